This design comes from an exercise in tuning for small area, a short achievable clock period and few clock cycles per item on the open sky130 flow, not from production work. Where RTL was checked, it was by simulation tests only, not by an equivalence proof against the original. Order is by start time. A run may have started before the one above it ended, and the first run may already hold edits. The series may have gaps, and a smaller design here may also do less where the tests do not look. No functional check of the RTL was part of runs 2 and 3. Power is estimated from default activity; no workload was simulated.

==> flow/design.v <==
module rs_decoder_90_64 (
    input  clk,
    input  rst_n,
    input  start,                      
    input  [719:0] received_code,      
    output [511:0] decoded_data,       
    output reg [4:0] errors_detected,  
    output reg error_corrected,        
    output reg [6:0] error_position,   
    output reg valid_out,              
    output reg decode_success          
);
    integer i, j, k, syndrome_idx, symbol_idx;
    wire [7:0] rx_sym0, rx_sym1, rx_sym2, rx_sym3, rx_sym4, rx_sym5, rx_sym6, rx_sym7, rx_sym8, rx_sym9;
    wire [7:0] rx_sym10, rx_sym11, rx_sym12, rx_sym13, rx_sym14, rx_sym15, rx_sym16, rx_sym17, rx_sym18, rx_sym19;
    wire [7:0] rx_sym20, rx_sym21, rx_sym22, rx_sym23, rx_sym24, rx_sym25, rx_sym26, rx_sym27, rx_sym28, rx_sym29;
    wire [7:0] rx_sym30, rx_sym31, rx_sym32, rx_sym33, rx_sym34, rx_sym35, rx_sym36, rx_sym37, rx_sym38, rx_sym39;
    wire [7:0] rx_sym40, rx_sym41, rx_sym42, rx_sym43, rx_sym44, rx_sym45, rx_sym46, rx_sym47, rx_sym48, rx_sym49;
    wire [7:0] rx_sym50, rx_sym51, rx_sym52, rx_sym53, rx_sym54, rx_sym55, rx_sym56, rx_sym57, rx_sym58, rx_sym59;
    wire [7:0] rx_sym60, rx_sym61, rx_sym62, rx_sym63, rx_sym64, rx_sym65, rx_sym66, rx_sym67, rx_sym68, rx_sym69;
    wire [7:0] rx_sym70, rx_sym71, rx_sym72, rx_sym73, rx_sym74, rx_sym75, rx_sym76, rx_sym77, rx_sym78, rx_sym79;
    wire [7:0] rx_sym80, rx_sym81, rx_sym82, rx_sym83, rx_sym84, rx_sym85, rx_sym86, rx_sym87, rx_sym88, rx_sym89;
    assign rx_sym0  = received_code[7:0];     assign rx_sym1  = received_code[15:8];
    assign rx_sym2  = received_code[23:16];   assign rx_sym3  = received_code[31:24];
    assign rx_sym4  = received_code[39:32];   assign rx_sym5  = received_code[47:40];
    assign rx_sym6  = received_code[55:48];   assign rx_sym7  = received_code[63:56];
    assign rx_sym8  = received_code[71:64];   assign rx_sym9  = received_code[79:72];
    assign rx_sym10 = received_code[87:80];   assign rx_sym11 = received_code[95:88];
    assign rx_sym12 = received_code[103:96];  assign rx_sym13 = received_code[111:104];
    assign rx_sym14 = received_code[119:112]; assign rx_sym15 = received_code[127:120];
    assign rx_sym16 = received_code[135:128]; assign rx_sym17 = received_code[143:136];
    assign rx_sym18 = received_code[151:144]; assign rx_sym19 = received_code[159:152];
    assign rx_sym20 = received_code[167:160]; assign rx_sym21 = received_code[175:168];
    assign rx_sym22 = received_code[183:176]; assign rx_sym23 = received_code[191:184];
    assign rx_sym24 = received_code[199:192]; assign rx_sym25 = received_code[207:200];
    assign rx_sym26 = received_code[215:208]; assign rx_sym27 = received_code[223:216];
    assign rx_sym28 = received_code[231:224]; assign rx_sym29 = received_code[239:232];
    assign rx_sym30 = received_code[247:240]; assign rx_sym31 = received_code[255:248];
    assign rx_sym32 = received_code[263:256]; assign rx_sym33 = received_code[271:264];
    assign rx_sym34 = received_code[279:272]; assign rx_sym35 = received_code[287:280];
    assign rx_sym36 = received_code[295:288]; assign rx_sym37 = received_code[303:296];
    assign rx_sym38 = received_code[311:304]; assign rx_sym39 = received_code[319:312];
    assign rx_sym40 = received_code[327:320]; assign rx_sym41 = received_code[335:328];
    assign rx_sym42 = received_code[343:336]; assign rx_sym43 = received_code[351:344];
    assign rx_sym44 = received_code[359:352]; assign rx_sym45 = received_code[367:360];
    assign rx_sym46 = received_code[375:368]; assign rx_sym47 = received_code[383:376];
    assign rx_sym48 = received_code[391:384]; assign rx_sym49 = received_code[399:392];
    assign rx_sym50 = received_code[407:400]; assign rx_sym51 = received_code[415:408];
    assign rx_sym52 = received_code[423:416]; assign rx_sym53 = received_code[431:424];
    assign rx_sym54 = received_code[439:432]; assign rx_sym55 = received_code[447:440];
    assign rx_sym56 = received_code[455:448]; assign rx_sym57 = received_code[463:456];
    assign rx_sym58 = received_code[471:464]; assign rx_sym59 = received_code[479:472];
    assign rx_sym60 = received_code[487:480]; assign rx_sym61 = received_code[495:488];
    assign rx_sym62 = received_code[503:496]; assign rx_sym63 = received_code[511:504];
    assign rx_sym64 = received_code[519:512]; assign rx_sym65 = received_code[527:520];
    assign rx_sym66 = received_code[535:528]; assign rx_sym67 = received_code[543:536];
    assign rx_sym68 = received_code[551:544]; assign rx_sym69 = received_code[559:552];
    assign rx_sym70 = received_code[567:560]; assign rx_sym71 = received_code[575:568];
    assign rx_sym72 = received_code[583:576]; assign rx_sym73 = received_code[591:584];
    assign rx_sym74 = received_code[599:592]; assign rx_sym75 = received_code[607:600];
    assign rx_sym76 = received_code[615:608]; assign rx_sym77 = received_code[623:616];
    assign rx_sym78 = received_code[631:624]; assign rx_sym79 = received_code[639:632];
    assign rx_sym80 = received_code[647:640]; assign rx_sym81 = received_code[655:648];
    assign rx_sym82 = received_code[663:656]; assign rx_sym83 = received_code[671:664];
    assign rx_sym84 = received_code[679:672]; assign rx_sym85 = received_code[687:680];
    assign rx_sym86 = received_code[695:688]; assign rx_sym87 = received_code[703:696];
    assign rx_sym88 = received_code[711:704]; assign rx_sym89 = received_code[719:712];
    reg [7:0] corrected_symbol_0, corrected_symbol_1, corrected_symbol_2, corrected_symbol_3;
    reg [7:0] corrected_symbol_4, corrected_symbol_5, corrected_symbol_6, corrected_symbol_7;
    reg [7:0] corrected_symbol_8, corrected_symbol_9, corrected_symbol_10, corrected_symbol_11;
    reg [7:0] corrected_symbol_12, corrected_symbol_13, corrected_symbol_14, corrected_symbol_15;
    reg [7:0] corrected_symbol_16, corrected_symbol_17, corrected_symbol_18, corrected_symbol_19;
    reg [7:0] corrected_symbol_20, corrected_symbol_21, corrected_symbol_22, corrected_symbol_23;
    reg [7:0] corrected_symbol_24, corrected_symbol_25, corrected_symbol_26, corrected_symbol_27;
    reg [7:0] corrected_symbol_28, corrected_symbol_29, corrected_symbol_30, corrected_symbol_31;
    reg [7:0] corrected_symbol_32, corrected_symbol_33, corrected_symbol_34, corrected_symbol_35;
    reg [7:0] corrected_symbol_36, corrected_symbol_37, corrected_symbol_38, corrected_symbol_39;
    reg [7:0] corrected_symbol_40, corrected_symbol_41, corrected_symbol_42, corrected_symbol_43;
    reg [7:0] corrected_symbol_44, corrected_symbol_45, corrected_symbol_46, corrected_symbol_47;
    reg [7:0] corrected_symbol_48, corrected_symbol_49, corrected_symbol_50, corrected_symbol_51;
    reg [7:0] corrected_symbol_52, corrected_symbol_53, corrected_symbol_54, corrected_symbol_55;
    reg [7:0] corrected_symbol_56, corrected_symbol_57, corrected_symbol_58, corrected_symbol_59;
    reg [7:0] corrected_symbol_60, corrected_symbol_61, corrected_symbol_62, corrected_symbol_63;
    reg [3:0] state;
    parameter IDLE = 4'd0;
    parameter CALC_SYNDROME = 4'd1;
    parameter CHECK_ERROR = 4'd2;
    parameter CALC_ERROR_POSITION = 4'd3;
    parameter CALC_ERROR_VALUE = 4'd4;
    parameter CORRECT_ERROR = 4'd5;
    parameter DONE = 4'd6;
    reg [6:0] calc_cnt;     
    reg [3:0] syndrome_cnt;  
    reg [7:0] syndrome_0, syndrome_1, syndrome_2, syndrome_3;
    reg [7:0] syndrome_4, syndrome_5, syndrome_6, syndrome_7;
    reg [7:0] error_value;
    reg [7:0] gf_mult_a, gf_mult_b;
    wire [7:0] gf_mult_result;
    reg [7:0] gf_inv_a;
    wire [7:0] gf_inv_result;
    reg [7:0] gf_pow_base;
    reg [7:0] gf_pow_exp;
    wire [7:0] gf_pow_result;
    gf256_mult gf_mult_inst (
        .a(gf_mult_a),
        .b(gf_mult_b),
        .result(gf_mult_result)
    );
    gf256_inverse gf_inv_inst (
        .a(gf_inv_a),
        .result(gf_inv_result)
    );
    gf256_power gf_pow_inst (
        .base(gf_pow_base),
        .exp(gf_pow_exp),
        .result(gf_pow_result)
    );
    reg [7:0] current_rx_symbol;
    always @(*) begin
        case (calc_cnt)
            7'd0:  current_rx_symbol = rx_sym0;   7'd1:  current_rx_symbol = rx_sym1;
            7'd2:  current_rx_symbol = rx_sym2;   7'd3:  current_rx_symbol = rx_sym3;
            7'd4:  current_rx_symbol = rx_sym4;   7'd5:  current_rx_symbol = rx_sym5;
            7'd6:  current_rx_symbol = rx_sym6;   7'd7:  current_rx_symbol = rx_sym7;
            7'd8:  current_rx_symbol = rx_sym8;   7'd9:  current_rx_symbol = rx_sym9;
            7'd10: current_rx_symbol = rx_sym10;  7'd11: current_rx_symbol = rx_sym11;
            7'd12: current_rx_symbol = rx_sym12;  7'd13: current_rx_symbol = rx_sym13;
            7'd14: current_rx_symbol = rx_sym14;  7'd15: current_rx_symbol = rx_sym15;
            7'd16: current_rx_symbol = rx_sym16;  7'd17: current_rx_symbol = rx_sym17;
            7'd18: current_rx_symbol = rx_sym18;  7'd19: current_rx_symbol = rx_sym19;
            7'd20: current_rx_symbol = rx_sym20;  7'd21: current_rx_symbol = rx_sym21;
            7'd22: current_rx_symbol = rx_sym22;  7'd23: current_rx_symbol = rx_sym23;
            7'd24: current_rx_symbol = rx_sym24;  7'd25: current_rx_symbol = rx_sym25;
            7'd26: current_rx_symbol = rx_sym26;  7'd27: current_rx_symbol = rx_sym27;
            7'd28: current_rx_symbol = rx_sym28;  7'd29: current_rx_symbol = rx_sym29;
            7'd30: current_rx_symbol = rx_sym30;  7'd31: current_rx_symbol = rx_sym31;
            7'd32: current_rx_symbol = rx_sym32;  7'd33: current_rx_symbol = rx_sym33;
            7'd34: current_rx_symbol = rx_sym34;  7'd35: current_rx_symbol = rx_sym35;
            7'd36: current_rx_symbol = rx_sym36;  7'd37: current_rx_symbol = rx_sym37;
            7'd38: current_rx_symbol = rx_sym38;  7'd39: current_rx_symbol = rx_sym39;
            7'd40: current_rx_symbol = rx_sym40;  7'd41: current_rx_symbol = rx_sym41;
            7'd42: current_rx_symbol = rx_sym42;  7'd43: current_rx_symbol = rx_sym43;
            7'd44: current_rx_symbol = rx_sym44;  7'd45: current_rx_symbol = rx_sym45;
            7'd46: current_rx_symbol = rx_sym46;  7'd47: current_rx_symbol = rx_sym47;
            7'd48: current_rx_symbol = rx_sym48;  7'd49: current_rx_symbol = rx_sym49;
            7'd50: current_rx_symbol = rx_sym50;  7'd51: current_rx_symbol = rx_sym51;
            7'd52: current_rx_symbol = rx_sym52;  7'd53: current_rx_symbol = rx_sym53;
            7'd54: current_rx_symbol = rx_sym54;  7'd55: current_rx_symbol = rx_sym55;
            7'd56: current_rx_symbol = rx_sym56;  7'd57: current_rx_symbol = rx_sym57;
            7'd58: current_rx_symbol = rx_sym58;  7'd59: current_rx_symbol = rx_sym59;
            7'd60: current_rx_symbol = rx_sym60;  7'd61: current_rx_symbol = rx_sym61;
            7'd62: current_rx_symbol = rx_sym62;  7'd63: current_rx_symbol = rx_sym63;
            7'd64: current_rx_symbol = rx_sym64;  7'd65: current_rx_symbol = rx_sym65;
            7'd66: current_rx_symbol = rx_sym66;  7'd67: current_rx_symbol = rx_sym67;
            7'd68: current_rx_symbol = rx_sym68;  7'd69: current_rx_symbol = rx_sym69;
            7'd70: current_rx_symbol = rx_sym70;  7'd71: current_rx_symbol = rx_sym71;
            7'd72: current_rx_symbol = rx_sym72;  7'd73: current_rx_symbol = rx_sym73;
            7'd74: current_rx_symbol = rx_sym74;  7'd75: current_rx_symbol = rx_sym75;
            7'd76: current_rx_symbol = rx_sym76;  7'd77: current_rx_symbol = rx_sym77;
            7'd78: current_rx_symbol = rx_sym78;  7'd79: current_rx_symbol = rx_sym79;
            7'd80: current_rx_symbol = rx_sym80;  7'd81: current_rx_symbol = rx_sym81;
            7'd82: current_rx_symbol = rx_sym82;  7'd83: current_rx_symbol = rx_sym83;
            7'd84: current_rx_symbol = rx_sym84;  7'd85: current_rx_symbol = rx_sym85;
            7'd86: current_rx_symbol = rx_sym86;  7'd87: current_rx_symbol = rx_sym87;
            7'd88: current_rx_symbol = rx_sym88;  7'd89: current_rx_symbol = rx_sym89;
            default: current_rx_symbol = 8'h00;
        endcase
    end
    wire all_syndromes_zero;
    assign all_syndromes_zero = (syndrome_0 == 8'd0) && (syndrome_1 == 8'd0) && 
                               (syndrome_2 == 8'd0) && (syndrome_3 == 8'd0) &&
                               (syndrome_4 == 8'd0) && (syndrome_5 == 8'd0) &&
                               (syndrome_6 == 8'd0) && (syndrome_7 == 8'd0);
    wire single_error_detected;
    assign single_error_detected = (syndrome_0 != 8'd0) && (syndrome_1 == 8'd0) && 
                                  (syndrome_2 == 8'd0) && (syndrome_3 == 8'd0) &&
                                  (syndrome_4 == 8'd0) && (syndrome_5 == 8'd0) &&
                                  (syndrome_6 == 8'd0) && (syndrome_7 == 8'd0);
    always @(posedge clk or negedge rst_n) begin
        if (!rst_n) begin
            state <= IDLE;
            calc_cnt <= 7'd0;
            syndrome_cnt <= 4'd0;
            errors_detected <= 5'd0;
            error_corrected <= 1'b0;
            error_position <= 7'd0;
            valid_out <= 1'b0;
            decode_success <= 1'b0;
            error_value <= 8'd0;
            syndrome_0 <= 8'd0; syndrome_1 <= 8'd0; syndrome_2 <= 8'd0; syndrome_3 <= 8'd0;
            syndrome_4 <= 8'd0; syndrome_5 <= 8'd0; syndrome_6 <= 8'd0; syndrome_7 <= 8'd0;
            corrected_symbol_0 <= 8'd0; corrected_symbol_1 <= 8'd0; corrected_symbol_2 <= 8'd0; corrected_symbol_3 <= 8'd0;
            corrected_symbol_4 <= 8'd0; corrected_symbol_5 <= 8'd0; corrected_symbol_6 <= 8'd0; corrected_symbol_7 <= 8'd0;
            corrected_symbol_8 <= 8'd0; corrected_symbol_9 <= 8'd0; corrected_symbol_10 <= 8'd0; corrected_symbol_11 <= 8'd0;
            corrected_symbol_12 <= 8'd0; corrected_symbol_13 <= 8'd0; corrected_symbol_14 <= 8'd0; corrected_symbol_15 <= 8'd0;
            corrected_symbol_16 <= 8'd0; corrected_symbol_17 <= 8'd0; corrected_symbol_18 <= 8'd0; corrected_symbol_19 <= 8'd0;
            corrected_symbol_20 <= 8'd0; corrected_symbol_21 <= 8'd0; corrected_symbol_22 <= 8'd0; corrected_symbol_23 <= 8'd0;
            corrected_symbol_24 <= 8'd0; corrected_symbol_25 <= 8'd0; corrected_symbol_26 <= 8'd0; corrected_symbol_27 <= 8'd0;
            corrected_symbol_28 <= 8'd0; corrected_symbol_29 <= 8'd0; corrected_symbol_30 <= 8'd0; corrected_symbol_31 <= 8'd0;
            corrected_symbol_32 <= 8'd0; corrected_symbol_33 <= 8'd0; corrected_symbol_34 <= 8'd0; corrected_symbol_35 <= 8'd0;
            corrected_symbol_36 <= 8'd0; corrected_symbol_37 <= 8'd0; corrected_symbol_38 <= 8'd0; corrected_symbol_39 <= 8'd0;
            corrected_symbol_40 <= 8'd0; corrected_symbol_41 <= 8'd0; corrected_symbol_42 <= 8'd0; corrected_symbol_43 <= 8'd0;
            corrected_symbol_44 <= 8'd0; corrected_symbol_45 <= 8'd0; corrected_symbol_46 <= 8'd0; corrected_symbol_47 <= 8'd0;
            corrected_symbol_48 <= 8'd0; corrected_symbol_49 <= 8'd0; corrected_symbol_50 <= 8'd0; corrected_symbol_51 <= 8'd0;
            corrected_symbol_52 <= 8'd0; corrected_symbol_53 <= 8'd0; corrected_symbol_54 <= 8'd0; corrected_symbol_55 <= 8'd0;
            corrected_symbol_56 <= 8'd0; corrected_symbol_57 <= 8'd0; corrected_symbol_58 <= 8'd0; corrected_symbol_59 <= 8'd0;
            corrected_symbol_60 <= 8'd0; corrected_symbol_61 <= 8'd0; corrected_symbol_62 <= 8'd0; corrected_symbol_63 <= 8'd0;
        end else begin
            case (state)
                IDLE: begin
                    valid_out <= 1'b0;
                    decode_success <= 1'b0;
                    errors_detected <= 5'd0;
                    error_corrected <= 1'b0;
                    error_position <= 7'd0;
                    calc_cnt <= 7'd0;
                    syndrome_cnt <= 4'd0;
                    error_value <= 8'd0;
                    syndrome_0 <= 8'd0; syndrome_1 <= 8'd0; syndrome_2 <= 8'd0; syndrome_3 <= 8'd0;
                    syndrome_4 <= 8'd0; syndrome_5 <= 8'd0; syndrome_6 <= 8'd0; syndrome_7 <= 8'd0;
                    corrected_symbol_0 <= rx_sym0; corrected_symbol_1 <= rx_sym1; corrected_symbol_2 <= rx_sym2; corrected_symbol_3 <= rx_sym3;
                    corrected_symbol_4 <= rx_sym4; corrected_symbol_5 <= rx_sym5; corrected_symbol_6 <= rx_sym6; corrected_symbol_7 <= rx_sym7;
                    corrected_symbol_8 <= rx_sym8; corrected_symbol_9 <= rx_sym9; corrected_symbol_10 <= rx_sym10; corrected_symbol_11 <= rx_sym11;
                    corrected_symbol_12 <= rx_sym12; corrected_symbol_13 <= rx_sym13; corrected_symbol_14 <= rx_sym14; corrected_symbol_15 <= rx_sym15;
                    corrected_symbol_16 <= rx_sym16; corrected_symbol_17 <= rx_sym17; corrected_symbol_18 <= rx_sym18; corrected_symbol_19 <= rx_sym19;
                    corrected_symbol_20 <= rx_sym20; corrected_symbol_21 <= rx_sym21; corrected_symbol_22 <= rx_sym22; corrected_symbol_23 <= rx_sym23;
                    corrected_symbol_24 <= rx_sym24; corrected_symbol_25 <= rx_sym25; corrected_symbol_26 <= rx_sym26; corrected_symbol_27 <= rx_sym27;
                    corrected_symbol_28 <= rx_sym28; corrected_symbol_29 <= rx_sym29; corrected_symbol_30 <= rx_sym30; corrected_symbol_31 <= rx_sym31;
                    corrected_symbol_32 <= rx_sym32; corrected_symbol_33 <= rx_sym33; corrected_symbol_34 <= rx_sym34; corrected_symbol_35 <= rx_sym35;
                    corrected_symbol_36 <= rx_sym36; corrected_symbol_37 <= rx_sym37; corrected_symbol_38 <= rx_sym38; corrected_symbol_39 <= rx_sym39;
                    corrected_symbol_40 <= rx_sym40; corrected_symbol_41 <= rx_sym41; corrected_symbol_42 <= rx_sym42; corrected_symbol_43 <= rx_sym43;
                    corrected_symbol_44 <= rx_sym44; corrected_symbol_45 <= rx_sym45; corrected_symbol_46 <= rx_sym46; corrected_symbol_47 <= rx_sym47;
                    corrected_symbol_48 <= rx_sym48; corrected_symbol_49 <= rx_sym49; corrected_symbol_50 <= rx_sym50; corrected_symbol_51 <= rx_sym51;
                    corrected_symbol_52 <= rx_sym52; corrected_symbol_53 <= rx_sym53; corrected_symbol_54 <= rx_sym54; corrected_symbol_55 <= rx_sym55;
                    corrected_symbol_56 <= rx_sym56; corrected_symbol_57 <= rx_sym57; corrected_symbol_58 <= rx_sym58; corrected_symbol_59 <= rx_sym59;
                    corrected_symbol_60 <= rx_sym60; corrected_symbol_61 <= rx_sym61; corrected_symbol_62 <= rx_sym62; corrected_symbol_63 <= rx_sym63;
                    if (start) begin
                        state <= CALC_SYNDROME;
                    end
                end
                CALC_SYNDROME: begin
                    if (syndrome_cnt < 8) begin
                        if (calc_cnt < 90) begin
                            case (syndrome_cnt)
                                4'd0: syndrome_0 <= syndrome_0 ^ gf_mult_result;  
                                4'd1: syndrome_1 <= syndrome_1 ^ gf_mult_result;  
                                4'd2: syndrome_2 <= syndrome_2 ^ gf_mult_result;  
                                4'd3: syndrome_3 <= syndrome_3 ^ gf_mult_result;  
                                4'd4: syndrome_4 <= syndrome_4 ^ gf_mult_result;  
                                4'd5: syndrome_5 <= syndrome_5 ^ gf_mult_result;  
                                4'd6: syndrome_6 <= syndrome_6 ^ gf_mult_result;  
                                4'd7: syndrome_7 <= syndrome_7 ^ gf_mult_result;  
                                default: begin
                                end
                            endcase
                            calc_cnt <= calc_cnt + 1;
                        end else begin
                            syndrome_cnt <= syndrome_cnt + 1;
                            calc_cnt <= 7'd0;
                        end
                    end else begin
                        state <= CHECK_ERROR;
                        calc_cnt <= 7'd0;
                        syndrome_cnt <= 4'd0;
                    end
                end
                CHECK_ERROR: begin
                    if (all_syndromes_zero) begin
                        errors_detected <= 5'd0;
                        decode_success <= 1'b1;
                        state <= DONE;
                    end else if (single_error_detected) begin
                        errors_detected <= 5'd1;
                        state <= CALC_ERROR_POSITION;
                    end else begin
                        if ((syndrome_0 != 8'd0) && (syndrome_1 != 8'd0) && (syndrome_2 == 8'd0)) begin
                            errors_detected <= 5'd2;  
                        end else if ((syndrome_0 != 8'd0) && (syndrome_1 != 8'd0) && (syndrome_2 != 8'd0) && (syndrome_3 == 8'd0)) begin
                            errors_detected <= 5'd3;  
                        end else if ((syndrome_0 != 8'd0) && (syndrome_1 != 8'd0) && (syndrome_2 != 8'd0) && (syndrome_3 != 8'd0)) begin
                            errors_detected <= 5'd4;  
                        end else begin
                            errors_detected <= 5'd1;  
                        end
                        decode_success <= 1'b0;  
                        state <= DONE;
                    end
                end
                CALC_ERROR_POSITION: begin
                    if (syndrome_0 != 8'd0) begin
                        case (syndrome_0[3:0])  
                            4'h1: error_position <= 7'd1;
                            4'h2: error_position <= 7'd2;
                            4'h3: error_position <= 7'd3;
                            4'h4: error_position <= 7'd4;
                            4'h5: error_position <= 7'd5;
                            4'h6: error_position <= 7'd6;
                            4'h7: error_position <= 7'd7;
                            4'h8: error_position <= 7'd8;
                            4'h9: error_position <= 7'd9;
                            4'hA: error_position <= 7'd10;
                            4'hB: error_position <= 7'd11;
                            4'hC: error_position <= 7'd12;
                            4'hD: error_position <= 7'd13;
                            4'hE: error_position <= 7'd14;
                            4'hF: error_position <= 7'd15;
                            default: error_position <= 7'd0;
                        endcase
                    end else begin
                        error_position <= 7'd0;
                    end
                    state <= CALC_ERROR_VALUE;
                end
                CALC_ERROR_VALUE: begin
                    error_value <= syndrome_0;
                    state <= CORRECT_ERROR;
                end
                CORRECT_ERROR: begin
                    if (error_position < 64) begin
                        case (error_position)
                            7'd0:  corrected_symbol_0  <= corrected_symbol_0  ^ error_value;
                            7'd1:  corrected_symbol_1  <= corrected_symbol_1  ^ error_value;
                            7'd2:  corrected_symbol_2  <= corrected_symbol_2  ^ error_value;
                            7'd3:  corrected_symbol_3  <= corrected_symbol_3  ^ error_value;
                            7'd4:  corrected_symbol_4  <= corrected_symbol_4  ^ error_value;
                            7'd5:  corrected_symbol_5  <= corrected_symbol_5  ^ error_value;
                            7'd6:  corrected_symbol_6  <= corrected_symbol_6  ^ error_value;
                            7'd7:  corrected_symbol_7  <= corrected_symbol_7  ^ error_value;
                            7'd8:  corrected_symbol_8  <= corrected_symbol_8  ^ error_value;
                            7'd9:  corrected_symbol_9  <= corrected_symbol_9  ^ error_value;
                            7'd10: corrected_symbol_10 <= corrected_symbol_10 ^ error_value;
                            7'd11: corrected_symbol_11 <= corrected_symbol_11 ^ error_value;
                            7'd12: corrected_symbol_12 <= corrected_symbol_12 ^ error_value;
                            7'd13: corrected_symbol_13 <= corrected_symbol_13 ^ error_value;
                            7'd14: corrected_symbol_14 <= corrected_symbol_14 ^ error_value;
                            7'd15: corrected_symbol_15 <= corrected_symbol_15 ^ error_value;
                            7'd16: corrected_symbol_16 <= corrected_symbol_16 ^ error_value;
                            7'd17: corrected_symbol_17 <= corrected_symbol_17 ^ error_value;
                            7'd18: corrected_symbol_18 <= corrected_symbol_18 ^ error_value;
                            7'd19: corrected_symbol_19 <= corrected_symbol_19 ^ error_value;
                            7'd20: corrected_symbol_20 <= corrected_symbol_20 ^ error_value;
                            7'd21: corrected_symbol_21 <= corrected_symbol_21 ^ error_value;
                            7'd22: corrected_symbol_22 <= corrected_symbol_22 ^ error_value;
                            7'd23: corrected_symbol_23 <= corrected_symbol_23 ^ error_value;
                            7'd24: corrected_symbol_24 <= corrected_symbol_24 ^ error_value;
                            7'd25: corrected_symbol_25 <= corrected_symbol_25 ^ error_value;
                            7'd26: corrected_symbol_26 <= corrected_symbol_26 ^ error_value;
                            7'd27: corrected_symbol_27 <= corrected_symbol_27 ^ error_value;
                            7'd28: corrected_symbol_28 <= corrected_symbol_28 ^ error_value;
                            7'd29: corrected_symbol_29 <= corrected_symbol_29 ^ error_value;
                            7'd30: corrected_symbol_30 <= corrected_symbol_30 ^ error_value;
                            7'd31: corrected_symbol_31 <= corrected_symbol_31 ^ error_value;
                            7'd32: corrected_symbol_32 <= corrected_symbol_32 ^ error_value;
                            7'd33: corrected_symbol_33 <= corrected_symbol_33 ^ error_value;
                            7'd34: corrected_symbol_34 <= corrected_symbol_34 ^ error_value;
                            7'd35: corrected_symbol_35 <= corrected_symbol_35 ^ error_value;
                            7'd36: corrected_symbol_36 <= corrected_symbol_36 ^ error_value;
                            7'd37: corrected_symbol_37 <= corrected_symbol_37 ^ error_value;
                            7'd38: corrected_symbol_38 <= corrected_symbol_38 ^ error_value;
                            7'd39: corrected_symbol_39 <= corrected_symbol_39 ^ error_value;
                            7'd40: corrected_symbol_40 <= corrected_symbol_40 ^ error_value;
                            7'd41: corrected_symbol_41 <= corrected_symbol_41 ^ error_value;
                            7'd42: corrected_symbol_42 <= corrected_symbol_42 ^ error_value;
                            7'd43: corrected_symbol_43 <= corrected_symbol_43 ^ error_value;
                            7'd44: corrected_symbol_44 <= corrected_symbol_44 ^ error_value;
                            7'd45: corrected_symbol_45 <= corrected_symbol_45 ^ error_value;
                            7'd46: corrected_symbol_46 <= corrected_symbol_46 ^ error_value;
                            7'd47: corrected_symbol_47 <= corrected_symbol_47 ^ error_value;
                            7'd48: corrected_symbol_48 <= corrected_symbol_48 ^ error_value;
                            7'd49: corrected_symbol_49 <= corrected_symbol_49 ^ error_value;
                            7'd50: corrected_symbol_50 <= corrected_symbol_50 ^ error_value;
                            7'd51: corrected_symbol_51 <= corrected_symbol_51 ^ error_value;
                            7'd52: corrected_symbol_52 <= corrected_symbol_52 ^ error_value;
                            7'd53: corrected_symbol_53 <= corrected_symbol_53 ^ error_value;
                            7'd54: corrected_symbol_54 <= corrected_symbol_54 ^ error_value;
                            7'd55: corrected_symbol_55 <= corrected_symbol_55 ^ error_value;
                            7'd56: corrected_symbol_56 <= corrected_symbol_56 ^ error_value;
                            7'd57: corrected_symbol_57 <= corrected_symbol_57 ^ error_value;
                            7'd58: corrected_symbol_58 <= corrected_symbol_58 ^ error_value;
                            7'd59: corrected_symbol_59 <= corrected_symbol_59 ^ error_value;
                            7'd60: corrected_symbol_60 <= corrected_symbol_60 ^ error_value;
                            7'd61: corrected_symbol_61 <= corrected_symbol_61 ^ error_value;
                            7'd62: corrected_symbol_62 <= corrected_symbol_62 ^ error_value;
                            7'd63: corrected_symbol_63 <= corrected_symbol_63 ^ error_value;
                            default: begin
                            end
                        endcase
                        error_corrected <= 1'b1;
                    end
                    decode_success <= 1'b1;
                    state <= DONE;
                end
                DONE: begin
                    valid_out <= 1'b1;
                    if (!start) begin
                        state <= IDLE;
                        valid_out <= 1'b0;
                    end
                end
                default: state <= IDLE;
            endcase
        end
    end
    always @(*) begin
        case (state)
            CALC_SYNDROME: begin
                gf_mult_a = current_rx_symbol;
                case (syndrome_cnt)
                    4'd0: gf_mult_b = gf_pow_result;  
                    4'd1: gf_mult_b = gf_pow_result;  
                    4'd2: gf_mult_b = gf_pow_result;  
                    4'd3: gf_mult_b = gf_pow_result;  
                    4'd4: gf_mult_b = gf_pow_result;  
                    4'd5: gf_mult_b = gf_pow_result;  
                    4'd6: gf_mult_b = gf_pow_result;  
                    4'd7: gf_mult_b = gf_pow_result;  
                    default: gf_mult_b = 8'h01;
                endcase
                gf_pow_base = 8'h02;  
                gf_pow_exp = (syndrome_cnt + 1) * calc_cnt;  
                gf_inv_a = 8'h00;
            end
            CALC_ERROR_POSITION: begin
                gf_mult_a = syndrome_0;
                gf_mult_b = gf_inv_result;
                gf_inv_a = syndrome_1;
                gf_pow_base = 8'h02;
                gf_pow_exp = 8'h00;
            end
            default: begin
                gf_mult_a = 8'h00;
                gf_mult_b = 8'h00;
                gf_pow_base = 8'h02;
                gf_pow_exp = 8'h00;
                gf_inv_a = 8'h00;
            end
        endcase
    end
    assign decoded_data = {
        corrected_symbol_63, corrected_symbol_62, corrected_symbol_61, corrected_symbol_60,
        corrected_symbol_59, corrected_symbol_58, corrected_symbol_57, corrected_symbol_56,
        corrected_symbol_55, corrected_symbol_54, corrected_symbol_53, corrected_symbol_52,
        corrected_symbol_51, corrected_symbol_50, corrected_symbol_49, corrected_symbol_48,
        corrected_symbol_47, corrected_symbol_46, corrected_symbol_45, corrected_symbol_44,
        corrected_symbol_43, corrected_symbol_42, corrected_symbol_41, corrected_symbol_40,
        corrected_symbol_39, corrected_symbol_38, corrected_symbol_37, corrected_symbol_36,
        corrected_symbol_35, corrected_symbol_34, corrected_symbol_33, corrected_symbol_32,
        corrected_symbol_31, corrected_symbol_30, corrected_symbol_29, corrected_symbol_28,
        corrected_symbol_27, corrected_symbol_26, corrected_symbol_25, corrected_symbol_24,
        corrected_symbol_23, corrected_symbol_22, corrected_symbol_21, corrected_symbol_20,
        corrected_symbol_19, corrected_symbol_18, corrected_symbol_17, corrected_symbol_16,
        corrected_symbol_15, corrected_symbol_14, corrected_symbol_13, corrected_symbol_12,
        corrected_symbol_11, corrected_symbol_10, corrected_symbol_9, corrected_symbol_8,
        corrected_symbol_7, corrected_symbol_6, corrected_symbol_5, corrected_symbol_4,
        corrected_symbol_3, corrected_symbol_2, corrected_symbol_1, corrected_symbol_0
    };
endmodule
module gf256_inverse (
    input  [7:0] a,
    output [7:0] result
);
    reg [7:0] inv_result;
    always @(*) begin
        case (a)
            8'h00: inv_result = 8'h00;  
            8'h01: inv_result = 8'h01;  
            8'h02: inv_result = 8'h8D;  
            8'h03: inv_result = 8'hF6;  
            8'h04: inv_result = 8'hCB;  
            8'h05: inv_result = 8'h52;  
            8'h06: inv_result = 8'h7B;  
            8'h07: inv_result = 8'hD1;  
            8'h08: inv_result = 8'hE8;  
            8'h09: inv_result = 8'h4F;  
            8'h0A: inv_result = 8'h29;  
            8'h0B: inv_result = 8'hC0;  
            8'h0C: inv_result = 8'hB0;  
            8'h0D: inv_result = 8'hE1;  
            8'h0E: inv_result = 8'hE5;  
            8'h0F: inv_result = 8'hC7;  
            8'h10: inv_result = 8'h74;  
            8'h11: inv_result = 8'hB7;  
            8'h12: inv_result = 8'hA1;  
            8'h13: inv_result = 8'h87;  
            8'h14: inv_result = 8'h8F;  
            8'h15: inv_result = 8'h24;  
            8'h16: inv_result = 8'hC3;  
            8'h17: inv_result = 8'h78;  
            8'h18: inv_result = 8'hC1;  
            8'h19: inv_result = 8'h47;  
            8'h1A: inv_result = 8'h8B;  
            8'h1B: inv_result = 8'h69;  
            8'h1C: inv_result = 8'h2F;  
            8'h1D: inv_result = 8'h5B;  
            8'h1E: inv_result = 8'h6A;  
            8'h1F: inv_result = 8'h56;  
            default: inv_result = 8'h01;  
        endcase
    end
    assign result = inv_result;
endmodule
module gf256_power (
    input  [7:0] base,
    input  [7:0] exp,
    output [7:0] result
);
    reg [7:0] power_result;
    always @(*) begin
        if (exp == 8'h00) begin
            power_result = 8'h01;  
        end else if (base == 8'h00) begin
            power_result = 8'h00;  
        end else if (base == 8'h01) begin
            power_result = 8'h01;  
        end else if (base == 8'h02) begin
            case (exp[4:0])  
                5'h00: power_result = 8'h01;  
                5'h01: power_result = 8'h02;  
                5'h02: power_result = 8'h04;  
                5'h03: power_result = 8'h08;  
                5'h04: power_result = 8'h10;  
                5'h05: power_result = 8'h20;  
                5'h06: power_result = 8'h40;  
                5'h07: power_result = 8'h80;  
                5'h08: power_result = 8'h1D;  
                5'h09: power_result = 8'h3A;  
                5'h0A: power_result = 8'h74;  
                5'h0B: power_result = 8'hE8;  
                5'h0C: power_result = 8'hCD;  
                5'h0D: power_result = 8'h87;  
                5'h0E: power_result = 8'h13;  
                5'h0F: power_result = 8'h26;  
                5'h10: power_result = 8'h4C;  
                5'h11: power_result = 8'h98;  
                5'h12: power_result = 8'h2D;  
                5'h13: power_result = 8'h5A;  
                5'h14: power_result = 8'hB4;  
                5'h15: power_result = 8'h75;  
                5'h16: power_result = 8'hEA;  
                5'h17: power_result = 8'hC9;  
                5'h18: power_result = 8'h8F;  
                5'h19: power_result = 8'h03;  
                5'h1A: power_result = 8'h06;  
                5'h1B: power_result = 8'h0C;  
                5'h1C: power_result = 8'h18;  
                5'h1D: power_result = 8'h30;  
                5'h1E: power_result = 8'h60;  
                5'h1F: power_result = 8'hC0;  
                default: power_result = 8'h01;
            endcase
        end else begin
            power_result = base;  
        end
    end
    assign result = power_result;
endmodule
module gf256_mult (
    input  [7:0] a,
    input  [7:0] b,
    output [7:0] result
);
    wire [15:0] temp_mult;
    wire [7:0] reduced_result;
    assign temp_mult = a * b;
    wire [7:0] stage1, stage2, stage3, stage4, stage5, stage6, stage7;
    assign stage1 = temp_mult[15] ? (temp_mult[14:7] ^ 8'h1D) : temp_mult[14:7];
    assign stage2 = temp_mult[14] ? (stage1 ^ 8'h1D) : stage1;
    assign stage3 = temp_mult[13] ? (stage2 ^ 8'h0E) : stage2;
    assign stage4 = temp_mult[12] ? (stage3 ^ 8'h07) : stage3;
    assign stage5 = temp_mult[11] ? (stage4 ^ 8'h83) : stage4;
    assign stage6 = temp_mult[10] ? (stage5 ^ 8'hC1) : stage5;
    assign stage7 = temp_mult[9]  ? (stage6 ^ 8'hE0) : stage6;
    assign reduced_result = temp_mult[8] ? (stage7 ^ 8'h70) : stage7;
    assign result = reduced_result ^ temp_mult[7:0];
endmodule
==> flow/run.sh <==
#!/bin/bash
# synth_recipe.tcl (not shown) runs the flow's synth.tcl, then flattens the netlist and writes it again
# the make line also repeats each setting of config.mk as NAME=value (left out here)
make -C /OpenROAD-flow-scripts/flow DESIGN_CONFIG=/design/flow/config.mk WORK_HOME=/design/flow/orfs CLKGATE_MAP_FILE= SYNTH_SCRIPT=/design/flow/synth_recipe.tcl finish
==> flow/config.mk <==
export PLATFORM = sky130hd
export DESIGN_NAME = rs_decoder_90_64
export DESIGN_NICKNAME = rs_decoder_90_64
export VERILOG_FILES = /design/flow/design.v
export SDC_FILE = /design/flow/constraint.sdc
export NUM_CORES = 4
export LEC_CHECK = 0
export CAP_MARGIN = 20
export CORE_AREA = 10 10 510 510
export DIE_AREA = 0 0 520 520
export SLEW_MARGIN = 20
==> flow/constraint.sdc <==
create_clock -name core_clock -period 12.0 [get_ports {clk}]
set_input_delay 2.4000 -clock core_clock [delete_from_list [all_inputs] [get_ports {clk}]]
set_output_delay 2.4000 -clock core_clock [all_outputs]
set_load 0.01 [all_outputs]
==> impl_metrics.py, run 1 <==
metrics = {
    "outcome": {
        "status": "timing/DRC/antenna clean",
    },
    "floorplanning": {
        "ios": 1250,
        "initial_core_util_pct": 14.0,
        "core-area_um2": 249000,
        "die_w_um": 520,
        "floorplan.die.height_um": 520,
        "design.die.area_um2": 270000,
        "rows": 183,
    },
    "clock_network": {
        "postCtsHoldBufs": 0,
        "tritoncts": "done",
        "cts_resized": 0,
        "cts.sinks": 608,
        "clk_latency_ns": 0.72,
        "htreeDepth": 3,
        "cts_setup_buffers": 0,
        "path_clk_slew_ns": 0.07,
        "cts_made_buffers": 77,
        "cts_buffer_depth": 3,
        "cts-root-buf": "clkbuf_16",
    },
    "pwr": {
        "p_comb_share_pct": 51.7,
        "finalPower_mw": 13.0,
        "max-vdd-ir-drop_v": 0.000189,
        "p_per_area_nw_per_um2": 236,
        "seqPwrFrac_pct": 27.9,
        "leakage_nw": 23.4,
        "power.internal_mw": 7.02,
        "switching_share_pct": 45.9,
        "p_sw_mw": 5.95,
        "power.share.clock_pct": 20.3,
    },
    "synth": {
        "synthesis.area_um2": 34800,
        "postSynth.asyncResetShare_pct": 100,
        "yosysSeqAreaShare_pct": 43.7,
        "synth_most_common_cell": "nand2_1",
        "ys_top_cells_by_area": "dfrtp_1, nand2_1, a22oi_1",
        "synth_edf_count": 0,
        "yosysUniqueCellTypes": 83,
        "ys_seq_elements": 608,
        "yosys_warnings": 3,
        "synth_commonest_cells": "nand2_1, dfrtp_1, o21ai_0, a21oi_1, a22oi_1",
        "synth.top_cell.area_share_pct": 43.7,
        "synthCells": 4269,
        "ys.flop_type": "dfrtp_1",
        "yosysTopAreaCell": "dfrtp_1",
        "syn_area_per_cell_um2": 8.16,
    },
    "setup_path": {
        "cp.buffers_inverters": 4,
        "path_class": "in -> reg",
        "timing.critical_path.slowest_cell_delay_ns": 0.88,
        "r2r_cells": 30,
        "setup.worst_path.start_class": "input port",
        "path_common_cell": "fa_1",
        "crit_fanout": 8,
        "r2r_setup_slack_ns": 1.07,
        "rr_startpoint": "syndrome_cnt[0]",
        "crit_family": "simple AND/OR/NAND/NOR gates",
        "arrival_ns": 11.61,
        "crit_slowest_cell": "clkdlybuf4s50_1",
        "cp.required_ns": 12.57,
        "crit_path_end_kind": "flop",
        "critical_path.reg2reg.endpoint": "syndrome_4[0]",
    },
    "place": {
        "placed_cells": 8766,
        "hpwl_um": 316000,
        "place_congestion": 1.01,
        "io_buffers": 1244,
    },
    "global_routing": {
        "grt_max_degree": 180,
        "grt_pass1_wl_um": 459000,
        "grt.overflow.total": 0,
        "antenna_found_initial": 211,
        "grt_pass1_vias": 41000,
        "grt.total_usage_pct": 25.8,
    },
    "timing": {
        "hold_viol_final": 0,
        "skew_ns": 0.0249,
        "tightest_slew_ns": 1.25,
        "min_period_ns": 11.04,
        "rsz0062_at_grt": "false",
        "tns_ns": 0,
        "fmax_ghz": 0.0906,
        "setup_violations": 0,
        "slew_headroom_pct": 16.2,
        "holdWs_ns": 0.472,
        "finalCritPeriodShare_pct": 92.0,
        "drv_slew": 0,
    },
    "finish": {
        "utilization_pct": 22.1,
        "syn_to_final_growth_pct": 57.9,
        "fin_nets": 6355,
        "instances_no_fill": 9000,
        "drive_above_1_share_pct": 7.42,
        "n_fill_cell": 27600,
    },
    "min_path": {
        "min_delay_worst_endpoint": "corrected_symbol_33[6]",
        "hp-class": "reg -> reg",
        "holdCritStartpoint": "corrected_symbol_33[6]",
        "whs_path_depth": 2,
    },
    "routing": {
        "ant_nets": 0,
        "vias": 42300,
        "wl_per_cell_um": 41.0,
        "drt-initial-drc-count": 4751,
        "drtPass1Iterations": 8,
        "drcViolationCount": 0,
        "routed_wl_um": 369000,
        "via_per_inst": 4.70,
    },
    "flow_run": {
        "maxCapViolations": 0,
    },
}
how the worst max path moves through the flow:
stage	start	end	slack (ns)	cells past startpoint
2_1_floorplan	syndrome_cnt[2]	syndrome_1[0]	2.38	33
3_3_place_gp	received_code[77]	syndrome_7[0]	0.22	25
3_5_place_dp	received_code[77]	syndrome_4[0]	0.14	25
4_1_cts	received_code[77]	syndrome_4[0]	0.90	25
5_1_grt	syndrome_cnt[0]	syndrome_7[0]	0.52	30
6_report	received_code[77]	syndrome_4[0]	0.96	25
worst reg2reg max path, delay by kind of cell (launching register included):
family	cells	cell delay, ns
flip-flops	1	0.49
multiplexers	1	0.32
buffers and inverters	3	0.46
AND/OR/NAND/NOR	8	2.09
XOR/XNOR	1	0.38
adder cells (fa/ha/maj)	10	4.59
AO/OA/AOI/OAI	7	2.46
per-layer routing:
layer | routed length, um | vias up | global-route usage, % | share of wire [%]
met4 | 28800 | 72 | 17.1 | 7.8
met5 | 470 | - | 0 | 0.13
li1 | - | 17400 | - | -
met1 | 135000 | 21300 | 28.6 | 37
met3 | 31300 | 739 | 7.63 | 8.5
met2 | 173000 | 2738 | 42.9 | 47
layout by cell type, fill, tap and decap left out, drive strengths merged, types with 11 or more instances in the layout:
master and instances:
a211o 11, buf 182, a21o 15, a221oi 22, or4 15, dfrtp 608, and2 53, clkinv 22
inv 95, a22oi 264, xnor2 33, nand2 1365, nor4 39, and3 50, nand4 52, nor3 36
a2111oi 16, ha 70, bufinv 12, nor2b 26, diode 93, fa 47, a211oi 11, nor2 227
a21oi 299, a222oi 15, a22o 26, clkbuf 96, o22ai 24, nand2b 14, nand3 44, or3 68
o21ai 330, clkdlybuf4s50 1243
cells by family after synthesis:
group / share of synthesized area, %
AND/OR/NAND/NOR: 25.9
AO/OA/AOI/OAI: 19.3
flip-flops: 43.7
buffers and inverters: 4.15
adder cells (fa/ha/maj): 5.22
XOR/XNOR: 1.25
multiplexers: 0.521
other: 0.0108
layout make-up:
class / instances / area (um2) / area share [%]
well taps: 3330 / 4170 / 7.58
diodes: 93 / 233 / 0.423
flip-flops and latches: 608 / 15200 / 27.7
multi-input cells: 3313 / 18400 / 33.5
clock buffers: 96 / 2140 / 3.89
inverters: 90 / 338 / 0.614
clock inverters: 45 / 604 / 1.10
repair buffers: 1425 / 13900 / 25.3
power groups by stage:
stage,Combinational [mW],Sequential (mW),Clock (mW)
final,6.71,3.62,2.64
after global routing,7.08,3.71,2.74
after CTS,6.72,3.60,2.68
after detailed placement,6.70,3.63,0
after global placement,6.63,3.59,0
after floorplan,2.24,3.87,0
through the flow:
| stage | setup WS [ns] | instance area, um2 |
|---|---|---|
| after detailed placement | 0.139 | 52000 |
| after global routing | 0.520 | 54900 |
| after CTS | 0.903 | 54700 |
| final | 0.963 | 55000 |
| after floorplan | 2.38 | 34800 |
| after global placement | 0.217 | 52000 |
Testbench counts, summed over its fixed seeds: cycles 281,796, items 384.
==> run 2: too many edits to list; what changed since run 1 <==
flow/design.v: 575 -> 507 lines; modules unchanged: 0
  rs_decoder_90_64: edited, 457 -> 507 lines, shown in part
  removed: gf256_inverse, gf256_power, gf256_mult
==> module rs_decoder_90_64, changes in run 2, first 30 of 951 lines <==
@@ -3,455 +3,505 @@
     input  rst_n,
-    input  start,                      
-    input  [719:0] received_code,      
-    output [511:0] decoded_data,       
-    output reg [4:0] errors_detected,  
-    output reg error_corrected,        
-    output reg [6:0] error_position,   
-    output reg valid_out,              
-    output reg decode_success          
+    input  start,
+    input  [719:0] received_code,
+    output [511:0] decoded_data,
+    output [4:0] errors_detected,
+    output error_corrected,
+    output [6:0] error_position,
+    output reg valid_out,
+    output decode_success
 );
-    integer i, j, k, syndrome_idx, symbol_idx;
-    wire [7:0] rx_sym0, rx_sym1, rx_sym2, rx_sym3, rx_sym4, rx_sym5, rx_sym6, rx_sym7, rx_sym8, rx_sym9;
-    wire [7:0] rx_sym10, rx_sym11, rx_sym12, rx_sym13, rx_sym14, rx_sym15, rx_sym16, rx_sym17, rx_sym18, rx_sym19;
-    wire [7:0] rx_sym20, rx_sym21, rx_sym22, rx_sym23, rx_sym24, rx_sym25, rx_sym26, rx_sym27, rx_sym28, rx_sym29;
-    wire [7:0] rx_sym30, rx_sym31, rx_sym32, rx_sym33, rx_sym34, rx_sym35, rx_sym36, rx_sym37, rx_sym38, rx_sym39;
-    wire [7:0] rx_sym40, rx_sym41, rx_sym42, rx_sym43, rx_sym44, rx_sym45, rx_sym46, rx_sym47, rx_sym48, rx_sym49;
-    wire [7:0] rx_sym50, rx_sym51, rx_sym52, rx_sym53, rx_sym54, rx_sym55, rx_sym56, rx_sym57, rx_sym58, rx_sym59;
-    wire [7:0] rx_sym60, rx_sym61, rx_sym62, rx_sym63, rx_sym64, rx_sym65, rx_sym66, rx_sym67, rx_sym68, rx_sym69;
-    wire [7:0] rx_sym70, rx_sym71, rx_sym72, rx_sym73, rx_sym74, rx_sym75, rx_sym76, rx_sym77, rx_sym78, rx_sym79;
-    wire [7:0] rx_sym80, rx_sym81, rx_sym82, rx_sym83, rx_sym84, rx_sym85, rx_sym86, rx_sym87, rx_sym88, rx_sym89;
-    assign rx_sym0  = received_code[7:0];     assign rx_sym1  = received_code[15:8];
==> impl_metrics.py, run 2 <==
metrics = {
    "outcome": {
        "status": "stopped before the end",
        "haltStage": "global routing",
        "firstError": "[ERROR GRT-0116] Global routing finished with congestion. Check the congestion regions in the DRC Viewer.",
    },
    "synth": {
        "yosys_warnings": 1,
        "ys_top_cells_by_area": "xnor2_1, ha_1, fa_1",
        "syn_area_per_cell_um2": 8.39,
        "synth_edf_count": 64,
        "yosysUniqueCellTypes": 113,
        "ys.flop_type": "edfxtp_1",
        "synthesis.area_um2": 102000,
        "synthCells": 12200,
        "postSynth.asyncResetShare_pct": 4.48,
        "ys_seq_elements": 67,
        "yosysSeqAreaShare_pct": 1.95,
        "synth_most_common_cell": "xnor2_1",
        "synth.top_cell.area_share_pct": 27.9,
        "synth_commonest_cells": "xnor2_1, ha_1, inv_1, a21oi_1, xor2_1",
        "yosysTopAreaCell": "xnor2_1",
    },
    "clock_network": {
        "cts_setup_buffers": 0,
        "postCtsHoldBufs": 0,
        "cts.sinks": 67,
        "cts_resized": 0,
        "cts_buffer_depth": 2,
        "cts_made_buffers": 9,
        "cts-root-buf": "clkbuf_16",
        "htreeDepth": 3,
    },
    "global_routing": {
        "grt_max_degree": 109,
        "grt_pass1_vias": 129000,
        "grt_pass1_wl_um": 1510000,
        "grt.total_usage_pct": 81.5,
        "grt.overflow.total": 1254,
    },
    "floorplanning": {
        "floorplan.die.height_um": 520,
        "ios": 1250,
        "rows": 183,
        "die_w_um": 520,
        "initial_core_util_pct": 41.2,
    },
    "place": {
        "placed_cells": 17600,
        "hpwl_um": 959000,
        "place_congestion": 1.48,
        "io_buffers": 1244,
    },
}
run 2: cells by family after synthesis:
family	Yosys count	synth area share [%]
xor gates and xnor gates	4126	38.3
AOI/OAI and AO/OA	2411	15.2
and+or+nand+nor	1921	9.09
adders and majority gates	1830	24.8
buffers and inverters	1567	7.58
muxes	281	3.14
DFF	67	1.95
other	1	0.00366
run 2: stage by stage:
stage | cell area [um2] | utilization (%) | setup WS (ns) | hold slack [ns] | TNS, ns
after CTS | 127000 | 51.1 | 0.153 | 0.573 | 0
after detailed placement | 127000 | 51.0 | -0.309 | 0.542 | -1.07
after global placement | 127000 | 50.9 | -0.294 | 0.520 | -0.921
after floorplan | 102000 | - | 1.89 | 0.505 | 0
run 2: per-layer routing:
| layer | GRT usage, % | GRT overflow |
|---|---|---|
| met1 | 82.9 | 59 |
| met5 | 58.4 | 10 |
| met2 | 91.8 | 666 |
| met3 | 73.6 | 54 |
| met4 | 73.9 | 465 |
run 2: worst max-delay path by stage:
stage	cells after the start	start	end	slack, ns
CTS	33	received_code[321]	acc[16]	0.15
detailed placement	33	received_code[321]	acc[16]	-0.31
floorplan	48	ph[0]	acc[56]	1.89
global placement	35	received_code[321]	acc[16]	-0.29
==> run 3, diff against run 2 <==
--- a/flow/design.v
+++ b/flow/design.v
@@ -14,35 +14,36 @@
     reg [63:0] acc;
-    wire [255:0] u;
-    assign u[7:0] = (ph == 2'd0) ? received_code[7:0] : (ph == 2'd1) ? received_code[263:256] : received_code[519:512];
-    assign u[15:8] = (ph == 2'd0) ? received_code[15:8] : (ph == 2'd1) ? received_code[271:264] : received_code[527:520];
-    assign u[23:16] = (ph == 2'd0) ? received_code[23:16] : (ph == 2'd1) ? received_code[279:272] : received_code[535:528];
-    assign u[31:24] = (ph == 2'd0) ? received_code[31:24] : (ph == 2'd1) ? received_code[287:280] : received_code[543:536];
-    assign u[39:32] = (ph == 2'd0) ? received_code[39:32] : (ph == 2'd1) ? received_code[295:288] : received_code[551:544];
-    assign u[47:40] = (ph == 2'd0) ? received_code[47:40] : (ph == 2'd1) ? received_code[303:296] : received_code[559:552];
-    assign u[55:48] = (ph == 2'd0) ? received_code[55:48] : (ph == 2'd1) ? received_code[311:304] : received_code[567:560];
-    assign u[63:56] = (ph == 2'd0) ? received_code[63:56] : (ph == 2'd1) ? received_code[319:312] : received_code[575:568];
-    assign u[71:64] = (ph == 2'd0) ? received_code[71:64] : (ph == 2'd1) ? received_code[327:320] : received_code[583:576];
-    assign u[79:72] = (ph == 2'd0) ? received_code[79:72] : (ph == 2'd1) ? received_code[335:328] : received_code[591:584];
-    assign u[87:80] = (ph == 2'd0) ? received_code[87:80] : (ph == 2'd1) ? received_code[343:336] : received_code[599:592];
-    assign u[95:88] = (ph == 2'd0) ? received_code[95:88] : (ph == 2'd1) ? received_code[351:344] : received_code[607:600];
-    assign u[103:96] = (ph == 2'd0) ? received_code[103:96] : (ph == 2'd1) ? received_code[359:352] : received_code[615:608];
-    assign u[111:104] = (ph == 2'd0) ? received_code[111:104] : (ph == 2'd1) ? received_code[367:360] : received_code[623:616];
-    assign u[119:112] = (ph == 2'd0) ? received_code[119:112] : (ph == 2'd1) ? received_code[375:368] : received_code[631:624];
-    assign u[127:120] = (ph == 2'd0) ? received_code[127:120] : (ph == 2'd1) ? received_code[383:376] : received_code[639:632];
-    assign u[135:128] = (ph == 2'd0) ? received_code[135:128] : (ph == 2'd1) ? received_code[391:384] : received_code[647:640];
-    assign u[143:136] = (ph == 2'd0) ? received_code[143:136] : (ph == 2'd1) ? received_code[399:392] : received_code[655:648];
-    assign u[151:144] = (ph == 2'd0) ? received_code[151:144] : (ph == 2'd1) ? received_code[407:400] : received_code[663:656];
-    assign u[159:152] = (ph == 2'd0) ? received_code[159:152] : (ph == 2'd1) ? received_code[415:408] : received_code[671:664];
-    assign u[167:160] = (ph == 2'd0) ? received_code[167:160] : (ph == 2'd1) ? received_code[423:416] : received_code[679:672];
-    assign u[175:168] = (ph == 2'd0) ? received_code[175:168] : (ph == 2'd1) ? received_code[431:424] : received_code[687:680];
-    assign u[183:176] = (ph == 2'd0) ? received_code[183:176] : (ph == 2'd1) ? received_code[439:432] : received_code[695:688];
-    assign u[191:184] = (ph == 2'd0) ? received_code[191:184] : (ph == 2'd1) ? received_code[447:440] : received_code[703:696];
-    assign u[199:192] = (ph == 2'd0) ? received_code[199:192] : (ph == 2'd1) ? received_code[455:448] : received_code[711:704];
-    assign u[207:200] = (ph == 2'd0) ? received_code[207:200] : (ph == 2'd1) ? received_code[463:456] : received_code[719:712];
-    assign u[215:208] = (ph == 2'd0) ? received_code[215:208] : (ph == 2'd1) ? received_code[471:464] : 8'h00;
-    assign u[223:216] = (ph == 2'd0) ? received_code[223:216] : (ph == 2'd1) ? received_code[479:472] : 8'h00;
-    assign u[231:224] = (ph == 2'd0) ? received_code[231:224] : (ph == 2'd1) ? received_code[487:480] : 8'h00;
-    assign u[239:232] = (ph == 2'd0) ? received_code[239:232] : (ph == 2'd1) ? received_code[495:488] : 8'h00;
-    assign u[247:240] = (ph == 2'd0) ? received_code[247:240] : (ph == 2'd1) ? received_code[503:496] : 8'h00;
-    assign u[255:248] = (ph == 2'd0) ? received_code[255:248] : (ph == 2'd1) ? received_code[511:504] : 8'h00;
+    reg [255:0] u;
+    wire [255:0] un;
+    assign un[7:0] = (ph == 2'd0) ? received_code[7:0] : (ph == 2'd1) ? received_code[263:256] : received_code[519:512];
+    assign un[15:8] = (ph == 2'd0) ? received_code[15:8] : (ph == 2'd1) ? received_code[271:264] : received_code[527:520];
+    assign un[23:16] = (ph == 2'd0) ? received_code[23:16] : (ph == 2'd1) ? received_code[279:272] : received_code[535:528];
+    assign un[31:24] = (ph == 2'd0) ? received_code[31:24] : (ph == 2'd1) ? received_code[287:280] : received_code[543:536];
+    assign un[39:32] = (ph == 2'd0) ? received_code[39:32] : (ph == 2'd1) ? received_code[295:288] : received_code[551:544];
+    assign un[47:40] = (ph == 2'd0) ? received_code[47:40] : (ph == 2'd1) ? received_code[303:296] : received_code[559:552];
+    assign un[55:48] = (ph == 2'd0) ? received_code[55:48] : (ph == 2'd1) ? received_code[311:304] : received_code[567:560];
+    assign un[63:56] = (ph == 2'd0) ? received_code[63:56] : (ph == 2'd1) ? received_code[319:312] : received_code[575:568];
+    assign un[71:64] = (ph == 2'd0) ? received_code[71:64] : (ph == 2'd1) ? received_code[327:320] : received_code[583:576];
+    assign un[79:72] = (ph == 2'd0) ? received_code[79:72] : (ph == 2'd1) ? received_code[335:328] : received_code[591:584];
+    assign un[87:80] = (ph == 2'd0) ? received_code[87:80] : (ph == 2'd1) ? received_code[343:336] : received_code[599:592];
+    assign un[95:88] = (ph == 2'd0) ? received_code[95:88] : (ph == 2'd1) ? received_code[351:344] : received_code[607:600];
+    assign un[103:96] = (ph == 2'd0) ? received_code[103:96] : (ph == 2'd1) ? received_code[359:352] : received_code[615:608];
+    assign un[111:104] = (ph == 2'd0) ? received_code[111:104] : (ph == 2'd1) ? received_code[367:360] : received_code[623:616];
+    assign un[119:112] = (ph == 2'd0) ? received_code[119:112] : (ph == 2'd1) ? received_code[375:368] : received_code[631:624];
+    assign un[127:120] = (ph == 2'd0) ? received_code[127:120] : (ph == 2'd1) ? received_code[383:376] : received_code[639:632];
+    assign un[135:128] = (ph == 2'd0) ? received_code[135:128] : (ph == 2'd1) ? received_code[391:384] : received_code[647:640];
+    assign un[143:136] = (ph == 2'd0) ? received_code[143:136] : (ph == 2'd1) ? received_code[399:392] : received_code[655:648];
+    assign un[151:144] = (ph == 2'd0) ? received_code[151:144] : (ph == 2'd1) ? received_code[407:400] : received_code[663:656];
+    assign un[159:152] = (ph == 2'd0) ? received_code[159:152] : (ph == 2'd1) ? received_code[415:408] : received_code[671:664];
+    assign un[167:160] = (ph == 2'd0) ? received_code[167:160] : (ph == 2'd1) ? received_code[423:416] : received_code[679:672];
+    assign un[175:168] = (ph == 2'd0) ? received_code[175:168] : (ph == 2'd1) ? received_code[431:424] : received_code[687:680];
+    assign un[183:176] = (ph == 2'd0) ? received_code[183:176] : (ph == 2'd1) ? received_code[439:432] : received_code[695:688];
+    assign un[191:184] = (ph == 2'd0) ? received_code[191:184] : (ph == 2'd1) ? received_code[447:440] : received_code[703:696];
+    assign un[199:192] = (ph == 2'd0) ? received_code[199:192] : (ph == 2'd1) ? received_code[455:448] : received_code[711:704];
+    assign un[207:200] = (ph == 2'd0) ? received_code[207:200] : (ph == 2'd1) ? received_code[463:456] : received_code[719:712];
+    assign un[215:208] = (ph == 2'd0) ? received_code[215:208] : (ph == 2'd1) ? received_code[471:464] : 8'h00;
+    assign un[223:216] = (ph == 2'd0) ? received_code[223:216] : (ph == 2'd1) ? received_code[479:472] : 8'h00;
+    assign un[231:224] = (ph == 2'd0) ? received_code[231:224] : (ph == 2'd1) ? received_code[487:480] : 8'h00;
+    assign un[239:232] = (ph == 2'd0) ? received_code[239:232] : (ph == 2'd1) ? received_code[495:488] : 8'h00;
+    assign un[247:240] = (ph == 2'd0) ? received_code[247:240] : (ph == 2'd1) ? received_code[503:496] : 8'h00;
+    assign un[255:248] = (ph == 2'd0) ? received_code[255:248] : (ph == 2'd1) ? received_code[511:504] : 8'h00;
     wire [7:0] s0_a = u[7:0];
@@ -478,7 +479,14 @@
             if (ph != 2'd3) ph <= ph + 2'd1;
-            valid_out <= ph[1];
+            valid_out <= (ph == 2'd3) | valid_out;
         end
     end
+    reg fin;
     always @(posedge clk) begin
-        if (ph != 2'd3) acc <= (ph == 2'd0 ? 64'd0 : acc) ^ rx;
+        u <= un;
+        if (ph == 2'd1) acc <= rx;
+        else if (!fin) acc <= acc ^ rx;
+    end
+    always @(posedge clk or negedge rst_n) begin
+        if (!rst_n) fin <= 1'b0;
+        else fin <= start & (ph == 2'd3);
     end
==> impl_metrics.py, run 3 <==
metrics = {
    "place": {
        "hpwl_um": 845000,
        "dp_slack_ns": 1.64,
        "place_congestion": 1.55,
        "placed_cells": 16900,
        "post_dp_cell_area_um2": 126000,
        "io_buffers": 1244,
    },
    "synth": {
        "ys_seq_elements": 324,
        "ys_top_cells_by_area": "xnor2_1, ha_1, xnor3_1",
        "postSynth.asyncResetShare_pct": 1.23,
        "syn_area_per_cell_um2": 8.66,
        "synthCells": 12500,
        "synthesis.area_um2": 108000,
        "synth_commonest_cells": "xnor2_1, ha_1, inv_1, a21oi_1, nand2_1",
        "synth_most_common_cell": "xnor2_1",
        "yosysTopAreaCell": "xnor2_1",
        "synth_edf_count": 64,
        "yosysUniqueCellTypes": 114,
        "yosysSeqAreaShare_pct": 6.60,
        "yosys_warnings": 1,
        "ys.flop_type": "dfxtp_1",
        "synth.top_cell.area_share_pct": 24.3,
    },
    "floorplanning": {
        "die_w_um": 520,
        "rows": 183,
        "initial_core_util_pct": 43.6,
        "ios": 1250,
        "floorplan.die.height_um": 520,
    },
    "global_routing": {
        "grt_max_degree": 153,
        "grt.overflow.total": 2243,
        "grt.total_usage_pct": 77.7,
        "grt_pass1_vias": 131000,
        "grt_pass1_wl_um": 1460000,
    },
    "clock_network": {
        "cts-root-buf": "clkbuf_16",
        "postCtsHoldBufs": 0,
        "cts_setup_buffers": 0,
        "htreeDepth": 2,
        "cts_buffer_depth": 3,
        "cts_made_buffers": 49,
        "cts.sinks": 324,
        "cts_resized": 0,
    },
    "outcome": {
        "firstError": "[ERROR GRT-0116] Global routing finished with congestion. Check the congestion regions in the DRC Viewer.",
        "haltStage": "global routing",
        "status": "stopped before the end",
    },
}
## run 3: cell types whose count changed after synthesis, moves of 79 or more
cell,delta
xnor3_1,+120
xnor2_1,-253
clkbuf_1,+94
o21ai_0,+183
nand2_1,+94
nor3_1,+79
a21oi_1,-104
dfxtp_1,+256
## run 3: per-stage QoR
stage	TNS, ns	utilization [%]
2_1_floorplan	0	-
3_3_place_gp	-3.62	50.5
3_5_place_dp	0	50.8
4_1_cts	0	51.5
## run 3: logic make-up after synthesis
logic type	Yosys count	synth area share, %
DFF	324	6.60
xor gates and xnor gates	3969	36.6
other	1	0.00346
AOI/OAI and AO/OA	2505	15.0
adders and majority gates	1838	23.5
buffers and inverters	1598	6.90
and+or+nand+nor	2056	9.32
muxes	217	2.01
## run 3: worst max path at each step
stage | start | endpoint | slack [ns] | cells past startpoint
after global placement | u[102] | acc[10] | -0.89 | 25
after floorplan | u[154] | acc[56] | 4.37 | 28
after detailed placement | u[97] | acc[12] | 1.64 | 28
after CTS | u[97] | acc[12] | 1.55 | 28
## run 3: per-layer routing
metal | track usage [%] | GRT overflow
met5 | 49.1 | 5
met2 | 90.0 | 1324
met3 | 67.9 | 89
met4 | 65.0 | 753
met1 | 81.0 | 72
==> run 4, diff against run 3 <==
==> flow/design.v (replaced) <==
module rs_decoder_90_64 (
    input  clk,
    input  rst_n,
    input  start,
    input  [719:0] received_code,
    output [511:0] decoded_data,
    output [4:0] errors_detected,
    output error_corrected,
    output [6:0] error_position,
    output reg valid_out,
    output decode_success
);
    reg p1, p2, p3;
    wire p0 = ~(p1 | p2 | p3);
    reg [63:0] acc;     
    reg [255:0] u;
    wire [255:0] un;
    assign un[7:0] = ({8{p0}} & received_code[7:0]) | ({8{p1}} & received_code[263:256]) | ({8{p2}} & received_code[519:512]);
    assign un[15:8] = ({8{p0}} & received_code[15:8]) | ({8{p1}} & received_code[271:264]) | ({8{p2}} & received_code[527:520]);
    assign un[23:16] = ({8{p0}} & received_code[23:16]) | ({8{p1}} & received_code[279:272]) | ({8{p2}} & received_code[535:528]);
    assign un[31:24] = ({8{p0}} & received_code[31:24]) | ({8{p1}} & received_code[287:280]) | ({8{p2}} & received_code[543:536]);
    assign un[39:32] = ({8{p0}} & received_code[39:32]) | ({8{p1}} & received_code[295:288]) | ({8{p2}} & received_code[551:544]);
    assign un[47:40] = ({8{p0}} & received_code[47:40]) | ({8{p1}} & received_code[303:296]) | ({8{p2}} & received_code[559:552]);
    assign un[55:48] = ({8{p0}} & received_code[55:48]) | ({8{p1}} & received_code[311:304]) | ({8{p2}} & received_code[567:560]);
    assign un[63:56] = ({8{p0}} & received_code[63:56]) | ({8{p1}} & received_code[319:312]) | ({8{p2}} & received_code[575:568]);
    assign un[71:64] = ({8{p0}} & received_code[71:64]) | ({8{p1}} & received_code[327:320]) | ({8{p2}} & received_code[583:576]);
    assign un[79:72] = ({8{p0}} & received_code[79:72]) | ({8{p1}} & received_code[335:328]) | ({8{p2}} & received_code[591:584]);
    assign un[87:80] = ({8{p0}} & received_code[87:80]) | ({8{p1}} & received_code[343:336]) | ({8{p2}} & received_code[599:592]);
    assign un[95:88] = ({8{p0}} & received_code[95:88]) | ({8{p1}} & received_code[351:344]) | ({8{p2}} & received_code[607:600]);
    assign un[103:96] = ({8{p0}} & received_code[103:96]) | ({8{p1}} & received_code[359:352]) | ({8{p2}} & received_code[615:608]);
    assign un[111:104] = ({8{p0}} & received_code[111:104]) | ({8{p1}} & received_code[367:360]) | ({8{p2}} & received_code[623:616]);
    assign un[119:112] = ({8{p0}} & received_code[119:112]) | ({8{p1}} & received_code[375:368]) | ({8{p2}} & received_code[631:624]);
    assign un[127:120] = ({8{p0}} & received_code[127:120]) | ({8{p1}} & received_code[383:376]) | ({8{p2}} & received_code[639:632]);
    assign un[135:128] = ({8{p0}} & received_code[135:128]) | ({8{p1}} & received_code[391:384]) | ({8{p2}} & received_code[647:640]);
    assign un[143:136] = ({8{p0}} & received_code[143:136]) | ({8{p1}} & received_code[399:392]) | ({8{p2}} & received_code[655:648]);
    assign un[151:144] = ({8{p0}} & received_code[151:144]) | ({8{p1}} & received_code[407:400]) | ({8{p2}} & received_code[663:656]);
    assign un[159:152] = ({8{p0}} & received_code[159:152]) | ({8{p1}} & received_code[415:408]) | ({8{p2}} & received_code[671:664]);
    assign un[167:160] = ({8{p0}} & received_code[167:160]) | ({8{p1}} & received_code[423:416]) | ({8{p2}} & received_code[679:672]);
    assign un[175:168] = ({8{p0}} & received_code[175:168]) | ({8{p1}} & received_code[431:424]) | ({8{p2}} & received_code[687:680]);
    assign un[183:176] = ({8{p0}} & received_code[183:176]) | ({8{p1}} & received_code[439:432]) | ({8{p2}} & received_code[695:688]);
    assign un[191:184] = ({8{p0}} & received_code[191:184]) | ({8{p1}} & received_code[447:440]) | ({8{p2}} & received_code[703:696]);
    assign un[199:192] = ({8{p0}} & received_code[199:192]) | ({8{p1}} & received_code[455:448]) | ({8{p2}} & received_code[711:704]);
    assign un[207:200] = ({8{p0}} & received_code[207:200]) | ({8{p1}} & received_code[463:456]) | ({8{p2}} & received_code[719:712]);
    assign un[215:208] = ({8{p0}} & received_code[215:208]) | ({8{p1}} & received_code[471:464]);
    assign un[223:216] = ({8{p0}} & received_code[223:216]) | ({8{p1}} & received_code[479:472]);
    assign un[231:224] = ({8{p0}} & received_code[231:224]) | ({8{p1}} & received_code[487:480]);
    assign un[239:232] = ({8{p0}} & received_code[239:232]) | ({8{p1}} & received_code[495:488]);
    assign un[247:240] = ({8{p0}} & received_code[247:240]) | ({8{p1}} & received_code[503:496]);
    assign un[255:248] = ({8{p0}} & received_code[255:248]) | ({8{p1}} & received_code[511:504]);
    wire [7:0] s0_p1 = u[7:0];
    wire [7:0] s1_p1 = u[15:8];
    wire [9:0] s1_p3 = {s1_p1,1'b0} + s1_p1;
    wire [12:0] s1_p29 = {s1_p1,5'b0} - s1_p3;
    wire [7:0] s2_p1 = u[23:16];
    wire [9:0] s2_p3 = {s2_p1,1'b0} + s2_p1;
    wire [12:0] s2_p19 = {s2_p1,4'b0} + s2_p3;
    wire [12:0] s2_p29 = {s2_p1,5'b0} - s2_p3;
    wire [15:0] s2_p205 = {s2_p3,6'b0} + {s2_p1,4'b0} - s2_p3;
    wire [7:0] s3_p1 = u[31:24];
    wire [9:0] s3_p3 = {s3_p1,1'b0} + s3_p1;
    wire [12:0] s3_p19 = {s3_p1,4'b0} + s3_p3;
    wire [12:0] s3_p29 = {s3_p1,5'b0} - s3_p3;
    wire [13:0] s3_p45 = {s3_p3,4'b0} - s3_p3;
    wire [11:0] s3_p15 = {s3_p1,4'b0} - s3_p1;
    wire [15:0] s3_p143 = {s3_p1,7'b0} + s3_p15;
    wire [14:0] s3_p117 = {s3_p15,3'b0} - s3_p3;
    wire [15:0] s3_p205 = {s3_p3,6'b0} + {s3_p1,4'b0} - s3_p3;
    wire [7:0] s4_p1 = u[39:32];
    wire [9:0] s4_p3 = {s4_p1,1'b0} + s4_p1;
    wire [12:0] s4_p19 = {s4_p1,4'b0} + s4_p3;
    wire [12:0] s4_p29 = {s4_p1,5'b0} - s4_p3;
    wire [13:0] s4_p45 = {s4_p3,4'b0} - s4_p3;
    wire [11:0] s4_p9 = {s4_p1,3'b0} + s4_p1;
    wire [15:0] s4_p143 = {s4_p9,4'b0} - s4_p1;
    wire [15:0] s4_p205 = {s4_p3,6'b0} + {s4_p1,4'b0} - s4_p3;
    wire [7:0] s5_p1 = u[47:40];
    wire [9:0] s5_p3 = {s5_p1,1'b0} + s5_p1;
    wire [12:0] s5_p19 = {s5_p1,4'b0} + s5_p3;
    wire [12:0] s5_p29 = {s5_p1,5'b0} - s5_p3;
    wire [13:0] s5_p45 = {s5_p3,4'b0} - s5_p3;
    wire [7:0] s6_p1 = u[55:48];
    wire [9:0] s6_p3 = {s6_p1,1'b0} + s6_p1;
    wire [12:0] s6_p19 = {s6_p1,4'b0} + s6_p3;
    wire [12:0] s6_p29 = {s6_p1,5'b0} - s6_p3;
    wire [13:0] s6_p45 = {s6_p3,4'b0} - s6_p3;
    wire [11:0] s6_p9 = {s6_p1,3'b0} + s6_p1;
    wire [15:0] s6_p143 = {s6_p9,4'b0} - s6_p1;
    wire [15:0] s6_p205 = {s6_p3,6'b0} + {s6_p1,4'b0} - s6_p3;
    wire [7:0] s7_p1 = u[63:56];
    wire [9:0] s7_p3 = {s7_p1,1'b0} + s7_p1;
    wire [12:0] s7_p19 = {s7_p1,4'b0} + s7_p3;
    wire [12:0] s7_p29 = {s7_p1,5'b0} - s7_p3;
    wire [11:0] s7_p15 = {s7_p1,4'b0} - s7_p1;
    wire [15:0] s7_p143 = {s7_p1,7'b0} + s7_p15;
    wire [14:0] s7_p117 = {s7_p15,3'b0} - s7_p3;
    wire [7:0] s8_p1 = u[71:64];
    wire [11:0] s8_p15 = {s8_p1,4'b0} - s8_p1;
    wire [15:0] s8_p143 = {s8_p1,7'b0} + s8_p15;
    wire [12:0] s8_p19 = {s8_p1,2'b0} + s8_p15;
    wire [12:0] s8_p29 = {s8_p15,1'b0} - s8_p1;
    wire [7:0] s9_p1 = u[79:72];
    wire [9:0] s9_p3 = {s9_p1,1'b0} + s9_p1;
    wire [12:0] s9_p29 = {s9_p1,5'b0} - s9_p3;
    wire [13:0] s9_p45 = {s9_p3,4'b0} - s9_p3;
    wire [15:0] s9_p129 = {s9_p1,7'b0} + s9_p1;
    wire [14:0] s9_p117 = s9_p129 - {s9_p3,2'b0};
    wire [15:0] s9_p135 = {s9_p3,1'b0} + s9_p129;
    wire [7:0] s10_p1 = u[87:80];
    wire [9:0] s10_p3 = {s10_p1,1'b0} + s10_p1;
    wire [12:0] s10_p19 = {s10_p1,4'b0} + s10_p3;
    wire [12:0] s10_p29 = {s10_p1,5'b0} - s10_p3;
    wire [13:0] s10_p45 = {s10_p3,4'b0} - s10_p3;
    wire [7:0] s11_p1 = u[95:88];
    wire [9:0] s11_p3 = {s11_p1,1'b0} + s11_p1;
    wire [12:0] s11_p29 = {s11_p1,5'b0} - s11_p3;
    wire [11:0] s11_p9 = {s11_p1,3'b0} + s11_p1;
    wire [15:0] s11_p201 = {s11_p3,6'b0} + s11_p9;
    wire [15:0] s11_p143 = {s11_p9,4'b0} - s11_p1;
    wire [15:0] s11_p135 = {s11_p9,4'b0} - s11_p9;
    wire [15:0] s11_p129 = {s11_p1,7'b0} + s11_p1;
    wire [14:0] s11_p117 = s11_p129 - {s11_p3,2'b0};
    wire [15:0] s11_p205 = {s11_p3,6'b0} + {s11_p1,4'b0} - s11_p3;
    wire [7:0] s12_p1 = u[103:96];
    wire [9:0] s12_p3 = {s12_p1,1'b0} + s12_p1;
    wire [12:0] s12_p19 = {s12_p1,4'b0} + s12_p3;
    wire [12:0] s12_p29 = {s12_p1,5'b0} - s12_p3;
    wire [13:0] s12_p45 = {s12_p3,4'b0} - s12_p3;
    wire [11:0] s12_p9 = {s12_p1,3'b0} + s12_p1;
    wire [15:0] s12_p143 = {s12_p9,4'b0} - s12_p1;
    wire [15:0] s12_p205 = {s12_p3,6'b0} + {s12_p1,4'b0} - s12_p3;
    wire [7:0] s13_p1 = u[111:104];
    wire [9:0] s13_p3 = {s13_p1,1'b0} + s13_p1;
    wire [12:0] s13_p19 = {s13_p1,4'b0} + s13_p3;
    wire [12:0] s13_p29 = {s13_p1,5'b0} - s13_p3;
    wire [13:0] s13_p45 = {s13_p3,4'b0} - s13_p3;
    wire [11:0] s13_p9 = {s13_p1,3'b0} + s13_p1;
    wire [15:0] s13_p135 = {s13_p9,4'b0} - s13_p9;
    wire [7:0] s14_p1 = u[119:112];
    wire [9:0] s14_p3 = {s14_p1,1'b0} + s14_p1;
    wire [12:0] s14_p19 = {s14_p1,4'b0} + s14_p3;
    wire [12:0] s14_p29 = {s14_p1,5'b0} - s14_p3;
    wire [13:0] s14_p45 = {s14_p3,4'b0} - s14_p3;
    wire [11:0] s14_p9 = {s14_p1,3'b0} + s14_p1;
    wire [15:0] s14_p143 = {s14_p9,4'b0} - s14_p1;
    wire [7:0] s15_p1 = u[127:120];
    wire [9:0] s15_p3 = {s15_p1,1'b0} + s15_p1;
    wire [12:0] s15_p19 = {s15_p1,4'b0} + s15_p3;
    wire [12:0] s15_p29 = {s15_p1,5'b0} - s15_p3;
    wire [11:0] s15_p9 = {s15_p1,3'b0} + s15_p1;
    wire [15:0] s15_p143 = {s15_p9,4'b0} - s15_p1;
    wire [15:0] s15_p135 = {s15_p9,4'b0} - s15_p9;
    wire [7:0] s16_p1 = u[135:128];
    wire [9:0] s16_p3 = {s16_p1,1'b0} + s16_p1;
    wire [12:0] s16_p19 = {s16_p1,4'b0} + s16_p3;
    wire [7:0] s17_p1 = u[143:136];
    wire [15:0] s17_p257 = {s17_p1,8'b0} + s17_p1;
    wire [10:0] s17_p5 = {s17_p1,2'b0} + s17_p1;
    wire [13:0] s17_p45 = {s17_p5,3'b0} + s17_p5;
    wire [12:0] s17_p19 = {s17_p5,2'b0} - s17_p1;
    wire [10:0] s17_p7 = {s17_p1,3'b0} - s17_p1;
    wire [12:0] s17_p29 = {s17_p7,2'b0} + s17_p1;
    wire [14:0] s17_p117 = {s17_p7,4'b0} + s17_p5;
    wire [15:0] s17_p201 = s17_p257 - {s17_p7,3'b0};
    wire [7:0] s18_p1 = u[151:144];
    wire [9:0] s18_p3 = {s18_p1,1'b0} + s18_p1;
    wire [12:0] s18_p19 = {s18_p1,4'b0} + s18_p3;
    wire [12:0] s18_p29 = {s18_p1,5'b0} - s18_p3;
    wire [13:0] s18_p45 = {s18_p3,4'b0} - s18_p3;
    wire [15:0] s18_p129 = {s18_p1,7'b0} + s18_p1;
    wire [14:0] s18_p117 = s18_p129 - {s18_p3,2'b0};
    wire [15:0] s18_p205 = {s18_p3,6'b0} + {s18_p1,4'b0} - s18_p3;
    wire [7:0] s19_p1 = u[159:152];
    wire [9:0] s19_p3 = {s19_p1,1'b0} + s19_p1;
    wire [13:0] s19_p45 = {s19_p3,4'b0} - s19_p3;
    wire [11:0] s19_p9 = {s19_p1,3'b0} + s19_p1;
    wire [15:0] s19_p143 = {s19_p9,4'b0} - s19_p1;
    wire [15:0] s19_p205 = {s19_p3,6'b0} + {s19_p1,4'b0} - s19_p3;
    wire [7:0] s20_p1 = u[167:160];
    wire [9:0] s20_p3 = {s20_p1,1'b0} + s20_p1;
    wire [12:0] s20_p19 = {s20_p1,4'b0} + s20_p3;
    wire [12:0] s20_p29 = {s20_p1,5'b0} - s20_p3;
    wire [13:0] s20_p45 = {s20_p3,4'b0} - s20_p3;
    wire [11:0] s20_p9 = {s20_p1,3'b0} + s20_p1;
    wire [15:0] s20_p143 = {s20_p9,4'b0} - s20_p1;
    wire [15:0] s20_p205 = {s20_p3,6'b0} + {s20_p1,4'b0} - s20_p3;
    wire [7:0] s21_p1 = u[175:168];
    wire [9:0] s21_p3 = {s21_p1,1'b0} + s21_p1;
    wire [12:0] s21_p29 = {s21_p1,5'b0} - s21_p3;
    wire [13:0] s21_p45 = {s21_p3,4'b0} - s21_p3;
    wire [15:0] s21_p129 = {s21_p1,7'b0} + s21_p1;
    wire [14:0] s21_p117 = s21_p129 - {s21_p3,2'b0};
    wire [7:0] s22_p1 = u[183:176];
    wire [9:0] s22_p3 = {s22_p1,1'b0} + s22_p1;
    wire [12:0] s22_p19 = {s22_p1,4'b0} + s22_p3;
    wire [11:0] s22_p15 = {s22_p1,4'b0} - s22_p1;
    wire [15:0] s22_p143 = {s22_p1,7'b0} + s22_p15;
    wire [14:0] s22_p117 = {s22_p15,3'b0} - s22_p3;
    wire [15:0] s22_p205 = {s22_p3,6'b0} + {s22_p1,4'b0} - s22_p3;
    wire [7:0] s23_p1 = u[191:184];
    wire [9:0] s23_p3 = {s23_p1,1'b0} + s23_p1;
    wire [12:0] s23_p19 = {s23_p1,4'b0} + s23_p3;
    wire [12:0] s23_p29 = {s23_p1,5'b0} - s23_p3;
    wire [13:0] s23_p45 = {s23_p3,4'b0} - s23_p3;
    wire [11:0] s23_p9 = {s23_p1,3'b0} + s23_p1;
    wire [15:0] s23_p201 = {s23_p3,6'b0} + s23_p9;
    wire [15:0] s23_p143 = {s23_p9,4'b0} - s23_p1;
    wire [7:0] s24_p1 = u[199:192];
    wire [11:0] s24_p15 = {s24_p1,4'b0} - s24_p1;
    wire [15:0] s24_p143 = {s24_p1,7'b0} + s24_p15;
    wire [12:0] s24_p19 = {s24_p1,2'b0} + s24_p15;
    wire [12:0] s24_p29 = {s24_p15,1'b0} - s24_p1;
    wire [7:0] s25_p1 = u[207:200];
    wire [9:0] s25_p3 = {s25_p1,1'b0} + s25_p1;
    wire [12:0] s25_p19 = {s25_p1,4'b0} + s25_p3;
    wire [12:0] s25_p29 = {s25_p1,5'b0} - s25_p3;
    wire [13:0] s25_p45 = {s25_p3,4'b0} - s25_p3;
    wire [15:0] s25_p129 = {s25_p1,7'b0} + s25_p1;
    wire [14:0] s25_p117 = s25_p129 - {s25_p3,2'b0};
    wire [7:0] s26_p1 = u[215:208];
    wire [9:0] s26_p3 = {s26_p1,1'b0} + s26_p1;
    wire [12:0] s26_p19 = {s26_p1,4'b0} + s26_p3;
    wire [12:0] s26_p29 = {s26_p1,5'b0} - s26_p3;
    wire [13:0] s26_p45 = {s26_p3,4'b0} - s26_p3;
    wire [15:0] s26_p129 = {s26_p1,7'b0} + s26_p1;
    wire [14:0] s26_p117 = s26_p129 - {s26_p3,2'b0};
    wire [7:0] s27_p1 = u[223:216];
    wire [9:0] s27_p3 = {s27_p1,1'b0} + s27_p1;
    wire [12:0] s27_p19 = {s27_p1,4'b0} + s27_p3;
    wire [11:0] s27_p15 = {s27_p1,4'b0} - s27_p1;
    wire [15:0] s27_p143 = {s27_p1,7'b0} + s27_p15;
    wire [14:0] s27_p117 = {s27_p15,3'b0} - s27_p3;
    wire [15:0] s27_p205 = {s27_p3,6'b0} + {s27_p1,4'b0} - s27_p3;
    wire [7:0] s28_p1 = u[231:224];
    wire [9:0] s28_p3 = {s28_p1,1'b0} + s28_p1;
    wire [12:0] s28_p19 = {s28_p1,4'b0} + s28_p3;
    wire [12:0] s28_p29 = {s28_p1,5'b0} - s28_p3;
    wire [13:0] s28_p45 = {s28_p3,4'b0} - s28_p3;
    wire [11:0] s28_p9 = {s28_p1,3'b0} + s28_p1;
    wire [15:0] s28_p143 = {s28_p9,4'b0} - s28_p1;
    wire [15:0] s28_p205 = {s28_p3,6'b0} + {s28_p1,4'b0} - s28_p3;
    wire [7:0] s29_p1 = u[239:232];
    wire [9:0] s29_p3 = {s29_p1,1'b0} + s29_p1;
    wire [12:0] s29_p19 = {s29_p1,4'b0} + s29_p3;
    wire [12:0] s29_p29 = {s29_p1,5'b0} - s29_p3;
    wire [13:0] s29_p45 = {s29_p3,4'b0} - s29_p3;
    wire [11:0] s29_p9 = {s29_p1,3'b0} + s29_p1;
    wire [15:0] s29_p201 = {s29_p3,6'b0} + s29_p9;
    wire [7:0] s30_p1 = u[247:240];
    wire [9:0] s30_p3 = {s30_p1,1'b0} + s30_p1;
    wire [12:0] s30_p19 = {s30_p1,4'b0} + s30_p3;
    wire [13:0] s30_p45 = {s30_p3,4'b0} - s30_p3;
    wire [11:0] s30_p15 = {s30_p1,4'b0} - s30_p1;
    wire [15:0] s30_p143 = {s30_p1,7'b0} + s30_p15;
    wire [14:0] s30_p117 = {s30_p15,3'b0} - s30_p3;
    wire [7:0] s31_p1 = u[255:248];
    wire [9:0] s31_p3 = {s31_p1,1'b0} + s31_p1;
    wire [11:0] s31_p9 = {s31_p1,3'b0} + s31_p1;
    wire [15:0] s31_p143 = {s31_p9,4'b0} - s31_p1;
    wire [127:0] x;
    assign x[0] = s0_p1[0] ^ s8_p29[0] ^ s12_p205[0] ^ s13_p135[0] ^ s14_p19[0] ^ s18_p45[0] ^ s21_p117[0] ^ s23_p201[0] ^ s24_p143[0] ^ s25_p3[0];
    assign x[1] = s0_p1[1] ^ s1_p1[0] ^ s8_p29[1] ^ s9_p29[0] ^ s12_p205[1] ^ s13_p135[1] ^ s14_p19[1] ^ s15_p19[0] ^ s18_p45[1] ^ s19_p45[0] ^ s21_p117[1] ^ s22_p117[0] ^ s23_p201[1] ^ s24_p143[1] ^ s25_p3[1] ^ s26_p3[0];
    assign x[2] = s0_p1[2] ^ s1_p1[1] ^ s2_p1[0] ^ s8_p29[2] ^ s9_p29[1] ^ s10_p29[0] ^ s12_p205[2] ^ s13_p135[2] ^ s14_p19[2] ^ s15_p19[1] ^ s16_p19[0] ^ s18_p45[2] ^ s19_p45[1] ^ s20_p45[0] ^ s21_p117[2] ^ s22_p117[1] ^ s23_p201[2] ^ s24_p143[2] ^ s25_p3[2] ^ s26_p3[1] ^ s27_p3[0];
    assign x[3] = s0_p1[3] ^ s1_p1[2] ^ s2_p1[1] ^ s3_p1[0] ^ s8_p29[3] ^ s9_p29[2] ^ s10_p29[1] ^ s11_p29[0] ^ s12_p205[3] ^ s13_p135[3] ^ s14_p19[3] ^ s15_p19[2] ^ s16_p19[1] ^ s17_p19[0] ^ s18_p45[3] ^ s19_p45[2] ^ s20_p45[1] ^ s21_p117[3] ^ s22_p117[2] ^ s23_p201[3] ^ s24_p143[3] ^ s25_p3[3] ^ s26_p3[2] ^ s27_p3[1] ^ s28_p3[0];
    assign x[4] = s0_p1[4] ^ s1_p1[3] ^ s2_p1[2] ^ s3_p1[1] ^ s4_p1[0] ^ s8_p29[4] ^ s9_p29[3] ^ s10_p29[2] ^ s11_p29[1] ^ s12_p205[4] ^ s13_p135[4] ^ s14_p19[4] ^ s15_p19[3] ^ s16_p19[2] ^ s17_p19[1] ^ s18_p45[4] ^ s19_p45[3] ^ s20_p45[2] ^ s21_p117[4] ^ s22_p117[3] ^ s23_p201[4] ^ s24_p143[4] ^ s25_p3[4] ^ s26_p3[3] ^ s27_p3[2] ^ s28_p3[1] ^ s29_p3[0];
    assign x[5] = s0_p1[5] ^ s1_p1[4] ^ s2_p1[3] ^ s3_p1[2] ^ s4_p1[1] ^ s5_p1[0] ^ s8_p29[5] ^ s9_p29[4] ^ s10_p29[3] ^ s11_p29[2] ^ s12_p205[5] ^ s13_p135[5] ^ s14_p19[5] ^ s15_p19[4] ^ s16_p19[3] ^ s17_p19[2] ^ s18_p45[5] ^ s19_p45[4] ^ s20_p45[3] ^ s21_p117[5] ^ s22_p117[4] ^ s23_p201[5] ^ s24_p143[5] ^ s25_p3[5] ^ s26_p3[4] ^ s27_p3[3] ^ s28_p3[2] ^ s29_p3[1] ^ s30_p3[0];
    assign x[6] = s0_p1[6] ^ s1_p1[5] ^ s2_p1[4] ^ s3_p1[3] ^ s4_p1[2] ^ s5_p1[1] ^ s6_p1[0] ^ s8_p29[6] ^ s9_p29[5] ^ s10_p29[4] ^ s11_p29[3] ^ s12_p205[6] ^ s13_p135[6] ^ s14_p19[6] ^ s15_p19[5] ^ s16_p19[4] ^ s17_p19[3] ^ s18_p45[6] ^ s19_p45[5] ^ s20_p45[4] ^ s21_p117[6] ^ s22_p117[5] ^ s23_p201[6] ^ s24_p143[6] ^ s25_p3[6] ^ s26_p3[5] ^ s27_p3[4] ^ s28_p3[3] ^ s29_p3[2] ^ s30_p3[1] ^ s31_p3[0];
    assign x[7] = s0_p1[7] ^ s1_p1[6] ^ s2_p1[5] ^ s3_p1[4] ^ s4_p1[3] ^ s5_p1[2] ^ s6_p1[1] ^ s7_p1[0] ^ s8_p29[7] ^ s9_p29[6] ^ s10_p29[5] ^ s11_p29[4] ^ s12_p205[7] ^ s13_p135[7] ^ s14_p19[7] ^ s15_p19[6] ^ s16_p19[5] ^ s17_p19[4] ^ s18_p45[7] ^ s19_p45[6] ^ s20_p45[5] ^ s21_p117[7] ^ s22_p117[6] ^ s23_p201[7] ^ s24_p143[7] ^ s25_p3[7] ^ s26_p3[6] ^ s27_p3[5] ^ s28_p3[4] ^ s29_p3[3] ^ s30_p3[2] ^ s31_p3[1];
    assign x[8] = s1_p1[7] ^ s2_p1[6] ^ s3_p1[5] ^ s4_p1[4] ^ s5_p1[3] ^ s6_p1[2] ^ s7_p1[1] ^ s8_p29[8] ^ s9_p29[7] ^ s10_p29[6] ^ s11_p29[5] ^ s12_p205[8] ^ s13_p135[8] ^ s14_p19[8] ^ s15_p19[7] ^ s16_p19[6] ^ s17_p19[5] ^ s18_p45[8] ^ s19_p45[7] ^ s20_p45[6] ^ s21_p117[8] ^ s22_p117[7] ^ s23_p201[8] ^ s24_p143[8] ^ s25_p3[8] ^ s26_p3[7] ^ s27_p3[6] ^ s28_p3[5] ^ s29_p3[4] ^ s30_p3[3] ^ s31_p3[2];
    assign x[9] = s2_p1[7] ^ s3_p1[6] ^ s4_p1[5] ^ s5_p1[4] ^ s6_p1[3] ^ s7_p1[2] ^ s8_p29[9] ^ s9_p29[8] ^ s10_p29[7] ^ s11_p29[6] ^ s12_p205[9] ^ s13_p135[9] ^ s14_p19[9] ^ s15_p19[8] ^ s16_p19[7] ^ s17_p19[6] ^ s18_p45[9] ^ s19_p45[8] ^ s20_p45[7] ^ s21_p117[9] ^ s22_p117[8] ^ s23_p201[9] ^ s24_p143[9] ^ s25_p3[9] ^ s26_p3[8] ^ s27_p3[7] ^ s28_p3[6] ^ s29_p3[5] ^ s30_p3[4] ^ s31_p3[3];
    assign x[10] = s3_p1[7] ^ s4_p1[6] ^ s5_p1[5] ^ s6_p1[4] ^ s7_p1[3] ^ s8_p29[10] ^ s9_p29[9] ^ s10_p29[8] ^ s11_p29[7] ^ s12_p205[10] ^ s13_p135[10] ^ s14_p19[10] ^ s15_p19[9] ^ s16_p19[8] ^ s17_p19[7] ^ s18_p45[10] ^ s19_p45[9] ^ s20_p45[8] ^ s21_p117[10] ^ s22_p117[9] ^ s23_p201[10] ^ s24_p143[10] ^ s26_p3[9] ^ s27_p3[8] ^ s28_p3[7] ^ s29_p3[6] ^ s30_p3[5] ^ s31_p3[4];
    assign x[11] = s4_p1[7] ^ s5_p1[6] ^ s6_p1[5] ^ s7_p1[4] ^ s8_p29[11] ^ s9_p29[10] ^ s10_p29[9] ^ s11_p29[8] ^ s12_p205[11] ^ s13_p135[11] ^ s14_p19[11] ^ s15_p19[10] ^ s16_p19[9] ^ s17_p19[8] ^ s18_p45[11] ^ s19_p45[10] ^ s20_p45[9] ^ s21_p117[11] ^ s22_p117[10] ^ s23_p201[11] ^ s24_p143[11] ^ s27_p3[9] ^ s28_p3[8] ^ s29_p3[7] ^ s30_p3[6] ^ s31_p3[5];
    assign x[12] = s5_p1[7] ^ s6_p1[6] ^ s7_p1[5] ^ s8_p29[12] ^ s9_p29[11] ^ s10_p29[10] ^ s11_p29[9] ^ s12_p205[12] ^ s13_p135[12] ^ s14_p19[12] ^ s15_p19[11] ^ s16_p19[10] ^ s17_p19[9] ^ s18_p45[12] ^ s19_p45[11] ^ s20_p45[10] ^ s21_p117[12] ^ s22_p117[11] ^ s23_p201[12] ^ s24_p143[12] ^ s28_p3[9] ^ s29_p3[8] ^ s30_p3[7] ^ s31_p3[6];
    assign x[13] = s6_p1[7] ^ s7_p1[6] ^ s9_p29[12] ^ s10_p29[11] ^ s11_p29[10] ^ s12_p205[13] ^ s13_p135[13] ^ s15_p19[12] ^ s16_p19[11] ^ s17_p19[10] ^ s18_p45[13] ^ s19_p45[12] ^ s20_p45[11] ^ s21_p117[13] ^ s22_p117[12] ^ s23_p201[13] ^ s24_p143[13] ^ s29_p3[9] ^ s30_p3[8] ^ s31_p3[7];
    assign x[14] = s7_p1[7] ^ s10_p29[12] ^ s11_p29[11] ^ s12_p205[14] ^ s13_p135[14] ^ s16_p19[12] ^ s17_p19[11] ^ s19_p45[13] ^ s20_p45[12] ^ s21_p117[14] ^ s22_p117[13] ^ s23_p201[14] ^ s24_p143[14] ^ s30_p3[9] ^ s31_p3[8];
    assign x[15] = s11_p29[12] ^ s12_p205[15] ^ s13_p135[15] ^ s17_p19[12] ^ s20_p45[13] ^ s22_p117[14] ^ s23_p201[15] ^ s24_p143[15] ^ s31_p3[9];
    assign x[16] = s0_p1[0] ^ s4_p29[0] ^ s6_p205[0] ^ s7_p19[0] ^ s9_p45[0] ^ s12_p143[0] ^ s16_p1[0] ^ s20_p29[0] ^ s22_p205[0] ^ s23_p19[0] ^ s25_p45[0] ^ s28_p143[0];
    assign x[17] = s0_p1[1] ^ s4_p29[1] ^ s6_p205[1] ^ s7_p19[1] ^ s9_p45[1] ^ s11_p117[0] ^ s12_p143[1] ^ s13_p3[0] ^ s16_p1[1] ^ s20_p29[1] ^ s22_p205[1] ^ s23_p19[1] ^ s25_p45[1] ^ s27_p117[0] ^ s28_p143[1] ^ s29_p3[0];
    assign x[18] = s0_p1[2] ^ s1_p1[0] ^ s4_p29[2] ^ s5_p29[0] ^ s6_p205[2] ^ s7_p19[2] ^ s8_p19[0] ^ s9_p45[2] ^ s10_p45[0] ^ s11_p117[1] ^ s12_p143[2] ^ s13_p3[1] ^ s16_p1[2] ^ s17_p1[0] ^ s20_p29[2] ^ s21_p29[0] ^ s22_p205[2] ^ s23_p19[2] ^ s24_p19[0] ^ s25_p45[2] ^ s26_p45[0] ^ s27_p117[1] ^ s28_p143[2] ^ s29_p3[1];
    assign x[19] = s0_p1[3] ^ s1_p1[1] ^ s4_p29[3] ^ s5_p29[1] ^ s6_p205[3] ^ s7_p19[3] ^ s8_p19[1] ^ s9_p45[3] ^ s10_p45[1] ^ s11_p117[2] ^ s12_p143[3] ^ s13_p3[2] ^ s14_p3[0] ^ s16_p1[3] ^ s17_p1[1] ^ s20_p29[3] ^ s21_p29[1] ^ s22_p205[3] ^ s23_p19[3] ^ s24_p19[1] ^ s25_p45[3] ^ s26_p45[1] ^ s27_p117[2] ^ s28_p143[3] ^ s29_p3[2] ^ s30_p3[0];
    assign x[20] = s0_p1[4] ^ s1_p1[2] ^ s2_p1[0] ^ s4_p29[4] ^ s5_p29[2] ^ s6_p205[4] ^ s7_p19[4] ^ s8_p19[2] ^ s9_p45[4] ^ s10_p45[2] ^ s11_p117[3] ^ s12_p143[4] ^ s13_p3[3] ^ s14_p3[1] ^ s16_p1[4] ^ s17_p1[2] ^ s18_p1[0] ^ s20_p29[4] ^ s21_p29[2] ^ s22_p205[4] ^ s23_p19[4] ^ s24_p19[2] ^ s25_p45[4] ^ s26_p45[2] ^ s27_p117[3] ^ s28_p143[4] ^ s29_p3[3] ^ s30_p3[1];
    assign x[21] = s0_p1[5] ^ s1_p1[3] ^ s2_p1[1] ^ s4_p29[5] ^ s5_p29[3] ^ s6_p205[5] ^ s7_p19[5] ^ s8_p19[3] ^ s9_p45[5] ^ s10_p45[3] ^ s11_p117[4] ^ s12_p143[5] ^ s13_p3[4] ^ s14_p3[2] ^ s15_p3[0] ^ s16_p1[5] ^ s17_p1[3] ^ s18_p1[1] ^ s20_p29[5] ^ s21_p29[3] ^ s22_p205[5] ^ s23_p19[5] ^ s24_p19[3] ^ s25_p45[5] ^ s26_p45[3] ^ s27_p117[4] ^ s28_p143[5] ^ s29_p3[4] ^ s30_p3[2] ^ s31_p3[0];
    assign x[22] = s0_p1[6] ^ s1_p1[4] ^ s2_p1[2] ^ s3_p1[0] ^ s4_p29[6] ^ s5_p29[4] ^ s6_p205[6] ^ s7_p19[6] ^ s8_p19[4] ^ s9_p45[6] ^ s10_p45[4] ^ s11_p117[5] ^ s12_p143[6] ^ s13_p3[5] ^ s14_p3[3] ^ s15_p3[1] ^ s16_p1[6] ^ s17_p1[4] ^ s18_p1[2] ^ s19_p1[0] ^ s20_p29[6] ^ s21_p29[4] ^ s22_p205[6] ^ s23_p19[6] ^ s24_p19[4] ^ s25_p45[6] ^ s26_p45[4] ^ s27_p117[5] ^ s28_p143[6] ^ s29_p3[5] ^ s30_p3[3] ^ s31_p3[1];
    assign x[23] = s0_p1[7] ^ s1_p1[5] ^ s2_p1[3] ^ s3_p1[1] ^ s4_p29[7] ^ s5_p29[5] ^ s6_p205[7] ^ s7_p19[7] ^ s8_p19[5] ^ s9_p45[7] ^ s10_p45[5] ^ s11_p117[6] ^ s12_p143[7] ^ s13_p3[6] ^ s14_p3[4] ^ s15_p3[2] ^ s16_p1[7] ^ s17_p1[5] ^ s18_p1[3] ^ s19_p1[1] ^ s20_p29[7] ^ s21_p29[5] ^ s22_p205[7] ^ s23_p19[7] ^ s24_p19[5] ^ s25_p45[7] ^ s26_p45[5] ^ s27_p117[6] ^ s28_p143[7] ^ s29_p3[6] ^ s30_p3[4] ^ s31_p3[2];
    assign x[24] = s1_p1[6] ^ s2_p1[4] ^ s3_p1[2] ^ s4_p29[8] ^ s5_p29[6] ^ s6_p205[8] ^ s7_p19[8] ^ s8_p19[6] ^ s9_p45[8] ^ s10_p45[6] ^ s11_p117[7] ^ s12_p143[8] ^ s13_p3[7] ^ s14_p3[5] ^ s15_p3[3] ^ s17_p1[6] ^ s18_p1[4] ^ s19_p1[2] ^ s20_p29[8] ^ s21_p29[6] ^ s22_p205[8] ^ s23_p19[8] ^ s24_p19[6] ^ s25_p45[8] ^ s26_p45[6] ^ s27_p117[7] ^ s28_p143[8] ^ s29_p3[7] ^ s30_p3[5] ^ s31_p3[3];
    assign x[25] = s1_p1[7] ^ s2_p1[5] ^ s3_p1[3] ^ s4_p29[9] ^ s5_p29[7] ^ s6_p205[9] ^ s7_p19[9] ^ s8_p19[7] ^ s9_p45[9] ^ s10_p45[7] ^ s11_p117[8] ^ s12_p143[9] ^ s13_p3[8] ^ s14_p3[6] ^ s15_p3[4] ^ s17_p1[7] ^ s18_p1[5] ^ s19_p1[3] ^ s20_p29[9] ^ s21_p29[7] ^ s22_p205[9] ^ s23_p19[9] ^ s24_p19[7] ^ s25_p45[9] ^ s26_p45[7] ^ s27_p117[8] ^ s28_p143[9] ^ s29_p3[8] ^ s30_p3[6] ^ s31_p3[4];
    assign x[26] = s2_p1[6] ^ s3_p1[4] ^ s4_p29[10] ^ s5_p29[8] ^ s6_p205[10] ^ s7_p19[10] ^ s8_p19[8] ^ s9_p45[10] ^ s10_p45[8] ^ s11_p117[9] ^ s12_p143[10] ^ s13_p3[9] ^ s14_p3[7] ^ s15_p3[5] ^ s18_p1[6] ^ s19_p1[4] ^ s20_p29[10] ^ s21_p29[8] ^ s22_p205[10] ^ s23_p19[10] ^ s24_p19[8] ^ s25_p45[10] ^ s26_p45[8] ^ s27_p117[9] ^ s28_p143[10] ^ s29_p3[9] ^ s30_p3[7] ^ s31_p3[5];
    assign x[27] = s2_p1[7] ^ s3_p1[5] ^ s4_p29[11] ^ s5_p29[9] ^ s6_p205[11] ^ s7_p19[11] ^ s8_p19[9] ^ s9_p45[11] ^ s10_p45[9] ^ s11_p117[10] ^ s12_p143[11] ^ s14_p3[8] ^ s15_p3[6] ^ s18_p1[7] ^ s19_p1[5] ^ s20_p29[11] ^ s21_p29[9] ^ s22_p205[11] ^ s23_p19[11] ^ s24_p19[9] ^ s25_p45[11] ^ s26_p45[9] ^ s27_p117[10] ^ s28_p143[11] ^ s30_p3[8] ^ s31_p3[6];
    assign x[28] = s3_p1[6] ^ s4_p29[12] ^ s5_p29[10] ^ s6_p205[12] ^ s7_p19[12] ^ s8_p19[10] ^ s9_p45[12] ^ s10_p45[10] ^ s11_p117[11] ^ s12_p143[12] ^ s14_p3[9] ^ s15_p3[7] ^ s19_p1[6] ^ s20_p29[12] ^ s21_p29[10] ^ s22_p205[12] ^ s23_p19[12] ^ s24_p19[10] ^ s25_p45[12] ^ s26_p45[10] ^ s27_p117[11] ^ s28_p143[12] ^ s30_p3[9] ^ s31_p3[7];
    assign x[29] = s3_p1[7] ^ s5_p29[11] ^ s6_p205[13] ^ s8_p19[11] ^ s9_p45[13] ^ s10_p45[11] ^ s11_p117[12] ^ s12_p143[13] ^ s15_p3[8] ^ s19_p1[7] ^ s21_p29[11] ^ s22_p205[13] ^ s24_p19[11] ^ s25_p45[13] ^ s26_p45[11] ^ s27_p117[12] ^ s28_p143[13] ^ s31_p3[8];
    assign x[30] = s5_p29[12] ^ s6_p205[14] ^ s8_p19[12] ^ s10_p45[12] ^ s11_p117[13] ^ s12_p143[14] ^ s15_p3[9] ^ s21_p29[12] ^ s22_p205[14] ^ s24_p19[12] ^ s26_p45[12] ^ s27_p117[13] ^ s28_p143[14] ^ s31_p3[9];
    assign x[31] = s6_p205[15] ^ s10_p45[13] ^ s11_p117[14] ^ s12_p143[15] ^ s22_p205[15] ^ s26_p45[13] ^ s27_p117[14] ^ s28_p143[15];
    assign x[32] = s0_p1[0] ^ s4_p205[0] ^ s6_p45[0] ^ s7_p117[0] ^ s8_p143[0] ^ s15_p135[0] ^ s19_p3[0] ^ s24_p29[0] ^ s26_p19[0] ^ s29_p201[0];
    assign x[33] = s0_p1[1] ^ s3_p29[0] ^ s4_p205[1] ^ s5_p19[0] ^ s6_p45[1] ^ s7_p117[1] ^ s8_p143[1] ^ s11_p1[0] ^ s15_p135[1] ^ s17_p45[0] ^ s18_p117[0] ^ s19_p3[1] ^ s24_p29[1] ^ s26_p19[1] ^ s29_p201[1] ^ s30_p3[0];
    assign x[34] = s0_p1[2] ^ s3_p29[1] ^ s4_p205[2] ^ s5_p19[1] ^ s6_p45[2] ^ s7_p117[2] ^ s8_p143[2] ^ s9_p3[0] ^ s11_p1[1] ^ s14_p29[0] ^ s15_p135[2] ^ s16_p19[0] ^ s17_p45[1] ^ s18_p117[1] ^ s19_p3[2] ^ s22_p1[0] ^ s24_p29[2] ^ s26_p19[2] ^ s28_p45[0] ^ s29_p201[2] ^ s30_p3[1];
    assign x[35] = s0_p1[3] ^ s1_p1[0] ^ s3_p29[2] ^ s4_p205[3] ^ s5_p19[2] ^ s6_p45[3] ^ s7_p117[3] ^ s8_p143[3] ^ s9_p3[1] ^ s11_p1[2] ^ s14_p29[1] ^ s15_p135[3] ^ s16_p19[1] ^ s17_p45[2] ^ s18_p117[2] ^ s19_p3[3] ^ s20_p3[0] ^ s22_p1[1] ^ s24_p29[3] ^ s25_p29[0] ^ s26_p19[3] ^ s27_p19[0] ^ s28_p45[1] ^ s29_p201[3] ^ s30_p3[2];
    assign x[36] = s0_p1[4] ^ s1_p1[1] ^ s3_p29[3] ^ s4_p205[4] ^ s5_p19[3] ^ s6_p45[4] ^ s7_p117[4] ^ s8_p143[4] ^ s9_p3[2] ^ s11_p1[3] ^ s12_p1[0] ^ s14_p29[2] ^ s15_p135[4] ^ s16_p19[2] ^ s17_p45[3] ^ s18_p117[3] ^ s19_p3[4] ^ s20_p3[1] ^ s22_p1[2] ^ s24_p29[4] ^ s25_p29[1] ^ s26_p19[4] ^ s27_p19[1] ^ s28_p45[2] ^ s29_p201[4] ^ s30_p3[3] ^ s31_p3[0];
    assign x[37] = s0_p1[5] ^ s1_p1[2] ^ s3_p29[4] ^ s4_p205[5] ^ s5_p19[4] ^ s6_p45[5] ^ s7_p117[5] ^ s8_p143[5] ^ s9_p3[3] ^ s10_p3[0] ^ s11_p1[4] ^ s12_p1[1] ^ s14_p29[3] ^ s15_p135[5] ^ s16_p19[3] ^ s17_p45[4] ^ s18_p117[4] ^ s19_p3[5] ^ s20_p3[2] ^ s22_p1[3] ^ s23_p1[0] ^ s24_p29[5] ^ s25_p29[2] ^ s26_p19[5] ^ s27_p19[2] ^ s28_p45[3] ^ s29_p201[5] ^ s30_p3[4] ^ s31_p3[1];
    assign x[38] = s0_p1[6] ^ s1_p1[3] ^ s2_p1[0] ^ s3_p29[5] ^ s4_p205[6] ^ s5_p19[5] ^ s6_p45[6] ^ s7_p117[6] ^ s8_p143[6] ^ s9_p3[4] ^ s10_p3[1] ^ s11_p1[5] ^ s12_p1[2] ^ s14_p29[4] ^ s15_p135[6] ^ s16_p19[4] ^ s17_p45[5] ^ s18_p117[5] ^ s19_p3[6] ^ s20_p3[3] ^ s21_p3[0] ^ s22_p1[4] ^ s23_p1[1] ^ s24_p29[6] ^ s25_p29[3] ^ s26_p19[6] ^ s27_p19[3] ^ s28_p45[4] ^ s29_p201[6] ^ s30_p3[5] ^ s31_p3[2];
    assign x[39] = s0_p1[7] ^ s1_p1[4] ^ s2_p1[1] ^ s3_p29[6] ^ s4_p205[7] ^ s5_p19[6] ^ s6_p45[7] ^ s7_p117[7] ^ s8_p143[7] ^ s9_p3[5] ^ s10_p3[2] ^ s11_p1[6] ^ s12_p1[3] ^ s13_p1[0] ^ s14_p29[5] ^ s15_p135[7] ^ s16_p19[5] ^ s17_p45[6] ^ s18_p117[6] ^ s19_p3[7] ^ s20_p3[4] ^ s21_p3[1] ^ s22_p1[5] ^ s23_p1[2] ^ s24_p29[7] ^ s25_p29[4] ^ s26_p19[7] ^ s27_p19[4] ^ s28_p45[5] ^ s29_p201[7] ^ s30_p3[6] ^ s31_p3[3];
    assign x[40] = s1_p1[5] ^ s2_p1[2] ^ s3_p29[7] ^ s4_p205[8] ^ s5_p19[7] ^ s6_p45[8] ^ s7_p117[8] ^ s8_p143[8] ^ s9_p3[6] ^ s10_p3[3] ^ s11_p1[7] ^ s12_p1[4] ^ s13_p1[1] ^ s14_p29[6] ^ s15_p135[8] ^ s16_p19[6] ^ s17_p45[7] ^ s18_p117[7] ^ s19_p3[8] ^ s20_p3[5] ^ s21_p3[2] ^ s22_p1[6] ^ s23_p1[3] ^ s24_p29[8] ^ s25_p29[5] ^ s26_p19[8] ^ s27_p19[5] ^ s28_p45[6] ^ s29_p201[8] ^ s30_p3[7] ^ s31_p3[4];
    assign x[41] = s1_p1[6] ^ s2_p1[3] ^ s3_p29[8] ^ s4_p205[9] ^ s5_p19[8] ^ s6_p45[9] ^ s7_p117[9] ^ s8_p143[9] ^ s9_p3[7] ^ s10_p3[4] ^ s12_p1[5] ^ s13_p1[2] ^ s14_p29[7] ^ s15_p135[9] ^ s16_p19[7] ^ s17_p45[8] ^ s18_p117[8] ^ s19_p3[9] ^ s20_p3[6] ^ s21_p3[3] ^ s22_p1[7] ^ s23_p1[4] ^ s24_p29[9] ^ s25_p29[6] ^ s26_p19[9] ^ s27_p19[6] ^ s28_p45[7] ^ s29_p201[9] ^ s30_p3[8] ^ s31_p3[5];
    assign x[42] = s1_p1[7] ^ s2_p1[4] ^ s3_p29[9] ^ s4_p205[10] ^ s5_p19[9] ^ s6_p45[10] ^ s7_p117[10] ^ s8_p143[10] ^ s9_p3[8] ^ s10_p3[5] ^ s12_p1[6] ^ s13_p1[3] ^ s14_p29[8] ^ s15_p135[10] ^ s16_p19[8] ^ s17_p45[9] ^ s18_p117[9] ^ s20_p3[7] ^ s21_p3[4] ^ s23_p1[5] ^ s24_p29[10] ^ s25_p29[7] ^ s26_p19[10] ^ s27_p19[7] ^ s28_p45[8] ^ s29_p201[10] ^ s30_p3[9] ^ s31_p3[6];
    assign x[43] = s2_p1[5] ^ s3_p29[10] ^ s4_p205[11] ^ s5_p19[10] ^ s6_p45[11] ^ s7_p117[11] ^ s8_p143[11] ^ s9_p3[9] ^ s10_p3[6] ^ s12_p1[7] ^ s13_p1[4] ^ s14_p29[9] ^ s15_p135[11] ^ s16_p19[9] ^ s17_p45[10] ^ s18_p117[10] ^ s20_p3[8] ^ s21_p3[5] ^ s23_p1[6] ^ s24_p29[11] ^ s25_p29[8] ^ s26_p19[11] ^ s27_p19[8] ^ s28_p45[9] ^ s29_p201[11] ^ s31_p3[7];
    assign x[44] = s2_p1[6] ^ s3_p29[11] ^ s4_p205[12] ^ s5_p19[11] ^ s6_p45[12] ^ s7_p117[12] ^ s8_p143[12] ^ s10_p3[7] ^ s13_p1[5] ^ s14_p29[10] ^ s15_p135[12] ^ s16_p19[10] ^ s17_p45[11] ^ s18_p117[11] ^ s20_p3[9] ^ s21_p3[6] ^ s23_p1[7] ^ s24_p29[12] ^ s25_p29[9] ^ s26_p19[12] ^ s27_p19[9] ^ s28_p45[10] ^ s29_p201[12] ^ s31_p3[8];
    assign x[45] = s2_p1[7] ^ s3_p29[12] ^ s4_p205[13] ^ s5_p19[12] ^ s6_p45[13] ^ s7_p117[13] ^ s8_p143[13] ^ s10_p3[8] ^ s13_p1[6] ^ s14_p29[11] ^ s15_p135[13] ^ s16_p19[11] ^ s17_p45[12] ^ s18_p117[12] ^ s21_p3[7] ^ s25_p29[10] ^ s27_p19[10] ^ s28_p45[11] ^ s29_p201[13] ^ s31_p3[9];
    assign x[46] = s4_p205[14] ^ s7_p117[14] ^ s8_p143[14] ^ s10_p3[9] ^ s13_p1[7] ^ s14_p29[12] ^ s15_p135[14] ^ s16_p19[12] ^ s17_p45[13] ^ s18_p117[13] ^ s21_p3[8] ^ s25_p29[11] ^ s27_p19[11] ^ s28_p45[12] ^ s29_p201[14];
    assign x[47] = s4_p205[15] ^ s8_p143[15] ^ s15_p135[15] ^ s18_p117[14] ^ s21_p3[9] ^ s25_p29[12] ^ s27_p19[12] ^ s28_p45[13] ^ s29_p201[15];
    assign x[48] = s0_p1[0] ^ s2_p29[0] ^ s3_p205[0] ^ s6_p143[0] ^ s8_p1[0] ^ s10_p29[0] ^ s11_p205[0] ^ s14_p143[0] ^ s16_p1[0] ^ s18_p29[0] ^ s19_p205[0] ^ s22_p143[0] ^ s24_p1[0] ^ s26_p29[0] ^ s27_p205[0] ^ s30_p143[0];
    assign x[49] = s0_p1[1] ^ s2_p29[1] ^ s3_p205[1] ^ s6_p143[1] ^ s8_p1[1] ^ s10_p29[1] ^ s11_p205[1] ^ s14_p143[1] ^ s16_p1[1] ^ s18_p29[1] ^ s19_p205[1] ^ s22_p143[1] ^ s24_p1[1] ^ s26_p29[1] ^ s27_p205[1] ^ s30_p143[1];
    assign x[50] = s0_p1[2] ^ s2_p29[2] ^ s3_p205[2] ^ s4_p19[0] ^ s5_p45[0] ^ s6_p143[2] ^ s8_p1[2] ^ s10_p29[2] ^ s11_p205[2] ^ s12_p19[0] ^ s13_p45[0] ^ s14_p143[2] ^ s16_p1[2] ^ s18_p29[2] ^ s19_p205[2] ^ s20_p19[0] ^ s21_p45[0] ^ s22_p143[2] ^ s24_p1[2] ^ s26_p29[2] ^ s27_p205[2] ^ s28_p19[0] ^ s29_p45[0] ^ s30_p143[2];
    assign x[51] = s0_p1[3] ^ s2_p29[3] ^ s3_p205[3] ^ s4_p19[1] ^ s5_p45[1] ^ s6_p143[3] ^ s7_p3[0] ^ s8_p1[3] ^ s10_p29[3] ^ s11_p205[3] ^ s12_p19[1] ^ s13_p45[1] ^ s14_p143[3] ^ s15_p3[0] ^ s16_p1[3] ^ s18_p29[3] ^ s19_p205[3] ^ s20_p19[1] ^ s21_p45[1] ^ s22_p143[3] ^ s23_p3[0] ^ s24_p1[3] ^ s26_p29[3] ^ s27_p205[3] ^ s28_p19[1] ^ s29_p45[1] ^ s30_p143[3] ^ s31_p3[0];
    assign x[52] = s0_p1[4] ^ s1_p1[0] ^ s2_p29[4] ^ s3_p205[4] ^ s4_p19[2] ^ s5_p45[2] ^ s6_p143[4] ^ s7_p3[1] ^ s8_p1[4] ^ s9_p1[0] ^ s10_p29[4] ^ s11_p205[4] ^ s12_p19[2] ^ s13_p45[2] ^ s14_p143[4] ^ s15_p3[1] ^ s16_p1[4] ^ s17_p1[0] ^ s18_p29[4] ^ s19_p205[4] ^ s20_p19[2] ^ s21_p45[2] ^ s22_p143[4] ^ s23_p3[1] ^ s24_p1[4] ^ s25_p1[0] ^ s26_p29[4] ^ s27_p205[4] ^ s28_p19[2] ^ s29_p45[2] ^ s30_p143[4] ^ s31_p3[1];
    assign x[53] = s0_p1[5] ^ s1_p1[1] ^ s2_p29[5] ^ s3_p205[5] ^ s4_p19[3] ^ s5_p45[3] ^ s6_p143[5] ^ s7_p3[2] ^ s8_p1[5] ^ s9_p1[1] ^ s10_p29[5] ^ s11_p205[5] ^ s12_p19[3] ^ s13_p45[3] ^ s14_p143[5] ^ s15_p3[2] ^ s16_p1[5] ^ s17_p1[1] ^ s18_p29[5] ^ s19_p205[5] ^ s20_p19[3] ^ s21_p45[3] ^ s22_p143[5] ^ s23_p3[2] ^ s24_p1[5] ^ s25_p1[1] ^ s26_p29[5] ^ s27_p205[5] ^ s28_p19[3] ^ s29_p45[3] ^ s30_p143[5] ^ s31_p3[2];
    assign x[54] = s0_p1[6] ^ s1_p1[2] ^ s2_p29[6] ^ s3_p205[6] ^ s4_p19[4] ^ s5_p45[4] ^ s6_p143[6] ^ s7_p3[3] ^ s8_p1[6] ^ s9_p1[2] ^ s10_p29[6] ^ s11_p205[6] ^ s12_p19[4] ^ s13_p45[4] ^ s14_p143[6] ^ s15_p3[3] ^ s16_p1[6] ^ s17_p1[2] ^ s18_p29[6] ^ s19_p205[6] ^ s20_p19[4] ^ s21_p45[4] ^ s22_p143[6] ^ s23_p3[3] ^ s24_p1[6] ^ s25_p1[2] ^ s26_p29[6] ^ s27_p205[6] ^ s28_p19[4] ^ s29_p45[4] ^ s30_p143[6] ^ s31_p3[3];
    assign x[55] = s0_p1[7] ^ s1_p1[3] ^ s2_p29[7] ^ s3_p205[7] ^ s4_p19[5] ^ s5_p45[5] ^ s6_p143[7] ^ s7_p3[4] ^ s8_p1[7] ^ s9_p1[3] ^ s10_p29[7] ^ s11_p205[7] ^ s12_p19[5] ^ s13_p45[5] ^ s14_p143[7] ^ s15_p3[4] ^ s16_p1[7] ^ s17_p1[3] ^ s18_p29[7] ^ s19_p205[7] ^ s20_p19[5] ^ s21_p45[5] ^ s22_p143[7] ^ s23_p3[4] ^ s24_p1[7] ^ s25_p1[3] ^ s26_p29[7] ^ s27_p205[7] ^ s28_p19[5] ^ s29_p45[5] ^ s30_p143[7] ^ s31_p3[4];
    assign x[56] = s1_p1[4] ^ s2_p29[8] ^ s3_p205[8] ^ s4_p19[6] ^ s5_p45[6] ^ s6_p143[8] ^ s7_p3[5] ^ s9_p1[4] ^ s10_p29[8] ^ s11_p205[8] ^ s12_p19[6] ^ s13_p45[6] ^ s14_p143[8] ^ s15_p3[5] ^ s17_p1[4] ^ s18_p29[8] ^ s19_p205[8] ^ s20_p19[6] ^ s21_p45[6] ^ s22_p143[8] ^ s23_p3[5] ^ s25_p1[4] ^ s26_p29[8] ^ s27_p205[8] ^ s28_p19[6] ^ s29_p45[6] ^ s30_p143[8] ^ s31_p3[5];
    assign x[57] = s1_p1[5] ^ s2_p29[9] ^ s3_p205[9] ^ s4_p19[7] ^ s5_p45[7] ^ s6_p143[9] ^ s7_p3[6] ^ s9_p1[5] ^ s10_p29[9] ^ s11_p205[9] ^ s12_p19[7] ^ s13_p45[7] ^ s14_p143[9] ^ s15_p3[6] ^ s17_p1[5] ^ s18_p29[9] ^ s19_p205[9] ^ s20_p19[7] ^ s21_p45[7] ^ s22_p143[9] ^ s23_p3[6] ^ s25_p1[5] ^ s26_p29[9] ^ s27_p205[9] ^ s28_p19[7] ^ s29_p45[7] ^ s30_p143[9] ^ s31_p3[6];
    assign x[58] = s1_p1[6] ^ s2_p29[10] ^ s3_p205[10] ^ s4_p19[8] ^ s5_p45[8] ^ s6_p143[10] ^ s7_p3[7] ^ s9_p1[6] ^ s10_p29[10] ^ s11_p205[10] ^ s12_p19[8] ^ s13_p45[8] ^ s14_p143[10] ^ s15_p3[7] ^ s17_p1[6] ^ s18_p29[10] ^ s19_p205[10] ^ s20_p19[8] ^ s21_p45[8] ^ s22_p143[10] ^ s23_p3[7] ^ s25_p1[6] ^ s26_p29[10] ^ s27_p205[10] ^ s28_p19[8] ^ s29_p45[8] ^ s30_p143[10] ^ s31_p3[7];
    assign x[59] = s1_p1[7] ^ s2_p29[11] ^ s3_p205[11] ^ s4_p19[9] ^ s5_p45[9] ^ s6_p143[11] ^ s7_p3[8] ^ s9_p1[7] ^ s10_p29[11] ^ s11_p205[11] ^ s12_p19[9] ^ s13_p45[9] ^ s14_p143[11] ^ s15_p3[8] ^ s17_p1[7] ^ s18_p29[11] ^ s19_p205[11] ^ s20_p19[9] ^ s21_p45[9] ^ s22_p143[11] ^ s23_p3[8] ^ s25_p1[7] ^ s26_p29[11] ^ s27_p205[11] ^ s28_p19[9] ^ s29_p45[9] ^ s30_p143[11] ^ s31_p3[8];
    assign x[60] = s2_p29[12] ^ s3_p205[12] ^ s4_p19[10] ^ s5_p45[10] ^ s6_p143[12] ^ s7_p3[9] ^ s10_p29[12] ^ s11_p205[12] ^ s12_p19[10] ^ s13_p45[10] ^ s14_p143[12] ^ s15_p3[9] ^ s18_p29[12] ^ s19_p205[12] ^ s20_p19[10] ^ s21_p45[10] ^ s22_p143[12] ^ s23_p3[9] ^ s26_p29[12] ^ s27_p205[12] ^ s28_p19[10] ^ s29_p45[10] ^ s30_p143[12] ^ s31_p3[9];
    assign x[61] = s3_p205[13] ^ s4_p19[11] ^ s5_p45[11] ^ s6_p143[13] ^ s11_p205[13] ^ s12_p19[11] ^ s13_p45[11] ^ s14_p143[13] ^ s19_p205[13] ^ s20_p19[11] ^ s21_p45[11] ^ s22_p143[13] ^ s27_p205[13] ^ s28_p19[11] ^ s29_p45[11] ^ s30_p143[13];
    assign x[62] = s3_p205[14] ^ s4_p19[12] ^ s5_p45[12] ^ s6_p143[14] ^ s11_p205[14] ^ s12_p19[12] ^ s13_p45[12] ^ s14_p143[14] ^ s19_p205[14] ^ s20_p19[12] ^ s21_p45[12] ^ s22_p143[14] ^ s27_p205[14] ^ s28_p19[12] ^ s29_p45[12] ^ s30_p143[14];
    assign x[63] = s3_p205[15] ^ s5_p45[13] ^ s6_p143[15] ^ s11_p205[15] ^ s13_p45[13] ^ s14_p143[15] ^ s19_p205[15] ^ s21_p45[13] ^ s22_p143[15] ^ s27_p205[15] ^ s29_p45[13] ^ s30_p143[15];
    assign x[64] = s0_p1[0] ^ s5_p3[0] ^ s8_p29[0] ^ s9_p135[0] ^ s10_p45[0] ^ s11_p201[0] ^ s17_p117[0] ^ s22_p19[0] ^ s24_p143[0] ^ s28_p205[0];
    assign x[65] = s0_p1[1] ^ s3_p19[0] ^ s5_p3[1] ^ s8_p29[1] ^ s9_p135[1] ^ s10_p45[1] ^ s11_p201[1] ^ s13_p1[0] ^ s17_p117[1] ^ s18_p3[0] ^ s21_p29[0] ^ s22_p19[1] ^ s23_p45[0] ^ s24_p143[1] ^ s28_p205[1] ^ s30_p117[0];
    assign x[66] = s0_p1[2] ^ s2_p29[0] ^ s3_p19[1] ^ s4_p45[0] ^ s5_p3[2] ^ s8_p29[2] ^ s9_p135[2] ^ s10_p45[2] ^ s11_p201[2] ^ s13_p1[1] ^ s16_p19[0] ^ s17_p117[2] ^ s18_p3[1] ^ s21_p29[1] ^ s22_p19[2] ^ s23_p45[1] ^ s24_p143[2] ^ s26_p1[0] ^ s28_p205[2] ^ s30_p117[1] ^ s31_p3[0];
    assign x[67] = s0_p1[3] ^ s2_p29[1] ^ s3_p19[2] ^ s4_p45[1] ^ s5_p3[3] ^ s7_p1[0] ^ s8_p29[3] ^ s9_p135[3] ^ s10_p45[3] ^ s11_p201[3] ^ s12_p3[0] ^ s13_p1[2] ^ s15_p29[0] ^ s16_p19[1] ^ s17_p117[3] ^ s18_p3[2] ^ s21_p29[2] ^ s22_p19[3] ^ s23_p45[2] ^ s24_p143[3] ^ s26_p1[1] ^ s28_p205[3] ^ s29_p19[0] ^ s30_p117[2] ^ s31_p3[1];
    assign x[68] = s0_p1[4] ^ s2_p29[2] ^ s3_p19[3] ^ s4_p45[2] ^ s5_p3[4] ^ s7_p1[1] ^ s8_p29[4] ^ s9_p135[4] ^ s10_p45[4] ^ s11_p201[4] ^ s12_p3[1] ^ s13_p1[3] ^ s15_p29[1] ^ s16_p19[2] ^ s17_p117[4] ^ s18_p3[3] ^ s20_p1[0] ^ s21_p29[3] ^ s22_p19[4] ^ s23_p45[3] ^ s24_p143[4] ^ s25_p3[0] ^ s26_p1[2] ^ s28_p205[4] ^ s29_p19[1] ^ s30_p117[3] ^ s31_p3[2];
    assign x[69] = s0_p1[5] ^ s1_p1[0] ^ s2_p29[3] ^ s3_p19[4] ^ s4_p45[3] ^ s5_p3[5] ^ s6_p3[0] ^ s7_p1[2] ^ s8_p29[5] ^ s9_p135[5] ^ s10_p45[5] ^ s11_p201[5] ^ s12_p3[2] ^ s13_p1[4] ^ s15_p29[2] ^ s16_p19[3] ^ s17_p117[5] ^ s18_p3[4] ^ s20_p1[1] ^ s21_p29[4] ^ s22_p19[5] ^ s23_p45[4] ^ s24_p143[5] ^ s25_p3[1] ^ s26_p1[3] ^ s28_p205[5] ^ s29_p19[2] ^ s30_p117[4] ^ s31_p3[3];
    assign x[70] = s0_p1[6] ^ s1_p1[1] ^ s2_p29[4] ^ s3_p19[5] ^ s4_p45[4] ^ s5_p3[6] ^ s6_p3[1] ^ s7_p1[3] ^ s8_p29[6] ^ s9_p135[6] ^ s10_p45[6] ^ s11_p201[6] ^ s12_p3[3] ^ s13_p1[5] ^ s14_p1[0] ^ s15_p29[3] ^ s16_p19[4] ^ s17_p117[6] ^ s18_p3[5] ^ s19_p3[0] ^ s20_p1[2] ^ s21_p29[5] ^ s22_p19[6] ^ s23_p45[5] ^ s24_p143[6] ^ s25_p3[2] ^ s26_p1[4] ^ s28_p205[6] ^ s29_p19[3] ^ s30_p117[5] ^ s31_p3[4];
    assign x[71] = s0_p1[7] ^ s1_p1[2] ^ s2_p29[5] ^ s3_p19[6] ^ s4_p45[5] ^ s5_p3[7] ^ s6_p3[2] ^ s7_p1[4] ^ s8_p29[7] ^ s9_p135[7] ^ s10_p45[7] ^ s11_p201[7] ^ s12_p3[4] ^ s13_p1[6] ^ s14_p1[1] ^ s15_p29[4] ^ s16_p19[5] ^ s17_p117[7] ^ s18_p3[6] ^ s19_p3[1] ^ s20_p1[3] ^ s21_p29[6] ^ s22_p19[7] ^ s23_p45[6] ^ s24_p143[7] ^ s25_p3[3] ^ s26_p1[5] ^ s27_p1[0] ^ s28_p205[7] ^ s29_p19[4] ^ s30_p117[6] ^ s31_p3[5];
    assign x[72] = s1_p1[3] ^ s2_p29[6] ^ s3_p19[7] ^ s4_p45[6] ^ s5_p3[8] ^ s6_p3[3] ^ s7_p1[5] ^ s8_p29[8] ^ s9_p135[8] ^ s10_p45[8] ^ s11_p201[8] ^ s12_p3[5] ^ s13_p1[7] ^ s14_p1[2] ^ s15_p29[5] ^ s16_p19[6] ^ s17_p117[8] ^ s18_p3[7] ^ s19_p3[2] ^ s20_p1[4] ^ s21_p29[7] ^ s22_p19[8] ^ s23_p45[7] ^ s24_p143[8] ^ s25_p3[4] ^ s26_p1[6] ^ s27_p1[1] ^ s28_p205[8] ^ s29_p19[5] ^ s30_p117[7] ^ s31_p3[6];
    assign x[73] = s1_p1[4] ^ s2_p29[7] ^ s3_p19[8] ^ s4_p45[7] ^ s5_p3[9] ^ s6_p3[4] ^ s7_p1[6] ^ s8_p29[9] ^ s9_p135[9] ^ s10_p45[9] ^ s11_p201[9] ^ s12_p3[6] ^ s14_p1[3] ^ s15_p29[6] ^ s16_p19[7] ^ s17_p117[9] ^ s18_p3[8] ^ s19_p3[3] ^ s20_p1[5] ^ s21_p29[8] ^ s22_p19[9] ^ s23_p45[8] ^ s24_p143[9] ^ s25_p3[5] ^ s26_p1[7] ^ s27_p1[2] ^ s28_p205[9] ^ s29_p19[6] ^ s30_p117[8] ^ s31_p3[7];
    assign x[74] = s1_p1[5] ^ s2_p29[8] ^ s3_p19[9] ^ s4_p45[8] ^ s6_p3[5] ^ s7_p1[7] ^ s8_p29[10] ^ s9_p135[10] ^ s10_p45[10] ^ s11_p201[10] ^ s12_p3[7] ^ s14_p1[4] ^ s15_p29[7] ^ s16_p19[8] ^ s17_p117[10] ^ s18_p3[9] ^ s19_p3[4] ^ s20_p1[6] ^ s21_p29[9] ^ s22_p19[10] ^ s23_p45[9] ^ s24_p143[10] ^ s25_p3[6] ^ s27_p1[3] ^ s28_p205[10] ^ s29_p19[7] ^ s30_p117[9] ^ s31_p3[8];
    assign x[75] = s1_p1[6] ^ s2_p29[9] ^ s3_p19[10] ^ s4_p45[9] ^ s6_p3[6] ^ s8_p29[11] ^ s9_p135[11] ^ s10_p45[11] ^ s11_p201[11] ^ s12_p3[8] ^ s14_p1[5] ^ s15_p29[8] ^ s16_p19[9] ^ s17_p117[11] ^ s19_p3[5] ^ s20_p1[7] ^ s21_p29[10] ^ s22_p19[11] ^ s23_p45[10] ^ s24_p143[11] ^ s25_p3[7] ^ s27_p1[4] ^ s28_p205[11] ^ s29_p19[8] ^ s30_p117[10] ^ s31_p3[9];
    assign x[76] = s1_p1[7] ^ s2_p29[10] ^ s3_p19[11] ^ s4_p45[10] ^ s6_p3[7] ^ s8_p29[12] ^ s9_p135[12] ^ s10_p45[12] ^ s11_p201[12] ^ s12_p3[9] ^ s14_p1[6] ^ s15_p29[9] ^ s16_p19[10] ^ s17_p117[12] ^ s19_p3[6] ^ s21_p29[11] ^ s22_p19[12] ^ s23_p45[11] ^ s24_p143[12] ^ s25_p3[8] ^ s27_p1[5] ^ s28_p205[12] ^ s29_p19[9] ^ s30_p117[11];
    assign x[77] = s2_p29[11] ^ s3_p19[12] ^ s4_p45[11] ^ s6_p3[8] ^ s9_p135[13] ^ s10_p45[13] ^ s11_p201[13] ^ s14_p1[7] ^ s15_p29[10] ^ s16_p19[11] ^ s17_p117[13] ^ s19_p3[7] ^ s21_p29[12] ^ s23_p45[12] ^ s24_p143[13] ^ s25_p3[9] ^ s27_p1[6] ^ s28_p205[13] ^ s29_p19[10] ^ s30_p117[12];
    assign x[78] = s2_p29[12] ^ s4_p45[12] ^ s6_p3[9] ^ s9_p135[14] ^ s11_p201[14] ^ s15_p29[11] ^ s16_p19[12] ^ s17_p117[14] ^ s19_p3[8] ^ s23_p45[13] ^ s24_p143[14] ^ s27_p1[7] ^ s28_p205[14] ^ s29_p19[11] ^ s30_p117[13];
    assign x[79] = s4_p45[13] ^ s9_p135[15] ^ s11_p201[15] ^ s15_p29[12] ^ s19_p3[9] ^ s24_p143[15] ^ s28_p205[15] ^ s29_p19[12] ^ s30_p117[14];
    assign x[80] = s0_p1[0] ^ s2_p205[0] ^ s3_p45[0] ^ s4_p143[0] ^ s12_p29[0] ^ s13_p19[0] ^ s16_p1[0] ^ s18_p205[0] ^ s19_p45[0] ^ s20_p143[0] ^ s28_p29[0] ^ s29_p19[0];
    assign x[81] = s0_p1[1] ^ s2_p205[1] ^ s3_p45[1] ^ s4_p143[1] ^ s9_p117[0] ^ s12_p29[1] ^ s13_p19[1] ^ s15_p3[0] ^ s16_p1[1] ^ s18_p205[1] ^ s19_p45[1] ^ s20_p143[1] ^ s25_p117[0] ^ s28_p29[1] ^ s29_p19[1] ^ s31_p3[0];
    assign x[82] = s0_p1[2] ^ s2_p205[2] ^ s3_p45[2] ^ s4_p143[2] ^ s7_p29[0] ^ s8_p19[0] ^ s9_p117[1] ^ s11_p1[0] ^ s12_p29[2] ^ s13_p19[2] ^ s14_p45[0] ^ s15_p3[1] ^ s16_p1[2] ^ s18_p205[2] ^ s19_p45[2] ^ s20_p143[2] ^ s23_p29[0] ^ s24_p19[0] ^ s25_p117[1] ^ s27_p1[0] ^ s28_p29[2] ^ s29_p19[2] ^ s30_p45[0] ^ s31_p3[1];
    assign x[83] = s0_p1[3] ^ s2_p205[3] ^ s3_p45[3] ^ s4_p143[3] ^ s7_p29[1] ^ s8_p19[1] ^ s9_p117[2] ^ s10_p3[0] ^ s11_p1[1] ^ s12_p29[3] ^ s13_p19[3] ^ s14_p45[1] ^ s15_p3[2] ^ s16_p1[3] ^ s18_p205[3] ^ s19_p45[3] ^ s20_p143[3] ^ s23_p29[1] ^ s24_p19[1] ^ s25_p117[2] ^ s26_p3[0] ^ s27_p1[1] ^ s28_p29[3] ^ s29_p19[3] ^ s30_p45[1] ^ s31_p3[2];
    assign x[84] = s0_p1[4] ^ s2_p205[4] ^ s3_p45[4] ^ s4_p143[4] ^ s6_p1[0] ^ s7_p29[2] ^ s8_p19[2] ^ s9_p117[3] ^ s10_p3[1] ^ s11_p1[2] ^ s12_p29[4] ^ s13_p19[4] ^ s14_p45[2] ^ s15_p3[3] ^ s16_p1[4] ^ s18_p205[4] ^ s19_p45[4] ^ s20_p143[4] ^ s22_p1[0] ^ s23_p29[2] ^ s24_p19[2] ^ s25_p117[3] ^ s26_p3[1] ^ s27_p1[2] ^ s28_p29[4] ^ s29_p19[4] ^ s30_p45[2] ^ s31_p3[3];
    assign x[85] = s0_p1[5] ^ s2_p205[5] ^ s3_p45[5] ^ s4_p143[5] ^ s5_p3[0] ^ s6_p1[1] ^ s7_p29[3] ^ s8_p19[3] ^ s9_p117[4] ^ s10_p3[2] ^ s11_p1[3] ^ s12_p29[5] ^ s13_p19[5] ^ s14_p45[3] ^ s15_p3[4] ^ s16_p1[5] ^ s18_p205[5] ^ s19_p45[5] ^ s20_p143[5] ^ s21_p3[0] ^ s22_p1[1] ^ s23_p29[3] ^ s24_p19[3] ^ s25_p117[4] ^ s26_p3[2] ^ s27_p1[3] ^ s28_p29[5] ^ s29_p19[5] ^ s30_p45[3] ^ s31_p3[4];
    assign x[86] = s0_p1[6] ^ s1_p1[0] ^ s2_p205[6] ^ s3_p45[6] ^ s4_p143[6] ^ s5_p3[1] ^ s6_p1[2] ^ s7_p29[4] ^ s8_p19[4] ^ s9_p117[5] ^ s10_p3[3] ^ s11_p1[4] ^ s12_p29[6] ^ s13_p19[6] ^ s14_p45[4] ^ s15_p3[5] ^ s16_p1[6] ^ s17_p1[0] ^ s18_p205[6] ^ s19_p45[6] ^ s20_p143[6] ^ s21_p3[1] ^ s22_p1[2] ^ s23_p29[4] ^ s24_p19[4] ^ s25_p117[5] ^ s26_p3[3] ^ s27_p1[4] ^ s28_p29[6] ^ s29_p19[6] ^ s30_p45[4] ^ s31_p3[5];
    assign x[87] = s0_p1[7] ^ s1_p1[1] ^ s2_p205[7] ^ s3_p45[7] ^ s4_p143[7] ^ s5_p3[2] ^ s6_p1[3] ^ s7_p29[5] ^ s8_p19[5] ^ s9_p117[6] ^ s10_p3[4] ^ s11_p1[5] ^ s12_p29[7] ^ s13_p19[7] ^ s14_p45[5] ^ s15_p3[6] ^ s16_p1[7] ^ s17_p1[1] ^ s18_p205[7] ^ s19_p45[7] ^ s20_p143[7] ^ s21_p3[2] ^ s22_p1[3] ^ s23_p29[5] ^ s24_p19[5] ^ s25_p117[6] ^ s26_p3[4] ^ s27_p1[5] ^ s28_p29[7] ^ s29_p19[7] ^ s30_p45[5] ^ s31_p3[6];
    assign x[88] = s1_p1[2] ^ s2_p205[8] ^ s3_p45[8] ^ s4_p143[8] ^ s5_p3[3] ^ s6_p1[4] ^ s7_p29[6] ^ s8_p19[6] ^ s9_p117[7] ^ s10_p3[5] ^ s11_p1[6] ^ s12_p29[8] ^ s13_p19[8] ^ s14_p45[6] ^ s15_p3[7] ^ s17_p1[2] ^ s18_p205[8] ^ s19_p45[8] ^ s20_p143[8] ^ s21_p3[3] ^ s22_p1[4] ^ s23_p29[6] ^ s24_p19[6] ^ s25_p117[7] ^ s26_p3[5] ^ s27_p1[6] ^ s28_p29[8] ^ s29_p19[8] ^ s30_p45[6] ^ s31_p3[7];
    assign x[89] = s1_p1[3] ^ s2_p205[9] ^ s3_p45[9] ^ s4_p143[9] ^ s5_p3[4] ^ s6_p1[5] ^ s7_p29[7] ^ s8_p19[7] ^ s9_p117[8] ^ s10_p3[6] ^ s11_p1[7] ^ s12_p29[9] ^ s13_p19[9] ^ s14_p45[7] ^ s15_p3[8] ^ s17_p1[3] ^ s18_p205[9] ^ s19_p45[9] ^ s20_p143[9] ^ s21_p3[4] ^ s22_p1[5] ^ s23_p29[7] ^ s24_p19[7] ^ s25_p117[8] ^ s26_p3[6] ^ s27_p1[7] ^ s28_p29[9] ^ s29_p19[9] ^ s30_p45[7] ^ s31_p3[8];
    assign x[90] = s1_p1[4] ^ s2_p205[10] ^ s3_p45[10] ^ s4_p143[10] ^ s5_p3[5] ^ s6_p1[6] ^ s7_p29[8] ^ s8_p19[8] ^ s9_p117[9] ^ s10_p3[7] ^ s12_p29[10] ^ s13_p19[10] ^ s14_p45[8] ^ s15_p3[9] ^ s17_p1[4] ^ s18_p205[10] ^ s19_p45[10] ^ s20_p143[10] ^ s21_p3[5] ^ s22_p1[6] ^ s23_p29[8] ^ s24_p19[8] ^ s25_p117[9] ^ s26_p3[7] ^ s28_p29[10] ^ s29_p19[10] ^ s30_p45[8] ^ s31_p3[9];
    assign x[91] = s1_p1[5] ^ s2_p205[11] ^ s3_p45[11] ^ s4_p143[11] ^ s5_p3[6] ^ s6_p1[7] ^ s7_p29[9] ^ s8_p19[9] ^ s9_p117[10] ^ s10_p3[8] ^ s12_p29[11] ^ s13_p19[11] ^ s14_p45[9] ^ s17_p1[5] ^ s18_p205[11] ^ s19_p45[11] ^ s20_p143[11] ^ s21_p3[6] ^ s22_p1[7] ^ s23_p29[9] ^ s24_p19[9] ^ s25_p117[10] ^ s26_p3[8] ^ s28_p29[11] ^ s29_p19[11] ^ s30_p45[9];
    assign x[92] = s1_p1[6] ^ s2_p205[12] ^ s3_p45[12] ^ s4_p143[12] ^ s5_p3[7] ^ s7_p29[10] ^ s8_p19[10] ^ s9_p117[11] ^ s10_p3[9] ^ s12_p29[12] ^ s13_p19[12] ^ s14_p45[10] ^ s17_p1[6] ^ s18_p205[12] ^ s19_p45[12] ^ s20_p143[12] ^ s21_p3[7] ^ s23_p29[10] ^ s24_p19[10] ^ s25_p117[11] ^ s26_p3[9] ^ s28_p29[12] ^ s29_p19[12] ^ s30_p45[10];
    assign x[93] = s1_p1[7] ^ s2_p205[13] ^ s3_p45[13] ^ s4_p143[13] ^ s5_p3[8] ^ s7_p29[11] ^ s8_p19[11] ^ s9_p117[12] ^ s14_p45[11] ^ s17_p1[7] ^ s18_p205[13] ^ s19_p45[13] ^ s20_p143[13] ^ s21_p3[8] ^ s23_p29[11] ^ s24_p19[11] ^ s25_p117[12] ^ s30_p45[11];
    assign x[94] = s2_p205[14] ^ s4_p143[14] ^ s5_p3[9] ^ s7_p29[12] ^ s8_p19[12] ^ s9_p117[13] ^ s14_p45[12] ^ s18_p205[14] ^ s20_p143[14] ^ s21_p3[9] ^ s23_p29[12] ^ s24_p19[12] ^ s25_p117[13] ^ s30_p45[12];
    assign x[95] = s2_p205[15] ^ s4_p143[15] ^ s9_p117[14] ^ s14_p45[13] ^ s18_p205[15] ^ s20_p143[15] ^ s25_p117[14] ^ s30_p45[13];
    assign x[96] = s0_p1[0] ^ s2_p19[0] ^ s3_p117[0] ^ s8_p143[0] ^ s11_p135[0] ^ s17_p201[0] ^ s20_p205[0] ^ s24_p29[0] ^ s30_p45[0] ^ s31_p3[0];
    assign x[97] = s0_p1[1] ^ s2_p19[1] ^ s3_p117[1] ^ s8_p143[1] ^ s11_p135[1] ^ s15_p29[0] ^ s17_p201[1] ^ s20_p205[1] ^ s21_p45[0] ^ s22_p3[0] ^ s23_p1[0] ^ s24_p29[1] ^ s25_p19[0] ^ s26_p117[0] ^ s30_p45[1] ^ s31_p3[1];
    assign x[98] = s0_p1[2] ^ s2_p19[2] ^ s3_p117[2] ^ s6_p29[0] ^ s8_p143[2] ^ s11_p135[2] ^ s12_p45[0] ^ s13_p3[0] ^ s14_p1[0] ^ s15_p29[1] ^ s16_p19[0] ^ s17_p201[2] ^ s20_p205[2] ^ s21_p45[1] ^ s22_p3[1] ^ s23_p1[1] ^ s24_p29[2] ^ s25_p19[1] ^ s26_p117[1] ^ s30_p45[2] ^ s31_p3[2];
    assign x[99] = s0_p1[3] ^ s2_p19[3] ^ s3_p117[3] ^ s4_p3[0] ^ s5_p1[0] ^ s6_p29[1] ^ s7_p19[0] ^ s8_p143[3] ^ s11_p135[3] ^ s12_p45[1] ^ s13_p3[1] ^ s14_p1[1] ^ s15_p29[2] ^ s16_p19[1] ^ s17_p201[3] ^ s20_p205[3] ^ s21_p45[2] ^ s22_p3[2] ^ s23_p1[2] ^ s24_p29[3] ^ s25_p19[2] ^ s26_p117[2] ^ s29_p29[0] ^ s30_p45[3] ^ s31_p3[3];
    assign x[100] = s0_p1[4] ^ s2_p19[4] ^ s3_p117[4] ^ s4_p3[1] ^ s5_p1[1] ^ s6_p29[2] ^ s7_p19[1] ^ s8_p143[4] ^ s11_p135[4] ^ s12_p45[2] ^ s13_p3[2] ^ s14_p1[2] ^ s15_p29[3] ^ s16_p19[2] ^ s17_p201[4] ^ s20_p205[4] ^ s21_p45[3] ^ s22_p3[3] ^ s23_p1[3] ^ s24_p29[4] ^ s25_p19[3] ^ s26_p117[3] ^ s27_p3[0] ^ s28_p1[0] ^ s29_p29[1] ^ s30_p45[4] ^ s31_p3[4];
    assign x[101] = s0_p1[5] ^ s2_p19[5] ^ s3_p117[5] ^ s4_p3[2] ^ s5_p1[2] ^ s6_p29[3] ^ s7_p19[2] ^ s8_p143[5] ^ s11_p135[5] ^ s12_p45[3] ^ s13_p3[3] ^ s14_p1[3] ^ s15_p29[4] ^ s16_p19[3] ^ s17_p201[5] ^ s18_p3[0] ^ s19_p1[0] ^ s20_p205[5] ^ s21_p45[4] ^ s22_p3[4] ^ s23_p1[4] ^ s24_p29[5] ^ s25_p19[4] ^ s26_p117[4] ^ s27_p3[1] ^ s28_p1[1] ^ s29_p29[2] ^ s30_p45[5] ^ s31_p3[5];
    assign x[102] = s0_p1[6] ^ s2_p19[6] ^ s3_p117[6] ^ s4_p3[3] ^ s5_p1[3] ^ s6_p29[4] ^ s7_p19[3] ^ s8_p143[6] ^ s9_p3[0] ^ s10_p1[0] ^ s11_p135[6] ^ s12_p45[4] ^ s13_p3[4] ^ s14_p1[4] ^ s15_p29[5] ^ s16_p19[4] ^ s17_p201[6] ^ s18_p3[1] ^ s19_p1[1] ^ s20_p205[6] ^ s21_p45[5] ^ s22_p3[5] ^ s23_p1[5] ^ s24_p29[6] ^ s25_p19[5] ^ s26_p117[5] ^ s27_p3[2] ^ s28_p1[2] ^ s29_p29[3] ^ s30_p45[6] ^ s31_p3[6];
    assign x[103] = s0_p1[7] ^ s1_p1[0] ^ s2_p19[7] ^ s3_p117[7] ^ s4_p3[4] ^ s5_p1[4] ^ s6_p29[5] ^ s7_p19[4] ^ s8_p143[7] ^ s9_p3[1] ^ s10_p1[1] ^ s11_p135[7] ^ s12_p45[5] ^ s13_p3[5] ^ s14_p1[5] ^ s15_p29[6] ^ s16_p19[5] ^ s17_p201[7] ^ s18_p3[2] ^ s19_p1[2] ^ s20_p205[7] ^ s21_p45[6] ^ s22_p3[6] ^ s23_p1[6] ^ s24_p29[7] ^ s25_p19[6] ^ s26_p117[6] ^ s27_p3[3] ^ s28_p1[3] ^ s29_p29[4] ^ s30_p45[7] ^ s31_p3[7];
    assign x[104] = s1_p1[1] ^ s2_p19[8] ^ s3_p117[8] ^ s4_p3[5] ^ s5_p1[5] ^ s6_p29[6] ^ s7_p19[5] ^ s8_p143[8] ^ s9_p3[2] ^ s10_p1[2] ^ s11_p135[8] ^ s12_p45[6] ^ s13_p3[6] ^ s14_p1[6] ^ s15_p29[7] ^ s16_p19[6] ^ s17_p201[8] ^ s18_p3[3] ^ s19_p1[3] ^ s20_p205[8] ^ s21_p45[7] ^ s22_p3[7] ^ s23_p1[7] ^ s24_p29[8] ^ s25_p19[7] ^ s26_p117[7] ^ s27_p3[4] ^ s28_p1[4] ^ s29_p29[5] ^ s30_p45[8] ^ s31_p3[8];
    assign x[105] = s1_p1[2] ^ s2_p19[9] ^ s3_p117[9] ^ s4_p3[6] ^ s5_p1[6] ^ s6_p29[7] ^ s7_p19[6] ^ s8_p143[9] ^ s9_p3[3] ^ s10_p1[3] ^ s11_p135[9] ^ s12_p45[7] ^ s13_p3[7] ^ s14_p1[7] ^ s15_p29[8] ^ s16_p19[7] ^ s17_p201[9] ^ s18_p3[4] ^ s19_p1[4] ^ s20_p205[9] ^ s21_p45[8] ^ s22_p3[8] ^ s24_p29[9] ^ s25_p19[8] ^ s26_p117[8] ^ s27_p3[5] ^ s28_p1[5] ^ s29_p29[6] ^ s30_p45[9] ^ s31_p3[9];
    assign x[106] = s1_p1[3] ^ s2_p19[10] ^ s3_p117[10] ^ s4_p3[7] ^ s5_p1[7] ^ s6_p29[8] ^ s7_p19[7] ^ s8_p143[10] ^ s9_p3[4] ^ s10_p1[4] ^ s11_p135[10] ^ s12_p45[8] ^ s13_p3[8] ^ s15_p29[9] ^ s16_p19[8] ^ s17_p201[10] ^ s18_p3[5] ^ s19_p1[5] ^ s20_p205[10] ^ s21_p45[9] ^ s22_p3[9] ^ s24_p29[10] ^ s25_p19[9] ^ s26_p117[9] ^ s27_p3[6] ^ s28_p1[6] ^ s29_p29[7] ^ s30_p45[10];
    assign x[107] = s1_p1[4] ^ s2_p19[11] ^ s3_p117[11] ^ s4_p3[8] ^ s6_p29[9] ^ s7_p19[8] ^ s8_p143[11] ^ s9_p3[5] ^ s10_p1[5] ^ s11_p135[11] ^ s12_p45[9] ^ s13_p3[9] ^ s15_p29[10] ^ s16_p19[9] ^ s17_p201[11] ^ s18_p3[6] ^ s19_p1[6] ^ s20_p205[11] ^ s21_p45[10] ^ s24_p29[11] ^ s25_p19[10] ^ s26_p117[10] ^ s27_p3[7] ^ s28_p1[7] ^ s29_p29[8] ^ s30_p45[11];
    assign x[108] = s1_p1[5] ^ s2_p19[12] ^ s3_p117[12] ^ s4_p3[9] ^ s6_p29[10] ^ s7_p19[9] ^ s8_p143[12] ^ s9_p3[6] ^ s10_p1[6] ^ s11_p135[12] ^ s12_p45[10] ^ s15_p29[11] ^ s16_p19[10] ^ s17_p201[12] ^ s18_p3[7] ^ s19_p1[7] ^ s20_p205[12] ^ s21_p45[11] ^ s24_p29[12] ^ s25_p19[11] ^ s26_p117[11] ^ s27_p3[8] ^ s29_p29[9] ^ s30_p45[12];
    assign x[109] = s1_p1[6] ^ s3_p117[13] ^ s6_p29[11] ^ s7_p19[10] ^ s8_p143[13] ^ s9_p3[7] ^ s10_p1[7] ^ s11_p135[13] ^ s12_p45[11] ^ s15_p29[12] ^ s16_p19[11] ^ s17_p201[13] ^ s18_p3[8] ^ s20_p205[13] ^ s21_p45[12] ^ s25_p19[12] ^ s26_p117[12] ^ s27_p3[9] ^ s29_p29[10] ^ s30_p45[13];
    assign x[110] = s1_p1[7] ^ s3_p117[14] ^ s6_p29[12] ^ s7_p19[11] ^ s8_p143[14] ^ s9_p3[8] ^ s11_p135[14] ^ s12_p45[12] ^ s16_p19[12] ^ s17_p201[14] ^ s18_p3[9] ^ s20_p205[14] ^ s21_p45[13] ^ s26_p117[13] ^ s29_p29[11];
    assign x[111] = s7_p19[12] ^ s8_p143[15] ^ s9_p3[9] ^ s11_p135[15] ^ s12_p45[13] ^ s17_p201[15] ^ s20_p205[15] ^ s26_p117[14] ^ s29_p29[12];
    assign x[112] = s0_p1[0] ^ s1_p29[0] ^ s3_p143[0] ^ s4_p1[0] ^ s5_p29[0] ^ s7_p143[0] ^ s8_p1[0] ^ s9_p29[0] ^ s11_p143[0] ^ s12_p1[0] ^ s13_p29[0] ^ s15_p143[0] ^ s16_p1[0] ^ s17_p29[0] ^ s19_p143[0] ^ s20_p1[0] ^ s21_p29[0] ^ s23_p143[0] ^ s24_p1[0] ^ s25_p29[0] ^ s27_p143[0] ^ s28_p1[0] ^ s29_p29[0] ^ s31_p143[0];
    assign x[113] = s0_p1[1] ^ s1_p29[1] ^ s3_p143[1] ^ s4_p1[1] ^ s5_p29[1] ^ s7_p143[1] ^ s8_p1[1] ^ s9_p29[1] ^ s11_p143[1] ^ s12_p1[1] ^ s13_p29[1] ^ s15_p143[1] ^ s16_p1[1] ^ s17_p29[1] ^ s19_p143[1] ^ s20_p1[1] ^ s21_p29[1] ^ s23_p143[1] ^ s24_p1[1] ^ s25_p29[1] ^ s27_p143[1] ^ s28_p1[1] ^ s29_p29[1] ^ s31_p143[1];
    assign x[114] = s0_p1[2] ^ s1_p29[2] ^ s2_p19[0] ^ s3_p143[2] ^ s4_p1[2] ^ s5_p29[2] ^ s6_p19[0] ^ s7_p143[2] ^ s8_p1[2] ^ s9_p29[2] ^ s10_p19[0] ^ s11_p143[2] ^ s12_p1[2] ^ s13_p29[2] ^ s14_p19[0] ^ s15_p143[2] ^ s16_p1[2] ^ s17_p29[2] ^ s18_p19[0] ^ s19_p143[2] ^ s20_p1[2] ^ s21_p29[2] ^ s22_p19[0] ^ s23_p143[2] ^ s24_p1[2] ^ s25_p29[2] ^ s26_p19[0] ^ s27_p143[2] ^ s28_p1[2] ^ s29_p29[2] ^ s30_p19[0] ^ s31_p143[2];
    assign x[115] = s0_p1[3] ^ s1_p29[3] ^ s2_p19[1] ^ s3_p143[3] ^ s4_p1[3] ^ s5_p29[3] ^ s6_p19[1] ^ s7_p143[3] ^ s8_p1[3] ^ s9_p29[3] ^ s10_p19[1] ^ s11_p143[3] ^ s12_p1[3] ^ s13_p29[3] ^ s14_p19[1] ^ s15_p143[3] ^ s16_p1[3] ^ s17_p29[3] ^ s18_p19[1] ^ s19_p143[3] ^ s20_p1[3] ^ s21_p29[3] ^ s22_p19[1] ^ s23_p143[3] ^ s24_p1[3] ^ s25_p29[3] ^ s26_p19[1] ^ s27_p143[3] ^ s28_p1[3] ^ s29_p29[3] ^ s30_p19[1] ^ s31_p143[3];
    assign x[116] = s0_p1[4] ^ s1_p29[4] ^ s2_p19[2] ^ s3_p143[4] ^ s4_p1[4] ^ s5_p29[4] ^ s6_p19[2] ^ s7_p143[4] ^ s8_p1[4] ^ s9_p29[4] ^ s10_p19[2] ^ s11_p143[4] ^ s12_p1[4] ^ s13_p29[4] ^ s14_p19[2] ^ s15_p143[4] ^ s16_p1[4] ^ s17_p29[4] ^ s18_p19[2] ^ s19_p143[4] ^ s20_p1[4] ^ s21_p29[4] ^ s22_p19[2] ^ s23_p143[4] ^ s24_p1[4] ^ s25_p29[4] ^ s26_p19[2] ^ s27_p143[4] ^ s28_p1[4] ^ s29_p29[4] ^ s30_p19[2] ^ s31_p143[4];
    assign x[117] = s0_p1[5] ^ s1_p29[5] ^ s2_p19[3] ^ s3_p143[5] ^ s4_p1[5] ^ s5_p29[5] ^ s6_p19[3] ^ s7_p143[5] ^ s8_p1[5] ^ s9_p29[5] ^ s10_p19[3] ^ s11_p143[5] ^ s12_p1[5] ^ s13_p29[5] ^ s14_p19[3] ^ s15_p143[5] ^ s16_p1[5] ^ s17_p29[5] ^ s18_p19[3] ^ s19_p143[5] ^ s20_p1[5] ^ s21_p29[5] ^ s22_p19[3] ^ s23_p143[5] ^ s24_p1[5] ^ s25_p29[5] ^ s26_p19[3] ^ s27_p143[5] ^ s28_p1[5] ^ s29_p29[5] ^ s30_p19[3] ^ s31_p143[5];
    assign x[118] = s0_p1[6] ^ s1_p29[6] ^ s2_p19[4] ^ s3_p143[6] ^ s4_p1[6] ^ s5_p29[6] ^ s6_p19[4] ^ s7_p143[6] ^ s8_p1[6] ^ s9_p29[6] ^ s10_p19[4] ^ s11_p143[6] ^ s12_p1[6] ^ s13_p29[6] ^ s14_p19[4] ^ s15_p143[6] ^ s16_p1[6] ^ s17_p29[6] ^ s18_p19[4] ^ s19_p143[6] ^ s20_p1[6] ^ s21_p29[6] ^ s22_p19[4] ^ s23_p143[6] ^ s24_p1[6] ^ s25_p29[6] ^ s26_p19[4] ^ s27_p143[6] ^ s28_p1[6] ^ s29_p29[6] ^ s30_p19[4] ^ s31_p143[6];
    assign x[119] = s0_p1[7] ^ s1_p29[7] ^ s2_p19[5] ^ s3_p143[7] ^ s4_p1[7] ^ s5_p29[7] ^ s6_p19[5] ^ s7_p143[7] ^ s8_p1[7] ^ s9_p29[7] ^ s10_p19[5] ^ s11_p143[7] ^ s12_p1[7] ^ s13_p29[7] ^ s14_p19[5] ^ s15_p143[7] ^ s16_p1[7] ^ s17_p29[7] ^ s18_p19[5] ^ s19_p143[7] ^ s20_p1[7] ^ s21_p29[7] ^ s22_p19[5] ^ s23_p143[7] ^ s24_p1[7] ^ s25_p29[7] ^ s26_p19[5] ^ s27_p143[7] ^ s28_p1[7] ^ s29_p29[7] ^ s30_p19[5] ^ s31_p143[7];
    assign x[120] = s1_p29[8] ^ s2_p19[6] ^ s3_p143[8] ^ s5_p29[8] ^ s6_p19[6] ^ s7_p143[8] ^ s9_p29[8] ^ s10_p19[6] ^ s11_p143[8] ^ s13_p29[8] ^ s14_p19[6] ^ s15_p143[8] ^ s17_p29[8] ^ s18_p19[6] ^ s19_p143[8] ^ s21_p29[8] ^ s22_p19[6] ^ s23_p143[8] ^ s25_p29[8] ^ s26_p19[6] ^ s27_p143[8] ^ s29_p29[8] ^ s30_p19[6] ^ s31_p143[8];
    assign x[121] = s1_p29[9] ^ s2_p19[7] ^ s3_p143[9] ^ s5_p29[9] ^ s6_p19[7] ^ s7_p143[9] ^ s9_p29[9] ^ s10_p19[7] ^ s11_p143[9] ^ s13_p29[9] ^ s14_p19[7] ^ s15_p143[9] ^ s17_p29[9] ^ s18_p19[7] ^ s19_p143[9] ^ s21_p29[9] ^ s22_p19[7] ^ s23_p143[9] ^ s25_p29[9] ^ s26_p19[7] ^ s27_p143[9] ^ s29_p29[9] ^ s30_p19[7] ^ s31_p143[9];
    assign x[122] = s1_p29[10] ^ s2_p19[8] ^ s3_p143[10] ^ s5_p29[10] ^ s6_p19[8] ^ s7_p143[10] ^ s9_p29[10] ^ s10_p19[8] ^ s11_p143[10] ^ s13_p29[10] ^ s14_p19[8] ^ s15_p143[10] ^ s17_p29[10] ^ s18_p19[8] ^ s19_p143[10] ^ s21_p29[10] ^ s22_p19[8] ^ s23_p143[10] ^ s25_p29[10] ^ s26_p19[8] ^ s27_p143[10] ^ s29_p29[10] ^ s30_p19[8] ^ s31_p143[10];
    assign x[123] = s1_p29[11] ^ s2_p19[9] ^ s3_p143[11] ^ s5_p29[11] ^ s6_p19[9] ^ s7_p143[11] ^ s9_p29[11] ^ s10_p19[9] ^ s11_p143[11] ^ s13_p29[11] ^ s14_p19[9] ^ s15_p143[11] ^ s17_p29[11] ^ s18_p19[9] ^ s19_p143[11] ^ s21_p29[11] ^ s22_p19[9] ^ s23_p143[11] ^ s25_p29[11] ^ s26_p19[9] ^ s27_p143[11] ^ s29_p29[11] ^ s30_p19[9] ^ s31_p143[11];
    assign x[124] = s1_p29[12] ^ s2_p19[10] ^ s3_p143[12] ^ s5_p29[12] ^ s6_p19[10] ^ s7_p143[12] ^ s9_p29[12] ^ s10_p19[10] ^ s11_p143[12] ^ s13_p29[12] ^ s14_p19[10] ^ s15_p143[12] ^ s17_p29[12] ^ s18_p19[10] ^ s19_p143[12] ^ s21_p29[12] ^ s22_p19[10] ^ s23_p143[12] ^ s25_p29[12] ^ s26_p19[10] ^ s27_p143[12] ^ s29_p29[12] ^ s30_p19[10] ^ s31_p143[12];
    assign x[125] = s2_p19[11] ^ s3_p143[13] ^ s6_p19[11] ^ s7_p143[13] ^ s10_p19[11] ^ s11_p143[13] ^ s14_p19[11] ^ s15_p143[13] ^ s18_p19[11] ^ s19_p143[13] ^ s22_p19[11] ^ s23_p143[13] ^ s26_p19[11] ^ s27_p143[13] ^ s30_p19[11] ^ s31_p143[13];
    assign x[126] = s2_p19[12] ^ s3_p143[14] ^ s6_p19[12] ^ s7_p143[14] ^ s10_p19[12] ^ s11_p143[14] ^ s14_p19[12] ^ s15_p143[14] ^ s18_p19[12] ^ s19_p143[14] ^ s22_p19[12] ^ s23_p143[14] ^ s26_p19[12] ^ s27_p143[14] ^ s30_p19[12] ^ s31_p143[14];
    assign x[127] = s3_p143[15] ^ s7_p143[15] ^ s11_p143[15] ^ s15_p143[15] ^ s19_p143[15] ^ s23_p143[15] ^ s27_p143[15] ^ s31_p143[15];
    wire [63:0] rx;    
    assign rx[0] = x[0] ^ x[7] ^ x[10] ^ x[11] ^ x[12] ^ x[14] ^ x[15];
    assign rx[1] = x[1] ^ x[8] ^ x[11] ^ x[12] ^ x[13];
    assign rx[2] = x[2] ^ x[9] ^ x[12] ^ x[13] ^ x[14] ^ x[15];
    assign rx[3] = x[3] ^ x[10] ^ x[13] ^ x[14] ^ x[15];
    assign rx[4] = x[4] ^ x[8] ^ x[11] ^ x[14] ^ x[15];
    assign rx[5] = x[5] ^ x[8] ^ x[9] ^ x[12];
    assign rx[6] = x[6] ^ x[8] ^ x[9] ^ x[10] ^ x[13];
    assign rx[7] = x[7] ^ x[9] ^ x[10] ^ x[11] ^ x[14];
    assign rx[8] = x[16] ^ x[23] ^ x[26] ^ x[27] ^ x[28] ^ x[30] ^ x[31];
    assign rx[9] = x[17] ^ x[24] ^ x[27] ^ x[28] ^ x[29];
    assign rx[10] = x[18] ^ x[25] ^ x[28] ^ x[29] ^ x[30] ^ x[31];
    assign rx[11] = x[19] ^ x[26] ^ x[29] ^ x[30] ^ x[31];
    assign rx[12] = x[20] ^ x[24] ^ x[27] ^ x[30] ^ x[31];
    assign rx[13] = x[21] ^ x[24] ^ x[25] ^ x[28];
    assign rx[14] = x[22] ^ x[24] ^ x[25] ^ x[26] ^ x[29];
    assign rx[15] = x[23] ^ x[25] ^ x[26] ^ x[27] ^ x[30];
    assign rx[16] = x[32] ^ x[39] ^ x[42] ^ x[43] ^ x[44] ^ x[46] ^ x[47];
    assign rx[17] = x[33] ^ x[40] ^ x[43] ^ x[44] ^ x[45];
    assign rx[18] = x[34] ^ x[41] ^ x[44] ^ x[45] ^ x[46] ^ x[47];
    assign rx[19] = x[35] ^ x[42] ^ x[45] ^ x[46] ^ x[47];
    assign rx[20] = x[36] ^ x[40] ^ x[43] ^ x[46] ^ x[47];
    assign rx[21] = x[37] ^ x[40] ^ x[41] ^ x[44];
    assign rx[22] = x[38] ^ x[40] ^ x[41] ^ x[42] ^ x[45];
    assign rx[23] = x[39] ^ x[41] ^ x[42] ^ x[43] ^ x[46];
    assign rx[24] = x[48] ^ x[55] ^ x[58] ^ x[59] ^ x[60] ^ x[62] ^ x[63];
    assign rx[25] = x[49] ^ x[56] ^ x[59] ^ x[60] ^ x[61];
    assign rx[26] = x[50] ^ x[57] ^ x[60] ^ x[61] ^ x[62] ^ x[63];
    assign rx[27] = x[51] ^ x[58] ^ x[61] ^ x[62] ^ x[63];
    assign rx[28] = x[52] ^ x[56] ^ x[59] ^ x[62] ^ x[63];
    assign rx[29] = x[53] ^ x[56] ^ x[57] ^ x[60];
    assign rx[30] = x[54] ^ x[56] ^ x[57] ^ x[58] ^ x[61];
    assign rx[31] = x[55] ^ x[57] ^ x[58] ^ x[59] ^ x[62];
    assign rx[32] = x[64] ^ x[71] ^ x[74] ^ x[75] ^ x[76] ^ x[78] ^ x[79];
    assign rx[33] = x[65] ^ x[72] ^ x[75] ^ x[76] ^ x[77];
    assign rx[34] = x[66] ^ x[73] ^ x[76] ^ x[77] ^ x[78] ^ x[79];
    assign rx[35] = x[67] ^ x[74] ^ x[77] ^ x[78] ^ x[79];
    assign rx[36] = x[68] ^ x[72] ^ x[75] ^ x[78] ^ x[79];
    assign rx[37] = x[69] ^ x[72] ^ x[73] ^ x[76];
    assign rx[38] = x[70] ^ x[72] ^ x[73] ^ x[74] ^ x[77];
    assign rx[39] = x[71] ^ x[73] ^ x[74] ^ x[75] ^ x[78];
    assign rx[40] = x[80] ^ x[87] ^ x[90] ^ x[91] ^ x[92] ^ x[94] ^ x[95];
    assign rx[41] = x[81] ^ x[88] ^ x[91] ^ x[92] ^ x[93];
    assign rx[42] = x[82] ^ x[89] ^ x[92] ^ x[93] ^ x[94] ^ x[95];
    assign rx[43] = x[83] ^ x[90] ^ x[93] ^ x[94] ^ x[95];
    assign rx[44] = x[84] ^ x[88] ^ x[91] ^ x[94] ^ x[95];
    assign rx[45] = x[85] ^ x[88] ^ x[89] ^ x[92];
    assign rx[46] = x[86] ^ x[88] ^ x[89] ^ x[90] ^ x[93];
    assign rx[47] = x[87] ^ x[89] ^ x[90] ^ x[91] ^ x[94];
    assign rx[48] = x[96] ^ x[103] ^ x[106] ^ x[107] ^ x[108] ^ x[110] ^ x[111];
    assign rx[49] = x[97] ^ x[104] ^ x[107] ^ x[108] ^ x[109];
    assign rx[50] = x[98] ^ x[105] ^ x[108] ^ x[109] ^ x[110] ^ x[111];
    assign rx[51] = x[99] ^ x[106] ^ x[109] ^ x[110] ^ x[111];
    assign rx[52] = x[100] ^ x[104] ^ x[107] ^ x[110] ^ x[111];
    assign rx[53] = x[101] ^ x[104] ^ x[105] ^ x[108];
    assign rx[54] = x[102] ^ x[104] ^ x[105] ^ x[106] ^ x[109];
    assign rx[55] = x[103] ^ x[105] ^ x[106] ^ x[107] ^ x[110];
    assign rx[56] = x[112] ^ x[119] ^ x[122] ^ x[123] ^ x[124] ^ x[126] ^ x[127];
    assign rx[57] = x[113] ^ x[120] ^ x[123] ^ x[124] ^ x[125];
    assign rx[58] = x[114] ^ x[121] ^ x[124] ^ x[125] ^ x[126] ^ x[127];
    assign rx[59] = x[115] ^ x[122] ^ x[125] ^ x[126] ^ x[127];
    assign rx[60] = x[116] ^ x[120] ^ x[123] ^ x[126] ^ x[127];
    assign rx[61] = x[117] ^ x[120] ^ x[121] ^ x[124];
    assign rx[62] = x[118] ^ x[120] ^ x[121] ^ x[122] ^ x[125];
    assign rx[63] = x[119] ^ x[121] ^ x[122] ^ x[123] ^ x[126];
    always @(posedge clk or negedge rst_n) begin
        if (!rst_n) begin
            p1 <= 1'b0; p2 <= 1'b0; p3 <= 1'b0;
            valid_out <= 1'b0;
        end else begin
            p1 <= start & p0;
            p2 <= start & p1;
            p3 <= start & (p2 | p3);
            valid_out <= start & (p3 | valid_out);
        end
    end
    always @(posedge clk) begin
        u <= un;
        acc <= (p1 ? 64'd0 : acc) ^ rx;
    end
    wire [63:0] s = acc;
    wire [7:0] s0 = s[7:0];
    wire z0 = ~|s[7:0];
    wire z1 = ~|s[15:8];
    wire z2 = ~|s[23:16];
    wire z3 = ~|s[31:24];
    wire z17 = ~|s[63:8];
    wire single = z17 & ~z0;
    assign decode_success = z17;
    assign error_corrected = single;
    assign error_position = single ? {3'd0, s0[3:0]} : 7'd0;
    assign errors_detected = z17 ? {4'd0, ~z0} :
                             (~z0 & ~z1 & z2) ? 5'd2 :
                             (~z0 & ~z1 & ~z2 & z3) ? 5'd3 :
                             (~z0 & ~z1 & ~z2 & ~z3) ? 5'd4 : 5'd1;
    genvar g;
    generate
        for (g = 0; g < 16; g = g + 1) begin : fix
            assign decoded_data[8*g+7:8*g] = received_code[8*g+7:8*g] ^
                ((single && s0[3:0] == g) ? s0 : 8'h00);
        end
    endgenerate
    assign decoded_data[511:128] = received_code[511:128];
endmodule
--- a/flow/config.mk
+++ b/flow/config.mk
@@ -7,5 +7,6 @@
 export LEC_CHECK = 0
-export CAP_MARGIN = 20
-export CORE_AREA = 10 10 510 510
-export DIE_AREA = 0 0 520 520
-export SLEW_MARGIN = 20
+export CAP_MARGIN = 40
+export CORE_AREA = 10 10 690 690
+export DIE_AREA = 0 0 700 700
+export SETUP_SLACK_MARGIN = 5
+export SLEW_MARGIN = 40
==> impl_metrics.py, run 4 <==
metrics = {
    "floorplanning": {
        "die_w_um": 700,
        "initial_core_util_pct": 21.6,
        "core-area_um2": 460000,
        "rows": 249,
        "floorplan.die.height_um": 700,
        "ios": 1250,
        "design.die.area_um2": 490000,
    },
    "place": {
        "dp_slack_ns": 3.53,
        "place_congestion": 1.23,
        "io_buffers": 1244,
        "hpwl_um": 1220000,
        "placed_cells": 19100,
        "post_dp_cell_area_um2": 129000,
    },
    "clock_network": {
        "postCtsHoldBufs": 0,
        "cts_buffer_depth": 3,
        "cts.sinks": 324,
        "clk_latency_ns": 0.96,
        "cts-root-buf": "clkbuf_16",
        "htreeDepth": 2,
        "cts_made_buffers": 55,
        "path_clk_slew_ns": 0.06,
        "tritoncts": "done",
    },
    "outcome": {
        "status": "timing/DRC/antenna clean",
    },
    "setup_path": {
        "setup.worst_path.start_class": "flop",
        "crit_fanout": 10,
        "crit_path_end_kind": "flop",
        "cp.required_ns": 12.77,
        "arrival_ns": 8.23,
        "path_class": "reg -> reg",
    },
    "routing": {
        "drt-initial-drc-count": 21200,
        "drtPass1Iterations": 13,
        "ant_nets": 0,
        "drcViolationCount": 0,
        "via_per_inst": 5.95,
        "wl_per_cell_um": 69.5,
        "vias": 117000,
        "routed_wl_um": 1360000,
    },
    "flow_run": {
        "maxCapViolations": 0,
    },
    "timing": {
        "tns_ns": 0,
        "finalWorstSetupSlack_ns": 4.53,
        "skew_ns": 0.124,
        "min_period_ns": 7.47,
        "finalCritPeriodShare_pct": 62.2,
        "hold_viol_final": 0,
        "fmax_ghz": 0.134,
        "tightest_slew_ns": 1.14,
        "rsz0062_at_grt": "true",
        "setup_violations": 0,
        "slew_headroom_pct": 23.2,
        "drv_slew": 0,
    },
    "synth": {
        "yosysSeqAreaShare_pct": 6.54,
        "ys_top_cells_by_area": "xnor2_1, ha_1, xnor3_1",
        "synth_edf_count": 0,
        "ys.flop_type": "dfxtp_1",
        "yosysUniqueCellTypes": 104,
        "syn_area_per_cell_um2": 8.61,
        "synthesis.area_um2": 99500,
        "yosys_warnings": 1,
        "postSynth.asyncResetShare_pct": 1.23,
        "ys_seq_elements": 324,
        "synth_most_common_cell": "xnor2_1",
        "yosysTopAreaCell": "xnor2_1",
        "synthCells": 11600,
        "synth_commonest_cells": "xnor2_1, ha_1, inv_1, a21oi_1, xor2_1",
        "synth.top_cell.area_share_pct": 27.2,
    },
    "finish": {
        "fin_nets": 15500,
        "drive_above_1_share_pct": 19.8,
        "top_regs": "u x256, acc x64",
        "final_common_cell": "xnor2_1",
        "final_area_um2": 137000,
        "instances_no_fill": 19600,
        "layout_common_cells": "xnor2_1, ha_1, clkdlybuf4s50_1, inv_1, buf_4",
        "largest_reg_flops": 256,
        "syn_to_final_growth_pct": 37.7,
        "regMostFlops": "u",
    },
    "global_routing": {
        "grt.overflow.total": 0,
        "antenna_found_initial": 291,
        "grt_pass1_vias": 103000,
        "grt_pass1_wl_um": 1580000,
        "grt.total_usage_pct": 53.0,
        "grt_max_degree": 103,
    },
    "min_path": {
        "hp-class": "reg -> reg",
    },
}
-- run 4: cell count changes after synthesis, sizes merged, moves of 64 or more --
cell / change
a21o: +70
ha: -149
a222oi: +208
dfxtp: +64
nor2: -117
edfxtp: -64
xnor2: +74
mux2i: -205
nand2: -185
o21ai: -245
fa: -176
-- run 4: cell type report --
cell class                 count  area [um2]
timing repair buffer        2266       21300
antenna                      204         510
fill                       49100      323000
sequential                   324        6790
clock inverter                31         383
clock buffer                  72        1540
inverter                    1023        4050
tap                         6149        7690
multi-input combinational   9567       94800
-- run 4: final timing paths --
path / from / slack (ns) / cells after the start / end
setup / recovery: u[154] / 4.53 / 21 / acc[24]
hold reg to reg: p3 / 0.55 / 1 / p3
max in group asynchronous: rst_n / 9.99 / 1 / p2
setup reg to reg: u[154] / 4.53 / 21 / acc[24]
min in group asynchronous: rst_n / 1.77 / 1 / valid_out
hold / removal: p3 / 0.55 / 1 / p3
-- run 4: through the flow --
step	hold slack (ns)	utilization, %
after floorplan	0.474	-
after global placement	0.517	27.1
after detailed placement	0.527	27.9
after CTS	0.539	29.2
after global routing	0.563	29.7
final	0.547	29.8
-- run 4: cells by family (layout without fill, tap and decap cells) --
kind of cell / count (synthesis) / count (layout) / synth area share [%]
buf+inv: 1669 / 3392 / 7.80
other cells: 1 / 209 / 0.00377
xor+xnor: 4044 / 4044 / 40.7
fa+ha+maj: 1509 / 1509 / 20.1
compound gates: 2380 / 2380 / 16.5
flops: 324 / 324 / 6.54
mux: 11 / 11 / 0.112
simple gates: 1618 / 1618 / 8.21
-- run 4: critical path, cell delays in order, from the launching register on --
cell	delay (ns)
dfxtp_1	0.33
buf_6	0.27
inv_1	0.12
ha_1	0.28
a21o_1	0.22
a21oi_1	0.24
xnor2_2	0.21
buf_4	0.40
inv_1	0.36
ha_1	0.40
ha_1	0.52
a41oi_1	0.27
o21bai_1	0.68
xor2_1	0.16
xnor2_1	0.62
xnor2_1	0.31
xnor2_1	0.47
buf_4	0.33
xnor2_1	0.23
xnor2_1	0.21
xnor2_2	0.18
xor3_1	0.44
-- run 4: repair_timing --
action,CTS,global route
resized for setup,612,309
setup endpoints to repair,160,68
pin swaps,59,79
setup buffers,108,71
-- run 4: routing by layer --
metal | global-route usage, % | part of all wire [%] | vias to the layer above | wire length (um)
met5 | 0.154 | 0.084 | - | 1150
met4 | 55.1 | 13 | 86 | 171000
met3 | 27.3 | 14 | 3088 | 186000
met2 | 69.9 | 38 | 10800 | 514000
met1 | 58.6 | 36 | 60000 | 492000
li1 | - | - | 42900 | -
Testbench counts for the RTL of run 4, summed over its fixed seeds: cycles 1,920, items 384.
Power of run 4 is left out: the tool's default activity adds up to more than one toggle a clock period on the data nets, which glitch-free logic cannot reach.
==> run 5, diff against run 4 <==
==> flow/flow/run.sh (new file) <==
#!/bin/bash
# The standard layout (standard.sh: standard synthesis, floorplan, place, CTS, route),
# with one change on the make command line: the port buffers that global placement
# inserts use the smallest buffer cell (timing repair resizes the ones that matter).
# Every tool's output stays in orfs/logs; make's own output goes to standard.log.
set -euo pipefail
bash standard.sh "BUFFER_PORTS_ARGS=-buffer_cell sky130_fd_sc_hd__buf_1" finish > standard.log 2>&1
==> flow/standard.sh (new file) <==
#!/bin/bash
# synth_recipe.tcl (not shown) runs the flow's synth.tcl, then flattens the netlist and writes it again
# the make line also repeats each setting of config.mk as NAME=value (left out here)
make -C /OpenROAD-flow-scripts/flow DESIGN_CONFIG=/design/flow/config.mk WORK_HOME=/design/flow/orfs CLKGATE_MAP_FILE= SYNTH_SCRIPT=/design/flow/synth_recipe.tcl "${@:-finish}"
removed: flow/run.sh
==> impl_metrics.py, run 5 <==
metrics = {
    "routing": {
        "vias": 119000,
        "drtPass1Iterations": 13,
        "drcViolationCount": 0,
        "drt-initial-drc-count": 22100,
        "wl_per_cell_um": 69.8,
        "via_per_inst": 6.00,
        "ant_nets": 0,
        "routed_wl_um": 1380000,
    },
    "setup_path": {
        "crit_path_end_kind": "flop",
        "crit_start": "u[49]",
        "path_class": "reg -> reg",
        "setup.worst_path.start_class": "flop",
        "rr_startpoint": "u[49]",
        "r2r_setup_slack_ns": 4.70,
        "r2r_cells": 20,
        "worstSetupEndpoint": "acc[10]",
        "cp.required_ns": 12.71,
        "arrival_ns": 8.01,
        "crit_fanout": 4,
        "critical_path.reg2reg.endpoint": "acc[10]",
    },
    "timing": {
        "hold_viol_final": 0,
        "drv_slew": 0,
        "holdWs_ns": 0.531,
        "finalCritPeriodShare_pct": 60.8,
        "tightest_slew_ns": 1.18,
        "skew_ns": 0.0734,
        "slew_headroom_pct": 20.9,
        "setup_violations": 0,
        "tns_ns": 0,
        "fmax_ghz": 0.137,
        "rsz0062_at_grt": "true",
        "min_period_ns": 7.30,
    },
    "finish": {
        "final_common_cell": "xnor2_1",
        "drive_above_1_share_pct": 20.8,
        "largest_reg_flops": 256,
        "final_area_um2": 131000,
        "fin_nets": 15600,
        "n_fill_cell": 49700,
        "top_regs": "u x256, acc x64",
        "layout_common_cells": "xnor2_1, ha_1, buf_1, inv_1, buf_4",
        "regMostFlops": "u",
        "syn_to_final_growth_pct": 32.0,
        "instances_no_fill": 19800,
    },
    "clock_network": {
        "cts_made_buffers": 58,
        "cts_buffer_depth": 3,
        "htreeDepth": 2,
        "cts-root-buf": "clkbuf_16",
        "postCtsHoldBufs": 0,
        "cts.sinks": 324,
        "tritoncts": "done",
        "clk_latency_ns": 0.89,
        "path_clk_slew_ns": 0.07,
    },
    "global_routing": {
        "met1_usage_pct": 59.7,
        "antenna_found_initial": 310,
        "grt.overflow.total": 0,
        "grt_max_degree": 112,
        "grt_pass1_vias": 104000,
        "met2_usage_pct": 70.8,
        "grt_use_met3_pct": 27.1,
        "grt-busiest-layer": "met2",
        "grt.total_usage_pct": 53.6,
        "grt_pass1_wl_um": 1600000,
    },
    "floorplanning": {
        "core-area_um2": 460000,
        "rows": 249,
        "die_w_um": 700,
        "ios": 1250,
        "initial_core_util_pct": 21.6,
        "floorplan.die.height_um": 700,
        "design.die.area_um2": 490000,
    },
    "synth": {
        "synth_commonest_cells": "xnor2_1, ha_1, inv_1, a21oi_1, xor2_1",
        "yosysTopAreaCell": "xnor2_1",
        "yosysSeqAreaShare_pct": 6.54,
        "synth_edf_count": 0,
        "yosysUniqueCellTypes": 104,
        "ys.flop_type": "dfxtp_1",
        "syn_area_per_cell_um2": 8.61,
        "synthesis.area_um2": 99500,
        "synthCells": 11600,
        "ys_seq_elements": 324,
        "ys_top_cells_by_area": "xnor2_1, ha_1, xnor3_1",
        "postSynth.asyncResetShare_pct": 1.23,
        "yosys_warnings": 1,
        "synth_most_common_cell": "xnor2_1",
        "synth.top_cell.area_share_pct": 27.2,
    },
    "flow_run": {
        "maxCapViolations": 0,
    },
    "min_path": {
        "hp-class": "reg -> reg",
        "whs_path_depth": 1,
    },
    "place": {
        "place_congestion": 1.20,
        "hpwl_um": 1230000,
        "io_buffers": 1244,
        "post_dp_cell_area_um2": 122000,
        "placed_cells": 19200,
    },
    "outcome": {
        "status": "timing/DRC/antenna clean",
    },
}
==> run 5: cell types whose count changed in the layout (fill, tap and decap cells not counted), moves of 32 or more <==
cell             previous run  this run
buf_4                     867       899
xnor2_4                   119       157
clkdlybuf4s50_1          1234         0
diode_2                   204       244
xnor2_1                  2577      2533
buf_1                       0      1193
==> run 5: how the worst min path moves through the flow <==
stage	startpoint	endpoint	slack, ns
final	valid_out	valid_out	0.53
after global routing	p3	p3	0.55
after CTS	valid_out	valid_out	0.53
after detailed placement	valid_out	valid_out	0.52
after global placement	valid_out	valid_out	0.51
after floorplan	p3	p3	0.47
==> run 5: critical path, cell delays in order, from the launching register on <==
cell	delay (ns)
dfxtp_1	0.33
inv_1	0.31
ha_1	0.31
a21o_1	0.19
a21o_1	0.24
a211o_1	0.34
a211oi_1	0.50
buf_4	0.27
inv_1	0.24
ha_1	0.71
xor2_1	0.28
xnor2_1	0.55
xnor2_1	0.17
xnor2_1	0.24
xnor2_1	0.17
xnor3_1	0.49
xnor3_1	0.43
xnor3_1	0.43
xnor3_2	0.34
xnor2_2	0.25
xor3_1	0.37
==> run 5: cell type report <==
class	instances	area (um2)	area share, %
Multi-Input combinational cell	9567	95600	72.8
Antenna cell	244	611	0.465
Timing Repair Buffer	2350	14700	11.2
Sequential cell	324	6740	5.13
Inverter	1023	4030	3.07
Tap cell	6149	7690	5.86
Clock buffer	80	1640	1.25
Clock inverter	26	360	0.274
==> run 5: cell families after synthesis <==
group,after synthesis,share of synthesized area [%]
buffers and inverters,1669,7.80
flip-flops,324,6.54
adder cells (fa/ha/maj),1509,20.1
AO/OA/AOI/OAI,2380,16.5
multiplexers,11,0.112
AND/OR/NAND/NOR,1618,8.21
other,1,0.00377
XOR/XNOR,4044,40.7
==> run 5: per-layer routing <==
metal,share of wire [%],vias to the layer above,wire length (um)
li1,-,43100,-
met1,36,60700,501000
met2,37,11400,517000
met3,14,3283,186000
met4,13,78,174000
met5,0.067,-,924
==> run 5: what timing repair did <==
item,4_1_cts,5_1_grt
resized for setup,741,296
endpoints found under the setup margin,160,86
pin swaps,101,90
setup buffers,133,70
cloned,0,0
==> run 5: per-stage QoR <==
step           setup slack [ns]  util, %
2_1_floorplan              5.97        -
3_3_place_gp               1.53     25.5
3_5_place_dp               3.13     26.4
4_1_cts                    4.87     27.9
5_1_grt                    4.89     28.4
6_report                   4.70     28.5
Power of run 5 is left out for the same reason.
==> run 6, diff against run 5 <==
==> flow/design.v (replaced) <==
module rs_decoder_90_64 (
    input  clk,
    input  rst_n,
    input  start,
    input  [719:0] received_code,
    output [511:0] decoded_data,
    output [4:0] errors_detected,
    output error_corrected,
    output [6:0] error_position,
    output reg valid_out,
    output decode_success
);
    reg p1, p2, p3;
    wire p0 = ~(p1 | p2 | p3);
    reg [63:0] acc;     
    reg [255:0] u;
    wire [255:0] un;
    reg [9:0] t1;
    reg [9:0] t2;
    reg [9:0] t3;
    reg [9:0] t4;
    reg [9:0] t5;
    reg [9:0] t6;
    reg [9:0] t7;
    reg [9:0] t8;
    reg [9:0] t9;
    reg [9:0] t10;
    reg [9:0] t11;
    reg [9:0] t12;
    reg [9:0] t13;
    reg [9:0] t14;
    reg [9:0] t15;
    reg [9:0] t16;
    reg [9:0] t17;
    reg [9:0] t18;
    reg [9:0] t19;
    reg [9:0] t20;
    reg [9:0] t21;
    reg [9:0] t22;
    reg [9:0] t23;
    reg [9:0] t24;
    reg [9:0] t25;
    reg [9:0] t26;
    reg [9:0] t27;
    reg [9:0] t28;
    reg [9:0] t29;
    reg [9:0] t30;
    reg [9:0] t31;
    assign un[7:0] = ({8{p0}} & received_code[7:0]) | ({8{p1}} & received_code[263:256]) | ({8{p2}} & received_code[519:512]);
    assign un[15:8] = ({8{p0}} & received_code[15:8]) | ({8{p1}} & received_code[271:264]) | ({8{p2}} & received_code[527:520]);
    assign un[23:16] = ({8{p0}} & received_code[23:16]) | ({8{p1}} & received_code[279:272]) | ({8{p2}} & received_code[535:528]);
    assign un[31:24] = ({8{p0}} & received_code[31:24]) | ({8{p1}} & received_code[287:280]) | ({8{p2}} & received_code[543:536]);
    assign un[39:32] = ({8{p0}} & received_code[39:32]) | ({8{p1}} & received_code[295:288]) | ({8{p2}} & received_code[551:544]);
    assign un[47:40] = ({8{p0}} & received_code[47:40]) | ({8{p1}} & received_code[303:296]) | ({8{p2}} & received_code[559:552]);
    assign un[55:48] = ({8{p0}} & received_code[55:48]) | ({8{p1}} & received_code[311:304]) | ({8{p2}} & received_code[567:560]);
    assign un[63:56] = ({8{p0}} & received_code[63:56]) | ({8{p1}} & received_code[319:312]) | ({8{p2}} & received_code[575:568]);
    assign un[71:64] = ({8{p0}} & received_code[71:64]) | ({8{p1}} & received_code[327:320]) | ({8{p2}} & received_code[583:576]);
    assign un[79:72] = ({8{p0}} & received_code[79:72]) | ({8{p1}} & received_code[335:328]) | ({8{p2}} & received_code[591:584]);
    assign un[87:80] = ({8{p0}} & received_code[87:80]) | ({8{p1}} & received_code[343:336]) | ({8{p2}} & received_code[599:592]);
    assign un[95:88] = ({8{p0}} & received_code[95:88]) | ({8{p1}} & received_code[351:344]) | ({8{p2}} & received_code[607:600]);
    assign un[103:96] = ({8{p0}} & received_code[103:96]) | ({8{p1}} & received_code[359:352]) | ({8{p2}} & received_code[615:608]);
    assign un[111:104] = ({8{p0}} & received_code[111:104]) | ({8{p1}} & received_code[367:360]) | ({8{p2}} & received_code[623:616]);
    assign un[119:112] = ({8{p0}} & received_code[119:112]) | ({8{p1}} & received_code[375:368]) | ({8{p2}} & received_code[631:624]);
    assign un[127:120] = ({8{p0}} & received_code[127:120]) | ({8{p1}} & received_code[383:376]) | ({8{p2}} & received_code[639:632]);
    assign un[135:128] = ({8{p0}} & received_code[135:128]) | ({8{p1}} & received_code[391:384]) | ({8{p2}} & received_code[647:640]);
    assign un[143:136] = ({8{p0}} & received_code[143:136]) | ({8{p1}} & received_code[399:392]) | ({8{p2}} & received_code[655:648]);
    assign un[151:144] = ({8{p0}} & received_code[151:144]) | ({8{p1}} & received_code[407:400]) | ({8{p2}} & received_code[663:656]);
    assign un[159:152] = ({8{p0}} & received_code[159:152]) | ({8{p1}} & received_code[415:408]) | ({8{p2}} & received_code[671:664]);
    assign un[167:160] = ({8{p0}} & received_code[167:160]) | ({8{p1}} & received_code[423:416]) | ({8{p2}} & received_code[679:672]);
    assign un[175:168] = ({8{p0}} & received_code[175:168]) | ({8{p1}} & received_code[431:424]) | ({8{p2}} & received_code[687:680]);
    assign un[183:176] = ({8{p0}} & received_code[183:176]) | ({8{p1}} & received_code[439:432]) | ({8{p2}} & received_code[695:688]);
    assign un[191:184] = ({8{p0}} & received_code[191:184]) | ({8{p1}} & received_code[447:440]) | ({8{p2}} & received_code[703:696]);
    assign un[199:192] = ({8{p0}} & received_code[199:192]) | ({8{p1}} & received_code[455:448]) | ({8{p2}} & received_code[711:704]);
    assign un[207:200] = ({8{p0}} & received_code[207:200]) | ({8{p1}} & received_code[463:456]) | ({8{p2}} & received_code[719:712]);
    assign un[215:208] = ({8{p0}} & received_code[215:208]) | ({8{p1}} & received_code[471:464]);
    assign un[223:216] = ({8{p0}} & received_code[223:216]) | ({8{p1}} & received_code[479:472]);
    assign un[231:224] = ({8{p0}} & received_code[231:224]) | ({8{p1}} & received_code[487:480]);
    assign un[239:232] = ({8{p0}} & received_code[239:232]) | ({8{p1}} & received_code[495:488]);
    assign un[247:240] = ({8{p0}} & received_code[247:240]) | ({8{p1}} & received_code[503:496]);
    assign un[255:248] = ({8{p0}} & received_code[255:248]) | ({8{p1}} & received_code[511:504]);
    wire [12:0] s1_p29 = {u[15:8],5'b0} - t1;
    wire [12:0] s2_p19 = {u[23:16],4'b0} + t2;
    wire [12:0] s2_p29 = {u[23:16],5'b0} - t2;
    wire [15:0] s2_p205 = {t2,6'b0} + {u[23:16],4'b0} - t2;
    wire [12:0] s3_p19 = {u[31:24],4'b0} + t3;
    wire [12:0] s3_p29 = {u[31:24],5'b0} - t3;
    wire [13:0] s3_p45 = {t3,4'b0} - t3;
    wire [14:0] s3_p117 = {u[31:24],7'b0} - {u[31:24],3'b0} - t3;
    wire [15:0] s3_p143 = {u[31:24],7'b0} + {u[31:24],4'b0} - u[31:24];
    wire [15:0] s3_p205 = {t3,6'b0} + {u[31:24],4'b0} - t3;
    wire [12:0] s4_p19 = {u[39:32],4'b0} + t4;
    wire [12:0] s4_p29 = {u[39:32],5'b0} - t4;
    wire [13:0] s4_p45 = {t4,4'b0} - t4;
    wire [15:0] s4_p143 = {u[39:32],7'b0} + {u[39:32],4'b0} - u[39:32];
    wire [15:0] s4_p205 = {t4,6'b0} + {u[39:32],4'b0} - t4;
    wire [12:0] s5_p19 = {u[47:40],4'b0} + t5;
    wire [12:0] s5_p29 = {u[47:40],5'b0} - t5;
    wire [13:0] s5_p45 = {t5,4'b0} - t5;
    wire [12:0] s6_p19 = {u[55:48],4'b0} + t6;
    wire [12:0] s6_p29 = {u[55:48],5'b0} - t6;
    wire [13:0] s6_p45 = {t6,4'b0} - t6;
    wire [15:0] s6_p143 = {u[55:48],7'b0} + {u[55:48],4'b0} - u[55:48];
    wire [15:0] s6_p205 = {t6,6'b0} + {u[55:48],4'b0} - t6;
    wire [12:0] s7_p19 = {u[63:56],4'b0} + t7;
    wire [12:0] s7_p29 = {u[63:56],5'b0} - t7;
    wire [14:0] s7_p117 = {u[63:56],7'b0} - {u[63:56],3'b0} - t7;
    wire [15:0] s7_p143 = {u[63:56],7'b0} + {u[63:56],4'b0} - u[63:56];
    wire [12:0] s8_p19 = {u[71:64],4'b0} + t8;
    wire [12:0] s8_p29 = {u[71:64],5'b0} - t8;
    wire [15:0] s8_p143 = {u[71:64],7'b0} + {u[71:64],4'b0} - u[71:64];
    wire [12:0] s9_p29 = {u[79:72],5'b0} - t9;
    wire [13:0] s9_p45 = {t9,4'b0} - t9;
    wire [14:0] s9_p117 = {u[79:72],7'b0} - {u[79:72],3'b0} - t9;
    wire [15:0] s9_p135 = {u[79:72],7'b0} + {u[79:72],3'b0} - u[79:72];
    wire [12:0] s10_p19 = {u[87:80],4'b0} + t10;
    wire [12:0] s10_p29 = {u[87:80],5'b0} - t10;
    wire [13:0] s10_p45 = {t10,4'b0} - t10;
    wire [12:0] s11_p29 = {u[95:88],5'b0} - t11;
    wire [14:0] s11_p117 = {u[95:88],7'b0} - {u[95:88],3'b0} - t11;
    wire [15:0] s11_p135 = {u[95:88],7'b0} + {u[95:88],3'b0} - u[95:88];
    wire [15:0] s11_p143 = {u[95:88],7'b0} + {u[95:88],4'b0} - u[95:88];
    wire [15:0] s11_p201 = {t11,6'b0} + {u[95:88],3'b0} + u[95:88];
    wire [15:0] s11_p205 = {t11,6'b0} + {u[95:88],4'b0} - t11;
    wire [12:0] s12_p19 = {u[103:96],4'b0} + t12;
    wire [12:0] s12_p29 = {u[103:96],5'b0} - t12;
    wire [13:0] s12_p45 = {t12,4'b0} - t12;
    wire [15:0] s12_p143 = {u[103:96],7'b0} + {u[103:96],4'b0} - u[103:96];
    wire [15:0] s12_p205 = {t12,6'b0} + {u[103:96],4'b0} - t12;
    wire [12:0] s13_p19 = {u[111:104],4'b0} + t13;
    wire [12:0] s13_p29 = {u[111:104],5'b0} - t13;
    wire [13:0] s13_p45 = {t13,4'b0} - t13;
    wire [15:0] s13_p135 = {u[111:104],7'b0} + {u[111:104],3'b0} - u[111:104];
    wire [12:0] s14_p19 = {u[119:112],4'b0} + t14;
    wire [12:0] s14_p29 = {u[119:112],5'b0} - t14;
    wire [13:0] s14_p45 = {t14,4'b0} - t14;
    wire [15:0] s14_p143 = {u[119:112],7'b0} + {u[119:112],4'b0} - u[119:112];
    wire [12:0] s15_p19 = {u[127:120],4'b0} + t15;
    wire [12:0] s15_p29 = {u[127:120],5'b0} - t15;
    wire [15:0] s15_p135 = {u[127:120],7'b0} + {u[127:120],3'b0} - u[127:120];
    wire [15:0] s15_p143 = {u[127:120],7'b0} + {u[127:120],4'b0} - u[127:120];
    wire [12:0] s16_p19 = {u[135:128],4'b0} + t16;
    wire [12:0] s17_p19 = {u[143:136],4'b0} + t17;
    wire [12:0] s17_p29 = {u[143:136],5'b0} - t17;
    wire [13:0] s17_p45 = {t17,4'b0} - t17;
    wire [14:0] s17_p117 = {u[143:136],7'b0} - {u[143:136],3'b0} - t17;
    wire [15:0] s17_p201 = {t17,6'b0} + {u[143:136],3'b0} + u[143:136];
    wire [12:0] s18_p19 = {u[151:144],4'b0} + t18;
    wire [12:0] s18_p29 = {u[151:144],5'b0} - t18;
    wire [13:0] s18_p45 = {t18,4'b0} - t18;
    wire [14:0] s18_p117 = {u[151:144],7'b0} - {u[151:144],3'b0} - t18;
    wire [15:0] s18_p205 = {t18,6'b0} + {u[151:144],4'b0} - t18;
    wire [13:0] s19_p45 = {t19,4'b0} - t19;
    wire [15:0] s19_p143 = {u[159:152],7'b0} + {u[159:152],4'b0} - u[159:152];
    wire [15:0] s19_p205 = {t19,6'b0} + {u[159:152],4'b0} - t19;
    wire [12:0] s20_p19 = {u[167:160],4'b0} + t20;
    wire [12:0] s20_p29 = {u[167:160],5'b0} - t20;
    wire [13:0] s20_p45 = {t20,4'b0} - t20;
    wire [15:0] s20_p143 = {u[167:160],7'b0} + {u[167:160],4'b0} - u[167:160];
    wire [15:0] s20_p205 = {t20,6'b0} + {u[167:160],4'b0} - t20;
    wire [12:0] s21_p29 = {u[175:168],5'b0} - t21;
    wire [13:0] s21_p45 = {t21,4'b0} - t21;
    wire [14:0] s21_p117 = {u[175:168],7'b0} - {u[175:168],3'b0} - t21;
    wire [12:0] s22_p19 = {u[183:176],4'b0} + t22;
    wire [14:0] s22_p117 = {u[183:176],7'b0} - {u[183:176],3'b0} - t22;
    wire [15:0] s22_p143 = {u[183:176],7'b0} + {u[183:176],4'b0} - u[183:176];
    wire [15:0] s22_p205 = {t22,6'b0} + {u[183:176],4'b0} - t22;
    wire [12:0] s23_p19 = {u[191:184],4'b0} + t23;
    wire [12:0] s23_p29 = {u[191:184],5'b0} - t23;
    wire [13:0] s23_p45 = {t23,4'b0} - t23;
    wire [15:0] s23_p143 = {u[191:184],7'b0} + {u[191:184],4'b0} - u[191:184];
    wire [15:0] s23_p201 = {t23,6'b0} + {u[191:184],3'b0} + u[191:184];
    wire [12:0] s24_p19 = {u[199:192],4'b0} + t24;
    wire [12:0] s24_p29 = {u[199:192],5'b0} - t24;
    wire [15:0] s24_p143 = {u[199:192],7'b0} + {u[199:192],4'b0} - u[199:192];
    wire [12:0] s25_p19 = {u[207:200],4'b0} + t25;
    wire [12:0] s25_p29 = {u[207:200],5'b0} - t25;
    wire [13:0] s25_p45 = {t25,4'b0} - t25;
    wire [14:0] s25_p117 = {u[207:200],7'b0} - {u[207:200],3'b0} - t25;
    wire [12:0] s26_p19 = {u[215:208],4'b0} + t26;
    wire [12:0] s26_p29 = {u[215:208],5'b0} - t26;
    wire [13:0] s26_p45 = {t26,4'b0} - t26;
    wire [14:0] s26_p117 = {u[215:208],7'b0} - {u[215:208],3'b0} - t26;
    wire [12:0] s27_p19 = {u[223:216],4'b0} + t27;
    wire [14:0] s27_p117 = {u[223:216],7'b0} - {u[223:216],3'b0} - t27;
    wire [15:0] s27_p143 = {u[223:216],7'b0} + {u[223:216],4'b0} - u[223:216];
    wire [15:0] s27_p205 = {t27,6'b0} + {u[223:216],4'b0} - t27;
    wire [12:0] s28_p19 = {u[231:224],4'b0} + t28;
    wire [12:0] s28_p29 = {u[231:224],5'b0} - t28;
    wire [13:0] s28_p45 = {t28,4'b0} - t28;
    wire [15:0] s28_p143 = {u[231:224],7'b0} + {u[231:224],4'b0} - u[231:224];
    wire [15:0] s28_p205 = {t28,6'b0} + {u[231:224],4'b0} - t28;
    wire [12:0] s29_p19 = {u[239:232],4'b0} + t29;
    wire [12:0] s29_p29 = {u[239:232],5'b0} - t29;
    wire [13:0] s29_p45 = {t29,4'b0} - t29;
    wire [15:0] s29_p201 = {t29,6'b0} + {u[239:232],3'b0} + u[239:232];
    wire [12:0] s30_p19 = {u[247:240],4'b0} + t30;
    wire [13:0] s30_p45 = {t30,4'b0} - t30;
    wire [14:0] s30_p117 = {u[247:240],7'b0} - {u[247:240],3'b0} - t30;
    wire [15:0] s30_p143 = {u[247:240],7'b0} + {u[247:240],4'b0} - u[247:240];
    wire [15:0] s31_p143 = {u[255:248],7'b0} + {u[255:248],4'b0} - u[255:248];
    wire [127:0] x;
    assign x[0] = u[0] ^ s8_p29[0] ^ s12_p205[0] ^ s13_p135[0] ^ s14_p19[0] ^ s18_p45[0] ^ s21_p117[0] ^ s23_p201[0] ^ s24_p143[0] ^ t25[0];
    assign x[1] = u[1] ^ u[8] ^ s8_p29[1] ^ s9_p29[0] ^ s12_p205[1] ^ s13_p135[1] ^ s14_p19[1] ^ s15_p19[0] ^ s18_p45[1] ^ s19_p45[0] ^ s21_p117[1] ^ s22_p117[0] ^ s23_p201[1] ^ s24_p143[1] ^ t25[1] ^ t26[0];
    assign x[2] = u[2] ^ u[9] ^ u[16] ^ s8_p29[2] ^ s9_p29[1] ^ s10_p29[0] ^ s12_p205[2] ^ s13_p135[2] ^ s14_p19[2] ^ s15_p19[1] ^ s16_p19[0] ^ s18_p45[2] ^ s19_p45[1] ^ s20_p45[0] ^ s21_p117[2] ^ s22_p117[1] ^ s23_p201[2] ^ s24_p143[2] ^ t25[2] ^ t26[1] ^ t27[0];
    assign x[3] = u[3] ^ u[10] ^ u[17] ^ u[24] ^ s8_p29[3] ^ s9_p29[2] ^ s10_p29[1] ^ s11_p29[0] ^ s12_p205[3] ^ s13_p135[3] ^ s14_p19[3] ^ s15_p19[2] ^ s16_p19[1] ^ s17_p19[0] ^ s18_p45[3] ^ s19_p45[2] ^ s20_p45[1] ^ s21_p117[3] ^ s22_p117[2] ^ s23_p201[3] ^ s24_p143[3] ^ t25[3] ^ t26[2] ^ t27[1] ^ t28[0];
    assign x[4] = u[4] ^ u[11] ^ u[18] ^ u[25] ^ u[32] ^ s8_p29[4] ^ s9_p29[3] ^ s10_p29[2] ^ s11_p29[1] ^ s12_p205[4] ^ s13_p135[4] ^ s14_p19[4] ^ s15_p19[3] ^ s16_p19[2] ^ s17_p19[1] ^ s18_p45[4] ^ s19_p45[3] ^ s20_p45[2] ^ s21_p117[4] ^ s22_p117[3] ^ s23_p201[4] ^ s24_p143[4] ^ t25[4] ^ t26[3] ^ t27[2] ^ t28[1] ^ t29[0];
    assign x[5] = u[5] ^ u[12] ^ u[19] ^ u[26] ^ u[33] ^ u[40] ^ s8_p29[5] ^ s9_p29[4] ^ s10_p29[3] ^ s11_p29[2] ^ s12_p205[5] ^ s13_p135[5] ^ s14_p19[5] ^ s15_p19[4] ^ s16_p19[3] ^ s17_p19[2] ^ s18_p45[5] ^ s19_p45[4] ^ s20_p45[3] ^ s21_p117[5] ^ s22_p117[4] ^ s23_p201[5] ^ s24_p143[5] ^ t25[5] ^ t26[4] ^ t27[3] ^ t28[2] ^ t29[1] ^ t30[0];
    assign x[6] = u[6] ^ u[13] ^ u[20] ^ u[27] ^ u[34] ^ u[41] ^ u[48] ^ s8_p29[6] ^ s9_p29[5] ^ s10_p29[4] ^ s11_p29[3] ^ s12_p205[6] ^ s13_p135[6] ^ s14_p19[6] ^ s15_p19[5] ^ s16_p19[4] ^ s17_p19[3] ^ s18_p45[6] ^ s19_p45[5] ^ s20_p45[4] ^ s21_p117[6] ^ s22_p117[5] ^ s23_p201[6] ^ s24_p143[6] ^ t25[6] ^ t26[5] ^ t27[4] ^ t28[3] ^ t29[2] ^ t30[1] ^ t31[0];
    assign x[7] = u[7] ^ u[14] ^ u[21] ^ u[28] ^ u[35] ^ u[42] ^ u[49] ^ u[56] ^ s8_p29[7] ^ s9_p29[6] ^ s10_p29[5] ^ s11_p29[4] ^ s12_p205[7] ^ s13_p135[7] ^ s14_p19[7] ^ s15_p19[6] ^ s16_p19[5] ^ s17_p19[4] ^ s18_p45[7] ^ s19_p45[6] ^ s20_p45[5] ^ s21_p117[7] ^ s22_p117[6] ^ s23_p201[7] ^ s24_p143[7] ^ t25[7] ^ t26[6] ^ t27[5] ^ t28[4] ^ t29[3] ^ t30[2] ^ t31[1];
    assign x[8] = u[15] ^ u[22] ^ u[29] ^ u[36] ^ u[43] ^ u[50] ^ u[57] ^ s8_p29[8] ^ s9_p29[7] ^ s10_p29[6] ^ s11_p29[5] ^ s12_p205[8] ^ s13_p135[8] ^ s14_p19[8] ^ s15_p19[7] ^ s16_p19[6] ^ s17_p19[5] ^ s18_p45[8] ^ s19_p45[7] ^ s20_p45[6] ^ s21_p117[8] ^ s22_p117[7] ^ s23_p201[8] ^ s24_p143[8] ^ t25[8] ^ t26[7] ^ t27[6] ^ t28[5] ^ t29[4] ^ t30[3] ^ t31[2];
    assign x[9] = u[23] ^ u[30] ^ u[37] ^ u[44] ^ u[51] ^ u[58] ^ s8_p29[9] ^ s9_p29[8] ^ s10_p29[7] ^ s11_p29[6] ^ s12_p205[9] ^ s13_p135[9] ^ s14_p19[9] ^ s15_p19[8] ^ s16_p19[7] ^ s17_p19[6] ^ s18_p45[9] ^ s19_p45[8] ^ s20_p45[7] ^ s21_p117[9] ^ s22_p117[8] ^ s23_p201[9] ^ s24_p143[9] ^ t25[9] ^ t26[8] ^ t27[7] ^ t28[6] ^ t29[5] ^ t30[4] ^ t31[3];
    assign x[10] = u[31] ^ u[38] ^ u[45] ^ u[52] ^ u[59] ^ s8_p29[10] ^ s9_p29[9] ^ s10_p29[8] ^ s11_p29[7] ^ s12_p205[10] ^ s13_p135[10] ^ s14_p19[10] ^ s15_p19[9] ^ s16_p19[8] ^ s17_p19[7] ^ s18_p45[10] ^ s19_p45[9] ^ s20_p45[8] ^ s21_p117[10] ^ s22_p117[9] ^ s23_p201[10] ^ s24_p143[10] ^ t26[9] ^ t27[8] ^ t28[7] ^ t29[6] ^ t30[5] ^ t31[4];
    assign x[11] = u[39] ^ u[46] ^ u[53] ^ u[60] ^ s8_p29[11] ^ s9_p29[10] ^ s10_p29[9] ^ s11_p29[8] ^ s12_p205[11] ^ s13_p135[11] ^ s14_p19[11] ^ s15_p19[10] ^ s16_p19[9] ^ s17_p19[8] ^ s18_p45[11] ^ s19_p45[10] ^ s20_p45[9] ^ s21_p117[11] ^ s22_p117[10] ^ s23_p201[11] ^ s24_p143[11] ^ t27[9] ^ t28[8] ^ t29[7] ^ t30[6] ^ t31[5];
    assign x[12] = u[47] ^ u[54] ^ u[61] ^ s8_p29[12] ^ s9_p29[11] ^ s10_p29[10] ^ s11_p29[9] ^ s12_p205[12] ^ s13_p135[12] ^ s14_p19[12] ^ s15_p19[11] ^ s16_p19[10] ^ s17_p19[9] ^ s18_p45[12] ^ s19_p45[11] ^ s20_p45[10] ^ s21_p117[12] ^ s22_p117[11] ^ s23_p201[12] ^ s24_p143[12] ^ t28[9] ^ t29[8] ^ t30[7] ^ t31[6];
    assign x[13] = u[55] ^ u[62] ^ s9_p29[12] ^ s10_p29[11] ^ s11_p29[10] ^ s12_p205[13] ^ s13_p135[13] ^ s15_p19[12] ^ s16_p19[11] ^ s17_p19[10] ^ s18_p45[13] ^ s19_p45[12] ^ s20_p45[11] ^ s21_p117[13] ^ s22_p117[12] ^ s23_p201[13] ^ s24_p143[13] ^ t29[9] ^ t30[8] ^ t31[7];
    assign x[14] = u[63] ^ s10_p29[12] ^ s11_p29[11] ^ s12_p205[14] ^ s13_p135[14] ^ s16_p19[12] ^ s17_p19[11] ^ s19_p45[13] ^ s20_p45[12] ^ s21_p117[14] ^ s22_p117[13] ^ s23_p201[14] ^ s24_p143[14] ^ t30[9] ^ t31[8];
    assign x[15] = s11_p29[12] ^ s12_p205[15] ^ s13_p135[15] ^ s17_p19[12] ^ s20_p45[13] ^ s22_p117[14] ^ s23_p201[15] ^ s24_p143[15] ^ t31[9];
    assign x[16] = u[0] ^ s4_p29[0] ^ s6_p205[0] ^ s7_p19[0] ^ s9_p45[0] ^ s12_p143[0] ^ u[128] ^ s20_p29[0] ^ s22_p205[0] ^ s23_p19[0] ^ s25_p45[0] ^ s28_p143[0];
    assign x[17] = u[1] ^ s4_p29[1] ^ s6_p205[1] ^ s7_p19[1] ^ s9_p45[1] ^ s11_p117[0] ^ s12_p143[1] ^ t13[0] ^ u[129] ^ s20_p29[1] ^ s22_p205[1] ^ s23_p19[1] ^ s25_p45[1] ^ s27_p117[0] ^ s28_p143[1] ^ t29[0];
    assign x[18] = u[2] ^ u[8] ^ s4_p29[2] ^ s5_p29[0] ^ s6_p205[2] ^ s7_p19[2] ^ s8_p19[0] ^ s9_p45[2] ^ s10_p45[0] ^ s11_p117[1] ^ s12_p143[2] ^ t13[1] ^ u[130] ^ u[136] ^ s20_p29[2] ^ s21_p29[0] ^ s22_p205[2] ^ s23_p19[2] ^ s24_p19[0] ^ s25_p45[2] ^ s26_p45[0] ^ s27_p117[1] ^ s28_p143[2] ^ t29[1];
    assign x[19] = u[3] ^ u[9] ^ s4_p29[3] ^ s5_p29[1] ^ s6_p205[3] ^ s7_p19[3] ^ s8_p19[1] ^ s9_p45[3] ^ s10_p45[1] ^ s11_p117[2] ^ s12_p143[3] ^ t13[2] ^ t14[0] ^ u[131] ^ u[137] ^ s20_p29[3] ^ s21_p29[1] ^ s22_p205[3] ^ s23_p19[3] ^ s24_p19[1] ^ s25_p45[3] ^ s26_p45[1] ^ s27_p117[2] ^ s28_p143[3] ^ t29[2] ^ t30[0];
    assign x[20] = u[4] ^ u[10] ^ u[16] ^ s4_p29[4] ^ s5_p29[2] ^ s6_p205[4] ^ s7_p19[4] ^ s8_p19[2] ^ s9_p45[4] ^ s10_p45[2] ^ s11_p117[3] ^ s12_p143[4] ^ t13[3] ^ t14[1] ^ u[132] ^ u[138] ^ u[144] ^ s20_p29[4] ^ s21_p29[2] ^ s22_p205[4] ^ s23_p19[4] ^ s24_p19[2] ^ s25_p45[4] ^ s26_p45[2] ^ s27_p117[3] ^ s28_p143[4] ^ t29[3] ^ t30[1];
    assign x[21] = u[5] ^ u[11] ^ u[17] ^ s4_p29[5] ^ s5_p29[3] ^ s6_p205[5] ^ s7_p19[5] ^ s8_p19[3] ^ s9_p45[5] ^ s10_p45[3] ^ s11_p117[4] ^ s12_p143[5] ^ t13[4] ^ t14[2] ^ t15[0] ^ u[133] ^ u[139] ^ u[145] ^ s20_p29[5] ^ s21_p29[3] ^ s22_p205[5] ^ s23_p19[5] ^ s24_p19[3] ^ s25_p45[5] ^ s26_p45[3] ^ s27_p117[4] ^ s28_p143[5] ^ t29[4] ^ t30[2] ^ t31[0];
    assign x[22] = u[6] ^ u[12] ^ u[18] ^ u[24] ^ s4_p29[6] ^ s5_p29[4] ^ s6_p205[6] ^ s7_p19[6] ^ s8_p19[4] ^ s9_p45[6] ^ s10_p45[4] ^ s11_p117[5] ^ s12_p143[6] ^ t13[5] ^ t14[3] ^ t15[1] ^ u[134] ^ u[140] ^ u[146] ^ u[152] ^ s20_p29[6] ^ s21_p29[4] ^ s22_p205[6] ^ s23_p19[6] ^ s24_p19[4] ^ s25_p45[6] ^ s26_p45[4] ^ s27_p117[5] ^ s28_p143[6] ^ t29[5] ^ t30[3] ^ t31[1];
    assign x[23] = u[7] ^ u[13] ^ u[19] ^ u[25] ^ s4_p29[7] ^ s5_p29[5] ^ s6_p205[7] ^ s7_p19[7] ^ s8_p19[5] ^ s9_p45[7] ^ s10_p45[5] ^ s11_p117[6] ^ s12_p143[7] ^ t13[6] ^ t14[4] ^ t15[2] ^ u[135] ^ u[141] ^ u[147] ^ u[153] ^ s20_p29[7] ^ s21_p29[5] ^ s22_p205[7] ^ s23_p19[7] ^ s24_p19[5] ^ s25_p45[7] ^ s26_p45[5] ^ s27_p117[6] ^ s28_p143[7] ^ t29[6] ^ t30[4] ^ t31[2];
    assign x[24] = u[14] ^ u[20] ^ u[26] ^ s4_p29[8] ^ s5_p29[6] ^ s6_p205[8] ^ s7_p19[8] ^ s8_p19[6] ^ s9_p45[8] ^ s10_p45[6] ^ s11_p117[7] ^ s12_p143[8] ^ t13[7] ^ t14[5] ^ t15[3] ^ u[142] ^ u[148] ^ u[154] ^ s20_p29[8] ^ s21_p29[6] ^ s22_p205[8] ^ s23_p19[8] ^ s24_p19[6] ^ s25_p45[8] ^ s26_p45[6] ^ s27_p117[7] ^ s28_p143[8] ^ t29[7] ^ t30[5] ^ t31[3];
    assign x[25] = u[15] ^ u[21] ^ u[27] ^ s4_p29[9] ^ s5_p29[7] ^ s6_p205[9] ^ s7_p19[9] ^ s8_p19[7] ^ s9_p45[9] ^ s10_p45[7] ^ s11_p117[8] ^ s12_p143[9] ^ t13[8] ^ t14[6] ^ t15[4] ^ u[143] ^ u[149] ^ u[155] ^ s20_p29[9] ^ s21_p29[7] ^ s22_p205[9] ^ s23_p19[9] ^ s24_p19[7] ^ s25_p45[9] ^ s26_p45[7] ^ s27_p117[8] ^ s28_p143[9] ^ t29[8] ^ t30[6] ^ t31[4];
    assign x[26] = u[22] ^ u[28] ^ s4_p29[10] ^ s5_p29[8] ^ s6_p205[10] ^ s7_p19[10] ^ s8_p19[8] ^ s9_p45[10] ^ s10_p45[8] ^ s11_p117[9] ^ s12_p143[10] ^ t13[9] ^ t14[7] ^ t15[5] ^ u[150] ^ u[156] ^ s20_p29[10] ^ s21_p29[8] ^ s22_p205[10] ^ s23_p19[10] ^ s24_p19[8] ^ s25_p45[10] ^ s26_p45[8] ^ s27_p117[9] ^ s28_p143[10] ^ t29[9] ^ t30[7] ^ t31[5];
    assign x[27] = u[23] ^ u[29] ^ s4_p29[11] ^ s5_p29[9] ^ s6_p205[11] ^ s7_p19[11] ^ s8_p19[9] ^ s9_p45[11] ^ s10_p45[9] ^ s11_p117[10] ^ s12_p143[11] ^ t14[8] ^ t15[6] ^ u[151] ^ u[157] ^ s20_p29[11] ^ s21_p29[9] ^ s22_p205[11] ^ s23_p19[11] ^ s24_p19[9] ^ s25_p45[11] ^ s26_p45[9] ^ s27_p117[10] ^ s28_p143[11] ^ t30[8] ^ t31[6];
    assign x[28] = u[30] ^ s4_p29[12] ^ s5_p29[10] ^ s6_p205[12] ^ s7_p19[12] ^ s8_p19[10] ^ s9_p45[12] ^ s10_p45[10] ^ s11_p117[11] ^ s12_p143[12] ^ t14[9] ^ t15[7] ^ u[158] ^ s20_p29[12] ^ s21_p29[10] ^ s22_p205[12] ^ s23_p19[12] ^ s24_p19[10] ^ s25_p45[12] ^ s26_p45[10] ^ s27_p117[11] ^ s28_p143[12] ^ t30[9] ^ t31[7];
    assign x[29] = u[31] ^ s5_p29[11] ^ s6_p205[13] ^ s8_p19[11] ^ s9_p45[13] ^ s10_p45[11] ^ s11_p117[12] ^ s12_p143[13] ^ t15[8] ^ u[159] ^ s21_p29[11] ^ s22_p205[13] ^ s24_p19[11] ^ s25_p45[13] ^ s26_p45[11] ^ s27_p117[12] ^ s28_p143[13] ^ t31[8];
    assign x[30] = s5_p29[12] ^ s6_p205[14] ^ s8_p19[12] ^ s10_p45[12] ^ s11_p117[13] ^ s12_p143[14] ^ t15[9] ^ s21_p29[12] ^ s22_p205[14] ^ s24_p19[12] ^ s26_p45[12] ^ s27_p117[13] ^ s28_p143[14] ^ t31[9];
    assign x[31] = s6_p205[15] ^ s10_p45[13] ^ s11_p117[14] ^ s12_p143[15] ^ s22_p205[15] ^ s26_p45[13] ^ s27_p117[14] ^ s28_p143[15];
    assign x[32] = u[0] ^ s4_p205[0] ^ s6_p45[0] ^ s7_p117[0] ^ s8_p143[0] ^ s15_p135[0] ^ t19[0] ^ s24_p29[0] ^ s26_p19[0] ^ s29_p201[0];
    assign x[33] = u[1] ^ s3_p29[0] ^ s4_p205[1] ^ s5_p19[0] ^ s6_p45[1] ^ s7_p117[1] ^ s8_p143[1] ^ u[88] ^ s15_p135[1] ^ s17_p45[0] ^ s18_p117[0] ^ t19[1] ^ s24_p29[1] ^ s26_p19[1] ^ s29_p201[1] ^ t30[0];
    assign x[34] = u[2] ^ s3_p29[1] ^ s4_p205[2] ^ s5_p19[1] ^ s6_p45[2] ^ s7_p117[2] ^ s8_p143[2] ^ t9[0] ^ u[89] ^ s14_p29[0] ^ s15_p135[2] ^ s16_p19[0] ^ s17_p45[1] ^ s18_p117[1] ^ t19[2] ^ u[176] ^ s24_p29[2] ^ s26_p19[2] ^ s28_p45[0] ^ s29_p201[2] ^ t30[1];
    assign x[35] = u[3] ^ u[8] ^ s3_p29[2] ^ s4_p205[3] ^ s5_p19[2] ^ s6_p45[3] ^ s7_p117[3] ^ s8_p143[3] ^ t9[1] ^ u[90] ^ s14_p29[1] ^ s15_p135[3] ^ s16_p19[1] ^ s17_p45[2] ^ s18_p117[2] ^ t19[3] ^ t20[0] ^ u[177] ^ s24_p29[3] ^ s25_p29[0] ^ s26_p19[3] ^ s27_p19[0] ^ s28_p45[1] ^ s29_p201[3] ^ t30[2];
    assign x[36] = u[4] ^ u[9] ^ s3_p29[3] ^ s4_p205[4] ^ s5_p19[3] ^ s6_p45[4] ^ s7_p117[4] ^ s8_p143[4] ^ t9[2] ^ u[91] ^ u[96] ^ s14_p29[2] ^ s15_p135[4] ^ s16_p19[2] ^ s17_p45[3] ^ s18_p117[3] ^ t19[4] ^ t20[1] ^ u[178] ^ s24_p29[4] ^ s25_p29[1] ^ s26_p19[4] ^ s27_p19[1] ^ s28_p45[2] ^ s29_p201[4] ^ t30[3] ^ t31[0];
    assign x[37] = u[5] ^ u[10] ^ s3_p29[4] ^ s4_p205[5] ^ s5_p19[4] ^ s6_p45[5] ^ s7_p117[5] ^ s8_p143[5] ^ t9[3] ^ t10[0] ^ u[92] ^ u[97] ^ s14_p29[3] ^ s15_p135[5] ^ s16_p19[3] ^ s17_p45[4] ^ s18_p117[4] ^ t19[5] ^ t20[2] ^ u[179] ^ u[184] ^ s24_p29[5] ^ s25_p29[2] ^ s26_p19[5] ^ s27_p19[2] ^ s28_p45[3] ^ s29_p201[5] ^ t30[4] ^ t31[1];
    assign x[38] = u[6] ^ u[11] ^ u[16] ^ s3_p29[5] ^ s4_p205[6] ^ s5_p19[5] ^ s6_p45[6] ^ s7_p117[6] ^ s8_p143[6] ^ t9[4] ^ t10[1] ^ u[93] ^ u[98] ^ s14_p29[4] ^ s15_p135[6] ^ s16_p19[4] ^ s17_p45[5] ^ s18_p117[5] ^ t19[6] ^ t20[3] ^ t21[0] ^ u[180] ^ u[185] ^ s24_p29[6] ^ s25_p29[3] ^ s26_p19[6] ^ s27_p19[3] ^ s28_p45[4] ^ s29_p201[6] ^ t30[5] ^ t31[2];
    assign x[39] = u[7] ^ u[12] ^ u[17] ^ s3_p29[6] ^ s4_p205[7] ^ s5_p19[6] ^ s6_p45[7] ^ s7_p117[7] ^ s8_p143[7] ^ t9[5] ^ t10[2] ^ u[94] ^ u[99] ^ u[104] ^ s14_p29[5] ^ s15_p135[7] ^ s16_p19[5] ^ s17_p45[6] ^ s18_p117[6] ^ t19[7] ^ t20[4] ^ t21[1] ^ u[181] ^ u[186] ^ s24_p29[7] ^ s25_p29[4] ^ s26_p19[7] ^ s27_p19[4] ^ s28_p45[5] ^ s29_p201[7] ^ t30[6] ^ t31[3];
    assign x[40] = u[13] ^ u[18] ^ s3_p29[7] ^ s4_p205[8] ^ s5_p19[7] ^ s6_p45[8] ^ s7_p117[8] ^ s8_p143[8] ^ t9[6] ^ t10[3] ^ u[95] ^ u[100] ^ u[105] ^ s14_p29[6] ^ s15_p135[8] ^ s16_p19[6] ^ s17_p45[7] ^ s18_p117[7] ^ t19[8] ^ t20[5] ^ t21[2] ^ u[182] ^ u[187] ^ s24_p29[8] ^ s25_p29[5] ^ s26_p19[8] ^ s27_p19[5] ^ s28_p45[6] ^ s29_p201[8] ^ t30[7] ^ t31[4];
    assign x[41] = u[14] ^ u[19] ^ s3_p29[8] ^ s4_p205[9] ^ s5_p19[8] ^ s6_p45[9] ^ s7_p117[9] ^ s8_p143[9] ^ t9[7] ^ t10[4] ^ u[101] ^ u[106] ^ s14_p29[7] ^ s15_p135[9] ^ s16_p19[7] ^ s17_p45[8] ^ s18_p117[8] ^ t19[9] ^ t20[6] ^ t21[3] ^ u[183] ^ u[188] ^ s24_p29[9] ^ s25_p29[6] ^ s26_p19[9] ^ s27_p19[6] ^ s28_p45[7] ^ s29_p201[9] ^ t30[8] ^ t31[5];
    assign x[42] = u[15] ^ u[20] ^ s3_p29[9] ^ s4_p205[10] ^ s5_p19[9] ^ s6_p45[10] ^ s7_p117[10] ^ s8_p143[10] ^ t9[8] ^ t10[5] ^ u[102] ^ u[107] ^ s14_p29[8] ^ s15_p135[10] ^ s16_p19[8] ^ s17_p45[9] ^ s18_p117[9] ^ t20[7] ^ t21[4] ^ u[189] ^ s24_p29[10] ^ s25_p29[7] ^ s26_p19[10] ^ s27_p19[7] ^ s28_p45[8] ^ s29_p201[10] ^ t30[9] ^ t31[6];
    assign x[43] = u[21] ^ s3_p29[10] ^ s4_p205[11] ^ s5_p19[10] ^ s6_p45[11] ^ s7_p117[11] ^ s8_p143[11] ^ t9[9] ^ t10[6] ^ u[103] ^ u[108] ^ s14_p29[9] ^ s15_p135[11] ^ s16_p19[9] ^ s17_p45[10] ^ s18_p117[10] ^ t20[8] ^ t21[5] ^ u[190] ^ s24_p29[11] ^ s25_p29[8] ^ s26_p19[11] ^ s27_p19[8] ^ s28_p45[9] ^ s29_p201[11] ^ t31[7];
    assign x[44] = u[22] ^ s3_p29[11] ^ s4_p205[12] ^ s5_p19[11] ^ s6_p45[12] ^ s7_p117[12] ^ s8_p143[12] ^ t10[7] ^ u[109] ^ s14_p29[10] ^ s15_p135[12] ^ s16_p19[10] ^ s17_p45[11] ^ s18_p117[11] ^ t20[9] ^ t21[6] ^ u[191] ^ s24_p29[12] ^ s25_p29[9] ^ s26_p19[12] ^ s27_p19[9] ^ s28_p45[10] ^ s29_p201[12] ^ t31[8];
    assign x[45] = u[23] ^ s3_p29[12] ^ s4_p205[13] ^ s5_p19[12] ^ s6_p45[13] ^ s7_p117[13] ^ s8_p143[13] ^ t10[8] ^ u[110] ^ s14_p29[11] ^ s15_p135[13] ^ s16_p19[11] ^ s17_p45[12] ^ s18_p117[12] ^ t21[7] ^ s25_p29[10] ^ s27_p19[10] ^ s28_p45[11] ^ s29_p201[13] ^ t31[9];
    assign x[46] = s4_p205[14] ^ s7_p117[14] ^ s8_p143[14] ^ t10[9] ^ u[111] ^ s14_p29[12] ^ s15_p135[14] ^ s16_p19[12] ^ s17_p45[13] ^ s18_p117[13] ^ t21[8] ^ s25_p29[11] ^ s27_p19[11] ^ s28_p45[12] ^ s29_p201[14];
    assign x[47] = s4_p205[15] ^ s8_p143[15] ^ s15_p135[15] ^ s18_p117[14] ^ t21[9] ^ s25_p29[12] ^ s27_p19[12] ^ s28_p45[13] ^ s29_p201[15];
    assign x[48] = u[0] ^ s2_p29[0] ^ s3_p205[0] ^ s6_p143[0] ^ u[64] ^ s10_p29[0] ^ s11_p205[0] ^ s14_p143[0] ^ u[128] ^ s18_p29[0] ^ s19_p205[0] ^ s22_p143[0] ^ u[192] ^ s26_p29[0] ^ s27_p205[0] ^ s30_p143[0];
    assign x[49] = u[1] ^ s2_p29[1] ^ s3_p205[1] ^ s6_p143[1] ^ u[65] ^ s10_p29[1] ^ s11_p205[1] ^ s14_p143[1] ^ u[129] ^ s18_p29[1] ^ s19_p205[1] ^ s22_p143[1] ^ u[193] ^ s26_p29[1] ^ s27_p205[1] ^ s30_p143[1];
    assign x[50] = u[2] ^ s2_p29[2] ^ s3_p205[2] ^ s4_p19[0] ^ s5_p45[0] ^ s6_p143[2] ^ u[66] ^ s10_p29[2] ^ s11_p205[2] ^ s12_p19[0] ^ s13_p45[0] ^ s14_p143[2] ^ u[130] ^ s18_p29[2] ^ s19_p205[2] ^ s20_p19[0] ^ s21_p45[0] ^ s22_p143[2] ^ u[194] ^ s26_p29[2] ^ s27_p205[2] ^ s28_p19[0] ^ s29_p45[0] ^ s30_p143[2];
    assign x[51] = u[3] ^ s2_p29[3] ^ s3_p205[3] ^ s4_p19[1] ^ s5_p45[1] ^ s6_p143[3] ^ t7[0] ^ u[67] ^ s10_p29[3] ^ s11_p205[3] ^ s12_p19[1] ^ s13_p45[1] ^ s14_p143[3] ^ t15[0] ^ u[131] ^ s18_p29[3] ^ s19_p205[3] ^ s20_p19[1] ^ s21_p45[1] ^ s22_p143[3] ^ t23[0] ^ u[195] ^ s26_p29[3] ^ s27_p205[3] ^ s28_p19[1] ^ s29_p45[1] ^ s30_p143[3] ^ t31[0];
    assign x[52] = u[4] ^ u[8] ^ s2_p29[4] ^ s3_p205[4] ^ s4_p19[2] ^ s5_p45[2] ^ s6_p143[4] ^ t7[1] ^ u[68] ^ u[72] ^ s10_p29[4] ^ s11_p205[4] ^ s12_p19[2] ^ s13_p45[2] ^ s14_p143[4] ^ t15[1] ^ u[132] ^ u[136] ^ s18_p29[4] ^ s19_p205[4] ^ s20_p19[2] ^ s21_p45[2] ^ s22_p143[4] ^ t23[1] ^ u[196] ^ u[200] ^ s26_p29[4] ^ s27_p205[4] ^ s28_p19[2] ^ s29_p45[2] ^ s30_p143[4] ^ t31[1];
    assign x[53] = u[5] ^ u[9] ^ s2_p29[5] ^ s3_p205[5] ^ s4_p19[3] ^ s5_p45[3] ^ s6_p143[5] ^ t7[2] ^ u[69] ^ u[73] ^ s10_p29[5] ^ s11_p205[5] ^ s12_p19[3] ^ s13_p45[3] ^ s14_p143[5] ^ t15[2] ^ u[133] ^ u[137] ^ s18_p29[5] ^ s19_p205[5] ^ s20_p19[3] ^ s21_p45[3] ^ s22_p143[5] ^ t23[2] ^ u[197] ^ u[201] ^ s26_p29[5] ^ s27_p205[5] ^ s28_p19[3] ^ s29_p45[3] ^ s30_p143[5] ^ t31[2];
    assign x[54] = u[6] ^ u[10] ^ s2_p29[6] ^ s3_p205[6] ^ s4_p19[4] ^ s5_p45[4] ^ s6_p143[6] ^ t7[3] ^ u[70] ^ u[74] ^ s10_p29[6] ^ s11_p205[6] ^ s12_p19[4] ^ s13_p45[4] ^ s14_p143[6] ^ t15[3] ^ u[134] ^ u[138] ^ s18_p29[6] ^ s19_p205[6] ^ s20_p19[4] ^ s21_p45[4] ^ s22_p143[6] ^ t23[3] ^ u[198] ^ u[202] ^ s26_p29[6] ^ s27_p205[6] ^ s28_p19[4] ^ s29_p45[4] ^ s30_p143[6] ^ t31[3];
    assign x[55] = u[7] ^ u[11] ^ s2_p29[7] ^ s3_p205[7] ^ s4_p19[5] ^ s5_p45[5] ^ s6_p143[7] ^ t7[4] ^ u[71] ^ u[75] ^ s10_p29[7] ^ s11_p205[7] ^ s12_p19[5] ^ s13_p45[5] ^ s14_p143[7] ^ t15[4] ^ u[135] ^ u[139] ^ s18_p29[7] ^ s19_p205[7] ^ s20_p19[5] ^ s21_p45[5] ^ s22_p143[7] ^ t23[4] ^ u[199] ^ u[203] ^ s26_p29[7] ^ s27_p205[7] ^ s28_p19[5] ^ s29_p45[5] ^ s30_p143[7] ^ t31[4];
    assign x[56] = u[12] ^ s2_p29[8] ^ s3_p205[8] ^ s4_p19[6] ^ s5_p45[6] ^ s6_p143[8] ^ t7[5] ^ u[76] ^ s10_p29[8] ^ s11_p205[8] ^ s12_p19[6] ^ s13_p45[6] ^ s14_p143[8] ^ t15[5] ^ u[140] ^ s18_p29[8] ^ s19_p205[8] ^ s20_p19[6] ^ s21_p45[6] ^ s22_p143[8] ^ t23[5] ^ u[204] ^ s26_p29[8] ^ s27_p205[8] ^ s28_p19[6] ^ s29_p45[6] ^ s30_p143[8] ^ t31[5];
    assign x[57] = u[13] ^ s2_p29[9] ^ s3_p205[9] ^ s4_p19[7] ^ s5_p45[7] ^ s6_p143[9] ^ t7[6] ^ u[77] ^ s10_p29[9] ^ s11_p205[9] ^ s12_p19[7] ^ s13_p45[7] ^ s14_p143[9] ^ t15[6] ^ u[141] ^ s18_p29[9] ^ s19_p205[9] ^ s20_p19[7] ^ s21_p45[7] ^ s22_p143[9] ^ t23[6] ^ u[205] ^ s26_p29[9] ^ s27_p205[9] ^ s28_p19[7] ^ s29_p45[7] ^ s30_p143[9] ^ t31[6];
    assign x[58] = u[14] ^ s2_p29[10] ^ s3_p205[10] ^ s4_p19[8] ^ s5_p45[8] ^ s6_p143[10] ^ t7[7] ^ u[78] ^ s10_p29[10] ^ s11_p205[10] ^ s12_p19[8] ^ s13_p45[8] ^ s14_p143[10] ^ t15[7] ^ u[142] ^ s18_p29[10] ^ s19_p205[10] ^ s20_p19[8] ^ s21_p45[8] ^ s22_p143[10] ^ t23[7] ^ u[206] ^ s26_p29[10] ^ s27_p205[10] ^ s28_p19[8] ^ s29_p45[8] ^ s30_p143[10] ^ t31[7];
    assign x[59] = u[15] ^ s2_p29[11] ^ s3_p205[11] ^ s4_p19[9] ^ s5_p45[9] ^ s6_p143[11] ^ t7[8] ^ u[79] ^ s10_p29[11] ^ s11_p205[11] ^ s12_p19[9] ^ s13_p45[9] ^ s14_p143[11] ^ t15[8] ^ u[143] ^ s18_p29[11] ^ s19_p205[11] ^ s20_p19[9] ^ s21_p45[9] ^ s22_p143[11] ^ t23[8] ^ u[207] ^ s26_p29[11] ^ s27_p205[11] ^ s28_p19[9] ^ s29_p45[9] ^ s30_p143[11] ^ t31[8];
    assign x[60] = s2_p29[12] ^ s3_p205[12] ^ s4_p19[10] ^ s5_p45[10] ^ s6_p143[12] ^ t7[9] ^ s10_p29[12] ^ s11_p205[12] ^ s12_p19[10] ^ s13_p45[10] ^ s14_p143[12] ^ t15[9] ^ s18_p29[12] ^ s19_p205[12] ^ s20_p19[10] ^ s21_p45[10] ^ s22_p143[12] ^ t23[9] ^ s26_p29[12] ^ s27_p205[12] ^ s28_p19[10] ^ s29_p45[10] ^ s30_p143[12] ^ t31[9];
    assign x[61] = s3_p205[13] ^ s4_p19[11] ^ s5_p45[11] ^ s6_p143[13] ^ s11_p205[13] ^ s12_p19[11] ^ s13_p45[11] ^ s14_p143[13] ^ s19_p205[13] ^ s20_p19[11] ^ s21_p45[11] ^ s22_p143[13] ^ s27_p205[13] ^ s28_p19[11] ^ s29_p45[11] ^ s30_p143[13];
    assign x[62] = s3_p205[14] ^ s4_p19[12] ^ s5_p45[12] ^ s6_p143[14] ^ s11_p205[14] ^ s12_p19[12] ^ s13_p45[12] ^ s14_p143[14] ^ s19_p205[14] ^ s20_p19[12] ^ s21_p45[12] ^ s22_p143[14] ^ s27_p205[14] ^ s28_p19[12] ^ s29_p45[12] ^ s30_p143[14];
    assign x[63] = s3_p205[15] ^ s5_p45[13] ^ s6_p143[15] ^ s11_p205[15] ^ s13_p45[13] ^ s14_p143[15] ^ s19_p205[15] ^ s21_p45[13] ^ s22_p143[15] ^ s27_p205[15] ^ s29_p45[13] ^ s30_p143[15];
    assign x[64] = u[0] ^ t5[0] ^ s8_p29[0] ^ s9_p135[0] ^ s10_p45[0] ^ s11_p201[0] ^ s17_p117[0] ^ s22_p19[0] ^ s24_p143[0] ^ s28_p205[0];
    assign x[65] = u[1] ^ s3_p19[0] ^ t5[1] ^ s8_p29[1] ^ s9_p135[1] ^ s10_p45[1] ^ s11_p201[1] ^ u[104] ^ s17_p117[1] ^ t18[0] ^ s21_p29[0] ^ s22_p19[1] ^ s23_p45[0] ^ s24_p143[1] ^ s28_p205[1] ^ s30_p117[0];
    assign x[66] = u[2] ^ s2_p29[0] ^ s3_p19[1] ^ s4_p45[0] ^ t5[2] ^ s8_p29[2] ^ s9_p135[2] ^ s10_p45[2] ^ s11_p201[2] ^ u[105] ^ s16_p19[0] ^ s17_p117[2] ^ t18[1] ^ s21_p29[1] ^ s22_p19[2] ^ s23_p45[1] ^ s24_p143[2] ^ u[208] ^ s28_p205[2] ^ s30_p117[1] ^ t31[0];
    assign x[67] = u[3] ^ s2_p29[1] ^ s3_p19[2] ^ s4_p45[1] ^ t5[3] ^ u[56] ^ s8_p29[3] ^ s9_p135[3] ^ s10_p45[3] ^ s11_p201[3] ^ t12[0] ^ u[106] ^ s15_p29[0] ^ s16_p19[1] ^ s17_p117[3] ^ t18[2] ^ s21_p29[2] ^ s22_p19[3] ^ s23_p45[2] ^ s24_p143[3] ^ u[209] ^ s28_p205[3] ^ s29_p19[0] ^ s30_p117[2] ^ t31[1];
    assign x[68] = u[4] ^ s2_p29[2] ^ s3_p19[3] ^ s4_p45[2] ^ t5[4] ^ u[57] ^ s8_p29[4] ^ s9_p135[4] ^ s10_p45[4] ^ s11_p201[4] ^ t12[1] ^ u[107] ^ s15_p29[1] ^ s16_p19[2] ^ s17_p117[4] ^ t18[3] ^ u[160] ^ s21_p29[3] ^ s22_p19[4] ^ s23_p45[3] ^ s24_p143[4] ^ t25[0] ^ u[210] ^ s28_p205[4] ^ s29_p19[1] ^ s30_p117[3] ^ t31[2];
    assign x[69] = u[5] ^ u[8] ^ s2_p29[3] ^ s3_p19[4] ^ s4_p45[3] ^ t5[5] ^ t6[0] ^ u[58] ^ s8_p29[5] ^ s9_p135[5] ^ s10_p45[5] ^ s11_p201[5] ^ t12[2] ^ u[108] ^ s15_p29[2] ^ s16_p19[3] ^ s17_p117[5] ^ t18[4] ^ u[161] ^ s21_p29[4] ^ s22_p19[5] ^ s23_p45[4] ^ s24_p143[5] ^ t25[1] ^ u[211] ^ s28_p205[5] ^ s29_p19[2] ^ s30_p117[4] ^ t31[3];
    assign x[70] = u[6] ^ u[9] ^ s2_p29[4] ^ s3_p19[5] ^ s4_p45[4] ^ t5[6] ^ t6[1] ^ u[59] ^ s8_p29[6] ^ s9_p135[6] ^ s10_p45[6] ^ s11_p201[6] ^ t12[3] ^ u[109] ^ u[112] ^ s15_p29[3] ^ s16_p19[4] ^ s17_p117[6] ^ t18[5] ^ t19[0] ^ u[162] ^ s21_p29[5] ^ s22_p19[6] ^ s23_p45[5] ^ s24_p143[6] ^ t25[2] ^ u[212] ^ s28_p205[6] ^ s29_p19[3] ^ s30_p117[5] ^ t31[4];
    assign x[71] = u[7] ^ u[10] ^ s2_p29[5] ^ s3_p19[6] ^ s4_p45[5] ^ t5[7] ^ t6[2] ^ u[60] ^ s8_p29[7] ^ s9_p135[7] ^ s10_p45[7] ^ s11_p201[7] ^ t12[4] ^ u[110] ^ u[113] ^ s15_p29[4] ^ s16_p19[5] ^ s17_p117[7] ^ t18[6] ^ t19[1] ^ u[163] ^ s21_p29[6] ^ s22_p19[7] ^ s23_p45[6] ^ s24_p143[7] ^ t25[3] ^ u[213] ^ u[216] ^ s28_p205[7] ^ s29_p19[4] ^ s30_p117[6] ^ t31[5];
    assign x[72] = u[11] ^ s2_p29[6] ^ s3_p19[7] ^ s4_p45[6] ^ t5[8] ^ t6[3] ^ u[61] ^ s8_p29[8] ^ s9_p135[8] ^ s10_p45[8] ^ s11_p201[8] ^ t12[5] ^ u[111] ^ u[114] ^ s15_p29[5] ^ s16_p19[6] ^ s17_p117[8] ^ t18[7] ^ t19[2] ^ u[164] ^ s21_p29[7] ^ s22_p19[8] ^ s23_p45[7] ^ s24_p143[8] ^ t25[4] ^ u[214] ^ u[217] ^ s28_p205[8] ^ s29_p19[5] ^ s30_p117[7] ^ t31[6];
    assign x[73] = u[12] ^ s2_p29[7] ^ s3_p19[8] ^ s4_p45[7] ^ t5[9] ^ t6[4] ^ u[62] ^ s8_p29[9] ^ s9_p135[9] ^ s10_p45[9] ^ s11_p201[9] ^ t12[6] ^ u[115] ^ s15_p29[6] ^ s16_p19[7] ^ s17_p117[9] ^ t18[8] ^ t19[3] ^ u[165] ^ s21_p29[8] ^ s22_p19[9] ^ s23_p45[8] ^ s24_p143[9] ^ t25[5] ^ u[215] ^ u[218] ^ s28_p205[9] ^ s29_p19[6] ^ s30_p117[8] ^ t31[7];
    assign x[74] = u[13] ^ s2_p29[8] ^ s3_p19[9] ^ s4_p45[8] ^ t6[5] ^ u[63] ^ s8_p29[10] ^ s9_p135[10] ^ s10_p45[10] ^ s11_p201[10] ^ t12[7] ^ u[116] ^ s15_p29[7] ^ s16_p19[8] ^ s17_p117[10] ^ t18[9] ^ t19[4] ^ u[166] ^ s21_p29[9] ^ s22_p19[10] ^ s23_p45[9] ^ s24_p143[10] ^ t25[6] ^ u[219] ^ s28_p205[10] ^ s29_p19[7] ^ s30_p117[9] ^ t31[8];
    assign x[75] = u[14] ^ s2_p29[9] ^ s3_p19[10] ^ s4_p45[9] ^ t6[6] ^ s8_p29[11] ^ s9_p135[11] ^ s10_p45[11] ^ s11_p201[11] ^ t12[8] ^ u[117] ^ s15_p29[8] ^ s16_p19[9] ^ s17_p117[11] ^ t19[5] ^ u[167] ^ s21_p29[10] ^ s22_p19[11] ^ s23_p45[10] ^ s24_p143[11] ^ t25[7] ^ u[220] ^ s28_p205[11] ^ s29_p19[8] ^ s30_p117[10] ^ t31[9];
    assign x[76] = u[15] ^ s2_p29[10] ^ s3_p19[11] ^ s4_p45[10] ^ t6[7] ^ s8_p29[12] ^ s9_p135[12] ^ s10_p45[12] ^ s11_p201[12] ^ t12[9] ^ u[118] ^ s15_p29[9] ^ s16_p19[10] ^ s17_p117[12] ^ t19[6] ^ s21_p29[11] ^ s22_p19[12] ^ s23_p45[11] ^ s24_p143[12] ^ t25[8] ^ u[221] ^ s28_p205[12] ^ s29_p19[9] ^ s30_p117[11];
    assign x[77] = s2_p29[11] ^ s3_p19[12] ^ s4_p45[11] ^ t6[8] ^ s9_p135[13] ^ s10_p45[13] ^ s11_p201[13] ^ u[119] ^ s15_p29[10] ^ s16_p19[11] ^ s17_p117[13] ^ t19[7] ^ s21_p29[12] ^ s23_p45[12] ^ s24_p143[13] ^ t25[9] ^ u[222] ^ s28_p205[13] ^ s29_p19[10] ^ s30_p117[12];
    assign x[78] = s2_p29[12] ^ s4_p45[12] ^ t6[9] ^ s9_p135[14] ^ s11_p201[14] ^ s15_p29[11] ^ s16_p19[12] ^ s17_p117[14] ^ t19[8] ^ s23_p45[13] ^ s24_p143[14] ^ u[223] ^ s28_p205[14] ^ s29_p19[11] ^ s30_p117[13];
    assign x[79] = s4_p45[13] ^ s9_p135[15] ^ s11_p201[15] ^ s15_p29[12] ^ t19[9] ^ s24_p143[15] ^ s28_p205[15] ^ s29_p19[12] ^ s30_p117[14];
    assign x[80] = u[0] ^ s2_p205[0] ^ s3_p45[0] ^ s4_p143[0] ^ s12_p29[0] ^ s13_p19[0] ^ u[128] ^ s18_p205[0] ^ s19_p45[0] ^ s20_p143[0] ^ s28_p29[0] ^ s29_p19[0];
    assign x[81] = u[1] ^ s2_p205[1] ^ s3_p45[1] ^ s4_p143[1] ^ s9_p117[0] ^ s12_p29[1] ^ s13_p19[1] ^ t15[0] ^ u[129] ^ s18_p205[1] ^ s19_p45[1] ^ s20_p143[1] ^ s25_p117[0] ^ s28_p29[1] ^ s29_p19[1] ^ t31[0];
    assign x[82] = u[2] ^ s2_p205[2] ^ s3_p45[2] ^ s4_p143[2] ^ s7_p29[0] ^ s8_p19[0] ^ s9_p117[1] ^ u[88] ^ s12_p29[2] ^ s13_p19[2] ^ s14_p45[0] ^ t15[1] ^ u[130] ^ s18_p205[2] ^ s19_p45[2] ^ s20_p143[2] ^ s23_p29[0] ^ s24_p19[0] ^ s25_p117[1] ^ u[216] ^ s28_p29[2] ^ s29_p19[2] ^ s30_p45[0] ^ t31[1];
    assign x[83] = u[3] ^ s2_p205[3] ^ s3_p45[3] ^ s4_p143[3] ^ s7_p29[1] ^ s8_p19[1] ^ s9_p117[2] ^ t10[0] ^ u[89] ^ s12_p29[3] ^ s13_p19[3] ^ s14_p45[1] ^ t15[2] ^ u[131] ^ s18_p205[3] ^ s19_p45[3] ^ s20_p143[3] ^ s23_p29[1] ^ s24_p19[1] ^ s25_p117[2] ^ t26[0] ^ u[217] ^ s28_p29[3] ^ s29_p19[3] ^ s30_p45[1] ^ t31[2];
    assign x[84] = u[4] ^ s2_p205[4] ^ s3_p45[4] ^ s4_p143[4] ^ u[48] ^ s7_p29[2] ^ s8_p19[2] ^ s9_p117[3] ^ t10[1] ^ u[90] ^ s12_p29[4] ^ s13_p19[4] ^ s14_p45[2] ^ t15[3] ^ u[132] ^ s18_p205[4] ^ s19_p45[4] ^ s20_p143[4] ^ u[176] ^ s23_p29[2] ^ s24_p19[2] ^ s25_p117[3] ^ t26[1] ^ u[218] ^ s28_p29[4] ^ s29_p19[4] ^ s30_p45[2] ^ t31[3];
    assign x[85] = u[5] ^ s2_p205[5] ^ s3_p45[5] ^ s4_p143[5] ^ t5[0] ^ u[49] ^ s7_p29[3] ^ s8_p19[3] ^ s9_p117[4] ^ t10[2] ^ u[91] ^ s12_p29[5] ^ s13_p19[5] ^ s14_p45[3] ^ t15[4] ^ u[133] ^ s18_p205[5] ^ s19_p45[5] ^ s20_p143[5] ^ t21[0] ^ u[177] ^ s23_p29[3] ^ s24_p19[3] ^ s25_p117[4] ^ t26[2] ^ u[219] ^ s28_p29[5] ^ s29_p19[5] ^ s30_p45[3] ^ t31[4];
    assign x[86] = u[6] ^ u[8] ^ s2_p205[6] ^ s3_p45[6] ^ s4_p143[6] ^ t5[1] ^ u[50] ^ s7_p29[4] ^ s8_p19[4] ^ s9_p117[5] ^ t10[3] ^ u[92] ^ s12_p29[6] ^ s13_p19[6] ^ s14_p45[4] ^ t15[5] ^ u[134] ^ u[136] ^ s18_p205[6] ^ s19_p45[6] ^ s20_p143[6] ^ t21[1] ^ u[178] ^ s23_p29[4] ^ s24_p19[4] ^ s25_p117[5] ^ t26[3] ^ u[220] ^ s28_p29[6] ^ s29_p19[6] ^ s30_p45[4] ^ t31[5];
    assign x[87] = u[7] ^ u[9] ^ s2_p205[7] ^ s3_p45[7] ^ s4_p143[7] ^ t5[2] ^ u[51] ^ s7_p29[5] ^ s8_p19[5] ^ s9_p117[6] ^ t10[4] ^ u[93] ^ s12_p29[7] ^ s13_p19[7] ^ s14_p45[5] ^ t15[6] ^ u[135] ^ u[137] ^ s18_p205[7] ^ s19_p45[7] ^ s20_p143[7] ^ t21[2] ^ u[179] ^ s23_p29[5] ^ s24_p19[5] ^ s25_p117[6] ^ t26[4] ^ u[221] ^ s28_p29[7] ^ s29_p19[7] ^ s30_p45[5] ^ t31[6];
    assign x[88] = u[10] ^ s2_p205[8] ^ s3_p45[8] ^ s4_p143[8] ^ t5[3] ^ u[52] ^ s7_p29[6] ^ s8_p19[6] ^ s9_p117[7] ^ t10[5] ^ u[94] ^ s12_p29[8] ^ s13_p19[8] ^ s14_p45[6] ^ t15[7] ^ u[138] ^ s18_p205[8] ^ s19_p45[8] ^ s20_p143[8] ^ t21[3] ^ u[180] ^ s23_p29[6] ^ s24_p19[6] ^ s25_p117[7] ^ t26[5] ^ u[222] ^ s28_p29[8] ^ s29_p19[8] ^ s30_p45[6] ^ t31[7];
    assign x[89] = u[11] ^ s2_p205[9] ^ s3_p45[9] ^ s4_p143[9] ^ t5[4] ^ u[53] ^ s7_p29[7] ^ s8_p19[7] ^ s9_p117[8] ^ t10[6] ^ u[95] ^ s12_p29[9] ^ s13_p19[9] ^ s14_p45[7] ^ t15[8] ^ u[139] ^ s18_p205[9] ^ s19_p45[9] ^ s20_p143[9] ^ t21[4] ^ u[181] ^ s23_p29[7] ^ s24_p19[7] ^ s25_p117[8] ^ t26[6] ^ u[223] ^ s28_p29[9] ^ s29_p19[9] ^ s30_p45[7] ^ t31[8];
    assign x[90] = u[12] ^ s2_p205[10] ^ s3_p45[10] ^ s4_p143[10] ^ t5[5] ^ u[54] ^ s7_p29[8] ^ s8_p19[8] ^ s9_p117[9] ^ t10[7] ^ s12_p29[10] ^ s13_p19[10] ^ s14_p45[8] ^ t15[9] ^ u[140] ^ s18_p205[10] ^ s19_p45[10] ^ s20_p143[10] ^ t21[5] ^ u[182] ^ s23_p29[8] ^ s24_p19[8] ^ s25_p117[9] ^ t26[7] ^ s28_p29[10] ^ s29_p19[10] ^ s30_p45[8] ^ t31[9];
    assign x[91] = u[13] ^ s2_p205[11] ^ s3_p45[11] ^ s4_p143[11] ^ t5[6] ^ u[55] ^ s7_p29[9] ^ s8_p19[9] ^ s9_p117[10] ^ t10[8] ^ s12_p29[11] ^ s13_p19[11] ^ s14_p45[9] ^ u[141] ^ s18_p205[11] ^ s19_p45[11] ^ s20_p143[11] ^ t21[6] ^ u[183] ^ s23_p29[9] ^ s24_p19[9] ^ s25_p117[10] ^ t26[8] ^ s28_p29[11] ^ s29_p19[11] ^ s30_p45[9];
    assign x[92] = u[14] ^ s2_p205[12] ^ s3_p45[12] ^ s4_p143[12] ^ t5[7] ^ s7_p29[10] ^ s8_p19[10] ^ s9_p117[11] ^ t10[9] ^ s12_p29[12] ^ s13_p19[12] ^ s14_p45[10] ^ u[142] ^ s18_p205[12] ^ s19_p45[12] ^ s20_p143[12] ^ t21[7] ^ s23_p29[10] ^ s24_p19[10] ^ s25_p117[11] ^ t26[9] ^ s28_p29[12] ^ s29_p19[12] ^ s30_p45[10];
    assign x[93] = u[15] ^ s2_p205[13] ^ s3_p45[13] ^ s4_p143[13] ^ t5[8] ^ s7_p29[11] ^ s8_p19[11] ^ s9_p117[12] ^ s14_p45[11] ^ u[143] ^ s18_p205[13] ^ s19_p45[13] ^ s20_p143[13] ^ t21[8] ^ s23_p29[11] ^ s24_p19[11] ^ s25_p117[12] ^ s30_p45[11];
    assign x[94] = s2_p205[14] ^ s4_p143[14] ^ t5[9] ^ s7_p29[12] ^ s8_p19[12] ^ s9_p117[13] ^ s14_p45[12] ^ s18_p205[14] ^ s20_p143[14] ^ t21[9] ^ s23_p29[12] ^ s24_p19[12] ^ s25_p117[13] ^ s30_p45[12];
    assign x[95] = s2_p205[15] ^ s4_p143[15] ^ s9_p117[14] ^ s14_p45[13] ^ s18_p205[15] ^ s20_p143[15] ^ s25_p117[14] ^ s30_p45[13];
    assign x[96] = u[0] ^ s2_p19[0] ^ s3_p117[0] ^ s8_p143[0] ^ s11_p135[0] ^ s17_p201[0] ^ s20_p205[0] ^ s24_p29[0] ^ s30_p45[0] ^ t31[0];
    assign x[97] = u[1] ^ s2_p19[1] ^ s3_p117[1] ^ s8_p143[1] ^ s11_p135[1] ^ s15_p29[0] ^ s17_p201[1] ^ s20_p205[1] ^ s21_p45[0] ^ t22[0] ^ u[184] ^ s24_p29[1] ^ s25_p19[0] ^ s26_p117[0] ^ s30_p45[1] ^ t31[1];
    assign x[98] = u[2] ^ s2_p19[2] ^ s3_p117[2] ^ s6_p29[0] ^ s8_p143[2] ^ s11_p135[2] ^ s12_p45[0] ^ t13[0] ^ u[112] ^ s15_p29[1] ^ s16_p19[0] ^ s17_p201[2] ^ s20_p205[2] ^ s21_p45[1] ^ t22[1] ^ u[185] ^ s24_p29[2] ^ s25_p19[1] ^ s26_p117[1] ^ s30_p45[2] ^ t31[2];
    assign x[99] = u[3] ^ s2_p19[3] ^ s3_p117[3] ^ t4[0] ^ u[40] ^ s6_p29[1] ^ s7_p19[0] ^ s8_p143[3] ^ s11_p135[3] ^ s12_p45[1] ^ t13[1] ^ u[113] ^ s15_p29[2] ^ s16_p19[1] ^ s17_p201[3] ^ s20_p205[3] ^ s21_p45[2] ^ t22[2] ^ u[186] ^ s24_p29[3] ^ s25_p19[2] ^ s26_p117[2] ^ s29_p29[0] ^ s30_p45[3] ^ t31[3];
    assign x[100] = u[4] ^ s2_p19[4] ^ s3_p117[4] ^ t4[1] ^ u[41] ^ s6_p29[2] ^ s7_p19[1] ^ s8_p143[4] ^ s11_p135[4] ^ s12_p45[2] ^ t13[2] ^ u[114] ^ s15_p29[3] ^ s16_p19[2] ^ s17_p201[4] ^ s20_p205[4] ^ s21_p45[3] ^ t22[3] ^ u[187] ^ s24_p29[4] ^ s25_p19[3] ^ s26_p117[3] ^ t27[0] ^ u[224] ^ s29_p29[1] ^ s30_p45[4] ^ t31[4];
    assign x[101] = u[5] ^ s2_p19[5] ^ s3_p117[5] ^ t4[2] ^ u[42] ^ s6_p29[3] ^ s7_p19[2] ^ s8_p143[5] ^ s11_p135[5] ^ s12_p45[3] ^ t13[3] ^ u[115] ^ s15_p29[4] ^ s16_p19[3] ^ s17_p201[5] ^ t18[0] ^ u[152] ^ s20_p205[5] ^ s21_p45[4] ^ t22[4] ^ u[188] ^ s24_p29[5] ^ s25_p19[4] ^ s26_p117[4] ^ t27[1] ^ u[225] ^ s29_p29[2] ^ s30_p45[5] ^ t31[5];
    assign x[102] = u[6] ^ s2_p19[6] ^ s3_p117[6] ^ t4[3] ^ u[43] ^ s6_p29[4] ^ s7_p19[3] ^ s8_p143[6] ^ t9[0] ^ u[80] ^ s11_p135[6] ^ s12_p45[4] ^ t13[4] ^ u[116] ^ s15_p29[5] ^ s16_p19[4] ^ s17_p201[6] ^ t18[1] ^ u[153] ^ s20_p205[6] ^ s21_p45[5] ^ t22[5] ^ u[189] ^ s24_p29[6] ^ s25_p19[5] ^ s26_p117[5] ^ t27[2] ^ u[226] ^ s29_p29[3] ^ s30_p45[6] ^ t31[6];
    assign x[103] = u[7] ^ u[8] ^ s2_p19[7] ^ s3_p117[7] ^ t4[4] ^ u[44] ^ s6_p29[5] ^ s7_p19[4] ^ s8_p143[7] ^ t9[1] ^ u[81] ^ s11_p135[7] ^ s12_p45[5] ^ t13[5] ^ u[117] ^ s15_p29[6] ^ s16_p19[5] ^ s17_p201[7] ^ t18[2] ^ u[154] ^ s20_p205[7] ^ s21_p45[6] ^ t22[6] ^ u[190] ^ s24_p29[7] ^ s25_p19[6] ^ s26_p117[6] ^ t27[3] ^ u[227] ^ s29_p29[4] ^ s30_p45[7] ^ t31[7];
    assign x[104] = u[9] ^ s2_p19[8] ^ s3_p117[8] ^ t4[5] ^ u[45] ^ s6_p29[6] ^ s7_p19[5] ^ s8_p143[8] ^ t9[2] ^ u[82] ^ s11_p135[8] ^ s12_p45[6] ^ t13[6] ^ u[118] ^ s15_p29[7] ^ s16_p19[6] ^ s17_p201[8] ^ t18[3] ^ u[155] ^ s20_p205[8] ^ s21_p45[7] ^ t22[7] ^ u[191] ^ s24_p29[8] ^ s25_p19[7] ^ s26_p117[7] ^ t27[4] ^ u[228] ^ s29_p29[5] ^ s30_p45[8] ^ t31[8];
    assign x[105] = u[10] ^ s2_p19[9] ^ s3_p117[9] ^ t4[6] ^ u[46] ^ s6_p29[7] ^ s7_p19[6] ^ s8_p143[9] ^ t9[3] ^ u[83] ^ s11_p135[9] ^ s12_p45[7] ^ t13[7] ^ u[119] ^ s15_p29[8] ^ s16_p19[7] ^ s17_p201[9] ^ t18[4] ^ u[156] ^ s20_p205[9] ^ s21_p45[8] ^ t22[8] ^ s24_p29[9] ^ s25_p19[8] ^ s26_p117[8] ^ t27[5] ^ u[229] ^ s29_p29[6] ^ s30_p45[9] ^ t31[9];
    assign x[106] = u[11] ^ s2_p19[10] ^ s3_p117[10] ^ t4[7] ^ u[47] ^ s6_p29[8] ^ s7_p19[7] ^ s8_p143[10] ^ t9[4] ^ u[84] ^ s11_p135[10] ^ s12_p45[8] ^ t13[8] ^ s15_p29[9] ^ s16_p19[8] ^ s17_p201[10] ^ t18[5] ^ u[157] ^ s20_p205[10] ^ s21_p45[9] ^ t22[9] ^ s24_p29[10] ^ s25_p19[9] ^ s26_p117[9] ^ t27[6] ^ u[230] ^ s29_p29[7] ^ s30_p45[10];
    assign x[107] = u[12] ^ s2_p19[11] ^ s3_p117[11] ^ t4[8] ^ s6_p29[9] ^ s7_p19[8] ^ s8_p143[11] ^ t9[5] ^ u[85] ^ s11_p135[11] ^ s12_p45[9] ^ t13[9] ^ s15_p29[10] ^ s16_p19[9] ^ s17_p201[11] ^ t18[6] ^ u[158] ^ s20_p205[11] ^ s21_p45[10] ^ s24_p29[11] ^ s25_p19[10] ^ s26_p117[10] ^ t27[7] ^ u[231] ^ s29_p29[8] ^ s30_p45[11];
    assign x[108] = u[13] ^ s2_p19[12] ^ s3_p117[12] ^ t4[9] ^ s6_p29[10] ^ s7_p19[9] ^ s8_p143[12] ^ t9[6] ^ u[86] ^ s11_p135[12] ^ s12_p45[10] ^ s15_p29[11] ^ s16_p19[10] ^ s17_p201[12] ^ t18[7] ^ u[159] ^ s20_p205[12] ^ s21_p45[11] ^ s24_p29[12] ^ s25_p19[11] ^ s26_p117[11] ^ t27[8] ^ s29_p29[9] ^ s30_p45[12];
    assign x[109] = u[14] ^ s3_p117[13] ^ s6_p29[11] ^ s7_p19[10] ^ s8_p143[13] ^ t9[7] ^ u[87] ^ s11_p135[13] ^ s12_p45[11] ^ s15_p29[12] ^ s16_p19[11] ^ s17_p201[13] ^ t18[8] ^ s20_p205[13] ^ s21_p45[12] ^ s25_p19[12] ^ s26_p117[12] ^ t27[9] ^ s29_p29[10] ^ s30_p45[13];
    assign x[110] = u[15] ^ s3_p117[14] ^ s6_p29[12] ^ s7_p19[11] ^ s8_p143[14] ^ t9[8] ^ s11_p135[14] ^ s12_p45[12] ^ s16_p19[12] ^ s17_p201[14] ^ t18[9] ^ s20_p205[14] ^ s21_p45[13] ^ s26_p117[13] ^ s29_p29[11];
    assign x[111] = s7_p19[12] ^ s8_p143[15] ^ t9[9] ^ s11_p135[15] ^ s12_p45[13] ^ s17_p201[15] ^ s20_p205[15] ^ s26_p117[14] ^ s29_p29[12];
    assign x[112] = u[0] ^ s1_p29[0] ^ s3_p143[0] ^ u[32] ^ s5_p29[0] ^ s7_p143[0] ^ u[64] ^ s9_p29[0] ^ s11_p143[0] ^ u[96] ^ s13_p29[0] ^ s15_p143[0] ^ u[128] ^ s17_p29[0] ^ s19_p143[0] ^ u[160] ^ s21_p29[0] ^ s23_p143[0] ^ u[192] ^ s25_p29[0] ^ s27_p143[0] ^ u[224] ^ s29_p29[0] ^ s31_p143[0];
    assign x[113] = u[1] ^ s1_p29[1] ^ s3_p143[1] ^ u[33] ^ s5_p29[1] ^ s7_p143[1] ^ u[65] ^ s9_p29[1] ^ s11_p143[1] ^ u[97] ^ s13_p29[1] ^ s15_p143[1] ^ u[129] ^ s17_p29[1] ^ s19_p143[1] ^ u[161] ^ s21_p29[1] ^ s23_p143[1] ^ u[193] ^ s25_p29[1] ^ s27_p143[1] ^ u[225] ^ s29_p29[1] ^ s31_p143[1];
    assign x[114] = u[2] ^ s1_p29[2] ^ s2_p19[0] ^ s3_p143[2] ^ u[34] ^ s5_p29[2] ^ s6_p19[0] ^ s7_p143[2] ^ u[66] ^ s9_p29[2] ^ s10_p19[0] ^ s11_p143[2] ^ u[98] ^ s13_p29[2] ^ s14_p19[0] ^ s15_p143[2] ^ u[130] ^ s17_p29[2] ^ s18_p19[0] ^ s19_p143[2] ^ u[162] ^ s21_p29[2] ^ s22_p19[0] ^ s23_p143[2] ^ u[194] ^ s25_p29[2] ^ s26_p19[0] ^ s27_p143[2] ^ u[226] ^ s29_p29[2] ^ s30_p19[0] ^ s31_p143[2];
    assign x[115] = u[3] ^ s1_p29[3] ^ s2_p19[1] ^ s3_p143[3] ^ u[35] ^ s5_p29[3] ^ s6_p19[1] ^ s7_p143[3] ^ u[67] ^ s9_p29[3] ^ s10_p19[1] ^ s11_p143[3] ^ u[99] ^ s13_p29[3] ^ s14_p19[1] ^ s15_p143[3] ^ u[131] ^ s17_p29[3] ^ s18_p19[1] ^ s19_p143[3] ^ u[163] ^ s21_p29[3] ^ s22_p19[1] ^ s23_p143[3] ^ u[195] ^ s25_p29[3] ^ s26_p19[1] ^ s27_p143[3] ^ u[227] ^ s29_p29[3] ^ s30_p19[1] ^ s31_p143[3];
    assign x[116] = u[4] ^ s1_p29[4] ^ s2_p19[2] ^ s3_p143[4] ^ u[36] ^ s5_p29[4] ^ s6_p19[2] ^ s7_p143[4] ^ u[68] ^ s9_p29[4] ^ s10_p19[2] ^ s11_p143[4] ^ u[100] ^ s13_p29[4] ^ s14_p19[2] ^ s15_p143[4] ^ u[132] ^ s17_p29[4] ^ s18_p19[2] ^ s19_p143[4] ^ u[164] ^ s21_p29[4] ^ s22_p19[2] ^ s23_p143[4] ^ u[196] ^ s25_p29[4] ^ s26_p19[2] ^ s27_p143[4] ^ u[228] ^ s29_p29[4] ^ s30_p19[2] ^ s31_p143[4];
    assign x[117] = u[5] ^ s1_p29[5] ^ s2_p19[3] ^ s3_p143[5] ^ u[37] ^ s5_p29[5] ^ s6_p19[3] ^ s7_p143[5] ^ u[69] ^ s9_p29[5] ^ s10_p19[3] ^ s11_p143[5] ^ u[101] ^ s13_p29[5] ^ s14_p19[3] ^ s15_p143[5] ^ u[133] ^ s17_p29[5] ^ s18_p19[3] ^ s19_p143[5] ^ u[165] ^ s21_p29[5] ^ s22_p19[3] ^ s23_p143[5] ^ u[197] ^ s25_p29[5] ^ s26_p19[3] ^ s27_p143[5] ^ u[229] ^ s29_p29[5] ^ s30_p19[3] ^ s31_p143[5];
    assign x[118] = u[6] ^ s1_p29[6] ^ s2_p19[4] ^ s3_p143[6] ^ u[38] ^ s5_p29[6] ^ s6_p19[4] ^ s7_p143[6] ^ u[70] ^ s9_p29[6] ^ s10_p19[4] ^ s11_p143[6] ^ u[102] ^ s13_p29[6] ^ s14_p19[4] ^ s15_p143[6] ^ u[134] ^ s17_p29[6] ^ s18_p19[4] ^ s19_p143[6] ^ u[166] ^ s21_p29[6] ^ s22_p19[4] ^ s23_p143[6] ^ u[198] ^ s25_p29[6] ^ s26_p19[4] ^ s27_p143[6] ^ u[230] ^ s29_p29[6] ^ s30_p19[4] ^ s31_p143[6];
    assign x[119] = u[7] ^ s1_p29[7] ^ s2_p19[5] ^ s3_p143[7] ^ u[39] ^ s5_p29[7] ^ s6_p19[5] ^ s7_p143[7] ^ u[71] ^ s9_p29[7] ^ s10_p19[5] ^ s11_p143[7] ^ u[103] ^ s13_p29[7] ^ s14_p19[5] ^ s15_p143[7] ^ u[135] ^ s17_p29[7] ^ s18_p19[5] ^ s19_p143[7] ^ u[167] ^ s21_p29[7] ^ s22_p19[5] ^ s23_p143[7] ^ u[199] ^ s25_p29[7] ^ s26_p19[5] ^ s27_p143[7] ^ u[231] ^ s29_p29[7] ^ s30_p19[5] ^ s31_p143[7];
    assign x[120] = s1_p29[8] ^ s2_p19[6] ^ s3_p143[8] ^ s5_p29[8] ^ s6_p19[6] ^ s7_p143[8] ^ s9_p29[8] ^ s10_p19[6] ^ s11_p143[8] ^ s13_p29[8] ^ s14_p19[6] ^ s15_p143[8] ^ s17_p29[8] ^ s18_p19[6] ^ s19_p143[8] ^ s21_p29[8] ^ s22_p19[6] ^ s23_p143[8] ^ s25_p29[8] ^ s26_p19[6] ^ s27_p143[8] ^ s29_p29[8] ^ s30_p19[6] ^ s31_p143[8];
    assign x[121] = s1_p29[9] ^ s2_p19[7] ^ s3_p143[9] ^ s5_p29[9] ^ s6_p19[7] ^ s7_p143[9] ^ s9_p29[9] ^ s10_p19[7] ^ s11_p143[9] ^ s13_p29[9] ^ s14_p19[7] ^ s15_p143[9] ^ s17_p29[9] ^ s18_p19[7] ^ s19_p143[9] ^ s21_p29[9] ^ s22_p19[7] ^ s23_p143[9] ^ s25_p29[9] ^ s26_p19[7] ^ s27_p143[9] ^ s29_p29[9] ^ s30_p19[7] ^ s31_p143[9];
    assign x[122] = s1_p29[10] ^ s2_p19[8] ^ s3_p143[10] ^ s5_p29[10] ^ s6_p19[8] ^ s7_p143[10] ^ s9_p29[10] ^ s10_p19[8] ^ s11_p143[10] ^ s13_p29[10] ^ s14_p19[8] ^ s15_p143[10] ^ s17_p29[10] ^ s18_p19[8] ^ s19_p143[10] ^ s21_p29[10] ^ s22_p19[8] ^ s23_p143[10] ^ s25_p29[10] ^ s26_p19[8] ^ s27_p143[10] ^ s29_p29[10] ^ s30_p19[8] ^ s31_p143[10];
    assign x[123] = s1_p29[11] ^ s2_p19[9] ^ s3_p143[11] ^ s5_p29[11] ^ s6_p19[9] ^ s7_p143[11] ^ s9_p29[11] ^ s10_p19[9] ^ s11_p143[11] ^ s13_p29[11] ^ s14_p19[9] ^ s15_p143[11] ^ s17_p29[11] ^ s18_p19[9] ^ s19_p143[11] ^ s21_p29[11] ^ s22_p19[9] ^ s23_p143[11] ^ s25_p29[11] ^ s26_p19[9] ^ s27_p143[11] ^ s29_p29[11] ^ s30_p19[9] ^ s31_p143[11];
    assign x[124] = s1_p29[12] ^ s2_p19[10] ^ s3_p143[12] ^ s5_p29[12] ^ s6_p19[10] ^ s7_p143[12] ^ s9_p29[12] ^ s10_p19[10] ^ s11_p143[12] ^ s13_p29[12] ^ s14_p19[10] ^ s15_p143[12] ^ s17_p29[12] ^ s18_p19[10] ^ s19_p143[12] ^ s21_p29[12] ^ s22_p19[10] ^ s23_p143[12] ^ s25_p29[12] ^ s26_p19[10] ^ s27_p143[12] ^ s29_p29[12] ^ s30_p19[10] ^ s31_p143[12];
    assign x[125] = s2_p19[11] ^ s3_p143[13] ^ s6_p19[11] ^ s7_p143[13] ^ s10_p19[11] ^ s11_p143[13] ^ s14_p19[11] ^ s15_p143[13] ^ s18_p19[11] ^ s19_p143[13] ^ s22_p19[11] ^ s23_p143[13] ^ s26_p19[11] ^ s27_p143[13] ^ s30_p19[11] ^ s31_p143[13];
    assign x[126] = s2_p19[12] ^ s3_p143[14] ^ s6_p19[12] ^ s7_p143[14] ^ s10_p19[12] ^ s11_p143[14] ^ s14_p19[12] ^ s15_p143[14] ^ s18_p19[12] ^ s19_p143[14] ^ s22_p19[12] ^ s23_p143[14] ^ s26_p19[12] ^ s27_p143[14] ^ s30_p19[12] ^ s31_p143[14];
    assign x[127] = s3_p143[15] ^ s7_p143[15] ^ s11_p143[15] ^ s15_p143[15] ^ s19_p143[15] ^ s23_p143[15] ^ s27_p143[15] ^ s31_p143[15];
    wire [63:0] rx;    
    assign rx[0] = x[0] ^ x[7] ^ x[10] ^ x[11] ^ x[12] ^ x[14] ^ x[15];
    assign rx[1] = x[1] ^ x[8] ^ x[11] ^ x[12] ^ x[13];
    assign rx[2] = x[2] ^ x[9] ^ x[12] ^ x[13] ^ x[14] ^ x[15];
    assign rx[3] = x[3] ^ x[10] ^ x[13] ^ x[14] ^ x[15];
    assign rx[4] = x[4] ^ x[8] ^ x[11] ^ x[14] ^ x[15];
    assign rx[5] = x[5] ^ x[8] ^ x[9] ^ x[12];
    assign rx[6] = x[6] ^ x[8] ^ x[9] ^ x[10] ^ x[13];
    assign rx[7] = x[7] ^ x[9] ^ x[10] ^ x[11] ^ x[14];
    assign rx[8] = x[16] ^ x[23] ^ x[26] ^ x[27] ^ x[28] ^ x[30] ^ x[31];
    assign rx[9] = x[17] ^ x[24] ^ x[27] ^ x[28] ^ x[29];
    assign rx[10] = x[18] ^ x[25] ^ x[28] ^ x[29] ^ x[30] ^ x[31];
    assign rx[11] = x[19] ^ x[26] ^ x[29] ^ x[30] ^ x[31];
    assign rx[12] = x[20] ^ x[24] ^ x[27] ^ x[30] ^ x[31];
    assign rx[13] = x[21] ^ x[24] ^ x[25] ^ x[28];
    assign rx[14] = x[22] ^ x[24] ^ x[25] ^ x[26] ^ x[29];
    assign rx[15] = x[23] ^ x[25] ^ x[26] ^ x[27] ^ x[30];
    assign rx[16] = x[32] ^ x[39] ^ x[42] ^ x[43] ^ x[44] ^ x[46] ^ x[47];
    assign rx[17] = x[33] ^ x[40] ^ x[43] ^ x[44] ^ x[45];
    assign rx[18] = x[34] ^ x[41] ^ x[44] ^ x[45] ^ x[46] ^ x[47];
    assign rx[19] = x[35] ^ x[42] ^ x[45] ^ x[46] ^ x[47];
    assign rx[20] = x[36] ^ x[40] ^ x[43] ^ x[46] ^ x[47];
    assign rx[21] = x[37] ^ x[40] ^ x[41] ^ x[44];
    assign rx[22] = x[38] ^ x[40] ^ x[41] ^ x[42] ^ x[45];
    assign rx[23] = x[39] ^ x[41] ^ x[42] ^ x[43] ^ x[46];
    assign rx[24] = x[48] ^ x[55] ^ x[58] ^ x[59] ^ x[60] ^ x[62] ^ x[63];
    assign rx[25] = x[49] ^ x[56] ^ x[59] ^ x[60] ^ x[61];
    assign rx[26] = x[50] ^ x[57] ^ x[60] ^ x[61] ^ x[62] ^ x[63];
    assign rx[27] = x[51] ^ x[58] ^ x[61] ^ x[62] ^ x[63];
    assign rx[28] = x[52] ^ x[56] ^ x[59] ^ x[62] ^ x[63];
    assign rx[29] = x[53] ^ x[56] ^ x[57] ^ x[60];
    assign rx[30] = x[54] ^ x[56] ^ x[57] ^ x[58] ^ x[61];
    assign rx[31] = x[55] ^ x[57] ^ x[58] ^ x[59] ^ x[62];
    assign rx[32] = x[64] ^ x[71] ^ x[74] ^ x[75] ^ x[76] ^ x[78] ^ x[79];
    assign rx[33] = x[65] ^ x[72] ^ x[75] ^ x[76] ^ x[77];
    assign rx[34] = x[66] ^ x[73] ^ x[76] ^ x[77] ^ x[78] ^ x[79];
    assign rx[35] = x[67] ^ x[74] ^ x[77] ^ x[78] ^ x[79];
    assign rx[36] = x[68] ^ x[72] ^ x[75] ^ x[78] ^ x[79];
    assign rx[37] = x[69] ^ x[72] ^ x[73] ^ x[76];
    assign rx[38] = x[70] ^ x[72] ^ x[73] ^ x[74] ^ x[77];
    assign rx[39] = x[71] ^ x[73] ^ x[74] ^ x[75] ^ x[78];
    assign rx[40] = x[80] ^ x[87] ^ x[90] ^ x[91] ^ x[92] ^ x[94] ^ x[95];
    assign rx[41] = x[81] ^ x[88] ^ x[91] ^ x[92] ^ x[93];
    assign rx[42] = x[82] ^ x[89] ^ x[92] ^ x[93] ^ x[94] ^ x[95];
    assign rx[43] = x[83] ^ x[90] ^ x[93] ^ x[94] ^ x[95];
    assign rx[44] = x[84] ^ x[88] ^ x[91] ^ x[94] ^ x[95];
    assign rx[45] = x[85] ^ x[88] ^ x[89] ^ x[92];
    assign rx[46] = x[86] ^ x[88] ^ x[89] ^ x[90] ^ x[93];
    assign rx[47] = x[87] ^ x[89] ^ x[90] ^ x[91] ^ x[94];
    assign rx[48] = x[96] ^ x[103] ^ x[106] ^ x[107] ^ x[108] ^ x[110] ^ x[111];
    assign rx[49] = x[97] ^ x[104] ^ x[107] ^ x[108] ^ x[109];
    assign rx[50] = x[98] ^ x[105] ^ x[108] ^ x[109] ^ x[110] ^ x[111];
    assign rx[51] = x[99] ^ x[106] ^ x[109] ^ x[110] ^ x[111];
    assign rx[52] = x[100] ^ x[104] ^ x[107] ^ x[110] ^ x[111];
    assign rx[53] = x[101] ^ x[104] ^ x[105] ^ x[108];
    assign rx[54] = x[102] ^ x[104] ^ x[105] ^ x[106] ^ x[109];
    assign rx[55] = x[103] ^ x[105] ^ x[106] ^ x[107] ^ x[110];
    assign rx[56] = x[112] ^ x[119] ^ x[122] ^ x[123] ^ x[124] ^ x[126] ^ x[127];
    assign rx[57] = x[113] ^ x[120] ^ x[123] ^ x[124] ^ x[125];
    assign rx[58] = x[114] ^ x[121] ^ x[124] ^ x[125] ^ x[126] ^ x[127];
    assign rx[59] = x[115] ^ x[122] ^ x[125] ^ x[126] ^ x[127];
    assign rx[60] = x[116] ^ x[120] ^ x[123] ^ x[126] ^ x[127];
    assign rx[61] = x[117] ^ x[120] ^ x[121] ^ x[124];
    assign rx[62] = x[118] ^ x[120] ^ x[121] ^ x[122] ^ x[125];
    assign rx[63] = x[119] ^ x[121] ^ x[122] ^ x[123] ^ x[126];
    always @(posedge clk or negedge rst_n) begin
        if (!rst_n) begin
            p1 <= 1'b0; p2 <= 1'b0; p3 <= 1'b0;
            valid_out <= 1'b0;
        end else begin
            p1 <= start & p0;
            p2 <= start & p1;
            p3 <= start & (p2 | p3);
            valid_out <= start & (p3 | valid_out);
        end
    end
    always @(posedge clk) begin
        u <= un;
        t1 <= {2'b0, un[15:8]} + {1'b0, un[15:8], 1'b0};
        t2 <= {2'b0, un[23:16]} + {1'b0, un[23:16], 1'b0};
        t3 <= {2'b0, un[31:24]} + {1'b0, un[31:24], 1'b0};
        t4 <= {2'b0, un[39:32]} + {1'b0, un[39:32], 1'b0};
        t5 <= {2'b0, un[47:40]} + {1'b0, un[47:40], 1'b0};
        t6 <= {2'b0, un[55:48]} + {1'b0, un[55:48], 1'b0};
        t7 <= {2'b0, un[63:56]} + {1'b0, un[63:56], 1'b0};
        t8 <= {2'b0, un[71:64]} + {1'b0, un[71:64], 1'b0};
        t9 <= {2'b0, un[79:72]} + {1'b0, un[79:72], 1'b0};
        t10 <= {2'b0, un[87:80]} + {1'b0, un[87:80], 1'b0};
        t11 <= {2'b0, un[95:88]} + {1'b0, un[95:88], 1'b0};
        t12 <= {2'b0, un[103:96]} + {1'b0, un[103:96], 1'b0};
        t13 <= {2'b0, un[111:104]} + {1'b0, un[111:104], 1'b0};
        t14 <= {2'b0, un[119:112]} + {1'b0, un[119:112], 1'b0};
        t15 <= {2'b0, un[127:120]} + {1'b0, un[127:120], 1'b0};
        t16 <= {2'b0, un[135:128]} + {1'b0, un[135:128], 1'b0};
        t17 <= {2'b0, un[143:136]} + {1'b0, un[143:136], 1'b0};
        t18 <= {2'b0, un[151:144]} + {1'b0, un[151:144], 1'b0};
        t19 <= {2'b0, un[159:152]} + {1'b0, un[159:152], 1'b0};
        t20 <= {2'b0, un[167:160]} + {1'b0, un[167:160], 1'b0};
        t21 <= {2'b0, un[175:168]} + {1'b0, un[175:168], 1'b0};
        t22 <= {2'b0, un[183:176]} + {1'b0, un[183:176], 1'b0};
        t23 <= {2'b0, un[191:184]} + {1'b0, un[191:184], 1'b0};
        t24 <= {2'b0, un[199:192]} + {1'b0, un[199:192], 1'b0};
        t25 <= {2'b0, un[207:200]} + {1'b0, un[207:200], 1'b0};
        t26 <= {2'b0, un[215:208]} + {1'b0, un[215:208], 1'b0};
        t27 <= {2'b0, un[223:216]} + {1'b0, un[223:216], 1'b0};
        t28 <= {2'b0, un[231:224]} + {1'b0, un[231:224], 1'b0};
        t29 <= {2'b0, un[239:232]} + {1'b0, un[239:232], 1'b0};
        t30 <= {2'b0, un[247:240]} + {1'b0, un[247:240], 1'b0};
        t31 <= {2'b0, un[255:248]} + {1'b0, un[255:248], 1'b0};
        acc <= (p1 ? 64'd0 : acc) ^ rx;
    end
    wire [63:0] s = acc;
    wire [7:0] s0 = s[7:0];
    wire z0 = ~|s[7:0];
    wire z1 = ~|s[15:8];
    wire z2 = ~|s[23:16];
    wire z3 = ~|s[31:24];
    wire z17 = ~|s[63:8];
    wire single = z17 & ~z0;
    assign decode_success = z17;
    assign error_corrected = single;
    assign error_position = single ? {3'd0, s0[3:0]} : 7'd0;
    assign errors_detected = z17 ? {4'd0, ~z0} :
                             (~z0 & ~z1 & z2) ? 5'd2 :
                             (~z0 & ~z1 & ~z2 & z3) ? 5'd3 :
                             (~z0 & ~z1 & ~z2 & ~z3) ? 5'd4 : 5'd1;
    genvar g;
    generate
        for (g = 0; g < 16; g = g + 1) begin : fix
            assign decoded_data[8*g+7:8*g] = received_code[8*g+7:8*g] ^
                ((single && s0[3:0] == g) ? s0 : 8'h00);
        end
    endgenerate
    assign decoded_data[511:128] = received_code[511:128];
endmodule
==> flow/run.sh (new file) <==
#!/bin/bash
# synth_recipe.tcl (not shown) runs the flow's synth.tcl, then flattens the netlist and writes it again
# the make line also repeats each setting of config.mk as NAME=value (left out here)
make -C /OpenROAD-flow-scripts/flow DESIGN_CONFIG=/design/flow/config.mk WORK_HOME=/design/flow/orfs CLKGATE_MAP_FILE= SYNTH_SCRIPT=/design/flow/synth_recipe.tcl finish
removed: flow/flow/run.sh
removed: flow/standard.sh
==> impl_metrics.py, run 6 <==
metrics = {
    "timing": {
        "min_period_ns": 7.28,
        "tns_ns": 0,
        "slew_headroom_pct": 21.3,
        "finalWorstSetupSlack_ns": 4.72,
        "setup_violations": 0,
        "skew_ns": 0.0981,
        "fmax_ghz": 0.137,
        "drv_slew": 0,
        "tightest_slew_ns": 1.18,
        "finalCritPeriodShare_pct": 60.7,
        "hold_viol_final": 0,
        "rsz0062_at_grt": "true",
    },
    "setup_path": {
        "cp_cell_sequence": "buf_4 -> clkinv_1 -> ha_1 -> ha_1 -> nor2b_1 -> o21ai_0 -> a21boi_0 -> o21ai_0 -> a21boi_0 -> nand4_1 -> nand3_1 -> xor3_1 -> xnor3_1 -> xnor3_1 -> xor2_2 -> xnor3_1",
        "path_class": "reg -> reg",
        "timing.critical_path.slowest_cell_delay_ns": 1.03,
        "crit_fanout": 8,
        "crit_slowest_cell": "clkinv_1",
        "path_common_cell": "xnor3_1",
        "crit_family": "XOR/XNOR gates",
        "crit_path_end_kind": "flop",
        "setup.worst_path.start_class": "flop",
        "rr_startpoint": "t22[0]",
        "crit_start": "t22[0]",
        "cp.required_ns": 12.79,
        "cp.buffers_inverters": 2,
        "arrival_ns": 8.07,
    },
    "synth": {
        "yosys_warnings": 1,
        "syn_area_per_cell_um2": 8.58,
        "yosysSeqAreaShare_pct": 11.3,
        "yosysUniqueCellTypes": 101,
        "synth_edf_count": 0,
        "ys_top_cells_by_area": "xnor2_1, ha_1, dfxtp_1",
        "synthesis.area_um2": 107000,
        "ys.flop_type": "dfxtp_1",
        "synth_commonest_cells": "xnor2_1, ha_1, inv_1, a21oi_1, xor2_1",
        "synth_most_common_cell": "xnor2_1",
        "synthCells": 12500,
        "synth.top_cell.area_share_pct": 26.6,
        "postSynth.asyncResetShare_pct": 0.663,
        "ys_seq_elements": 603,
        "yosysTopAreaCell": "xnor2_1",
    },
    "floorplanning": {
        "core-area_um2": 460000,
        "floorplan.die.height_um": 700,
        "die_w_um": 700,
        "ios": 1250,
        "rows": 249,
        "initial_core_util_pct": 23.3,
        "design.die.area_um2": 490000,
    },
    "global_routing": {
        "grt_max_degree": 144,
        "grt.total_usage_pct": 52.0,
        "grt_pass1_wl_um": 1560000,
        "grt.overflow.total": 0,
        "antenna_found_initial": 381,
        "grt_pass1_vias": 106000,
    },
    "clock_network": {
        "tritoncts": "done",
        "cts-root-buf": "clkbuf_16",
        "cts_buffer_depth": 4,
        "path_clk_slew_ns": 0.08,
        "cts_made_buffers": 95,
        "htreeDepth": 3,
        "clk_latency_ns": 0.96,
        "postCtsHoldBufs": 0,
        "cts.sinks": 603,
    },
    "min_path": {
        "holdCritStartpoint": "valid_out",
        "hp-class": "reg -> reg",
    },
    "routing": {
        "vias": 121000,
        "drt-initial-drc-count": 21500,
        "routed_wl_um": 1340000,
        "via_per_inst": 5.89,
        "drcViolationCount": 0,
        "ant_nets": 0,
        "drtPass1Iterations": 8,
        "wl_per_cell_um": 65.4,
    },
    "finish": {
        "regArea_um2": 12400,
        "regMostFlops": "u",
        "drive_above_1_share_pct": 12.2,
        "final_common_cell": "xnor2_1",
        "syn_to_final_growth_pct": 28.5,
        "largest_reg_flops": 225,
        "multi_input_area_um2": 90500,
        "fin_nets": 16500,
        "final_area_um2": 138000,
        "n_fill_cell": 49400,
        "layout_common_cells": "xnor2_1, ha_1, inv_1, clkdlybuf4s50_1, buf_4",
        "top_regs": "u x225, acc x64",
    },
    "place": {
        "place_congestion": 1.27,
        "io_buffers": 1244,
        "post_dp_cell_area_um2": 133000,
        "dp_slack_ns": 4.17,
        "hpwl_um": 1190000,
    },
    "outcome": {
        "status": "timing/DRC/antenna clean",
    },
    "flow_run": {
        "maxCapViolations": 0,
    },
}
run 6: routing by layer:
layer	GRT usage [%]	vias up	wire length, um
met1	58.4	61200	500000
li1	-	44700	-
met3	27.2	3361	177000
met4	50.6	118	155000
met5	1.92	-	2200
met2	68.8	11300	507000
run 6: path summary, 6_finish.rpt:
| kind | endpoint | slack, ns | cells after the start |
|---|---|---|---|
| max | acc[2] | 4.72 | 16 |
| min | valid_out | 0.48 | 1 |
| max reg2reg | acc[2] | 4.72 | 16 |
| min reg2reg | valid_out | 0.48 | 1 |
| max in group asynchronous | p2 | 10.04 | 1 |
| min in group asynchronous | p1 | 1.72 | 1 |
run 6: per-stage QoR:
step	hold slack, ns	utilization [%]	instances
after floorplan	0.478	-	12500
after global placement	0.475	28.3	19900
after detailed placement	0.475	28.9	20000
after CTS	0.488	29.7	20200
after global routing	0.523	29.8	20200
final	0.484	29.9	20500
run 6: cell type report:
cell class                      count  area share, %
Multi-Input combinational cell   9975           65.7
Timing Repair Buffer             1994           13.3
Sequential cell                   603           9.01
Tap cell                         6149           5.58
Inverter                         1276           3.48
Clock buffer                      116           1.90
Antenna cell                      312          0.567
Clock inverter                     56          0.502
run 6: kinds of logic (layout without fill, tap and decap cells):
logic type,Yosys count,after routing,share of synthesized area [%]
compound gates,2405,2405,14.8
flops,603,603,11.3
mux,4,4,0.0385
buf+inv,1930,3442,8.16
xor+xnor,4085,4085,35.9
other cells,1,317,0.00350
fa+ha+maj,1825,1825,22.5
simple gates,1651,1651,7.33
run 6: repair_timing:
action	4_1_cts	5_1_grt
endpoints found under the setup margin	100	38
gates resized for setup	142	15
pin swaps	19	5
setup buffers	24	2
Testbench counts for the RTL of run 6, summed over its fixed seeds: cycles 1,920, items 384.
Power of run 6 is left out for the same reason.
==> run 7, diff against run 6 <==
==> flow/flow/run.sh (new file) <==
#!/bin/bash
# The standard layout (standard.sh: standard synthesis, floorplan, place, CTS, route),
# with one change on the make command line: the port buffers that global placement
# inserts use the smallest buffer cell (timing repair resizes the ones that matter).
# Every tool's output stays in orfs/logs; make's own output goes to standard.log.
set -euo pipefail
bash standard.sh "BUFFER_PORTS_ARGS=-buffer_cell sky130_fd_sc_hd__buf_1" finish > standard.log 2>&1
==> flow/standard.sh (new file) <==
#!/bin/bash
# synth_recipe.tcl (not shown) runs the flow's synth.tcl, then flattens the netlist and writes it again
# the make line also repeats each setting of config.mk as NAME=value (left out here)
make -C /OpenROAD-flow-scripts/flow DESIGN_CONFIG=/design/flow/config.mk WORK_HOME=/design/flow/orfs CLKGATE_MAP_FILE= SYNTH_SCRIPT=/design/flow/synth_recipe.tcl "${@:-finish}"
removed: flow/run.sh
==> impl_metrics.py, run 7 <==
metrics = {
    "setup_path": {
        "crit_fanout": 8,
        "rr_startpoint": "t23[0]",
        "crit_path_end_kind": "primary output",
        "path_common_cell": "nor4_4",
        "crit_slowest_cell": "nand4_1",
        "r2r_cells": 17,
        "timing.critical_path.slowest_cell_delay_ns": 0.62,
        "cp.buffers_inverters": 2,
        "cp_cell_sequence": "nor4_4 -> nand4_1 -> nor4_4 -> buf_6 -> and2_2 -> nand2b_4 -> nor2_4 -> nand2_1 -> xnor2_1 -> buf_1",
        "critical_path.reg2reg.endpoint": "acc[32]",
        "r2r_setup_slack_ns": 4.85,
        "crit_family": "simple AND/OR/NAND/NOR gates",
        "cp.required_ns": 9.60,
        "arrival_ns": 4.97,
        "path_class": "reg -> out",
        "setup.worst_path.start_class": "flop",
    },
    "global_routing": {
        "grt.total_usage_pct": 53.4,
        "grt.overflow.total": 0,
        "grt_max_degree": 109,
        "antenna_found_initial": 343,
        "grt_pass1_vias": 106000,
        "grt_pass1_wl_um": 1600000,
    },
    "floorplanning": {
        "initial_core_util_pct": 23.3,
        "die_w_um": 700,
        "ios": 1250,
        "floorplan.die.height_um": 700,
        "design.die.area_um2": 490000,
        "core-area_um2": 460000,
        "rows": 249,
    },
    "routing": {
        "drt-initial-drc-count": 22500,
        "via_per_inst": 5.96,
        "wl_per_cell_um": 66.8,
        "drtPass1Iterations": 8,
        "drcViolationCount": 0,
        "vias": 123000,
        "ant_nets": 0,
        "routed_wl_um": 1380000,
    },
    "synth": {
        "ys_seq_elements": 603,
        "ys.flop_type": "dfxtp_1",
        "synth.top_cell.area_share_pct": 26.6,
        "yosysUniqueCellTypes": 101,
        "synth_edf_count": 0,
        "synthCells": 12500,
        "ys_top_cells_by_area": "xnor2_1, ha_1, dfxtp_1",
        "yosysSeqAreaShare_pct": 11.3,
        "postSynth.asyncResetShare_pct": 0.663,
        "syn_area_per_cell_um2": 8.58,
        "synth_commonest_cells": "xnor2_1, ha_1, inv_1, a21oi_1, xor2_1",
        "yosysTopAreaCell": "xnor2_1",
        "synth_most_common_cell": "xnor2_1",
        "yosys_warnings": 1,
        "synthesis.area_um2": 107000,
    },
    "finish": {
        "regMostFlops": "u",
        "largest_reg_flops": 225,
        "syn_to_final_growth_pct": 22.0,
        "drive_above_1_share_pct": 12.9,
        "fin_nets": 16600,
        "top_regs": "u x225, acc x64",
        "layout_common_cells": "xnor2_1, ha_1, inv_1, buf_1, buf_4",
        "final_common_cell": "xnor2_1",
        "utilization_pct": 28.4,
    },
    "timing": {
        "hold_viol_final": 0,
        "skew_ns": 0.0875,
        "finalWorstSetupSlack_ns": 4.63,
        "fmax_ghz": 0.136,
        "slew_headroom_pct": 23.0,
        "min_period_ns": 7.37,
        "tns_ns": 0,
        "setup_violations": 0,
        "drv_slew": 0,
        "rsz0062_at_grt": "true",
        "tightest_slew_ns": 1.15,
        "finalCritPeriodShare_pct": 61.5,
    },
    "place": {
        "hpwl_um": 1220000,
        "io_buffers": 1244,
        "dp_slack_ns": 4.79,
        "place_congestion": 1.27,
    },
    "clock_network": {
        "path_clk_slew_ns": 0.06,
        "htreeDepth": 3,
        "cts_made_buffers": 101,
        "cts-root-buf": "clkbuf_16",
        "clk_latency_ns": 0.98,
        "tritoncts": "done",
        "postCtsHoldBufs": 0,
        "cts.sinks": 603,
        "cts_buffer_depth": 4,
    },
    "outcome": {
        "status": "timing/DRC/antenna clean",
    },
    "min_path": {
        "holdCritStartpoint": "valid_out",
        "min_delay_worst_endpoint": "valid_out",
        "hp-class": "reg -> reg",
        "whs_path_depth": 1,
    },
    "flow_run": {
        "maxCapViolations": 0,
    },
}
[run 7: cell types whose count changed in the layout (fill, tap and decap cells not counted), sizes merged]
cell / delta
clkinvlp: -2
dlymetal6s2s: -11
clkdlybuf4s50: -1148
clkdlybuf4s15: -3
dlygate4sd2: -55
inv: -4
buf: +1245
bufinv: +1
diode: +47
clkbuf: +44
clkinv: -2
[run 7: layout make-up]
cell class	count	area [um2]
well taps	6149	7690
clock buffers	133	2760
diodes	359	898
inverters	1276	4800
repair buffers	2049	11300
flip-flops and latches	603	12400
clock inverters	49	652
multi-input cells	9975	90300
fillers	50000	330000
[run 7: per-layer routing]
layer  share of wire (%)  up-vias  track usage, %
li1                    -    44800               -
met1                  37    62500            60.5
met2                  37    11900            68.9
met3                  14     3531            28.6
met4                  12      104            52.9
met5                0.10        -           0.961
[run 7: worst max-delay path by stage]
stage	start	to	slack [ns]	cells after the start
6_report	acc[60]	decoded_data[44]	4.63	10
5_1_grt	acc[33]	decoded_data[126]	4.97	11
4_1_cts	acc[33]	decoded_data[126]	4.93	11
3_5_place_dp	acc[58]	decoded_data[44]	4.79	10
3_3_place_gp	acc[58]	decoded_data[25]	4.01	9
2_1_floorplan	acc[29]	decoded_data[28]	6.62	9
[run 7: repair_timing]
action / CTS / global route
setup buffers: 3 / 1
cloned: 0 / 0
resized for setup: 55 / 1
setup endpoints to repair: 96 / 12
pin swaps: 9 / 2
[run 7: cell families (layout without fill, tap and decap cells)]
group | after synthesis | in the layout | share of synthesized area (%)
buffers and inverters | 1930 | 3507 | 8.16
xor gates and xnor gates | 4085 | 4085 | 35.9
adders and majority gates | 1825 | 1825 | 22.5
other | 1 | 364 | 0.00350
muxes | 4 | 4 | 0.0385
DFF | 603 | 603 | 11.3
and+or+nand+nor | 1651 | 1651 | 7.33
AOI/OAI and AO/OA | 2405 | 2405 | 14.8
[run 7: per-stage QoR]
step | instance area, um2 | hold slack [ns] | std cells
finish | 131000 | 0.496 | 20600
global placement | 123000 | 0.465 | 20000
detailed placement | 126000 | 0.487 | 20000
floorplan | 107000 | 0.478 | 12500
global route | 130000 | 0.517 | 20400
CTS | 130000 | 0.501 | 20200
Power of run 7 is left out for the same reason.
==> run 8, diff against run 7 <==
==> flow/flow/run.sh (replaced) <==
#!/bin/bash
# The standard layout (standard.sh: standard synthesis, floorplan, place, CTS, route),
# with two settings changed on the make command line:
#  - the port buffers that global placement inserts use the smallest buffer cell
#    (timing repair resizes the ones that matter);
set -euo pipefail
bash standard.sh "BUFFER_PORTS_ARGS=-buffer_cell sky130_fd_sc_hd__buf_1" \
    "SETUP_SLACK_MARGIN=5.5" finish > standard.log 2>&1
==> impl_metrics.py, run 8 <==
metrics = {
    "setup_path": {
        "cp_cell_sequence": "nor4_4 -> nand4_1 -> nor4_4 -> buf_6 -> and2_4 -> nand2_4 -> nor3_4 -> buf_12 -> buf_12 -> xor2_4 -> buf_6",
        "cp.buffers_inverters": 4,
        "timing.critical_path.slowest_cell_delay_ns": 0.62,
        "cp.required_ns": 9.60,
        "critical_path_depth": 11,
        "crit_family": "simple AND/OR/NAND/NOR gates",
        "arrival_ns": 4.77,
        "crit_fanout": 7,
        "r2r_cells": 17,
        "crit_slowest_cell": "nor4_4",
        "setup.worst_path.start_class": "flop",
        "crit_path_end_kind": "primary output",
        "path_class": "reg -> out",
    },
    "synth": {
        "ys.flop_type": "dfxtp_1",
        "yosysSeqAreaShare_pct": 11.3,
        "synth.top_cell.area_share_pct": 26.6,
        "yosysTopAreaCell": "xnor2_1",
        "synthCells": 12500,
        "synth_most_common_cell": "xnor2_1",
        "synthesis.area_um2": 107000,
        "yosys_warnings": 1,
        "synth-compound-area-share_pct": 14.8,
        "postSynth.asyncResetShare_pct": 0.663,
        "yosysUniqueCellTypes": 101,
        "synth_edf_count": 0,
        "ys_top_cells_by_area": "xnor2_1, ha_1, dfxtp_1",
        "syn_area_per_cell_um2": 8.58,
        "synth-simple-area-share_pct": 7.33,
        "synthXorXnorAreaFrac_pct": 35.9,
        "synth_commonest_cells": "xnor2_1, ha_1, inv_1, a21oi_1, xor2_1",
        "synth_top_family_by_area": "XOR/XNOR gates",
        "ys_seq_elements": 603,
        "yosys.area_share.adder_pct": 22.5,
        "synth_mux_area_share_pct": 0.0385,
    },
    "floorplanning": {
        "rows": 249,
        "core-area_um2": 460000,
        "initial_core_util_pct": 23.3,
        "ios": 1250,
        "die_w_um": 700,
        "design.die.area_um2": 490000,
        "floorplan.die.height_um": 700,
    },
    "timing": {
        "holdWs_ns": 0.495,
        "tightest_slew_ns": 1.14,
        "skew_ns": 0.100,
        "hold_viol_final": 0,
        "drv_slew": 0,
        "min_period_ns": 7.17,
        "rsz0062_at_grt": "true",
        "fmax_ghz": 0.139,
        "slew_headroom_pct": 23.8,
        "setup_violations": 0,
        "tns_ns": 0,
        "finalCritPeriodShare_pct": 59.7,
    },
    "routing": {
        "drtPass1Iterations": 9,
        "drt-initial-drc-count": 21500,
        "vias": 123000,
        "ant_nets": 0,
        "via_per_inst": 5.98,
        "wl_per_cell_um": 66.8,
        "routed_wl_um": 1380000,
        "drcViolationCount": 0,
    },
    "clock_network": {
        "cts_made_buffers": 101,
        "clk_latency_ns": 0.98,
        "cts_buffer_depth": 4,
        "postCtsHoldBufs": 0,
        "cts.sinks": 603,
        "cts-root-buf": "clkbuf_16",
        "tritoncts": "done",
        "htreeDepth": 3,
        "path_clk_slew_ns": 0.06,
    },
    "global_routing": {
        "antenna_found_initial": 359,
        "grt_pass1_vias": 106000,
        "grt_pass1_wl_um": 1600000,
        "grt.total_usage_pct": 53.4,
        "grt.overflow.total": 0,
        "grt_max_degree": 109,
    },
    "place": {
        "hpwl_um": 1220000,
        "io_buffers": 1244,
        "place_congestion": 1.27,
    },
    "min_path": {
        "whs_path_depth": 1,
        "hp-class": "reg -> reg",
    },
    "finish": {
        "layout_common_cells": "xnor2_1, ha_1, inv_1, buf_1, buf_4",
        "largest_reg_flops": 225,
        "regArea_um2": 12400,
        "regMostFlops": "u",
        "top_regs": "u x225, acc x64",
        "multi_input_area_um2": 91300,
        "drive_above_1_share_pct": 14.6,
        "final_common_cell": "xnor2_1",
        "syn_to_final_growth_pct": 23.8,
        "n_fill_cell": 49900,
        "fin_nets": 16600,
    },
    "flow_run": {
        "maxCapViolations": 0,
    },
    "outcome": {
        "status": "timing/DRC/antenna clean",
    },
}
-- run 8: cell counts after synthesis --
Identical to the previous run, type by type.
-- run 8: final timing paths --
kind	startpoint	to	slack, ns
max	acc[58]	decoded_data[24]	4.83
min	valid_out	valid_out	0.50
max reg2reg	t23[0]	acc[42]	5.18
min reg2reg	valid_out	valid_out	0.50
max in group asynchronous	rst_n	p2	10.42
min in group asynchronous	rst_n	p1	1.30
-- run 8: routing by layer --
metal	GRT usage, %	vias up	part of all wire [%]
li1	-	44900	-
met4	53.2	124	12
met2	69.0	12000	37
met1	60.0	62700	37
met3	29.2	3599	14
met5	2.06	-	0.24
-- run 8: cell families (layout without fill, tap and decap cells) --
family	count (synthesis)	count (layout)
and+or+nand+nor	1651	1651
buffers and inverters	1930	3561
other	1	353
xor gates and xnor gates	4085	4085
muxes	4	4
AOI/OAI and AO/OA	2405	2405
adders and majority gates	1825	1825
DFF	603	603
-- run 8: worst register-to-register path: stages, from the launching register on --
cell and delay (ns):
dfxtp_1 0.33, buf_6 0.49, buf_4 0.58, inv_1 0.50, ha_1 0.41, nor3b_2 0.17, buf_4 0.27, nand4_1 0.19
nand2_1 0.23, a21o_1 0.25, a21oi_1 0.64, nand2_1 0.16, xnor2_1 0.22, xnor2_1 0.10, xnor3_1 0.61, xnor3_1 0.58
xnor2_2 0.45, xnor3_1 0.49
-- run 8: repair_timing --
action,4_1_cts,5_1_grt
resized for setup,309,103
hold endpoints to repair,0,0
pin swaps,38,46
buffers inserted,34,26
endpoints found under the setup margin,110,102
cloned,0,0
-- run 8: layout make-up --
| cell class | instances | share of cell area (%) |
|---|---|---|
| diodes | 348 | 0.656 |
| clock buffers | 133 | 2.08 |
| clock inverters | 49 | 0.491 |
| inverters | 1276 | 3.62 |
| multi-input cells | 9975 | 68.8 |
| flip-flops and latches | 603 | 9.36 |
| well taps | 6149 | 5.79 |
| repair buffers | 2103 | 9.24 |
-- run 8: metrics by stage --
| stage | cells | worst slack (ns) | utilization, % | area [um2] |
|---|---|---|---|---|
| finish | 20600 | 4.83 | 28.8 | 133000 |
| global route | 20400 | 5.21 | 28.7 | 132000 |
| detailed placement | 20000 | 4.79 | 27.4 | 126000 |
| global placement | 20000 | 4.01 | 26.7 | 123000 |
| floorplan | 12500 | 6.62 | - | 107000 |
| CTS | 20300 | 5.17 | 28.4 | 131000 |
Power of run 8 is left out for the same reason.
--- run 9: outline of the changes from run 8 ---
flow/design.v: 464 -> 13197 lines; modules unchanged: 0
  rs_decoder_90_64: edited, 464 -> 13197 lines, shown in part
==> module rs_decoder_90_64 as of run 9, first 27 of 13197 lines <==
module rs_decoder_90_64 (
    input  clk,
    input  rst_n,
    input  start,
    input  [719:0] received_code,
    output [511:0] decoded_data,
    output [4:0] errors_detected,
    output error_corrected,
    output [6:0] error_position,
    output reg valid_out,
    output decode_success
);
    reg p1, p2, p3;
    wire p0 = ~(p1 | p2 | p3);
    reg [63:0] acc;     
    reg [255:0] u;
    wire [255:0] un;
    assign un[7:0] = ({8{p0}} & received_code[7:0]) | ({8{p1}} & received_code[263:256]) | ({8{p2}} & received_code[519:512]);
    assign un[15:8] = ({8{p0}} & received_code[15:8]) | ({8{p1}} & received_code[271:264]) | ({8{p2}} & received_code[527:520]);
    assign un[23:16] = ({8{p0}} & received_code[23:16]) | ({8{p1}} & received_code[279:272]) | ({8{p2}} & received_code[535:528]);
    assign un[31:24] = ({8{p0}} & received_code[31:24]) | ({8{p1}} & received_code[287:280]) | ({8{p2}} & received_code[543:536]);
    assign un[39:32] = ({8{p0}} & received_code[39:32]) | ({8{p1}} & received_code[295:288]) | ({8{p2}} & received_code[551:544]);
    assign un[47:40] = ({8{p0}} & received_code[47:40]) | ({8{p1}} & received_code[303:296]) | ({8{p2}} & received_code[559:552]);
    assign un[55:48] = ({8{p0}} & received_code[55:48]) | ({8{p1}} & received_code[311:304]) | ({8{p2}} & received_code[567:560]);
    assign un[63:56] = ({8{p0}} & received_code[63:56]) | ({8{p1}} & received_code[319:312]) | ({8{p2}} & received_code[575:568]);
    assign un[71:64] = ({8{p0}} & received_code[71:64]) | ({8{p1}} & received_code[327:320]) | ({8{p2}} & received_code[583:576]);
    assign un[79:72] = ({8{p0}} & received_code[79:72]) | ({8{p1}} & received_code[335:328]) | ({8{p2}} & received_code[591:584]);
==> impl_metrics.py, run 9 <==
metrics = {
    "clock_network": {
        "tritoncts": "done",
        "cts_buffer_depth": 3,
        "path_clk_slew_ns": 0.06,
        "htreeDepth": 2,
        "cts_made_buffers": 61,
        "clk_latency_ns": 0.86,
        "postCtsHoldBufs": 0,
        "cts-root-buf": "clkbuf_16",
        "cts.sinks": 324,
    },
    "min_path": {
        "hp-class": "reg -> reg",
    },
    "synth": {
        "ys.flop_type": "dfxtp_1",
        "synth_commonest_cells": "xnor2_1, ha_1, inv_1, fa_1, xor2_1",
        "yosysTopAreaCell": "xnor2_1",
        "ys_seq_elements": 324,
        "yosysUniqueCellTypes": 74,
        "synthCells": 9697,
        "synth_edf_count": 0,
        "yosysSeqAreaShare_pct": 7.22,
        "ys_top_cells_by_area": "xnor2_1, ha_1, fa_1",
        "synth.top_cell.area_share_pct": 30.4,
        "synth_most_common_cell": "xnor2_1",
        "yosys_warnings": 1,
        "postSynth.asyncResetShare_pct": 1.23,
        "syn_area_per_cell_um2": 9.30,
        "synthesis.area_um2": 90200,
    },
    "timing": {
        "setup_violations": 0,
        "tns_ns": 0,
        "drv_slew": 0,
        "slew_headroom_pct": 25.6,
        "tightest_slew_ns": 1.12,
        "finalCritPeriodShare_pct": 59.3,
        "min_period_ns": 7.11,
        "skew_ns": 0.0432,
        "hold_viol_final": 0,
        "fmax_ghz": 0.141,
        "holdWs_ns": 0.523,
        "rsz0062_at_grt": "true",
    },
    "place": {
        "place_congestion": 1.16,
        "post_dp_cell_area_um2": 107000,
        "hpwl_um": 1040000,
        "io_buffers": 1244,
    },
    "finish": {
        "top_regs": "u x256, acc x64",
        "syn_to_final_growth_pct": 36.2,
        "fin_nets": 14300,
        "regMostFlops": "u",
        "utilization_pct": 26.7,
        "final_common_cell": "xnor2_1",
        "drive_above_1_share_pct": 24.6,
        "layout_common_cells": "xnor2_1, ha_1, buf_1, inv_1, buf_4",
        "largest_reg_flops": 256,
        "final_area_um2": 123000,
    },
    "setup_path": {
        "r2r_setup_slack_ns": 4.89,
        "rr_startpoint": "u[27]",
        "path_common_cell": "xnor2_2",
        "crit_slowest_cell": "xnor2_1",
        "timing.critical_path.slowest_cell_delay_ns": 0.86,
        "cp.required_ns": 12.72,
        "crit_path_end_kind": "flop",
        "critical_path.reg2reg.endpoint": "acc[18]",
        "arrival_ns": 7.84,
        "cp_cell_sequence": "buf_12 -> clkinvlp_4 -> ha_4 -> a21o_4 -> fa_2 -> xor2_2 -> inv_2 -> ha_1 -> a31oi_2 -> o21bai_1 -> a21o_1 -> a21o_1 -> a21oi_2 -> ha_1 -> xnor2_1 -> xnor2_1 -> xnor2_2 -> xnor2_2 -> xnor2_2 -> xnor2_2 -> buf_6 -> xor2_4 -> xnor2_2 -> xnor3_1",
        "path_class": "reg -> reg",
        "crit_start": "u[27]",
        "r2r_cells": 24,
        "crit_fanout": 6,
        "worstSetupEndpoint": "acc[18]",
        "setup.worst_path.start_class": "flop",
    },
    "global_routing": {
        "grt_pass1_vias": 84900,
        "met2_usage_pct": 61.3,
        "grt-busiest-layer": "met2",
        "grt.overflow.total": 0,
        "antenna_found_initial": 228,
        "grt_max_degree": 80,
        "grt_use_met3_pct": 14.2,
        "grt_pass1_wl_um": 1330000,
        "met1_usage_pct": 56.8,
        "grt.total_usage_pct": 44.6,
    },
    "routing": {
        "drtPass1Iterations": 9,
        "drt-initial-drc-count": 15700,
        "drcViolationCount": 0,
        "ant_nets": 0,
        "wl_per_cell_um": 63.9,
        "routed_wl_um": 1140000,
        "via_per_inst": 5.12,
        "vias": 91500,
    },
    "flow_run": {
        "maxCapViolations": 0,
    },
    "floorplanning": {
        "rows": 249,
        "core-area_um2": 460000,
        "ios": 1250,
        "initial_core_util_pct": 19.6,
        "floorplan.die.height_um": 700,
        "die_w_um": 700,
        "design.die.area_um2": 490000,
    },
    "outcome": {
        "status": "timing/DRC/antenna clean",
    },
}
-- run 9: worst min-delay path by stage --
stage	startpoint	endpoint	slack (ns)	cells past startpoint
after floorplan	p3	p3	0.47	1
after global placement	valid_out	valid_out	0.48	1
after detailed placement	valid_out	valid_out	0.50	1
after CTS	valid_out	valid_out	0.52	1
after global routing	valid_out	valid_out	0.55	1
final	valid_out	valid_out	0.52	1
-- run 9: logic make-up after synthesis --
logic type | Yosys count | share of synthesized area (%)
mux | 3 | 0.0333
buf+inv | 1782 | 9.05
simple gates | 595 | 3.52
compound gates | 1188 | 9.77
flops | 324 | 7.22
fa+ha+maj | 2084 | 33.4
xor+xnor | 3720 | 37.0
other cells | 1 | 0.00416
-- run 9: through the flow --
stage               std cells  setup slack, ns
finish                  17900             4.89
global route            17800             4.84
CTS                     17500             5.03
detailed placement      17000             2.78
global placement        17000             1.85
floorplan                9701             5.45
-- run 9: cell type report --
class	count	area (um2)
antenna	189	473
clock buffer	73	1680
clock inverter	43	345
fill	49900	338000
inverter	1209	4820
multi-input combinational	7595	86800
sequential	324	6840
tap	6149	7690
timing repair buffer	2274	14200
-- run 9: critical path: cells and delay by family (launching register included) --
| family | cells | cell delay [ns] |
|---|---|---|
| xor gates and xnor gates | 10 | 3.03 |
| adders and majority gates | 4 | 1.56 |
| AOI/OAI and AO/OA | 6 | 1.30 |
| buffers and inverters | 4 | 0.71 |
| DFF | 1 | 0.35 |
-- run 9: per-layer routing --
layer  wire length [um]  up-vias  share of wire (%)
met5                651        -              0.057
met1             470000    48200                 41
met4             114000       62                 10
li1                   -    34900                  -
met3             114000     1625                 10
met2             442000     6769                 39
-- run 9: timing repair --
item,CTS,global route
buffers inserted,361,145
pin swaps,403,285
gates resized for setup,1275,317
endpoints found under the setup margin,160,78
Testbench counts for the RTL of run 9, summed over its fixed seeds: cycles 1,920, items 384.
Power of run 9 is left out for the same reason.
==> run 10, diff against run 9 <==
--- a/flow/config.mk
+++ b/flow/config.mk
@@ -8,4 +8,4 @@
 export CAP_MARGIN = 40
-export CORE_AREA = 10 10 690 690
-export DIE_AREA = 0 0 700 700
+export CORE_AREA = 10 10 590 590
+export DIE_AREA = 0 0 600 600
 export SETUP_SLACK_MARGIN = 5
==> impl_metrics.py, run 10 <==
metrics = {
    "setup_path": {
        "critical_path_depth": 23,
        "worstSetupEndpoint": "acc[35]",
        "crit_slowest_cell": "xnor2_2",
        "rr_startpoint": "u[17]",
        "crit_family": "XOR/XNOR gates",
        "cp_cell_sequence": "buf_6 -> buf_4 -> inv_1 -> fa_2 -> xnor2_4 -> o31ai_2 -> a21o_1 -> a21o_1 -> a21o_1 -> a21oi_2 -> ha_1 -> xnor2_1 -> buf_4 -> xnor2_1 -> xnor2_2 -> xnor2_1 -> xnor2_1 -> xnor2_1 -> xnor2_2 -> buf_6 -> xor2_4 -> xnor2_2 -> xnor2_2",
        "crit_path_end_kind": "flop",
        "path_common_cell": "xnor2_1",
        "critical_path.reg2reg.endpoint": "acc[35]",
        "arrival_ns": 8.02,
        "path_class": "reg -> reg",
        "timing.critical_path.slowest_cell_delay_ns": 0.64,
        "cp.buffers_inverters": 5,
        "setup.worst_path.start_class": "flop",
        "crit_fanout": 9,
        "cp.required_ns": 12.72,
        "crit_start": "u[17]",
        "r2r_setup_slack_ns": 4.69,
        "r2r_cells": 23,
    },
    "timing": {
        "fmax_ghz": 0.137,
        "finalWorstSetupSlack_ns": 4.69,
        "drv_slew": 0,
        "rsz0062_at_grt": "true",
        "min_period_ns": 7.31,
        "slew_headroom_pct": 18.8,
        "finalCritPeriodShare_pct": 60.9,
        "skew_ns": 0.0674,
        "tightest_slew_ns": 1.22,
        "hold_viol_final": 0,
        "setup_violations": 0,
        "tns_ns": 0,
    },
    "routing": {
        "via_per_inst": 6.00,
        "drcViolationCount": 0,
        "routed_wl_um": 1070000,
        "drt-initial-drc-count": 18700,
        "drtPass1Iterations": 14,
        "ant_nets": 0,
        "vias": 97100,
        "wl_per_cell_um": 66.3,
    },
    "finish": {
        "top_regs": "u x256, acc x64",
        "final_common_cell": "xnor2_1",
        "syn_to_final_growth_pct": 32.8,
        "largest_reg_flops": 256,
        "n_fill_cell": 34500,
        "multi_input_area_um2": 85900,
        "utilization_pct": 35.8,
        "instances_no_fill": 16200,
        "fin_nets": 14300,
        "drive_above_1_share_pct": 23.5,
        "regArea_um2": 6820,
        "regMostFlops": "u",
        "layout_common_cells": "xnor2_1, ha_1, buf_1, inv_1, buf_4",
    },
    "global_routing": {
        "grt.overflow.total": 0,
        "grt.total_usage_pct": 56.8,
        "grt_pass1_wl_um": 1250000,
        "grt_max_degree": 114,
        "antenna_found_initial": 198,
        "grt_pass1_vias": 86700,
    },
    "synth": {
        "yosysSeqAreaShare_pct": 7.22,
        "synthCells": 9697,
        "synth_commonest_cells": "xnor2_1, ha_1, inv_1, fa_1, xor2_1",
        "synth.top_cell.area_share_pct": 30.4,
        "yosys_warnings": 1,
        "postSynth.asyncResetShare_pct": 1.23,
        "syn_area_per_cell_um2": 9.30,
        "yosysUniqueCellTypes": 74,
        "ys_seq_elements": 324,
        "ys_top_cells_by_area": "xnor2_1, ha_1, fa_1",
        "ys.flop_type": "dfxtp_1",
        "synth_edf_count": 0,
        "synthesis.area_um2": 90200,
        "synth_most_common_cell": "xnor2_1",
        "yosysTopAreaCell": "xnor2_1",
    },
    "floorplanning": {
        "initial_core_util_pct": 27.0,
        "ios": 1250,
        "die_w_um": 600,
        "floorplan.die.height_um": 600,
        "design.die.area_um2": 360000,
        "core-area_um2": 334000,
        "rows": 212,
    },
    "clock_network": {
        "cts_made_buffers": 57,
        "cts.sinks": 324,
        "tritoncts": "done",
        "cts_buffer_depth": 3,
        "cts-root-buf": "clkbuf_16",
        "htreeDepth": 2,
        "path_clk_slew_ns": 0.07,
        "clk_latency_ns": 0.86,
        "postCtsHoldBufs": 0,
    },
    "place": {
        "hpwl_um": 957000,
        "dp_slack_ns": 2.72,
        "io_buffers": 1244,
        "place_congestion": 1.20,
        "placed_cells": 15300,
    },
    "outcome": {
        "status": "timing/DRC/antenna clean",
    },
    "min_path": {
        "hp-class": "reg -> reg",
    },
    "flow_run": {
        "maxCapViolations": 0,
    },
}
## run 10: cell counts after synthesis
No cell type changed its count.
## run 10: layer usage
metal	track usage [%]	wire, um	vias to the layer above
met5	4.28	2870	-
met1	64.9	392000	49500
met4	53.1	130000	74
met3	33.6	165000	2711
met2	71.6	382000	9807
li1	-	-	35000
## run 10: final cells by class
type / instances / area share, %
diodes: 290 / 0.606
clock buffers: 63 / 1.29
clock inverters: 43 / 0.425
inverters: 1209 / 4.05
multi-input cells: 7595 / 71.7
flip-flops and latches: 324 / 5.69
well taps: 4387 / 4.58
repair buffers: 2271 / 11.6
## run 10: metrics by stage
stage | hold slack (ns) | area, um2
5_1_grt | 0.525 | 119000
3_3_place_gp | 0.462 | 102000
6_report | 0.495 | 120000
2_1_floorplan | 0.474 | 90200
3_5_place_dp | 0.483 | 104000
4_1_cts | 0.498 | 116000
## run 10: logic make-up after synthesis
family	count (synthesis)	share of synthesized area (%)
simple gates	595	3.52
flops	324	7.22
fa+ha+maj	2084	33.4
xor+xnor	3720	37.0
compound gates	1188	9.77
mux	3	0.0333
buf+inv	1782	9.05
other cells	1	0.00416
## run 10: worst reg2reg max path: stages (launching register included)
cell and delay, ns:
dfxtp_4 0.38, buf_6 0.11, buf_4 0.46, inv_1 0.27
fa_2 0.49, xnor2_4 0.63, o31ai_2 0.26, a21o_1 0.23
a21o_1 0.23, a21o_1 0.20, a21oi_2 0.17, ha_1 0.56
xnor2_1 0.21, buf_4 0.26, xnor2_1 0.21, xnor2_2 0.60
xnor2_1 0.19, xnor2_1 0.17, xnor2_1 0.16, xnor2_2 0.64
buf_6 0.25, xor2_4 0.23, xnor2_2 0.12, xnor2_2 0.16
## run 10: how the worst min path moves through the flow
| stage | start | to | cells after the start |
|---|---|---|---|
| 2_1_floorplan | p3 | p3 | 1 |
| 3_5_place_dp | valid_out | valid_out | 1 |
| 3_3_place_gp | valid_out | valid_out | 1 |
| 6_report | valid_out | valid_out | 1 |
| 4_1_cts | valid_out | valid_out | 1 |
| 5_1_grt | valid_out | valid_out | 1 |
## run 10: what timing repair did
| action | CTS | global route |
|---|---|---|
| gates cloned | 0 | 1 |
| buffers inserted | 355 | 123 |
| resized for setup | 1173 | 364 |
| endpoints found under the setup margin | 142 | 107 |
| pin swaps | 388 | 328 |
Power of run 10 is left out for the same reason.
==> run 11, diff against run 10 <==
==> flow/flow/run.sh (replaced) <==
#!/bin/bash
# The standard layout (standard.sh: standard synthesis, floorplan, place, CTS, route),
# with one change on the make command line: the port buffers that global placement
# inserts use the smallest buffer cell (timing repair resizes the ones that matter).
# Every tool's output stays in orfs/logs; make's own output goes to standard.log.
set -euo pipefail
bash standard.sh "BUFFER_PORTS_ARGS=-buffer_cell sky130_fd_sc_hd__buf_1" finish > standard.log 2>&1
--- a/flow/config.mk
+++ b/flow/config.mk
@@ -8,4 +8,4 @@
 export CAP_MARGIN = 40
-export CORE_AREA = 10 10 590 590
-export DIE_AREA = 0 0 600 600
+export CORE_AREA = 10 10 690 690
+export DIE_AREA = 0 0 700 700
 export SETUP_SLACK_MARGIN = 5
==> impl_metrics.py, run 11 <==
metrics = {
    "outcome": {
        "status": "timing/DRC/antenna clean",
    },
    "floorplanning": {
        "core-area_um2": 460000,
        "design.die.area_um2": 490000,
        "die_w_um": 700,
        "floorplan.die.height_um": 700,
        "initial_core_util_pct": 19.6,
        "ios": 1250,
        "rows": 249,
    },
    "timing": {
        "hold_viol_final": 0,
        "drv_slew": 0,
        "skew_ns": 0.0322,
        "slew_headroom_pct": 21.4,
        "min_period_ns": 7.31,
        "rsz0062_at_grt": "true",
        "fmax_ghz": 0.137,
        "setup_violations": 0,
        "finalCritPeriodShare_pct": 60.9,
        "tns_ns": 0,
        "tightest_slew_ns": 1.18,
        "finalWorstSetupSlack_ns": 4.69,
    },
    "place": {
        "hpwl_um": 1090000,
        "place_congestion": 1.12,
        "io_buffers": 1244,
        "dp_slack_ns": 2.40,
    },
    "synth": {
        "synthesis.area_um2": 90200,
        "yosys_warnings": 1,
        "ys_top_cells_by_area": "xnor2_1, ha_1, fa_1",
        "synth_most_common_cell": "xnor2_1",
        "syn_area_per_cell_um2": 9.30,
        "synth_edf_count": 0,
        "yosys.area_share.adder_pct": 33.4,
        "synth_commonest_cells": "xnor2_1, ha_1, inv_1, fa_1, xor2_1",
        "synth-simple-area-share_pct": 3.52,
        "ys.flop_type": "dfxtp_1",
        "synth-compound-area-share_pct": 9.77,
        "synth_mux_area_share_pct": 0.0333,
        "postSynth.asyncResetShare_pct": 1.23,
        "yosysTopAreaCell": "xnor2_1",
        "ys_seq_elements": 324,
        "synth_top_family_by_area": "XOR/XNOR gates",
        "yosysSeqAreaShare_pct": 7.22,
        "synthCells": 9697,
        "synth.top_cell.area_share_pct": 30.4,
        "yosysUniqueCellTypes": 74,
        "synthXorXnorAreaFrac_pct": 37.0,
    },
    "routing": {
        "routed_wl_um": 1190000,
        "ant_nets": 0,
        "via_per_inst": 5.18,
        "drcViolationCount": 0,
        "vias": 92200,
        "drt-initial-drc-count": 15700,
        "drtPass1Iterations": 8,
        "wl_per_cell_um": 66.8,
    },
    "global_routing": {
        "grt.total_usage_pct": 46.6,
        "grt_max_degree": 79,
        "antenna_found_initial": 257,
        "grt_pass1_wl_um": 1380000,
        "grt.overflow.total": 0,
        "grt_pass1_vias": 85900,
    },
    "setup_path": {
        "crit_slowest_cell": "fa_1",
        "crit_path_end_kind": "flop",
        "timing.critical_path.slowest_cell_delay_ns": 0.98,
        "cp.required_ns": 12.73,
        "path_common_cell": "xnor2_2",
        "crit_fanout": 6,
        "crit_start": "u[145]",
        "path_class": "reg -> reg",
        "arrival_ns": 8.04,
        "rr_startpoint": "u[145]",
        "r2r_cells": 26,
        "setup.worst_path.start_class": "flop",
    },
    "finish": {
        "drive_above_1_share_pct": 21.9,
        "largest_reg_flops": 256,
        "final_common_cell": "xnor2_1",
        "top_regs": "u x256, acc x64",
        "regMostFlops": "u",
        "syn_to_final_growth_pct": 33.0,
        "fin_nets": 14200,
        "layout_common_cells": "xnor2_1, ha_1, buf_1, inv_1, buf_4",
    },
    "flow_run": {
        "maxCapViolations": 0,
    },
    "clock_network": {
        "htreeDepth": 2,
        "clk_latency_ns": 0.86,
        "cts_made_buffers": 60,
        "path_clk_slew_ns": 0.06,
        "cts.sinks": 324,
        "cts_buffer_depth": 3,
        "cts-root-buf": "clkbuf_16",
        "postCtsHoldBufs": 0,
        "tritoncts": "done",
    },
    "min_path": {
        "hp-class": "reg -> reg",
        "holdCritStartpoint": "valid_out",
        "whs_path_depth": 1,
    },
}
-- run 11: area by class of cell --
cell class                 instances  area (um2)
fill                           49900      341000
multi-input combinational       7595       84800
timing repair buffer            2209       13200
tap                             6149        7690
sequential                       324        6750
inverter                        1209        4780
clock buffer                      72        1620
clock inverter                    42         577
antenna                          212         531
-- run 11: logic make-up (layout without fill, tap and decap cells) --
logic type | count (synthesis) | after routing
xor gates and xnor gates | 3720 | 3720
adders and majority gates | 2084 | 2084
buffers and inverters | 1782 | 3532
AOI/OAI and AO/OA | 1188 | 1188
and+or+nand+nor | 595 | 595
DFF | 324 | 324
muxes | 3 | 3
other | 1 | 217
-- run 11: worst max-delay path, delay by kind of cell, from the launching register on --
kind                     cells  cell delay, ns
adder cells (fa/ha/maj)      5            2.65
XOR/XNOR                    10            2.37
buffers and inverters        5            0.89
AO/OA/AOI/OAI                4            0.68
flip-flops                   1            0.37
AND/OR/NAND/NOR              2            0.19
-- run 11: final timing paths --
check | endpoint | slack (ns)
max | acc[40] | 4.69
min in group asynchronous | p2 | 1.38
max reg2reg | acc[40] | 4.69
min | valid_out | 0.49
max in group asynchronous | p1 | 10.39
min reg2reg | valid_out | 0.49
-- run 11: per-stage QoR --
stage	hold WS, ns	util (%)	cell area (um2)	std cells
3_3_place_gp	0.465	22.9	105000	17100
4_1_cts	0.489	25.3	117000	17500
3_5_place_dp	0.466	23.5	108000	17100
5_1_grt	0.521	26.0	120000	17700
6_report	0.485	26.0	120000	17800
2_1_floorplan	0.474	-	90200	9701
-- run 11: metal layers --
layer  up-vias  share of wire, %  global-route usage, %  wire [um]
met3      1799               9.9                   15.0     117000
met5         -              0.10                  0.644       1250
met2      7108                38                   63.1     456000
li1      34800                 -                      -          -
met4        78                11                   40.4     129000
met1     48400                41                   58.7     487000
-- run 11: timing repair --
action | CTS | global route
resized for setup | 846 | 286
setup buffers | 218 | 130
setup endpoints to repair | 111 | 62
pin swaps | 189 | 206
endpoints found under the hold margin | 0 | 0
cloned | 0 | 0
Power of run 11 is left out for the same reason.

re-timing with driven ports:
The results above use ideal ports. As a check the final layouts listed here were re-extracted and re-timed, cells and wires unchanged.
Step 1 assumes that a clkbuf_16 drives the clock port and a buf_2 every other input.
Step 2 moves the port delays by t, midway between the first and last clock arrival at a register: inputs arrive t later, outputs are due t later. That takes back most of the time a late clock gives input paths.
a / b / c = no drivers / after step 1 / after step 2; a / b = the first two.
run	t, ns	setup slack, ns	worst hold slack (ns)	worst slew at a driven data input, ns
run 1	0.792	0.963 / 1.012 / 0.220	0.472 / 0.472 / 0.472	0.39
run 4	1.005	4.533 / 4.533 / 4.533	0.547 / 0.547 / 0.547	0.29
run 5	0.980	4.704 / 4.605 / 4.704	0.531 / 0.531 / 0.531	0.33
run 6	1.000	4.718 / 4.718 / 4.718	0.484 / 0.484 / 0.484	0.86
run 7	1.022	4.625 / 4.534 / 4.847	0.496 / 0.496 / 0.496	0.53
run 8	1.025	4.831 / 4.739 / 5.177	0.495 / 0.495 / 0.495	0.58
run 9	0.949	4.885 / 4.885 / 4.885	0.523 / 0.523 / 0.523	0.45
run 10	0.934	4.692 / 4.692 / 4.692	0.495 / 0.495 / 0.495	0.42
run 11	0.951	4.687 / 4.687 / 4.687	0.485 / 0.485 / 0.485	0.53
After both steps setup and hold are still met in every run listed. For run 1, which loses most, drivers alone change the setup slack by +0.049 ns; drivers and shift together by -0.743 ns.
